What follows belongs to an exercise in optimizing a design on an open flow for small area and a short achievable clock period; a production flow would make more cautious choices.
At most, simulation tests tie the RTL to the original design; equivalence was not proved.
Runs are listed by start time; runs that overlapped did not see each other's results, and the first one shown may already differ from the original design.
Some runs may be left out. An edit can pass the tests and still lose a function that they never use.
For runs 2 to 12, only the layout was checked, not whether the RTL still works.
Power is estimated from default activity; no workload was simulated.

==> design/flow/design.v <==
module mac_unit(input logic clk,
                input logic rst_n_pe,
				input shortint input_feature,
				input shortint input_weight_bias,
				input logic [3:0]conv_num,
				input logic feature_valid,
				input logic weight_valid,
				input logic relu_en,
				input logic partial_en,
				output shortint output_feature
				);
	longint mac_result;
	int ac_result;
	enum {idle,work,relu} state;
	always_ff @(posedge clk) begin
  		if (rst_n_pe==0) begin
	 		mac_result     = 0;
         	ac_result      = 0; 
	 		output_feature <= 0;
	 		state = idle;
  		end
  		else
  		begin
  		case (state)
  		idle:begin
  			if(feature_valid && weight_valid) begin
				ac_result  = input_feature * input_weight_bias;
    			mac_result = mac_result + ac_result;         
  			end
  			else if(weight_valid) begin
  				if(partial_en == 1)
  				begin
  					case(conv_num)
						4'd0: ac_result = input_weight_bias * 65536; 
						4'd1: ac_result =  input_weight_bias * 65536;
						4'd2: ac_result = input_weight_bias * 32768;
						4'd3: ac_result = input_weight_bias *32768;
						4'd4: ac_result = input_weight_bias * 16384;
						4'd5: ac_result = input_weight_bias * 16384;
						4'd6: ac_result = input_weight_bias * 32768;
						4'd7: ac_result = input_weight_bias * 8192;
						4'd8: ac_result = input_weight_bias * 8192;
						4'd9: ac_result = input_weight_bias * 8192;
						4'd10: ac_result = input_weight_bias * 8192;
						4'd11: ac_result = input_weight_bias * 8192;
						4'd12: ac_result = input_weight_bias * 16384;
  					endcase
  				end
  				else
  				begin
  					case (conv_num)
						4'd0: ac_result = input_weight_bias*512; 
						4'd1: ac_result =  input_weight_bias*64;
						4'd2: ac_result =  input_weight_bias*8;
						4'd3: ac_result =  input_weight_bias*4;
						4'd4: ac_result =  input_weight_bias*2;
						4'd5: ac_result =  input_weight_bias*2;
						4'd6: ac_result =  input_weight_bias*2;
						4'd7: ac_result =  input_weight_bias*0;
						4'd8: ac_result =  input_weight_bias*2;
						4'd9: ac_result =  input_weight_bias*4;
						4'd10: ac_result =  input_weight_bias*8;
						4'd11: ac_result =  input_weight_bias*16;
						4'd12: ac_result =  input_weight_bias*512;
						4'd13: ac_result =  input_weight_bias;
						4'd14: ac_result =  input_weight_bias;
						4'd15: ac_result =  input_weight_bias;
					endcase
				end
				mac_result = mac_result + ac_result;
    			state = relu;
    		end
    	end
    	relu:begin
    		if (relu_en == 1)
    		begin
    			if (mac_result [31] == 1)
    			begin	
    				mac_result = 0;
    			end
    		end
    		state = work;
    	end
		work:begin
				case (conv_num)
				4'd0: output_feature <= mac_result[31:16];
				4'd1: output_feature <= mac_result[31:16];
				4'd2: output_feature <= mac_result[30:15];
				4'd3: output_feature <= mac_result[30:15];
				4'd4: output_feature <= mac_result[29:14];
				4'd5: output_feature <= mac_result[29:14];
				4'd6: output_feature <= mac_result[30:15];
				4'd7: output_feature <= mac_result[28:13];
				4'd8: output_feature <= mac_result[28:13];
				4'd9: output_feature <= mac_result[28:13];
				4'd10: output_feature <= mac_result[28:13];
				4'd11: output_feature <= mac_result[28:13];
				4'd12: output_feature <= mac_result[29:14];
				4'd13: output_feature <= mac_result[25:10];
				4'd14: output_feature <= mac_result[27:12];
				4'd15: output_feature <= mac_result[30:15];
				endcase
  		end
  		endcase
		end
	end
endmodule
module pe_array #(parameter NPE = 4)(
	input logic clk,
	input logic rst_n_pe,
	input logic weight_valid,
	input logic feature_valid,
	input logic[15:0]input_feature,
	input logic[NPE*16-1:0]input_weight_bias,
	input logic [3:0]conv_num,
	output logic[NPE*16-1:0]output_feature,
	input logic relu_en,
	input logic partial_en
);
	genvar i;
	generate
		for (i=0; i<NPE; i=i+1)
			begin:mac
			mac_unit mac(
				.clk(clk),
				.rst_n_pe(rst_n_pe),
				.input_feature(input_feature),
				.input_weight_bias(input_weight_bias[(i+1)*16-1:(i)*16]),
				.output_feature(   output_feature   [(i+1)*16-1:(i)*16]),
				.conv_num(conv_num),                  
				.weight_valid(weight_valid),
				.feature_valid(feature_valid),
				.relu_en(relu_en),
				.partial_en(partial_en)
			);
		end
	endgenerate
endmodule
module onchip_read_master_weight #(parameter NPE = 4)( 
	input logic clk,
	input logic rst_n,
	output logic [16:0]  addr_read,
	input logic  [NPE*16-1:0]data_read_input,
	output logic [NPE*2-1:0] byteenable,
	output logic         read,
	input  logic         wait_request,
	input  logic   	     readdatavalid,
	output logic chipselect,
	input logic[16:0]addr_read_input,
	input logic read_en_input,
	output logic [NPE*16-1:0]data_read,
	output logic data_valid,
	output logic readdatavalid_out
);
    enum {IDLE, READ} state;
    assign byteenable={(NPE*2){1'b1}};
    assign readdatavalid_out = readdatavalid;
	logic read_en_reg;
	always_ff @(posedge clk) 
	begin
		if (rst_n == 0) begin
			state <= IDLE;
			data_valid <= 1'b0;
			read <= 1'b0;
			chipselect <= 0;
			read_en_reg <= 0;
		end
		else begin	
			addr_read <= addr_read_input;
			read_en_reg <=	read_en_input;
			case(state)
			IDLE:
			begin
				if (read_en_reg == 1) begin 
					data_valid <= 1'b0;
					read  <= 1'b1;
					state <= READ;
					chipselect <= 1;
				end
				else if(read_en_reg == 0) begin
					data_valid <= 1'b0;
					state <= IDLE;
					chipselect <= 0;
				end
			end
            READ:
            	begin 
					if (readdatavalid == 1 && wait_request == 0) begin
                        data_read <= data_read_input;
                        data_valid <= 1'b1;
                        if (read_en_reg == 1) begin 
                            	state <= READ;
                            	chipselect <= 1;
                        end 
                        else begin 
                            state <= IDLE;
                            chipselect <= 0;
                        end
                    end 
                    else begin 
                        data_valid <= 1'b0;
                        chipselect <= 0;
                    end
                end
			endcase
		end
	end
endmodule
module onchip_read_master_input(
	input logic clk,
	input logic rst_n,
	output logic [16:0]addr_read,
	input  logic [15:0]data_read_input,
	output logic [1:0] byteenable,
	output logic 	   read,
	input  logic 	   wait_request,
	input  logic	   readdatavalid,
	output logic 	   chipselect,
	input logic [16:0]addr_read_input,
	input logic read_en_input,
	output logic [15:0]data_read,
	output logic data_valid,
	output logic readdatavalid_out
);
	enum {IDLE, READ, ENABLE_READ} state;
	assign byteenable = 2'b11;
	assign readdatavalid_out = readdatavalid;
	logic read_en_reg;
	always_ff @(posedge clk) 
	begin
		if (rst_n == 0) begin
			state <= IDLE;
			data_valid <= 1'b0;
			read <= 1'b0;
			chipselect <= 0;
			read_en_reg <= 0;
		end
		else begin	
			addr_read <= addr_read_input;
			read_en_reg <=	read_en_input;
			case(state)
			IDLE:
			begin
				if (read_en_reg == 1) begin 
					data_valid <= 1'b0;
					read  <= 1'b1;
					state <= READ;
					chipselect <= 1;
				end
				else if(read_en_reg == 0) begin
					data_valid <= 1'b0;
					state <= IDLE;
					chipselect <= 0;
				end
			end
            READ:
            	begin 
					if (readdatavalid == 1 && wait_request == 0) begin
                        data_read <= data_read_input;
                        data_valid <= 1'b1;
                        if (read_en_reg == 1) begin 
                            state <= READ;
                            chipselect <= 1;
                        end 
                        else begin 
                            state <= IDLE;
                            chipselect <= 0;
                        end
                    end 
                    else begin 
                        data_valid <= 1'b0;
                        chipselect <= 0;
                    end
                end
			endcase
		end
	end
endmodule
module p1024_to_s16 #(parameter NPE = 4)(
	input logic clk,
    input logic rst_n,
	input logic [NPE*16-1:0] datain_pe,
	input logic 		 input_en_control,
	input logic  [14:0] addr_in_control,
	input logic pool_en,
	input logic output_en,
	output logic [15:0] writedata_output,	
	output logic [14:0] address_output,
	output logic        write_output,
	input  logic 		waitrequest_output,
	output logic [1:0]	byteenable_output,
	output logic chipselect
);
	logic [NPE*16-1:0] buffer;
	logic [NPE*16-1:0] buffer_out;
	logic [6:0]    i,q;
	logic [14:0]   addr_out_base;
	logic [14:0]   address_output_in;
	shortint buffer_int[NPE-1:0];
	shortint buffer_out_int[NPE-1:0];
	shortint buffer_out_0;
	shortint buffer_0;
	logic [15:0]buffer_m;
	enum {IDLE,OUT,POOL,POOL_INIT,POOL_INIT2}state;
	assign byteenable_output=2'b11;
    always_ff @(posedge clk)
	begin
		if(rst_n==0) begin
			buffer <= '0;
			state <= IDLE;
			write_output <= 1;
			chipselect <= 0;
			buffer_out <= '0;
			i <= 0;
			address_output_in <= 0;
			address_output <= 0;
			writedata_output <= 0;
		end
		else begin
			case(state)
				IDLE: begin
					if (input_en_control==1) begin
						buffer <= datain_pe;
						i	   <= 0;
						state  <= POOL_INIT;
						address_output_in <= addr_in_control;
						write_output <= 1;
					end
				end
				POOL_INIT:
				begin
					for (int k = 0; k < NPE; k++) begin
						buffer_out_int[k] <= buffer_out[k*16 +: 16];
						buffer_int[k] <= buffer[k*16 +: 16];
					end
					state <= POOL;
				end
				POOL:begin
					if(pool_en==1)begin
						for (int k = 0; k < NPE; k++) begin
							if (buffer_int[k] > buffer_out_int[k])
								buffer_out[k*16 +: 16] <= buffer[k*16 +: 16];
						end
					end
					else if(pool_en == 0)
					begin
						buffer_out <= buffer;
					end
					state <= OUT;
				end
				OUT: begin
					if (output_en ==1)
					begin
						if (waitrequest_output == 0) begin
							if (i <= NPE-1)
							begin
								address_output    <= address_output_in;
								address_output_in <= address_output_in+2;
								writedata_output  <= buffer_out[15:0];
								buffer_out            <= buffer_out >> 16;
							end
							else if (i > NPE-1) begin
								state <= IDLE;
								chipselect <= 0;
								buffer <= '0;
								buffer_out <= '0;
							end
							else begin
								chipselect <= 1;
							end
							i <= i + 1;
						end
					end
					else if(output_en == 0)
					begin
						state <= IDLE;
					end
				end
			endcase
		end
	end
endmodule
module pe_array_top #(parameter NPE = 4)
                   (input logic clk,
                    input logic rst_n,
                    input logic rst_n_pe,
                    input logic [3:0] conv_num,
                    input logic partial_en_control,
                    input logic [NPE*16-1:0]data_readw_weight,
                    input logic [15:0]data_readi_input,
                    output logic [15:0]data_write_output,
                    output logic [16:0]addr_readi_input,
                    output logic [16:0]addr_readw_weight,
                    output logic [14:0]addr_write_output,
                    output logic [1:0]byteenable_readi_input,
                    output logic [NPE*2-1:0]byteenable_readw_weight,
		            output logic [1:0]byteenable_write_output,
                    input logic [16:0]addr_readi_control,
                    input logic [16:0]addr_readw_control,
                    input logic [14:0]addr_write_control,
                    input logic pool_en_control,
                    input logic relu_en_control,
                    input logic output_en_control,
		            input logic waitrequest_output,
		            input logic waitrequest_input,
		            input logic waitrequest_weight,
                    input logic en_write_control,
                    input logic en_readi_control,
                    input logic en_readw_control,
                    input logic readdatavalid_input,
                    input logic readdatavalid_weight,
                    output logic write_output,
                    output logic read_readw_weight,
                    output logic read_readi_input,
                    output logic chipselect_input,
                    output logic chipselect_weight,
                    output logic chipselect_output,
                    output logic readdatavalid_out_input,
                    output logic readdatavalid_out_weight
                    );
logic[NPE*16-1:0]data_write_pe;
logic[NPE*16-1:0]data_readw_pe;
logic[15:0]data_readi_pe;
logic data_valid_readi_pe;
logic data_valid_readw_pe;
p1024_to_s16 #(.NPE(NPE)) pts(.clk(clk),
			 	.rst_n(rst_n),
				.datain_pe(data_write_pe),
				.input_en_control(en_write_control),
				.addr_in_control(addr_write_control),
				.writedata_output(data_write_output),
				.address_output(addr_write_output),
				.write_output(write_output),
				.waitrequest_output(waitrequest_output),
				.byteenable_output(byteenable_write_output),
				.chipselect(chipselect_output),
				.pool_en(pool_en_control),
				.output_en(output_en_control)
                );
onchip_read_master_weight #(.NPE(NPE)) master_to_weight_bias(.clk(clk),
                                         .addr_read(addr_readw_weight),
                                         .data_read_input(data_readw_weight),
                                         .byteenable(byteenable_readw_weight),
                                         .read(read_readw_weight),
					                     .wait_request(waitrequest_weight),
                                         .addr_read_input(addr_readw_control),
                                         .read_en_input(en_readw_control),
                                         .rst_n(rst_n),
                                         .data_read(data_readw_pe),
                                         .readdatavalid(readdatavalid_weight),
                                         .data_valid(data_valid_readw_pe),
                                         .chipselect(chipselect_weight),
                                         .readdatavalid_out(readdatavalid_out_weight)
                                         );
onchip_read_master_input master_to_input(.clk(clk),
                                   .addr_read(addr_readi_input),
                                   .data_read_input(data_readi_input),
                                   .byteenable(byteenable_readi_input),
                                   .read(read_readi_input),
				   				   .wait_request(waitrequest_input),
                                   .addr_read_input(addr_readi_control),
                                   .read_en_input(en_readi_control),
                                   .rst_n(rst_n),
                                   .data_read(data_readi_pe),
                                   .readdatavalid(readdatavalid_input),
                                   .data_valid(data_valid_readi_pe),
                                   .chipselect(chipselect_input),
                                   .readdatavalid_out(readdatavalid_out_input)
                                   );
pe_array #(.NPE(NPE)) array(.clk(clk),
               .rst_n_pe(rst_n_pe),
               .feature_valid(data_valid_readi_pe),
	       	   .weight_valid(data_valid_readw_pe),
               .input_feature(data_readi_pe),
               .conv_num(conv_num),
               .output_feature(data_write_pe),
               .input_weight_bias(data_readw_pe),
               .relu_en(relu_en_control),
               .partial_en(partial_en_control));
endmodule 
==> design/flow/run.sh <==
#!/bin/bash
# synth_recipe.tcl (not shown) runs the flow's synth.tcl, then flattens the netlist and writes it again
# the make line also repeats each setting of config.mk as NAME=value (left out here)
make -C /OpenROAD-flow-scripts/flow DESIGN_CONFIG=/design/flow/config.mk WORK_HOME=/design/flow/orfs CLKGATE_MAP_FILE= SYNTH_SCRIPT=/design/flow/synth_recipe.tcl finish
==> design/flow/config.mk <==
export PLATFORM = sky130hd
export DESIGN_NAME = pe_array_top
export DESIGN_NICKNAME = pe_array_top
export VERILOG_FILES = /design/flow/design.v
export SDC_FILE = /design/flow/constraint.sdc
export NUM_CORES = 8
export LEC_CHECK = 0
export CAP_MARGIN = 20
export CORE_MARGIN = 2
export CORE_UTILIZATION = 40
export SLEW_MARGIN = 20
==> design/flow/constraint.sdc <==
create_clock -name core_clock -period 10.0 [get_ports {clk}]
set_input_delay 2.0000 -clock core_clock [delete_from_list [all_inputs] [get_ports {clk}]]
set_output_delay 2.0000 -clock core_clock [all_outputs]
set_load 0.01 [all_outputs]
==> results.txt, run 1 <==
status=complete, no violations; Reg-to-Reg End=array.mac[1].mac.mac_result[31]; Clock Latency Late Sink=~0.77 ns; Synth area leaders=fa_1, dfxtp_1, edfxtp_1; Root Driver=clkbuf_16; final hold vios=0; CTS tree=done; synthesized area=roughly 81,000 um2; combinational family with the most area after synthesis=adder cells; CTS sink count=around 760; share of layout cells above drive strength 1=0.04349; Detailed Route Iter0 Violations=~6,900; R2R cell count=30; r2r setup slk=between 0.7 and 0.8 ns; Die Wd=between 400 and 500 um; Layout Nets=roughly 11,000; multi-input logic area=about 56,000 um2; Final TNS setup=0 ns; synth warn=6; area of the core=~200,000 um2; Simple-Gate Fraction of Synth Area=0.1574; commonest non-fill, non-tap cell in the layout=inv_1; pwr/cell area=139.5 nW/um2; cts hold-fix bufs=0; router iterations before antenna repair=14; max_cap viols=0; Slew Limit Fails=0; unrepaired setup endpoints after global routing=false; Final setup viols=0; CP max stage delay=slightly above 0.9 ns; Seq/Total Area, Yosys=0.2179; Post-DP HPWL=around 190 mm; Main synth FF type=dfxtp_1; crit-path max FO=20; CP max-delay cell=edfxtp_1; fill count=~20,000; crit end category=register; GRT Total Usage=0.2437; Placer Congestion=0.9132; TritonCTS Buffers=approximately 90; Distinct cells, synth=between 80 and 90; hold depth=2; Post-CTS Resized=0; Post-CTS Setup Repair Bufs=0; Data required, critical path=10.67 ns; commonest non-fill, non-tap cells in the layout=inv_1, nand2_1, fa_1; Final WS setup=~0.79 ns; largest net degree at the start of global routing=97; Critical Path AT=about 9.9 ns; Die H=454.9 um; Avg Cell Area, Syn=around 8.7 um2; antenna violations before repair=9; Post-Synth Adder-Cell Area=0.3401; pre-CTS setup slack=around 0.9 ns; Leakage=38.85 nW; Vias=slightly below 70,000; Final Skew=0.08901 ns; Detail Route Antenna Nets=0; H-tree levels=3; vias in the first global route=68,200; Setup CP Type=register to register; hold path start=master_to_weight_bias.read_en_reg; Reg clk slew, reported paths=0.06 ns; DRC Markers=0; GR Overflow Total=0; Seq cells post-synth=roughly 760; Yosys top cell by area=fa_1; min-delay worst type=register to register; worst-margin pin slew=1.178 ns; crit path from=master_to_input.data_read[12]; port buffer count=roughly 220; # rows=roughly 170; period utilization=0.9208; P&R area growth vs syn=9.570%; mux contribution to synthesized area=0.003585; Ports=roughly 230; Startpoint Class=register; compound-gate portion of the synthesized area=0.1624; Critical Path Most Common Cell=fa_1; Async S/R FF share, synth=0; Routed WL per cell=21.22 um; min Tclk post-route=approximately 9.2 ns; starting density of the core=0.4023; area share of the largest cell type after synthesis=0.2590; Post-synth EDFFs=242; Worst Hold End=master_to_weight_bias.chipselect; Post-Synthesis Cells=just over 9,000; Crit Reg-Reg Startpoint=master_to_input.data_read[12]; first-pass GRT wire length=398.8 mm; Post-Synth XOR/XNOR Area=0.02574; vias per cell=~5.6; Max VDD drop=roughly 0.17 mV; register area=about 18,000 um2; Die Area=around 210,000 um2; total length of routed wires=between 200 and 300 mm; Final Core Density=0.4408; fmax=between 100 and 150 MHz; Slew HR=0.2103; Overall Power=roughly 12 mW; Bufs on Longest Clock Path=3
## kinds of logic after synthesis
group / count (synthesis)
mux: 29
compound gates: 1986
fa+ha+maj: 1579
buf+inv: 1995
xor+xnor: 239
other cells: 1
flops: 764
simple gates: 2763
## cells in the mapped netlist, types with 15 or more instances
cell type,instances
inv_1,1321
nand2_1,1073
fa_1,1052
clkbuf_1,592
nor2_1,581
ha_1,527
dfxtp_1,522
and2_1,519
a21oi_1,506
o21ai_0,346
a22oi_1,258
edfxtp_1,242
nand3_1,208
xnor2_1,156
nor3_1,121
a222oi_1,119
a31oi_1,110
a21o_1,100
xor2_1,83
nand2b_1,76
a221oi_1,66
buf_1,66
o21a_1,60
a311oi_1,56
nor2b_1,47
o21ai_1,47
a211oi_1,43
o22ai_1,31
and3_1,30
o211ai_1,29
mux2i_1,28
o21bai_1,27
or3_1,24
o221ai_1,21
nand4_1,19
a221o_1,15
buf_4,15
o31ai_1,15
## area by class of cell
type / instances / area share
Antenna cell: 2 / 0.00005618
Clock buffer: 120 / 0.02789
Clock inverter: 48 / 0.006840
Inverter: 1322 / 0.05578
Multi-Input combinational cell: 6609 / 0.6317
Sequential cell: 764 / 0.1989
Tap cell: 2672 / 0.03753
Timing Repair Buffer: 404 / 0.04136
## through the flow
step	cells	instance area, um2	hold slack [ns]
2_1_floorplan	9368	81350	0.4248
3_3_place_gp	11770	85930	0.4388
3_5_place_dp	11770	85940	0.4384
4_1_cts	11940	89030	0.4494
5_1_grt	11940	89090	0.4666
6_report	11940	89090	0.4479
## how the worst max path moves through the flow
stage / to / slack [ns] / cells after the start
global placement: array.mac[2].mac.mac_result[30] / 0.55 / 32
CTS: array.mac[0].mac.mac_result[31] / 0.88 / 31
detailed placement: array.mac[2].mac.mac_result[31] / 0.88 / 30
global route: array.mac[2].mac.mac_result[31] / 0.26 / 30
floorplan: array.mac[2].mac.mac_result[31] / 1.87 / 35
finish: array.mac[1].mac.mac_result[31] / 0.79 / 30
## power breakdown
group | total (mW) | leakage [nW] | internal (mW) | switching [mW]
clock network | 3.48 | 1.51 | 1.98 | 1.50
registers | 3.49 | 6.50 | 3.37 | 0.120
logic | 5.46 | 30.8 | 2.08 | 3.37
total | 12.4 | 38.9 | 7.44 | 4.99
## critical path, delay by kind of cell (launching register included)
family,cells,cell delay [ns]
compound gates,13,3.12
xor+xnor,2,0.41
fa+ha+maj,8,3.79
buf+inv,4,0.58
flops,1,0.92
simple gates,3,0.32
## metal layers
layer | wire, um | track usage | up-vias
met5 | 40 | 0 | -
met4 | 10090 | 0.09266 | 6
met3 | 18910 | 0.03716 | 481
met2 | 115400 | 0.3932 | 2772
met1 | 109000 | 0.3297 | 33400
li1 | - | - | 30650
==> inputs of run 2 (changes only) <==
==> design/flow/design.v (replaced) <==
module mac_unit(
	input  logic        clk,
	input  logic        rst_n_pe,
	input  logic [7:0]  neg, one, two,
	input  logic        four7,
	input  logic [15:0] weight,
	input  logic [3:0]  conv_prev,
	input  logic        load_product,
	input  logic        add,
	input  logic        fold,
	input  logic        relu,
	input  logic        out_valid,
	output logic [15:0] output_feature
);
	logic [31:0] acc, addend, sum, product;
	booth_mul mul(.neg(neg), .one(one), .two(two), .four7(four7), .w(weight), .p(product));
	assign sum = acc + addend;
	always_ff @(posedge clk) begin
		if (!rst_n_pe) begin
			acc    <= '0;
			addend <= '0;
		end else begin
			if (load_product)
				addend <= product;
			if (add)
				acc <= sum;
			else if (fold)
				acc <= (relu && sum[31]) ? '0 : sum;
		end
	end
	always_comb begin
		case (conv_prev)
			4'd0, 4'd1:              output_feature = acc[31:16];
			4'd2, 4'd3, 4'd6, 4'd15: output_feature = acc[30:15];
			4'd4, 4'd5, 4'd12:       output_feature = acc[29:14];
			4'd13:                   output_feature = acc[25:10];
			4'd14:                   output_feature = acc[27:12];
			default:                 output_feature = acc[28:13];
		endcase
		if (!out_valid) output_feature = '0;
	end
endmodule
module booth_mul(input [7:0] neg, input [7:0] one, input [7:0] two, input four7, input [15:0] w, output [31:0] p);
  wire m1;
  assign m1 = (one[0] & w[0]) | (two[0] & 1'b0);
  wire pp2;
  assign pp2 = m1 ^ neg[0];
  wire m3;
  assign m3 = (one[0] & w[1]) | (two[0] & w[0]);
  wire pp4;
  assign pp4 = m3 ^ neg[0];
  wire m5;
  assign m5 = (one[0] & w[2]) | (two[0] & w[1]);
  wire pp6;
  assign pp6 = m5 ^ neg[0];
  wire m7;
  assign m7 = (one[0] & w[3]) | (two[0] & w[2]);
  wire pp8;
  assign pp8 = m7 ^ neg[0];
  wire m9;
  assign m9 = (one[0] & w[4]) | (two[0] & w[3]);
  wire pp10;
  assign pp10 = m9 ^ neg[0];
  wire m11;
  assign m11 = (one[0] & w[5]) | (two[0] & w[4]);
  wire pp12;
  assign pp12 = m11 ^ neg[0];
  wire m13;
  assign m13 = (one[0] & w[6]) | (two[0] & w[5]);
  wire pp14;
  assign pp14 = m13 ^ neg[0];
  wire m15;
  assign m15 = (one[0] & w[7]) | (two[0] & w[6]);
  wire pp16;
  assign pp16 = m15 ^ neg[0];
  wire m17;
  assign m17 = (one[0] & w[8]) | (two[0] & w[7]);
  wire pp18;
  assign pp18 = m17 ^ neg[0];
  wire m19;
  assign m19 = (one[0] & w[9]) | (two[0] & w[8]);
  wire pp20;
  assign pp20 = m19 ^ neg[0];
  wire m21;
  assign m21 = (one[0] & w[10]) | (two[0] & w[9]);
  wire pp22;
  assign pp22 = m21 ^ neg[0];
  wire m23;
  assign m23 = (one[0] & w[11]) | (two[0] & w[10]);
  wire pp24;
  assign pp24 = m23 ^ neg[0];
  wire m25;
  assign m25 = (one[0] & w[12]) | (two[0] & w[11]);
  wire pp26;
  assign pp26 = m25 ^ neg[0];
  wire m27;
  assign m27 = (one[0] & w[13]) | (two[0] & w[12]);
  wire pp28;
  assign pp28 = m27 ^ neg[0];
  wire m29;
  assign m29 = (one[0] & w[14]) | (two[0] & w[13]);
  wire pp30;
  assign pp30 = m29 ^ neg[0];
  wire m31;
  assign m31 = (one[0] & w[15]) | (two[0] & w[14]);
  wire pp32;
  assign pp32 = m31 ^ neg[0];
  wire m33;
  assign m33 = (one[0] & w[15]) | (two[0] & w[15]);
  wire ps34;
  assign ps34 = ~(m33 ^ neg[0]);
  wire m35;
  assign m35 = (one[1] & w[0]) | (two[1] & 1'b0);
  wire pp36;
  assign pp36 = m35 ^ neg[1];
  wire m37;
  assign m37 = (one[1] & w[1]) | (two[1] & w[0]);
  wire pp38;
  assign pp38 = m37 ^ neg[1];
  wire m39;
  assign m39 = (one[1] & w[2]) | (two[1] & w[1]);
  wire pp40;
  assign pp40 = m39 ^ neg[1];
  wire m41;
  assign m41 = (one[1] & w[3]) | (two[1] & w[2]);
  wire pp42;
  assign pp42 = m41 ^ neg[1];
  wire m43;
  assign m43 = (one[1] & w[4]) | (two[1] & w[3]);
  wire pp44;
  assign pp44 = m43 ^ neg[1];
  wire m45;
  assign m45 = (one[1] & w[5]) | (two[1] & w[4]);
  wire pp46;
  assign pp46 = m45 ^ neg[1];
  wire m47;
  assign m47 = (one[1] & w[6]) | (two[1] & w[5]);
  wire pp48;
  assign pp48 = m47 ^ neg[1];
  wire m49;
  assign m49 = (one[1] & w[7]) | (two[1] & w[6]);
  wire pp50;
  assign pp50 = m49 ^ neg[1];
  wire m51;
  assign m51 = (one[1] & w[8]) | (two[1] & w[7]);
  wire pp52;
  assign pp52 = m51 ^ neg[1];
  wire m53;
  assign m53 = (one[1] & w[9]) | (two[1] & w[8]);
  wire pp54;
  assign pp54 = m53 ^ neg[1];
  wire m55;
  assign m55 = (one[1] & w[10]) | (two[1] & w[9]);
  wire pp56;
  assign pp56 = m55 ^ neg[1];
  wire m57;
  assign m57 = (one[1] & w[11]) | (two[1] & w[10]);
  wire pp58;
  assign pp58 = m57 ^ neg[1];
  wire m59;
  assign m59 = (one[1] & w[12]) | (two[1] & w[11]);
  wire pp60;
  assign pp60 = m59 ^ neg[1];
  wire m61;
  assign m61 = (one[1] & w[13]) | (two[1] & w[12]);
  wire pp62;
  assign pp62 = m61 ^ neg[1];
  wire m63;
  assign m63 = (one[1] & w[14]) | (two[1] & w[13]);
  wire pp64;
  assign pp64 = m63 ^ neg[1];
  wire m65;
  assign m65 = (one[1] & w[15]) | (two[1] & w[14]);
  wire pp66;
  assign pp66 = m65 ^ neg[1];
  wire m67;
  assign m67 = (one[1] & w[15]) | (two[1] & w[15]);
  wire ps68;
  assign ps68 = ~(m67 ^ neg[1]);
  wire m69;
  assign m69 = (one[2] & w[0]) | (two[2] & 1'b0);
  wire pp70;
  assign pp70 = m69 ^ neg[2];
  wire m71;
  assign m71 = (one[2] & w[1]) | (two[2] & w[0]);
  wire pp72;
  assign pp72 = m71 ^ neg[2];
  wire m73;
  assign m73 = (one[2] & w[2]) | (two[2] & w[1]);
  wire pp74;
  assign pp74 = m73 ^ neg[2];
  wire m75;
  assign m75 = (one[2] & w[3]) | (two[2] & w[2]);
  wire pp76;
  assign pp76 = m75 ^ neg[2];
  wire m77;
  assign m77 = (one[2] & w[4]) | (two[2] & w[3]);
  wire pp78;
  assign pp78 = m77 ^ neg[2];
  wire m79;
  assign m79 = (one[2] & w[5]) | (two[2] & w[4]);
  wire pp80;
  assign pp80 = m79 ^ neg[2];
  wire m81;
  assign m81 = (one[2] & w[6]) | (two[2] & w[5]);
  wire pp82;
  assign pp82 = m81 ^ neg[2];
  wire m83;
  assign m83 = (one[2] & w[7]) | (two[2] & w[6]);
  wire pp84;
  assign pp84 = m83 ^ neg[2];
  wire m85;
  assign m85 = (one[2] & w[8]) | (two[2] & w[7]);
  wire pp86;
  assign pp86 = m85 ^ neg[2];
  wire m87;
  assign m87 = (one[2] & w[9]) | (two[2] & w[8]);
  wire pp88;
  assign pp88 = m87 ^ neg[2];
  wire m89;
  assign m89 = (one[2] & w[10]) | (two[2] & w[9]);
  wire pp90;
  assign pp90 = m89 ^ neg[2];
  wire m91;
  assign m91 = (one[2] & w[11]) | (two[2] & w[10]);
  wire pp92;
  assign pp92 = m91 ^ neg[2];
  wire m93;
  assign m93 = (one[2] & w[12]) | (two[2] & w[11]);
  wire pp94;
  assign pp94 = m93 ^ neg[2];
  wire m95;
  assign m95 = (one[2] & w[13]) | (two[2] & w[12]);
  wire pp96;
  assign pp96 = m95 ^ neg[2];
  wire m97;
  assign m97 = (one[2] & w[14]) | (two[2] & w[13]);
  wire pp98;
  assign pp98 = m97 ^ neg[2];
  wire m99;
  assign m99 = (one[2] & w[15]) | (two[2] & w[14]);
  wire pp100;
  assign pp100 = m99 ^ neg[2];
  wire m101;
  assign m101 = (one[2] & w[15]) | (two[2] & w[15]);
  wire ps102;
  assign ps102 = ~(m101 ^ neg[2]);
  wire m103;
  assign m103 = (one[3] & w[0]) | (two[3] & 1'b0);
  wire pp104;
  assign pp104 = m103 ^ neg[3];
  wire m105;
  assign m105 = (one[3] & w[1]) | (two[3] & w[0]);
  wire pp106;
  assign pp106 = m105 ^ neg[3];
  wire m107;
  assign m107 = (one[3] & w[2]) | (two[3] & w[1]);
  wire pp108;
  assign pp108 = m107 ^ neg[3];
  wire m109;
  assign m109 = (one[3] & w[3]) | (two[3] & w[2]);
  wire pp110;
  assign pp110 = m109 ^ neg[3];
  wire m111;
  assign m111 = (one[3] & w[4]) | (two[3] & w[3]);
  wire pp112;
  assign pp112 = m111 ^ neg[3];
  wire m113;
  assign m113 = (one[3] & w[5]) | (two[3] & w[4]);
  wire pp114;
  assign pp114 = m113 ^ neg[3];
  wire m115;
  assign m115 = (one[3] & w[6]) | (two[3] & w[5]);
  wire pp116;
  assign pp116 = m115 ^ neg[3];
  wire m117;
  assign m117 = (one[3] & w[7]) | (two[3] & w[6]);
  wire pp118;
  assign pp118 = m117 ^ neg[3];
  wire m119;
  assign m119 = (one[3] & w[8]) | (two[3] & w[7]);
  wire pp120;
  assign pp120 = m119 ^ neg[3];
  wire m121;
  assign m121 = (one[3] & w[9]) | (two[3] & w[8]);
  wire pp122;
  assign pp122 = m121 ^ neg[3];
  wire m123;
  assign m123 = (one[3] & w[10]) | (two[3] & w[9]);
  wire pp124;
  assign pp124 = m123 ^ neg[3];
  wire m125;
  assign m125 = (one[3] & w[11]) | (two[3] & w[10]);
  wire pp126;
  assign pp126 = m125 ^ neg[3];
  wire m127;
  assign m127 = (one[3] & w[12]) | (two[3] & w[11]);
  wire pp128;
  assign pp128 = m127 ^ neg[3];
  wire m129;
  assign m129 = (one[3] & w[13]) | (two[3] & w[12]);
  wire pp130;
  assign pp130 = m129 ^ neg[3];
  wire m131;
  assign m131 = (one[3] & w[14]) | (two[3] & w[13]);
  wire pp132;
  assign pp132 = m131 ^ neg[3];
  wire m133;
  assign m133 = (one[3] & w[15]) | (two[3] & w[14]);
  wire pp134;
  assign pp134 = m133 ^ neg[3];
  wire m135;
  assign m135 = (one[3] & w[15]) | (two[3] & w[15]);
  wire ps136;
  assign ps136 = ~(m135 ^ neg[3]);
  wire m137;
  assign m137 = (one[4] & w[0]) | (two[4] & 1'b0);
  wire pp138;
  assign pp138 = m137 ^ neg[4];
  wire m139;
  assign m139 = (one[4] & w[1]) | (two[4] & w[0]);
  wire pp140;
  assign pp140 = m139 ^ neg[4];
  wire m141;
  assign m141 = (one[4] & w[2]) | (two[4] & w[1]);
  wire pp142;
  assign pp142 = m141 ^ neg[4];
  wire m143;
  assign m143 = (one[4] & w[3]) | (two[4] & w[2]);
  wire pp144;
  assign pp144 = m143 ^ neg[4];
  wire m145;
  assign m145 = (one[4] & w[4]) | (two[4] & w[3]);
  wire pp146;
  assign pp146 = m145 ^ neg[4];
  wire m147;
  assign m147 = (one[4] & w[5]) | (two[4] & w[4]);
  wire pp148;
  assign pp148 = m147 ^ neg[4];
  wire m149;
  assign m149 = (one[4] & w[6]) | (two[4] & w[5]);
  wire pp150;
  assign pp150 = m149 ^ neg[4];
  wire m151;
  assign m151 = (one[4] & w[7]) | (two[4] & w[6]);
  wire pp152;
  assign pp152 = m151 ^ neg[4];
  wire m153;
  assign m153 = (one[4] & w[8]) | (two[4] & w[7]);
  wire pp154;
  assign pp154 = m153 ^ neg[4];
  wire m155;
  assign m155 = (one[4] & w[9]) | (two[4] & w[8]);
  wire pp156;
  assign pp156 = m155 ^ neg[4];
  wire m157;
  assign m157 = (one[4] & w[10]) | (two[4] & w[9]);
  wire pp158;
  assign pp158 = m157 ^ neg[4];
  wire m159;
  assign m159 = (one[4] & w[11]) | (two[4] & w[10]);
  wire pp160;
  assign pp160 = m159 ^ neg[4];
  wire m161;
  assign m161 = (one[4] & w[12]) | (two[4] & w[11]);
  wire pp162;
  assign pp162 = m161 ^ neg[4];
  wire m163;
  assign m163 = (one[4] & w[13]) | (two[4] & w[12]);
  wire pp164;
  assign pp164 = m163 ^ neg[4];
  wire m165;
  assign m165 = (one[4] & w[14]) | (two[4] & w[13]);
  wire pp166;
  assign pp166 = m165 ^ neg[4];
  wire m167;
  assign m167 = (one[4] & w[15]) | (two[4] & w[14]);
  wire pp168;
  assign pp168 = m167 ^ neg[4];
  wire m169;
  assign m169 = (one[4] & w[15]) | (two[4] & w[15]);
  wire ps170;
  assign ps170 = ~(m169 ^ neg[4]);
  wire m171;
  assign m171 = (one[5] & w[0]) | (two[5] & 1'b0);
  wire pp172;
  assign pp172 = m171 ^ neg[5];
  wire m173;
  assign m173 = (one[5] & w[1]) | (two[5] & w[0]);
  wire pp174;
  assign pp174 = m173 ^ neg[5];
  wire m175;
  assign m175 = (one[5] & w[2]) | (two[5] & w[1]);
  wire pp176;
  assign pp176 = m175 ^ neg[5];
  wire m177;
  assign m177 = (one[5] & w[3]) | (two[5] & w[2]);
  wire pp178;
  assign pp178 = m177 ^ neg[5];
  wire m179;
  assign m179 = (one[5] & w[4]) | (two[5] & w[3]);
  wire pp180;
  assign pp180 = m179 ^ neg[5];
  wire m181;
  assign m181 = (one[5] & w[5]) | (two[5] & w[4]);
  wire pp182;
  assign pp182 = m181 ^ neg[5];
  wire m183;
  assign m183 = (one[5] & w[6]) | (two[5] & w[5]);
  wire pp184;
  assign pp184 = m183 ^ neg[5];
  wire m185;
  assign m185 = (one[5] & w[7]) | (two[5] & w[6]);
  wire pp186;
  assign pp186 = m185 ^ neg[5];
  wire m187;
  assign m187 = (one[5] & w[8]) | (two[5] & w[7]);
  wire pp188;
  assign pp188 = m187 ^ neg[5];
  wire m189;
  assign m189 = (one[5] & w[9]) | (two[5] & w[8]);
  wire pp190;
  assign pp190 = m189 ^ neg[5];
  wire m191;
  assign m191 = (one[5] & w[10]) | (two[5] & w[9]);
  wire pp192;
  assign pp192 = m191 ^ neg[5];
  wire m193;
  assign m193 = (one[5] & w[11]) | (two[5] & w[10]);
  wire pp194;
  assign pp194 = m193 ^ neg[5];
  wire m195;
  assign m195 = (one[5] & w[12]) | (two[5] & w[11]);
  wire pp196;
  assign pp196 = m195 ^ neg[5];
  wire m197;
  assign m197 = (one[5] & w[13]) | (two[5] & w[12]);
  wire pp198;
  assign pp198 = m197 ^ neg[5];
  wire m199;
  assign m199 = (one[5] & w[14]) | (two[5] & w[13]);
  wire pp200;
  assign pp200 = m199 ^ neg[5];
  wire m201;
  assign m201 = (one[5] & w[15]) | (two[5] & w[14]);
  wire pp202;
  assign pp202 = m201 ^ neg[5];
  wire m203;
  assign m203 = (one[5] & w[15]) | (two[5] & w[15]);
  wire ps204;
  assign ps204 = ~(m203 ^ neg[5]);
  wire m205;
  assign m205 = (one[6] & w[0]) | (two[6] & 1'b0);
  wire pp206;
  assign pp206 = m205 ^ neg[6];
  wire m207;
  assign m207 = (one[6] & w[1]) | (two[6] & w[0]);
  wire pp208;
  assign pp208 = m207 ^ neg[6];
  wire m209;
  assign m209 = (one[6] & w[2]) | (two[6] & w[1]);
  wire pp210;
  assign pp210 = m209 ^ neg[6];
  wire m211;
  assign m211 = (one[6] & w[3]) | (two[6] & w[2]);
  wire pp212;
  assign pp212 = m211 ^ neg[6];
  wire m213;
  assign m213 = (one[6] & w[4]) | (two[6] & w[3]);
  wire pp214;
  assign pp214 = m213 ^ neg[6];
  wire m215;
  assign m215 = (one[6] & w[5]) | (two[6] & w[4]);
  wire pp216;
  assign pp216 = m215 ^ neg[6];
  wire m217;
  assign m217 = (one[6] & w[6]) | (two[6] & w[5]);
  wire pp218;
  assign pp218 = m217 ^ neg[6];
  wire m219;
  assign m219 = (one[6] & w[7]) | (two[6] & w[6]);
  wire pp220;
  assign pp220 = m219 ^ neg[6];
  wire m221;
  assign m221 = (one[6] & w[8]) | (two[6] & w[7]);
  wire pp222;
  assign pp222 = m221 ^ neg[6];
  wire m223;
  assign m223 = (one[6] & w[9]) | (two[6] & w[8]);
  wire pp224;
  assign pp224 = m223 ^ neg[6];
  wire m225;
  assign m225 = (one[6] & w[10]) | (two[6] & w[9]);
  wire pp226;
  assign pp226 = m225 ^ neg[6];
  wire m227;
  assign m227 = (one[6] & w[11]) | (two[6] & w[10]);
  wire pp228;
  assign pp228 = m227 ^ neg[6];
  wire m229;
  assign m229 = (one[6] & w[12]) | (two[6] & w[11]);
  wire pp230;
  assign pp230 = m229 ^ neg[6];
  wire m231;
  assign m231 = (one[6] & w[13]) | (two[6] & w[12]);
  wire pp232;
  assign pp232 = m231 ^ neg[6];
  wire m233;
  assign m233 = (one[6] & w[14]) | (two[6] & w[13]);
  wire pp234;
  assign pp234 = m233 ^ neg[6];
  wire m235;
  assign m235 = (one[6] & w[15]) | (two[6] & w[14]);
  wire pp236;
  assign pp236 = m235 ^ neg[6];
  wire m237;
  assign m237 = (one[6] & w[15]) | (two[6] & w[15]);
  wire ps238;
  assign ps238 = ~(m237 ^ neg[6]);
  wire m239;
  assign m239 = (one[7] & w[0]) | (two[7] & 1'b0) | (four7 & 1'b0);
  wire pp240;
  assign pp240 = m239 ^ neg[7];
  wire m241;
  assign m241 = (one[7] & w[1]) | (two[7] & w[0]) | (four7 & 1'b0);
  wire pp242;
  assign pp242 = m241 ^ neg[7];
  wire m243;
  assign m243 = (one[7] & w[2]) | (two[7] & w[1]) | (four7 & w[0]);
  wire pp244;
  assign pp244 = m243 ^ neg[7];
  wire m245;
  assign m245 = (one[7] & w[3]) | (two[7] & w[2]) | (four7 & w[1]);
  wire pp246;
  assign pp246 = m245 ^ neg[7];
  wire m247;
  assign m247 = (one[7] & w[4]) | (two[7] & w[3]) | (four7 & w[2]);
  wire pp248;
  assign pp248 = m247 ^ neg[7];
  wire m249;
  assign m249 = (one[7] & w[5]) | (two[7] & w[4]) | (four7 & w[3]);
  wire pp250;
  assign pp250 = m249 ^ neg[7];
  wire m251;
  assign m251 = (one[7] & w[6]) | (two[7] & w[5]) | (four7 & w[4]);
  wire pp252;
  assign pp252 = m251 ^ neg[7];
  wire m253;
  assign m253 = (one[7] & w[7]) | (two[7] & w[6]) | (four7 & w[5]);
  wire pp254;
  assign pp254 = m253 ^ neg[7];
  wire m255;
  assign m255 = (one[7] & w[8]) | (two[7] & w[7]) | (four7 & w[6]);
  wire pp256;
  assign pp256 = m255 ^ neg[7];
  wire m257;
  assign m257 = (one[7] & w[9]) | (two[7] & w[8]) | (four7 & w[7]);
  wire pp258;
  assign pp258 = m257 ^ neg[7];
  wire m259;
  assign m259 = (one[7] & w[10]) | (two[7] & w[9]) | (four7 & w[8]);
  wire pp260;
  assign pp260 = m259 ^ neg[7];
  wire m261;
  assign m261 = (one[7] & w[11]) | (two[7] & w[10]) | (four7 & w[9]);
  wire pp262;
  assign pp262 = m261 ^ neg[7];
  wire m263;
  assign m263 = (one[7] & w[12]) | (two[7] & w[11]) | (four7 & w[10]);
  wire pp264;
  assign pp264 = m263 ^ neg[7];
  wire m265;
  assign m265 = (one[7] & w[13]) | (two[7] & w[12]) | (four7 & w[11]);
  wire pp266;
  assign pp266 = m265 ^ neg[7];
  wire m267;
  assign m267 = (one[7] & w[14]) | (two[7] & w[13]) | (four7 & w[12]);
  wire pp268;
  assign pp268 = m267 ^ neg[7];
  wire m269;
  assign m269 = (one[7] & w[15]) | (two[7] & w[14]) | (four7 & w[13]);
  wire pp270;
  assign pp270 = m269 ^ neg[7];
  wire m271;
  assign m271 = (one[7] & w[15]) | (two[7] & w[15]) | (four7 & w[14]);
  wire pp272;
  assign pp272 = m271 ^ neg[7];
  wire m273;
  assign m273 = (one[7] & w[15]) | (two[7] & w[15]) | (four7 & w[15]);
  wire pp274;
  assign pp274 = m273 ^ neg[7];
  wire s275;
  wire c276;
  assign s275 = pp22 ^ pp52;
  assign c276 = pp22 & pp52;
  wire s277;
  wire c278;
  assign s277 = pp24 ^ pp54;
  assign c278 = pp24 & pp54;
  wire s279;
  wire c280;
  assign s279 = pp26 ^ pp56 ^ pp86;
  assign c280 = (pp26 & pp56) | (pp26 & pp86) | (pp56 & pp86);
  wire s281;
  wire c282;
  assign s281 = pp116 ^ pp146;
  assign c282 = pp116 & pp146;
  wire s283;
  wire c284;
  assign s283 = pp28 ^ pp58 ^ pp88;
  assign c284 = (pp28 & pp58) | (pp28 & pp88) | (pp58 & pp88);
  wire s285;
  wire c286;
  assign s285 = pp118 ^ pp148;
  assign c286 = pp118 & pp148;
  wire s287;
  wire c288;
  assign s287 = pp30 ^ pp60 ^ pp90;
  assign c288 = (pp30 & pp60) | (pp30 & pp90) | (pp60 & pp90);
  wire s289;
  wire c290;
  assign s289 = pp120 ^ pp150 ^ pp180;
  assign c290 = (pp120 & pp150) | (pp120 & pp180) | (pp150 & pp180);
  wire s291;
  wire c292;
  assign s291 = pp210 ^ pp240;
  assign c292 = pp210 & pp240;
  wire s293;
  wire c294;
  assign s293 = pp32 ^ pp62 ^ pp92;
  assign c294 = (pp32 & pp62) | (pp32 & pp92) | (pp62 & pp92);
  wire s295;
  wire c296;
  assign s295 = pp122 ^ pp152 ^ pp182;
  assign c296 = (pp122 & pp152) | (pp122 & pp182) | (pp152 & pp182);
  wire s297;
  wire c298;
  assign s297 = pp212 ^ pp242;
  assign c298 = pp212 & pp242;
  wire s299;
  wire c300;
  assign s299 = ps34 ^ pp64 ^ pp94;
  assign c300 = (ps34 & pp64) | (ps34 & pp94) | (pp64 & pp94);
  wire s301;
  wire c302;
  assign s301 = pp124 ^ pp154 ^ pp184;
  assign c302 = (pp124 & pp154) | (pp124 & pp184) | (pp154 & pp184);
  wire s303;
  wire c304;
  assign s303 = pp214 ^ pp244 ^ 1'b1;
  assign c304 = (pp214 & pp244) | (pp214 & 1'b1) | (pp244 & 1'b1);
  wire s305;
  wire c306;
  assign s305 = pp66 ^ pp96 ^ pp126;
  assign c306 = (pp66 & pp96) | (pp66 & pp126) | (pp96 & pp126);
  wire s307;
  wire c308;
  assign s307 = pp156 ^ pp186 ^ pp216;
  assign c308 = (pp156 & pp186) | (pp156 & pp216) | (pp186 & pp216);
  wire s309;
  wire c310;
  assign s309 = pp246 ^ 1'b1;
  assign c310 = pp246 & 1'b1;
  wire s311;
  wire c312;
  assign s311 = ps68 ^ pp98 ^ pp128;
  assign c312 = (ps68 & pp98) | (ps68 & pp128) | (pp98 & pp128);
  wire s313;
  wire c314;
  assign s313 = pp158 ^ pp188 ^ pp218;
  assign c314 = (pp158 & pp188) | (pp158 & pp218) | (pp188 & pp218);
  wire s315;
  wire c316;
  assign s315 = pp100 ^ pp130 ^ pp160;
  assign c316 = (pp100 & pp130) | (pp100 & pp160) | (pp130 & pp160);
  wire s317;
  wire c318;
  assign s317 = pp190 ^ pp220;
  assign c318 = pp190 & pp220;
  wire s319;
  wire c320;
  assign s319 = ps102 ^ pp132 ^ pp162;
  assign c320 = (ps102 & pp132) | (ps102 & pp162) | (pp132 & pp162);
  wire s321;
  wire c322;
  assign s321 = pp134 ^ pp164;
  assign c322 = pp134 & pp164;
  wire s323;
  wire c324;
  assign s323 = pp14 ^ pp44;
  assign c324 = pp14 & pp44;
  wire s325;
  wire c326;
  assign s325 = pp16 ^ pp46;
  assign c326 = pp16 & pp46;
  wire s327;
  wire c328;
  assign s327 = pp18 ^ pp48 ^ pp78;
  assign c328 = (pp18 & pp48) | (pp18 & pp78) | (pp48 & pp78);
  wire s329;
  wire c330;
  assign s329 = pp108 ^ pp138;
  assign c330 = pp108 & pp138;
  wire s331;
  wire c332;
  assign s331 = pp20 ^ pp50 ^ pp80;
  assign c332 = (pp20 & pp50) | (pp20 & pp80) | (pp50 & pp80);
  wire s333;
  wire c334;
  assign s333 = pp110 ^ pp140;
  assign c334 = pp110 & pp140;
  wire s335;
  wire c336;
  assign s335 = s275 ^ pp82 ^ pp112;
  assign c336 = (s275 & pp82) | (s275 & pp112) | (pp82 & pp112);
  wire s337;
  wire c338;
  assign s337 = pp142 ^ pp172 ^ neg[5];
  assign c338 = (pp142 & pp172) | (pp142 & neg[5]) | (pp172 & neg[5]);
  wire s339;
  wire c340;
  assign s339 = c276 ^ s277 ^ pp84;
  assign c340 = (c276 & s277) | (c276 & pp84) | (s277 & pp84);
  wire s341;
  wire c342;
  assign s341 = pp114 ^ pp144 ^ pp174;
  assign c342 = (pp114 & pp144) | (pp114 & pp174) | (pp144 & pp174);
  wire s343;
  wire c344;
  assign s343 = c278 ^ s279 ^ s281;
  assign c344 = (c278 & s279) | (c278 & s281) | (s279 & s281);
  wire s345;
  wire c346;
  assign s345 = pp176 ^ pp206 ^ neg[6];
  assign c346 = (pp176 & pp206) | (pp176 & neg[6]) | (pp206 & neg[6]);
  wire s347;
  wire c348;
  assign s347 = c280 ^ c282 ^ s283;
  assign c348 = (c280 & c282) | (c280 & s283) | (c282 & s283);
  wire s349;
  wire c350;
  assign s349 = s285 ^ pp178 ^ pp208;
  assign c350 = (s285 & pp178) | (s285 & pp208) | (pp178 & pp208);
  wire s351;
  wire c352;
  assign s351 = c284 ^ c286 ^ s287;
  assign c352 = (c284 & c286) | (c284 & s287) | (c286 & s287);
  wire s353;
  wire c354;
  assign s353 = s289 ^ s291 ^ neg[7];
  assign c354 = (s289 & s291) | (s289 & neg[7]) | (s291 & neg[7]);
  wire s355;
  wire c356;
  assign s355 = c288 ^ c290 ^ c292;
  assign c356 = (c288 & c290) | (c288 & c292) | (c290 & c292);
  wire s357;
  wire c358;
  assign s357 = s293 ^ s295 ^ s297;
  assign c358 = (s293 & s295) | (s293 & s297) | (s295 & s297);
  wire s359;
  wire c360;
  assign s359 = c294 ^ c296 ^ c298;
  assign c360 = (c294 & c296) | (c294 & c298) | (c296 & c298);
  wire s361;
  wire c362;
  assign s361 = s299 ^ s301 ^ s303;
  assign c362 = (s299 & s301) | (s299 & s303) | (s301 & s303);
  wire s363;
  wire c364;
  assign s363 = c300 ^ c302 ^ c304;
  assign c364 = (c300 & c302) | (c300 & c304) | (c302 & c304);
  wire s365;
  wire c366;
  assign s365 = s305 ^ s307 ^ s309;
  assign c366 = (s305 & s307) | (s305 & s309) | (s307 & s309);
  wire s367;
  wire c368;
  assign s367 = c306 ^ c308 ^ c310;
  assign c368 = (c306 & c308) | (c306 & c310) | (c308 & c310);
  wire s369;
  wire c370;
  assign s369 = s311 ^ s313 ^ pp248;
  assign c370 = (s311 & s313) | (s311 & pp248) | (s313 & pp248);
  wire s371;
  wire c372;
  assign s371 = c312 ^ c314 ^ s315;
  assign c372 = (c312 & c314) | (c312 & s315) | (c314 & s315);
  wire s373;
  wire c374;
  assign s373 = s317 ^ pp250 ^ 1'b1;
  assign c374 = (s317 & pp250) | (s317 & 1'b1) | (pp250 & 1'b1);
  wire s375;
  wire c376;
  assign s375 = c316 ^ c318 ^ s319;
  assign c376 = (c316 & c318) | (c316 & s319) | (c318 & s319);
  wire s377;
  wire c378;
  assign s377 = pp192 ^ pp222 ^ pp252;
  assign c378 = (pp192 & pp222) | (pp192 & pp252) | (pp222 & pp252);
  wire s379;
  wire c380;
  assign s379 = c320 ^ s321 ^ pp194;
  assign c380 = (c320 & s321) | (c320 & pp194) | (s321 & pp194);
  wire s381;
  wire c382;
  assign s381 = pp224 ^ pp254 ^ 1'b1;
  assign c382 = (pp224 & pp254) | (pp224 & 1'b1) | (pp254 & 1'b1);
  wire s383;
  wire c384;
  assign s383 = c322 ^ ps136 ^ pp166;
  assign c384 = (c322 & ps136) | (c322 & pp166) | (ps136 & pp166);
  wire s385;
  wire c386;
  assign s385 = pp196 ^ pp226 ^ pp256;
  assign c386 = (pp196 & pp226) | (pp196 & pp256) | (pp226 & pp256);
  wire s387;
  wire c388;
  assign s387 = pp168 ^ pp198 ^ pp228;
  assign c388 = (pp168 & pp198) | (pp168 & pp228) | (pp198 & pp228);
  wire s389;
  wire c390;
  assign s389 = pp258 ^ 1'b1;
  assign c390 = pp258 & 1'b1;
  wire s391;
  wire c392;
  assign s391 = ps170 ^ pp200 ^ pp230;
  assign c392 = (ps170 & pp200) | (ps170 & pp230) | (pp200 & pp230);
  wire s393;
  wire c394;
  assign s393 = pp202 ^ pp232;
  assign c394 = pp202 & pp232;
  wire s395;
  wire c396;
  assign s395 = pp10 ^ pp40;
  assign c396 = pp10 & pp40;
  wire s397;
  wire c398;
  assign s397 = pp12 ^ pp42;
  assign c398 = pp12 & pp42;
  wire s399;
  wire c400;
  assign s399 = s323 ^ pp74 ^ pp104;
  assign c400 = (s323 & pp74) | (s323 & pp104) | (pp74 & pp104);
  wire s401;
  wire c402;
  assign s401 = c324 ^ s325 ^ pp76;
  assign c402 = (c324 & s325) | (c324 & pp76) | (s325 & pp76);
  wire s403;
  wire c404;
  assign s403 = c326 ^ s327 ^ s329;
  assign c404 = (c326 & s327) | (c326 & s329) | (s327 & s329);
  wire s405;
  wire c406;
  assign s405 = c328 ^ c330 ^ s331;
  assign c406 = (c328 & c330) | (c328 & s331) | (c330 & s331);
  wire s407;
  wire c408;
  assign s407 = c332 ^ c334 ^ s335;
  assign c408 = (c332 & c334) | (c332 & s335) | (c334 & s335);
  wire s409;
  wire c410;
  assign s409 = c336 ^ c338 ^ s339;
  assign c410 = (c336 & c338) | (c336 & s339) | (c338 & s339);
  wire s411;
  wire c412;
  assign s411 = c340 ^ c342 ^ s343;
  assign c412 = (c340 & c342) | (c340 & s343) | (c342 & s343);
  wire s413;
  wire c414;
  assign s413 = c344 ^ c346 ^ s347;
  assign c414 = (c344 & c346) | (c344 & s347) | (c346 & s347);
  wire s415;
  wire c416;
  assign s415 = c348 ^ c350 ^ s351;
  assign c416 = (c348 & c350) | (c348 & s351) | (c350 & s351);
  wire s417;
  wire c418;
  assign s417 = c352 ^ c354 ^ s355;
  assign c418 = (c352 & c354) | (c352 & s355) | (c354 & s355);
  wire s419;
  wire c420;
  assign s419 = c356 ^ c358 ^ s359;
  assign c420 = (c356 & c358) | (c356 & s359) | (c358 & s359);
  wire s421;
  wire c422;
  assign s421 = c360 ^ c362 ^ s363;
  assign c422 = (c360 & c362) | (c360 & s363) | (c362 & s363);
  wire s423;
  wire c424;
  assign s423 = c364 ^ c366 ^ s367;
  assign c424 = (c364 & c366) | (c364 & s367) | (c366 & s367);
  wire s425;
  wire c426;
  assign s425 = c368 ^ c370 ^ s371;
  assign c426 = (c368 & c370) | (c368 & s371) | (c370 & s371);
  wire s427;
  wire c428;
  assign s427 = c372 ^ c374 ^ s375;
  assign c428 = (c372 & c374) | (c372 & s375) | (c374 & s375);
  wire s429;
  wire c430;
  assign s429 = c376 ^ c378 ^ s379;
  assign c430 = (c376 & c378) | (c376 & s379) | (c378 & s379);
  wire s431;
  wire c432;
  assign s431 = c380 ^ c382 ^ s383;
  assign c432 = (c380 & c382) | (c380 & s383) | (c382 & s383);
  wire s433;
  wire c434;
  assign s433 = c384 ^ c386 ^ s387;
  assign c434 = (c384 & c386) | (c384 & s387) | (c386 & s387);
  wire s435;
  wire c436;
  assign s435 = c388 ^ c390 ^ s391;
  assign c436 = (c388 & c390) | (c388 & s391) | (c390 & s391);
  wire s437;
  wire c438;
  assign s437 = c392 ^ s393 ^ pp262;
  assign c438 = (c392 & s393) | (c392 & pp262) | (s393 & pp262);
  wire s439;
  wire c440;
  assign s439 = c394 ^ ps204 ^ pp234;
  assign c440 = (c394 & ps204) | (c394 & pp234) | (ps204 & pp234);
  wire s441;
  wire c442;
  assign s441 = pp236 ^ pp266;
  assign c442 = pp236 & pp266;
  wire s443;
  wire c444;
  assign s443 = pp6 ^ pp36;
  assign c444 = pp6 & pp36;
  wire s445;
  wire c446;
  assign s445 = pp8 ^ pp38;
  assign c446 = pp8 & pp38;
  wire s447;
  wire c448;
  assign s447 = s395 ^ pp70 ^ neg[2];
  assign c448 = (s395 & pp70) | (s395 & neg[2]) | (pp70 & neg[2]);
  wire s449;
  wire c450;
  assign s449 = c396 ^ s397 ^ pp72;
  assign c450 = (c396 & s397) | (c396 & pp72) | (s397 & pp72);
  wire s451;
  wire c452;
  assign s451 = c398 ^ s399 ^ neg[3];
  assign c452 = (c398 & s399) | (c398 & neg[3]) | (s399 & neg[3]);
  wire s453;
  wire c454;
  assign s453 = c400 ^ s401 ^ pp106;
  assign c454 = (c400 & s401) | (c400 & pp106) | (s401 & pp106);
  wire s455;
  wire c456;
  assign s455 = c402 ^ s403 ^ neg[4];
  assign c456 = (c402 & s403) | (c402 & neg[4]) | (s403 & neg[4]);
  wire s457;
  wire c458;
  assign s457 = c404 ^ s405 ^ s333;
  assign c458 = (c404 & s405) | (c404 & s333) | (s405 & s333);
  wire s459;
  wire c460;
  assign s459 = c406 ^ s407 ^ s337;
  assign c460 = (c406 & s407) | (c406 & s337) | (s407 & s337);
  wire s461;
  wire c462;
  assign s461 = c408 ^ s409 ^ s341;
  assign c462 = (c408 & s409) | (c408 & s341) | (s409 & s341);
  wire s463;
  wire c464;
  assign s463 = c410 ^ s411 ^ s345;
  assign c464 = (c410 & s411) | (c410 & s345) | (s411 & s345);
  wire s465;
  wire c466;
  assign s465 = c412 ^ s413 ^ s349;
  assign c466 = (c412 & s413) | (c412 & s349) | (s413 & s349);
  wire s467;
  wire c468;
  assign s467 = c414 ^ s415 ^ s353;
  assign c468 = (c414 & s415) | (c414 & s353) | (s415 & s353);
  wire s469;
  wire c470;
  assign s469 = c416 ^ s417 ^ s357;
  assign c470 = (c416 & s417) | (c416 & s357) | (s417 & s357);
  wire s471;
  wire c472;
  assign s471 = c418 ^ s419 ^ s361;
  assign c472 = (c418 & s419) | (c418 & s361) | (s419 & s361);
  wire s473;
  wire c474;
  assign s473 = c420 ^ s421 ^ s365;
  assign c474 = (c420 & s421) | (c420 & s365) | (s421 & s365);
  wire s475;
  wire c476;
  assign s475 = c422 ^ s423 ^ s369;
  assign c476 = (c422 & s423) | (c422 & s369) | (s423 & s369);
  wire s477;
  wire c478;
  assign s477 = c424 ^ s425 ^ s373;
  assign c478 = (c424 & s425) | (c424 & s373) | (s425 & s373);
  wire s479;
  wire c480;
  assign s479 = c426 ^ s427 ^ s377;
  assign c480 = (c426 & s427) | (c426 & s377) | (s427 & s377);
  wire s481;
  wire c482;
  assign s481 = c428 ^ s429 ^ s381;
  assign c482 = (c428 & s429) | (c428 & s381) | (s429 & s381);
  wire s483;
  wire c484;
  assign s483 = c430 ^ s431 ^ s385;
  assign c484 = (c430 & s431) | (c430 & s385) | (s431 & s385);
  wire s485;
  wire c486;
  assign s485 = c432 ^ s433 ^ s389;
  assign c486 = (c432 & s433) | (c432 & s389) | (s433 & s389);
  wire s487;
  wire c488;
  assign s487 = c434 ^ s435 ^ pp260;
  assign c488 = (c434 & s435) | (c434 & pp260) | (s435 & pp260);
  wire s489;
  wire c490;
  assign s489 = c436 ^ s437 ^ 1'b1;
  assign c490 = (c436 & s437) | (c436 & 1'b1) | (s437 & 1'b1);
  wire s491;
  wire c492;
  assign s491 = c438 ^ s439 ^ pp264;
  assign c492 = (c438 & s439) | (c438 & pp264) | (s439 & pp264);
  wire s493;
  wire c494;
  assign s493 = c440 ^ s441 ^ 1'b1;
  assign c494 = (c440 & s441) | (c440 & 1'b1) | (s441 & 1'b1);
  wire s495;
  wire c496;
  assign s495 = c442 ^ ps238 ^ pp268;
  assign c496 = (c442 & ps238) | (c442 & pp268) | (ps238 & pp268);
  wire s497;
  wire c498;
  assign s497 = pp270 ^ 1'b1;
  assign c498 = pp270 & 1'b1;
  wire s499;
  wire c500;
  assign s499 = pp272 ^ 1'b1;
  assign c500 = pp272 & 1'b1;
  wire s501;
  wire c502;
  assign s501 = pp274 ^ 1'b1;
  assign c502 = pp274 & 1'b1;
  assign p = {c500, c498, c496, c494, c492, c490, c488, c486, c484, c482, c480, c478, c476, c474, c472, c470, c468, c466, c464, c462, c460, c458, c456, c454, c452, c450, c448, c446, c444, s443, pp4, pp2} + {s501, s499, s497, s495, s493, s491, s489, s487, s485, s483, s481, s479, s477, s475, s473, s471, s469, s467, s465, s463, s461, s459, s457, s455, s453, s451, s449, s447, s445, neg[1], 1'b0, neg[0]};
endmodule
module pe_array #(parameter NPE = 4)(
	input  logic              clk,
	input  logic              rst_n_pe,
	input  logic              weight_valid,
	input  logic              feature_valid,
	input  logic [15:0]       feature_in,      
	input  logic [NPE*16-1:0] weight_in,       
	input  logic [3:0]        conv_num,
	output logic [NPE*16-1:0] output_feature,
	input  logic              relu_en,
	input  logic              partial_en
);
	localparam logic [1:0] IDLE = 2'd0, BIAS = 2'd1, FOLD = 2'd2, OUT = 2'd3;
	logic [1:0] state;
	logic [3:0] conv_prev;
	logic       relu_prev, keep_prev;
	logic       mac_step, bias_step, bias_load;
	logic [7:0] neg, one, two;
	logic       four7;
	logic [7:0] f_neg, f_one, f_two, b_one, b_two;
	logic       b_four7, keep;
	logic [NPE*16-1:0] weight;
	assign mac_step  = (state == IDLE) & feature_valid & weight_valid;
	assign bias_step = (state == IDLE) & ~feature_valid & weight_valid;
	assign bias_load = bias_step & rst_n_pe;
	booth_enc enc(.f(feature_in), .neg(f_neg), .one(f_one), .two(f_two));
	always_comb begin
		logic [4:0] sh;
		logic       zero;
		keep = 1'b0;
		zero = 1'b0;
		sh = 5'd0;
		if (partial_en) begin
			case (conv_num)
				4'd0, 4'd1:                     sh = 5'd16;
				4'd2, 4'd3, 4'd6:               sh = 5'd15;
				4'd4, 4'd5, 4'd12:              sh = 5'd14;
				4'd7, 4'd8, 4'd9, 4'd10, 4'd11: sh = 5'd13;
				default:                        keep = 1'b1;
			endcase
		end else begin
			case (conv_num)
				4'd0, 4'd12:                    sh = 5'd9;
				4'd1:                           sh = 5'd6;
				4'd2, 4'd10:                    sh = 5'd3;
				4'd3, 4'd9:                     sh = 5'd2;
				4'd4, 4'd5, 4'd6, 4'd8:         sh = 5'd1;
				4'd7:                           zero = 1'b1;
				4'd11:                          sh = 5'd4;
				default:                        sh = 5'd0;
			endcase
		end
		for (int j = 0; j < 8; j++) begin
			b_one[j] = ~zero & ~keep & (sh == 5'(2 * j));
			b_two[j] = ~zero & ~keep & (sh == 5'(2 * j + 1));
		end
		b_four7 = ~keep & (sh == 5'd16);
	end
	always_ff @(posedge clk) begin
		conv_prev <= conv_num;
		relu_prev <= relu_en;
		keep_prev <= keep;
		if (bias_load) begin
			neg <= '0; one <= b_one; two <= b_two; four7 <= b_four7;
		end else begin
			neg <= f_neg; one <= f_one; two <= f_two; four7 <= 1'b0;
			weight <= weight_in;
		end
		if (!rst_n_pe)
			state <= IDLE;
		else case (state)
			IDLE: if (bias_step) state <= BIAS;
			BIAS: state <= FOLD;
			default: state <= OUT;
		endcase
	end
	for (genvar i = 0; i < NPE; i++) begin : mac
		mac_unit u(
			.clk(clk),
			.rst_n_pe(rst_n_pe),
			.neg(neg), .one(one), .two(two), .four7(four7),
			.weight(weight[i*16 +: 16]),
			.conv_prev(conv_prev),
			.load_product(mac_step | (state == BIAS && !keep_prev)),
			.add(mac_step | bias_step),
			.fold(state == FOLD),
			.relu(relu_prev),
			.out_valid(state == OUT),
			.output_feature(output_feature[i*16 +: 16])
		);
	end
endmodule
module booth_enc(input logic [15:0] f, output logic [7:0] neg, output logic [7:0] one,
                 output logic [7:0] two);
	logic [16:0] fx;
	assign fx = {f, 1'b0};
	always_comb
		for (int j = 0; j < 8; j++) begin
			neg[j] = fx[2*j+2] & ~(fx[2*j+1] & fx[2*j]);
			one[j] = fx[2*j+1] ^ fx[2*j];
			two[j] = (fx[2*j+2] & ~fx[2*j+1] & ~fx[2*j]) | (~fx[2*j+2] & fx[2*j+1] & fx[2*j]);
		end
endmodule
module onchip_read_master_weight #(parameter NPE = 4)(
	input  logic        clk,
	input  logic        rst_n,
	output logic [16:0] addr_read,
	output logic [NPE*2-1:0] byteenable,
	output logic        read,
	input  logic        wait_request,
	input  logic        readdatavalid,
	output logic        chipselect,
	input  logic [16:0] addr_read_input,
	input  logic        read_en_input,
	output logic        data_valid,
	output logic        readdatavalid_out
);
	logic state;         
	logic read_en_reg;
	logic xfer;
	assign byteenable = {(NPE*2){1'b1}};
	assign readdatavalid_out = readdatavalid;
	assign xfer = readdatavalid & ~wait_request;
	always_ff @(posedge clk) begin
		if (rst_n) addr_read <= addr_read_input;
	end
	always_ff @(posedge clk) begin
		if (!rst_n) begin
			state       <= 1'b0;
			data_valid  <= 1'b0;
			read        <= 1'b0;
			chipselect  <= 1'b0;
			read_en_reg <= 1'b0;
		end else begin
			read_en_reg <= read_en_input;
			data_valid  <= state & xfer;
			chipselect  <= read_en_reg & (~state | xfer);
			if (!state && read_en_reg) read <= 1'b1;
			if (!state) state <= read_en_reg;
			else if (xfer && !read_en_reg) state <= 1'b0;
		end
	end
endmodule
module onchip_read_master_input(
	input  logic        clk,
	input  logic        rst_n,
	output logic [16:0] addr_read,
	output logic [1:0]  byteenable,
	output logic        read,
	input  logic        wait_request,
	input  logic        readdatavalid,
	output logic        chipselect,
	input  logic [16:0] addr_read_input,
	input  logic        read_en_input,
	output logic        data_valid,
	output logic        readdatavalid_out
);
	logic state;         
	logic read_en_reg;
	logic xfer;
	assign byteenable = 2'b11;
	assign readdatavalid_out = readdatavalid;
	assign xfer = readdatavalid & ~wait_request;
	always_ff @(posedge clk) begin
		if (rst_n) addr_read <= addr_read_input;
	end
	always_ff @(posedge clk) begin
		if (!rst_n) begin
			state       <= 1'b0;
			data_valid  <= 1'b0;
			read        <= 1'b0;
			chipselect  <= 1'b0;
			read_en_reg <= 1'b0;
		end else begin
			read_en_reg <= read_en_input;
			data_valid  <= state & xfer;
			chipselect  <= read_en_reg & (~state | xfer);
			if (!state && read_en_reg) read <= 1'b1;
			if (!state) state <= read_en_reg;
			else if (xfer && !read_en_reg) state <= 1'b0;
		end
	end
endmodule
module p1024_to_s16 #(parameter NPE = 4)(
	input  logic            clk,
	input  logic            rst_n,
	input  logic [NPE*16-1:0] datain_pe,
	input  logic            input_en_control,
	input  logic [14:0]     addr_in_control,
	input  logic            pool_en,
	input  logic            output_en,
	output logic [15:0]     writedata_output,
	output logic [14:0]     address_output,
	output logic            write_output,
	input  logic            waitrequest_output,
	output logic [1:0]      byteenable_output,
	output logic            chipselect
);
	localparam logic [2:0] IDLE = 3'd0, POOL_INIT = 3'd1, POOL = 3'd2, OUT0 = 3'd3;
	localparam logic [2:0] OUTN = OUT0 + NPE;
	logic [2:0]  state;
	logic [NPE*16-1:0] buffer, buffer_out;
	logic [14:0] address_output_in;
	assign byteenable_output = 2'b11;
	assign write_output = 1'b1;
	assign chipselect = 1'b0;
	always_ff @(posedge clk) begin
		if (state == IDLE && input_en_control) begin
			buffer <= datain_pe;
			address_output_in <= addr_in_control;
		end else if (state >= OUT0 && state != OUTN && output_en && !waitrequest_output)
			address_output_in <= address_output_in + 15'd2;
	end
	always_ff @(posedge clk) begin
		if (!rst_n) begin
			state <= IDLE;
			buffer_out <= '0;
			address_output <= '0;
			writedata_output <= '0;
		end else begin
			case (state)
				IDLE: if (input_en_control) state <= POOL_INIT;
				POOL_INIT: state <= POOL;
				POOL: begin
					for (int k = 0; k < NPE; k++)
						if (!pool_en || $signed(buffer[k*16 +: 16]) > $signed(buffer_out[k*16 +: 16]))
							buffer_out[k*16 +: 16] <= buffer[k*16 +: 16];
					state <= OUT0;
				end
				default: begin
					if (!output_en)
						state <= IDLE;
					else if (!waitrequest_output) begin
						if (state == OUTN)
							state <= IDLE;
						else begin
							address_output   <= address_output_in;
							writedata_output <= buffer_out[15:0];
							buffer_out       <= buffer_out >> 16;
							state            <= state + 3'd1;
						end
					end
				end
			endcase
		end
	end
endmodule
module pe_array_top #(parameter NPE = 4)
                   (input logic clk,
                    input logic rst_n,
                    input logic rst_n_pe,
                    input logic [3:0] conv_num,
                    input logic partial_en_control,
                    input logic [NPE*16-1:0]data_readw_weight,
                    input logic [15:0]data_readi_input,
                    output logic [15:0]data_write_output,
                    output logic [16:0]addr_readi_input,
                    output logic [16:0]addr_readw_weight,
                    output logic [14:0]addr_write_output,
                    output logic [1:0]byteenable_readi_input,
                    output logic [NPE*2-1:0]byteenable_readw_weight,
		            output logic [1:0]byteenable_write_output,
                    input logic [16:0]addr_readi_control,
                    input logic [16:0]addr_readw_control,
                    input logic [14:0]addr_write_control,
                    input logic pool_en_control,
                    input logic relu_en_control,
                    input logic output_en_control,
		            input logic waitrequest_output,
		            input logic waitrequest_input,
		            input logic waitrequest_weight,
                    input logic en_write_control,
                    input logic en_readi_control,
                    input logic en_readw_control,
                    input logic readdatavalid_input,
                    input logic readdatavalid_weight,
                    output logic write_output,
                    output logic read_readw_weight,
                    output logic read_readi_input,
                    output logic chipselect_input,
                    output logic chipselect_weight,
                    output logic chipselect_output,
                    output logic readdatavalid_out_input,
                    output logic readdatavalid_out_weight
                    );
logic[NPE*16-1:0]data_write_pe;
logic data_valid_readi_pe;
logic data_valid_readw_pe;
p1024_to_s16 #(.NPE(NPE)) pts(.clk(clk),
			 	.rst_n(rst_n),
				.datain_pe(data_write_pe),
				.input_en_control(en_write_control),
				.addr_in_control(addr_write_control),
				.writedata_output(data_write_output),
				.address_output(addr_write_output),
				.write_output(write_output),
				.waitrequest_output(waitrequest_output),
				.byteenable_output(byteenable_write_output),
				.chipselect(chipselect_output),
				.pool_en(pool_en_control),
				.output_en(output_en_control)
                );
onchip_read_master_weight #(.NPE(NPE)) master_to_weight_bias(.clk(clk),
                                         .addr_read(addr_readw_weight),
                                         .byteenable(byteenable_readw_weight),
                                         .read(read_readw_weight),
					                     .wait_request(waitrequest_weight),
                                         .addr_read_input(addr_readw_control),
                                         .read_en_input(en_readw_control),
                                         .rst_n(rst_n),
                                         .readdatavalid(readdatavalid_weight),
                                         .data_valid(data_valid_readw_pe),
                                         .chipselect(chipselect_weight),
                                         .readdatavalid_out(readdatavalid_out_weight)
                                         );
onchip_read_master_input master_to_input(.clk(clk),
                                   .addr_read(addr_readi_input),
                                   .byteenable(byteenable_readi_input),
                                   .read(read_readi_input),
				   				   .wait_request(waitrequest_input),
                                   .addr_read_input(addr_readi_control),
                                   .read_en_input(en_readi_control),
                                   .rst_n(rst_n),
                                   .readdatavalid(readdatavalid_input),
                                   .data_valid(data_valid_readi_pe),
                                   .chipselect(chipselect_input),
                                   .readdatavalid_out(readdatavalid_out_input)
                                   );
pe_array #(.NPE(NPE)) array(.clk(clk),
               .rst_n_pe(rst_n_pe),
               .feature_valid(data_valid_readi_pe),
	       	   .weight_valid(data_valid_readw_pe),
               .feature_in(data_readi_input),
               .conv_num(conv_num),
               .output_feature(data_write_pe),
               .weight_in(data_readw_weight),
               .relu_en(relu_en_control),
               .partial_en(partial_en_control));
endmodule 
==> run 2 against run 1 <==
Against the previous run: design area down 32%; cell count fell by 33%; first-iteration DRC count is 35% lower; clock skew is 0.059 ns lower; sequential share of layout area is 2.0 points higher; critical path type unchanged; still clean on timing, DRC and antenna; global-route usage is 2.3 points lower; register-to-register slack better by 2.8 ns; synthesized area decreased by 32%; die area fell by 32%; critical path depth shrank 11; flip-flop and latch count is 190 lower.
==> results.txt, run 2 <==
Post-synth EDFFs=177 (-27%); most frequent cell after synthesis=inv_1; Yosys top cell by area=dfxtp_1; synth warn=6 (unchanged); Die Area=141,000 um2 (-32%); Post-CTS Resized=0 (unchanged); TritonCTS Buffers=74 (-17%); Layout Nets=7,035 (-36%); crit-path max FO=56 (+180%); Die H=375.5 um (-17%); finished layout cell area=60,860 um2 (-32%); Ports=233 (unchanged); GRT Total Usage=0.2204 (-0.02336); share of layout cells above drive strength 1=0.04767 (+0.004178); worst-margin pin slew=1.119 ns (-0.05903 ns); Slew HR=0.2539 (+0.04363); status=complete, no violations; Critical Path Most Common Cell=fa_1; Post-Synthesis Cells=6,276 (-33%); compound-gate portion of the synthesized area=0.2417 (+0.07930); Final Skew=0.02951 ns (-0.05950 ns); diode count=0 (-2); commonest non-fill, non-tap cells in the layout=inv_1, nand2_1, xnor2_1; GR Overflow Total=0 (unchanged); port buffer count=218 (-0.46%); # rows=136 (-18%); vias per cell=5.745 (+1.9%); Seq cells post-synth=574 (-25%); final hold vios=0 (unchanged); Final WS setup=3.561 ns (+2.769 ns); critical path, cell by cell=buf_4 -> xnor2_1 -> fa_1 -> fa_1 -> inv_1 -> fa_1 -> inv_1 -> fa_1 -> ha_1 -> a21o_1 -> a21o_1 -> a21oi_1 -> nor2b_1 -> a211oi_1 -> o21ai_0 -> a2111oi_1 -> o31ai_1 -> xnor2_1 -> o21ai_0; CP max stage delay=0.85 ns (-0.07 ns); most instantiated cells after synthesis=inv_1, nand2_1, xnor2_1; Synth area leaders=dfxtp_1, fa_1, edfxtp_1; Final setup viols=0 (unchanged); DRC Markers=0 (unchanged); CP max-delay cell=buf_4; Data required, critical path=10.51 ns (-0.16 ns); cts hold-fix bufs=0 (unchanged); min-delay worst type=register to register; commonest non-fill, non-tap cell in the layout=inv_1; fill count=13,310 (-32%); synthesized area=55,220 um2 (-32%); Detailed Route Iter0 Violations=4,489 (-35%); Vias=45,860 (-32%); Detail Route Antenna Nets=0 (unchanged); total length of routed wires=158.4 mm (-37%); Post-Layout Cell Count=7,983 (-33%); Placed Cells=7,847 (-33%); antenna violations before repair=1 (-8); router iterations before antenna repair=9 (-5); starting density of the core=0.4021 (about the same); pre-CTS setup slack=3.617 ns (+2.736 ns); Seq/Total Area, Yosys=0.2402 (+0.02229); Post-Synth XOR/XNOR Area=0.1188 (+0.09306); CTS tree=done; largest net degree at the start of global routing=76 (-22%); Bufs on Longest Clock Path=3 (unchanged); Main synth FF type=dfxtp_1; placed cell area=58,280 um2 (-32%); P&R area growth vs syn=10.22%; min Tclk post-route=6.439 ns (-2.769 ns); Post-CTS Setup Repair Bufs=0 (unchanged); period utilization=0.6439 (-0.2769); register area=13,310 um2 (-25%); fmax=155.3 MHz (+43%); Critical Path AT=6.95 ns (-2.93 ns); Routed WL per cell=19.85 um (-6.5%); area share of the largest cell type after synthesis=0.1439 (-0.1151); max_cap viols=0 (unchanged); vias in the first global route=44,390 (-35%); Die Wd=375.5 um (-17%); Distinct cells, synth=90 (+7.1%); Avg Cell Area, Syn=8.798 um2 (+1.2%); multi-input logic area=38,040 um2 (-32%); Root Driver=clkbuf_16; Setup CP Type=register to register; r2r setup slk=3.56 ns (+2.77 ns); combinational family with the most area after synthesis=compound AO/OA/AOI/OAI gates; unrepaired setup endpoints after global routing=false; Reg clk slew, reported paths=0.06 ns (about the same); area of the core=137,300 um2 (-32%); CTS sink count=574 (-25%); Placer Congestion=0.8876 (-2.8%); Slew Limit Fails=0 (unchanged); Startpoint Class=register; Async S/R FF share, synth=0 (unchanged); crit end category=register; Post-Synth Adder-Cell Area=0.2174 (-0.1227); Final TNS setup=0 ns (unchanged); mux contribution to synthesized area=0.008860 (+0.005274); first-pass GRT wire length=253.0 mm (-37%); Simple-Gate Fraction of Synth Area=0.09900 (-0.05839); H-tree levels=3 (unchanged); Post-DP HPWL=111.3 mm (-40%); Clock Latency Late Sink=0.68 ns (-0.09 ns)
[run 2: changes by cell type after synthesis, moves of 136 or more]
cell	delta
xor2_1	+174
a22o_1	+178
nand2_1	-539
o21ai_0	-201
nand3_1	-136
and2_1	-498
clkbuf_1	-184
xnor2_1	+336
nor2_1	-318
a22oi_1	+170
inv_1	-774
fa_1	-716
[run 2: per-stage QoR]
stage,util,hold slack [ns]
detailed placement,0.4244,0.4397
global route,0.4432,0.4671
global placement,0.4244,0.4392
CTS,0.4432,0.4526
finish,0.4432,0.4512
floorplan,-,0.4248
[run 2: layout make-up]
cell class,instances,area share
multi-input cells,4651,0.6250
flip-flops and latches,574,0.2187
repair buffers,278,0.04309
well taps,1794,0.03688
inverters,550,0.03398
clock buffers,98,0.03396
clock inverters,38,0.008367
[run 2: cell families (layout without fill, tap and decap cells)]
logic type | after synthesis | after routing
other | 2 | 14
muxes | 46 | 46
buffers and inverters | 1063 | 964
adders and majority gates | 758 | 758
AOI/OAI and AO/OA | 1888 | 1888
xor gates and xnor gates | 749 | 749
DFF | 574 | 574
and+or+nand+nor | 1196 | 1196
[run 2: critical path, delay by kind of cell, from the launching register on]
| family | cells | cell delay, ns |
|---|---|---|
| AO/OA/AOI/OAI | 8 | 1.92 |
| XOR/XNOR | 2 | 0.40 |
| adder cells (fa/ha/maj) | 5 | 2.31 |
| buffers and inverters | 3 | 0.95 |
| flip-flops | 1 | 0.56 |
| AND/OR/NAND/NOR | 1 | 0.07 |
[run 2: final timing paths]
path	from	endpoint	cells after the start
setup / recovery	array.neg[0]	array.mac[0].u.addend[30]	19
hold / removal	master_to_weight_bias.read_en_reg	master_to_weight_bias.chipselect	2
setup reg to reg	array.neg[0]	array.mac[0].u.addend[30]	19
hold reg to reg	master_to_weight_bias.read_en_reg	master_to_weight_bias.chipselect	2
[run 2: layer usage]
layer  wire length (um)  vias up  GRT usage  share of wire
met3              12990      267    0.04465          0.082
met4               4507        0    0.06009          0.028
met5                  0        -          0              0
met1              76570    21820     0.3278           0.48
li1                   -    21930          -              -
met2              64360     1847     0.3208           0.41
Power of run 2 is not shown: the default activity estimate is doubtful for this run.
==> inputs of run 3 (changes only) <==
--- a/design/flow/config.mk
+++ b/design/flow/config.mk
@@ -10,2 +10,3 @@
 export CORE_UTILIZATION = 40
+export SETUP_SLACK_MARGIN = 5
 export SLEW_MARGIN = 20
==> run 3 against run 2 <==
Against the previous run: still clean on timing, DRC and antenna; via count increased by 8.0%; fmax increased by 20%; sequential share of layout area decreased by 2.1 points; global-route usage increased by 3.7 points; highest routed layer unchanged.
==> results.txt, run 3 <==
Data required, critical path=10.59 ns (+0.08 ns); min-delay worst type=register to register; GRT Total Usage=0.2571 (+0.03672); CTS sink count=574 (unchanged); CP max stage delay=0.82 ns (-0.03 ns); router iterations before antenna repair=10 (+1); Avg Cell Area, Syn=8.798 um2 (unchanged); Final Skew=0.03897 ns (+0.009463 ns); Main synth FF type=dfxtp_1; commonest non-fill, non-tap cells in the layout=nand2_1, inv_1, xnor2_1; starting density of the core=0.4021 (unchanged); max_cap viols=0 (unchanged); Clock Latency Late Sink=0.69 ns (about the same); antenna violations before repair=1 (unchanged); commonest non-fill, non-tap cell in the layout=nand2_1; crit-path max FO=17 (-70%); min Tclk post-route=5.369 ns (-1.071 ns); period utilization=0.5369 (-0.1071); most instantiated cells after synthesis=inv_1, nand2_1, xnor2_1; final hold vios=0 (unchanged); TritonCTS Buffers=72 (-2.7%); Final setup viols=0 (unchanged); DRC Markers=0 (unchanged); P&R area growth vs syn=22.41%; Die Area=141,000 um2 (unchanged); Seq/Total Area, Yosys=0.2402 (unchanged); status=complete, no violations; Synth area leaders=dfxtp_1, fa_1, edfxtp_1; synth warn=6 (unchanged); H-tree levels=3 (unchanged); Placer Congestion=0.8833 (-0.48%); Die Wd=375.5 um (unchanged); share of layout cells above drive strength 1=0.1563 (+0.1086); first-pass GRT wire length=285.8 mm (+13%); CTS tree=done; # rows=136 (unchanged); area share of the largest cell type after synthesis=0.1439 (unchanged); Slew HR=0.3111 (+0.05725); worst-margin pin slew=1.030 ns (-0.08914 ns); Distinct cells, synth=90 (unchanged); Post-DP HPWL=113.9 mm (+2.4%); total length of routed wires=188.0 mm (+19%); crit end category=register; Vias=49,530 (+8.0%); Critical Path AT=5.96 ns (-0.99 ns); Routed WL per cell=22.42 um (+13%); critical path, cell by cell=a22oi_1 -> xnor2_1 -> ha_1 -> inv_1 -> fa_1 -> inv_1 -> fa_2 -> ha_1 -> a21o_1 -> a21o_1 -> a211oi_4 -> buf_4 -> a2111oi_2 -> o41ai_2 -> a31oi_2 -> a221o_1 -> buf_4 -> buf_6 -> a31oi_4 -> nand4_1 -> o211ai_1; mux contribution to synthesized area=0.008860 (unchanged); delay-heaviest family, CP=compound AO/OA/AOI/OAI gates; Post-Synth XOR/XNOR Area=0.1188 (unchanged); Simple-Gate Fraction of Synth Area=0.09900 (unchanged); Startpoint Class=register; CP max-delay cell=edfxtp_1; Die H=375.5 um (unchanged); Post-synth EDFFs=177 (unchanged); hold_ws=0.4522 ns (+0.001023 ns); Post-Synth Adder-Cell Area=0.2174 (unchanged); Post-Synthesis Cells=6,276 (unchanged); Final TNS setup=0 ns (unchanged); port buffer count=218 (unchanged); Detail Route Antenna Nets=0 (unchanged); vias in the first global route=47,480 (+6.9%); Yosys top cell by area=dfxtp_1; combinational family with the most area after synthesis=compound AO/OA/AOI/OAI gates; Setup CP Type=register to register; largest net degree at the start of global routing=89 (+17%); synthesized area=55,220 um2 (unchanged); unrepaired setup endpoints after global routing=true; most frequent cell after synthesis=inv_1; Reg clk slew, reported paths=0.06 ns (about the same); worst path buffer plus inverter count=5 (+2); Bufs on Longest Clock Path=3 (unchanged); fmax=186.3 MHz (+20%); compound-gate portion of the synthesized area=0.2417 (unchanged); Seq cells post-synth=574 (unchanged); Detailed Route Iter0 Violations=5,955 (+33%); GR Overflow Total=0 (unchanged); Slew Limit Fails=0 (unchanged); vias per cell=5.905 (+2.8%); Async S/R FF share, synth=0 (unchanged); Root Driver=clkbuf_16; area of the core=137,300 um2 (unchanged); Layout Nets=7,441 (+5.8%); cts hold-fix bufs=0 (unchanged); Ports=233 (unchanged)
-- run 3: cell count changes in the layout (fill, tap and decap cells not counted), moves of 45 or more --
| cell | delta |
|---|---|
| buf_6 | +60 |
| a22oi_1 | -70 |
| buf_4 | +257 |
| ha_1 | -45 |
| a21oi_1 | -47 |
| a22oi_2 | +70 |
-- run 3: cell type report --
class / count / area [um2]
multi-input combinational: 4651 / 40170
sequential: 574 / 13360
clock buffer: 102 / 2058
antenna: 1 / 2.502
timing repair buffer: 686 / 7355
inverter: 550 / 2078
clock inverter: 29 / 324.1
tap: 1794 / 2245
fill: 12600 / 69730
-- run 3: per-stage QoR --
step,cells,cell area (um2),setup slack [ns],util
6_report,8387,67590,4.631,0.4922
5_1_grt,8386,67590,4.450,0.4922
4_1_cts,8325,66100,4.648,0.4814
3_5_place_dp,7847,58550,3.563,0.4264
3_3_place_gp,7846,58530,3.656,0.4263
2_1_floorplan,6288,55960,4.871,-
-- run 3: worst register-to-register path, stage by stage, from the launching register on --
cell and delay, ns:
edfxtp_1 0.82, a22oi_1 0.23, xnor2_1 0.28, ha_1 0.27, inv_1 0.08, fa_1 0.42
inv_1 0.10, fa_2 0.45, ha_1 0.23, a21o_1 0.19, a21o_1 0.19, a211oi_4 0.23
buf_4 0.16, a2111oi_2 0.07, o41ai_2 0.34, a31oi_2 0.19, a221o_1 0.38, buf_4 0.16
buf_6 0.11, a31oi_4 0.16, nand4_1 0.10, o211ai_1 0.11
-- run 3: repair_timing --
item / CTS / global route
pin swaps: 179 / 209
setup endpoints to repair: 86 / 72
setup buffers: 326 / 58
cloned: 21 / 2
resized for setup: 351 / 219
-- run 3: routing by layer --
metal,routed length (um),vias up,GRT usage
met5,0,-,0
met4,11270,0,0.1352
met3,17390,613,0.05307
met2,79090,2603,0.3825
met1,80250,23560,0.3501
li1,-,22750,-
-- run 3: cell families (layout without fill, tap and decap cells) --
family          after synthesis  count (layout)
fa+ha+maj                   758             758
compound gates             1888            1888
mux                          46              46
buf+inv                    1063            1367
other cells                   2              15
flops                       574             574
simple gates               1196            1196
xor+xnor                    749             749
-- run 3: final timing paths --
path / from / slack (ns) / to / cells after the start
hold / removal: pts.address_output[3] / 0.45 / pts.address_output[3] / 2
setup reg to reg: array.weight[49] / 4.63 / array.mac[3].u.addend[28] / 21
setup / recovery: array.weight[49] / 4.63 / array.mac[3].u.addend[28] / 21
hold reg to reg: pts.address_output[3] / 0.45 / pts.address_output[3] / 2
Power of run 3 is not shown: the default activity estimate is doubtful for this run.
==> inputs of run 4 (changes only) <==
==> design/flow/flow/run.sh (new file) <==
#!/bin/bash
# Standard layout, unchanged; logs kept in the work folder.
set -o pipefail
bash standard.sh > standard.log 2>&1
==> design/flow/standard.sh (new file) <==
#!/bin/bash
# synth_recipe.tcl (not shown) runs the flow's synth.tcl, then flattens the netlist and writes it again
# the make line also repeats each setting of config.mk as NAME=value (left out here)
make -C /OpenROAD-flow-scripts/flow DESIGN_CONFIG=/design/flow/config.mk WORK_HOME=/design/flow/orfs CLKGATE_MAP_FILE= SYNTH_SCRIPT=/design/flow/synth_recipe.tcl "${@:-finish}"
--- a/design/flow/config.mk
+++ b/design/flow/config.mk
@@ -10,3 +10,2 @@
 export CORE_UTILIZATION = 40
-export SETUP_SLACK_MARGIN = 5
 export SLEW_MARGIN = 20
removed: design/flow/run.sh
==> run 4 against run 3 <==
Against the previous run: design area down 10%; critical endpoint is now array.mac[0].u.addend[30]; die area unchanged; first-iteration DRC count down 25%; sequential share of layout area up 2.1 points; still clean on timing, DRC and antenna; global-route usage down 3.7 points.
==> results.txt, run 4 <==
GRT Total Usage=0.2204 (-0.03672); Distinct cells, synth=90 (unchanged); Data required, critical path=10.51 ns (-0.08 ns); Placer Congestion=0.8876 (+0.49%); worst path buffer plus inverter count=3 (-2); hold depth=2 (unchanged); compound-gate portion of the synthesized area=0.2417 (unchanged); min-delay worst type=register to register; Avg Cell Area, Syn=8.798 um2 (unchanged); register area=13,310 um2 (-0.34%); cts hold-fix bufs=0 (unchanged); Post-CTS Resized=0 (-100%); Reg clk slew, reported paths=0.06 ns (about the same); Detail Route Antenna Nets=0 (unchanged); fill count=13,310 (+5.7%); Final WS setup=3.561 ns (-1.071 ns); Slew Limit Fails=0 (unchanged); Post-Synth Adder-Cell Area=0.2174 (unchanged); most frequent cell after synthesis=inv_1; DRC Markers=0 (unchanged); antenna violations before repair=1 (unchanged); delay-heaviest family, CP=adder cells; Final Skew=0.02951 ns (-0.009463 ns); Critical Path Most Common Cell=fa_1; Yosys top cell by area=dfxtp_1; status=complete, no violations; Ports=233 (unchanged); Critical Path AT=6.95 ns (+0.99 ns); Post-synth EDFFs=177 (unchanged); largest net degree at the start of global routing=76 (-15%); Synth area leaders=dfxtp_1, fa_1, edfxtp_1; hold path start=master_to_weight_bias.read_en_reg; combinational family with the most area after synthesis=compound AO/OA/AOI/OAI gates; R2R cell count=19 (-9.5%); # rows=136 (unchanged); Post-Synth XOR/XNOR Area=0.1188 (unchanged); Detailed Route Iter0 Violations=4,489 (-25%); Die Area=141,000 um2 (unchanged); Clock Latency Late Sink=0.68 ns (about the same); CTS tree=done; Reg-to-Reg End=array.mac[0].u.addend[30]; critical path, cell by cell=buf_4 -> xnor2_1 -> fa_1 -> fa_1 -> inv_1 -> fa_1 -> inv_1 -> fa_1 -> ha_1 -> a21o_1 -> a21o_1 -> a21oi_1 -> nor2b_1 -> a211oi_1 -> o21ai_0 -> a2111oi_1 -> o31ai_1 -> xnor2_1 -> o21ai_0; Setup CP Type=register to register; CTS sink count=574 (unchanged); commonest non-fill, non-tap cells in the layout=inv_1, nand2_1, xnor2_1; diode count=0 (-1); Final TNS setup=0 ns (unchanged); port buffer count=218 (unchanged); max_cap viols=0 (unchanged); Slew HR=0.2539 (-0.05725); area share of the largest cell type after synthesis=0.1439 (unchanged); Post-CTS Setup Repair Bufs=0 (-100%); final hold vios=0 (unchanged); Layout Nets=7,035 (-5.5%); P&R area growth vs syn=10.22%; Bufs on Longest Clock Path=3 (unchanged); hold_ws=0.4512 ns (-0.001023 ns); H-tree levels=3 (unchanged); worst-margin pin slew=1.119 ns (+0.08914 ns); commonest non-fill, non-tap cell in the layout=inv_1; Vias=45,860 (-7.4%); crit end category=register; GR Overflow Total=0 (unchanged); period utilization=0.6439 (+0.1071); crit-path max FO=56 (+39); CP max stage delay=0.85 ns (+0.03 ns); Seq cells post-synth=574 (unchanged); Simple-Gate Fraction of Synth Area=0.09900 (unchanged); Die H=375.5 um (unchanged); Post-Synthesis Cells=6,276 (unchanged); Worst Hold End=master_to_weight_bias.chipselect; Post-DP HPWL=111.3 mm (-2.3%); Seq/Total Area, Yosys=0.2402 (unchanged); router iterations before antenna repair=9 (-1); fmax=155.3 MHz (-17%); TritonCTS Buffers=74 (+2.8%); Startpoint Class=register; first-pass GRT wire length=253.0 mm (-11%); Async S/R FF share, synth=0 (unchanged); synth warn=6 (unchanged); vias in the first global route=44,390 (-6.5%); Main synth FF type=dfxtp_1; Routed WL per cell=19.85 um (-11%); Final setup viols=0 (unchanged); pre-CTS setup slack=3.617 ns (+0.05401 ns); Root Driver=clkbuf_16; Crit Reg-Reg Startpoint=array.neg[0]; area of the core=137,300 um2 (unchanged); most instantiated cells after synthesis=inv_1, nand2_1, xnor2_1; starting density of the core=0.4021 (unchanged); CP max-delay cell=buf_4; Die Wd=375.5 um (unchanged); Final Core Density=0.4432 (-0.04902); min Tclk post-route=6.439 ns (+1.071 ns); unrepaired setup endpoints after global routing=false; total length of routed wires=158.4 mm (-16%); multi-input logic area=38,040 um2 (-5.3%); mux contribution to synthesized area=0.008860 (unchanged); share of layout cells above drive strength 1=0.04767 (-0.1086); r2r setup slk=3.56 ns (-1.07 ns); vias per cell=5.745 (-2.7%); synthesized area=55,220 um2 (unchanged)
run 4: layout make-up:
cell class	instances	share of cell area
multi-input combinational	4651	0.6250
clock inverter	38	0.008367
timing repair buffer	278	0.04309
inverter	550	0.03398
tap	1794	0.03688
clock buffer	98	0.03396
sequential	574	0.2187
run 4: cell families after synthesis:
logic type / after synthesis
flip-flops: 574
buffers and inverters: 1063
XOR/XNOR: 749
AO/OA/AOI/OAI: 1888
other: 2
adder cells (fa/ha/maj): 758
AND/OR/NAND/NOR: 1196
multiplexers: 46
run 4: metrics by stage:
| step | area, um2 | std cells |
|---|---|---|
| global placement | 58280 | 7847 |
| detailed placement | 58280 | 7847 |
| finish | 60860 | 7983 |
| floorplan | 55260 | 6288 |
| CTS | 60860 | 7983 |
| global route | 60860 | 7983 |
run 4: how the worst max path moves through the flow:
| stage | start | cells after the start | to | slack (ns) |
|---|---|---|---|---|
| floorplan | array.neg[0] | 21 | array.mac[3].u.addend[30] | 4.05 |
| global placement | array.neg[0] | 19 | array.mac[0].u.addend[30] | 3.75 |
| detailed placement | array.neg[0] | 19 | array.mac[0].u.addend[30] | 3.62 |
| CTS | array.neg[0] | 19 | array.mac[0].u.addend[30] | 3.60 |
| global route | array.one[1] | 20 | array.mac[0].u.addend[30] | 3.20 |
| finish | array.neg[0] | 19 | array.mac[0].u.addend[30] | 3.56 |
run 4: routing by layer:
metal / vias to the layer above / GRT usage / wire, um / part of all wire
met1: 21820 / 0.3278 / 76570 / 0.48
met4: 0 / 0.06009 / 4507 / 0.028
li1: 21930 / - / - / -
met5: - / 0 / 0 / 0
met2: 1847 / 0.3208 / 64360 / 0.41
met3: 267 / 0.04465 / 12990 / 0.082
run 4: tightest hold or removal path: stages (launching register included):
cell	delay, ns
dfxtp_1	0.32
nand2_1	0.06
a21oi_1	0.03
Power of run 4 is not shown: the default activity estimate is doubtful for this run.
==> inputs of run 5 (changes only) <==
--- a/design/flow/design.v
+++ b/design/flow/design.v
@@ -14,16 +14,22 @@
 );
-	logic [31:0] acc, addend, sum, product;
-	booth_mul mul(.neg(neg), .one(one), .two(two), .four7(four7), .w(weight), .p(product));
-	assign sum = acc + addend;
+	logic [31:0] acc, addend_s, addend_c, sum, product_s, product_c;
+	logic        zero;    
+	booth_mul mul(.neg(neg), .one(one), .two(two), .four7(four7), .w(weight),
+	              .ps(product_s), .pc(product_c));
+	add3 adder(.a(acc), .b(addend_s), .c(addend_c), .s(sum));
 	always_ff @(posedge clk) begin
 		if (!rst_n_pe) begin
-			acc    <= '0;
-			addend <= '0;
+			acc      <= '0;
+			addend_s <= '0;
+			addend_c <= '0;
+			zero     <= 1'b0;
 		end else begin
-			if (load_product)
-				addend <= product;
-			if (add)
+			if (load_product) begin
+				addend_s <= product_s;
+				addend_c <= product_c;
+			end
+			if (add || fold)
 				acc <= sum;
-			else if (fold)
-				acc <= (relu && sum[31]) ? '0 : sum;
+			if (fold)
+				zero <= relu & sum[31];
 		end
@@ -39,6 +45,27 @@
 		endcase
-		if (!out_valid) output_feature = '0;
+		if (!out_valid || zero) output_feature = '0;
 	end
 endmodule
-module booth_mul(input [7:0] neg, input [7:0] one, input [7:0] two, input four7, input [15:0] w, output [31:0] p);
+module add3(input logic [31:0] a, input logic [31:0] b, input logic [31:0] c,
+            output logic [31:0] s);
+	logic [31:0] x, y, p, g;
+	logic [32:0] cy;
+	always_comb begin
+		x = a ^ b ^ c;
+		y = {(a[30:0] & b[30:0]) | (a[30:0] & c[30:0]) | (b[30:0] & c[30:0]), 1'b0};
+		p = x ^ y;
+		g = x & y;
+		cy[0] = 1'b0;
+		for (int k = 0; k < 32; k += 4) begin
+			cy[k+1] = g[k] | (p[k] & cy[k]);
+			cy[k+2] = g[k+1] | (p[k+1] & g[k]) | (p[k+1] & p[k] & cy[k]);
+			cy[k+3] = g[k+2] | (p[k+2] & g[k+1]) | (p[k+2] & p[k+1] & g[k])
+			        | (p[k+2] & p[k+1] & p[k] & cy[k]);
+			cy[k+4] = g[k+3] | (p[k+3] & g[k+2]) | (p[k+3] & p[k+2] & g[k+1])
+			        | (p[k+3] & p[k+2] & p[k+1] & g[k]) | (p[k+3] & p[k+2] & p[k+1] & p[k] & cy[k]);
+		end
+		s = p ^ cy[31:0];
+	end
+endmodule
+module booth_mul(input [7:0] neg, input [7:0] one, input [7:0] two, input four7, input [15:0] w, output [31:0] ps, output [31:0] pc);
   wire m1;
@@ -1047,3 +1074,4 @@
   assign c502 = pp274 & 1'b1;
-  assign p = {c500, c498, c496, c494, c492, c490, c488, c486, c484, c482, c480, c478, c476, c474, c472, c470, c468, c466, c464, c462, c460, c458, c456, c454, c452, c450, c448, c446, c444, s443, pp4, pp2} + {s501, s499, s497, s495, s493, s491, s489, s487, s485, s483, s481, s479, s477, s475, s473, s471, s469, s467, s465, s463, s461, s459, s457, s455, s453, s451, s449, s447, s445, neg[1], 1'b0, neg[0]};
+  assign ps = {c500, c498, c496, c494, c492, c490, c488, c486, c484, c482, c480, c478, c476, c474, c472, c470, c468, c466, c464, c462, c460, c458, c456, c454, c452, c450, c448, c446, c444, s443, pp4, pp2};
+  assign pc = {s501, s499, s497, s495, s493, s491, s489, s487, s485, s483, s481, s479, s477, s475, s473, s471, s469, s467, s465, s463, s461, s459, s457, s455, s453, s451, s449, s447, s445, neg[1], 1'b0, neg[0]};
 endmodule
==> design/flow/run.sh (new file) <==
#!/bin/bash
# synth_recipe.tcl (not shown) runs the flow's synth.tcl, then flattens the netlist and writes it again
# the make line also repeats each setting of config.mk as NAME=value (left out here)
make -C /OpenROAD-flow-scripts/flow DESIGN_CONFIG=/design/flow/config.mk WORK_HOME=/design/flow/orfs CLKGATE_MAP_FILE= SYNTH_SCRIPT=/design/flow/synth_recipe.tcl finish
--- a/design/flow/config.mk
+++ b/design/flow/config.mk
@@ -10,2 +10,3 @@
 export CORE_UTILIZATION = 40
+export SETUP_SLACK_MARGIN = 5
 export SLEW_MARGIN = 20
removed: design/flow/flow/run.sh
removed: design/flow/standard.sh
==> run 5 against run 4 <==
Against the previous run: wire length up 0.76%; register-to-register slack better by 1.9 ns; critical path type is now input port to primary output; count of clock-buffer cells in the layout up 18; setup slack better by 1.7 ns; still clean on timing, DRC and antenna; via count down 6.2%; non-clock buffer count down 3.
==> results.txt, run 5 <==
status=complete, no violations; CP max-delay cell=clkdlybuf4s50_1; Post-CTS Setup Repair Bufs=0 (unchanged); pre-CTS setup slack=4.984 ns (+1.367 ns); fill count=13,200 (-0.83%); period utilization=0.4742 (-0.1697); Setup CP Type=input port to primary output; worst-margin pin slew=1.097 ns (-0.02225 ns); Final Skew=0.06227 ns (+0.03276 ns); Clk network pwr share=0.263; CTS tree=done; TritonCTS Buffers=86 (+16%); Avg Cell Area, Syn=9.302 um2 (+5.7%); Post-Synthesis Cells=5,971 (-4.9%); Root Driver=clkbuf_16; Layout Nets=6,723 (-4.4%); Overall Power=roughly 12 mW; Data required, critical path=8.00 ns (-2.51 ns); port buffer count=218 (unchanged); Bufs on Longest Clock Path=3 (unchanged); vias per cell=5.620 (-2.2%); commonest non-fill, non-tap cells in the layout=nand2_1, dfxtp_1, fa_1; synthesized area=55,540 um2 (+0.59%); router iterations before antenna repair=7 (-2); Seq/Total Area, Yosys=0.2828 (+0.04257); Detail Route Antenna Nets=0 (unchanged); Placed Cells=7,499 (-4.4%); DRC Markers=0 (unchanged); final hold vios=0 (unchanged); Placer Congestion=0.8397 (-5.4%); commonest non-fill, non-tap cell in the layout=nand2_1; fmax=210.9 MHz (+36%); worst path buffer plus inverter count=2 (-1); Post-synth EDFFs=177 (unchanged); pwr/cell area=around 200 nW/um2; H-tree levels=3 (unchanged); Max VDD drop=~0.13 mV; Clock Latency Late Sink=0.72 ns (+0.04 ns); Ports=233 (unchanged); Synth area leaders=dfxtp_1, fa_1, edfxtp_1; r2r setup slk=5.47 ns (+1.91 ns); antenna violations before repair=1 (unchanged); Final WS setup=5.258 ns (+1.697 ns); Final setup viols=0 (unchanged); CTS sink count=696 (+21%); critical path, cell by cell=clkdlybuf4s50_1 -> dlygate4sd2_1; Reg clk slew, reported paths=0.06 ns (about the same); Main synth FF type=dfxtp_1; Post-DP HPWL=107.7 mm (-3.2%); # rows=136 (unchanged); Comb power frac=0.435; Startpoint Class=input port; M1 WL=74.89 mm (-2.2%); Reg power frac=0.303; Leakage=roughly 25 nW; multi-input logic area=36,070 um2 (-5.2%); unrepaired setup endpoints after global routing=false; max_cap viols=0 (unchanged); Slew HR=0.2687 (+0.01483); Async S/R FF share, synth=0 (unchanged); crit end category=primary output; Vias=43,040 (-6.2%); crit-path max FO=2 (-96%); NetSw=between 4 and 5 mW; switch share=0.3977; met2 wire length=67.90 mm (+5.5%); synth warn=7 (+1); largest net degree at the start of global routing=101 (+33%); highest metal used=met4; Final TNS setup=0 ns (unchanged); GR Overflow Total=0 (unchanged); register area=15,750 um2 (+18%); Pint=7.528 mW; Die Wd=376.6 um (+0.29%); CP max stage delay=0.48 ns (-0.37 ns); first-pass GRT wire length=250.9 mm (-0.82%); starting density of the core=0.4035 (+0.001360); Routed WL per cell=20.85 um (+5.1%); Slew Limit Fails=0 (unchanged); area share of the largest cell type after synthesis=0.1871 (+0.04313); GRT Total Usage=0.2224 (+0.002069); vias in the first global route=42,660 (-3.9%); wire length on met3=13.03 mm (+0.32%); Seq cells post-synth=696 (+21%); Post-Layout Cell Count=7,657 (-4.1%); most frequent cell after synthesis=nand2_1; total length of routed wires=159.6 mm (+0.76%); Die H=376.6 um (+0.29%); P&R area growth vs syn=10.52%; area of the core=137,700 um2 (+0.25%); Critical Path AT=2.74 ns (-4.21 ns); Detailed Route Iter0 Violations=4,378 (-2.5%); Yosys top cell by area=dfxtp_1; share of layout cells above drive strength 1=0.04725 (-0.0004117); Die Area=141,900 um2 (+0.58%); Distinct cells, synth=78 (-13%); min-delay worst type=register to register; min Tclk post-route=4.742 ns (-1.697 ns); most instantiated cells after synthesis=nand2_1, dfxtp_1, fa_1; delay-heaviest family, CP=buffers and inverters
## run 5: cell types whose count changed after synthesis, moves of 124 or more
cell / delta
a21boi_0: +223
ha_1: -124
fa_1: +148
a21oi_1: -244
nor2_1: -141
nand2_1: +373
a22o_1: -124
## run 5: power groups by stage
stage / Combinational, mW / Clock, mW / Sequential, mW
floorplan: 4.05 / 0 / 3.56
global placement: 5.30 / 0 / 3.82
detailed placement: 5.39 / 0 / 3.83
CTS: 5.42 / 3.37 / 3.77
global route: 6.25 / 3.48 / 3.83
finish: 5.43 / 3.28 / 3.78
## run 5: tightest hold or removal path: cells and delay by family (launching register included)
family / cells / cell delay, ns
AO/OA/AOI/OAI: 1 / 0.05
flip-flops: 1 / 0.32
AND/OR/NAND/NOR: 1 / 0.04
## run 5: final cells by class
| type | count | area share |
|---|---|---|
| well taps | 1794 | 0.03657 |
| clock buffers | 116 | 0.03985 |
| clock inverters | 41 | 0.008438 |
| inverters | 464 | 0.02839 |
| repair buffers | 275 | 0.04248 |
| multi-input cells | 4270 | 0.5876 |
| diodes | 1 | 0.00004077 |
| flip-flops and latches | 696 | 0.2566 |
## run 5: logic make-up after synthesis
family                     count (synthesis)  synth area share
DFF                                      696            0.2828
buffers and inverters                   1017           0.07006
other                                      2         0.0001352
adders and majority gates                782            0.2416
xor gates and xnor gates                 656            0.1034
AOI/OAI and AO/OA                       1523            0.2020
muxes                                     14          0.002545
and+or+nand+nor                         1281           0.09752
## run 5: worst paths after layout
path                             start                     endpoint  cells after the start
setup reg to reg          array.neg[3]  array.mac[0].u.addend_c[16]                     12
hold reg to reg    array.mac[0].u.zero          array.mac[0].u.zero                      2
hold / removal     array.mac[0].u.zero          array.mac[0].u.zero                      2
setup / recovery  readdatavalid_weight     readdatavalid_out_weight                      2
## run 5: repair_timing
action	4_1_cts	5_1_grt
setup endpoints to repair	2	0
resized for setup	2	0
hold buffers	0	0
## run 5: per-stage QoR
step	instance area, um2	hold WS, ns	utilization
2_1_floorplan	55590	0.4175	-
4_1_cts	61380	0.4473	0.4459
3_5_place_dp	58420	0.4340	0.4244
5_1_grt	61380	0.4638	0.4459
6_report	61390	0.4439	0.4459
3_3_place_gp	58420	0.4306	0.4244
## run 5: routing by layer
metal / global-route usage / vias to the layer above
met4: 0.06642 / 0
met2: 0.3309 / 1721
li1: - / 20030
met3: 0.04298 / 260
met1: 0.3248 / 21030
met5: 0 / -
==> inputs of run 6 (changes only) <==
--- a/design/flow/config.mk
+++ b/design/flow/config.mk
@@ -10,3 +10,2 @@
 export CORE_UTILIZATION = 40
-export SETUP_SLACK_MARGIN = 5
 export SLEW_MARGIN = 20
==> run 6 against run 5 <==
Against the previous run: largest cell class unchanged; sequential power about the same; highest routed layer unchanged; fmax decreased by 5.4%; clock power about the same; core utilization about the same.
==> results.txt, run 6 <==
r2r setup slk=5.47 ns (about the same); GR Overflow Total=0 (unchanged); Die Area=141,900 um2 (unchanged); final hold vios=0 (unchanged); CTS tree=done; area share of the largest cell type after synthesis=0.1871 (unchanged); finished layout cell area=61,390 um2 (about the same); commonest non-fill, non-tap cells in the layout=nand2_1, dfxtp_1, fa_1; share of layout cells above drive strength 1=0.04725 (unchanged); fmax=199.4 MHz (-5.4%); worst-margin pin slew=1.097 ns (+0.0004544 ns); Placer Congestion=0.8397 (unchanged); Setup CP Type=input port to primary output; Reg power frac=0.303 (about the same); delay-heaviest family, CP=buffers and inverters; Crit Reg-Reg Startpoint=array.neg[3]; Overall Power=12.50 mW (about the same); critical path, cell by cell=clkdlybuf4s50_1 -> clkdlybuf4s50_1; register area=15,750 um2 (unchanged); vias in the first global route=42,660 (unchanged); area of the core=137,700 um2 (unchanged); CP max stage delay=0.53 ns (+0.05 ns); antenna violations before repair=1 (unchanged); placed cell area=58,420 um2 (unchanged); most instantiated cells after synthesis=nand2_1, dfxtp_1, fa_1; Routed WL per cell=20.85 um (about the same); Post-CTS Resized=0 (-2); synth warn=7 (unchanged); Final WS setup=4.986 ns (-0.2719 ns); crit end category=primary output; Post-Synthesis Cells=5,971 (unchanged); Slew Limit Fails=0 (unchanged); first-pass GRT wire length=250.9 mm (unchanged); most frequent cell after synthesis=nand2_1; critical path depth=2 (unchanged); commonest non-fill, non-tap cell in the layout=nand2_1; Final Skew=0.06205 ns (-0.0002240 ns); DRC Markers=0 (unchanged); Detail Route Antenna Nets=0 (unchanged); Final TNS setup=0 ns (unchanged); fill count=13,200 (unchanged); router iterations before antenna repair=10 (+3); Layout Nets=6,723 (unchanged); cts hold-fix bufs=0 (unchanged); P&R area growth vs syn=10.52% (about the same); Placed Cells=7,499 (unchanged); GRT Total Usage=0.2224 (unchanged); Reg clk slew, reported paths=0.06 ns (about the same); Detailed Route Iter0 Violations=4,378 (unchanged); R2R cell count=12 (unchanged); min Tclk post-route=5.014 ns (+0.2719 ns); Clock Latency Late Sink=0.72 ns (about the same); period utilization=0.5014 (+0.02719); switch share=0.3977 (about the same); Die Wd=376.6 um (unchanged); Pint=7.528 mW (about the same); port buffer count=218 (unchanged); Root Driver=clkbuf_16; CTS sink count=696 (unchanged); Final Core Density=0.4459 (about the same); Data required, critical path=8.00 ns (about the same); Startpoint Class=input port; Ports=233 (unchanged); worst setup path end=readdatavalid_out_weight; Die H=376.6 um (unchanged); Comb power frac=0.435 (about the same); # rows=136 (unchanged); Post-Layout Cell Count=7,657 (unchanged); max_cap viols=0 (unchanged); Critical Path Most Common Cell=clkdlybuf4s50_1; Slew HR=0.2684 (-0.0003030); pwr/cell area=203.6 nW/um2 (about the same); largest net degree at the start of global routing=101 (unchanged); Vias=43,050 (+0.021%); starting density of the core=0.4035 (unchanged); TritonCTS Buffers=86 (unchanged); vias per cell=5.622 (about the same); crit path from=readdatavalid_weight; total length of routed wires=159.7 mm (about the same); Seq cells post-synth=696 (unchanged); Final setup viols=0 (unchanged); Reg-to-Reg End=array.mac[0].u.addend_c[16]; Yosys top cell by area=dfxtp_1; Async S/R FF share, synth=0 (unchanged); Seq/Total Area, Yosys=0.2828 (unchanged); synthesized area=55,540 um2 (unchanged); Post-CTS Setup Repair Bufs=0 (unchanged); Clk network pwr share=0.262 (about the same); Post-synth EDFFs=177 (unchanged); Bufs on Longest Clock Path=3 (unchanged); worst path buffer plus inverter count=2 (unchanged); Critical Path AT=3.01 ns (+0.27 ns); min-delay worst type=register to register; pre-CTS setup slack=4.984 ns (unchanged); unrepaired setup endpoints after global routing=false; Distinct cells, synth=78 (unchanged); NetSw=4.971 mW (about the same); H-tree levels=3 (unchanged); Leakage=24.74 nW (about the same); Synth area leaders=dfxtp_1, fa_1, edfxtp_1; Main synth FF type=dfxtp_1; CP max-delay cell=clkdlybuf4s50_1; status=complete, no violations; hold_ws=0.4439 ns (unchanged); Avg Cell Area, Syn=9.302 um2 (unchanged); multi-input logic area=36,070 um2 (unchanged); crit-path max FO=2 (unchanged); Max VDD drop=0.1329 mV (unchanged); Post-DP HPWL=107.7 mm (unchanged)
==> run 6: cell count changes in the layout (fill, tap and decap cells not counted), sizes merged <==
cell,change
dlygate4sd2,-2
clkdlybuf4s50,+2
==> run 6: final cells by class <==
class,instances,share of cell area
inverters,464,0.02839
well taps,1794,0.03657
clock buffers,116,0.03985
diodes,1,0.00004076
clock inverters,41,0.008438
flip-flops and latches,696,0.2566
multi-input cells,4270,0.5876
repair buffers,275,0.04252
==> run 6: cell families after synthesis <==
| group | count (synthesis) | share of synthesized area |
|---|---|---|
| other | 2 | 0.0001352 |
| AND/OR/NAND/NOR | 1281 | 0.09752 |
| AO/OA/AOI/OAI | 1523 | 0.2020 |
| XOR/XNOR | 656 | 0.1034 |
| buffers and inverters | 1017 | 0.07006 |
| adder cells (fa/ha/maj) | 782 | 0.2416 |
| flip-flops | 696 | 0.2828 |
| multiplexers | 14 | 0.002545 |
==> run 6: metal layers <==
layer,global-route usage,up-vias,share of wire
li1,-,20030,-
met1,0.3248,21060,0.47
met5,0,-,0
met3,0.04298,255,0.081
met4,0.06642,0,0.023
met2,0.3309,1709,0.43
==> run 6: power groups by stage <==
stage / logic (mW) / clock network [mW] / registers (mW)
3_5_place_dp: 5.39 / 0 / 3.83
5_1_grt: 6.25 / 3.48 / 3.83
2_1_floorplan: 4.05 / 0 / 3.56
6_report: 5.43 / 3.28 / 3.78
4_1_cts: 5.42 / 3.37 / 3.77
3_3_place_gp: 5.30 / 0 / 3.82
==> run 6: worst min path at each step <==
stage | cells after the start | slack (ns) | start | endpoint
after global placement | 2 | 0.43 | array.mac[0].u.zero | array.mac[0].u.zero
after global routing | 2 | 0.46 | pts.buffer_out[3] | pts.writedata_output[3]
after detailed placement | 2 | 0.43 | array.mac[0].u.zero | array.mac[0].u.zero
after CTS | 2 | 0.45 | array.mac[2].u.zero | array.mac[2].u.zero
final | 2 | 0.44 | array.mac[0].u.zero | array.mac[0].u.zero
after floorplan | 2 | 0.42 | array.mac[0].u.zero | array.mac[0].u.zero
==> inputs of run 7 (changes only) <==
==> design/flow/flow/run.sh (new file) <==
#!/bin/bash
# Standard synthesis unchanged, then the standard layout steps with port
# buffers of sky130_fd_sc_hd__buf_1 and a setup margin for timing repair.
set -eo pipefail
bash standard.sh synth > synth.log 2>&1
bash standard.sh BUFFER_PORTS_ARGS="-buffer_cell sky130_fd_sc_hd__buf_1" SETUP_SLACK_MARGIN=5.6 finish > layout.log 2>&1
==> design/flow/standard.sh (new file) <==
#!/bin/bash
# synth_recipe.tcl (not shown) runs the flow's synth.tcl, then flattens the netlist and writes it again
# the make line also repeats each setting of config.mk as NAME=value (left out here)
make -C /OpenROAD-flow-scripts/flow DESIGN_CONFIG=/design/flow/config.mk WORK_HOME=/design/flow/orfs CLKGATE_MAP_FILE= SYNTH_SCRIPT=/design/flow/synth_recipe.tcl "${@:-finish}"
removed: design/flow/run.sh
==> run 7 against run 6 <==
Against the previous run: clock power barely moved; sequential share of layout area grew 0.56 points; via count decreased by 0.22%; synthesized area did not move; worst hold slack better by 0.0037 ns; synthesized cell count did not move; first-iteration DRC count fell by 0.18%; non-clock buffer count down 3; still clean on timing, DRC and antenna.
==> results.txt, run 7 <==
Placer Congestion=0.8597 (+2.4%); crit end category=register; largest net degree at the start of global routing=227 (+120%); Clock Latency Late Sink=0.71 ns (about the same); Detailed Route Iter0 Violations=4,370 (-0.18%); worst-margin pin slew=1.132 ns (+0.03419 ns); crit-path max FO=55 (+53); hold depth=2 (unchanged); Max VDD drop=0.1336 mV (+0.54%); Critical Path AT=4.86 ns (+1.85 ns); vias in the first global route=42,660 (-0.0047%); CTS tree=done; area of the core=137,700 um2 (unchanged); highest metal used=met5; period utilization=0.4272 (-0.07427); M1 WL=76.58 mm (+2.1%); starting density of the core=0.4035 (unchanged); cts hold-fix bufs=0 (unchanged); # rows=136 (unchanged); commonest non-fill, non-tap cell in the layout=nand2_1; fmax=234.1 MHz (+17%); Post-synth EDFFs=177 (unchanged); Final setup viols=0 (unchanged); Final TNS setup=0 ns (unchanged); area share of the largest cell type after synthesis=0.1871 (unchanged); Vias=42,950 (-0.22%); commonest non-fill, non-tap cells in the layout=nand2_1, dfxtp_1, fa_1; first-pass GRT wire length=252.5 mm (+0.61%); CP max stage delay=0.72 ns (+0.19 ns); GRT Total Usage=0.2246 (+0.002147); Final Core Density=0.4364 (-0.009516); antenna violations before repair=2 (+1); Setup CP Type=register to register; Die Area=141,900 um2 (unchanged); Seq/Total Area, Yosys=0.2828 (unchanged); Yosys top cell by area=dfxtp_1; Die H=376.6 um (unchanged); R2R cell count=10 (-2); final hold vios=0 (unchanged); most frequent cell after synthesis=nand2_1; min-delay worst type=register to register; Placed Cells=7,493 (-0.080%); wire length on met3=13.75 mm (+6.1%); port buffer count=218 (unchanged); Bufs on Longest Clock Path=3 (unchanged); r2r setup slk=5.73 ns (+0.26 ns); Post-DP HPWL=108.9 mm (+1.1%); Synth area leaders=dfxtp_1, fa_1, edfxtp_1; share of layout cells above drive strength 1=0.04807 (+0.0008201); Detail Route Antenna Nets=0 (unchanged); total length of routed wires=161.0 mm (+0.85%); Startpoint Class=register; critical path, cell by cell=buf_4 -> a22oi_1 -> xor2_1 -> fa_1 -> fa_1 -> fa_1 -> inv_1 -> fa_1 -> nand2_1 -> a21boi_0; P&R area growth vs syn=8.166%; synth warn=7 (unchanged); Seq cells post-synth=696 (unchanged); diode count=0 (-1); Distinct cells, synth=78 (unchanged); Leakage=24.17 nW (-2.3%); H-tree levels=3 (unchanged); pwr/cell area=210.4 nW/um2 (+3.3%); Data required, critical path=10.59 ns (+2.59 ns); Die Wd=376.6 um (unchanged); DRC Markers=0 (unchanged); Critical Path Most Common Cell=fa_1; most instantiated cells after synthesis=nand2_1, dfxtp_1, fa_1; min Tclk post-route=4.272 ns (-0.7427 ns); Avg Cell Area, Syn=9.302 um2 (unchanged); Final Skew=0.05402 ns (-0.008022 ns); Overall Power=12.64 mW (+1.1%); Main synth FF type=dfxtp_1; synthesized area=55,540 um2 (unchanged); CTS sink count=696 (unchanged); Routed WL per cell=21.02 um (+0.81%); Slew Limit Fails=0 (unchanged); vias per cell=5.607 (-0.26%); status=complete, no violations; router iterations before antenna repair=10 (unchanged); Ports=233 (unchanged); CP max-delay cell=buf_4; unrepaired setup endpoints after global routing=false; Post-Synthesis Cells=5,971 (unchanged); Post-Layout Cell Count=7,660 (+0.039%); Async S/R FF share, synth=0 (unchanged); TritonCTS Buffers=87 (+1.2%); Reg clk slew, reported paths=0.06 ns (about the same); GR Overflow Total=0 (unchanged); Slew HR=0.2456 (-0.02279); met2 wire length=66.98 mm (-1.5%); Root Driver=clkbuf_16; max_cap viols=0 (unchanged); Layout Nets=6,722 (-0.015%)
run 7: cell counts after synthesis:
Identical to the previous run, type by type.
run 7: timing repair:
action                     in CTS  in global routing
hold endpoints to repair        0                  0
buffers inserted                0                  1
gates resized for setup         0                  5
setup endpoints to repair       0                  8
run 7: power breakdown:
part / internal [mW] / total [mW] / switching (mW) / leakage, nW
sequential: 3.29 / 3.78 / 0.490 / 6.00
combinational: 2.28 / 5.60 / 3.31 / 16.7
clock: 1.91 / 3.26 / 1.36 / 1.45
run 7: final timing paths:
check,startpoint,to
min,array.mac[3].u.zero,array.mac[3].u.zero
max,array.one[5],array.mac[1].u.addend_c[19]
min reg2reg,array.mac[3].u.zero,array.mac[3].u.zero
max reg2reg,array.one[5],array.mac[1].u.addend_c[19]
run 7: cells by family after synthesis:
family                     Yosys count  share of synthesized area
DFF                                696                     0.2828
muxes                               14                   0.002545
xor gates and xnor gates           656                     0.1034
other                                2                  0.0001352
and+or+nand+nor                   1281                    0.09752
buffers and inverters             1017                    0.07006
AOI/OAI and AO/OA                 1523                     0.2020
adders and majority gates          782                     0.2416
run 7: critical path: cells and delay by family, from the launching register on:
family                   cells  cell delay [ns]
AND/OR/NAND/NOR              1             0.04
buffers and inverters        2             0.78
flip-flops                   1             0.60
XOR/XNOR                     1             0.22
AO/OA/AOI/OAI                2             0.39
adder cells (fa/ha/maj)      4             1.99
run 7: layout make-up:
class,count,area (um2)
fillers,13250,77580
multi-input cells,4271,36080
well taps,1794,2245
flip-flops and latches,696,15750
inverters,464,1747
clock buffers,113,2465
clock inverters,50,491.7
repair buffers,272,1296
run 7: layer usage:
| metal | vias to the layer above | GRT usage |
|---|---|---|
| li1 | 20040 | - |
| met1 | 20910 | 0.3342 |
| met2 | 1762 | 0.3268 |
| met3 | 245 | 0.04467 |
| met4 | 2 | 0.06445 |
| met5 | - | 0 |
run 7: per-stage QoR:
stage	worst slack, ns	area, um2	hold WS, ns
2_1_floorplan	5.881	55590	0.4175
3_3_place_gp	5.595	57040	0.4266
3_5_place_dp	5.571	57040	0.4385
4_1_cts	5.660	60000	0.4481
5_1_grt	5.637	60080	0.4588
6_report	5.728	60080	0.4476
==> inputs of run 8 (changes only) <==
==> design/flow/flow/run.sh (replaced) <==
#!/bin/bash
# Standard synthesis unchanged, then the standard layout steps with port
# buffers of sky130_fd_sc_hd__buf_2 and a setup margin for timing repair.
set -eo pipefail
bash standard.sh synth > synth.log 2>&1
bash standard.sh BUFFER_PORTS_ARGS="-buffer_cell sky130_fd_sc_hd__buf_2" SETUP_SLACK_MARGIN=5.6 finish > layout.log 2>&1
==> run 8 against run 7 <==
Against the previous run: still clean; via count rose by 0.37%; synthesized cell count stayed put; synthesized area unchanged; critical path type unchanged; largest cell class unchanged.
==> results.txt, run 8 <==
crit end category=register; Yosys top cell by area=dfxtp_1; Post-Synthesis Cells=5,971 (unchanged); unrepaired setup endpoints after global routing=false; Final setup viols=0 (unchanged); Reg power frac=0.297 (-0.002); H-tree levels=3 (unchanged); Post-Layout Cell Count=7,657 (-0.039%); Routed WL per cell=21.20 um (+0.85%); Die H=376.6 um (unchanged); min-delay worst type=register to register; cts hold-fix bufs=0 (unchanged); Critical Path Most Common Cell=fa_1; critical path, cell by cell=buf_4 -> a22oi_1 -> xnor2_1 -> fa_1 -> fa_1 -> inv_1 -> fa_1 -> inv_1 -> fa_1 -> nand2_1 -> a21boi_0; first-pass GRT wire length=254.6 mm (+0.84%); Die Area=141,900 um2 (unchanged); Slew Limit Fails=0 (unchanged); Detailed Route Iter0 Violations=4,417 (+1.1%); GRT met2 Usage=0.3334 (+0.006625); NetSw=5.119 mW (-0.79%); switch share=0.4018 (-0.006467); Reg clk slew, reported paths=0.06 ns (about the same); Final TNS setup=0 ns (unchanged); fmax=233.4 MHz (-0.28%); Post-CTS Resized=0 (unchanged); Async S/R FF share, synth=0 (unchanged); antenna violations before repair=2 (unchanged); Vias=43,110 (+0.37%); max_cap viols=0 (unchanged); worst-margin pin slew=1.100 ns (-0.03132 ns); synth warn=7 (unchanged); router iterations before antenna repair=9 (-1); Post-synth EDFFs=177 (unchanged); vias per cell=5.631 (+0.41%); Root Driver=clkbuf_16; Final Core Density=0.4389 (+0.002436); Pint=7.621 mW (+1.9%); Data required, critical path=10.61 ns (+0.02 ns); Placer Congestion=0.8464 (-1.5%); largest net degree at the start of global routing=108 (-52%); Avg Cell Area, Syn=9.302 um2 (unchanged); Max VDD drop=0.1397 mV (+4.6%); Clk network pwr share=0.266 (+0.008); Ports=233 (unchanged); port buffer count=218 (unchanged); area of the core=137,700 um2 (unchanged); crit-path max FO=56 (+1.8%); area share of the largest cell type after synthesis=0.1871 (unchanged); most frequent cell after synthesis=nand2_1; commonest non-fill, non-tap cell in the layout=nand2_1; starting density of the core=0.4035 (unchanged); Post-DP HPWL=110.4 mm (+1.3%); total length of routed wires=162.3 mm (+0.81%); diode count=0 (unchanged); finished layout cell area=60,410 um2 (+0.56%); GR peak layer=met2; CP max stage delay=0.75 ns (+0.03 ns); Comb power frac=0.437 (-0.006); Main synth FF type=dfxtp_1; TritonCTS Buffers=88 (+1.1%); Synth area leaders=dfxtp_1, fa_1, edfxtp_1; Critical Path AT=4.89 ns (+0.03 ns); Clock Latency Late Sink=0.69 ns (-0.02 ns); P&R area growth vs syn=8.770%; Final Skew=0.03581 ns (-0.01822 ns); Post-CTS Setup Repair Bufs=0 (unchanged); pwr/cell area=210.9 nW/um2 (+0.25%); period utilization=0.4284 (+0.001216); commonest non-fill, non-tap cells in the layout=nand2_1, dfxtp_1, fa_1; Bufs on Longest Clock Path=3 (unchanged); M3 GR Usage=0.04754 (+0.002872); # rows=136 (unchanged); vias in the first global route=42,970 (+0.73%); Final WS setup=5.716 ns (-0.01216 ns); Leakage=24.85 nW (+2.8%); pre-CTS setup slack=5.433 ns (-0.1386 ns); CTS sink count=696 (unchanged); status=complete, no violations; Startpoint Class=register; min Tclk post-route=4.284 ns (+0.01216 ns); Layout Nets=6,722 (unchanged); CTS tree=done; Setup CP Type=register to register; Seq/Total Area, Yosys=0.2828 (unchanged); placed cell area=57,320 um2 (+0.49%); CP max-delay cell=buf_4; final hold vios=0 (unchanged); Seq cells post-synth=696 (unchanged); GR Overflow Total=0 (unchanged); synthesized area=55,540 um2 (unchanged); Detail Route Antenna Nets=0 (unchanged); Distinct cells, synth=78 (unchanged); Placed Cells=7,496 (+0.040%); Die Wd=376.6 um (unchanged); most instantiated cells after synthesis=nand2_1, dfxtp_1, fa_1; Slew HR=0.2665 (+0.02088); GRT Total Usage=0.2263 (+0.001660); share of layout cells above drive strength 1=0.08426 (+0.03618); DRC Markers=0 (unchanged); routing usage on met1=0.3333 (-0.0009481)
## run 8: cell counts after synthesis
Identical to the previous run, type by type.
## run 8: power by group through the flow
stage	clock network (mW)	logic [mW]	registers (mW)
detailed placement	0	5.48	3.83
finish	3.39	5.57	3.78
CTS	3.48	5.51	3.77
global placement	0	5.38	3.82
floorplan	0	4.05	3.56
global route	3.58	6.35	3.83
## run 8: worst max-delay path: cells and delay by family (launching register included)
kind | cells | cell delay (ns)
xor+xnor | 1 | 0.20
compound gates | 2 | 0.40
simple gates | 1 | 0.09
fa+ha+maj | 4 | 2.09
buf+inv | 3 | 0.85
flops | 1 | 0.57
## run 8: cell families (layout without fill, tap and decap cells)
kind of cell | Yosys count | count (layout) | share of synthesized area
AOI/OAI and AO/OA | 1523 | 1523 | 0.2020
xor gates and xnor gates | 656 | 656 | 0.1034
adders and majority gates | 782 | 782 | 0.2416
buffers and inverters | 1017 | 897 | 0.07006
DFF | 696 | 696 | 0.2828
muxes | 14 | 14 | 0.002545
other | 2 | 14 | 0.0001352
and+or+nand+nor | 1281 | 1281 | 0.09752
## run 8: through the flow
step / hold slack, ns / power [mW]
5_1_grt: 0.4598 / 13.76
4_1_cts: 0.4461 / 12.76
3_5_place_dp: 0.4379 / 9.314
3_3_place_gp: 0.4317 / 9.207
6_report: 0.4442 / 12.74
2_1_floorplan: 0.4175 / 7.605
## run 8: final cells by class
| cell class | count | area [um2] |
|---|---|---|
| Timing Repair Buffer | 272 | 1529 |
| Multi-Input combinational cell | 4270 | 36070 |
| Inverter | 464 | 1743 |
| Tap cell | 1794 | 2245 |
| Clock buffer | 118 | 2502 |
| Fill cell | 13250 | 77250 |
| Clock inverter | 43 | 563.0 |
| Sequential cell | 696 | 15760 |
## run 8: final timing paths
check	from	endpoint	slack, ns	cells past startpoint
setup / recovery	array.one[4]	array.mac[3].u.addend_c[21]	5.72	11
hold / removal	array.mac[2].u.zero	array.mac[2].u.zero	0.44	2
setup reg to reg	array.one[4]	array.mac[3].u.addend_c[21]	5.72	11
hold reg to reg	array.mac[2].u.zero	array.mac[2].u.zero	0.44	2
## run 8: routing by layer
metal / vias up / share of wire
li1: 20070 / -
met1: 20900 / 0.47
met2: 1882 / 0.42
met3: 261 / 0.088
met4: 2 / 0.025
met5: - / 0.000074
==> inputs of run 9 (changes only) <==
==> design/flow/flow/run.sh (replaced) <==
#!/bin/bash
# Standard synthesis unchanged, then the standard layout steps with other settings.
set -eo pipefail
bash standard.sh synth > synth.log 2>&1
bash standard.sh BUFFER_PORTS_ARGS="-buffer_cell sky130_fd_sc_hd__buf_1" SETUP_SLACK_MARGIN=5.8 CTS_ARGS="-sink_clustering_enable -repair_clock_nets -dont_use_dummy_load" finish > layout.log 2>&1
==> run 9 against run 8 <==
Against the previous run: combinational power increased by 0.7%; sequential power about the same; flip-flop and latch count unchanged; synthesized area unchanged; design area decreased by 1.6%; critical path depth decreased by 9; wire length decreased by 1.2%; fmax increased by 1.9%; synthesized cell count unchanged; largest power group unchanged; count of clock-buffer cells in the layout decreased by 31; clock power decreased by 21%; sequential share of layout area increased by 0.43 points.
==> results.txt, run 9 <==
status=complete, no violations; fmax=237.8 MHz (+1.9%); placed cell area=57,040 um2 (-0.49%); Vias=42,790 (-0.75%); hold depth=2 (unchanged); routing usage on met1=0.3324 (-0.0008706); Seq/Total Area, Yosys=0.2828 (unchanged); GRT met2 Usage=0.3263 (-0.007110); Slew HR=0.2600 (-0.006490); worst-margin pin slew=1.110 ns (+0.009735 ns); hold_ws=0.4466 ns (+0.002378 ns); Startpoint Class=input port; Detail Route Antenna Nets=0 (unchanged); Bufs on Longest Clock Path=3 (unchanged); worst path buffer plus inverter count=2 (-1); # rows=136 (unchanged); synth warn=7 (unchanged); Final Skew=0.09335 ns (+0.05754 ns); Placed Cells=7,493 (-0.040%); Detailed Route Iter0 Violations=4,295 (-2.8%); total length of routed wires=160.4 mm (-1.2%); Root Driver=clkbuf_16; Slew Limit Fails=0 (unchanged); CTS sink count=696 (unchanged); hold path start=array.mac[3].u.zero; Crit Reg-Reg Startpoint=array.two[2]; largest net degree at the start of global routing=227 (+110%); commonest non-fill, non-tap cells in the layout=nand2_1, dfxtp_1, fa_1; vias per cell=5.639 (+0.15%); Reg-to-Reg End=array.mac[1].u.addend_c[21]; Critical Path AT=2.21 ns (-2.68 ns); Layout Nets=6,726 (+0.060%); Async S/R FF share, synth=0 (unchanged); most frequent cell after synthesis=nand2_1; Routed WL per cell=21.14 um (-0.26%); pre-CTS setup slack=5.571 ns (+0.1386 ns); Post-Layout Cell Count=7,588 (-0.90%); finished layout cell area=59,430 um2 (-1.6%); unrepaired setup endpoints after global routing=true; critical path, cell by cell=buf_6 -> buf_6; crit-path max FO=2 (-96%); synthesized area=55,540 um2 (unchanged); diode count=0 (unchanged); most instantiated cells after synthesis=nand2_1, dfxtp_1, fa_1; crit path from=readdatavalid_input; vias in the first global route=42,610 (-0.83%); Placer Congestion=0.8597 (+1.6%); r2r setup slk=5.93 ns (+0.21 ns); Post-Synthesis Cells=5,971 (unchanged); R2R cell count=11 (unchanged); critical path depth=2 (-9); period utilization=0.4206 (-0.007811); router iterations before antenna repair=10 (+1); antenna violations before repair=2 (unchanged); Reg clk slew, reported paths=0.05 ns (about the same); CP max-delay cell=buf_6; M3 GR Usage=0.04558 (-0.001960); Worst Hold End=array.mac[3].u.zero; GRT Total Usage=0.2242 (-0.002049); Post-synth EDFFs=177 (unchanged); starting density of the core=0.4035 (unchanged); crit end category=primary output; Data required, critical path=8.00 ns (-2.61 ns); delay-heaviest family, CP=buffers and inverters; Seq cells post-synth=696 (unchanged); pwr/cell area=203.2 nW/um2 (-3.6%); share of layout cells above drive strength 1=0.04056 (-0.04370); Main synth FF type=dfxtp_1; Die Wd=376.6 um (unchanged); first-pass GRT wire length=251.9 mm (-1.1%); H-tree levels=3 (unchanged); Distinct cells, synth=78 (unchanged); Die H=376.6 um (unchanged); Max VDD drop=0.1303 mV (-6.7%); Avg Cell Area, Syn=9.302 um2 (unchanged); CP max stage delay=0.11 ns (-0.64 ns); DRC Markers=0 (unchanged); area of the core=137,700 um2 (unchanged); Synth area leaders=dfxtp_1, fa_1, edfxtp_1; area share of the largest cell type after synthesis=0.1871 (unchanged); commonest non-fill, non-tap cell in the layout=nand2_1; Die Area=141,900 um2 (unchanged); Setup CP Type=input port to primary output; P&R area growth vs syn=7.006%; GR peak layer=met1; Ports=233 (unchanged); final hold vios=0 (unchanged); Final TNS setup=0 ns (unchanged); Final setup viols=0 (unchanged); GR Overflow Total=0 (unchanged); Leakage=23.85 nW (-4.0%); Final WS setup=5.794 ns (+0.07811 ns); Post-DP HPWL=108.9 mm (-1.3%); port buffer count=218 (unchanged); TritonCTS Buffers=87 (-1.1%); min Tclk post-route=4.206 ns (-0.07811 ns); max_cap viols=0 (unchanged); Clock Latency Late Sink=0.70 ns (about the same); Critical Path Most Common Cell=buf_6; min-delay worst type=register to register; Yosys top cell by area=dfxtp_1; CTS tree=done
-- run 9: power breakdown --
group	switching (mW)	internal (mW)	leakage [nW]	total [mW]
Clock	1.17	1.51	1.07	2.69
Sequential	0.489	3.29	6.00	3.78
Combinational	3.32	2.29	16.8	5.61
-- run 9: timing repair --
action / CTS / global route
gates resized for setup: 11 / 28
gates cloned: 0 / 1
setup buffers: 4 / 1
endpoints found under the setup margin: 20 / 53
hold buffers: 0 / 0
-- run 9: logic make-up after synthesis --
| group | count (synthesis) | share of synthesized area |
|---|---|---|
| muxes | 14 | 0.002545 |
| xor gates and xnor gates | 656 | 0.1034 |
| other | 2 | 0.0001352 |
| buffers and inverters | 1017 | 0.07006 |
| and+or+nand+nor | 1281 | 0.09752 |
| DFF | 696 | 0.2828 |
| adders and majority gates | 782 | 0.2416 |
| AOI/OAI and AO/OA | 1523 | 0.2020 |
-- run 9: final cells by class --
cell class / count / area [um2]
Sequential cell: 696 / 15760
Timing Repair Buffer: 276 / 1428
Fill cell: 13280 / 78230
Clock buffer: 87 / 2177
Inverter: 464 / 1747
Tap cell: 1794 / 2245
Multi-Input combinational cell: 4271 / 36080
-- run 9: through the flow --
| step | utilization | power, mW |
|---|---|---|
| after floorplan | - | 7.605 |
| final | 0.4317 | 12.08 |
| after global placement | 0.4143 | 9.241 |
| after detailed placement | 0.4143 | 9.324 |
| after CTS | 0.4306 | 12.07 |
| after global routing | 0.4317 | 13.09 |
-- run 9: worst max-delay path by stage --
| stage | to | slack [ns] |
|---|---|---|
| final | readdatavalid_out_input | 5.79 |
| after global routing | array.mac[1].u.addend_c[19] | 5.75 |
| after CTS | readdatavalid_out_input | 5.79 |
| after detailed placement | pts.buffer_out[63] | 5.57 |
| after global placement | array.mac[2].u.acc[23] | 5.60 |
| after floorplan | readdatavalid_out_input | 5.88 |
-- run 9: per-layer routing --
layer	part of all wire	up-vias
met5	0.000075	-
met4	0.024	2
met3	0.088	261
met2	0.41	1783
met1	0.47	20780
li1	-	19960
==> inputs of run 10 (changes only) <==
==> design/flow/flow/run.sh (replaced) <==
#!/bin/bash
# Standard synthesis unchanged, then the standard layout steps with other settings.
set -eo pipefail
bash standard.sh synth > synth.log 2>&1
bash standard.sh BUFFER_PORTS_ARGS="-buffer_cell sky130_fd_sc_hd__buf_1" SETUP_SLACK_MARGIN=5.8 CTS_ARGS="-sink_clustering_enable -repair_clock_nets -dont_use_dummy_load -buf_list sky130_fd_sc_hd__clkbuf_4 sky130_fd_sc_hd__clkbuf_8" finish > layout.log 2>&1
==> run 10 against run 9 <==
Against the previous run: synthesized cell count is the same; the flow now stops in clock tree synthesis; synthesized area is the same.
==> results.txt, run 10 <==
status=stopped before the end; Exit stage=clock tree synthesis; stop err=[ERROR STA-0564] clock_tree_synthesis positional arguments not supported.; synthesized area=55,540 um2 (unchanged); port buffer count=218 (unchanged); starting density of the core=0.4035 (unchanged); Yosys top cell by area=dfxtp_1; synth warn=7 (unchanged); Seq/Total Area, Yosys=0.2828 (unchanged); Async S/R FF share, synth=0 (unchanged); most instantiated cells after synthesis=nand2_1, dfxtp_1, fa_1; most frequent cell after synthesis=nand2_1; Distinct cells, synth=78 (unchanged); Die Wd=376.6 um (unchanged); Placed Cells=7,493 (unchanged); Avg Cell Area, Syn=9.302 um2 (unchanged); Post-Synthesis Cells=5,971 (unchanged); Post-DP HPWL=108.9 mm (unchanged); Synth area leaders=dfxtp_1, fa_1, edfxtp_1; Die H=376.6 um (unchanged); area share of the largest cell type after synthesis=0.1871 (unchanged); # rows=136 (unchanged); Seq cells post-synth=696 (unchanged); Main synth FF type=dfxtp_1; Ports=233 (unchanged); Post-synth EDFFs=177 (unchanged); placed cell area=57,040 um2 (unchanged); Placer Congestion=0.8597 (unchanged)
run 10: stage by stage:
| stage | utilization | setup slack [ns] |
|---|---|---|
| floorplan | - | 5.881 |
| global placement | 0.4143 | 5.595 |
| detailed placement | 0.4143 | 5.571 |
run 10: worst min path at each step:
stage	start	endpoint	cells past startpoint
3_3_place_gp	array.mac[0].u.zero	array.mac[0].u.zero	2
3_5_place_dp	array.mac[0].u.zero	array.mac[0].u.zero	2
2_1_floorplan	array.mac[0].u.zero	array.mac[0].u.zero	2
run 10: logic make-up after synthesis:
kind of cell               synth area share
AOI/OAI and AO/OA                    0.2020
and+or+nand+nor                     0.09752
buffers and inverters               0.07006
adders and majority gates            0.2416
DFF                                  0.2828
xor gates and xnor gates             0.1034
muxes                              0.002545
other                             0.0001352
==> inputs of run 11 (changes only) <==
==> design/flow/design.v (replaced) <==
module mac_unit(
	input  logic        clk,
	input  logic [7:0]  neg, one, two,
	input  logic        four7,
	input  logic [15:0] weight,
	input  logic        load_product,
	input  logic        acc_zero,
	input  logic        add,
	input  logic        fold,
	input  logic        relu,
	output logic        zero,           
	input  logic [3:0]  sel,
	input  logic        valid,
	output logic [15:0] output_feature
);
	logic [31:0] acc, acc_in, addend_s, addend_c, sum, product_s, product_c;
	booth_mul mul(.neg(neg), .one(one), .two(two), .four7(four7), .w(weight),
	              .ps(product_s), .pc(product_c));
	assign acc_in = acc_zero ? '0 : acc;
	add3 adder(.a(acc_in), .b(addend_s), .c(addend_c), .s(sum));
	always_ff @(posedge clk) begin
		if (load_product) begin
			addend_s <= product_s;
			addend_c <= product_c;
		end
		if (add)
			acc <= sum;
		if (fold)
			zero <= relu & sum[31];
	end
	always_comb begin
		case (sel)
			4'd0, 4'd1:              output_feature = acc[31:16];
			4'd2, 4'd3, 4'd6, 4'd15: output_feature = acc[30:15];
			4'd4, 4'd5, 4'd12:       output_feature = acc[29:14];
			4'd13:                   output_feature = acc[25:10];
			4'd14:                   output_feature = acc[27:12];
			default:                 output_feature = acc[28:13];
		endcase
		if (!valid) output_feature = '0;
	end
endmodule
module add3(input logic [31:0] a, input logic [31:0] b, input logic [31:0] c,
            output logic [31:0] s);
	logic [31:0] x, y, p, g;
	logic [32:0] cy;
	always_comb begin
		x = a ^ b ^ c;
		y = {(a[30:0] & b[30:0]) | (a[30:0] & c[30:0]) | (b[30:0] & c[30:0]), 1'b0};
		p = x ^ y;
		g = x & y;
		cy[0] = 1'b0;
		for (int k = 0; k < 32; k += 4) begin
			cy[k+1] = g[k] | (p[k] & cy[k]);
			cy[k+2] = g[k+1] | (p[k+1] & g[k]) | (p[k+1] & p[k] & cy[k]);
			cy[k+3] = g[k+2] | (p[k+2] & g[k+1]) | (p[k+2] & p[k+1] & g[k])
			        | (p[k+2] & p[k+1] & p[k] & cy[k]);
			cy[k+4] = g[k+3] | (p[k+3] & g[k+2]) | (p[k+3] & p[k+2] & g[k+1])
			        | (p[k+3] & p[k+2] & p[k+1] & g[k]) | (p[k+3] & p[k+2] & p[k+1] & p[k] & cy[k]);
		end
		s = p ^ cy[31:0];
	end
endmodule
module booth_mul(input [7:0] neg, input [7:0] one, input [7:0] two, input four7, input [15:0] w, output [31:0] ps, output [31:0] pc);
  wire m1;
  assign m1 = (one[0] & w[0]) | (two[0] & 1'b0);
  wire pp2;
  assign pp2 = ~(m1 ^ neg[0]);
  wire m3;
  assign m3 = (one[0] & w[1]) | (two[0] & w[0]);
  wire pp4;
  assign pp4 = ~(m3 ^ neg[0]);
  wire m5;
  assign m5 = (one[0] & w[2]) | (two[0] & w[1]);
  wire pp6;
  assign pp6 = ~(m5 ^ neg[0]);
  wire m7;
  assign m7 = (one[0] & w[3]) | (two[0] & w[2]);
  wire pp8;
  assign pp8 = ~(m7 ^ neg[0]);
  wire m9;
  assign m9 = (one[0] & w[4]) | (two[0] & w[3]);
  wire pp10;
  assign pp10 = ~(m9 ^ neg[0]);
  wire m11;
  assign m11 = (one[0] & w[5]) | (two[0] & w[4]);
  wire pp12;
  assign pp12 = ~(m11 ^ neg[0]);
  wire m13;
  assign m13 = (one[0] & w[6]) | (two[0] & w[5]);
  wire pp14;
  assign pp14 = ~(m13 ^ neg[0]);
  wire m15;
  assign m15 = (one[0] & w[7]) | (two[0] & w[6]);
  wire pp16;
  assign pp16 = ~(m15 ^ neg[0]);
  wire m17;
  assign m17 = (one[0] & w[8]) | (two[0] & w[7]);
  wire pp18;
  assign pp18 = ~(m17 ^ neg[0]);
  wire m19;
  assign m19 = (one[0] & w[9]) | (two[0] & w[8]);
  wire pp20;
  assign pp20 = ~(m19 ^ neg[0]);
  wire m21;
  assign m21 = (one[0] & w[10]) | (two[0] & w[9]);
  wire pp22;
  assign pp22 = ~(m21 ^ neg[0]);
  wire m23;
  assign m23 = (one[0] & w[11]) | (two[0] & w[10]);
  wire pp24;
  assign pp24 = ~(m23 ^ neg[0]);
  wire m25;
  assign m25 = (one[0] & w[12]) | (two[0] & w[11]);
  wire pp26;
  assign pp26 = ~(m25 ^ neg[0]);
  wire m27;
  assign m27 = (one[0] & w[13]) | (two[0] & w[12]);
  wire pp28;
  assign pp28 = ~(m27 ^ neg[0]);
  wire m29;
  assign m29 = (one[0] & w[14]) | (two[0] & w[13]);
  wire pp30;
  assign pp30 = ~(m29 ^ neg[0]);
  wire m31;
  assign m31 = (one[0] & w[15]) | (two[0] & w[14]);
  wire pp32;
  assign pp32 = ~(m31 ^ neg[0]);
  wire m33;
  assign m33 = (one[0] & w[15]) | (two[0] & w[15]);
  wire ps34;
  assign ps34 = (m33 ^ neg[0]);
  wire n35;
  assign n35 = ~neg[0];
  wire m36;
  assign m36 = (one[1] & w[0]) | (two[1] & 1'b0);
  wire pp37;
  assign pp37 = ~(m36 ^ neg[1]);
  wire m38;
  assign m38 = (one[1] & w[1]) | (two[1] & w[0]);
  wire pp39;
  assign pp39 = ~(m38 ^ neg[1]);
  wire m40;
  assign m40 = (one[1] & w[2]) | (two[1] & w[1]);
  wire pp41;
  assign pp41 = ~(m40 ^ neg[1]);
  wire m42;
  assign m42 = (one[1] & w[3]) | (two[1] & w[2]);
  wire pp43;
  assign pp43 = ~(m42 ^ neg[1]);
  wire m44;
  assign m44 = (one[1] & w[4]) | (two[1] & w[3]);
  wire pp45;
  assign pp45 = ~(m44 ^ neg[1]);
  wire m46;
  assign m46 = (one[1] & w[5]) | (two[1] & w[4]);
  wire pp47;
  assign pp47 = ~(m46 ^ neg[1]);
  wire m48;
  assign m48 = (one[1] & w[6]) | (two[1] & w[5]);
  wire pp49;
  assign pp49 = ~(m48 ^ neg[1]);
  wire m50;
  assign m50 = (one[1] & w[7]) | (two[1] & w[6]);
  wire pp51;
  assign pp51 = ~(m50 ^ neg[1]);
  wire m52;
  assign m52 = (one[1] & w[8]) | (two[1] & w[7]);
  wire pp53;
  assign pp53 = ~(m52 ^ neg[1]);
  wire m54;
  assign m54 = (one[1] & w[9]) | (two[1] & w[8]);
  wire pp55;
  assign pp55 = ~(m54 ^ neg[1]);
  wire m56;
  assign m56 = (one[1] & w[10]) | (two[1] & w[9]);
  wire pp57;
  assign pp57 = ~(m56 ^ neg[1]);
  wire m58;
  assign m58 = (one[1] & w[11]) | (two[1] & w[10]);
  wire pp59;
  assign pp59 = ~(m58 ^ neg[1]);
  wire m60;
  assign m60 = (one[1] & w[12]) | (two[1] & w[11]);
  wire pp61;
  assign pp61 = ~(m60 ^ neg[1]);
  wire m62;
  assign m62 = (one[1] & w[13]) | (two[1] & w[12]);
  wire pp63;
  assign pp63 = ~(m62 ^ neg[1]);
  wire m64;
  assign m64 = (one[1] & w[14]) | (two[1] & w[13]);
  wire pp65;
  assign pp65 = ~(m64 ^ neg[1]);
  wire m66;
  assign m66 = (one[1] & w[15]) | (two[1] & w[14]);
  wire pp67;
  assign pp67 = ~(m66 ^ neg[1]);
  wire m68;
  assign m68 = (one[1] & w[15]) | (two[1] & w[15]);
  wire ps69;
  assign ps69 = (m68 ^ neg[1]);
  wire n70;
  assign n70 = ~neg[1];
  wire m71;
  assign m71 = (one[2] & w[0]) | (two[2] & 1'b0);
  wire pp72;
  assign pp72 = ~(m71 ^ neg[2]);
  wire m73;
  assign m73 = (one[2] & w[1]) | (two[2] & w[0]);
  wire pp74;
  assign pp74 = ~(m73 ^ neg[2]);
  wire m75;
  assign m75 = (one[2] & w[2]) | (two[2] & w[1]);
  wire pp76;
  assign pp76 = ~(m75 ^ neg[2]);
  wire m77;
  assign m77 = (one[2] & w[3]) | (two[2] & w[2]);
  wire pp78;
  assign pp78 = ~(m77 ^ neg[2]);
  wire m79;
  assign m79 = (one[2] & w[4]) | (two[2] & w[3]);
  wire pp80;
  assign pp80 = ~(m79 ^ neg[2]);
  wire m81;
  assign m81 = (one[2] & w[5]) | (two[2] & w[4]);
  wire pp82;
  assign pp82 = ~(m81 ^ neg[2]);
  wire m83;
  assign m83 = (one[2] & w[6]) | (two[2] & w[5]);
  wire pp84;
  assign pp84 = ~(m83 ^ neg[2]);
  wire m85;
  assign m85 = (one[2] & w[7]) | (two[2] & w[6]);
  wire pp86;
  assign pp86 = ~(m85 ^ neg[2]);
  wire m87;
  assign m87 = (one[2] & w[8]) | (two[2] & w[7]);
  wire pp88;
  assign pp88 = ~(m87 ^ neg[2]);
  wire m89;
  assign m89 = (one[2] & w[9]) | (two[2] & w[8]);
  wire pp90;
  assign pp90 = ~(m89 ^ neg[2]);
  wire m91;
  assign m91 = (one[2] & w[10]) | (two[2] & w[9]);
  wire pp92;
  assign pp92 = ~(m91 ^ neg[2]);
  wire m93;
  assign m93 = (one[2] & w[11]) | (two[2] & w[10]);
  wire pp94;
  assign pp94 = ~(m93 ^ neg[2]);
  wire m95;
  assign m95 = (one[2] & w[12]) | (two[2] & w[11]);
  wire pp96;
  assign pp96 = ~(m95 ^ neg[2]);
  wire m97;
  assign m97 = (one[2] & w[13]) | (two[2] & w[12]);
  wire pp98;
  assign pp98 = ~(m97 ^ neg[2]);
  wire m99;
  assign m99 = (one[2] & w[14]) | (two[2] & w[13]);
  wire pp100;
  assign pp100 = ~(m99 ^ neg[2]);
  wire m101;
  assign m101 = (one[2] & w[15]) | (two[2] & w[14]);
  wire pp102;
  assign pp102 = ~(m101 ^ neg[2]);
  wire m103;
  assign m103 = (one[2] & w[15]) | (two[2] & w[15]);
  wire ps104;
  assign ps104 = (m103 ^ neg[2]);
  wire n105;
  assign n105 = ~neg[2];
  wire m106;
  assign m106 = (one[3] & w[0]) | (two[3] & 1'b0);
  wire pp107;
  assign pp107 = ~(m106 ^ neg[3]);
  wire m108;
  assign m108 = (one[3] & w[1]) | (two[3] & w[0]);
  wire pp109;
  assign pp109 = ~(m108 ^ neg[3]);
  wire m110;
  assign m110 = (one[3] & w[2]) | (two[3] & w[1]);
  wire pp111;
  assign pp111 = ~(m110 ^ neg[3]);
  wire m112;
  assign m112 = (one[3] & w[3]) | (two[3] & w[2]);
  wire pp113;
  assign pp113 = ~(m112 ^ neg[3]);
  wire m114;
  assign m114 = (one[3] & w[4]) | (two[3] & w[3]);
  wire pp115;
  assign pp115 = ~(m114 ^ neg[3]);
  wire m116;
  assign m116 = (one[3] & w[5]) | (two[3] & w[4]);
  wire pp117;
  assign pp117 = ~(m116 ^ neg[3]);
  wire m118;
  assign m118 = (one[3] & w[6]) | (two[3] & w[5]);
  wire pp119;
  assign pp119 = ~(m118 ^ neg[3]);
  wire m120;
  assign m120 = (one[3] & w[7]) | (two[3] & w[6]);
  wire pp121;
  assign pp121 = ~(m120 ^ neg[3]);
  wire m122;
  assign m122 = (one[3] & w[8]) | (two[3] & w[7]);
  wire pp123;
  assign pp123 = ~(m122 ^ neg[3]);
  wire m124;
  assign m124 = (one[3] & w[9]) | (two[3] & w[8]);
  wire pp125;
  assign pp125 = ~(m124 ^ neg[3]);
  wire m126;
  assign m126 = (one[3] & w[10]) | (two[3] & w[9]);
  wire pp127;
  assign pp127 = ~(m126 ^ neg[3]);
  wire m128;
  assign m128 = (one[3] & w[11]) | (two[3] & w[10]);
  wire pp129;
  assign pp129 = ~(m128 ^ neg[3]);
  wire m130;
  assign m130 = (one[3] & w[12]) | (two[3] & w[11]);
  wire pp131;
  assign pp131 = ~(m130 ^ neg[3]);
  wire m132;
  assign m132 = (one[3] & w[13]) | (two[3] & w[12]);
  wire pp133;
  assign pp133 = ~(m132 ^ neg[3]);
  wire m134;
  assign m134 = (one[3] & w[14]) | (two[3] & w[13]);
  wire pp135;
  assign pp135 = ~(m134 ^ neg[3]);
  wire m136;
  assign m136 = (one[3] & w[15]) | (two[3] & w[14]);
  wire pp137;
  assign pp137 = ~(m136 ^ neg[3]);
  wire m138;
  assign m138 = (one[3] & w[15]) | (two[3] & w[15]);
  wire ps139;
  assign ps139 = (m138 ^ neg[3]);
  wire n140;
  assign n140 = ~neg[3];
  wire m141;
  assign m141 = (one[4] & w[0]) | (two[4] & 1'b0);
  wire pp142;
  assign pp142 = ~(m141 ^ neg[4]);
  wire m143;
  assign m143 = (one[4] & w[1]) | (two[4] & w[0]);
  wire pp144;
  assign pp144 = ~(m143 ^ neg[4]);
  wire m145;
  assign m145 = (one[4] & w[2]) | (two[4] & w[1]);
  wire pp146;
  assign pp146 = ~(m145 ^ neg[4]);
  wire m147;
  assign m147 = (one[4] & w[3]) | (two[4] & w[2]);
  wire pp148;
  assign pp148 = ~(m147 ^ neg[4]);
  wire m149;
  assign m149 = (one[4] & w[4]) | (two[4] & w[3]);
  wire pp150;
  assign pp150 = ~(m149 ^ neg[4]);
  wire m151;
  assign m151 = (one[4] & w[5]) | (two[4] & w[4]);
  wire pp152;
  assign pp152 = ~(m151 ^ neg[4]);
  wire m153;
  assign m153 = (one[4] & w[6]) | (two[4] & w[5]);
  wire pp154;
  assign pp154 = ~(m153 ^ neg[4]);
  wire m155;
  assign m155 = (one[4] & w[7]) | (two[4] & w[6]);
  wire pp156;
  assign pp156 = ~(m155 ^ neg[4]);
  wire m157;
  assign m157 = (one[4] & w[8]) | (two[4] & w[7]);
  wire pp158;
  assign pp158 = ~(m157 ^ neg[4]);
  wire m159;
  assign m159 = (one[4] & w[9]) | (two[4] & w[8]);
  wire pp160;
  assign pp160 = ~(m159 ^ neg[4]);
  wire m161;
  assign m161 = (one[4] & w[10]) | (two[4] & w[9]);
  wire pp162;
  assign pp162 = ~(m161 ^ neg[4]);
  wire m163;
  assign m163 = (one[4] & w[11]) | (two[4] & w[10]);
  wire pp164;
  assign pp164 = ~(m163 ^ neg[4]);
  wire m165;
  assign m165 = (one[4] & w[12]) | (two[4] & w[11]);
  wire pp166;
  assign pp166 = ~(m165 ^ neg[4]);
  wire m167;
  assign m167 = (one[4] & w[13]) | (two[4] & w[12]);
  wire pp168;
  assign pp168 = ~(m167 ^ neg[4]);
  wire m169;
  assign m169 = (one[4] & w[14]) | (two[4] & w[13]);
  wire pp170;
  assign pp170 = ~(m169 ^ neg[4]);
  wire m171;
  assign m171 = (one[4] & w[15]) | (two[4] & w[14]);
  wire pp172;
  assign pp172 = ~(m171 ^ neg[4]);
  wire m173;
  assign m173 = (one[4] & w[15]) | (two[4] & w[15]);
  wire ps174;
  assign ps174 = (m173 ^ neg[4]);
  wire n175;
  assign n175 = ~neg[4];
  wire m176;
  assign m176 = (one[5] & w[0]) | (two[5] & 1'b0);
  wire pp177;
  assign pp177 = ~(m176 ^ neg[5]);
  wire m178;
  assign m178 = (one[5] & w[1]) | (two[5] & w[0]);
  wire pp179;
  assign pp179 = ~(m178 ^ neg[5]);
  wire m180;
  assign m180 = (one[5] & w[2]) | (two[5] & w[1]);
  wire pp181;
  assign pp181 = ~(m180 ^ neg[5]);
  wire m182;
  assign m182 = (one[5] & w[3]) | (two[5] & w[2]);
  wire pp183;
  assign pp183 = ~(m182 ^ neg[5]);
  wire m184;
  assign m184 = (one[5] & w[4]) | (two[5] & w[3]);
  wire pp185;
  assign pp185 = ~(m184 ^ neg[5]);
  wire m186;
  assign m186 = (one[5] & w[5]) | (two[5] & w[4]);
  wire pp187;
  assign pp187 = ~(m186 ^ neg[5]);
  wire m188;
  assign m188 = (one[5] & w[6]) | (two[5] & w[5]);
  wire pp189;
  assign pp189 = ~(m188 ^ neg[5]);
  wire m190;
  assign m190 = (one[5] & w[7]) | (two[5] & w[6]);
  wire pp191;
  assign pp191 = ~(m190 ^ neg[5]);
  wire m192;
  assign m192 = (one[5] & w[8]) | (two[5] & w[7]);
  wire pp193;
  assign pp193 = ~(m192 ^ neg[5]);
  wire m194;
  assign m194 = (one[5] & w[9]) | (two[5] & w[8]);
  wire pp195;
  assign pp195 = ~(m194 ^ neg[5]);
  wire m196;
  assign m196 = (one[5] & w[10]) | (two[5] & w[9]);
  wire pp197;
  assign pp197 = ~(m196 ^ neg[5]);
  wire m198;
  assign m198 = (one[5] & w[11]) | (two[5] & w[10]);
  wire pp199;
  assign pp199 = ~(m198 ^ neg[5]);
  wire m200;
  assign m200 = (one[5] & w[12]) | (two[5] & w[11]);
  wire pp201;
  assign pp201 = ~(m200 ^ neg[5]);
  wire m202;
  assign m202 = (one[5] & w[13]) | (two[5] & w[12]);
  wire pp203;
  assign pp203 = ~(m202 ^ neg[5]);
  wire m204;
  assign m204 = (one[5] & w[14]) | (two[5] & w[13]);
  wire pp205;
  assign pp205 = ~(m204 ^ neg[5]);
  wire m206;
  assign m206 = (one[5] & w[15]) | (two[5] & w[14]);
  wire pp207;
  assign pp207 = ~(m206 ^ neg[5]);
  wire m208;
  assign m208 = (one[5] & w[15]) | (two[5] & w[15]);
  wire ps209;
  assign ps209 = (m208 ^ neg[5]);
  wire n210;
  assign n210 = ~neg[5];
  wire m211;
  assign m211 = (one[6] & w[0]) | (two[6] & 1'b0);
  wire pp212;
  assign pp212 = ~(m211 ^ neg[6]);
  wire m213;
  assign m213 = (one[6] & w[1]) | (two[6] & w[0]);
  wire pp214;
  assign pp214 = ~(m213 ^ neg[6]);
  wire m215;
  assign m215 = (one[6] & w[2]) | (two[6] & w[1]);
  wire pp216;
  assign pp216 = ~(m215 ^ neg[6]);
  wire m217;
  assign m217 = (one[6] & w[3]) | (two[6] & w[2]);
  wire pp218;
  assign pp218 = ~(m217 ^ neg[6]);
  wire m219;
  assign m219 = (one[6] & w[4]) | (two[6] & w[3]);
  wire pp220;
  assign pp220 = ~(m219 ^ neg[6]);
  wire m221;
  assign m221 = (one[6] & w[5]) | (two[6] & w[4]);
  wire pp222;
  assign pp222 = ~(m221 ^ neg[6]);
  wire m223;
  assign m223 = (one[6] & w[6]) | (two[6] & w[5]);
  wire pp224;
  assign pp224 = ~(m223 ^ neg[6]);
  wire m225;
  assign m225 = (one[6] & w[7]) | (two[6] & w[6]);
  wire pp226;
  assign pp226 = ~(m225 ^ neg[6]);
  wire m227;
  assign m227 = (one[6] & w[8]) | (two[6] & w[7]);
  wire pp228;
  assign pp228 = ~(m227 ^ neg[6]);
  wire m229;
  assign m229 = (one[6] & w[9]) | (two[6] & w[8]);
  wire pp230;
  assign pp230 = ~(m229 ^ neg[6]);
  wire m231;
  assign m231 = (one[6] & w[10]) | (two[6] & w[9]);
  wire pp232;
  assign pp232 = ~(m231 ^ neg[6]);
  wire m233;
  assign m233 = (one[6] & w[11]) | (two[6] & w[10]);
  wire pp234;
  assign pp234 = ~(m233 ^ neg[6]);
  wire m235;
  assign m235 = (one[6] & w[12]) | (two[6] & w[11]);
  wire pp236;
  assign pp236 = ~(m235 ^ neg[6]);
  wire m237;
  assign m237 = (one[6] & w[13]) | (two[6] & w[12]);
  wire pp238;
  assign pp238 = ~(m237 ^ neg[6]);
  wire m239;
  assign m239 = (one[6] & w[14]) | (two[6] & w[13]);
  wire pp240;
  assign pp240 = ~(m239 ^ neg[6]);
  wire m241;
  assign m241 = (one[6] & w[15]) | (two[6] & w[14]);
  wire pp242;
  assign pp242 = ~(m241 ^ neg[6]);
  wire m243;
  assign m243 = (one[6] & w[15]) | (two[6] & w[15]);
  wire ps244;
  assign ps244 = (m243 ^ neg[6]);
  wire n245;
  assign n245 = ~neg[6];
  wire m246;
  assign m246 = (one[7] & w[0]) | (two[7] & 1'b0) | (four7 & 1'b0);
  wire pp247;
  assign pp247 = ~(m246 ^ neg[7]);
  wire m248;
  assign m248 = (one[7] & w[1]) | (two[7] & w[0]) | (four7 & 1'b0);
  wire pp249;
  assign pp249 = ~(m248 ^ neg[7]);
  wire m250;
  assign m250 = (one[7] & w[2]) | (two[7] & w[1]) | (four7 & w[0]);
  wire pp251;
  assign pp251 = ~(m250 ^ neg[7]);
  wire m252;
  assign m252 = (one[7] & w[3]) | (two[7] & w[2]) | (four7 & w[1]);
  wire pp253;
  assign pp253 = ~(m252 ^ neg[7]);
  wire m254;
  assign m254 = (one[7] & w[4]) | (two[7] & w[3]) | (four7 & w[2]);
  wire pp255;
  assign pp255 = ~(m254 ^ neg[7]);
  wire m256;
  assign m256 = (one[7] & w[5]) | (two[7] & w[4]) | (four7 & w[3]);
  wire pp257;
  assign pp257 = ~(m256 ^ neg[7]);
  wire m258;
  assign m258 = (one[7] & w[6]) | (two[7] & w[5]) | (four7 & w[4]);
  wire pp259;
  assign pp259 = ~(m258 ^ neg[7]);
  wire m260;
  assign m260 = (one[7] & w[7]) | (two[7] & w[6]) | (four7 & w[5]);
  wire pp261;
  assign pp261 = ~(m260 ^ neg[7]);
  wire m262;
  assign m262 = (one[7] & w[8]) | (two[7] & w[7]) | (four7 & w[6]);
  wire pp263;
  assign pp263 = ~(m262 ^ neg[7]);
  wire m264;
  assign m264 = (one[7] & w[9]) | (two[7] & w[8]) | (four7 & w[7]);
  wire pp265;
  assign pp265 = ~(m264 ^ neg[7]);
  wire m266;
  assign m266 = (one[7] & w[10]) | (two[7] & w[9]) | (four7 & w[8]);
  wire pp267;
  assign pp267 = ~(m266 ^ neg[7]);
  wire m268;
  assign m268 = (one[7] & w[11]) | (two[7] & w[10]) | (four7 & w[9]);
  wire pp269;
  assign pp269 = ~(m268 ^ neg[7]);
  wire m270;
  assign m270 = (one[7] & w[12]) | (two[7] & w[11]) | (four7 & w[10]);
  wire pp271;
  assign pp271 = ~(m270 ^ neg[7]);
  wire m272;
  assign m272 = (one[7] & w[13]) | (two[7] & w[12]) | (four7 & w[11]);
  wire pp273;
  assign pp273 = ~(m272 ^ neg[7]);
  wire m274;
  assign m274 = (one[7] & w[14]) | (two[7] & w[13]) | (four7 & w[12]);
  wire pp275;
  assign pp275 = ~(m274 ^ neg[7]);
  wire m276;
  assign m276 = (one[7] & w[15]) | (two[7] & w[14]) | (four7 & w[13]);
  wire pp277;
  assign pp277 = ~(m276 ^ neg[7]);
  wire m278;
  assign m278 = (one[7] & w[15]) | (two[7] & w[15]) | (four7 & w[14]);
  wire pp279;
  assign pp279 = ~(m278 ^ neg[7]);
  wire m280;
  assign m280 = (one[7] & w[15]) | (two[7] & w[15]) | (four7 & w[15]);
  wire pp281;
  assign pp281 = ~(m280 ^ neg[7]);
  wire n282;
  assign n282 = ~neg[7];
  wire s283;
  wire c284;
  assign s283 = ~(pp22 ^ pp53);
  assign c284 = pp22 | pp53;
  wire s285;
  wire c286;
  assign s285 = ~(pp24 ^ pp55);
  assign c286 = pp24 | pp55;
  wire s287;
  wire c288;
  assign {c288, s287} = pp26 + pp57 + pp88;
  wire s289;
  wire c290;
  assign s289 = ~(pp119 ^ pp150);
  assign c290 = pp119 | pp150;
  wire s291;
  wire c292;
  assign {c292, s291} = pp28 + pp59 + pp90;
  wire s293;
  wire c294;
  assign s293 = ~(pp121 ^ pp152);
  assign c294 = pp121 | pp152;
  wire s295;
  wire c296;
  assign {c296, s295} = pp30 + pp61 + pp92;
  wire s297;
  wire c298;
  assign {c298, s297} = pp123 + pp154 + pp185;
  wire s299;
  wire c300;
  assign s299 = ~(pp216 ^ pp247);
  assign c300 = pp216 | pp247;
  wire s301;
  wire c302;
  assign {c302, s301} = pp32 + pp63 + pp94;
  wire s303;
  wire c304;
  assign {c304, s303} = pp125 + pp156 + pp187;
  wire s305;
  wire c306;
  assign s305 = ~(pp218 ^ pp249);
  assign c306 = pp218 | pp249;
  wire s307;
  wire c308;
  assign {c308, s307} = ps34 + pp65 + pp96;
  wire s309;
  wire c310;
  assign {c310, s309} = pp127 + pp158 + pp189;
  wire s311;
  wire c312;
  assign {c312, s311} = pp220 + pp251 + 1'b0;
  wire s313;
  wire c314;
  assign {c314, s313} = pp67 + pp98 + pp129;
  wire s315;
  wire c316;
  assign {c316, s315} = pp160 + pp191 + pp222;
  wire s317;
  wire c318;
  assign s317 = ~(pp253 ^ 1'b0);
  assign c318 = pp253 | 1'b0;
  wire s319;
  wire c320;
  assign {c320, s319} = ps69 + pp100 + pp131;
  wire s321;
  wire c322;
  assign {c322, s321} = pp162 + pp193 + pp224;
  wire s323;
  wire c324;
  assign {c324, s323} = pp102 + pp133 + pp164;
  wire s325;
  wire c326;
  assign s325 = ~(pp195 ^ pp226);
  assign c326 = pp195 | pp226;
  wire s327;
  wire c328;
  assign {c328, s327} = ps104 + pp135 + pp166;
  wire s329;
  wire c330;
  assign s329 = ~(pp137 ^ pp168);
  assign c330 = pp137 | pp168;
  wire s331;
  wire c332;
  assign s331 = ~(pp14 ^ pp45);
  assign c332 = pp14 | pp45;
  wire s333;
  wire c334;
  assign s333 = ~(pp16 ^ pp47);
  assign c334 = pp16 | pp47;
  wire s335;
  wire c336;
  assign {c336, s335} = pp18 + pp49 + pp80;
  wire s337;
  wire c338;
  assign s337 = ~(pp111 ^ pp142);
  assign c338 = pp111 | pp142;
  wire s339;
  wire c340;
  assign {c340, s339} = pp20 + pp51 + pp82;
  wire s341;
  wire c342;
  assign s341 = ~(pp113 ^ pp144);
  assign c342 = pp113 | pp144;
  wire s343;
  wire c344;
  assign {c344, s343} = s283 + pp84 + pp115;
  wire s345;
  wire c346;
  assign {c346, s345} = pp146 + pp177 + n210;
  wire s347;
  wire c348;
  assign {c348, s347} = c284 + s285 + pp86;
  wire s349;
  wire c350;
  assign {c350, s349} = pp117 + pp148 + pp179;
  wire s351;
  wire c352;
  assign {c352, s351} = c286 + s287 + s289;
  wire s353;
  wire c354;
  assign {c354, s353} = pp181 + pp212 + n245;
  wire s355;
  wire c356;
  assign {c356, s355} = c288 + c290 + s291;
  wire s357;
  wire c358;
  assign {c358, s357} = s293 + pp183 + pp214;
  wire s359;
  wire c360;
  assign {c360, s359} = c292 + c294 + s295;
  wire s361;
  wire c362;
  assign {c362, s361} = s297 + s299 + n282;
  wire s363;
  wire c364;
  assign {c364, s363} = c296 + c298 + c300;
  wire s365;
  wire c366;
  assign {c366, s365} = s301 + s303 + s305;
  wire s367;
  wire c368;
  assign {c368, s367} = c302 + c304 + c306;
  wire s369;
  wire c370;
  assign {c370, s369} = s307 + s309 + s311;
  wire s371;
  wire c372;
  assign {c372, s371} = c308 + c310 + c312;
  wire s373;
  wire c374;
  assign {c374, s373} = s313 + s315 + s317;
  wire s375;
  wire c376;
  assign {c376, s375} = c314 + c316 + c318;
  wire s377;
  wire c378;
  assign {c378, s377} = s319 + s321 + pp255;
  wire s379;
  wire c380;
  assign {c380, s379} = c320 + c322 + s323;
  wire s381;
  wire c382;
  assign {c382, s381} = s325 + pp257 + 1'b0;
  wire s383;
  wire c384;
  assign {c384, s383} = c324 + c326 + s327;
  wire s385;
  wire c386;
  assign {c386, s385} = pp197 + pp228 + pp259;
  wire s387;
  wire c388;
  assign {c388, s387} = c328 + s329 + pp199;
  wire s389;
  wire c390;
  assign {c390, s389} = pp230 + pp261 + 1'b0;
  wire s391;
  wire c392;
  assign {c392, s391} = c330 + ps139 + pp170;
  wire s393;
  wire c394;
  assign {c394, s393} = pp201 + pp232 + pp263;
  wire s395;
  wire c396;
  assign {c396, s395} = pp172 + pp203 + pp234;
  wire s397;
  wire c398;
  assign s397 = ~(pp265 ^ 1'b0);
  assign c398 = pp265 | 1'b0;
  wire s399;
  wire c400;
  assign {c400, s399} = ps174 + pp205 + pp236;
  wire s401;
  wire c402;
  assign s401 = ~(pp207 ^ pp238);
  assign c402 = pp207 | pp238;
  wire s403;
  wire c404;
  assign s403 = ~(pp10 ^ pp41);
  assign c404 = pp10 | pp41;
  wire s405;
  wire c406;
  assign s405 = ~(pp12 ^ pp43);
  assign c406 = pp12 | pp43;
  wire s407;
  wire c408;
  assign {c408, s407} = s331 + pp76 + pp107;
  wire s409;
  wire c410;
  assign {c410, s409} = c332 + s333 + pp78;
  wire s411;
  wire c412;
  assign {c412, s411} = c334 + s335 + s337;
  wire s413;
  wire c414;
  assign {c414, s413} = c336 + c338 + s339;
  wire s415;
  wire c416;
  assign {c416, s415} = c340 + c342 + s343;
  wire s417;
  wire c418;
  assign {c418, s417} = c344 + c346 + s347;
  wire s419;
  wire c420;
  assign {c420, s419} = c348 + c350 + s351;
  wire s421;
  wire c422;
  assign {c422, s421} = c352 + c354 + s355;
  wire s423;
  wire c424;
  assign {c424, s423} = c356 + c358 + s359;
  wire s425;
  wire c426;
  assign {c426, s425} = c360 + c362 + s363;
  wire s427;
  wire c428;
  assign {c428, s427} = c364 + c366 + s367;
  wire s429;
  wire c430;
  assign {c430, s429} = c368 + c370 + s371;
  wire s431;
  wire c432;
  assign {c432, s431} = c372 + c374 + s375;
  wire s433;
  wire c434;
  assign {c434, s433} = c376 + c378 + s379;
  wire s435;
  wire c436;
  assign {c436, s435} = c380 + c382 + s383;
  wire s437;
  wire c438;
  assign {c438, s437} = c384 + c386 + s387;
  wire s439;
  wire c440;
  assign {c440, s439} = c388 + c390 + s391;
  wire s441;
  wire c442;
  assign {c442, s441} = c392 + c394 + s395;
  wire s443;
  wire c444;
  assign {c444, s443} = c396 + c398 + s399;
  wire s445;
  wire c446;
  assign {c446, s445} = c400 + s401 + pp269;
  wire s447;
  wire c448;
  assign {c448, s447} = c402 + ps209 + pp240;
  wire s449;
  wire c450;
  assign s449 = ~(pp242 ^ pp273);
  assign c450 = pp242 | pp273;
  wire s451;
  wire c452;
  assign s451 = ~(pp6 ^ pp37);
  assign c452 = pp6 | pp37;
  wire s453;
  wire c454;
  assign s453 = ~(pp8 ^ pp39);
  assign c454 = pp8 | pp39;
  wire s455;
  wire c456;
  assign {c456, s455} = s403 + pp72 + n105;
  wire s457;
  wire c458;
  assign {c458, s457} = c404 + s405 + pp74;
  wire s459;
  wire c460;
  assign {c460, s459} = c406 + s407 + n140;
  wire s461;
  wire c462;
  assign {c462, s461} = c408 + s409 + pp109;
  wire s463;
  wire c464;
  assign {c464, s463} = c410 + s411 + n175;
  wire s465;
  wire c466;
  assign {c466, s465} = c412 + s413 + s341;
  wire s467;
  wire c468;
  assign {c468, s467} = c414 + s415 + s345;
  wire s469;
  wire c470;
  assign {c470, s469} = c416 + s417 + s349;
  wire s471;
  wire c472;
  assign {c472, s471} = c418 + s419 + s353;
  wire s473;
  wire c474;
  assign {c474, s473} = c420 + s421 + s357;
  wire s475;
  wire c476;
  assign {c476, s475} = c422 + s423 + s361;
  wire s477;
  wire c478;
  assign {c478, s477} = c424 + s425 + s365;
  wire s479;
  wire c480;
  assign {c480, s479} = c426 + s427 + s369;
  wire s481;
  wire c482;
  assign {c482, s481} = c428 + s429 + s373;
  wire s483;
  wire c484;
  assign {c484, s483} = c430 + s431 + s377;
  wire s485;
  wire c486;
  assign {c486, s485} = c432 + s433 + s381;
  wire s487;
  wire c488;
  assign {c488, s487} = c434 + s435 + s385;
  wire s489;
  wire c490;
  assign {c490, s489} = c436 + s437 + s389;
  wire s491;
  wire c492;
  assign {c492, s491} = c438 + s439 + s393;
  wire s493;
  wire c494;
  assign {c494, s493} = c440 + s441 + s397;
  wire s495;
  wire c496;
  assign {c496, s495} = c442 + s443 + pp267;
  wire s497;
  wire c498;
  assign {c498, s497} = c444 + s445 + 1'b0;
  wire s499;
  wire c500;
  assign {c500, s499} = c446 + s447 + pp271;
  wire s501;
  wire c502;
  assign {c502, s501} = c448 + s449 + 1'b0;
  wire s503;
  wire c504;
  assign {c504, s503} = c450 + ps244 + pp275;
  wire s505;
  wire c506;
  assign s505 = ~(pp277 ^ 1'b0);
  assign c506 = pp277 | 1'b0;
  wire s507;
  wire c508;
  assign s507 = ~(pp279 ^ 1'b0);
  assign c508 = pp279 | 1'b0;
  wire s509;
  wire c510;
  assign s509 = ~(pp281 ^ 1'b0);
  assign c510 = pp281 | 1'b0;
  assign ps = {~c508, ~c506, ~c504, ~c502, ~c500, ~c498, ~c496, ~c494, ~c492, ~c490, ~c488, ~c486, ~c484, ~c482, ~c480, ~c478, ~c476, ~c474, ~c472, ~c470, ~c468, ~c466, ~c464, ~c462, ~c460, ~c458, ~c456, ~c454, ~c452, ~s451, ~pp4, ~pp2};
  assign pc = {~s509, ~s507, ~s505, ~s503, ~s501, ~s499, ~s497, ~s495, ~s493, ~s491, ~s489, ~s487, ~s485, ~s483, ~s481, ~s479, ~s477, ~s475, ~s473, ~s471, ~s469, ~s467, ~s465, ~s463, ~s461, ~s459, ~s457, ~s455, ~s453, ~n70, ~1'b1, ~n35};
endmodule
module pe_array #(parameter NPE = 4)(
	input  logic              clk,
	input  logic              rst_n_pe,
	input  logic              weight_valid,
	input  logic              feature_valid,
	input  logic [15:0]       feature_in,      
	input  logic [NPE*16-1:0] weight_in,       
	input  logic [3:0]        conv_num,
	input  logic              capture,         
	output logic [NPE*16-1:0] output_feature,  
	input  logic              relu_en,
	input  logic              partial_en
);
	localparam logic [1:0] IDLE = 2'd0, BIAS = 2'd1, FOLD = 2'd2, OUT = 2'd3;
	logic [1:0] state;
	logic [3:0] conv_prev, conv_cap;
	logic       relu_prev, keep_prev;
	logic       acc_zero, have;
	logic       mac_step, bias_step, bias_load, load_product, add, fold;
	logic [NPE-1:0] zero, valid_cap;
	logic [7:0] neg, one, two;
	logic       four7;
	logic [7:0] f_neg, f_one, f_two, b_one, b_two;
	logic       b_four7, keep;
	logic [NPE*16-1:0] weight;
	assign mac_step     = (state == IDLE) & feature_valid & weight_valid;
	assign bias_step    = (state == IDLE) & ~feature_valid & weight_valid;
	assign bias_load    = bias_step & rst_n_pe;
	assign load_product = mac_step | (state == BIAS && !keep_prev);
	assign add          = (mac_step | bias_step) & have;
	assign fold         = (state == FOLD) & have;
	booth_enc enc(.f(feature_in), .neg(f_neg), .one(f_one), .two(f_two));
	always_comb begin
		logic [4:0] sh;
		logic       zero_bias;
		keep = 1'b0;
		zero_bias = 1'b0;
		sh = 5'd0;
		if (partial_en) begin
			case (conv_num)
				4'd0, 4'd1:                     sh = 5'd16;
				4'd2, 4'd3, 4'd6:               sh = 5'd15;
				4'd4, 4'd5, 4'd12:              sh = 5'd14;
				4'd7, 4'd8, 4'd9, 4'd10, 4'd11: sh = 5'd13;
				default:                        keep = 1'b1;
			endcase
		end else begin
			case (conv_num)
				4'd0, 4'd12:                    sh = 5'd9;
				4'd1:                           sh = 5'd6;
				4'd2, 4'd10:                    sh = 5'd3;
				4'd3, 4'd9:                     sh = 5'd2;
				4'd4, 4'd5, 4'd6, 4'd8:         sh = 5'd1;
				4'd7:                           zero_bias = 1'b1;
				4'd11:                          sh = 5'd4;
				default:                        sh = 5'd0;
			endcase
		end
		for (int j = 0; j < 8; j++) begin
			b_one[j] = ~zero_bias & ~keep & (sh == 5'(2 * j));
			b_two[j] = ~zero_bias & ~keep & (sh == 5'(2 * j + 1));
		end
		b_four7 = ~keep & (sh == 5'd16);
	end
	always_ff @(posedge clk) begin
		conv_prev <= conv_num;
		relu_prev <= relu_en;
		keep_prev <= keep;
		if (capture) begin
			conv_cap  <= conv_prev;
			valid_cap <= {NPE{state == OUT && !acc_zero}} & ~zero;
		end
		if (bias_load) begin
			neg <= '0; one <= b_one; two <= b_two; four7 <= b_four7;
		end else begin
			neg <= f_neg; one <= f_one; two <= f_two; four7 <= 1'b0;
			weight <= weight_in;
		end
		if (!rst_n_pe) begin
			state    <= IDLE;
			acc_zero <= 1'b1;
			have     <= 1'b0;
		end else begin
			case (state)
				IDLE: if (bias_step) state <= BIAS;
				BIAS: state <= FOLD;
				default: state <= OUT;
			endcase
			if (load_product) have <= 1'b1;
			if (add || fold) acc_zero <= 1'b0;
		end
	end
	for (genvar i = 0; i < NPE; i++) begin : mac
		mac_unit u(
			.clk(clk),
			.neg(neg), .one(one), .two(two), .four7(four7),
			.weight(weight[i*16 +: 16]),
			.load_product(load_product),
			.acc_zero(acc_zero),
			.add(add | fold),
			.fold(state == FOLD),
			.relu(relu_prev & have),
			.zero(zero[i]),
			.sel(conv_cap),
			.valid(valid_cap[i]),
			.output_feature(output_feature[i*16 +: 16])
		);
	end
endmodule
module booth_enc(input logic [15:0] f, output logic [7:0] neg, output logic [7:0] one,
                 output logic [7:0] two);
	logic [16:0] fx;
	assign fx = {f, 1'b0};
	always_comb
		for (int j = 0; j < 8; j++) begin
			neg[j] = fx[2*j+2] & ~(fx[2*j+1] & fx[2*j]);
			one[j] = fx[2*j+1] ^ fx[2*j];
			two[j] = (fx[2*j+2] & ~fx[2*j+1] & ~fx[2*j]) | (~fx[2*j+2] & fx[2*j+1] & fx[2*j]);
		end
endmodule
module onchip_read_master_weight #(parameter NPE = 4)(
	input  logic        clk,
	input  logic        rst_n,
	output logic [16:0] addr_read,
	output logic [NPE*2-1:0] byteenable,
	output logic        read,
	input  logic        wait_request,
	input  logic        readdatavalid,
	output logic        chipselect,
	input  logic [16:0] addr_read_input,
	input  logic        read_en_input,
	output logic        data_valid,
	output logic        readdatavalid_out
);
	logic state;         
	logic read_en_reg;
	logic xfer;
	assign byteenable = {(NPE*2){1'b1}};
	assign readdatavalid_out = readdatavalid;
	assign xfer = readdatavalid & ~wait_request;
	always_ff @(posedge clk) begin
		if (rst_n) addr_read <= addr_read_input;
	end
	always_ff @(posedge clk) begin
		if (!rst_n) begin
			state       <= 1'b0;
			data_valid  <= 1'b0;
			read        <= 1'b0;
			chipselect  <= 1'b0;
			read_en_reg <= 1'b0;
		end else begin
			read_en_reg <= read_en_input;
			data_valid  <= state & xfer;
			chipselect  <= read_en_reg & (~state | xfer);
			if (!state && read_en_reg) read <= 1'b1;
			if (!state) state <= read_en_reg;
			else if (xfer && !read_en_reg) state <= 1'b0;
		end
	end
endmodule
module onchip_read_master_input(
	input  logic        clk,
	input  logic        rst_n,
	output logic [16:0] addr_read,
	output logic [1:0]  byteenable,
	output logic        read,
	input  logic        wait_request,
	input  logic        readdatavalid,
	output logic        chipselect,
	input  logic [16:0] addr_read_input,
	input  logic        read_en_input,
	output logic        data_valid,
	output logic        readdatavalid_out
);
	logic state;         
	logic read_en_reg;
	logic xfer;
	assign byteenable = 2'b11;
	assign readdatavalid_out = readdatavalid;
	assign xfer = readdatavalid & ~wait_request;
	always_ff @(posedge clk) begin
		if (rst_n) addr_read <= addr_read_input;
	end
	always_ff @(posedge clk) begin
		if (!rst_n) begin
			state       <= 1'b0;
			data_valid  <= 1'b0;
			read        <= 1'b0;
			chipselect  <= 1'b0;
			read_en_reg <= 1'b0;
		end else begin
			read_en_reg <= read_en_input;
			data_valid  <= state & xfer;
			chipselect  <= read_en_reg & (~state | xfer);
			if (!state && read_en_reg) read <= 1'b1;
			if (!state) state <= read_en_reg;
			else if (xfer && !read_en_reg) state <= 1'b0;
		end
	end
endmodule
module p1024_to_s16 #(parameter NPE = 4)(
	input  logic              clk,
	input  logic              rst_n,
	input  logic [NPE*16-1:0] datain_pe,
	input  logic              input_en_control,
	output logic              capture,
	input  logic [14:0]       addr_in_control,
	input  logic              pool_en,
	input  logic              output_en,
	output logic [15:0]       writedata_output,
	output logic [14:0]       address_output,
	output logic              write_output,
	input  logic              waitrequest_output,
	output logic [1:0]        byteenable_output,
	output logic              chipselect
);
	localparam logic [2:0] IDLE = 3'd0, POOL_INIT = 3'd1, POOL = 3'd2, OUT0 = 3'd3;
	localparam logic [2:0] OUTN = OUT0 + NPE;
	logic [2:0]  state;
	logic [NPE*16-1:0] buffer_out;
	logic [14:0] address_output_in;
	assign byteenable_output = 2'b11;
	assign write_output = 1'b1;
	assign chipselect = 1'b0;
	assign capture = (state == IDLE) & input_en_control;
	always_ff @(posedge clk) begin
		if (capture)
			address_output_in <= addr_in_control;
		else if (state >= OUT0 && state != OUTN && output_en && !waitrequest_output)
			address_output_in <= address_output_in + 15'd2;
	end
	always_ff @(posedge clk) begin
		if (!rst_n) begin
			state <= IDLE;
			buffer_out <= '0;
			address_output <= '0;
			writedata_output <= '0;
		end else begin
			case (state)
				IDLE: if (input_en_control) state <= POOL_INIT;
				POOL_INIT: state <= POOL;
				POOL: begin
					for (int k = 0; k < NPE; k++)
						if (!pool_en || $signed(datain_pe[k*16 +: 16]) > $signed(buffer_out[k*16 +: 16]))
							buffer_out[k*16 +: 16] <= datain_pe[k*16 +: 16];
					state <= OUT0;
				end
				default: begin
					if (!output_en)
						state <= IDLE;
					else if (!waitrequest_output) begin
						if (state == OUTN)
							state <= IDLE;
						else begin
							address_output   <= address_output_in;
							writedata_output <= buffer_out[15:0];
							buffer_out       <= buffer_out >> 16;
							state            <= state + 3'd1;
						end
					end
				end
			endcase
		end
	end
endmodule
module pe_array_top #(parameter NPE = 4)
                   (input logic clk,
                    input logic rst_n,
                    input logic rst_n_pe,
                    input logic [3:0] conv_num,
                    input logic partial_en_control,
                    input logic [NPE*16-1:0]data_readw_weight,
                    input logic [15:0]data_readi_input,
                    output logic [15:0]data_write_output,
                    output logic [16:0]addr_readi_input,
                    output logic [16:0]addr_readw_weight,
                    output logic [14:0]addr_write_output,
                    output logic [1:0]byteenable_readi_input,
                    output logic [NPE*2-1:0]byteenable_readw_weight,
		            output logic [1:0]byteenable_write_output,
                    input logic [16:0]addr_readi_control,
                    input logic [16:0]addr_readw_control,
                    input logic [14:0]addr_write_control,
                    input logic pool_en_control,
                    input logic relu_en_control,
                    input logic output_en_control,
		            input logic waitrequest_output,
		            input logic waitrequest_input,
		            input logic waitrequest_weight,
                    input logic en_write_control,
                    input logic en_readi_control,
                    input logic en_readw_control,
                    input logic readdatavalid_input,
                    input logic readdatavalid_weight,
                    output logic write_output,
                    output logic read_readw_weight,
                    output logic read_readi_input,
                    output logic chipselect_input,
                    output logic chipselect_weight,
                    output logic chipselect_output,
                    output logic readdatavalid_out_input,
                    output logic readdatavalid_out_weight
                    );
logic[NPE*16-1:0]data_write_pe;
logic data_valid_readi_pe;
logic data_valid_readw_pe;
logic capture;
p1024_to_s16 #(.NPE(NPE)) pts(.clk(clk),
			 	.rst_n(rst_n),
				.datain_pe(data_write_pe),
				.input_en_control(en_write_control),
				.capture(capture),
				.addr_in_control(addr_write_control),
				.writedata_output(data_write_output),
				.address_output(addr_write_output),
				.write_output(write_output),
				.waitrequest_output(waitrequest_output),
				.byteenable_output(byteenable_write_output),
				.chipselect(chipselect_output),
				.pool_en(pool_en_control),
				.output_en(output_en_control)
                );
onchip_read_master_weight #(.NPE(NPE)) master_to_weight_bias(.clk(clk),
                                         .addr_read(addr_readw_weight),
                                         .byteenable(byteenable_readw_weight),
                                         .read(read_readw_weight),
					                     .wait_request(waitrequest_weight),
                                         .addr_read_input(addr_readw_control),
                                         .read_en_input(en_readw_control),
                                         .rst_n(rst_n),
                                         .readdatavalid(readdatavalid_weight),
                                         .data_valid(data_valid_readw_pe),
                                         .chipselect(chipselect_weight),
                                         .readdatavalid_out(readdatavalid_out_weight)
                                         );
onchip_read_master_input master_to_input(.clk(clk),
                                   .addr_read(addr_readi_input),
                                   .byteenable(byteenable_readi_input),
                                   .read(read_readi_input),
				   				   .wait_request(waitrequest_input),
                                   .addr_read_input(addr_readi_control),
                                   .read_en_input(en_readi_control),
                                   .rst_n(rst_n),
                                   .readdatavalid(readdatavalid_input),
                                   .data_valid(data_valid_readi_pe),
                                   .chipselect(chipselect_input),
                                   .readdatavalid_out(readdatavalid_out_input)
                                   );
pe_array #(.NPE(NPE)) array(.clk(clk),
               .rst_n_pe(rst_n_pe),
               .feature_valid(data_valid_readi_pe),
	       	   .weight_valid(data_valid_readw_pe),
               .feature_in(data_readi_input),
               .conv_num(conv_num),
               .capture(capture),
               .output_feature(data_write_pe),
               .weight_in(data_readw_weight),
               .relu_en(relu_en_control),
               .partial_en(partial_en_control));
endmodule 
==> design/flow/flow/run.sh (replaced) <==
#!/bin/bash
# Standard synthesis unchanged, then the standard layout steps with other settings.
set -eo pipefail
bash standard.sh synth > synth.log 2>&1
bash standard.sh BUFFER_PORTS_ARGS="-buffer_cell sky130_fd_sc_hd__buf_1" SETUP_SLACK_MARGIN=5.8 CTS_ARGS="-sink_clustering_enable -repair_clock_nets -dont_use_dummy_load -buf_list sky130_fd_sc_hd__clkbuf_8 -sink_clustering_size 10 -sink_clustering_max_diameter 50" finish > layout.log 2>&1
--- a/design/flow/config.mk
+++ b/design/flow/config.mk
@@ -9,3 +9,3 @@
 export CORE_MARGIN = 2
-export CORE_UTILIZATION = 40
+export CORE_UTILIZATION = 55
 export SLEW_MARGIN = 20
==> run 11 against run 10 <==
Against the previous run: the run now finishes clean; synthesized area fell by 2.8%; synthesized cell count fell by 12%.
==> results.txt, run 11 <==
Slew Limit Fails=0; Placer Congestion=0.8842 (+2.8%); final hold vios=0; Post-Synthesis Cells=5,239 (-12%); CTS sink count=642; Seq/Total Area, Yosys=0.3307 (+0.04790); Critical Path AT=approximately 2.2 ns; min Tclk post-route=around 4.2 ns; unrepaired setup endpoints after global routing=true; compound-gate portion of the synthesized area=0.1538 (-0.04815); Post-synth EDFFs=499 (+180%); Post-Synth Adder-Cell Area=0.2486 (+0.007017); most instantiated cells after synthesis=inv_1, edfxtp_1, fa_1; Leakage=approximately 23 nW; max_cap viols=0; Final Core Density=0.5897; pwr/cell area=between 200 and 250 nW/um2; Final TNS setup=0 ns; Die Area=100,700 um2; H-tree levels=3; antenna violations before repair=3; mux contribution to synthesized area=0.008345 (+0.005800); Routed WL per cell=23.47 um; # rows=114 (-16%); CTS tree=done; area of the core=about 97,000 um2; Post-Synth XOR/XNOR Area=0.1061 (+0.002680); starting density of the core=0.5565 (+0.1530); area share of the largest cell type after synthesis=0.2776 (+0.09056); Post-DP HPWL=104.3 mm (-4.3%); Vias=slightly below 40,000; Clock Latency Late Sink=about 0.75 ns; Simple-Gate Fraction of Synth Area=0.07699 (-0.02053); Layout Nets=6,138; Seq cells post-synth=642 (-7.8%); TritonCTS Buffers=between 90 and 100; fmax=237.9 MHz; cts hold-fix bufs=0; Main synth FF type=edfxtp_1; Reg clk slew, reported paths=approximately 0.060 ns; Final Skew=between 0.07 and 0.08 ns; status=complete, no violations; worst path buffer plus inverter count=2; fill count=about 8,400; total length of routed wires=152.2 mm; share of layout cells above drive strength 1=0.05820; vias in the first global route=just under 40,000; largest net degree at the start of global routing=170; Avg Cell Area, Syn=10.30 um2 (+11%); Detailed Route Iter0 Violations=between 4,000 and 5,000; P&R area growth vs syn=5.965%; Die Wd=317.3 um (-16%); crit end category=primary output; crit-path max FO=2; delay-heaviest family, CP=buffers and inverters; Yosys top cell by area=edfxtp_1; Slew HR=0.1644; CP max-delay cell=buf_6; commonest non-fill, non-tap cell in the layout=inv_1; Bufs on Longest Clock Path=3; synthesized area=53,970 um2 (-2.8%); most frequent cell after synthesis=inv_1; CP max stage delay=0.11 ns; Final setup viols=0; Setup CP Type=input port to primary output; GRT Total Usage=0.3024; hold_ws=0.4517 ns; Detail Route Antenna Nets=0; Max VDD drop=0.1449 mV; Ports=233 (unchanged); port buffer count=218 (unchanged); Synth area leaders=edfxtp_1, fa_1, ha_1; Critical Path Most Common Cell=buf_6; critical path, cell by cell=buf_6 -> buf_6; Die H=317.3 um (-16%); Startpoint Class=input port; first-pass GRT wire length=234.4 mm; router iterations before antenna repair=9; Async S/R FF share, synth=0 (unchanged); Data required, critical path=8.00 ns; synth warn=7 (unchanged); GR Overflow Total=0; min-delay worst type=register to register; vias per cell=roughly 6; DRC Markers=0; Distinct cells, synth=86 (+10%); Root Driver=clkbuf_8; combinational family with the most area after synthesis=adder cells; worst-margin pin slew=~1.3 ns; period utilization=0.4203; commonest non-fill, non-tap cells in the layout=inv_1, edfxtp_1, fa_1
run 11: cell types whose count changed after synthesis, moves of 96 or more:
| cell | delta |
|---|---|
| a21boi_0 | -215 |
| nand2_1 | -445 |
| dfxtp_1 | -376 |
| clkbuf_1 | -101 |
| xnor2_1 | -96 |
| inv_1 | +122 |
| edfxtp_1 | +322 |
run 11: final cells by class:
type                    count  area, um2  share of cell area
inverters                 589       2235             0.03907
diodes                      5      12.51           0.0002188
multi-input cells        3562      32310              0.5650
repair buffers            319       1827             0.03194
well taps                1276       1597             0.02791
clock buffers              94       1294             0.02262
flip-flops and latches    642      17920              0.3133
run 11: final timing paths:
path	start	endpoint	slack [ns]	cells past startpoint
min reg2reg	pts.address_output[2]	pts.address_output[2]	0.45	2
max	readdatavalid_weight	readdatavalid_out_weight	5.80	2
max reg2reg	array.neg[5]	array.mac[3].u.addend_c[16]	5.91	8
min	pts.address_output[2]	pts.address_output[2]	0.45	2
run 11: per-stage QoR:
step | setup slack [ns] | power (mW) | instances | instance area, um2
global route | 5.786 | 13.50 | 6483 | 57180
detailed placement | 4.686 | 10.49 | 6349 | 55190
CTS | 5.787 | 12.33 | 6457 | 56720
floorplan | 5.368 | 8.641 | 5251 | 54030
finish | 5.797 | 12.41 | 6487 | 57190
global placement | 4.750 | 10.32 | 6349 | 55190
run 11: per-layer routing:
metal | global-route usage | vias to the layer above | wire length, um
met5 | 0.0009470 | - | 0
met4 | 0.08963 | 0 | 4283
met3 | 0.05015 | 248 | 13640
met2 | 0.4552 | 1834 | 66740
met1 | 0.4495 | 19430 | 67570
li1 | - | 17870 | -
run 11: logic make-up after synthesis:
family	count (synthesis)
buffers and inverters	1050
other	2
multiplexers	41
XOR/XNOR	654
flip-flops	642
adder cells (fa/ha/maj)	782
AO/OA/AOI/OAI	1172
AND/OR/NAND/NOR	896
run 11: timing repair:
item,4_1_cts,5_1_grt
setup buffers,12,21
gates resized for setup,33,50
cloned,2,3
endpoints found under the setup margin,189,102
pin swaps,3,9
run 11: power by group:
part | internal, mW | leakage (nW) | total (mW) | switching (mW)
logic | 2.76 | 16.3 | 6.52 | 3.76
clock network | 0.824 | 0.676 | 1.78 | 0.960
registers | 3.76 | 5.83 | 4.11 | 0.351
total | 7.34 | 22.9 | 12.4 | 5.07
==> inputs of run 12 (changes only) <==
==> design/flow/flow/run.sh (replaced) <==
#!/bin/bash
# Standard synthesis unchanged, then the standard layout steps with other settings.
set -eo pipefail
bash standard.sh synth > synth.log 2>&1
bash standard.sh BUFFER_PORTS_ARGS="-buffer_cell sky130_fd_sc_hd__buf_1" SETUP_SLACK_MARGIN=5.8 CTS_ARGS="-sink_clustering_enable -repair_clock_nets -dont_use_dummy_load -buf_list sky130_fd_sc_hd__clkbuf_8 -sink_clustering_size 12 -sink_clustering_max_diameter 60" finish > layout.log 2>&1
--- a/design/flow/config.mk
+++ b/design/flow/config.mk
@@ -9,3 +9,3 @@
 export CORE_MARGIN = 2
-export CORE_UTILIZATION = 55
+export CORE_UTILIZATION = 40
 export SLEW_MARGIN = 20
==> run 12 against run 11 <==
Against the previous run: still clean on timing, DRC and antenna; global-route usage down 8.1 points; design area grew 1.1%; cell count increased by 7.4%; clock power shrank 7%; power is 2.0% lower; fmax shrank 0.18%; worst hold slack improved by 0.0025 ns; die area increased by 37%; largest power group unchanged; highest routed layer unchanged.
==> results.txt, run 12 <==
Slew Limit Fails=0 (unchanged); Clock Latency Late Sink=0.79 ns (+0.04 ns); total length of routed wires=155.2 mm (+1.9%); worst path buffer plus inverter count=2 (unchanged); Max VDD drop=0.1218 mV (-16%); Reg clk slew, reported paths=0.06 ns (about the same); hold depth=2 (unchanged); largest net degree at the start of global routing=88 (-48%); Final TNS setup=0 ns (unchanged); Distinct cells, synth=86 (unchanged); Main synth FF type=edfxtp_1; Ports=233 (unchanged); vias in the first global route=40,130 (+2.9%); area share of the largest cell type after synthesis=0.2776 (unchanged); starting density of the core=0.4039 (-0.1526); Synth area leaders=edfxtp_1, fa_1, ha_1; Post-Layout Cell Count=6,969 (+7.4%); max_cap viols=0 (unchanged); Crit Reg-Reg Startpoint=array.acc_zero; min-delay worst type=register to register; most frequent cell after synthesis=inv_1; pre-CTS setup slack=4.897 ns (+0.2113 ns); delay-heaviest family, CP=buffers and inverters; Leakage=22.79 nW (-0.27%); most instantiated cells after synthesis=inv_1, edfxtp_1, fa_1; Seq cells post-synth=642 (unchanged); Post-Synthesis Cells=5,239 (unchanged); Die Wd=371.3 um (+17%); TritonCTS Buffers=81 (-14%); router iterations before antenna repair=11 (+2); port buffer count=218 (unchanged); CP max-delay cell=buf_6; CTS sink count=642 (unchanged); Final WS setup=5.790 ns (-0.007590 ns); CTS tree=done; Seq/Total Area, Yosys=0.3307 (unchanged); period utilization=0.4210 (+0.0007590); synth warn=7 (unchanged); worst-margin pin slew=1.034 ns (-0.2194 ns); Die Area=137,900 um2 (+37%); Post-synth EDFFs=499 (unchanged); vias per cell=5.699 (-6.1%); Async S/R FF share, synth=0 (unchanged); H-tree levels=3 (unchanged); Avg Cell Area, Syn=10.30 um2 (unchanged); GR Overflow Total=0 (unchanged); Layout Nets=6,130 (-0.13%); fill count=12,610 (+50%); finished layout cell area=57,810 um2 (+1.1%); first-pass GRT wire length=238.9 mm (+1.9%); Vias=39,720 (+0.86%); Critical Path AT=2.21 ns (about the same); Bufs on Longest Clock Path=3 (unchanged); P&R area growth vs syn=7.112%; R2R cell count=17 (+9); fmax=237.5 MHz (-0.18%); Final Skew=0.08896 ns (+0.01086 ns); critical path depth=2 (unchanged); Root Driver=clkbuf_8; Post-DP HPWL=105.8 mm (+1.5%); crit end category=primary output; # rows=134 (+18%); hold path start=pts.writedata_output[3]; min Tclk post-route=4.210 ns (+0.007590 ns); Startpoint Class=input port; Detailed Route Iter0 Violations=4,549 (-6.0%); Yosys top cell by area=edfxtp_1; Final setup viols=0 (unchanged); Detail Route Antenna Nets=0 (unchanged); commonest non-fill, non-tap cells in the layout=inv_1, edfxtp_1, fa_1; final hold vios=0 (unchanged); status=complete, no violations; Setup CP Type=input port to primary output; synthesized area=53,970 um2 (unchanged); pwr/cell area=210.4 nW/um2 (-3.0%); Slew HR=0.3106 (+0.1462); cts hold-fix bufs=0 (unchanged); GRT Total Usage=0.2214 (-0.08102); CP max stage delay=0.11 ns (about the same); placed cell area=55,800 um2 (+1.1%); share of layout cells above drive strength 1=0.05964 (+0.001436); unrepaired setup endpoints after global routing=true; antenna violations before repair=13 (+10); DRC Markers=0 (unchanged); Die H=371.3 um (+17%); Placer Congestion=0.8691 (-1.7%); Routed WL per cell=22.27 um (-5.1%); commonest non-fill, non-tap cell in the layout=inv_1; Placed Cells=6,840 (+7.7%); critical path, cell by cell=buf_8 -> buf_6; area of the core=133,600 um2 (+38%); Data required, critical path=8.00 ns (about the same); crit path from=readdatavalid_input; crit-path max FO=2 (unchanged)
## run 12: final cells by class
type	count	area (um2)	area share
clock buffer	81	1115	0.01928
timing repair buffer	318	1804	0.03121
sequential	642	17920	0.3099
antenna	3	7.507	0.0001299
inverter	589	2231	0.03859
timing repair inverter	1	8.758	0.0001515
multi-input combinational	3567	32520	0.5625
tap	1768	2212	0.03826
## run 12: through the flow
| step | hold slack, ns | power [mW] | utilization |
|---|---|---|---|
| after global placement | 0.4387 | 10.10 | 0.4175 |
| after CTS | 0.4569 | 12.09 | 0.4286 |
| final | 0.4542 | 12.16 | 0.4326 |
| after floorplan | 0.3855 | 8.641 | - |
| after global routing | 0.4720 | 13.27 | 0.4326 |
| after detailed placement | 0.4463 | 10.34 | 0.4176 |
## run 12: power by group
group	internal, mW	leakage [nW]	switching, mW
sequential	3.75	5.83	0.371
combinational	2.71	16.4	3.67
clock	0.713	0.582	0.948
## run 12: kinds of logic (layout without fill, tap and decap cells)
group | count (synthesis) | after routing | synth area share
AOI/OAI and AO/OA | 1172 | 1175 | 0.1538
xor gates and xnor gates | 654 | 654 | 0.1061
and+or+nand+nor | 896 | 900 | 0.07699
other | 2 | 17 | 0.0001391
adders and majority gates | 782 | 782 | 0.2486
buffers and inverters | 1050 | 989 | 0.07534
muxes | 41 | 42 | 0.008345
DFF | 642 | 642 | 0.3307
## run 12: final timing paths
| check | end | slack [ns] |
|---|---|---|
| worst max-delay path | readdatavalid_out_input | 5.79 |
| worst min-delay path | pts.writedata_output[3] | 0.45 |
| worst max register to register | array.mac[0].u.acc[29] | 5.94 |
| worst min register to register | pts.writedata_output[3] | 0.45 |
## run 12: what timing repair did
item                                    CTS  global route
gates resized for setup                  43            63
endpoints found under the setup margin  159           122
gates cloned                              4             7
buffers inserted                         16            16
endpoints found under the hold margin     0             0
pin swaps                                 3            14
## run 12: layer usage
metal  part of all wire  vias to the layer above  GRT usage
li1                   -                    17850          -
met3              0.088                      296    0.03922
met4              0.029                        0    0.07077
met1               0.44                    19590     0.3106
met5                  0                        -          0
met2               0.45                     1985     0.3466
==> inputs of run 13 (changes only) <==
==> design/flow/design.v (replaced) <==
module mac_unit(
	input  logic        clk,
	input  logic        rst_n_pe,
	input  logic [7:0]  neg, one, two,
	input  logic        four7,
	input  logic [15:0] weight,
	input  logic [3:0]  conv_prev,
	input  logic        load_product,
	input  logic        add,
	input  logic        fold,
	input  logic        relu,
	input  logic        out_valid,
	output logic [15:0] output_feature
);
	logic [31:0] acc, addend_s, addend_c, sum, product_s, product_c;
	logic        zero;    
	booth_mul mul(.neg(neg), .one(one), .two(two), .four7(four7), .w(weight),
	              .ps(product_s), .pc(product_c));
	add3 adder(.a(acc), .b(addend_s), .c(addend_c), .s(sum));
	always_ff @(posedge clk) begin
		if (!rst_n_pe) begin
			acc      <= '0;
			addend_s <= '0;
			addend_c <= '0;
			zero     <= 1'b0;
		end else begin
			if (load_product) begin
				addend_s <= product_s;
				addend_c <= product_c;
			end
			if (add || fold)
				acc <= sum;
			if (fold)
				zero <= relu & sum[31];
		end
	end
	always_comb begin
		case (conv_prev)
			4'd0, 4'd1:              output_feature = acc[31:16];
			4'd2, 4'd3, 4'd6, 4'd15: output_feature = acc[30:15];
			4'd4, 4'd5, 4'd12:       output_feature = acc[29:14];
			4'd13:                   output_feature = acc[25:10];
			4'd14:                   output_feature = acc[27:12];
			default:                 output_feature = acc[28:13];
		endcase
		if (!out_valid || zero) output_feature = '0;
	end
endmodule
module add3(input logic [31:0] a, input logic [31:0] b, input logic [31:0] c,
            output logic [31:0] s);
	logic [31:0] x, y, p, g;
	logic [32:0] cy;
	always_comb begin
		x = a ^ b ^ c;
		y = {(a[30:0] & b[30:0]) | (a[30:0] & c[30:0]) | (b[30:0] & c[30:0]), 1'b0};
		p = x ^ y;
		g = x & y;
		cy[0] = 1'b0;
		for (int k = 0; k < 32; k += 4) begin
			cy[k+1] = g[k] | (p[k] & cy[k]);
			cy[k+2] = g[k+1] | (p[k+1] & g[k]) | (p[k+1] & p[k] & cy[k]);
			cy[k+3] = g[k+2] | (p[k+2] & g[k+1]) | (p[k+2] & p[k+1] & g[k])
			        | (p[k+2] & p[k+1] & p[k] & cy[k]);
			cy[k+4] = g[k+3] | (p[k+3] & g[k+2]) | (p[k+3] & p[k+2] & g[k+1])
			        | (p[k+3] & p[k+2] & p[k+1] & g[k]) | (p[k+3] & p[k+2] & p[k+1] & p[k] & cy[k]);
		end
		s = p ^ cy[31:0];
	end
endmodule
module booth_mul(input [7:0] neg, input [7:0] one, input [7:0] two, input four7, input [15:0] w, output [31:0] ps, output [31:0] pc);
  wire m1;
  assign m1 = (one[0] & w[0]) | (two[0] & 1'b0);
  wire pp2;
  assign pp2 = m1 ^ neg[0];
  wire m3;
  assign m3 = (one[0] & w[1]) | (two[0] & w[0]);
  wire pp4;
  assign pp4 = m3 ^ neg[0];
  wire m5;
  assign m5 = (one[0] & w[2]) | (two[0] & w[1]);
  wire pp6;
  assign pp6 = m5 ^ neg[0];
  wire m7;
  assign m7 = (one[0] & w[3]) | (two[0] & w[2]);
  wire pp8;
  assign pp8 = m7 ^ neg[0];
  wire m9;
  assign m9 = (one[0] & w[4]) | (two[0] & w[3]);
  wire pp10;
  assign pp10 = m9 ^ neg[0];
  wire m11;
  assign m11 = (one[0] & w[5]) | (two[0] & w[4]);
  wire pp12;
  assign pp12 = m11 ^ neg[0];
  wire m13;
  assign m13 = (one[0] & w[6]) | (two[0] & w[5]);
  wire pp14;
  assign pp14 = m13 ^ neg[0];
  wire m15;
  assign m15 = (one[0] & w[7]) | (two[0] & w[6]);
  wire pp16;
  assign pp16 = m15 ^ neg[0];
  wire m17;
  assign m17 = (one[0] & w[8]) | (two[0] & w[7]);
  wire pp18;
  assign pp18 = m17 ^ neg[0];
  wire m19;
  assign m19 = (one[0] & w[9]) | (two[0] & w[8]);
  wire pp20;
  assign pp20 = m19 ^ neg[0];
  wire m21;
  assign m21 = (one[0] & w[10]) | (two[0] & w[9]);
  wire pp22;
  assign pp22 = m21 ^ neg[0];
  wire m23;
  assign m23 = (one[0] & w[11]) | (two[0] & w[10]);
  wire pp24;
  assign pp24 = m23 ^ neg[0];
  wire m25;
  assign m25 = (one[0] & w[12]) | (two[0] & w[11]);
  wire pp26;
  assign pp26 = m25 ^ neg[0];
  wire m27;
  assign m27 = (one[0] & w[13]) | (two[0] & w[12]);
  wire pp28;
  assign pp28 = m27 ^ neg[0];
  wire m29;
  assign m29 = (one[0] & w[14]) | (two[0] & w[13]);
  wire pp30;
  assign pp30 = m29 ^ neg[0];
  wire m31;
  assign m31 = (one[0] & w[15]) | (two[0] & w[14]);
  wire pp32;
  assign pp32 = m31 ^ neg[0];
  wire m33;
  assign m33 = (one[0] & w[15]) | (two[0] & w[15]);
  wire ps34;
  assign ps34 = ~(m33 ^ neg[0]);
  wire m35;
  assign m35 = (one[1] & w[0]) | (two[1] & 1'b0);
  wire pp36;
  assign pp36 = m35 ^ neg[1];
  wire m37;
  assign m37 = (one[1] & w[1]) | (two[1] & w[0]);
  wire pp38;
  assign pp38 = m37 ^ neg[1];
  wire m39;
  assign m39 = (one[1] & w[2]) | (two[1] & w[1]);
  wire pp40;
  assign pp40 = m39 ^ neg[1];
  wire m41;
  assign m41 = (one[1] & w[3]) | (two[1] & w[2]);
  wire pp42;
  assign pp42 = m41 ^ neg[1];
  wire m43;
  assign m43 = (one[1] & w[4]) | (two[1] & w[3]);
  wire pp44;
  assign pp44 = m43 ^ neg[1];
  wire m45;
  assign m45 = (one[1] & w[5]) | (two[1] & w[4]);
  wire pp46;
  assign pp46 = m45 ^ neg[1];
  wire m47;
  assign m47 = (one[1] & w[6]) | (two[1] & w[5]);
  wire pp48;
  assign pp48 = m47 ^ neg[1];
  wire m49;
  assign m49 = (one[1] & w[7]) | (two[1] & w[6]);
  wire pp50;
  assign pp50 = m49 ^ neg[1];
  wire m51;
  assign m51 = (one[1] & w[8]) | (two[1] & w[7]);
  wire pp52;
  assign pp52 = m51 ^ neg[1];
  wire m53;
  assign m53 = (one[1] & w[9]) | (two[1] & w[8]);
  wire pp54;
  assign pp54 = m53 ^ neg[1];
  wire m55;
  assign m55 = (one[1] & w[10]) | (two[1] & w[9]);
  wire pp56;
  assign pp56 = m55 ^ neg[1];
  wire m57;
  assign m57 = (one[1] & w[11]) | (two[1] & w[10]);
  wire pp58;
  assign pp58 = m57 ^ neg[1];
  wire m59;
  assign m59 = (one[1] & w[12]) | (two[1] & w[11]);
  wire pp60;
  assign pp60 = m59 ^ neg[1];
  wire m61;
  assign m61 = (one[1] & w[13]) | (two[1] & w[12]);
  wire pp62;
  assign pp62 = m61 ^ neg[1];
  wire m63;
  assign m63 = (one[1] & w[14]) | (two[1] & w[13]);
  wire pp64;
  assign pp64 = m63 ^ neg[1];
  wire m65;
  assign m65 = (one[1] & w[15]) | (two[1] & w[14]);
  wire pp66;
  assign pp66 = m65 ^ neg[1];
  wire m67;
  assign m67 = (one[1] & w[15]) | (two[1] & w[15]);
  wire ps68;
  assign ps68 = ~(m67 ^ neg[1]);
  wire m69;
  assign m69 = (one[2] & w[0]) | (two[2] & 1'b0);
  wire pp70;
  assign pp70 = m69 ^ neg[2];
  wire m71;
  assign m71 = (one[2] & w[1]) | (two[2] & w[0]);
  wire pp72;
  assign pp72 = m71 ^ neg[2];
  wire m73;
  assign m73 = (one[2] & w[2]) | (two[2] & w[1]);
  wire pp74;
  assign pp74 = m73 ^ neg[2];
  wire m75;
  assign m75 = (one[2] & w[3]) | (two[2] & w[2]);
  wire pp76;
  assign pp76 = m75 ^ neg[2];
  wire m77;
  assign m77 = (one[2] & w[4]) | (two[2] & w[3]);
  wire pp78;
  assign pp78 = m77 ^ neg[2];
  wire m79;
  assign m79 = (one[2] & w[5]) | (two[2] & w[4]);
  wire pp80;
  assign pp80 = m79 ^ neg[2];
  wire m81;
  assign m81 = (one[2] & w[6]) | (two[2] & w[5]);
  wire pp82;
  assign pp82 = m81 ^ neg[2];
  wire m83;
  assign m83 = (one[2] & w[7]) | (two[2] & w[6]);
  wire pp84;
  assign pp84 = m83 ^ neg[2];
  wire m85;
  assign m85 = (one[2] & w[8]) | (two[2] & w[7]);
  wire pp86;
  assign pp86 = m85 ^ neg[2];
  wire m87;
  assign m87 = (one[2] & w[9]) | (two[2] & w[8]);
  wire pp88;
  assign pp88 = m87 ^ neg[2];
  wire m89;
  assign m89 = (one[2] & w[10]) | (two[2] & w[9]);
  wire pp90;
  assign pp90 = m89 ^ neg[2];
  wire m91;
  assign m91 = (one[2] & w[11]) | (two[2] & w[10]);
  wire pp92;
  assign pp92 = m91 ^ neg[2];
  wire m93;
  assign m93 = (one[2] & w[12]) | (two[2] & w[11]);
  wire pp94;
  assign pp94 = m93 ^ neg[2];
  wire m95;
  assign m95 = (one[2] & w[13]) | (two[2] & w[12]);
  wire pp96;
  assign pp96 = m95 ^ neg[2];
  wire m97;
  assign m97 = (one[2] & w[14]) | (two[2] & w[13]);
  wire pp98;
  assign pp98 = m97 ^ neg[2];
  wire m99;
  assign m99 = (one[2] & w[15]) | (two[2] & w[14]);
  wire pp100;
  assign pp100 = m99 ^ neg[2];
  wire m101;
  assign m101 = (one[2] & w[15]) | (two[2] & w[15]);
  wire ps102;
  assign ps102 = ~(m101 ^ neg[2]);
  wire m103;
  assign m103 = (one[3] & w[0]) | (two[3] & 1'b0);
  wire pp104;
  assign pp104 = m103 ^ neg[3];
  wire m105;
  assign m105 = (one[3] & w[1]) | (two[3] & w[0]);
  wire pp106;
  assign pp106 = m105 ^ neg[3];
  wire m107;
  assign m107 = (one[3] & w[2]) | (two[3] & w[1]);
  wire pp108;
  assign pp108 = m107 ^ neg[3];
  wire m109;
  assign m109 = (one[3] & w[3]) | (two[3] & w[2]);
  wire pp110;
  assign pp110 = m109 ^ neg[3];
  wire m111;
  assign m111 = (one[3] & w[4]) | (two[3] & w[3]);
  wire pp112;
  assign pp112 = m111 ^ neg[3];
  wire m113;
  assign m113 = (one[3] & w[5]) | (two[3] & w[4]);
  wire pp114;
  assign pp114 = m113 ^ neg[3];
  wire m115;
  assign m115 = (one[3] & w[6]) | (two[3] & w[5]);
  wire pp116;
  assign pp116 = m115 ^ neg[3];
  wire m117;
  assign m117 = (one[3] & w[7]) | (two[3] & w[6]);
  wire pp118;
  assign pp118 = m117 ^ neg[3];
  wire m119;
  assign m119 = (one[3] & w[8]) | (two[3] & w[7]);
  wire pp120;
  assign pp120 = m119 ^ neg[3];
  wire m121;
  assign m121 = (one[3] & w[9]) | (two[3] & w[8]);
  wire pp122;
  assign pp122 = m121 ^ neg[3];
  wire m123;
  assign m123 = (one[3] & w[10]) | (two[3] & w[9]);
  wire pp124;
  assign pp124 = m123 ^ neg[3];
  wire m125;
  assign m125 = (one[3] & w[11]) | (two[3] & w[10]);
  wire pp126;
  assign pp126 = m125 ^ neg[3];
  wire m127;
  assign m127 = (one[3] & w[12]) | (two[3] & w[11]);
  wire pp128;
  assign pp128 = m127 ^ neg[3];
  wire m129;
  assign m129 = (one[3] & w[13]) | (two[3] & w[12]);
  wire pp130;
  assign pp130 = m129 ^ neg[3];
  wire m131;
  assign m131 = (one[3] & w[14]) | (two[3] & w[13]);
  wire pp132;
  assign pp132 = m131 ^ neg[3];
  wire m133;
  assign m133 = (one[3] & w[15]) | (two[3] & w[14]);
  wire pp134;
  assign pp134 = m133 ^ neg[3];
  wire m135;
  assign m135 = (one[3] & w[15]) | (two[3] & w[15]);
  wire ps136;
  assign ps136 = ~(m135 ^ neg[3]);
  wire m137;
  assign m137 = (one[4] & w[0]) | (two[4] & 1'b0);
  wire pp138;
  assign pp138 = m137 ^ neg[4];
  wire m139;
  assign m139 = (one[4] & w[1]) | (two[4] & w[0]);
  wire pp140;
  assign pp140 = m139 ^ neg[4];
  wire m141;
  assign m141 = (one[4] & w[2]) | (two[4] & w[1]);
  wire pp142;
  assign pp142 = m141 ^ neg[4];
  wire m143;
  assign m143 = (one[4] & w[3]) | (two[4] & w[2]);
  wire pp144;
  assign pp144 = m143 ^ neg[4];
  wire m145;
  assign m145 = (one[4] & w[4]) | (two[4] & w[3]);
  wire pp146;
  assign pp146 = m145 ^ neg[4];
  wire m147;
  assign m147 = (one[4] & w[5]) | (two[4] & w[4]);
  wire pp148;
  assign pp148 = m147 ^ neg[4];
  wire m149;
  assign m149 = (one[4] & w[6]) | (two[4] & w[5]);
  wire pp150;
  assign pp150 = m149 ^ neg[4];
  wire m151;
  assign m151 = (one[4] & w[7]) | (two[4] & w[6]);
  wire pp152;
  assign pp152 = m151 ^ neg[4];
  wire m153;
  assign m153 = (one[4] & w[8]) | (two[4] & w[7]);
  wire pp154;
  assign pp154 = m153 ^ neg[4];
  wire m155;
  assign m155 = (one[4] & w[9]) | (two[4] & w[8]);
  wire pp156;
  assign pp156 = m155 ^ neg[4];
  wire m157;
  assign m157 = (one[4] & w[10]) | (two[4] & w[9]);
  wire pp158;
  assign pp158 = m157 ^ neg[4];
  wire m159;
  assign m159 = (one[4] & w[11]) | (two[4] & w[10]);
  wire pp160;
  assign pp160 = m159 ^ neg[4];
  wire m161;
  assign m161 = (one[4] & w[12]) | (two[4] & w[11]);
  wire pp162;
  assign pp162 = m161 ^ neg[4];
  wire m163;
  assign m163 = (one[4] & w[13]) | (two[4] & w[12]);
  wire pp164;
  assign pp164 = m163 ^ neg[4];
  wire m165;
  assign m165 = (one[4] & w[14]) | (two[4] & w[13]);
  wire pp166;
  assign pp166 = m165 ^ neg[4];
  wire m167;
  assign m167 = (one[4] & w[15]) | (two[4] & w[14]);
  wire pp168;
  assign pp168 = m167 ^ neg[4];
  wire m169;
  assign m169 = (one[4] & w[15]) | (two[4] & w[15]);
  wire ps170;
  assign ps170 = ~(m169 ^ neg[4]);
  wire m171;
  assign m171 = (one[5] & w[0]) | (two[5] & 1'b0);
  wire pp172;
  assign pp172 = m171 ^ neg[5];
  wire m173;
  assign m173 = (one[5] & w[1]) | (two[5] & w[0]);
  wire pp174;
  assign pp174 = m173 ^ neg[5];
  wire m175;
  assign m175 = (one[5] & w[2]) | (two[5] & w[1]);
  wire pp176;
  assign pp176 = m175 ^ neg[5];
  wire m177;
  assign m177 = (one[5] & w[3]) | (two[5] & w[2]);
  wire pp178;
  assign pp178 = m177 ^ neg[5];
  wire m179;
  assign m179 = (one[5] & w[4]) | (two[5] & w[3]);
  wire pp180;
  assign pp180 = m179 ^ neg[5];
  wire m181;
  assign m181 = (one[5] & w[5]) | (two[5] & w[4]);
  wire pp182;
  assign pp182 = m181 ^ neg[5];
  wire m183;
  assign m183 = (one[5] & w[6]) | (two[5] & w[5]);
  wire pp184;
  assign pp184 = m183 ^ neg[5];
  wire m185;
  assign m185 = (one[5] & w[7]) | (two[5] & w[6]);
  wire pp186;
  assign pp186 = m185 ^ neg[5];
  wire m187;
  assign m187 = (one[5] & w[8]) | (two[5] & w[7]);
  wire pp188;
  assign pp188 = m187 ^ neg[5];
  wire m189;
  assign m189 = (one[5] & w[9]) | (two[5] & w[8]);
  wire pp190;
  assign pp190 = m189 ^ neg[5];
  wire m191;
  assign m191 = (one[5] & w[10]) | (two[5] & w[9]);
  wire pp192;
  assign pp192 = m191 ^ neg[5];
  wire m193;
  assign m193 = (one[5] & w[11]) | (two[5] & w[10]);
  wire pp194;
  assign pp194 = m193 ^ neg[5];
  wire m195;
  assign m195 = (one[5] & w[12]) | (two[5] & w[11]);
  wire pp196;
  assign pp196 = m195 ^ neg[5];
  wire m197;
  assign m197 = (one[5] & w[13]) | (two[5] & w[12]);
  wire pp198;
  assign pp198 = m197 ^ neg[5];
  wire m199;
  assign m199 = (one[5] & w[14]) | (two[5] & w[13]);
  wire pp200;
  assign pp200 = m199 ^ neg[5];
  wire m201;
  assign m201 = (one[5] & w[15]) | (two[5] & w[14]);
  wire pp202;
  assign pp202 = m201 ^ neg[5];
  wire m203;
  assign m203 = (one[5] & w[15]) | (two[5] & w[15]);
  wire ps204;
  assign ps204 = ~(m203 ^ neg[5]);
  wire m205;
  assign m205 = (one[6] & w[0]) | (two[6] & 1'b0);
  wire pp206;
  assign pp206 = m205 ^ neg[6];
  wire m207;
  assign m207 = (one[6] & w[1]) | (two[6] & w[0]);
  wire pp208;
  assign pp208 = m207 ^ neg[6];
  wire m209;
  assign m209 = (one[6] & w[2]) | (two[6] & w[1]);
  wire pp210;
  assign pp210 = m209 ^ neg[6];
  wire m211;
  assign m211 = (one[6] & w[3]) | (two[6] & w[2]);
  wire pp212;
  assign pp212 = m211 ^ neg[6];
  wire m213;
  assign m213 = (one[6] & w[4]) | (two[6] & w[3]);
  wire pp214;
  assign pp214 = m213 ^ neg[6];
  wire m215;
  assign m215 = (one[6] & w[5]) | (two[6] & w[4]);
  wire pp216;
  assign pp216 = m215 ^ neg[6];
  wire m217;
  assign m217 = (one[6] & w[6]) | (two[6] & w[5]);
  wire pp218;
  assign pp218 = m217 ^ neg[6];
  wire m219;
  assign m219 = (one[6] & w[7]) | (two[6] & w[6]);
  wire pp220;
  assign pp220 = m219 ^ neg[6];
  wire m221;
  assign m221 = (one[6] & w[8]) | (two[6] & w[7]);
  wire pp222;
  assign pp222 = m221 ^ neg[6];
  wire m223;
  assign m223 = (one[6] & w[9]) | (two[6] & w[8]);
  wire pp224;
  assign pp224 = m223 ^ neg[6];
  wire m225;
  assign m225 = (one[6] & w[10]) | (two[6] & w[9]);
  wire pp226;
  assign pp226 = m225 ^ neg[6];
  wire m227;
  assign m227 = (one[6] & w[11]) | (two[6] & w[10]);
  wire pp228;
  assign pp228 = m227 ^ neg[6];
  wire m229;
  assign m229 = (one[6] & w[12]) | (two[6] & w[11]);
  wire pp230;
  assign pp230 = m229 ^ neg[6];
  wire m231;
  assign m231 = (one[6] & w[13]) | (two[6] & w[12]);
  wire pp232;
  assign pp232 = m231 ^ neg[6];
  wire m233;
  assign m233 = (one[6] & w[14]) | (two[6] & w[13]);
  wire pp234;
  assign pp234 = m233 ^ neg[6];
  wire m235;
  assign m235 = (one[6] & w[15]) | (two[6] & w[14]);
  wire pp236;
  assign pp236 = m235 ^ neg[6];
  wire m237;
  assign m237 = (one[6] & w[15]) | (two[6] & w[15]);
  wire ps238;
  assign ps238 = ~(m237 ^ neg[6]);
  wire m239;
  assign m239 = (one[7] & w[0]) | (two[7] & 1'b0) | (four7 & 1'b0);
  wire pp240;
  assign pp240 = m239 ^ neg[7];
  wire m241;
  assign m241 = (one[7] & w[1]) | (two[7] & w[0]) | (four7 & 1'b0);
  wire pp242;
  assign pp242 = m241 ^ neg[7];
  wire m243;
  assign m243 = (one[7] & w[2]) | (two[7] & w[1]) | (four7 & w[0]);
  wire pp244;
  assign pp244 = m243 ^ neg[7];
  wire m245;
  assign m245 = (one[7] & w[3]) | (two[7] & w[2]) | (four7 & w[1]);
  wire pp246;
  assign pp246 = m245 ^ neg[7];
  wire m247;
  assign m247 = (one[7] & w[4]) | (two[7] & w[3]) | (four7 & w[2]);
  wire pp248;
  assign pp248 = m247 ^ neg[7];
  wire m249;
  assign m249 = (one[7] & w[5]) | (two[7] & w[4]) | (four7 & w[3]);
  wire pp250;
  assign pp250 = m249 ^ neg[7];
  wire m251;
  assign m251 = (one[7] & w[6]) | (two[7] & w[5]) | (four7 & w[4]);
  wire pp252;
  assign pp252 = m251 ^ neg[7];
  wire m253;
  assign m253 = (one[7] & w[7]) | (two[7] & w[6]) | (four7 & w[5]);
  wire pp254;
  assign pp254 = m253 ^ neg[7];
  wire m255;
  assign m255 = (one[7] & w[8]) | (two[7] & w[7]) | (four7 & w[6]);
  wire pp256;
  assign pp256 = m255 ^ neg[7];
  wire m257;
  assign m257 = (one[7] & w[9]) | (two[7] & w[8]) | (four7 & w[7]);
  wire pp258;
  assign pp258 = m257 ^ neg[7];
  wire m259;
  assign m259 = (one[7] & w[10]) | (two[7] & w[9]) | (four7 & w[8]);
  wire pp260;
  assign pp260 = m259 ^ neg[7];
  wire m261;
  assign m261 = (one[7] & w[11]) | (two[7] & w[10]) | (four7 & w[9]);
  wire pp262;
  assign pp262 = m261 ^ neg[7];
  wire m263;
  assign m263 = (one[7] & w[12]) | (two[7] & w[11]) | (four7 & w[10]);
  wire pp264;
  assign pp264 = m263 ^ neg[7];
  wire m265;
  assign m265 = (one[7] & w[13]) | (two[7] & w[12]) | (four7 & w[11]);
  wire pp266;
  assign pp266 = m265 ^ neg[7];
  wire m267;
  assign m267 = (one[7] & w[14]) | (two[7] & w[13]) | (four7 & w[12]);
  wire pp268;
  assign pp268 = m267 ^ neg[7];
  wire m269;
  assign m269 = (one[7] & w[15]) | (two[7] & w[14]) | (four7 & w[13]);
  wire pp270;
  assign pp270 = m269 ^ neg[7];
  wire m271;
  assign m271 = (one[7] & w[15]) | (two[7] & w[15]) | (four7 & w[14]);
  wire pp272;
  assign pp272 = m271 ^ neg[7];
  wire m273;
  assign m273 = (one[7] & w[15]) | (two[7] & w[15]) | (four7 & w[15]);
  wire pp274;
  assign pp274 = m273 ^ neg[7];
  wire s275;
  wire c276;
  assign s275 = pp22 ^ pp52;
  assign c276 = pp22 & pp52;
  wire s277;
  wire c278;
  assign s277 = pp24 ^ pp54;
  assign c278 = pp24 & pp54;
  wire s279;
  wire c280;
  assign s279 = pp26 ^ pp56 ^ pp86;
  assign c280 = (pp26 & pp56) | (pp26 & pp86) | (pp56 & pp86);
  wire s281;
  wire c282;
  assign s281 = pp116 ^ pp146;
  assign c282 = pp116 & pp146;
  wire s283;
  wire c284;
  assign s283 = pp28 ^ pp58 ^ pp88;
  assign c284 = (pp28 & pp58) | (pp28 & pp88) | (pp58 & pp88);
  wire s285;
  wire c286;
  assign s285 = pp118 ^ pp148;
  assign c286 = pp118 & pp148;
  wire s287;
  wire c288;
  assign s287 = pp30 ^ pp60 ^ pp90;
  assign c288 = (pp30 & pp60) | (pp30 & pp90) | (pp60 & pp90);
  wire s289;
  wire c290;
  assign s289 = pp120 ^ pp150 ^ pp180;
  assign c290 = (pp120 & pp150) | (pp120 & pp180) | (pp150 & pp180);
  wire s291;
  wire c292;
  assign s291 = pp210 ^ pp240;
  assign c292 = pp210 & pp240;
  wire s293;
  wire c294;
  assign s293 = pp32 ^ pp62 ^ pp92;
  assign c294 = (pp32 & pp62) | (pp32 & pp92) | (pp62 & pp92);
  wire s295;
  wire c296;
  assign s295 = pp122 ^ pp152 ^ pp182;
  assign c296 = (pp122 & pp152) | (pp122 & pp182) | (pp152 & pp182);
  wire s297;
  wire c298;
  assign s297 = pp212 ^ pp242;
  assign c298 = pp212 & pp242;
  wire s299;
  wire c300;
  assign s299 = ps34 ^ pp64 ^ pp94;
  assign c300 = (ps34 & pp64) | (ps34 & pp94) | (pp64 & pp94);
  wire s301;
  wire c302;
  assign s301 = pp124 ^ pp154 ^ pp184;
  assign c302 = (pp124 & pp154) | (pp124 & pp184) | (pp154 & pp184);
  wire s303;
  wire c304;
  assign s303 = pp214 ^ pp244 ^ 1'b1;
  assign c304 = (pp214 & pp244) | (pp214 & 1'b1) | (pp244 & 1'b1);
  wire s305;
  wire c306;
  assign s305 = pp66 ^ pp96 ^ pp126;
  assign c306 = (pp66 & pp96) | (pp66 & pp126) | (pp96 & pp126);
  wire s307;
  wire c308;
  assign s307 = pp156 ^ pp186 ^ pp216;
  assign c308 = (pp156 & pp186) | (pp156 & pp216) | (pp186 & pp216);
  wire s309;
  wire c310;
  assign s309 = pp246 ^ 1'b1;
  assign c310 = pp246 & 1'b1;
  wire s311;
  wire c312;
  assign s311 = ps68 ^ pp98 ^ pp128;
  assign c312 = (ps68 & pp98) | (ps68 & pp128) | (pp98 & pp128);
  wire s313;
  wire c314;
  assign s313 = pp158 ^ pp188 ^ pp218;
  assign c314 = (pp158 & pp188) | (pp158 & pp218) | (pp188 & pp218);
  wire s315;
  wire c316;
  assign s315 = pp100 ^ pp130 ^ pp160;
  assign c316 = (pp100 & pp130) | (pp100 & pp160) | (pp130 & pp160);
  wire s317;
  wire c318;
  assign s317 = pp190 ^ pp220;
  assign c318 = pp190 & pp220;
  wire s319;
  wire c320;
  assign s319 = ps102 ^ pp132 ^ pp162;
  assign c320 = (ps102 & pp132) | (ps102 & pp162) | (pp132 & pp162);
  wire s321;
  wire c322;
  assign s321 = pp134 ^ pp164;
  assign c322 = pp134 & pp164;
  wire s323;
  wire c324;
  assign s323 = pp14 ^ pp44;
  assign c324 = pp14 & pp44;
  wire s325;
  wire c326;
  assign s325 = pp16 ^ pp46;
  assign c326 = pp16 & pp46;
  wire s327;
  wire c328;
  assign s327 = pp18 ^ pp48 ^ pp78;
  assign c328 = (pp18 & pp48) | (pp18 & pp78) | (pp48 & pp78);
  wire s329;
  wire c330;
  assign s329 = pp108 ^ pp138;
  assign c330 = pp108 & pp138;
  wire s331;
  wire c332;
  assign s331 = pp20 ^ pp50 ^ pp80;
  assign c332 = (pp20 & pp50) | (pp20 & pp80) | (pp50 & pp80);
  wire s333;
  wire c334;
  assign s333 = pp110 ^ pp140;
  assign c334 = pp110 & pp140;
  wire s335;
  wire c336;
  assign s335 = s275 ^ pp82 ^ pp112;
  assign c336 = (s275 & pp82) | (s275 & pp112) | (pp82 & pp112);
  wire s337;
  wire c338;
  assign s337 = pp142 ^ pp172 ^ neg[5];
  assign c338 = (pp142 & pp172) | (pp142 & neg[5]) | (pp172 & neg[5]);
  wire s339;
  wire c340;
  assign s339 = c276 ^ s277 ^ pp84;
  assign c340 = (c276 & s277) | (c276 & pp84) | (s277 & pp84);
  wire s341;
  wire c342;
  assign s341 = pp114 ^ pp144 ^ pp174;
  assign c342 = (pp114 & pp144) | (pp114 & pp174) | (pp144 & pp174);
  wire s343;
  wire c344;
  assign s343 = c278 ^ s279 ^ s281;
  assign c344 = (c278 & s279) | (c278 & s281) | (s279 & s281);
  wire s345;
  wire c346;
  assign s345 = pp176 ^ pp206 ^ neg[6];
  assign c346 = (pp176 & pp206) | (pp176 & neg[6]) | (pp206 & neg[6]);
  wire s347;
  wire c348;
  assign s347 = c280 ^ c282 ^ s283;
  assign c348 = (c280 & c282) | (c280 & s283) | (c282 & s283);
  wire s349;
  wire c350;
  assign s349 = s285 ^ pp178 ^ pp208;
  assign c350 = (s285 & pp178) | (s285 & pp208) | (pp178 & pp208);
  wire s351;
  wire c352;
  assign s351 = c284 ^ c286 ^ s287;
  assign c352 = (c284 & c286) | (c284 & s287) | (c286 & s287);
  wire s353;
  wire c354;
  assign s353 = s289 ^ s291 ^ neg[7];
  assign c354 = (s289 & s291) | (s289 & neg[7]) | (s291 & neg[7]);
  wire s355;
  wire c356;
  assign s355 = c288 ^ c290 ^ c292;
  assign c356 = (c288 & c290) | (c288 & c292) | (c290 & c292);
  wire s357;
  wire c358;
  assign s357 = s293 ^ s295 ^ s297;
  assign c358 = (s293 & s295) | (s293 & s297) | (s295 & s297);
  wire s359;
  wire c360;
  assign s359 = c294 ^ c296 ^ c298;
  assign c360 = (c294 & c296) | (c294 & c298) | (c296 & c298);
  wire s361;
  wire c362;
  assign s361 = s299 ^ s301 ^ s303;
  assign c362 = (s299 & s301) | (s299 & s303) | (s301 & s303);
  wire s363;
  wire c364;
  assign s363 = c300 ^ c302 ^ c304;
  assign c364 = (c300 & c302) | (c300 & c304) | (c302 & c304);
  wire s365;
  wire c366;
  assign s365 = s305 ^ s307 ^ s309;
  assign c366 = (s305 & s307) | (s305 & s309) | (s307 & s309);
  wire s367;
  wire c368;
  assign s367 = c306 ^ c308 ^ c310;
  assign c368 = (c306 & c308) | (c306 & c310) | (c308 & c310);
  wire s369;
  wire c370;
  assign s369 = s311 ^ s313 ^ pp248;
  assign c370 = (s311 & s313) | (s311 & pp248) | (s313 & pp248);
  wire s371;
  wire c372;
  assign s371 = c312 ^ c314 ^ s315;
  assign c372 = (c312 & c314) | (c312 & s315) | (c314 & s315);
  wire s373;
  wire c374;
  assign s373 = s317 ^ pp250 ^ 1'b1;
  assign c374 = (s317 & pp250) | (s317 & 1'b1) | (pp250 & 1'b1);
  wire s375;
  wire c376;
  assign s375 = c316 ^ c318 ^ s319;
  assign c376 = (c316 & c318) | (c316 & s319) | (c318 & s319);
  wire s377;
  wire c378;
  assign s377 = pp192 ^ pp222 ^ pp252;
  assign c378 = (pp192 & pp222) | (pp192 & pp252) | (pp222 & pp252);
  wire s379;
  wire c380;
  assign s379 = c320 ^ s321 ^ pp194;
  assign c380 = (c320 & s321) | (c320 & pp194) | (s321 & pp194);
  wire s381;
  wire c382;
  assign s381 = pp224 ^ pp254 ^ 1'b1;
  assign c382 = (pp224 & pp254) | (pp224 & 1'b1) | (pp254 & 1'b1);
  wire s383;
  wire c384;
  assign s383 = c322 ^ ps136 ^ pp166;
  assign c384 = (c322 & ps136) | (c322 & pp166) | (ps136 & pp166);
  wire s385;
  wire c386;
  assign s385 = pp196 ^ pp226 ^ pp256;
  assign c386 = (pp196 & pp226) | (pp196 & pp256) | (pp226 & pp256);
  wire s387;
  wire c388;
  assign s387 = pp168 ^ pp198 ^ pp228;
  assign c388 = (pp168 & pp198) | (pp168 & pp228) | (pp198 & pp228);
  wire s389;
  wire c390;
  assign s389 = pp258 ^ 1'b1;
  assign c390 = pp258 & 1'b1;
  wire s391;
  wire c392;
  assign s391 = ps170 ^ pp200 ^ pp230;
  assign c392 = (ps170 & pp200) | (ps170 & pp230) | (pp200 & pp230);
  wire s393;
  wire c394;
  assign s393 = pp202 ^ pp232;
  assign c394 = pp202 & pp232;
  wire s395;
  wire c396;
  assign s395 = pp10 ^ pp40;
  assign c396 = pp10 & pp40;
  wire s397;
  wire c398;
  assign s397 = pp12 ^ pp42;
  assign c398 = pp12 & pp42;
  wire s399;
  wire c400;
  assign s399 = s323 ^ pp74 ^ pp104;
  assign c400 = (s323 & pp74) | (s323 & pp104) | (pp74 & pp104);
  wire s401;
  wire c402;
  assign s401 = c324 ^ s325 ^ pp76;
  assign c402 = (c324 & s325) | (c324 & pp76) | (s325 & pp76);
  wire s403;
  wire c404;
  assign s403 = c326 ^ s327 ^ s329;
  assign c404 = (c326 & s327) | (c326 & s329) | (s327 & s329);
  wire s405;
  wire c406;
  assign s405 = c328 ^ c330 ^ s331;
  assign c406 = (c328 & c330) | (c328 & s331) | (c330 & s331);
  wire s407;
  wire c408;
  assign s407 = c332 ^ c334 ^ s335;
  assign c408 = (c332 & c334) | (c332 & s335) | (c334 & s335);
  wire s409;
  wire c410;
  assign s409 = c336 ^ c338 ^ s339;
  assign c410 = (c336 & c338) | (c336 & s339) | (c338 & s339);
  wire s411;
  wire c412;
  assign s411 = c340 ^ c342 ^ s343;
  assign c412 = (c340 & c342) | (c340 & s343) | (c342 & s343);
  wire s413;
  wire c414;
  assign s413 = c344 ^ c346 ^ s347;
  assign c414 = (c344 & c346) | (c344 & s347) | (c346 & s347);
  wire s415;
  wire c416;
  assign s415 = c348 ^ c350 ^ s351;
  assign c416 = (c348 & c350) | (c348 & s351) | (c350 & s351);
  wire s417;
  wire c418;
  assign s417 = c352 ^ c354 ^ s355;
  assign c418 = (c352 & c354) | (c352 & s355) | (c354 & s355);
  wire s419;
  wire c420;
  assign s419 = c356 ^ c358 ^ s359;
  assign c420 = (c356 & c358) | (c356 & s359) | (c358 & s359);
  wire s421;
  wire c422;
  assign s421 = c360 ^ c362 ^ s363;
  assign c422 = (c360 & c362) | (c360 & s363) | (c362 & s363);
  wire s423;
  wire c424;
  assign s423 = c364 ^ c366 ^ s367;
  assign c424 = (c364 & c366) | (c364 & s367) | (c366 & s367);
  wire s425;
  wire c426;
  assign s425 = c368 ^ c370 ^ s371;
  assign c426 = (c368 & c370) | (c368 & s371) | (c370 & s371);
  wire s427;
  wire c428;
  assign s427 = c372 ^ c374 ^ s375;
  assign c428 = (c372 & c374) | (c372 & s375) | (c374 & s375);
  wire s429;
  wire c430;
  assign s429 = c376 ^ c378 ^ s379;
  assign c430 = (c376 & c378) | (c376 & s379) | (c378 & s379);
  wire s431;
  wire c432;
  assign s431 = c380 ^ c382 ^ s383;
  assign c432 = (c380 & c382) | (c380 & s383) | (c382 & s383);
  wire s433;
  wire c434;
  assign s433 = c384 ^ c386 ^ s387;
  assign c434 = (c384 & c386) | (c384 & s387) | (c386 & s387);
  wire s435;
  wire c436;
  assign s435 = c388 ^ c390 ^ s391;
  assign c436 = (c388 & c390) | (c388 & s391) | (c390 & s391);
  wire s437;
  wire c438;
  assign s437 = c392 ^ s393 ^ pp262;
  assign c438 = (c392 & s393) | (c392 & pp262) | (s393 & pp262);
  wire s439;
  wire c440;
  assign s439 = c394 ^ ps204 ^ pp234;
  assign c440 = (c394 & ps204) | (c394 & pp234) | (ps204 & pp234);
  wire s441;
  wire c442;
  assign s441 = pp236 ^ pp266;
  assign c442 = pp236 & pp266;
  wire s443;
  wire c444;
  assign s443 = pp6 ^ pp36;
  assign c444 = pp6 & pp36;
  wire s445;
  wire c446;
  assign s445 = pp8 ^ pp38;
  assign c446 = pp8 & pp38;
  wire s447;
  wire c448;
  assign s447 = s395 ^ pp70 ^ neg[2];
  assign c448 = (s395 & pp70) | (s395 & neg[2]) | (pp70 & neg[2]);
  wire s449;
  wire c450;
  assign s449 = c396 ^ s397 ^ pp72;
  assign c450 = (c396 & s397) | (c396 & pp72) | (s397 & pp72);
  wire s451;
  wire c452;
  assign s451 = c398 ^ s399 ^ neg[3];
  assign c452 = (c398 & s399) | (c398 & neg[3]) | (s399 & neg[3]);
  wire s453;
  wire c454;
  assign s453 = c400 ^ s401 ^ pp106;
  assign c454 = (c400 & s401) | (c400 & pp106) | (s401 & pp106);
  wire s455;
  wire c456;
  assign s455 = c402 ^ s403 ^ neg[4];
  assign c456 = (c402 & s403) | (c402 & neg[4]) | (s403 & neg[4]);
  wire s457;
  wire c458;
  assign s457 = c404 ^ s405 ^ s333;
  assign c458 = (c404 & s405) | (c404 & s333) | (s405 & s333);
  wire s459;
  wire c460;
  assign s459 = c406 ^ s407 ^ s337;
  assign c460 = (c406 & s407) | (c406 & s337) | (s407 & s337);
  wire s461;
  wire c462;
  assign s461 = c408 ^ s409 ^ s341;
  assign c462 = (c408 & s409) | (c408 & s341) | (s409 & s341);
  wire s463;
  wire c464;
  assign s463 = c410 ^ s411 ^ s345;
  assign c464 = (c410 & s411) | (c410 & s345) | (s411 & s345);
  wire s465;
  wire c466;
  assign s465 = c412 ^ s413 ^ s349;
  assign c466 = (c412 & s413) | (c412 & s349) | (s413 & s349);
  wire s467;
  wire c468;
  assign s467 = c414 ^ s415 ^ s353;
  assign c468 = (c414 & s415) | (c414 & s353) | (s415 & s353);
  wire s469;
  wire c470;
  assign s469 = c416 ^ s417 ^ s357;
  assign c470 = (c416 & s417) | (c416 & s357) | (s417 & s357);
  wire s471;
  wire c472;
  assign s471 = c418 ^ s419 ^ s361;
  assign c472 = (c418 & s419) | (c418 & s361) | (s419 & s361);
  wire s473;
  wire c474;
  assign s473 = c420 ^ s421 ^ s365;
  assign c474 = (c420 & s421) | (c420 & s365) | (s421 & s365);
  wire s475;
  wire c476;
  assign s475 = c422 ^ s423 ^ s369;
  assign c476 = (c422 & s423) | (c422 & s369) | (s423 & s369);
  wire s477;
  wire c478;
  assign s477 = c424 ^ s425 ^ s373;
  assign c478 = (c424 & s425) | (c424 & s373) | (s425 & s373);
  wire s479;
  wire c480;
  assign s479 = c426 ^ s427 ^ s377;
  assign c480 = (c426 & s427) | (c426 & s377) | (s427 & s377);
  wire s481;
  wire c482;
  assign s481 = c428 ^ s429 ^ s381;
  assign c482 = (c428 & s429) | (c428 & s381) | (s429 & s381);
  wire s483;
  wire c484;
  assign s483 = c430 ^ s431 ^ s385;
  assign c484 = (c430 & s431) | (c430 & s385) | (s431 & s385);
  wire s485;
  wire c486;
  assign s485 = c432 ^ s433 ^ s389;
  assign c486 = (c432 & s433) | (c432 & s389) | (s433 & s389);
  wire s487;
  wire c488;
  assign s487 = c434 ^ s435 ^ pp260;
  assign c488 = (c434 & s435) | (c434 & pp260) | (s435 & pp260);
  wire s489;
  wire c490;
  assign s489 = c436 ^ s437 ^ 1'b1;
  assign c490 = (c436 & s437) | (c436 & 1'b1) | (s437 & 1'b1);
  wire s491;
  wire c492;
  assign s491 = c438 ^ s439 ^ pp264;
  assign c492 = (c438 & s439) | (c438 & pp264) | (s439 & pp264);
  wire s493;
  wire c494;
  assign s493 = c440 ^ s441 ^ 1'b1;
  assign c494 = (c440 & s441) | (c440 & 1'b1) | (s441 & 1'b1);
  wire s495;
  wire c496;
  assign s495 = c442 ^ ps238 ^ pp268;
  assign c496 = (c442 & ps238) | (c442 & pp268) | (ps238 & pp268);
  wire s497;
  wire c498;
  assign s497 = pp270 ^ 1'b1;
  assign c498 = pp270 & 1'b1;
  wire s499;
  wire c500;
  assign s499 = pp272 ^ 1'b1;
  assign c500 = pp272 & 1'b1;
  wire s501;
  wire c502;
  assign s501 = pp274 ^ 1'b1;
  assign c502 = pp274 & 1'b1;
  assign ps = {c500, c498, c496, c494, c492, c490, c488, c486, c484, c482, c480, c478, c476, c474, c472, c470, c468, c466, c464, c462, c460, c458, c456, c454, c452, c450, c448, c446, c444, s443, pp4, pp2};
  assign pc = {s501, s499, s497, s495, s493, s491, s489, s487, s485, s483, s481, s479, s477, s475, s473, s471, s469, s467, s465, s463, s461, s459, s457, s455, s453, s451, s449, s447, s445, neg[1], 1'b0, neg[0]};
endmodule
module pe_array #(parameter NPE = 4)(
	input  logic              clk,
	input  logic              rst_n_pe,
	input  logic              weight_valid,
	input  logic              feature_valid,
	input  logic [15:0]       feature_in,      
	input  logic [NPE*16-1:0] weight_in,       
	input  logic [3:0]        conv_num,
	output logic [NPE*16-1:0] output_feature,
	input  logic              relu_en,
	input  logic              partial_en
);
	localparam logic [1:0] IDLE = 2'd0, BIAS = 2'd1, FOLD = 2'd2, OUT = 2'd3;
	logic [1:0] state;
	logic [3:0] conv_prev;
	logic       relu_prev, keep_prev;
	logic       mac_step, bias_step, bias_load;
	logic [7:0] neg, one, two;
	logic       four7;
	logic [7:0] f_neg, f_one, f_two, b_one, b_two;
	logic       b_four7, keep;
	logic [NPE*16-1:0] weight;
	assign mac_step  = (state == IDLE) & feature_valid & weight_valid;
	assign bias_step = (state == IDLE) & ~feature_valid & weight_valid;
	assign bias_load = bias_step & rst_n_pe;
	booth_enc enc(.f(feature_in), .neg(f_neg), .one(f_one), .two(f_two));
	always_comb begin
		logic [4:0] sh;
		logic       zero;
		keep = 1'b0;
		zero = 1'b0;
		sh = 5'd0;
		if (partial_en) begin
			case (conv_num)
				4'd0, 4'd1:                     sh = 5'd16;
				4'd2, 4'd3, 4'd6:               sh = 5'd15;
				4'd4, 4'd5, 4'd12:              sh = 5'd14;
				4'd7, 4'd8, 4'd9, 4'd10, 4'd11: sh = 5'd13;
				default:                        keep = 1'b1;
			endcase
		end else begin
			case (conv_num)
				4'd0, 4'd12:                    sh = 5'd9;
				4'd1:                           sh = 5'd6;
				4'd2, 4'd10:                    sh = 5'd3;
				4'd3, 4'd9:                     sh = 5'd2;
				4'd4, 4'd5, 4'd6, 4'd8:         sh = 5'd1;
				4'd7:                           zero = 1'b1;
				4'd11:                          sh = 5'd4;
				default:                        sh = 5'd0;
			endcase
		end
		for (int j = 0; j < 8; j++) begin
			b_one[j] = ~zero & ~keep & (sh == 5'(2 * j));
			b_two[j] = ~zero & ~keep & (sh == 5'(2 * j + 1));
		end
		b_four7 = ~keep & (sh == 5'd16);
	end
	always_ff @(posedge clk) begin
		conv_prev <= conv_num;
		relu_prev <= relu_en;
		keep_prev <= keep;
		if (bias_load) begin
			neg <= '0; one <= b_one; two <= b_two; four7 <= b_four7;
		end else begin
			neg <= f_neg; one <= f_one; two <= f_two; four7 <= 1'b0;
			weight <= weight_in;
		end
		if (!rst_n_pe)
			state <= IDLE;
		else case (state)
			IDLE: if (bias_step) state <= BIAS;
			BIAS: state <= FOLD;
			default: state <= OUT;
		endcase
	end
	for (genvar i = 0; i < NPE; i++) begin : mac
		mac_unit u(
			.clk(clk),
			.rst_n_pe(rst_n_pe),
			.neg(neg), .one(one), .two(two), .four7(four7),
			.weight(weight[i*16 +: 16]),
			.conv_prev(conv_prev),
			.load_product(mac_step | (state == BIAS && !keep_prev)),
			.add(mac_step | bias_step),
			.fold(state == FOLD),
			.relu(relu_prev),
			.out_valid(state == OUT),
			.output_feature(output_feature[i*16 +: 16])
		);
	end
endmodule
module booth_enc(input logic [15:0] f, output logic [7:0] neg, output logic [7:0] one,
                 output logic [7:0] two);
	logic [16:0] fx;
	assign fx = {f, 1'b0};
	always_comb
		for (int j = 0; j < 8; j++) begin
			neg[j] = fx[2*j+2] & ~(fx[2*j+1] & fx[2*j]);
			one[j] = fx[2*j+1] ^ fx[2*j];
			two[j] = (fx[2*j+2] & ~fx[2*j+1] & ~fx[2*j]) | (~fx[2*j+2] & fx[2*j+1] & fx[2*j]);
		end
endmodule
module onchip_read_master_weight #(parameter NPE = 4)(
	input  logic        clk,
	input  logic        rst_n,
	output logic [16:0] addr_read,
	output logic [NPE*2-1:0] byteenable,
	output logic        read,
	input  logic        wait_request,
	input  logic        readdatavalid,
	output logic        chipselect,
	input  logic [16:0] addr_read_input,
	input  logic        read_en_input,
	output logic        data_valid,
	output logic        readdatavalid_out
);
	logic state;         
	logic read_en_reg;
	logic xfer;
	assign byteenable = {(NPE*2){1'b1}};
	assign readdatavalid_out = readdatavalid;
	assign xfer = readdatavalid & ~wait_request;
	always_ff @(posedge clk) begin
		if (rst_n) addr_read <= addr_read_input;
	end
	always_ff @(posedge clk) begin
		if (!rst_n) begin
			state       <= 1'b0;
			data_valid  <= 1'b0;
			read        <= 1'b0;
			chipselect  <= 1'b0;
			read_en_reg <= 1'b0;
		end else begin
			read_en_reg <= read_en_input;
			data_valid  <= state & xfer;
			chipselect  <= read_en_reg & (~state | xfer);
			if (!state && read_en_reg) read <= 1'b1;
			if (!state) state <= read_en_reg;
			else if (xfer && !read_en_reg) state <= 1'b0;
		end
	end
endmodule
module onchip_read_master_input(
	input  logic        clk,
	input  logic        rst_n,
	output logic [16:0] addr_read,
	output logic [1:0]  byteenable,
	output logic        read,
	input  logic        wait_request,
	input  logic        readdatavalid,
	output logic        chipselect,
	input  logic [16:0] addr_read_input,
	input  logic        read_en_input,
	output logic        data_valid,
	output logic        readdatavalid_out
);
	logic state;         
	logic read_en_reg;
	logic xfer;
	assign byteenable = 2'b11;
	assign readdatavalid_out = readdatavalid;
	assign xfer = readdatavalid & ~wait_request;
	always_ff @(posedge clk) begin
		if (rst_n) addr_read <= addr_read_input;
	end
	always_ff @(posedge clk) begin
		if (!rst_n) begin
			state       <= 1'b0;
			data_valid  <= 1'b0;
			read        <= 1'b0;
			chipselect  <= 1'b0;
			read_en_reg <= 1'b0;
		end else begin
			read_en_reg <= read_en_input;
			data_valid  <= state & xfer;
			chipselect  <= read_en_reg & (~state | xfer);
			if (!state && read_en_reg) read <= 1'b1;
			if (!state) state <= read_en_reg;
			else if (xfer && !read_en_reg) state <= 1'b0;
		end
	end
endmodule
module p1024_to_s16 #(parameter NPE = 4)(
	input  logic            clk,
	input  logic            rst_n,
	input  logic [NPE*16-1:0] datain_pe,
	input  logic            input_en_control,
	input  logic [14:0]     addr_in_control,
	input  logic            pool_en,
	input  logic            output_en,
	output logic [15:0]     writedata_output,
	output logic [14:0]     address_output,
	output logic            write_output,
	input  logic            waitrequest_output,
	output logic [1:0]      byteenable_output,
	output logic            chipselect
);
	localparam logic [2:0] IDLE = 3'd0, POOL_INIT = 3'd1, POOL = 3'd2, OUT0 = 3'd3;
	localparam logic [2:0] OUTN = OUT0 + NPE;
	logic [2:0]  state;
	logic [NPE*16-1:0] buffer, buffer_out;
	logic [14:0] address_output_in;
	assign byteenable_output = 2'b11;
	assign write_output = 1'b1;
	assign chipselect = 1'b0;
	always_ff @(posedge clk) begin
		if (state == IDLE && input_en_control) begin
			buffer <= datain_pe;
			address_output_in <= addr_in_control;
		end else if (state >= OUT0 && state != OUTN && output_en && !waitrequest_output)
			address_output_in <= address_output_in + 15'd2;
	end
	always_ff @(posedge clk) begin
		if (!rst_n) begin
			state <= IDLE;
			buffer_out <= '0;
			address_output <= '0;
			writedata_output <= '0;
		end else begin
			case (state)
				IDLE: if (input_en_control) state <= POOL_INIT;
				POOL_INIT: state <= POOL;
				POOL: begin
					for (int k = 0; k < NPE; k++)
						if (!pool_en || {~buffer[k*16+15], buffer[k*16 +: 15]} > {~buffer_out[k*16+15], buffer_out[k*16 +: 15]})
							buffer_out[k*16 +: 16] <= buffer[k*16 +: 16];
					state <= OUT0;
				end
				default: begin
					if (!output_en)
						state <= IDLE;
					else if (!waitrequest_output) begin
						if (state == OUTN)
							state <= IDLE;
						else begin
							address_output   <= address_output_in;
							writedata_output <= buffer_out[15:0];
							buffer_out       <= buffer_out >> 16;
							state            <= state + 3'd1;
						end
					end
				end
			endcase
		end
	end
endmodule
module pe_array_top #(parameter NPE = 4)
                   (input logic clk,
                    input logic rst_n,
                    input logic rst_n_pe,
                    input logic [3:0] conv_num,
                    input logic partial_en_control,
                    input logic [NPE*16-1:0]data_readw_weight,
                    input logic [15:0]data_readi_input,
                    output logic [15:0]data_write_output,
                    output logic [16:0]addr_readi_input,
                    output logic [16:0]addr_readw_weight,
                    output logic [14:0]addr_write_output,
                    output logic [1:0]byteenable_readi_input,
                    output logic [NPE*2-1:0]byteenable_readw_weight,
		            output logic [1:0]byteenable_write_output,
                    input logic [16:0]addr_readi_control,
                    input logic [16:0]addr_readw_control,
                    input logic [14:0]addr_write_control,
                    input logic pool_en_control,
                    input logic relu_en_control,
                    input logic output_en_control,
		            input logic waitrequest_output,
		            input logic waitrequest_input,
		            input logic waitrequest_weight,
                    input logic en_write_control,
                    input logic en_readi_control,
                    input logic en_readw_control,
                    input logic readdatavalid_input,
                    input logic readdatavalid_weight,
                    output logic write_output,
                    output logic read_readw_weight,
                    output logic read_readi_input,
                    output logic chipselect_input,
                    output logic chipselect_weight,
                    output logic chipselect_output,
                    output logic readdatavalid_out_input,
                    output logic readdatavalid_out_weight
                    );
logic[NPE*16-1:0]data_write_pe;
logic data_valid_readi_pe;
logic data_valid_readw_pe;
p1024_to_s16 #(.NPE(NPE)) pts(.clk(clk),
			 	.rst_n(rst_n),
				.datain_pe(data_write_pe),
				.input_en_control(en_write_control),
				.addr_in_control(addr_write_control),
				.writedata_output(data_write_output),
				.address_output(addr_write_output),
				.write_output(write_output),
				.waitrequest_output(waitrequest_output),
				.byteenable_output(byteenable_write_output),
				.chipselect(chipselect_output),
				.pool_en(pool_en_control),
				.output_en(output_en_control)
                );
onchip_read_master_weight #(.NPE(NPE)) master_to_weight_bias(.clk(clk),
                                         .addr_read(addr_readw_weight),
                                         .byteenable(byteenable_readw_weight),
                                         .read(read_readw_weight),
					                     .wait_request(waitrequest_weight),
                                         .addr_read_input(addr_readw_control),
                                         .read_en_input(en_readw_control),
                                         .rst_n(rst_n),
                                         .readdatavalid(readdatavalid_weight),
                                         .data_valid(data_valid_readw_pe),
                                         .chipselect(chipselect_weight),
                                         .readdatavalid_out(readdatavalid_out_weight)
                                         );
onchip_read_master_input master_to_input(.clk(clk),
                                   .addr_read(addr_readi_input),
                                   .byteenable(byteenable_readi_input),
                                   .read(read_readi_input),
				   				   .wait_request(waitrequest_input),
                                   .addr_read_input(addr_readi_control),
                                   .read_en_input(en_readi_control),
                                   .rst_n(rst_n),
                                   .readdatavalid(readdatavalid_input),
                                   .data_valid(data_valid_readi_pe),
                                   .chipselect(chipselect_input),
                                   .readdatavalid_out(readdatavalid_out_input)
                                   );
pe_array #(.NPE(NPE)) array(.clk(clk),
               .rst_n_pe(rst_n_pe),
               .feature_valid(data_valid_readi_pe),
	       	   .weight_valid(data_valid_readw_pe),
               .feature_in(data_readi_input),
               .conv_num(conv_num),
               .output_feature(data_write_pe),
               .weight_in(data_readw_weight),
               .relu_en(relu_en_control),
               .partial_en(partial_en_control));
endmodule 
==> design/flow/flow/run.sh (replaced) <==
#!/bin/bash
# Standard synthesis unchanged, then the standard layout steps with other settings.
set -eo pipefail
bash standard.sh synth > synth.log 2>&1
bash standard.sh BUFFER_PORTS_ARGS="-buffer_cell sky130_fd_sc_hd__buf_1" SETUP_SLACK_MARGIN=5.8 CTS_ARGS="-sink_clustering_enable -repair_clock_nets -dont_use_dummy_load" finish > layout.log 2>&1
==> run 13 against run 12 <==
Against the previous run: synthesized cell count up 15%; synthesized area up 3.5%; first-iteration DRC count down 5.0%; global-route usage up 0.72 points; highest routed layer is now met5; worst hold slack worse by 0.0074 ns; still clean; critical path type unchanged; clock power up 58%.
==> results.txt, run 13 <==
Detailed Route Iter0 Violations=4,322 (-5.0%); delay-heaviest family, CP=buffers and inverters; mux contribution to synthesized area=0.009410 (+0.001064); H-tree levels=3 (unchanged); synth warn=7 (unchanged); Final TNS setup=0 ns (unchanged); most frequent cell after synthesis=nand2_1; area share of the largest cell type after synthesis=0.1860 (-0.09158); unrepaired setup endpoints after global routing=true; Die Area=142,600 um2 (+3.4%); Critical Path Most Common Cell=buf_6; TritonCTS Buffers=84 (+3.7%); routing usage on met1=0.3302 (+0.01960); Simple-Gate Fraction of Synth Area=0.1018 (+0.02484); CTS tree=done; # rows=137 (+2.2%); commonest non-fill, non-tap cell in the layout=nand2_1; combinational family with the most area after synthesis=adder cells; Post-Synthesis Cells=6,044 (+15%); CP max-delay cell=buf_6; Avg Cell Area, Syn=9.240 um2 (-10%); min-delay worst type=register to register; cts hold-fix bufs=0 (unchanged); Main synth FF type=dfxtp_1; port buffer count=218 (unchanged); Yosys top cell by area=dfxtp_1; Post-synth EDFFs=177 (-65%); worst path buffer plus inverter count=2 (unchanged); Seq cells post-synth=696 (+8.4%); Synth area leaders=dfxtp_1, fa_1, edfxtp_1; GR peak layer=met2; crit-path max FO=2 (unchanged); Leakage=24.17 nW (+6.1%); compound-gate portion of the synthesized area=0.1961 (+0.04225); CTS sink count=696 (+8.4%); Placer Congestion=0.8635 (-0.64%); Post-Layout Cell Count=7,745 (+11%); final hold vios=0 (unchanged); share of layout cells above drive strength 1=0.03868 (-0.02095); vias in the first global route=43,620 (+8.7%); Distinct cells, synth=79 (-8.1%); commonest non-fill, non-tap cells in the layout=nand2_1, dfxtp_1, fa_1; GRT Total Usage=0.2286 (+0.007189); starting density of the core=0.4017 (-0.002192); antenna violations before repair=2 (-11); Detail Route Antenna Nets=0 (unchanged); Post-Synth Adder-Cell Area=0.2403 (-0.008338); min Tclk post-route=4.204 ns (-0.006570 ns); GR Overflow Total=0 (unchanged); Routed WL per cell=21.22 um (-4.7%); Critical Path AT=2.20 ns (about the same); Vias=43,790 (+10%); CP max stage delay=0.11 ns (about the same); synthesized area=55,850 um2 (+3.5%); Slew HR=0.2940 (-0.01659); Die Wd=377.7 um (+1.7%); Startpoint Class=input port; Die H=377.7 um (+1.7%); GRT met2 Usage=0.3375 (-0.009073); Final Skew=0.05885 ns (-0.03011 ns); fill count=13,500 (+7.0%); router iterations before antenna repair=9 (-2); vias per cell=5.654 (-0.80%); first-pass GRT wire length=256.9 mm (+7.5%); period utilization=0.4204 (-0.0006570); Root Driver=clkbuf_16; Slew Limit Fails=0 (unchanged); Final Core Density=0.4301 (-0.002577); largest net degree at the start of global routing=214 (+140%); Seq/Total Area, Yosys=0.2812 (-0.04945); Data required, critical path=8.00 ns (about the same); most instantiated cells after synthesis=nand2_1, dfxtp_1, fa_1; multi-input logic area=36,400 um2 (+12%); status=complete, no violations; Async S/R FF share, synth=0 (unchanged); Clock Latency Late Sink=0.69 ns (-0.10 ns); Placed Cells=7,655 (+12%); Max VDD drop=0.1164 mV (-4.4%); Layout Nets=6,800 (+11%); Reg clk slew, reported paths=0.05 ns (about the same); Overall Power=11.96 mW (-1.7%); DRC Markers=0 (unchanged); worst-margin pin slew=1.059 ns (+0.02489 ns); area of the core=139,000 um2 (+4.0%); critical path, cell by cell=buf_6 -> buf_6; fmax=237.9 MHz (+0.16%); Final WS setup=5.796 ns (+0.006570 ns); M3 GR Usage=0.04912 (+0.009907); Post-DP HPWL=111.5 mm (+5.3%); Setup CP Type=input port to primary output; total length of routed wires=164.4 mm (+5.9%); Final setup viols=0 (unchanged); crit end category=primary output; Bufs on Longest Clock Path=3 (unchanged); Ports=233 (unchanged); pre-CTS setup slack=5.287 ns (+0.3898 ns); max_cap viols=0 (unchanged); register area=15,780 um2 (-12%); pwr/cell area=200.1 nW/um2 (-4.9%); P&R area growth vs syn=7.055% (about the same); Post-Synth XOR/XNOR Area=0.1012 (-0.004971)
run 13: changes by cell type in the layout (fill, tap and decap cells not counted), moves of 85 or more:
cell / before / now
nand2_1: 461 / 985
dfxtp_1: 117 / 493
edfxtp_1: 499 / 177
a21boi_0: 13 / 236
inv_1: 581 / 466
nor2b_1: 118 / 24
xor2_1: 312 / 218
xnor2_1: 342 / 427
run 13: logic make-up after synthesis:
group           Yosys count
mux                      52
buf+inv                1021
xor+xnor                645
compound gates         1499
other cells               2
fa+ha+maj               782
flops                   696
simple gates           1347
run 13: area by class of cell:
cell class | instances | area share
sequential | 696 | 0.2639
tap | 1876 | 0.03926
antenna | 1 | 0.00004186
timing repair buffer | 279 | 0.02321
clock buffer | 84 | 0.03516
inverter | 470 | 0.02957
multi-input combinational | 4339 | 0.6089
run 13: through the flow:
| step | cell area (um2) | hold slack [ns] |
|---|---|---|
| 2_1_floorplan | 55890 | 0.4174 |
| 3_3_place_gp | 57510 | 0.4332 |
| 3_5_place_dp | 57520 | 0.4372 |
| 4_1_cts | 59680 | 0.4455 |
| 5_1_grt | 59780 | 0.4724 |
| 6_report | 59790 | 0.4468 |
run 13: final timing paths:
kind / startpoint / to / slack (ns) / cells past startpoint
max: readdatavalid_input / readdatavalid_out_input / 5.80 / 2
min: array.mac[1].u.zero / array.mac[1].u.zero / 0.45 / 2
max reg2reg: array.one[3] / array.mac[3].u.addend_c[20] / 5.94 / 11
min reg2reg: array.mac[1].u.zero / array.mac[1].u.zero / 0.45 / 2
run 13: repair_timing:
item,in CTS,in global routing
setup buffers,3,2
gates resized for setup,10,23
setup endpoints to repair,53,50
run 13: per-layer routing:
metal	part of all wire	wire length (um)
met1	0.46	74810
met2	0.42	68760
met3	0.095	15610
met4	0.031	5153
met5	0.000073	12
run 13: power breakdown:
group | internal, mW | leakage, nW | switching [mW]
combinational | 2.28 | 17.1 | 3.29
sequential | 3.27 | 6.00 | 0.508
clock | 1.46 | 1.04 | 1.15
total | 7.01 | 24.2 | 4.95
==> inputs of run 14 (changes only) <==
==> design/flow/design.v (replaced) <==
module mac_unit(
	input  logic        clk,
	input  logic [7:0]  neg, one, two,
	input  logic        four7,
	input  logic [15:0] weight,
	input  logic        load_product,
	input  logic        acc_zero,
	input  logic        add,
	input  logic        fold,
	input  logic        relu,
	output logic        zero,           
	input  logic [3:0]  sel,
	input  logic        valid,
	output logic [15:0] output_feature
);
	logic [31:0] acc, acc_in, addend_s, addend_c, sum, product_s, product_c;
	booth_mul mul(.neg(neg), .one(one), .two(two), .four7(four7), .w(weight),
	              .ps(product_s), .pc(product_c));
	assign acc_in = acc_zero ? '0 : acc;
	add3 adder(.a(acc_in), .b(addend_s), .c(addend_c), .s(sum));
	always_ff @(posedge clk) begin
		if (load_product) begin
			addend_s <= product_s;
			addend_c <= product_c;
		end
		if (add)
			acc <= sum;
		if (fold)
			zero <= relu & sum[31];
	end
	always_comb begin
		case (sel)
			4'd0, 4'd1:              output_feature = acc[31:16];
			4'd2, 4'd3, 4'd6, 4'd15: output_feature = acc[30:15];
			4'd4, 4'd5, 4'd12:       output_feature = acc[29:14];
			4'd13:                   output_feature = acc[25:10];
			4'd14:                   output_feature = acc[27:12];
			default:                 output_feature = acc[28:13];
		endcase
		if (!valid) output_feature = '0;
	end
endmodule
module add3(input logic [31:0] a, input logic [31:0] b, input logic [31:0] c,
            output logic [31:0] s);
	logic [31:0] x, y, p, g;
	logic [32:0] cy;
	always_comb begin
		x = a ^ b ^ c;
		y = {(a[30:0] & b[30:0]) | (a[30:0] & c[30:0]) | (b[30:0] & c[30:0]), 1'b0};
		p = x ^ y;
		g = x & y;
		cy[0] = 1'b0;
		for (int k = 0; k < 32; k += 4) begin
			cy[k+1] = g[k] | (p[k] & cy[k]);
			cy[k+2] = g[k+1] | (p[k+1] & g[k]) | (p[k+1] & p[k] & cy[k]);
			cy[k+3] = g[k+2] | (p[k+2] & g[k+1]) | (p[k+2] & p[k+1] & g[k])
			        | (p[k+2] & p[k+1] & p[k] & cy[k]);
			cy[k+4] = g[k+3] | (p[k+3] & g[k+2]) | (p[k+3] & p[k+2] & g[k+1])
			        | (p[k+3] & p[k+2] & p[k+1] & g[k]) | (p[k+3] & p[k+2] & p[k+1] & p[k] & cy[k]);
		end
		s = p ^ cy[31:0];
	end
endmodule
module booth_mul(input [7:0] neg, input [7:0] one, input [7:0] two, input four7, input [15:0] w, output [31:0] ps, output [31:0] pc);
  wire m1;
  assign m1 = (one[0] & w[0]) | (two[0] & 1'b0);
  wire pp2;
  assign pp2 = ~(m1 ^ neg[0]);
  wire m3;
  assign m3 = (one[0] & w[1]) | (two[0] & w[0]);
  wire pp4;
  assign pp4 = ~(m3 ^ neg[0]);
  wire m5;
  assign m5 = (one[0] & w[2]) | (two[0] & w[1]);
  wire pp6;
  assign pp6 = ~(m5 ^ neg[0]);
  wire m7;
  assign m7 = (one[0] & w[3]) | (two[0] & w[2]);
  wire pp8;
  assign pp8 = ~(m7 ^ neg[0]);
  wire m9;
  assign m9 = (one[0] & w[4]) | (two[0] & w[3]);
  wire pp10;
  assign pp10 = ~(m9 ^ neg[0]);
  wire m11;
  assign m11 = (one[0] & w[5]) | (two[0] & w[4]);
  wire pp12;
  assign pp12 = ~(m11 ^ neg[0]);
  wire m13;
  assign m13 = (one[0] & w[6]) | (two[0] & w[5]);
  wire pp14;
  assign pp14 = ~(m13 ^ neg[0]);
  wire m15;
  assign m15 = (one[0] & w[7]) | (two[0] & w[6]);
  wire pp16;
  assign pp16 = ~(m15 ^ neg[0]);
  wire m17;
  assign m17 = (one[0] & w[8]) | (two[0] & w[7]);
  wire pp18;
  assign pp18 = ~(m17 ^ neg[0]);
  wire m19;
  assign m19 = (one[0] & w[9]) | (two[0] & w[8]);
  wire pp20;
  assign pp20 = ~(m19 ^ neg[0]);
  wire m21;
  assign m21 = (one[0] & w[10]) | (two[0] & w[9]);
  wire pp22;
  assign pp22 = ~(m21 ^ neg[0]);
  wire m23;
  assign m23 = (one[0] & w[11]) | (two[0] & w[10]);
  wire pp24;
  assign pp24 = ~(m23 ^ neg[0]);
  wire m25;
  assign m25 = (one[0] & w[12]) | (two[0] & w[11]);
  wire pp26;
  assign pp26 = ~(m25 ^ neg[0]);
  wire m27;
  assign m27 = (one[0] & w[13]) | (two[0] & w[12]);
  wire pp28;
  assign pp28 = ~(m27 ^ neg[0]);
  wire m29;
  assign m29 = (one[0] & w[14]) | (two[0] & w[13]);
  wire pp30;
  assign pp30 = ~(m29 ^ neg[0]);
  wire m31;
  assign m31 = (one[0] & w[15]) | (two[0] & w[14]);
  wire pp32;
  assign pp32 = ~(m31 ^ neg[0]);
  wire m33;
  assign m33 = (one[0] & w[15]) | (two[0] & w[15]);
  wire ps34;
  assign ps34 = (m33 ^ neg[0]);
  wire n35;
  assign n35 = ~neg[0];
  wire m36;
  assign m36 = (one[1] & w[0]) | (two[1] & 1'b0);
  wire pp37;
  assign pp37 = ~(m36 ^ neg[1]);
  wire m38;
  assign m38 = (one[1] & w[1]) | (two[1] & w[0]);
  wire pp39;
  assign pp39 = ~(m38 ^ neg[1]);
  wire m40;
  assign m40 = (one[1] & w[2]) | (two[1] & w[1]);
  wire pp41;
  assign pp41 = ~(m40 ^ neg[1]);
  wire m42;
  assign m42 = (one[1] & w[3]) | (two[1] & w[2]);
  wire pp43;
  assign pp43 = ~(m42 ^ neg[1]);
  wire m44;
  assign m44 = (one[1] & w[4]) | (two[1] & w[3]);
  wire pp45;
  assign pp45 = ~(m44 ^ neg[1]);
  wire m46;
  assign m46 = (one[1] & w[5]) | (two[1] & w[4]);
  wire pp47;
  assign pp47 = ~(m46 ^ neg[1]);
  wire m48;
  assign m48 = (one[1] & w[6]) | (two[1] & w[5]);
  wire pp49;
  assign pp49 = ~(m48 ^ neg[1]);
  wire m50;
  assign m50 = (one[1] & w[7]) | (two[1] & w[6]);
  wire pp51;
  assign pp51 = ~(m50 ^ neg[1]);
  wire m52;
  assign m52 = (one[1] & w[8]) | (two[1] & w[7]);
  wire pp53;
  assign pp53 = ~(m52 ^ neg[1]);
  wire m54;
  assign m54 = (one[1] & w[9]) | (two[1] & w[8]);
  wire pp55;
  assign pp55 = ~(m54 ^ neg[1]);
  wire m56;
  assign m56 = (one[1] & w[10]) | (two[1] & w[9]);
  wire pp57;
  assign pp57 = ~(m56 ^ neg[1]);
  wire m58;
  assign m58 = (one[1] & w[11]) | (two[1] & w[10]);
  wire pp59;
  assign pp59 = ~(m58 ^ neg[1]);
  wire m60;
  assign m60 = (one[1] & w[12]) | (two[1] & w[11]);
  wire pp61;
  assign pp61 = ~(m60 ^ neg[1]);
  wire m62;
  assign m62 = (one[1] & w[13]) | (two[1] & w[12]);
  wire pp63;
  assign pp63 = ~(m62 ^ neg[1]);
  wire m64;
  assign m64 = (one[1] & w[14]) | (two[1] & w[13]);
  wire pp65;
  assign pp65 = ~(m64 ^ neg[1]);
  wire m66;
  assign m66 = (one[1] & w[15]) | (two[1] & w[14]);
  wire pp67;
  assign pp67 = ~(m66 ^ neg[1]);
  wire m68;
  assign m68 = (one[1] & w[15]) | (two[1] & w[15]);
  wire ps69;
  assign ps69 = (m68 ^ neg[1]);
  wire n70;
  assign n70 = ~neg[1];
  wire m71;
  assign m71 = (one[2] & w[0]) | (two[2] & 1'b0);
  wire pp72;
  assign pp72 = ~(m71 ^ neg[2]);
  wire m73;
  assign m73 = (one[2] & w[1]) | (two[2] & w[0]);
  wire pp74;
  assign pp74 = ~(m73 ^ neg[2]);
  wire m75;
  assign m75 = (one[2] & w[2]) | (two[2] & w[1]);
  wire pp76;
  assign pp76 = ~(m75 ^ neg[2]);
  wire m77;
  assign m77 = (one[2] & w[3]) | (two[2] & w[2]);
  wire pp78;
  assign pp78 = ~(m77 ^ neg[2]);
  wire m79;
  assign m79 = (one[2] & w[4]) | (two[2] & w[3]);
  wire pp80;
  assign pp80 = ~(m79 ^ neg[2]);
  wire m81;
  assign m81 = (one[2] & w[5]) | (two[2] & w[4]);
  wire pp82;
  assign pp82 = ~(m81 ^ neg[2]);
  wire m83;
  assign m83 = (one[2] & w[6]) | (two[2] & w[5]);
  wire pp84;
  assign pp84 = ~(m83 ^ neg[2]);
  wire m85;
  assign m85 = (one[2] & w[7]) | (two[2] & w[6]);
  wire pp86;
  assign pp86 = ~(m85 ^ neg[2]);
  wire m87;
  assign m87 = (one[2] & w[8]) | (two[2] & w[7]);
  wire pp88;
  assign pp88 = ~(m87 ^ neg[2]);
  wire m89;
  assign m89 = (one[2] & w[9]) | (two[2] & w[8]);
  wire pp90;
  assign pp90 = ~(m89 ^ neg[2]);
  wire m91;
  assign m91 = (one[2] & w[10]) | (two[2] & w[9]);
  wire pp92;
  assign pp92 = ~(m91 ^ neg[2]);
  wire m93;
  assign m93 = (one[2] & w[11]) | (two[2] & w[10]);
  wire pp94;
  assign pp94 = ~(m93 ^ neg[2]);
  wire m95;
  assign m95 = (one[2] & w[12]) | (two[2] & w[11]);
  wire pp96;
  assign pp96 = ~(m95 ^ neg[2]);
  wire m97;
  assign m97 = (one[2] & w[13]) | (two[2] & w[12]);
  wire pp98;
  assign pp98 = ~(m97 ^ neg[2]);
  wire m99;
  assign m99 = (one[2] & w[14]) | (two[2] & w[13]);
  wire pp100;
  assign pp100 = ~(m99 ^ neg[2]);
  wire m101;
  assign m101 = (one[2] & w[15]) | (two[2] & w[14]);
  wire pp102;
  assign pp102 = ~(m101 ^ neg[2]);
  wire m103;
  assign m103 = (one[2] & w[15]) | (two[2] & w[15]);
  wire ps104;
  assign ps104 = (m103 ^ neg[2]);
  wire n105;
  assign n105 = ~neg[2];
  wire m106;
  assign m106 = (one[3] & w[0]) | (two[3] & 1'b0);
  wire pp107;
  assign pp107 = ~(m106 ^ neg[3]);
  wire m108;
  assign m108 = (one[3] & w[1]) | (two[3] & w[0]);
  wire pp109;
  assign pp109 = ~(m108 ^ neg[3]);
  wire m110;
  assign m110 = (one[3] & w[2]) | (two[3] & w[1]);
  wire pp111;
  assign pp111 = ~(m110 ^ neg[3]);
  wire m112;
  assign m112 = (one[3] & w[3]) | (two[3] & w[2]);
  wire pp113;
  assign pp113 = ~(m112 ^ neg[3]);
  wire m114;
  assign m114 = (one[3] & w[4]) | (two[3] & w[3]);
  wire pp115;
  assign pp115 = ~(m114 ^ neg[3]);
  wire m116;
  assign m116 = (one[3] & w[5]) | (two[3] & w[4]);
  wire pp117;
  assign pp117 = ~(m116 ^ neg[3]);
  wire m118;
  assign m118 = (one[3] & w[6]) | (two[3] & w[5]);
  wire pp119;
  assign pp119 = ~(m118 ^ neg[3]);
  wire m120;
  assign m120 = (one[3] & w[7]) | (two[3] & w[6]);
  wire pp121;
  assign pp121 = ~(m120 ^ neg[3]);
  wire m122;
  assign m122 = (one[3] & w[8]) | (two[3] & w[7]);
  wire pp123;
  assign pp123 = ~(m122 ^ neg[3]);
  wire m124;
  assign m124 = (one[3] & w[9]) | (two[3] & w[8]);
  wire pp125;
  assign pp125 = ~(m124 ^ neg[3]);
  wire m126;
  assign m126 = (one[3] & w[10]) | (two[3] & w[9]);
  wire pp127;
  assign pp127 = ~(m126 ^ neg[3]);
  wire m128;
  assign m128 = (one[3] & w[11]) | (two[3] & w[10]);
  wire pp129;
  assign pp129 = ~(m128 ^ neg[3]);
  wire m130;
  assign m130 = (one[3] & w[12]) | (two[3] & w[11]);
  wire pp131;
  assign pp131 = ~(m130 ^ neg[3]);
  wire m132;
  assign m132 = (one[3] & w[13]) | (two[3] & w[12]);
  wire pp133;
  assign pp133 = ~(m132 ^ neg[3]);
  wire m134;
  assign m134 = (one[3] & w[14]) | (two[3] & w[13]);
  wire pp135;
  assign pp135 = ~(m134 ^ neg[3]);
  wire m136;
  assign m136 = (one[3] & w[15]) | (two[3] & w[14]);
  wire pp137;
  assign pp137 = ~(m136 ^ neg[3]);
  wire m138;
  assign m138 = (one[3] & w[15]) | (two[3] & w[15]);
  wire ps139;
  assign ps139 = (m138 ^ neg[3]);
  wire n140;
  assign n140 = ~neg[3];
  wire m141;
  assign m141 = (one[4] & w[0]) | (two[4] & 1'b0);
  wire pp142;
  assign pp142 = ~(m141 ^ neg[4]);
  wire m143;
  assign m143 = (one[4] & w[1]) | (two[4] & w[0]);
  wire pp144;
  assign pp144 = ~(m143 ^ neg[4]);
  wire m145;
  assign m145 = (one[4] & w[2]) | (two[4] & w[1]);
  wire pp146;
  assign pp146 = ~(m145 ^ neg[4]);
  wire m147;
  assign m147 = (one[4] & w[3]) | (two[4] & w[2]);
  wire pp148;
  assign pp148 = ~(m147 ^ neg[4]);
  wire m149;
  assign m149 = (one[4] & w[4]) | (two[4] & w[3]);
  wire pp150;
  assign pp150 = ~(m149 ^ neg[4]);
  wire m151;
  assign m151 = (one[4] & w[5]) | (two[4] & w[4]);
  wire pp152;
  assign pp152 = ~(m151 ^ neg[4]);
  wire m153;
  assign m153 = (one[4] & w[6]) | (two[4] & w[5]);
  wire pp154;
  assign pp154 = ~(m153 ^ neg[4]);
  wire m155;
  assign m155 = (one[4] & w[7]) | (two[4] & w[6]);
  wire pp156;
  assign pp156 = ~(m155 ^ neg[4]);
  wire m157;
  assign m157 = (one[4] & w[8]) | (two[4] & w[7]);
  wire pp158;
  assign pp158 = ~(m157 ^ neg[4]);
  wire m159;
  assign m159 = (one[4] & w[9]) | (two[4] & w[8]);
  wire pp160;
  assign pp160 = ~(m159 ^ neg[4]);
  wire m161;
  assign m161 = (one[4] & w[10]) | (two[4] & w[9]);
  wire pp162;
  assign pp162 = ~(m161 ^ neg[4]);
  wire m163;
  assign m163 = (one[4] & w[11]) | (two[4] & w[10]);
  wire pp164;
  assign pp164 = ~(m163 ^ neg[4]);
  wire m165;
  assign m165 = (one[4] & w[12]) | (two[4] & w[11]);
  wire pp166;
  assign pp166 = ~(m165 ^ neg[4]);
  wire m167;
  assign m167 = (one[4] & w[13]) | (two[4] & w[12]);
  wire pp168;
  assign pp168 = ~(m167 ^ neg[4]);
  wire m169;
  assign m169 = (one[4] & w[14]) | (two[4] & w[13]);
  wire pp170;
  assign pp170 = ~(m169 ^ neg[4]);
  wire m171;
  assign m171 = (one[4] & w[15]) | (two[4] & w[14]);
  wire pp172;
  assign pp172 = ~(m171 ^ neg[4]);
  wire m173;
  assign m173 = (one[4] & w[15]) | (two[4] & w[15]);
  wire ps174;
  assign ps174 = (m173 ^ neg[4]);
  wire n175;
  assign n175 = ~neg[4];
  wire m176;
  assign m176 = (one[5] & w[0]) | (two[5] & 1'b0);
  wire pp177;
  assign pp177 = ~(m176 ^ neg[5]);
  wire m178;
  assign m178 = (one[5] & w[1]) | (two[5] & w[0]);
  wire pp179;
  assign pp179 = ~(m178 ^ neg[5]);
  wire m180;
  assign m180 = (one[5] & w[2]) | (two[5] & w[1]);
  wire pp181;
  assign pp181 = ~(m180 ^ neg[5]);
  wire m182;
  assign m182 = (one[5] & w[3]) | (two[5] & w[2]);
  wire pp183;
  assign pp183 = ~(m182 ^ neg[5]);
  wire m184;
  assign m184 = (one[5] & w[4]) | (two[5] & w[3]);
  wire pp185;
  assign pp185 = ~(m184 ^ neg[5]);
  wire m186;
  assign m186 = (one[5] & w[5]) | (two[5] & w[4]);
  wire pp187;
  assign pp187 = ~(m186 ^ neg[5]);
  wire m188;
  assign m188 = (one[5] & w[6]) | (two[5] & w[5]);
  wire pp189;
  assign pp189 = ~(m188 ^ neg[5]);
  wire m190;
  assign m190 = (one[5] & w[7]) | (two[5] & w[6]);
  wire pp191;
  assign pp191 = ~(m190 ^ neg[5]);
  wire m192;
  assign m192 = (one[5] & w[8]) | (two[5] & w[7]);
  wire pp193;
  assign pp193 = ~(m192 ^ neg[5]);
  wire m194;
  assign m194 = (one[5] & w[9]) | (two[5] & w[8]);
  wire pp195;
  assign pp195 = ~(m194 ^ neg[5]);
  wire m196;
  assign m196 = (one[5] & w[10]) | (two[5] & w[9]);
  wire pp197;
  assign pp197 = ~(m196 ^ neg[5]);
  wire m198;
  assign m198 = (one[5] & w[11]) | (two[5] & w[10]);
  wire pp199;
  assign pp199 = ~(m198 ^ neg[5]);
  wire m200;
  assign m200 = (one[5] & w[12]) | (two[5] & w[11]);
  wire pp201;
  assign pp201 = ~(m200 ^ neg[5]);
  wire m202;
  assign m202 = (one[5] & w[13]) | (two[5] & w[12]);
  wire pp203;
  assign pp203 = ~(m202 ^ neg[5]);
  wire m204;
  assign m204 = (one[5] & w[14]) | (two[5] & w[13]);
  wire pp205;
  assign pp205 = ~(m204 ^ neg[5]);
  wire m206;
  assign m206 = (one[5] & w[15]) | (two[5] & w[14]);
  wire pp207;
  assign pp207 = ~(m206 ^ neg[5]);
  wire m208;
  assign m208 = (one[5] & w[15]) | (two[5] & w[15]);
  wire ps209;
  assign ps209 = (m208 ^ neg[5]);
  wire n210;
  assign n210 = ~neg[5];
  wire m211;
  assign m211 = (one[6] & w[0]) | (two[6] & 1'b0);
  wire pp212;
  assign pp212 = ~(m211 ^ neg[6]);
  wire m213;
  assign m213 = (one[6] & w[1]) | (two[6] & w[0]);
  wire pp214;
  assign pp214 = ~(m213 ^ neg[6]);
  wire m215;
  assign m215 = (one[6] & w[2]) | (two[6] & w[1]);
  wire pp216;
  assign pp216 = ~(m215 ^ neg[6]);
  wire m217;
  assign m217 = (one[6] & w[3]) | (two[6] & w[2]);
  wire pp218;
  assign pp218 = ~(m217 ^ neg[6]);
  wire m219;
  assign m219 = (one[6] & w[4]) | (two[6] & w[3]);
  wire pp220;
  assign pp220 = ~(m219 ^ neg[6]);
  wire m221;
  assign m221 = (one[6] & w[5]) | (two[6] & w[4]);
  wire pp222;
  assign pp222 = ~(m221 ^ neg[6]);
  wire m223;
  assign m223 = (one[6] & w[6]) | (two[6] & w[5]);
  wire pp224;
  assign pp224 = ~(m223 ^ neg[6]);
  wire m225;
  assign m225 = (one[6] & w[7]) | (two[6] & w[6]);
  wire pp226;
  assign pp226 = ~(m225 ^ neg[6]);
  wire m227;
  assign m227 = (one[6] & w[8]) | (two[6] & w[7]);
  wire pp228;
  assign pp228 = ~(m227 ^ neg[6]);
  wire m229;
  assign m229 = (one[6] & w[9]) | (two[6] & w[8]);
  wire pp230;
  assign pp230 = ~(m229 ^ neg[6]);
  wire m231;
  assign m231 = (one[6] & w[10]) | (two[6] & w[9]);
  wire pp232;
  assign pp232 = ~(m231 ^ neg[6]);
  wire m233;
  assign m233 = (one[6] & w[11]) | (two[6] & w[10]);
  wire pp234;
  assign pp234 = ~(m233 ^ neg[6]);
  wire m235;
  assign m235 = (one[6] & w[12]) | (two[6] & w[11]);
  wire pp236;
  assign pp236 = ~(m235 ^ neg[6]);
  wire m237;
  assign m237 = (one[6] & w[13]) | (two[6] & w[12]);
  wire pp238;
  assign pp238 = ~(m237 ^ neg[6]);
  wire m239;
  assign m239 = (one[6] & w[14]) | (two[6] & w[13]);
  wire pp240;
  assign pp240 = ~(m239 ^ neg[6]);
  wire m241;
  assign m241 = (one[6] & w[15]) | (two[6] & w[14]);
  wire pp242;
  assign pp242 = ~(m241 ^ neg[6]);
  wire m243;
  assign m243 = (one[6] & w[15]) | (two[6] & w[15]);
  wire ps244;
  assign ps244 = (m243 ^ neg[6]);
  wire n245;
  assign n245 = ~neg[6];
  wire m246;
  assign m246 = (one[7] & w[0]) | (two[7] & 1'b0) | (four7 & 1'b0);
  wire pp247;
  assign pp247 = ~(m246 ^ neg[7]);
  wire m248;
  assign m248 = (one[7] & w[1]) | (two[7] & w[0]) | (four7 & 1'b0);
  wire pp249;
  assign pp249 = ~(m248 ^ neg[7]);
  wire m250;
  assign m250 = (one[7] & w[2]) | (two[7] & w[1]) | (four7 & w[0]);
  wire pp251;
  assign pp251 = ~(m250 ^ neg[7]);
  wire m252;
  assign m252 = (one[7] & w[3]) | (two[7] & w[2]) | (four7 & w[1]);
  wire pp253;
  assign pp253 = ~(m252 ^ neg[7]);
  wire m254;
  assign m254 = (one[7] & w[4]) | (two[7] & w[3]) | (four7 & w[2]);
  wire pp255;
  assign pp255 = ~(m254 ^ neg[7]);
  wire m256;
  assign m256 = (one[7] & w[5]) | (two[7] & w[4]) | (four7 & w[3]);
  wire pp257;
  assign pp257 = ~(m256 ^ neg[7]);
  wire m258;
  assign m258 = (one[7] & w[6]) | (two[7] & w[5]) | (four7 & w[4]);
  wire pp259;
  assign pp259 = ~(m258 ^ neg[7]);
  wire m260;
  assign m260 = (one[7] & w[7]) | (two[7] & w[6]) | (four7 & w[5]);
  wire pp261;
  assign pp261 = ~(m260 ^ neg[7]);
  wire m262;
  assign m262 = (one[7] & w[8]) | (two[7] & w[7]) | (four7 & w[6]);
  wire pp263;
  assign pp263 = ~(m262 ^ neg[7]);
  wire m264;
  assign m264 = (one[7] & w[9]) | (two[7] & w[8]) | (four7 & w[7]);
  wire pp265;
  assign pp265 = ~(m264 ^ neg[7]);
  wire m266;
  assign m266 = (one[7] & w[10]) | (two[7] & w[9]) | (four7 & w[8]);
  wire pp267;
  assign pp267 = ~(m266 ^ neg[7]);
  wire m268;
  assign m268 = (one[7] & w[11]) | (two[7] & w[10]) | (four7 & w[9]);
  wire pp269;
  assign pp269 = ~(m268 ^ neg[7]);
  wire m270;
  assign m270 = (one[7] & w[12]) | (two[7] & w[11]) | (four7 & w[10]);
  wire pp271;
  assign pp271 = ~(m270 ^ neg[7]);
  wire m272;
  assign m272 = (one[7] & w[13]) | (two[7] & w[12]) | (four7 & w[11]);
  wire pp273;
  assign pp273 = ~(m272 ^ neg[7]);
  wire m274;
  assign m274 = (one[7] & w[14]) | (two[7] & w[13]) | (four7 & w[12]);
  wire pp275;
  assign pp275 = ~(m274 ^ neg[7]);
  wire m276;
  assign m276 = (one[7] & w[15]) | (two[7] & w[14]) | (four7 & w[13]);
  wire pp277;
  assign pp277 = ~(m276 ^ neg[7]);
  wire m278;
  assign m278 = (one[7] & w[15]) | (two[7] & w[15]) | (four7 & w[14]);
  wire pp279;
  assign pp279 = ~(m278 ^ neg[7]);
  wire m280;
  assign m280 = (one[7] & w[15]) | (two[7] & w[15]) | (four7 & w[15]);
  wire pp281;
  assign pp281 = ~(m280 ^ neg[7]);
  wire n282;
  assign n282 = ~neg[7];
  wire s283;
  wire c284;
  assign s283 = ~(pp22 ^ pp53);
  assign c284 = pp22 | pp53;
  wire s285;
  wire c286;
  assign s285 = ~(pp24 ^ pp55);
  assign c286 = pp24 | pp55;
  wire s287;
  wire c288;
  assign {c288, s287} = pp26 + pp57 + pp88;
  wire s289;
  wire c290;
  assign s289 = ~(pp119 ^ pp150);
  assign c290 = pp119 | pp150;
  wire s291;
  wire c292;
  assign {c292, s291} = pp28 + pp59 + pp90;
  wire s293;
  wire c294;
  assign s293 = ~(pp121 ^ pp152);
  assign c294 = pp121 | pp152;
  wire s295;
  wire c296;
  assign {c296, s295} = pp30 + pp61 + pp92;
  wire s297;
  wire c298;
  assign {c298, s297} = pp123 + pp154 + pp185;
  wire s299;
  wire c300;
  assign s299 = ~(pp216 ^ pp247);
  assign c300 = pp216 | pp247;
  wire s301;
  wire c302;
  assign {c302, s301} = pp32 + pp63 + pp94;
  wire s303;
  wire c304;
  assign {c304, s303} = pp125 + pp156 + pp187;
  wire s305;
  wire c306;
  assign s305 = ~(pp218 ^ pp249);
  assign c306 = pp218 | pp249;
  wire s307;
  wire c308;
  assign {c308, s307} = ps34 + pp65 + pp96;
  wire s309;
  wire c310;
  assign {c310, s309} = pp127 + pp158 + pp189;
  wire s311;
  wire c312;
  assign {c312, s311} = pp220 + pp251 + 1'b0;
  wire s313;
  wire c314;
  assign {c314, s313} = pp67 + pp98 + pp129;
  wire s315;
  wire c316;
  assign {c316, s315} = pp160 + pp191 + pp222;
  wire s317;
  wire c318;
  assign s317 = ~(pp253 ^ 1'b0);
  assign c318 = pp253 | 1'b0;
  wire s319;
  wire c320;
  assign {c320, s319} = ps69 + pp100 + pp131;
  wire s321;
  wire c322;
  assign {c322, s321} = pp162 + pp193 + pp224;
  wire s323;
  wire c324;
  assign {c324, s323} = pp102 + pp133 + pp164;
  wire s325;
  wire c326;
  assign s325 = ~(pp195 ^ pp226);
  assign c326 = pp195 | pp226;
  wire s327;
  wire c328;
  assign {c328, s327} = ps104 + pp135 + pp166;
  wire s329;
  wire c330;
  assign s329 = ~(pp137 ^ pp168);
  assign c330 = pp137 | pp168;
  wire s331;
  wire c332;
  assign s331 = ~(pp14 ^ pp45);
  assign c332 = pp14 | pp45;
  wire s333;
  wire c334;
  assign s333 = ~(pp16 ^ pp47);
  assign c334 = pp16 | pp47;
  wire s335;
  wire c336;
  assign {c336, s335} = pp18 + pp49 + pp80;
  wire s337;
  wire c338;
  assign s337 = ~(pp111 ^ pp142);
  assign c338 = pp111 | pp142;
  wire s339;
  wire c340;
  assign {c340, s339} = pp20 + pp51 + pp82;
  wire s341;
  wire c342;
  assign s341 = ~(pp113 ^ pp144);
  assign c342 = pp113 | pp144;
  wire s343;
  wire c344;
  assign {c344, s343} = s283 + pp84 + pp115;
  wire s345;
  wire c346;
  assign {c346, s345} = pp146 + pp177 + n210;
  wire s347;
  wire c348;
  assign {c348, s347} = c284 + s285 + pp86;
  wire s349;
  wire c350;
  assign {c350, s349} = pp117 + pp148 + pp179;
  wire s351;
  wire c352;
  assign {c352, s351} = c286 + s287 + s289;
  wire s353;
  wire c354;
  assign {c354, s353} = pp181 + pp212 + n245;
  wire s355;
  wire c356;
  assign {c356, s355} = c288 + c290 + s291;
  wire s357;
  wire c358;
  assign {c358, s357} = s293 + pp183 + pp214;
  wire s359;
  wire c360;
  assign {c360, s359} = c292 + c294 + s295;
  wire s361;
  wire c362;
  assign {c362, s361} = s297 + s299 + n282;
  wire s363;
  wire c364;
  assign {c364, s363} = c296 + c298 + c300;
  wire s365;
  wire c366;
  assign {c366, s365} = s301 + s303 + s305;
  wire s367;
  wire c368;
  assign {c368, s367} = c302 + c304 + c306;
  wire s369;
  wire c370;
  assign {c370, s369} = s307 + s309 + s311;
  wire s371;
  wire c372;
  assign {c372, s371} = c308 + c310 + c312;
  wire s373;
  wire c374;
  assign {c374, s373} = s313 + s315 + s317;
  wire s375;
  wire c376;
  assign {c376, s375} = c314 + c316 + c318;
  wire s377;
  wire c378;
  assign {c378, s377} = s319 + s321 + pp255;
  wire s379;
  wire c380;
  assign {c380, s379} = c320 + c322 + s323;
  wire s381;
  wire c382;
  assign {c382, s381} = s325 + pp257 + 1'b0;
  wire s383;
  wire c384;
  assign {c384, s383} = c324 + c326 + s327;
  wire s385;
  wire c386;
  assign {c386, s385} = pp197 + pp228 + pp259;
  wire s387;
  wire c388;
  assign {c388, s387} = c328 + s329 + pp199;
  wire s389;
  wire c390;
  assign {c390, s389} = pp230 + pp261 + 1'b0;
  wire s391;
  wire c392;
  assign {c392, s391} = c330 + ps139 + pp170;
  wire s393;
  wire c394;
  assign {c394, s393} = pp201 + pp232 + pp263;
  wire s395;
  wire c396;
  assign {c396, s395} = pp172 + pp203 + pp234;
  wire s397;
  wire c398;
  assign s397 = ~(pp265 ^ 1'b0);
  assign c398 = pp265 | 1'b0;
  wire s399;
  wire c400;
  assign {c400, s399} = ps174 + pp205 + pp236;
  wire s401;
  wire c402;
  assign s401 = ~(pp207 ^ pp238);
  assign c402 = pp207 | pp238;
  wire s403;
  wire c404;
  assign s403 = ~(pp10 ^ pp41);
  assign c404 = pp10 | pp41;
  wire s405;
  wire c406;
  assign s405 = ~(pp12 ^ pp43);
  assign c406 = pp12 | pp43;
  wire s407;
  wire c408;
  assign {c408, s407} = s331 + pp76 + pp107;
  wire s409;
  wire c410;
  assign {c410, s409} = c332 + s333 + pp78;
  wire s411;
  wire c412;
  assign {c412, s411} = c334 + s335 + s337;
  wire s413;
  wire c414;
  assign {c414, s413} = c336 + c338 + s339;
  wire s415;
  wire c416;
  assign {c416, s415} = c340 + c342 + s343;
  wire s417;
  wire c418;
  assign {c418, s417} = c344 + c346 + s347;
  wire s419;
  wire c420;
  assign {c420, s419} = c348 + c350 + s351;
  wire s421;
  wire c422;
  assign {c422, s421} = c352 + c354 + s355;
  wire s423;
  wire c424;
  assign {c424, s423} = c356 + c358 + s359;
  wire s425;
  wire c426;
  assign {c426, s425} = c360 + c362 + s363;
  wire s427;
  wire c428;
  assign {c428, s427} = c364 + c366 + s367;
  wire s429;
  wire c430;
  assign {c430, s429} = c368 + c370 + s371;
  wire s431;
  wire c432;
  assign {c432, s431} = c372 + c374 + s375;
  wire s433;
  wire c434;
  assign {c434, s433} = c376 + c378 + s379;
  wire s435;
  wire c436;
  assign {c436, s435} = c380 + c382 + s383;
  wire s437;
  wire c438;
  assign {c438, s437} = c384 + c386 + s387;
  wire s439;
  wire c440;
  assign {c440, s439} = c388 + c390 + s391;
  wire s441;
  wire c442;
  assign {c442, s441} = c392 + c394 + s395;
  wire s443;
  wire c444;
  assign {c444, s443} = c396 + c398 + s399;
  wire s445;
  wire c446;
  assign {c446, s445} = c400 + s401 + pp269;
  wire s447;
  wire c448;
  assign {c448, s447} = c402 + ps209 + pp240;
  wire s449;
  wire c450;
  assign s449 = ~(pp242 ^ pp273);
  assign c450 = pp242 | pp273;
  wire s451;
  wire c452;
  assign s451 = ~(pp6 ^ pp37);
  assign c452 = pp6 | pp37;
  wire s453;
  wire c454;
  assign s453 = ~(pp8 ^ pp39);
  assign c454 = pp8 | pp39;
  wire s455;
  wire c456;
  assign {c456, s455} = s403 + pp72 + n105;
  wire s457;
  wire c458;
  assign {c458, s457} = c404 + s405 + pp74;
  wire s459;
  wire c460;
  assign {c460, s459} = c406 + s407 + n140;
  wire s461;
  wire c462;
  assign {c462, s461} = c408 + s409 + pp109;
  wire s463;
  wire c464;
  assign {c464, s463} = c410 + s411 + n175;
  wire s465;
  wire c466;
  assign {c466, s465} = c412 + s413 + s341;
  wire s467;
  wire c468;
  assign {c468, s467} = c414 + s415 + s345;
  wire s469;
  wire c470;
  assign {c470, s469} = c416 + s417 + s349;
  wire s471;
  wire c472;
  assign {c472, s471} = c418 + s419 + s353;
  wire s473;
  wire c474;
  assign {c474, s473} = c420 + s421 + s357;
  wire s475;
  wire c476;
  assign {c476, s475} = c422 + s423 + s361;
  wire s477;
  wire c478;
  assign {c478, s477} = c424 + s425 + s365;
  wire s479;
  wire c480;
  assign {c480, s479} = c426 + s427 + s369;
  wire s481;
  wire c482;
  assign {c482, s481} = c428 + s429 + s373;
  wire s483;
  wire c484;
  assign {c484, s483} = c430 + s431 + s377;
  wire s485;
  wire c486;
  assign {c486, s485} = c432 + s433 + s381;
  wire s487;
  wire c488;
  assign {c488, s487} = c434 + s435 + s385;
  wire s489;
  wire c490;
  assign {c490, s489} = c436 + s437 + s389;
  wire s491;
  wire c492;
  assign {c492, s491} = c438 + s439 + s393;
  wire s493;
  wire c494;
  assign {c494, s493} = c440 + s441 + s397;
  wire s495;
  wire c496;
  assign {c496, s495} = c442 + s443 + pp267;
  wire s497;
  wire c498;
  assign {c498, s497} = c444 + s445 + 1'b0;
  wire s499;
  wire c500;
  assign {c500, s499} = c446 + s447 + pp271;
  wire s501;
  wire c502;
  assign {c502, s501} = c448 + s449 + 1'b0;
  wire s503;
  wire c504;
  assign {c504, s503} = c450 + ps244 + pp275;
  wire s505;
  wire c506;
  assign s505 = ~(pp277 ^ 1'b0);
  assign c506 = pp277 | 1'b0;
  wire s507;
  wire c508;
  assign s507 = ~(pp279 ^ 1'b0);
  assign c508 = pp279 | 1'b0;
  wire s509;
  wire c510;
  assign s509 = ~(pp281 ^ 1'b0);
  assign c510 = pp281 | 1'b0;
  assign ps = {~c508, ~c506, ~c504, ~c502, ~c500, ~c498, ~c496, ~c494, ~c492, ~c490, ~c488, ~c486, ~c484, ~c482, ~c480, ~c478, ~c476, ~c474, ~c472, ~c470, ~c468, ~c466, ~c464, ~c462, ~c460, ~c458, ~c456, ~c454, ~c452, ~s451, ~pp4, ~pp2};
  assign pc = {~s509, ~s507, ~s505, ~s503, ~s501, ~s499, ~s497, ~s495, ~s493, ~s491, ~s489, ~s487, ~s485, ~s483, ~s481, ~s479, ~s477, ~s475, ~s473, ~s471, ~s469, ~s467, ~s465, ~s463, ~s461, ~s459, ~s457, ~s455, ~s453, ~n70, ~1'b1, ~n35};
endmodule
module pe_array #(parameter NPE = 4)(
	input  logic              clk,
	input  logic              rst_n_pe,
	input  logic              weight_valid,
	input  logic              feature_valid,
	input  logic [15:0]       feature_in,      
	input  logic [NPE*16-1:0] weight_in,       
	input  logic [3:0]        conv_num,
	input  logic              capture,         
	output logic [NPE*16-1:0] output_feature,  
	input  logic              relu_en,
	input  logic              partial_en
);
	localparam logic [1:0] IDLE = 2'd0, BIAS = 2'd1, FOLD = 2'd2, OUT = 2'd3;
	logic [1:0] state;
	logic [3:0] conv_prev, conv_cap;
	logic       relu_prev, keep_prev;
	logic       acc_zero, have;
	logic       mac_step, bias_step, bias_load, load_product, add, fold;
	logic [NPE-1:0] zero, valid_cap;
	logic [7:0] neg, one, two;
	logic       four7;
	logic [7:0] f_neg, f_one, f_two, b_one, b_two;
	logic       b_four7, keep;
	logic [NPE*16-1:0] weight;
	assign mac_step     = (state == IDLE) & feature_valid & weight_valid;
	assign bias_step    = (state == IDLE) & ~feature_valid & weight_valid;
	assign bias_load    = bias_step & rst_n_pe;
	assign load_product = mac_step | (state == BIAS && !keep_prev);
	assign add          = (mac_step | bias_step) & have;
	assign fold         = (state == FOLD) & have;
	booth_enc enc(.f(feature_in), .neg(f_neg), .one(f_one), .two(f_two));
	always_comb begin
		logic [4:0] sh;
		logic       zero_bias;
		keep = 1'b0;
		zero_bias = 1'b0;
		sh = 5'd0;
		if (partial_en) begin
			case (conv_num)
				4'd0, 4'd1:                     sh = 5'd16;
				4'd2, 4'd3, 4'd6:               sh = 5'd15;
				4'd4, 4'd5, 4'd12:              sh = 5'd14;
				4'd7, 4'd8, 4'd9, 4'd10, 4'd11: sh = 5'd13;
				default:                        keep = 1'b1;
			endcase
		end else begin
			case (conv_num)
				4'd0, 4'd12:                    sh = 5'd9;
				4'd1:                           sh = 5'd6;
				4'd2, 4'd10:                    sh = 5'd3;
				4'd3, 4'd9:                     sh = 5'd2;
				4'd4, 4'd5, 4'd6, 4'd8:         sh = 5'd1;
				4'd7:                           zero_bias = 1'b1;
				4'd11:                          sh = 5'd4;
				default:                        sh = 5'd0;
			endcase
		end
		for (int j = 0; j < 8; j++) begin
			b_one[j] = ~zero_bias & ~keep & (sh == 5'(2 * j));
			b_two[j] = ~zero_bias & ~keep & (sh == 5'(2 * j + 1));
		end
		b_four7 = ~keep & (sh == 5'd16);
	end
	always_ff @(posedge clk) begin
		conv_prev <= conv_num;
		relu_prev <= relu_en;
		keep_prev <= keep;
		if (capture) begin
			conv_cap  <= conv_prev;
			valid_cap <= {NPE{state == OUT && !acc_zero}} & ~zero;
		end
		if (bias_load) begin
			neg <= '0; one <= b_one; two <= b_two; four7 <= b_four7;
		end else begin
			neg <= f_neg; one <= f_one; two <= f_two; four7 <= 1'b0;
			weight <= weight_in;
		end
		if (!rst_n_pe) begin
			state    <= IDLE;
			acc_zero <= 1'b1;
			have     <= 1'b0;
		end else begin
			case (state)
				IDLE: if (bias_step) state <= BIAS;
				BIAS: state <= FOLD;
				default: state <= OUT;
			endcase
			if (load_product) have <= 1'b1;
			if (add || fold) acc_zero <= 1'b0;
		end
	end
	for (genvar i = 0; i < NPE; i++) begin : mac
		mac_unit u(
			.clk(clk),
			.neg(neg), .one(one), .two(two), .four7(four7),
			.weight(weight[i*16 +: 16]),
			.load_product(load_product),
			.acc_zero(acc_zero),
			.add(add | fold),
			.fold(state == FOLD),
			.relu(relu_prev & have),
			.zero(zero[i]),
			.sel(conv_cap),
			.valid(valid_cap[i]),
			.output_feature(output_feature[i*16 +: 16])
		);
	end
endmodule
module booth_enc(input logic [15:0] f, output logic [7:0] neg, output logic [7:0] one,
                 output logic [7:0] two);
	logic [16:0] fx;
	assign fx = {f, 1'b0};
	always_comb
		for (int j = 0; j < 8; j++) begin
			neg[j] = fx[2*j+2] & ~(fx[2*j+1] & fx[2*j]);
			one[j] = fx[2*j+1] ^ fx[2*j];
			two[j] = (fx[2*j+2] & ~fx[2*j+1] & ~fx[2*j]) | (~fx[2*j+2] & fx[2*j+1] & fx[2*j]);
		end
endmodule
module onchip_read_master_weight #(parameter NPE = 4)(
	input  logic        clk,
	input  logic        rst_n,
	output logic [16:0] addr_read,
	output logic [NPE*2-1:0] byteenable,
	output logic        read,
	input  logic        wait_request,
	input  logic        readdatavalid,
	output logic        chipselect,
	input  logic [16:0] addr_read_input,
	input  logic        read_en_input,
	output logic        data_valid,
	output logic        readdatavalid_out
);
	logic state;         
	logic read_en_reg;
	logic xfer;
	assign byteenable = {(NPE*2){1'b1}};
	assign readdatavalid_out = readdatavalid;
	assign xfer = readdatavalid & ~wait_request;
	always_ff @(posedge clk) begin
		if (rst_n) addr_read <= addr_read_input;
	end
	always_ff @(posedge clk) begin
		if (!rst_n) begin
			state       <= 1'b0;
			data_valid  <= 1'b0;
			read        <= 1'b0;
			chipselect  <= 1'b0;
			read_en_reg <= 1'b0;
		end else begin
			read_en_reg <= read_en_input;
			data_valid  <= state & xfer;
			chipselect  <= read_en_reg & (~state | xfer);
			if (!state && read_en_reg) read <= 1'b1;
			if (!state) state <= read_en_reg;
			else if (xfer && !read_en_reg) state <= 1'b0;
		end
	end
endmodule
module onchip_read_master_input(
	input  logic        clk,
	input  logic        rst_n,
	output logic [16:0] addr_read,
	output logic [1:0]  byteenable,
	output logic        read,
	input  logic        wait_request,
	input  logic        readdatavalid,
	output logic        chipselect,
	input  logic [16:0] addr_read_input,
	input  logic        read_en_input,
	output logic        data_valid,
	output logic        readdatavalid_out
);
	logic state;         
	logic read_en_reg;
	logic xfer;
	assign byteenable = 2'b11;
	assign readdatavalid_out = readdatavalid;
	assign xfer = readdatavalid & ~wait_request;
	always_ff @(posedge clk) begin
		if (rst_n) addr_read <= addr_read_input;
	end
	always_ff @(posedge clk) begin
		if (!rst_n) begin
			state       <= 1'b0;
			data_valid  <= 1'b0;
			read        <= 1'b0;
			chipselect  <= 1'b0;
			read_en_reg <= 1'b0;
		end else begin
			read_en_reg <= read_en_input;
			data_valid  <= state & xfer;
			chipselect  <= read_en_reg & (~state | xfer);
			if (!state && read_en_reg) read <= 1'b1;
			if (!state) state <= read_en_reg;
			else if (xfer && !read_en_reg) state <= 1'b0;
		end
	end
endmodule
module p1024_to_s16 #(parameter NPE = 4)(
	input  logic              clk,
	input  logic              rst_n,
	input  logic [NPE*16-1:0] datain_pe,
	input  logic              input_en_control,
	output logic              capture,
	input  logic [14:0]       addr_in_control,
	input  logic              pool_en,
	input  logic              output_en,
	output logic [15:0]       writedata_output,
	output logic [14:0]       address_output,
	output logic              write_output,
	input  logic              waitrequest_output,
	output logic [1:0]        byteenable_output,
	output logic              chipselect
);
	localparam logic [2:0] IDLE = 3'd0, POOL_INIT = 3'd1, POOL = 3'd2, OUT0 = 3'd3;
	localparam logic [2:0] OUTN = OUT0 + NPE;
	logic [2:0]  state;
	logic [NPE*16-1:0] buffer_out;
	logic [14:0] address_output_in;
	assign byteenable_output = 2'b11;
	assign write_output = 1'b1;
	assign chipselect = 1'b0;
	assign capture = (state == IDLE) & input_en_control;
	always_ff @(posedge clk) begin
		if (capture)
			address_output_in <= addr_in_control;
		else if (state >= OUT0 && state != OUTN && output_en && !waitrequest_output)
			address_output_in <= address_output_in + 15'd2;
	end
	always_ff @(posedge clk) begin
		if (!rst_n) begin
			state <= IDLE;
			buffer_out <= '0;
			address_output <= '0;
			writedata_output <= '0;
		end else begin
			case (state)
				IDLE: if (input_en_control) state <= POOL_INIT;
				POOL_INIT: state <= POOL;
				POOL: begin
					for (int k = 0; k < NPE; k++)
						if (!pool_en || {~datain_pe[k*16+15], datain_pe[k*16 +: 15]} > {~buffer_out[k*16+15], buffer_out[k*16 +: 15]})
							buffer_out[k*16 +: 16] <= datain_pe[k*16 +: 16];
					state <= OUT0;
				end
				default: begin
					if (!output_en)
						state <= IDLE;
					else if (!waitrequest_output) begin
						if (state == OUTN)
							state <= IDLE;
						else begin
							address_output   <= address_output_in;
							writedata_output <= buffer_out[15:0];
							buffer_out       <= buffer_out >> 16;
							state            <= state + 3'd1;
						end
					end
				end
			endcase
		end
	end
endmodule
module pe_array_top #(parameter NPE = 4)
                   (input logic clk,
                    input logic rst_n,
                    input logic rst_n_pe,
                    input logic [3:0] conv_num,
                    input logic partial_en_control,
                    input logic [NPE*16-1:0]data_readw_weight,
                    input logic [15:0]data_readi_input,
                    output logic [15:0]data_write_output,
                    output logic [16:0]addr_readi_input,
                    output logic [16:0]addr_readw_weight,
                    output logic [14:0]addr_write_output,
                    output logic [1:0]byteenable_readi_input,
                    output logic [NPE*2-1:0]byteenable_readw_weight,
		            output logic [1:0]byteenable_write_output,
                    input logic [16:0]addr_readi_control,
                    input logic [16:0]addr_readw_control,
                    input logic [14:0]addr_write_control,
                    input logic pool_en_control,
                    input logic relu_en_control,
                    input logic output_en_control,
		            input logic waitrequest_output,
		            input logic waitrequest_input,
		            input logic waitrequest_weight,
                    input logic en_write_control,
                    input logic en_readi_control,
                    input logic en_readw_control,
                    input logic readdatavalid_input,
                    input logic readdatavalid_weight,
                    output logic write_output,
                    output logic read_readw_weight,
                    output logic read_readi_input,
                    output logic chipselect_input,
                    output logic chipselect_weight,
                    output logic chipselect_output,
                    output logic readdatavalid_out_input,
                    output logic readdatavalid_out_weight
                    );
logic[NPE*16-1:0]data_write_pe;
logic data_valid_readi_pe;
logic data_valid_readw_pe;
logic capture;
p1024_to_s16 #(.NPE(NPE)) pts(.clk(clk),
			 	.rst_n(rst_n),
				.datain_pe(data_write_pe),
				.input_en_control(en_write_control),
				.capture(capture),
				.addr_in_control(addr_write_control),
				.writedata_output(data_write_output),
				.address_output(addr_write_output),
				.write_output(write_output),
				.waitrequest_output(waitrequest_output),
				.byteenable_output(byteenable_write_output),
				.chipselect(chipselect_output),
				.pool_en(pool_en_control),
				.output_en(output_en_control)
                );
onchip_read_master_weight #(.NPE(NPE)) master_to_weight_bias(.clk(clk),
                                         .addr_read(addr_readw_weight),
                                         .byteenable(byteenable_readw_weight),
                                         .read(read_readw_weight),
					                     .wait_request(waitrequest_weight),
                                         .addr_read_input(addr_readw_control),
                                         .read_en_input(en_readw_control),
                                         .rst_n(rst_n),
                                         .readdatavalid(readdatavalid_weight),
                                         .data_valid(data_valid_readw_pe),
                                         .chipselect(chipselect_weight),
                                         .readdatavalid_out(readdatavalid_out_weight)
                                         );
onchip_read_master_input master_to_input(.clk(clk),
                                   .addr_read(addr_readi_input),
                                   .byteenable(byteenable_readi_input),
                                   .read(read_readi_input),
				   				   .wait_request(waitrequest_input),
                                   .addr_read_input(addr_readi_control),
                                   .read_en_input(en_readi_control),
                                   .rst_n(rst_n),
                                   .readdatavalid(readdatavalid_input),
                                   .data_valid(data_valid_readi_pe),
                                   .chipselect(chipselect_input),
                                   .readdatavalid_out(readdatavalid_out_input)
                                   );
pe_array #(.NPE(NPE)) array(.clk(clk),
               .rst_n_pe(rst_n_pe),
               .feature_valid(data_valid_readi_pe),
	       	   .weight_valid(data_valid_readw_pe),
               .feature_in(data_readi_input),
               .conv_num(conv_num),
               .capture(capture),
               .output_feature(data_write_pe),
               .weight_in(data_readw_weight),
               .relu_en(relu_en_control),
               .partial_en(partial_en_control));
endmodule 
==> design/flow/flow/run.sh (replaced) <==
#!/bin/bash
# Standard synthesis unchanged, then the standard layout steps with other settings.
set -eo pipefail
bash standard.sh synth > synth.log 2>&1
bash standard.sh BUFFER_PORTS_ARGS="-buffer_cell sky130_fd_sc_hd__buf_1" SETUP_SLACK_MARGIN=5.8 CTS_ARGS="-sink_clustering_enable -repair_clock_nets -dont_use_dummy_load -buf_list sky130_fd_sc_hd__clkbuf_8 -sink_clustering_size 10 -sink_clustering_max_diameter 50" finish > layout.log 2>&1
--- a/design/flow/config.mk
+++ b/design/flow/config.mk
@@ -9,3 +9,3 @@
 export CORE_MARGIN = 2
-export CORE_UTILIZATION = 40
+export CORE_UTILIZATION = 55
 export SLEW_MARGIN = 20
==> run 14 against run 13 <==
Against the previous run: clock power shrank 31%; die area shrank 30%; wire length shrank 5.2%; synthesized area shrank 3.5%; critical path depth is the same; design area shrank 4.5%; flip-flop and latch count shrank 54; synthesized cell count shrank 14%; critical endpoint unchanged; highest routed layer is now met4.
==> results.txt, run 14 <==
status=complete, no violations; Reg-to-Reg End=array.mac[1].u.addend_c[20]; combinational family with the most area after synthesis=adder cells; Async S/R FF share, synth=0 (unchanged); Data required, critical path=8.00 ns (about the same); Main synth FF type=edfxtp_1; crit end category=primary output; vias per cell=6.146 (+8.7%); fmax=237.3 MHz (-0.25%); area of the core=96,850 um2 (-30%); Slew HR=0.1984 (-0.09561); Critical Path AT=2.21 ns (about the same); Root Driver=clkbuf_8; synthesized area=53,870 um2 (-3.5%); Post-synth EDFFs=499 (+180%); CTS tree=done; port buffer count=218 (unchanged); R2R cell count=9 (-2); most frequent cell after synthesis=inv_1; Slew Limit Fails=0 (unchanged); Leakage=22.61 nW (-6.4%); share of layout cells above drive strength 1=0.05462 (+0.01593); worst path buffer plus inverter count=2 (unchanged); most instantiated cells after synthesis=inv_1, a22oi_1, edfxtp_1; Routed WL per cell=24.25 um (+14%); Detailed Route Iter0 Violations=4,532 (+4.9%); Post-Layout Cell Count=6,424 (-17%); fill count=8,363 (-38%); placed cell area=55,070 um2 (-4.2%); hold_ws=0.4330 ns (-0.01376 ns); Seq/Total Area, Yosys=0.3313 (+0.05011); commonest non-fill, non-tap cells in the layout=inv_1, a22oi_1, edfxtp_1; Vias=39,490 (-9.8%); Post-Synth Adder-Cell Area=0.2491 (+0.008840); DRC Markers=0 (unchanged); Synth area leaders=edfxtp_1, fa_1, a22oi_1; Reg clk slew, reported paths=0.07 ns (+0.02 ns); Bufs on Longest Clock Path=3 (unchanged); H-tree levels=3 (unchanged); unrepaired setup endpoints after global routing=true; Placer Congestion=0.8831 (+2.3%); Final setup viols=0 (unchanged); CTS sink count=642 (-7.8%); Final Skew=0.09385 ns (+0.03500 ns); Post-Synth XOR/XNOR Area=0.1055 (+0.004372); mux contribution to synthesized area=0.007015 (-0.002395); hold path start=master_to_weight_bias.read_en_reg; Yosys top cell by area=edfxtp_1; period utilization=0.4214 (+0.001045); Layout Nets=6,077 (-11%); worst-margin pin slew=1.202 ns (+0.1434 ns); TritonCTS Buffers=95 (+13%); total length of routed wires=155.8 mm (-5.2%); Simple-Gate Fraction of Synth Area=0.07164 (-0.03019); Crit Reg-Reg Startpoint=array.two[4]; Clock Latency Late Sink=0.79 ns (+0.10 ns); Ports=233 (unchanged); min-delay worst type=register to register; Die H=317.0 um (-16%); pre-CTS setup slack=4.851 ns (-0.4358 ns); Final TNS setup=0 ns (unchanged); area share of the largest cell type after synthesis=0.2782 (+0.09214); vias in the first global route=38,700 (-11%); pwr/cell area=231.4 nW/um2 (+16%); Final Core Density=0.5895 (+0.1594); Post-DP HPWL=104.9 mm (-5.9%); Avg Cell Area, Syn=10.38 um2 (+12%); starting density of the core=0.5562 (+0.1544); largest net degree at the start of global routing=84 (-61%); max_cap viols=0 (unchanged); final hold vios=0 (unchanged); Post-Synthesis Cells=5,190 (-14%); Worst Hold End=master_to_weight_bias.chipselect; compound-gate portion of the synthesized area=0.1588 (-0.03729); first-pass GRT wire length=236.7 mm (-7.9%); hold depth=2 (unchanged); P&R area growth vs syn=5.993%; CP max-delay cell=buf_2; antenna violations before repair=10 (+8); finished layout cell area=57,090 um2 (-4.5%); r2r setup slk=5.89 ns (-0.05 ns); Die Wd=317.0 um (-16%); # rows=114 (-17%); Die Area=100,500 um2 (-30%); CP max stage delay=0.13 ns (+0.02 ns); Distinct cells, synth=81 (+2.5%); Placed Cells=6,297 (-18%); Setup CP Type=input port to primary output; GRT Total Usage=0.3089 (+0.08030); multi-input logic area=32,200 um2 (-12%); min Tclk post-route=4.214 ns (+0.01045 ns); register area=17,910 um2 (+14%); Seq cells post-synth=642 (-7.8%); GR Overflow Total=0 (unchanged); commonest non-fill, non-tap cell in the layout=inv_1; delay-heaviest family, CP=buffers and inverters; Max VDD drop=0.1395 mV (+20%); critical path, cell by cell=buf_1 -> buf_2; router iterations before antenna repair=12 (+3); Overall Power=13.21 mW (+10%); Detail Route Antenna Nets=0 (unchanged); crit-path max FO=2 (unchanged); Final WS setup=5.786 ns (-0.01045 ns); Startpoint Class=input port; synth warn=7 (unchanged)
run 14: cell types whose count changed in the layout (fill, tap and decap cells not counted), sizes merged, moves of 94 or more:
cell    before  now
a21boi     236    6
nand2      986  386
dfxtp      519  143
edfxtp     177  499
xor2       218  316
inv        469  626
xnor2      427  333
a22oi      430  548
run 14: how the worst max path moves through the flow:
stage,slack [ns],endpoint,cells after the start,from
final,5.79,readdatavalid_out_input,2,readdatavalid_input
after detailed placement,4.85,array.mac[3].u.acc[29],15,array.acc_zero
after floorplan,5.37,array.mac[0].u.addend_c[0],4,array.state[0]
after CTS,5.75,array.mac[3].u.acc[29],15,array.acc_zero
after global placement,5.00,array.mac[3].u.acc[29],13,array.acc_zero
after global routing,5.74,readdatavalid_out_input,2,readdatavalid_input
run 14: area by class of cell:
| class | instances | share of cell area |
|---|---|---|
| multi-input cells | 3484 | 0.5640 |
| repair buffers | 296 | 0.02961 |
| diodes | 3 | 0.0001315 |
| well taps | 1276 | 0.02796 |
| inverters | 628 | 0.04159 |
| clock buffers | 95 | 0.02290 |
| flip-flops and latches | 642 | 0.3138 |
run 14: power by group:
part           internal [mW]  leakage (nW)  switching [mW]
registers               3.78          5.83           0.408
logic                   2.94          16.1            4.27
clock network          0.832         0.683           0.972
total                   7.55          22.6            5.65
run 14: cells by family (layout without fill, tap and decap cells):
kind of cell	Yosys count	after routing
flops	642	642
mux	36	36
other cells	2	17
compound gates	1174	1174
xor+xnor	649	649
buf+inv	1076	1019
fa+ha+maj	782	782
simple gates	829	829
run 14: routing by layer:
metal / vias to the layer above / wire [um] / GRT usage
li1: 17750 / - / -
met1: 19240 / 71450 / 0.4839
met5: - / 0 / 0
met2: 2229 / 64190 / 0.4289
met4: 0 / 3593 / 0.07858
met3: 267 / 16540 / 0.06952
run 14: timing repair:
item | CTS | global route
pin swaps | 2 | 6
buffers inserted | 9 | 14
cloned | 2 | 3
hold buffers | 0 | 0
gates resized for setup | 32 | 49
endpoints found under the setup margin | 140 | 76
run 14: worst min-delay path, stage by stage, from the launching register on:
cell     delay, ns
dfxtp_1       0.32
nand2_1       0.06
a21oi_1       0.03
==> inputs of run 15 (changes only) <==
--- a/design/flow/design.v
+++ b/design/flow/design.v
@@ -1215,3 +1215,3 @@
 	logic [2:0]  state;
-	logic [NPE*16-1:0] buffer_out;
+	logic [NPE*16-1:0] buffer_out_n;    
 	logic [14:0] address_output_in;
@@ -1221,2 +1221,15 @@
 	assign capture = (state == IDLE) & input_en_control;
+	function automatic logic greater(input logic [15:0] x, input logic [15:0] y);
+		logic [15:0] a, b, g, e;
+		a = {~x[15], x[14:0]};
+		b = {~y[15], y[14:0]};
+		g = a & ~b;
+		e = ~(a ^ b);
+		for (int w = 1; w < 16; w = w * 2)
+			for (int i = 0; i < 16; i += 2 * w) begin
+				g[i] = g[i + w] | (e[i + w] & g[i]);
+				e[i] = e[i + w] & e[i];
+			end
+		greater = g[0];
+	endfunction
 	always_ff @(posedge clk) begin
@@ -1230,3 +1243,3 @@
 			state <= IDLE;
-			buffer_out <= '0;
+			buffer_out_n <= '1;
 			address_output <= '0;
@@ -1239,4 +1252,4 @@
 					for (int k = 0; k < NPE; k++)
-						if (!pool_en || {~datain_pe[k*16+15], datain_pe[k*16 +: 15]} > {~buffer_out[k*16+15], buffer_out[k*16 +: 15]})
-							buffer_out[k*16 +: 16] <= datain_pe[k*16 +: 16];
+						if (!pool_en || greater(datain_pe[k*16 +: 16], ~buffer_out_n[k*16 +: 16]))
+							buffer_out_n[k*16 +: 16] <= ~datain_pe[k*16 +: 16];
 					state <= OUT0;
@@ -1251,4 +1264,4 @@
 							address_output   <= address_output_in;
-							writedata_output <= buffer_out[15:0];
-							buffer_out       <= buffer_out >> 16;
+							writedata_output <= ~buffer_out_n[15:0];
+							buffer_out_n     <= {16'hffff, buffer_out_n[NPE*16-1:16]};
 							state            <= state + 3'd1;
==> run 15 against run 14 <==
Against the previous run: synthesized cell count down 3.5%; core utilization up 0.41 points; global-route usage down 0.36 points; clock power about the same; combinational power down 9.1%; design area down 0.92%; first-iteration DRC count up 19%; die area down 1.4%; non-clock buffer count up 28; critical path type unchanged; largest cell class unchanged.
==> results.txt, run 15 <==
status=complete, no violations; Die Wd=314.8 um (-0.69%); CP max-delay cell=buf_6; GRT Total Usage=0.3053 (-0.003561); CTS sink count=642 (unchanged); Final WS setup=5.799 ns (+0.01380 ns); Clock Latency Late Sink=0.78 ns (about the same); Post-Synth XOR/XNOR Area=0.1080 (+0.002476); fill count=8,156 (-2.5%); total length of routed wires=153.3 mm (-1.6%); Post-Synthesis Cells=5,009 (-3.5%); hold_ws=0.4460 ns (+0.01294 ns); finished layout cell area=56,570 um2 (-0.92%); Crit Reg-Reg Startpoint=array.one[4]; Setup CP Type=input port to primary output; Reg clk slew, reported paths=0.07 ns (about the same); starting density of the core=0.5574 (+0.001233); Yosys top cell by area=edfxtp_1; Main synth FF type=edfxtp_1; fmax=238.1 MHz (+0.33%); CP max stage delay=0.11 ns (-0.02 ns); most frequent cell after synthesis=inv_1; compound-gate portion of the synthesized area=0.1613 (+0.002543); worst-margin pin slew=1.139 ns (-0.06358 ns); Max VDD drop=0.1214 mV (-13%); worst setup path end=readdatavalid_out_weight; Detail Route Antenna Nets=0 (unchanged); Die Area=99,080 um2 (-1.4%); Synth area leaders=edfxtp_1, fa_1, a22oi_1; Comb power frac=0.520 (-0.026); final hold vios=0 (unchanged); area of the core=95,290 um2 (-1.6%); Final Core Density=0.5936 (+0.004127); pwr/cell area=223.1 nW/um2 (-3.5%); R2R cell count=8 (-1); Simple-Gate Fraction of Synth Area=0.06402 (-0.007612); crit path from=readdatavalid_weight; min Tclk post-route=4.201 ns (-0.01380 ns); Post-Synth Adder-Cell Area=0.2514 (+0.002331); max_cap viols=0 (unchanged); Seq/Total Area, Yosys=0.3360 (+0.004667); Distinct cells, synth=79 (-2.5%); combinational family with the most area after synthesis=adder cells; Routed WL per cell=24.49 um (+1.0%); Ports=233 (unchanged); Startpoint Class=input port; DRC Markers=0 (unchanged); r2r setup slk=5.90 ns (about the same); unrepaired setup endpoints after global routing=true; switch share=0.4085 (-0.01957); largest net degree at the start of global routing=83 (-1.2%); P&R area growth vs syn=6.499%; Final TNS setup=0 ns (unchanged); Detailed Route Iter0 Violations=5,385 (+19%); Async S/R FF share, synth=0 (unchanged); Vias=38,720 (-1.9%); Seq cells post-synth=642 (unchanged); router iterations before antenna repair=13 (+1); Avg Cell Area, Syn=10.60 um2 (+2.2%); GR Overflow Total=0 (unchanged); vias in the first global route=38,390 (-0.80%); pre-CTS setup slack=5.150 ns (+0.2986 ns); H-tree levels=3 (unchanged); period utilization=0.4201 (-0.001380); TritonCTS Buffers=96 (+1.1%); area share of the largest cell type after synthesis=0.2821 (+0.003919); Leakage=22.96 nW (+1.5%); synth warn=7 (unchanged); Layout Nets=5,918 (-2.6%); Post-synth EDFFs=499 (unchanged); Final setup viols=0 (unchanged); Root Driver=clkbuf_8; Critical Path AT=2.20 ns (about the same); critical path, cell by cell=buf_6 -> buf_6; crit end category=primary output; Die H=314.8 um (-0.69%); NetSw=5.156 mW (-8.8%); Placer Congestion=0.8676 (-1.8%); Final Skew=0.07646 ns (-0.01738 ns); antenna violations before repair=4 (-6); Slew HR=0.2408 (+0.04239); min-delay worst type=register to register; vias per cell=6.187 (+0.66%); CTS tree=done; critical path depth=2 (unchanged); worst path buffer plus inverter count=2 (unchanged); Slew Limit Fails=0 (unchanged); Clk network pwr share=0.143 (+0.006); synthesized area=53,120 um2 (-1.4%); Critical Path Most Common Cell=buf_6; Reg-to-Reg End=array.mac[3].u.addend_c[19]; share of layout cells above drive strength 1=0.06291 (+0.008297); first-pass GRT wire length=232.7 mm (-1.7%); Post-DP HPWL=102.6 mm (-2.2%); crit-path max FO=2 (unchanged); commonest non-fill, non-tap cells in the layout=inv_1, a22oi_1, edfxtp_1; commonest non-fill, non-tap cell in the layout=inv_1; mux contribution to synthesized area=0.005748 (-0.001267); # rows=113 (-0.88%); delay-heaviest family, CP=buffers and inverters; placed cell area=54,330 um2 (-1.3%); Reg power frac=0.337 (+0.020); port buffer count=218 (unchanged); Bufs on Longest Clock Path=3 (unchanged); most instantiated cells after synthesis=inv_1, a22oi_1, edfxtp_1; Data required, critical path=8.00 ns (about the same); Pint=7.467 mW (-1.2%)
## run 15: area by class of cell
class / instances / area (um2) / area share
flip-flops and latches: 642 / 17910 / 0.3166
clock buffers: 96 / 1321 / 0.02336
well taps: 1265 / 1583 / 0.02798
repair buffers: 324 / 1962 / 0.03468
inverters: 561 / 2125 / 0.03756
diodes: 3 / 7.507 / 0.0001327
multi-input cells: 3368 / 31660 / 0.5597
## run 15: power groups by stage
| stage | clock (mW) | combinational, mW | sequential [mW] |
|---|---|---|---|
| finish | 1.81 | 6.56 | 4.25 |
| global route | 1.95 | 7.45 | 4.29 |
| CTS | 1.86 | 6.41 | 4.25 |
| detailed placement | 0 | 6.35 | 4.31 |
| global placement | 0 | 6.20 | 4.31 |
| floorplan | 0 | 4.67 | 4.04 |
## run 15: worst min-delay path: stages, from the launching register on
cell     delay (ns)
dfxtp_1        0.32
nand2_1        0.05
a21oi_1        0.03
## run 15: per-stage QoR
step | cells | power, mW
floorplan | 5021 | 8.713
global placement | 6111 | 10.51
detailed placement | 6111 | 10.66
CTS | 6223 | 12.51
global route | 6258 | 13.69
finish | 6259 | 12.62
## run 15: worst min path at each step
stage | startpoint | end | slack [ns] | depth (start not counted)
3_5_place_dp | master_to_input.read_en_reg | master_to_input.chipselect | 0.44 | 2
6_report | master_to_input.read_en_reg | master_to_input.chipselect | 0.45 | 2
5_1_grt | master_to_input.read | master_to_input.read | 0.49 | 1
2_1_floorplan | array.conv_prev[0] | array.conv_cap[0] | 0.39 | 0
4_1_cts | master_to_input.read_en_reg | master_to_input.chipselect | 0.44 | 2
3_3_place_gp | master_to_input.read_en_reg | master_to_input.chipselect | 0.43 | 2
## run 15: what timing repair did
action                                  CTS  global route
endpoints found under the setup margin  151           102
cloned                                    3             6
resized for setup                        39            61
pin swaps                                 5            13
buffers inserted                         13            27
hold buffers                              0             0
## run 15: cell families (layout without fill, tap and decap cells)
group | count (synthesis) | after routing
xor gates and xnor gates | 655 | 655
and+or+nand+nor | 730 | 731
other | 2 | 17
buffers and inverters | 1013 | 981
adders and majority gates | 777 | 777
DFF | 642 | 642
muxes | 29 | 29
AOI/OAI and AO/OA | 1161 | 1162
## run 15: routing by layer
metal  GRT usage  vias up  wire, um
met3     0.05874      324     15120
li1            -    17290         -
met1      0.4458    19030     65610
met5           0        -        11
met4      0.1051        2      5520
met2      0.4563     2079     67040
==> inputs of run 16 (changes only) <==
==> design/flow/flow/run.sh (replaced) <==
#!/bin/bash
# Standard synthesis unchanged, then the standard layout steps with other settings.
set -eo pipefail
bash standard.sh synth > synth.log 2>&1
bash standard.sh BUFFER_PORTS_ARGS="-buffer_cell sky130_fd_sc_hd__buf_1" SETUP_SLACK_MARGIN=5.8 CTS_ARGS="-sink_clustering_enable -repair_clock_nets -dont_use_dummy_load -buf_list sky130_fd_sc_hd__clkbuf_2 -sink_clustering_size 5 -sink_clustering_max_diameter 30" finish > layout.log 2>&1
==> run 16 against run 15 <==
Against the previous run: still clean; cell count is 1.5% higher; worst hold slack worse by 0.0086 ns; non-clock buffer count increased by 3; core utilization shrank 0.30 points; largest power group unchanged; highest routed layer unchanged.
==> results.txt, run 16 <==
total length of routed wires=153.9 mm (+0.39%); max_cap viols=0 (unchanged); port buffer count=218 (unchanged); Post-Synthesis Cells=5,009 (unchanged); Avg Cell Area, Syn=10.60 um2 (unchanged); r2r setup slk=5.91 ns (about the same); status=complete, no violations; switch share=0.4216 (+0.01312); CP max-delay cell=buf_6; Slew Limit Fails=0 (unchanged); commonest non-fill, non-tap cell in the layout=inv_1; most frequent cell after synthesis=inv_1; Yosys top cell by area=edfxtp_1; delay-heaviest family, CP=buffers and inverters; Post-synth EDFFs=499 (unchanged); period utilization=0.4201 (about the same); Setup CP Type=input port to primary output; crit path from=readdatavalid_weight; Die Wd=314.8 um (unchanged); router iterations before antenna repair=13 (unchanged); Main synth FF type=edfxtp_1; critical path, cell by cell=buf_6 -> buf_6; Final Skew=0.2609 ns (+0.1844 ns); Detailed Route Iter0 Violations=5,294 (-1.7%); # rows=113 (unchanged); synthesized area=53,120 um2 (unchanged); largest net degree at the start of global routing=83 (unchanged); Pint=7.103 mW (-4.9%); Async S/R FF share, synth=0 (unchanged); Detail Route Antenna Nets=0 (unchanged); P&R area growth vs syn=5.957%; Ports=233 (unchanged); vias per cell=6.176 (-0.18%); Post-DP HPWL=102.6 mm (unchanged); Bufs on Longest Clock Path=3 (unchanged); Clk network pwr share=0.118 (-0.025); Placer Congestion=0.8676 (unchanged); Slew HR=0.2722 (+0.03134); Synth area leaders=edfxtp_1, fa_1, a22oi_1; CTS sink count=642 (unchanged); Max VDD drop=0.1219 mV (+0.39%); synth warn=7 (unchanged); area of the core=95,290 um2 (unchanged); share of layout cells above drive strength 1=0.08094 (+0.01802); Final setup viols=0 (unchanged); antenna violations before repair=7 (+3); CTS tree=done; fmax=238.1 MHz (about the same); Vias=39,220 (+1.3%); Final TNS setup=0 ns (unchanged); pwr/cell area=218.2 nW/um2 (-2.2%); DRC Markers=0 (unchanged); Leakage=23.09 nW (+0.60%); worst-margin pin slew=1.091 ns (-0.04821 ns); crit end category=primary output; NetSw=5.177 mW (+0.41%); Root Driver=clkbuf_2; CP max stage delay=0.11 ns (about the same); Die H=314.8 um (unchanged); final hold vios=0 (unchanged); worst path buffer plus inverter count=2 (unchanged); Routed WL per cell=24.24 um (-1.1%); commonest non-fill, non-tap cells in the layout=inv_1, a22oi_1, edfxtp_1; GR Overflow Total=0 (unchanged); Comb power frac=0.536 (+0.016); Layout Nets=6,005 (+1.5%); finished layout cell area=56,280 um2 (-0.51%); min Tclk post-route=4.201 ns (+0.00006000 ns); Critical Path Most Common Cell=buf_6; Distinct cells, synth=79 (unchanged); first-pass GRT wire length=235.1 mm (+1.0%); Crit Reg-Reg Startpoint=array.neg[3]; unrepaired setup endpoints after global routing=true; Seq/Total Area, Yosys=0.3360 (unchanged); H-tree levels=4 (+1); Data required, critical path=8.00 ns (about the same); most instantiated cells after synthesis=inv_1, a22oi_1, edfxtp_1; Critical Path AT=2.20 ns (about the same); Reg clk slew, reported paths=0.09 ns (+0.02 ns); area share of the largest cell type after synthesis=0.2821 (unchanged); Reg power frac=0.346 (+0.009); starting density of the core=0.5574 (unchanged); Die Area=99,080 um2 (unchanged); min-delay worst type=register to register; GRT Total Usage=0.3097 (+0.004422); TritonCTS Buffers=179 (+86%); Clock Latency Late Sink=1.55 ns (+0.77 ns); hold path start=master_to_weight_bias.read_en_reg; vias in the first global route=39,170 (+2.0%); Startpoint Class=input port; crit-path max FO=2 (unchanged); Seq cells post-synth=642 (unchanged); placed cell area=54,330 um2 (unchanged)
-- run 16: cell counts after synthesis --
No cell type changed its count.
-- run 16: power groups by stage --
| stage | registers (mW) | logic (mW) | clock network (mW) |
|---|---|---|---|
| 6_report | 4.25 | 6.59 | 1.44 |
| 5_1_grt | 4.29 | 7.49 | 1.63 |
| 4_1_cts | 4.24 | 6.44 | 1.51 |
| 3_5_place_dp | 4.31 | 6.35 | 0 |
| 3_3_place_gp | 4.31 | 6.20 | 0 |
| 2_1_floorplan | 4.04 | 4.67 | 0 |
-- run 16: area by class of cell --
type	count	area, um2
multi-input combinational	3369	31690
inverter	561	2121
tap	1265	1583
antenna	7	17.52
sequential	642	17920
clock buffer	179	895.9
fill	8261	39010
timing repair buffer	327	2057
-- run 16: path summary, 6_finish.rpt --
check                                     endpoint  cells after the start
hold reg to reg   master_to_weight_bias.chipselect                      2
setup reg to reg       array.mac[1].u.addend_c[20]                      9
setup / recovery          readdatavalid_out_weight                      2
hold / removal    master_to_weight_bias.chipselect                      2
-- run 16: cells by family after synthesis --
logic type,share of synthesized area
other,0.0001414
XOR/XNOR,0.1080
adder cells (fa/ha/maj),0.2514
AND/OR/NAND/NOR,0.06402
flip-flops,0.3360
AO/OA/AOI/OAI,0.1613
multiplexers,0.005747
buffers and inverters,0.07335
-- run 16: repair_timing --
| action | CTS | global route |
|---|---|---|
| hold buffers | 0 | 0 |
| setup endpoints to repair | 158 | 93 |
| buffers inserted | 18 | 24 |
| gates cloned | 6 | 5 |
| pin swaps | 10 | 13 |
| resized for setup | 58 | 58 |
-- run 16: routing by layer --
layer / GRT usage / share of wire / vias up
met5: 0 / 0.00027 / -
met4: 0.1165 / 0.033 / 6
met3: 0.06821 / 0.10 / 345
met2: 0.4613 / 0.44 / 2106
met1: 0.4439 / 0.43 / 19230
li1: - / - / 17530
-- run 16: through the flow --
stage | std cells | power, mW | util | hold WS, ns | worst slack, ns
after global routing | 6348 | 13.41 | 0.5906 | 0.4706 | 5.730
after CTS | 6314 | 12.20 | 0.5844 | 0.4346 | 5.748
after detailed placement | 6111 | 10.66 | 0.5702 | 0.4352 | 5.150
after global placement | 6111 | 10.51 | 0.5702 | 0.4310 | 5.257
after floorplan | 5021 | 8.713 | - | 0.3855 | 5.368
final | 6350 | 12.28 | 0.5906 | 0.4374 | 5.799
==> inputs of run 17 (changes only) <==
==> design/flow/flow/run.sh (replaced) <==
#!/bin/bash
# Standard synthesis unchanged, then the standard layout steps with other settings.
set -eo pipefail
bash standard.sh synth > synth.log 2>&1
bash standard.sh BUFFER_PORTS_ARGS="-buffer_cell sky130_fd_sc_hd__buf_1" SETUP_SLACK_MARGIN=5.8 CTS_ARGS="-sink_clustering_enable -repair_clock_nets -dont_use_dummy_load -buf_list sky130_fd_sc_hd__clkbuf_4 -sink_clustering_size 10 -sink_clustering_max_diameter 50" finish > layout.log 2>&1
==> run 17 against run 16 <==
Against the previous run: still clean on timing, DRC and antenna; core utilization shrank 0.35 points; sequential share of layout area grew 0.18 points; register-to-register slack is essentially flat; critical path type unchanged; largest power group unchanged; highest routed layer unchanged.
==> results.txt, run 17 <==
Post-DP HPWL=102.6 mm (unchanged); crit end category=primary output; Final Skew=0.1215 ns (-0.1394 ns); Routed WL per cell=24.49 um (+1.1%); most instantiated cells after synthesis=inv_1, a22oi_1, edfxtp_1; critical path depth=2 (unchanged); first-pass GRT wire length=233.2 mm (-0.80%); unrepaired setup endpoints after global routing=true; commonest non-fill, non-tap cell in the layout=inv_1; Post-Synthesis Cells=5,009 (unchanged); min Tclk post-route=4.201 ns (+0.00001000 ns); Main synth FF type=edfxtp_1; crit-path max FO=2 (unchanged); Detailed Route Iter0 Violations=5,541 (+4.7%); Critical Path Most Common Cell=buf_6; area share of the largest cell type after synthesis=0.2821 (unchanged); DRC Markers=0 (unchanged); Vias=38,680 (-1.4%); synth warn=7 (unchanged); antenna violations before repair=4 (-3); Die Area=99,080 um2 (unchanged); Post-synth EDFFs=499 (unchanged); Seq/Total Area, Yosys=0.3360 (unchanged); min-delay worst type=register to register; Reg clk slew, reported paths=0.10 ns (about the same); status=complete, no violations; Avg Cell Area, Syn=10.60 um2 (unchanged); TritonCTS Buffers=96 (-46%); total length of routed wires=153.2 mm (-0.43%); delay-heaviest family, CP=buffers and inverters; P&R area growth vs syn=5.324%; GR Overflow Total=0 (unchanged); vias per cell=6.182 (+0.10%); router iterations before antenna repair=14 (+1); hold depth=2 (unchanged); CTS tree=done; Seq cells post-synth=642 (unchanged); most frequent cell after synthesis=inv_1; Root Driver=clkbuf_4; vias in the first global route=38,290 (-2.2%); largest net degree at the start of global routing=83 (unchanged); Setup CP Type=input port to primary output; commonest non-fill, non-tap cells in the layout=inv_1, a22oi_1, edfxtp_1; share of layout cells above drive strength 1=0.06236 (-0.01858); Async S/R FF share, synth=0 (unchanged); Startpoint Class=input port; fmax=238.1 MHz (about the same); R2R cell count=8 (-1); H-tree levels=3 (-1); Critical Path AT=2.20 ns (about the same); Die Wd=314.8 um (unchanged); GRT Total Usage=0.3062 (-0.003518); hold_ws=0.4528 ns (+0.01537 ns); Max VDD drop=0.1074 mV (-12%); Detail Route Antenna Nets=0 (unchanged); Data required, critical path=8.00 ns (about the same); Final setup viols=0 (unchanged); Ports=233 (unchanged); Clock Latency Late Sink=1.03 ns (-0.52 ns); worst-margin pin slew=1.095 ns (+0.004783 ns); period utilization=0.4201 (about the same); final hold vios=0 (unchanged); max_cap viols=0 (unchanged); Slew HR=0.2698 (-0.002388); Distinct cells, synth=79 (unchanged); synthesized area=53,120 um2 (unchanged); # rows=113 (unchanged); Bufs on Longest Clock Path=3 (unchanged); starting density of the core=0.5574 (unchanged); Leakage=22.70 nW (-1.7%); area of the core=95,290 um2 (unchanged); critical path, cell by cell=buf_6 -> buf_6; Yosys top cell by area=edfxtp_1; fill count=8,250 (-0.13%); Die H=314.8 um (unchanged); Placer Congestion=0.8676 (unchanged); Overall Power=12.15 mW (-1.1%); CP max stage delay=0.11 ns (about the same); CTS sink count=642 (unchanged); pwr/cell area=217.2 nW/um2 (-0.47%); Final TNS setup=0 ns (unchanged); Synth area leaders=edfxtp_1, fa_1, a22oi_1; CP max-delay cell=buf_6; Layout Nets=5,914 (-1.5%); r2r setup slk=5.90 ns (about the same); port buffer count=218 (unchanged); worst path buffer plus inverter count=2 (unchanged); Slew Limit Fails=0 (unchanged)
## run 17: changes by cell type in the layout (fill, tap and decap cells not counted), sizes merged
cell	previous run	this run
clkbuf	185	102
clkinv	3	2
buf	320	314
diode	7	5
a2111o	4	3
bufbuf	1	0
clkinvlp	0	1
## run 17: kinds of logic (layout without fill, tap and decap cells)
kind of cell	count (synthesis)	count (layout)	share of synthesized area
AND/OR/NAND/NOR	730	731	0.06402
other	2	19	0.0001414
adder cells (fa/ha/maj)	777	777	0.2514
XOR/XNOR	655	655	0.1080
AO/OA/AOI/OAI	1161	1162	0.1613
flip-flops	642	642	0.3360
multiplexers	29	29	0.005747
buffers and inverters	1013	977	0.07335
## run 17: power breakdown
part           switching [mW]  leakage, nW  internal (mW)
registers               0.450         5.84           3.80
clock network           0.904        0.442          0.436
logic                    3.74         16.4           2.82
total                    5.09         22.7           7.06
## run 17: final cells by class
cell class                 instances  area (um2)  area share
clock buffer                      96       720.7     0.01288
timing repair buffer             320        1924     0.03440
antenna                            5       12.51   0.0002236
inverter                         561        2120     0.03789
multi-input combinational       3368       31670      0.5662
sequential                       642       17910      0.3202
tap                             1265        1583     0.02829
## run 17: repair_timing
item	in CTS	in global routing
buffers inserted	14	22
hold buffers	0	0
gates cloned	3	6
pin swaps	6	15
endpoints found under the setup margin	149	97
resized for setup	40	64
## run 17: worst paths after layout
check / startpoint / end
setup / recovery: readdatavalid_weight / readdatavalid_out_weight
setup reg to reg: array.one[4] / array.mac[3].u.addend_c[19]
hold reg to reg: master_to_input.read_en_reg / master_to_input.chipselect
hold / removal: master_to_input.read_en_reg / master_to_input.chipselect
## run 17: metal layers
metal	share of wire	track usage	vias up
met3	0.095	0.05979	308
li1	-	-	17320
met2	0.44	0.4581	2065
met1	0.43	0.4467	18990
met4	0.034	0.1040	2
met5	0.000085	0	-
## run 17: per-stage QoR
step / worst slack, ns / cells / utilization / cell area, um2
2_1_floorplan: 5.368 / 5021 / - / 53170
4_1_cts: 5.748 / 6224 / 0.5812 / 55390
3_5_place_dp: 5.150 / 6111 / 0.5702 / 54330
5_1_grt: 5.717 / 6256 / 0.5871 / 55940
6_report: 5.799 / 6257 / 0.5871 / 55940
3_3_place_gp: 5.257 / 6111 / 0.5702 / 54330
==> inputs of run 18 (changes only) <==
==> design/flow/flow/run.sh (replaced) <==
#!/bin/bash
# Standard synthesis unchanged, then the standard layout steps with other settings.
set -eo pipefail
bash standard.sh synth > synth.log 2>&1
bash standard.sh BUFFER_PORTS_ARGS="-buffer_cell sky130_fd_sc_hd__buf_1" SETUP_SLACK_MARGIN=5.8 CTS_ARGS="-sink_clustering_enable -repair_clock_nets -dont_use_dummy_load -buf_list sky130_fd_sc_hd__clkbuf_4 -sink_clustering_size 8 -sink_clustering_max_diameter 40" finish > layout.log 2>&1
--- a/design/flow/config.mk
+++ b/design/flow/config.mk
@@ -9,3 +9,3 @@
 export CORE_MARGIN = 2
-export CORE_UTILIZATION = 55
+export CORE_UTILIZATION = 70
 export SLEW_MARGIN = 20
==> run 18 against run 17 <==
Against the previous run: first-iteration DRC count shrank 6.0%; via count grew 2.8%; register-to-register slack lost 0.07 ns; synthesized area is the same; highest routed layer unchanged.
==> results.txt, run 18 <==
Placer Congestion=0.8903 (+2.6%); fmax=236.9 MHz (-0.48%); Synth area leaders=edfxtp_1, fa_1, a22oi_1; Yosys top cell by area=edfxtp_1; status=complete, no violations; Post-synth EDFFs=499 (unchanged); cts hold-fix bufs=0 (unchanged); Final TNS setup=0 ns (unchanged); # rows=101 (-11%); port buffer count=218 (unchanged); largest net degree at the start of global routing=94 (+13%); Slew HR=0.2813 (+0.01151); area of the core=75,570 um2 (-21%); synth warn=7 (unchanged); CTS sink count=642 (unchanged); vias in the first global route=39,870 (+4.1%); Layout Nets=5,919 (+0.085%); Pint=7.121 mW (+0.92%); Post-Synthesis Cells=5,009 (unchanged); Die H=279.5 um (-11%); Reg power frac=0.346 (-0.004); Vias=39,780 (+2.8%); hold depth=2 (unchanged); worst path buffer plus inverter count=2 (unchanged); Startpoint Class=input port; Slew Limit Fails=0 (unchanged); Post-DP HPWL=98.37 mm (-4.1%); critical path, cell by cell=buf_1 -> buf_2; switch share=0.4179 (-0.001284); min-delay worst type=register to register; Ports=233 (unchanged); Distinct cells, synth=79 (unchanged); Setup CP Type=input port to primary output; R2R cell count=17 (+9); Detailed Route Iter0 Violations=5,209 (-6.0%); Critical Path AT=2.22 ns (+0.02 ns); critical path depth=2 (unchanged); NetSw=5.112 mW (+0.39%); most instantiated cells after synthesis=inv_1, a22oi_1, edfxtp_1; vias per cell=6.661 (+7.7%); CP max-delay cell=buf_2; Placed Cells=5,822 (-4.7%); max_cap viols=0 (unchanged); Die Area=78,100 um2 (-21%); Final setup viols=0 (unchanged); unrepaired setup endpoints after global routing=true; GRT Total Usage=0.3767 (+0.07047); DRC Markers=0 (unchanged); commonest non-fill, non-tap cells in the layout=inv_1, a22oi_1, edfxtp_1; H-tree levels=3 (unchanged); share of layout cells above drive strength 1=0.06290 (+0.0005385); pwr/cell area=220.4 nW/um2 (+1.5%); router iterations before antenna repair=14 (unchanged); Detail Route Antenna Nets=0 (unchanged); Clk network pwr share=0.118 (+0.008); Die Wd=279.5 um (-11%); crit-path max FO=2 (unchanged); period utilization=0.4221 (+0.002041); crit end category=primary output; Seq cells post-synth=642 (unchanged); Main synth FF type=edfxtp_1; Async S/R FF share, synth=0 (unchanged); area share of the largest cell type after synthesis=0.2821 (unchanged); GR Overflow Total=0 (unchanged); Avg Cell Area, Syn=10.60 um2 (unchanged); CTS tree=done; CP max stage delay=0.13 ns (+0.02 ns); TritonCTS Buffers=116 (+21%); Overall Power=12.23 mW (+0.69%); starting density of the core=0.7029 (+0.1455); Seq/Total Area, Yosys=0.3360 (unchanged); Routed WL per cell=24.69 um (+0.82%); most frequent cell after synthesis=inv_1; delay-heaviest family, CP=buffers and inverters; Reg clk slew, reported paths=0.09 ns (about the same); Clock Latency Late Sink=0.98 ns (-0.05 ns); total length of routed wires=147.5 mm (-3.8%); Comb power frac=0.536 (-0.004); Post-Layout Cell Count=5,973 (-4.5%); Bufs on Longest Clock Path=3 (unchanged); commonest non-fill, non-tap cell in the layout=inv_1; antenna violations before repair=6 (+2); final hold vios=0 (unchanged); Final Skew=0.2274 ns (+0.1059 ns); Data required, critical path=8.00 ns (about the same); Leakage=22.66 nW (-0.14%); Root Driver=clkbuf_4; Max VDD drop=0.1285 mV (+20%); synthesized area=53,120 um2 (unchanged); hold_ws=0.4471 ns (-0.005652 ns); worst-margin pin slew=1.077 ns (-0.01846 ns); P&R area growth vs syn=4.471%; first-pass GRT wire length=227.1 mm (-2.6%); min Tclk post-route=4.221 ns (+0.02041 ns)
==> run 18: cell counts after synthesis <==
No cell type changed its count.
==> run 18: final timing paths <==
kind | start | endpoint | slack, ns
worst min register to register | master_to_input.read_en_reg | master_to_input.chipselect | 0.45
worst max-delay path | readdatavalid_input | readdatavalid_out_input | 5.78
worst max register to register | array.acc_zero | array.mac[2].u.acc[25] | 5.83
worst min-delay path | master_to_input.read_en_reg | master_to_input.chipselect | 0.45
==> run 18: logic make-up after synthesis <==
logic type / share of synthesized area
other cells: 0.0001414
buf+inv: 0.07335
fa+ha+maj: 0.2514
mux: 0.005747
simple gates: 0.06402
xor+xnor: 0.1080
flops: 0.3360
compound gates: 0.1613
==> run 18: cell type report <==
class                           instances  area, um2
Multi-Input combinational cell       3370      31710
Antenna cell                            3      7.507
Fill cell                            5469      20080
Sequential cell                       642      17900
Clock buffer                          116      870.8
Inverter                              561       2110
Tap cell                              978       1224
Timing Repair Buffer                  303       1670
==> run 18: layer usage <==
layer  part of all wire  global-route usage  vias to the layer above
met5            0.00031                   0                        -
met4              0.043              0.1673                        8
met3               0.13              0.1030                      514
met2               0.45              0.5729                     2623
met1               0.38              0.5099                    19320
li1                   -                   -                    17320
==> run 18: repair_timing <==
item / CTS / global route
pin swaps: 1 / 10
gates cloned: 3 / 3
resized for setup: 33 / 58
endpoints found under the setup margin: 107 / 113
buffers inserted: 9 / 17
==> run 18: power by group through the flow <==
stage | Sequential [mW] | Combinational (mW) | Clock (mW)
final | 4.23 | 6.55 | 1.45
after detailed placement | 4.28 | 6.32 | 0
after floorplan | 4.04 | 4.67 | 0
after CTS | 4.22 | 6.39 | 1.48
after global placement | 4.27 | 6.05 | 0
after global routing | 4.27 | 7.39 | 1.57
==> run 18: through the flow <==
step,area (um2),utilization,setup slack (ns)
final,55490,0.7343,5.779
after global routing,55490,0.7342,5.594
after CTS,55100,0.7291,5.784
after detailed placement,53940,0.7138,5.309
after global placement,53940,0.7138,5.373
after floorplan,53170,-,5.368
==> inputs of run 19 (changes only) <==
==> design/flow/flow/run.sh (replaced) <==
#!/bin/bash
# Standard synthesis unchanged, then the standard layout steps with other settings.
set -eo pipefail
bash standard.sh synth > synth.log 2>&1
bash standard.sh BUFFER_PORTS_ARGS="-buffer_cell sky130_fd_sc_hd__buf_1" SETUP_SLACK_MARGIN=5.85 CTS_ARGS="-sink_clustering_enable -repair_clock_nets -dont_use_dummy_load -buf_list sky130_fd_sc_hd__clkbuf_4 -sink_clustering_size 8 -sink_clustering_max_diameter 40" finish > layout.log 2>&1
--- a/design/flow/config.mk
+++ b/design/flow/config.mk
@@ -9,3 +9,3 @@
 export CORE_MARGIN = 2
-export CORE_UTILIZATION = 70
+export CORE_UTILIZATION = 55
 export SLEW_MARGIN = 20
==> run 19 against run 18 <==
Against the previous run: combinational power hardly changed; power is 0.25% higher; global-route usage is 6.8 points lower; design area is 1.8% higher; worst hold slack better by 0.0044 ns; fmax is 0.31% higher; largest power group unchanged.
==> results.txt, run 19 <==
min-delay worst type=register to register; period utilization=0.4208 (-0.001291); GR Overflow Total=0 (unchanged); Post-synth EDFFs=499 (unchanged); CP max-delay cell=buf_2; fill count=8,137 (+49%); first-pass GRT wire length=235.0 mm (+3.5%); Critical Path AT=2.21 ns (about the same); critical path, cell by cell=buf_1 -> buf_2; delay-heaviest family, CP=buffers and inverters; area share of the largest cell type after synthesis=0.2821 (unchanged); crit end category=primary output; # rows=113 (+12%); cts hold-fix bufs=0 (unchanged); CTS sink count=642 (unchanged); Main synth FF type=edfxtp_1; Post-DP HPWL=103.4 mm (+5.1%); Die H=314.8 um (+13%); area of the core=95,290 um2 (+26%); most frequent cell after synthesis=inv_1; Synth area leaders=edfxtp_1, fa_1, a22oi_1; fmax=237.6 MHz (+0.31%); min Tclk post-route=4.208 ns (-0.01291 ns); Post-Synthesis Cells=5,009 (unchanged); max_cap viols=0 (unchanged); Overall Power=12.26 mW (+0.25%); share of layout cells above drive strength 1=0.07553 (+0.01263); Yosys top cell by area=edfxtp_1; pwr/cell area=217.2 nW/um2 (-1.5%); crit-path max FO=2 (unchanged); Detailed Route Iter0 Violations=5,592 (+7.4%); hold_ws=0.4515 ns (+0.004385 ns); Slew HR=0.2788 (-0.002442); GRT Total Usage=0.3090 (-0.06766); Final Skew=0.1562 ns (-0.07118 ns); synth warn=7 (unchanged); total length of routed wires=154.7 mm (+4.9%); status=complete, no violations; commonest non-fill, non-tap cell in the layout=inv_1; port buffer count=218 (unchanged); Leakage=22.91 nW (+1.1%); Final WS setup=5.792 ns (+0.01291 ns); Final Core Density=0.5926 (-0.1418); multi-input logic area=31,890 um2 (+0.58%); final hold vios=0 (unchanged); Die Wd=314.8 um (+13%); Final TNS setup=0 ns (unchanged); Avg Cell Area, Syn=10.60 um2 (unchanged); Async S/R FF share, synth=0 (unchanged); largest net degree at the start of global routing=169 (+80%); Clock Latency Late Sink=1.05 ns (+0.07 ns); Post-Layout Cell Count=6,308 (+5.6%); Bufs on Longest Clock Path=3 (unchanged); finished layout cell area=56,470 um2 (+1.8%); TritonCTS Buffers=121 (+4.3%); Vias=39,070 (-1.8%); antenna violations before repair=8 (+2); Distinct cells, synth=79 (unchanged); Layout Nets=5,958 (+0.66%); Die Area=99,080 um2 (+27%); synthesized area=53,120 um2 (unchanged); r2r setup slk=5.93 ns (+0.10 ns); Placer Congestion=0.8517 (-4.3%); vias in the first global route=39,020 (-2.1%); Detail Route Antenna Nets=0 (unchanged); DRC Markers=0 (unchanged); Startpoint Class=input port; CP max stage delay=0.13 ns (about the same); Seq cells post-synth=642 (unchanged); unrepaired setup endpoints after global routing=true; Ports=233 (unchanged); Seq/Total Area, Yosys=0.3360 (unchanged); Root Driver=clkbuf_4; H-tree levels=3 (unchanged); Routed WL per cell=24.52 um (-0.67%); P&R area growth vs syn=6.306%; CTS tree=done; Final setup viols=0 (unchanged); Placed Cells=6,115 (+5.0%); pre-CTS setup slack=5.213 ns (-0.09627 ns); placed cell area=54,380 um2 (+0.81%); Data required, critical path=8.00 ns (about the same); Slew Limit Fails=0 (unchanged); Setup CP Type=input port to primary output; commonest non-fill, non-tap cells in the layout=inv_1, a22oi_1, edfxtp_1; worst-margin pin slew=1.082 ns (+0.004849 ns); worst path buffer plus inverter count=2 (unchanged); Max VDD drop=0.1135 mV (-12%); starting density of the core=0.5574 (-0.1455); register area=17,910 um2 (about the same); most instantiated cells after synthesis=inv_1, a22oi_1, edfxtp_1; vias per cell=6.193 (-7.0%); Reg clk slew, reported paths=0.08 ns (about the same); router iterations before antenna repair=14 (unchanged)
[run 19: changes by cell type in the layout (fill, tap and decap cells not counted), sizes merged]
cell / previous run / this run
a2111o: 3 / 4
diode: 3 / 12
clkbuf: 118 / 126
and4b: 5 / 3
inv: 560 / 557
clkinv: 1 / 4
or2: 9 / 10
buf: 301 / 332
[run 19: timing repair]
item	CTS	global route
pin swaps	11	37
setup endpoints to repair	164	104
gates resized for setup	51	78
setup buffers	19	28
gates cloned	5	8
[run 19: final cells by class]
type / instances / share of cell area
Inverter: 561 / 0.03756
Timing Repair Buffer: 337 / 0.03581
Multi-Input combinational cell: 3370 / 0.5647
Antenna cell: 12 / 0.0005318
Tap cell: 1265 / 0.02803
Clock buffer: 121 / 0.01609
Sequential cell: 642 / 0.3172
[run 19: worst register-to-register path, cell delays in order (launching register included)]
cell and delay [ns]:
dfxtp_2 0.31, buf_4 0.49, clkinv_2 0.56, buf_4 0.51, xnor2_1 0.26, ha_1 0.16
inv_1 0.05, fa_1 0.50, fa_1 0.49, fa_1 0.56
[run 19: where the power goes]
group          leakage, nW  internal (mW)  total, mW  switching, mW
Clock                0.557          0.544       1.46          0.917
Sequential            5.84           3.80       4.25          0.447
Combinational         16.5           2.82       6.55           3.73
[run 19: worst paths after layout]
kind	startpoint	endpoint	cells past startpoint
worst max register to register	array.neg[7]	array.mac[3].u.addend_c[18]	9
worst min-delay path	master_to_weight_bias.read_en_reg	master_to_weight_bias.chipselect	2
worst min register to register	master_to_weight_bias.read_en_reg	master_to_weight_bias.chipselect	2
worst max-delay path	readdatavalid_input	readdatavalid_out_input	2
[run 19: per-layer routing]
layer | track usage | wire, um | vias to the layer above
li1 | - | - | 17440
met3 | 0.05947 | 14910 | 400
met4 | 0.1148 | 6226 | 2
met5 | 0 | 13 | -
met2 | 0.4672 | 67960 | 2069
met1 | 0.4429 | 65590 | 19160
[run 19: cells by family (layout without fill, tap and decap cells)]
kind of cell	Yosys count	in the layout	synth area share
compound gates	1161	1163	0.1613
buf+inv	1013	1019	0.07335
fa+ha+maj	777	777	0.2514
simple gates	730	732	0.06402
xor+xnor	655	655	0.1080
flops	642	642	0.3360
mux	29	29	0.005747
other cells	2	26	0.0001414
==> inputs of run 20 (changes only) <==
==> design/flow/flow/run.sh (replaced) <==
#!/bin/bash
# Standard synthesis unchanged, then the standard layout steps with other settings.
set -eo pipefail
bash standard.sh synth > synth.log 2>&1
bash standard.sh BUFFER_PORTS_ARGS="-buffer_cell sky130_fd_sc_hd__buf_1" SETUP_SLACK_MARGIN=5.8 CTS_ARGS="-sink_clustering_enable -repair_clock_nets -dont_use_dummy_load -buf_list sky130_fd_sc_hd__clkbuf_4 -sink_clustering_size 8 -sink_clustering_max_diameter 40" finish > layout.log 2>&1
==> run 20 against run 19 <==
Against the previous run: still clean on timing, DRC and antenna; clock skew down 0.0042 ns; die area unchanged; wire length down 1.0%; clock power about the same; largest cell class unchanged.
==> results.txt, run 20 <==
TritonCTS Buffers=121 (unchanged); DRC Markers=0 (unchanged); Synth area leaders=edfxtp_1, fa_1, a22oi_1; GR Overflow Total=0 (unchanged); CTS tree=done; Critical Path Most Common Cell=buf_6; Setup CP Type=input port to primary output; Post-Synth XOR/XNOR Area=0.1080 (unchanged); Clock Latency Late Sink=1.03 ns (-0.02 ns); Seq cells post-synth=642 (unchanged); Final Skew=0.1520 ns (-0.004169 ns); cts hold-fix bufs=0 (unchanged); most instantiated cells after synthesis=inv_1, a22oi_1, edfxtp_1; register area=17,910 um2 (about the same); Final TNS setup=0 ns (unchanged); worst-margin pin slew=1.100 ns (+0.01833 ns); combinational family with the most area after synthesis=adder cells; Seq/Total Area, Yosys=0.3360 (unchanged); critical path, cell by cell=buf_6 -> buf_6; synthesized area=53,120 um2 (unchanged); Data required, critical path=8.00 ns (about the same); final hold vios=0 (unchanged); Reg clk slew, reported paths=0.09 ns (about the same); Placed Cells=6,111 (-0.065%); starting density of the core=0.5574 (unchanged); Clk network pwr share=0.119 (about the same); hold path start=master_to_input.read_en_reg; Slew Limit Fails=0 (unchanged); Crit Reg-Reg Startpoint=array.one[2]; NetSw=5.113 mW (+0.37%); largest net degree at the start of global routing=83 (-51%); switch share=0.4163 (+0.0008925); antenna violations before repair=4 (-4); vias in the first global route=38,410 (-1.6%); period utilization=0.4201 (-0.0007570); first-pass GRT wire length=233.0 mm (-0.85%); Slew HR=0.2658 (-0.01303); CP max stage delay=0.11 ns (-0.02 ns); router iterations before antenna repair=14 (unchanged); finished layout cell area=56,180 um2 (-0.50%); commonest non-fill, non-tap cell in the layout=inv_1; Detailed Route Iter0 Violations=5,450 (-2.5%); area share of the largest cell type after synthesis=0.2821 (unchanged); placed cell area=54,330 um2 (about the same); total length of routed wires=153.1 mm (-1.0%); Reg power frac=0.346 (about the same); Post-Layout Cell Count=6,282 (-0.41%); Bufs on Longest Clock Path=3 (unchanged); min-delay worst type=register to register; fmax=238.1 MHz (+0.18%); min Tclk post-route=4.201 ns (-0.007570 ns); Pint=7.169 mW (about the same); # rows=113 (unchanged); crit end category=primary output; commonest non-fill, non-tap cells in the layout=inv_1, a22oi_1, edfxtp_1; status=complete, no violations; Placer Congestion=0.8676 (+1.9%); worst path buffer plus inverter count=2 (unchanged); port buffer count=218 (unchanged); Avg Cell Area, Syn=10.60 um2 (unchanged); most frequent cell after synthesis=inv_1; multi-input logic area=31,710 um2 (-0.57%); Yosys top cell by area=edfxtp_1; Simple-Gate Fraction of Synth Area=0.06402 (unchanged); Post-Synth Adder-Cell Area=0.2514 (unchanged); Post-DP HPWL=102.6 mm (-0.79%); GRT Total Usage=0.3055 (-0.003468); Max VDD drop=0.1112 mV (-2.1%); max_cap viols=0 (unchanged); Routed WL per cell=24.37 um (-0.63%); Vias=38,940 (-0.32%); Final setup viols=0 (unchanged); pre-CTS setup slack=5.150 ns (-0.06296 ns); crit path from=readdatavalid_weight; Distinct cells, synth=79 (unchanged); share of layout cells above drive strength 1=0.06761 (-0.007921); Post-Synthesis Cells=5,009 (unchanged); Final WS setup=5.799 ns (+0.007570 ns); Main synth FF type=edfxtp_1; Post-synth EDFFs=499 (unchanged); Layout Nets=5,941 (-0.29%); Critical Path AT=2.20 ns (about the same); mux contribution to synthesized area=0.005748 (unchanged); Die Wd=314.8 um (unchanged); compound-gate portion of the synthesized area=0.1613 (unchanged); Comb power frac=0.534 (about the same); synth warn=7 (unchanged); Final Core Density=0.5896 (-0.002968); fill count=8,240 (+1.3%); crit-path max FO=2 (unchanged); delay-heaviest family, CP=buffers and inverters; hold_ws=0.4468 ns (-0.004713 ns); Die H=314.8 um (unchanged); Detail Route Antenna Nets=0 (unchanged); Async S/R FF share, synth=0 (unchanged); P&R area growth vs syn=5.773%; Startpoint Class=input port; pwr/cell area=218.6 nW/um2 (+0.66%); unrepaired setup endpoints after global routing=true; vias per cell=6.199 (about the same); H-tree levels=3 (unchanged); Root Driver=clkbuf_4; CTS sink count=642 (unchanged); Ports=233 (unchanged); Die Area=99,080 um2 (unchanged); CP max-delay cell=buf_6; Leakage=22.84 nW (-0.34%); area of the core=95,290 um2 (unchanged); Overall Power=12.28 mW (+0.15%)
==> run 20: worst min-delay path, stage by stage (launching register included) <==
cell and delay, ns:
dfxtp_1 0.32, nand2_1 0.05, a21oi_1 0.03
==> run 20: layout make-up <==
| class | instances | area share |
|---|---|---|
| inverter | 561 | 0.03775 |
| clock buffer | 121 | 0.01617 |
| timing repair buffer | 321 | 0.03470 |
| sequential | 642 | 0.3187 |
| antenna | 3 | 0.0001336 |
| multi-input combinational | 3369 | 0.5643 |
| tap | 1265 | 0.02817 |
==> run 20: what timing repair did <==
action,4_1_cts,5_1_grt
setup endpoints to repair,152,91
cloned,3,8
setup buffers,13,23
pin swaps,6,14
resized for setup,44,65
==> run 20: final timing paths <==
path / endpoint / slack (ns) / depth (start not counted)
setup reg to reg: array.mac[3].u.addend_c[20] / 5.90 / 9
setup / recovery: readdatavalid_out_weight / 5.80 / 2
hold / removal: master_to_input.chipselect / 0.45 / 2
hold reg to reg: master_to_input.chipselect / 0.45 / 2
==> run 20: logic make-up (layout without fill, tap and decap cells) <==
group | Yosys count | in the layout
multiplexers | 29 | 29
buffers and inverters | 1013 | 1003
AND/OR/NAND/NOR | 730 | 731
flip-flops | 642 | 642
AO/OA/AOI/OAI | 1161 | 1163
adder cells (fa/ha/maj) | 777 | 777
other | 2 | 17
XOR/XNOR | 655 | 655
==> run 20: metal layers <==
| metal | part of all wire | track usage |
|---|---|---|
| met1 | 0.43 | 0.4455 |
| met4 | 0.036 | 0.1035 |
| met2 | 0.44 | 0.4580 |
| met5 | 0.000072 | 0 |
| met3 | 0.099 | 0.05887 |
==> run 20: power by group through the flow <==
stage	registers, mW	logic, mW	clock network (mW)
2_1_floorplan	4.04	4.67	0
3_3_place_gp	4.31	6.20	0
3_5_place_dp	4.31	6.35	0
4_1_cts	4.25	6.41	1.53
5_1_grt	4.29	7.47	1.63
6_report	4.25	6.56	1.47
==> inputs of run 21 (changes only) <==
--- a/design/flow/config.mk
+++ b/design/flow/config.mk
@@ -7,2 +7,3 @@
 export LEC_CHECK = 0
+export ABC_AREA = 1
 export CAP_MARGIN = 20
==> run 21 against run 20 <==
Against the previous run: cell count up 9.8%; synthesized cell count is 11% higher; synthesized area hardly changed; global-route usage rose by 1.8 points; core utilization decreased by 0.13 points; setup slack worse by 0.0036 ns; first-iteration DRC count fell by 25%; wire length increased by 4.5%; die area hardly changed; largest cell class unchanged.
==> results.txt, run 21 <==
vias per cell=5.913 (-4.6%); Startpoint Class=input port; DRC Markers=0 (unchanged); Final TNS setup=0 ns (unchanged); Distinct cells, synth=50 (-37%); starting density of the core=0.5573 (about the same); Post-synth EDFFs=499 (unchanged); delay-heaviest family, CP=buffers and inverters; Vias=40,780 (+4.7%); Post-Synthesis Cells=5,550 (+11%); Slew Limit Fails=0 (unchanged); commonest non-fill, non-tap cell in the layout=inv_1; Avg Cell Area, Syn=9.569 um2 (-9.8%); Main synth FF type=edfxtp_1; Async S/R FF share, synth=0 (unchanged); TritonCTS Buffers=121 (unchanged); Yosys top cell by area=edfxtp_1; cts hold-fix bufs=0 (unchanged); # rows=113 (unchanged); Routed WL per cell=23.21 um (-4.8%); Data required, critical path=8.00 ns (about the same); Bufs on Longest Clock Path=3 (unchanged); Die Wd=314.7 um (about the same); Slew HR=0.2930 (+0.02715); Seq/Total Area, Yosys=0.3361 (about the same); CTS tree=done; Placer Congestion=0.8995 (+3.7%); CP max-delay cell=buf_6; Root Driver=clkbuf_4; Final Core Density=0.5883 (-0.001286); Leakage=25.25 nW (+11%); Layout Nets=6,551 (+10%); area share of the largest cell type after synthesis=0.2821 (about the same); P&R area growth vs syn=5.560%; Critical Path Most Common Cell=buf_6; Die Area=99,060 um2 (about the same); most instantiated cells after synthesis=inv_1, nand2_1, xor2_1; Ports=233 (unchanged); Clock Latency Late Sink=1.07 ns (+0.04 ns); Detail Route Antenna Nets=0 (unchanged); Post-DP HPWL=111.8 mm (+9.0%); antenna violations before repair=4 (unchanged); unrepaired setup endpoints after global routing=true; synthesized area=53,110 um2 (about the same); first-pass GRT wire length=243.5 mm (+4.5%); commonest non-fill, non-tap cells in the layout=inv_1, nand2_1, xor2_1; Max VDD drop=0.1147 mV (+3.2%); total length of routed wires=160.0 mm (+4.5%); pwr/cell area=221.0 nW/um2 (+1.1%); period utilization=0.4204 (about the same); area of the core=95,290 um2 (unchanged); most frequent cell after synthesis=inv_1; hold_ws=0.4493 ns (+0.002492 ns); Setup CP Type=input port to primary output; Seq cells post-synth=642 (unchanged); critical path, cell by cell=buf_6 -> buf_6; final hold vios=0 (unchanged); largest net degree at the start of global routing=138 (+66%); share of layout cells above drive strength 1=0.05601 (-0.01160); synth warn=7 (unchanged); Final setup viols=0 (unchanged); min Tclk post-route=4.204 ns (+0.003600 ns); max_cap viols=0 (unchanged); Synth area leaders=edfxtp_1, fa_1, xor2_1; GR Overflow Total=0 (unchanged); Die H=314.7 um (about the same); GRT Total Usage=0.3235 (+0.01801); H-tree levels=3 (unchanged); port buffer count=218 (unchanged); crit end category=primary output; vias in the first global route=40,810 (+6.3%); Final Skew=0.1409 ns (-0.01112 ns); worst path buffer plus inverter count=2 (unchanged); worst-margin pin slew=1.061 ns (-0.03951 ns); CP max stage delay=0.11 ns (about the same); status=complete, no violations; Critical Path AT=2.20 ns (about the same); Reg clk slew, reported paths=0.08 ns (about the same); crit-path max FO=2 (unchanged); Detailed Route Iter0 Violations=4,090 (-25%); fmax=237.9 MHz (about the same); min-delay worst type=register to register; router iterations before antenna repair=6 (-8); CTS sink count=642 (unchanged)
run 21: area by class of cell:
type | instances | area [um2]
fillers | 8514 | 39230
multi-input cells | 3645 | 30570
flip-flops and latches | 642 | 17870
inverters | 922 | 3513
repair buffers | 294 | 1602
well taps | 1265 | 1583
clock buffers | 121 | 908.4
diodes | 7 | 17.52
run 21: repair_timing:
item,CTS,global route
setup endpoints to repair,174,116
gates resized for setup,30,74
setup buffers,0,5
gates cloned,2,1
pin swaps,0,5
run 21: routing by layer:
metal,track usage,part of all wire
met4,0.1314,0.045
met5,0,0.000075
met1,0.4303,0.41
met3,0.06756,0.092
met2,0.5183,0.46
run 21: cell families (layout without fill, tap and decap cells):
family,Yosys count,after routing,synth area share
AO/OA/AOI/OAI,993,993,0.1167
AND/OR/NAND/NOR,1214,1214,0.09648
other,2,21,0.0001414
flip-flops,642,642,0.3361
buffers and inverters,1275,1337,0.09249
XOR/XNOR,647,647,0.1067
adder cells (fa/ha/maj),777,777,0.2515
run 21: final timing paths:
kind	depth (start not counted)	from	endpoint	slack [ns]
worst min-delay path	1	master_to_weight_bias.state	master_to_weight_bias.chipselect	0.45
worst max-delay path	2	readdatavalid_weight	readdatavalid_out_weight	5.80
worst min register to register	1	master_to_weight_bias.state	master_to_weight_bias.chipselect	0.45
worst max register to register	9	array.one[5]	array.mac[2].u.addend_c[17]	5.85
run 21: power breakdown:
part	leakage, nW	switching [mW]	internal (mW)
Clock	0.557	0.951	0.544
Sequential	5.83	0.307	3.85
Combinational	18.9	4.09	2.65
run 21: per-stage QoR:
step | setup WS [ns] | power, mW | cell area (um2) | instances
finish | 5.796 | 12.39 | 56060 | 6896
global placement | 5.418 | 10.62 | 54690 | 6760
floorplan | 5.121 | 9.037 | 53170 | 5562
detailed placement | 5.319 | 10.85 | 54690 | 6760
global route | 5.788 | 13.56 | 56060 | 6894
CTS | 5.774 | 12.37 | 55740 | 6883

==> afterwards: timing with drivers on the ports <==
The flow's constraints put no driver on any port. The routed layouts listed below were extracted and timed again, unchanged, in two steps. Step 1 assumes that a clkbuf_16 drives the clock port and a buf_2 every other input. Step 2 also shifts input and output timing later by t, the mid clock arrival at the registers, as if the neighbouring blocks saw the same clock. Slacks: ideal ports / drivers / drivers and shift; pairs: ideal ports / drivers.
| run | shift t [ns] | setup slack, ns | worst data-port slew with drivers (ns) |
|---|---|---|---|
| run 1 | 0.809 | 0.792 / 0.792 / 0.792 | 0.16 |
| run 2 | 0.743 | 3.561 / 3.561 / 3.561 | 0.10 |
| run 3 | 0.749 | 4.631 / 4.631 / 4.631 | 0.07 |
| run 4 | 0.743 | 3.561 / 3.561 / 3.561 | 0.10 |
| run 5 | 0.768 | 5.258 / 5.232 / 5.232 | 0.07 |
| run 6 | 0.768 | 4.986 / 4.960 / 4.960 | 0.07 |
| run 7 | 0.770 | 5.728 / 5.728 / 5.529 | 0.08 |
| run 8 | 0.754 | 5.716 / 5.716 / 5.377 | 0.08 |
| run 9 | 0.739 | 5.794 / 5.760 / 5.566 | 0.08 |
| run 11 | 0.780 | 5.797 / 5.765 / 5.257 | 0.10 |
| run 12 | 0.823 | 5.790 / 5.747 / 5.453 | 0.14 |
| run 13 | 0.740 | 5.796 / 5.758 / 5.187 | 0.14 |
| run 14 | 0.809 | 5.786 / 5.758 / 5.609 | 0.08 |
| run 15 | 0.807 | 5.799 / 5.766 / 5.611 | 0.09 |
| run 16 | 1.481 | 5.799 / 5.766 / 5.595 | 0.09 |
| run 17 | 1.036 | 5.799 / 5.766 / 5.571 | 0.09 |
| run 18 | 0.944 | 5.779 / 5.756 / 5.756 | 0.08 |
| run 19 | 1.053 | 5.792 / 5.766 / 5.508 | 0.10 |
| run 20 | 1.023 | 5.799 / 5.766 / 5.597 | 0.09 |
| run 21 | 1.074 | 5.796 / 5.764 / 5.764 | 0.06 |
After both steps setup and hold are still met in every run listed. The setup slack of run 13, which loses most, moves by -0.038 ns with the drivers and by -0.609 ns with both steps.
